Context: an optimization exercise on an open-source flow, tuned for small area, a short achievable clock period and few clock cycles per item. The choices shown serve that exercise and are no tape-out recipe. RTL that was checked went through simulation tests only; none was proved equivalent to the original. The runs stand in the order in which they began. Some may have run side by side, so a run need not build on the results above it, and the first need not be the original design. The series may have gaps, and a smaller design here may also do less where the tests do not look. Only the layout flow was run in runs 5 to 18, 20 to 24, 35 and 36; the RTL was not checked for function there. Power and IR drop assume default switching activity.

--- design/flow/run.sh ---
#!/bin/bash
# synth_recipe.tcl (not shown) runs the flow's synth.tcl, then flattens the netlist and writes it again
# the make line also repeats each setting of config.mk as NAME=value (left out here)
make -C /OpenROAD-flow-scripts/flow DESIGN_CONFIG=/design/flow/config.mk WORK_HOME=/design/flow/orfs CLKGATE_MAP_FILE= SYNTH_SCRIPT=/design/flow/synth_recipe.tcl finish
--- design/flow/config.mk ---
export PLATFORM = sky130hd
export DESIGN_NAME = Cache
export DESIGN_NICKNAME = Cache
export VERILOG_FILES = /design/flow/design.v
export SDC_FILE = /design/flow/constraint.sdc
export NUM_CORES = 4
export LEC_CHECK = 0
export CAP_MARGIN = 20
export CORE_MARGIN = 2
export CORE_UTILIZATION = 40
export SLEW_MARGIN = 20
--- design/flow/constraint.sdc ---
create_clock -name core_clock -period 10.0 [get_ports {clk}]
set_input_delay 2.0000 -clock core_clock [delete_from_list [all_inputs] [get_ports {clk}]]
set_output_delay 2.0000 -clock core_clock [all_outputs]
set_load 0.01 [all_outputs]
--- design/flow/design.v ---
`timescale 100ps / 100ps
`default_nettype none
module BESDPB #(
    parameter DATA_FILE = "",
    parameter ADDRESS_BITWIDTH = 16,
    parameter DATA_BITWIDTH = 32,
    parameter COLUMN_BITWIDTH = 8,
    parameter COLUMN_COUNT = DATA_BITWIDTH / COLUMN_BITWIDTH
) (
    input wire clk,
    input wire [COLUMN_COUNT-1:0] write_enable,
    input wire [ADDRESS_BITWIDTH-1:0] address,
    output wire [DATA_BITWIDTH-1:0] data_out,
    input wire [DATA_BITWIDTH-1:0] data_in
);
  reg [DATA_BITWIDTH-1:0] data[2**ADDRESS_BITWIDTH-1:0];
  assign data_out = data[address];
  always @(posedge clk) begin
    for (int i = 0; i < COLUMN_COUNT; i++) begin
      if (write_enable[i]) begin
        data[address][(i+1)*COLUMN_BITWIDTH-1-:COLUMN_BITWIDTH] <= data_in[(i+1)*COLUMN_BITWIDTH-1-:COLUMN_BITWIDTH];
      end
    end
  end
endmodule
`default_nettype wire
`timescale 100ps / 100ps
`default_nettype none
module Cache #(
    parameter LINE_IX_BITWIDTH = 4,
    parameter RAM_DEPTH_BITWIDTH = 21,
    parameter COMMAND_DELAY_INTERVAL = 13,
    parameter RAM_ADDRESSING_MODE = 0
) (
    input wire clk,
    input wire rst_n,
    input wire enable,
    input wire [31:0] address,
    output reg [31:0] data_out,
    output reg data_out_ready,
    input wire [31:0] data_in,
    input wire [3:0] write_enable,
    output wire busy,
    output reg br_cmd,   
    output reg br_cmd_en,   
    output reg [RAM_DEPTH_BITWIDTH-1:0] br_addr,   
    output reg [63:0] br_wr_data,   
    output wire [7:0] br_data_mask,   
    input wire [63:0] br_rd_data,   
    input wire br_rd_data_valid   
);
  localparam ZEROS_BITWIDTH = 2;   
  localparam COLUMN_IX_BITWIDTH = 3;   
  localparam COLUMN_COUNT = 2 ** COLUMN_IX_BITWIDTH;
  localparam LINE_COUNT = 2 ** LINE_IX_BITWIDTH;
  localparam TAG_BITWIDTH = 32 - LINE_IX_BITWIDTH - COLUMN_IX_BITWIDTH - ZEROS_BITWIDTH;
  localparam LINE_VALID_BIT = TAG_BITWIDTH;
  localparam LINE_DIRTY_BIT = TAG_BITWIDTH + 1;
  localparam LINE_TO_RAM_ADDRESS_LEFT_SHIFT = COLUMN_IX_BITWIDTH + ZEROS_BITWIDTH - RAM_ADDRESSING_MODE;
  wire [COLUMN_IX_BITWIDTH-1:0] column_ix = address[
    COLUMN_IX_BITWIDTH+ZEROS_BITWIDTH-1
    -:COLUMN_IX_BITWIDTH
  ];
  wire [LINE_IX_BITWIDTH-1:0] line_ix =  address[
    LINE_IX_BITWIDTH+COLUMN_IX_BITWIDTH+ZEROS_BITWIDTH-1
    -:LINE_IX_BITWIDTH
  ];
  wire [TAG_BITWIDTH-1:0] address_tag = address[
    TAG_BITWIDTH+LINE_IX_BITWIDTH+COLUMN_IX_BITWIDTH+ZEROS_BITWIDTH-1
    -:TAG_BITWIDTH
  ];
  wire [RAM_DEPTH_BITWIDTH-1:0] burst_line_address = {
    address[31:COLUMN_IX_BITWIDTH+ZEROS_BITWIDTH], {LINE_TO_RAM_ADDRESS_LEFT_SHIFT{1'b0}}
  };
  reg burst_is_reading;   
  reg [31:0] burst_data_in[COLUMN_COUNT];
  reg [3:0] burst_write_enable[COLUMN_COUNT];
  reg [3:0] burst_tag_write_enable;
  reg burst_is_writing;   
  wire [31:0] cached_tag_and_flags;
  reg [3:0] tag_write_enable;   
  reg [31:0] tag_data_in;   
  assign br_data_mask = 0;   
  BESDPB #(
      .ADDRESS_BITWIDTH(LINE_IX_BITWIDTH)
  ) tag (
      .clk(clk),
      .write_enable(tag_write_enable),
      .address(line_ix),
      .data_in(tag_data_in),
      .data_out(cached_tag_and_flags)
  );
  reg [LINE_COUNT-1:0] line_valid_flags;
  reg [LINE_COUNT-1:0] line_dirty_flags;
  wire line_valid = line_valid_flags[line_ix];
  wire line_dirty = line_dirty_flags[line_ix];
  always_ff @(posedge clk, negedge rst_n) begin
    if (!rst_n) begin
      line_valid_flags <= 0;
      line_dirty_flags <= 0;
    end else if (tag_write_enable[0]) begin
      line_valid_flags[line_ix] <= tag_data_in[LINE_VALID_BIT];
      line_dirty_flags[line_ix] <= tag_data_in[LINE_DIRTY_BIT];
    end
  end
  wire [TAG_BITWIDTH-1:0] cached_tag = cached_tag_and_flags[TAG_BITWIDTH-1:0];
  wire [RAM_DEPTH_BITWIDTH-1:0] cached_line_address = {
    {cached_tag, line_ix}, {LINE_TO_RAM_ADDRESS_LEFT_SHIFT{1'b0}}
  };
  wire cache_line_hit = line_valid && address_tag == cached_tag;
  reg [5:0] command_delay_interval_counter;
  assign busy = !cache_line_hit || command_delay_interval_counter != 0;
  assign data_out = column_data_out[column_ix];
  assign data_out_ready = write_enable ? 0 : cache_line_hit;
  reg [31:0] column_data_in[COLUMN_COUNT];
  reg [3:0] column_write_enable[COLUMN_COUNT];
  wire [31:0] column_data_out[COLUMN_COUNT];
  generate
    for (genvar i = 0; i < COLUMN_COUNT; i++) begin : column
      BESDPB #(
          .ADDRESS_BITWIDTH(LINE_IX_BITWIDTH)
      ) column (
          .clk(clk),
          .write_enable(column_write_enable[i]),
          .address(line_ix),
          .data_in(burst_is_reading ? burst_data_in[i] : column_data_in[i]),
          .data_out(column_data_out[i])
      );
    end
  endgenerate
  always_comb begin
    for (int i = 0; i < COLUMN_COUNT; i++) begin
      column_write_enable[i] = 0;
      column_data_in[i] = 0;
    end
    tag_write_enable = 0;
    tag_data_in = 0;
    if (burst_is_reading) begin
      for (int i = 0; i < COLUMN_COUNT; i++) begin
        column_write_enable[i] = burst_write_enable[i];
      end
      tag_write_enable = burst_tag_write_enable;
      tag_data_in = {1'b0, 1'b1, address_tag};
    end else if (burst_is_writing) begin
    end else if (write_enable) begin
      if (cache_line_hit) begin
        tag_write_enable = 4'b1111;
        tag_data_in = {1'b1, 1'b1, address_tag};
        column_write_enable[column_ix] = write_enable;
        column_data_in[column_ix] = data_in;
      end else begin   
      end
    end else begin
    end
  end
  reg [10:0] state;
  localparam STATE_IDLE = 11'b000_0000_0001;
  localparam STATE_READ_WAIT_FOR_DATA_READY = 11'b000_0000_0010;
  localparam STATE_READ_1 = 11'b000_0000_0100;
  localparam STATE_READ_2 = 11'b000_0000_1000;
  localparam STATE_READ_3 = 11'b000_0001_0000;
  localparam STATE_READ_UPDATE_TAG = 11'b000_0010_0000;
  localparam STATE_READ_FINISH = 11'b000_0100_0000;
  localparam STATE_WRITE_1 = 11'b000_1000_0000;
  localparam STATE_WRITE_2 = 11'b001_0000_0000;
  localparam STATE_WRITE_3 = 11'b010_0000_0000;
  localparam STATE_WRITE_FINISH = 11'b100_0000_0000;
  always_ff @(posedge clk, negedge rst_n) begin
    if (!rst_n) begin
      burst_tag_write_enable <= 0;
      for (int i = 0; i < COLUMN_COUNT; i++) begin
        burst_write_enable[i] <= 0;
      end
      burst_is_reading <= 0;
      burst_is_writing <= 0;
      command_delay_interval_counter <= 0;
      br_cmd_en <= 0;
      state <= STATE_IDLE;
    end else begin
      if (command_delay_interval_counter != 0) begin
        command_delay_interval_counter <= command_delay_interval_counter - 1;
      end
      case (state)
        STATE_IDLE: begin
          if (enable && !cache_line_hit && command_delay_interval_counter == 0) begin
            if (line_dirty) begin
              br_cmd <= 1;   
              br_addr <= cached_line_address;
              br_wr_data[31:0] <= column_data_out[0];
              br_wr_data[63:32] <= column_data_out[1];
              br_cmd_en <= 1;
              command_delay_interval_counter <= COMMAND_DELAY_INTERVAL;
              burst_is_writing <= 1;
              state <= STATE_WRITE_1;
            end else begin   
              br_cmd <= 0;   
              br_addr <= burst_line_address;
              br_cmd_en <= 1;
              command_delay_interval_counter <= COMMAND_DELAY_INTERVAL;
              burst_is_reading <= 1;
              state <= STATE_READ_WAIT_FOR_DATA_READY;
            end
          end
        end
        STATE_READ_WAIT_FOR_DATA_READY: begin
          br_cmd_en <= 0;
          if (br_rd_data_valid) begin
            burst_write_enable[0] <= 4'b1111;
            burst_data_in[0] <= br_rd_data[31:0];
            burst_write_enable[1] <= 4'b1111;
            burst_data_in[1] <= br_rd_data[63:32];
            state <= STATE_READ_1;
          end else begin   
          end
        end
        STATE_READ_1: begin
          burst_write_enable[0] <= 0;
          burst_write_enable[1] <= 0;
          burst_write_enable[2] <= 4'b1111;
          burst_data_in[2] <= br_rd_data[31:0];
          burst_write_enable[3] <= 4'b1111;
          burst_data_in[3] <= br_rd_data[63:32];
          state <= STATE_READ_2;
        end
        STATE_READ_2: begin
          burst_write_enable[2] <= 0;
          burst_write_enable[3] <= 0;
          burst_write_enable[4] <= 4'b1111;
          burst_data_in[4] <= br_rd_data[31:0];
          burst_write_enable[5] <= 4'b1111;
          burst_data_in[5] <= br_rd_data[63:32];
          state <= STATE_READ_3;
        end
        STATE_READ_3: begin
          burst_write_enable[4] <= 0;
          burst_write_enable[5] <= 0;
          burst_write_enable[6] <= 4'b1111;
          burst_data_in[6] <= br_rd_data[31:0];
          burst_write_enable[7] <= 4'b1111;
          burst_data_in[7] <= br_rd_data[63:32];
          state <= STATE_READ_UPDATE_TAG;
        end
        STATE_READ_UPDATE_TAG: begin
          burst_write_enable[6] <= 0;
          burst_write_enable[7] <= 0;
          burst_tag_write_enable <= 4'b1111;
          state <= STATE_READ_FINISH;
        end
        STATE_READ_FINISH: begin
          burst_is_reading <= 0;
          burst_tag_write_enable <= 0;
          state <= STATE_IDLE;
        end
        STATE_WRITE_1: begin
          br_cmd_en <= 0;   
          br_wr_data[31:0] <= column_data_out[2];
          br_wr_data[63:32] <= column_data_out[3];
          state <= STATE_WRITE_2;
        end
        STATE_WRITE_2: begin
          br_wr_data[31:0] <= column_data_out[4];
          br_wr_data[63:32] <= column_data_out[5];
          state <= STATE_WRITE_3;
        end
        STATE_WRITE_3: begin
          br_wr_data[31:0] <= column_data_out[6];
          br_wr_data[63:32] <= column_data_out[7];
          state <= STATE_WRITE_FINISH;
        end
        STATE_WRITE_FINISH: begin
          if (command_delay_interval_counter == 0) begin
            br_cmd <= 0;   
            br_addr <= burst_line_address;
            br_cmd_en <= 1;
            command_delay_interval_counter <= COMMAND_DELAY_INTERVAL;
            burst_is_writing <= 0;
            burst_is_reading <= 1;
            state <= STATE_READ_WAIT_FOR_DATA_READY;
          end else begin
          end
        end
      endcase
    end
  end
endmodule
`default_nettype wire
==> results of run 1 <==
==> worst register-to-register path, stage by stage, from the launching register on <==
cell	delay, ps
edfxtp_1	370
mux4_2	480
mux2i_1	150
nor2_1	80
a31oi_1	560
xnor2_1	230
a2111oi_4	500
nand4_4	490
buf_4	430
nor2_4	690
buf_4	510
a22o_1	630
==> where the power goes <==
| group | switching, uW | internal, uW |
|---|---|---|
| Clock | 7640 | 9900 |
| Sequential | 194 | 24100 |
| Combinational | 3910 | 1450 |
| Total | 11700 | 35500 |
==> synth_stat cells (all sizes together), types with 20 or more instances <==
cell type	number	area, sq um
nand2	609	2290
xnor2	24	210
nor2	510	1920
edfxtp	4801	144000
o21ai	233	1170
a221oi	33	345
nor3	27	135
mux2i	96	961
a21o	21	158
a22o	345	3020
mux4	1339	30200
a221o	77	771
buf	305	1870
clkbuf	349	1310
nor2b	37	231
a22oi	61	458
and2	32	200
o22ai	20	125
dfrtp	56	1400
a21oi	47	235
==> cells by family after synthesis <==
| logic type | count (synthesis) |
|---|---|
| buf+inv | 673 |
| fa+ha+maj | 8 |
| xor+xnor | 34 |
| flops | 4858 |
| simple gates | 1289 |
| mux | 1453 |
| compound gates | 899 |
| other cells | 1 |
==> layout make-up <==
cell class	instances	share of cell area (%)
sequential	4858	66.7
clock inverter	281	1.26
inverter	19	0.0332
tap	6400	3.67
clock buffer	573	5.61
multi-input combinational	3696	20.2
timing repair buffer	550	2.40
antenna	78	0.0894
==> flip-flops by register name, indices dropped and copies added (netlist names) <==
name / count
column.column.data: 4096
tag.data: 368
burst_data_in: 256
br_wr_data: 64
br_addr: 16
line_dirty_flags: 16
line_valid_flags: 16
state: 11
command_delay_interval_counter: 6
burst_write_enable: 4
br_cmd: 1
br_cmd_en: 1
burst_is_reading: 1
burst_is_writing: 1
burst_tag_write_enable: 1
==> stage by stage <==
stage	power (uW)	instances	setup slack [ps]	hold slack (ps)	utilization, %
finish	47200	16500	1630	460	45.6
global route	48500	16400	1450	477	45.6
CTS	47300	16400	1570	458	45.5
detailed placement	30000	15500	1570	444	42.4
global placement	29700	15500	1570	436	42.4
floorplan	27700	9227	2810	423	-
==> worst paths after layout <==
check / startpoint / slack [ps] / endpoint / depth (start not counted)
max: address[5] / 1630 / data_out[4] / 9
min: line_valid_flags[4] / 460 / line_valid_flags[4] / 1
max reg2reg: tag.data[14][3] / 4600 / column[1].column.data[3][17] / 11
min reg2reg: line_valid_flags[4] / 460 / line_valid_flags[4] / 1
max in group asynchronous: rst_n / 8210 / burst_is_reading / 2
min in group asynchronous: rst_n / 1150 / command_delay_interval_counter[3] / 2
==> placed cells by master (no fill, tap or decap), drive strengths merged, types with 13 or more instances in the layout <==
cell	instances
nor2b	37
clkinv	208
edfxtp	4801
mux2	18
o21ai	233
o22ai	20
a22oi	61
inv	33
conb	13
mux2i	96
nand2	609
nor2	510
bufinv	47
clkbuf	573
dfrtp	56
nand3	18
a21o	21
a221oi	33
a22o	345
and2	32
a21oi	47
nor3	27
buf	310
clkdlybuf4s50	240
xnor2	24
diode	78
and3	13
mux4	1339
a221o	77
==> per-layer routing <==
layer | vias to the layer above | track usage (%) | share of wire [%]
li1 | 39200 | - | -
met1 | 52800 | 31.2 | 38
met2 | 5969 | 35.1 | 46
met3 | 1111 | 6.33 | 12
met5 | - | 0 | 0.046
met4 | 38 | 9.79 | 4.7
==> metrics.log, run 1 <==
[metrics] run status: timing/DRC/antenna clean
[metrics] antenna-violating nets left: 0
[metrics] buffer cell driving the clock tree root: clkbuf_16
[metrics] clock buffers created by TritonCTS: 469
[metrics] number of I/O port buffers: 249
[metrics] max_cap viols: 0
[metrics] area growth from synthesis to layout: 13.3%
[metrics] worst stage delay on the critical path: 640 ps
[metrics] Most used DFF post-synth: edfxtp_1
[metrics] sequential area share after synthesis: 75.6%
[metrics] Detailed Route Iter0 Violations: 15,100
[metrics] slew at the pin with the worst max-slew slack: 1230 ps
[metrics] CP bufs+invs: 4
[metrics] Slew headroom: 17.6%
[metrics] Remaining DRCs: 0
[metrics] area taken by flip-flops and latches: 0.146 sq mm
[metrics] count of final setup violators: 0
[metrics] synthesized area: 0.193 sq mm
[metrics] largest fanout on the critical path: 92
[metrics] height of the die: 698 microns
[metrics] proportion of register bits with asynchronous set or reset after synthesis: 1.17%
[metrics] CP cell instances: buf_16, buf_12, mux4_2, mux4_2, a221o_1, a221oi_2, o22ai_1, buf_4, clkdlybuf4s50_1
[metrics] Total Routed Length: 573,000 microns
[metrics] GRT overflow: 0
[metrics] share of the clock period used by the worst path: 83.7%
[metrics] CTS clk-pin slew, worst paths: 60 ps
[metrics] worst path arrival time: 6370 ps
[metrics] post-route cell area: 0.218 sq mm
[metrics] overall die width: 698 microns
[metrics] aggregate global-route resource usage: 23.0%
[metrics] path type of the worst setup path: input pin to output pin
[metrics] number of fill cells: 39,600
[metrics] number of warnings printed during yosys synthesis: 14
[metrics] unrepaired setup endpoints after global routing: no
[metrics] vias per cell: 6.02
[metrics] highest clock frequency the design can meet: 0.120 GHz
[metrics] synthesized area divided by synthesized cell count: 20.9 sq um
[metrics] Slowest cell on crit path: mux4_2
[metrics] leak pwr: 0.0685 uW
[metrics] area share of fa/ha/maj cells after synthesis: 0.0520%
[metrics] mux cell area share after synthesis: 16.3%
[metrics] final hold vios: 0
[metrics] Post-Synth Simple-Gate Area: 2.73%
[metrics] share of post-route cells with drive strength above 1: 24.3%
[metrics] final-stage net count: 9,738
[metrics] dominant combinational cell family by area after synthesis: multiplexers
[metrics] skew final: 90.1 ps
[metrics] count of pins over their slew limit: 0
[metrics] fraction of the mapped netlist area in compound gates: 3.53%
[metrics] Unique masters post-synth: 70
[metrics] number of buffers inserted to repair setup after CTS: 0
[metrics] number of cell rows: 254
[metrics] placement-stage cell area: 0.203 sq mm
[metrics] total of hold buffers inserted after clock tree synthesis: 0
[metrics] initial core utilization: 40.2%
[metrics] Critical Path Start Type: input pin
[metrics] total area of multi-input combinational cells: 0.0442 sq mm
[metrics] clock sink total: 4,858
[metrics] RD Place Congestion: 0.900
[metrics] later-pin clock latency in the skew report: 1040 ps
[metrics] I/O pin count: 265
[metrics] post-CTS resize count: 0
[metrics] antenna violations before repair: 120
[metrics] detailed placer's ending HPWL: 375,000 microns
[metrics] die footprint: 0.487 sq mm
[metrics] maximum number of pins on one net before global-route repair: 145
[metrics] via count: 99,100
[metrics] TritonCTS clock tree: yes
[metrics] Fin Setup TNS: 0 ps
[metrics] Tightest Hold Check Type: flip-flop to flip-flop
[metrics] Critical Path Most Common Cell: mux4_2
[metrics] Routed wire per std cell: 34.8 microns
[metrics] drt pass-1 iters: 8
[metrics] CTS H-Tree Depth: 5
[metrics] global-route wire length before repair: 783,000 microns
[metrics] #FFs+latches synth: 4,858
[metrics] critical path's top delay family: buffers and inverters
[metrics] post-route minimum period: 8370 ps
[metrics] area share of xor/xnor cells in the synthesized design: 0.155%
[metrics] power per cell area: 216 mW/mm^2
[metrics] count of mapped cells out of synthesis: 9,215
[metrics] number of buffers on the longest clock path: 4
[metrics] vias in the first global route: 96,800
[metrics] area of the core region: 0.479 sq mm
[metrics] required time of the worst setup path: 8000 ps
[metrics] VDD IR-drop max: 0.158 mV
[metrics] endpoint kind of the worst setup timing path: output pin
[metrics] number of synthesized flops with an enable pin: 4,801
Testbench counts, summed over its fixed seeds: cycles 202,092, transactions 16,000.
==> run 2, diff against run 1 <==
==> design/flow/design.v (replaced) <==
`timescale 100ps / 100ps
`default_nettype none
module BESDPB #(
    parameter DATA_FILE = "",
    parameter ADDRESS_BITWIDTH = 16,
    parameter DATA_BITWIDTH = 32,
    parameter COLUMN_BITWIDTH = 8,
    parameter COLUMN_COUNT = DATA_BITWIDTH / COLUMN_BITWIDTH
) (
    input wire clk,
    input wire [COLUMN_COUNT-1:0] write_enable,
    input wire [ADDRESS_BITWIDTH-1:0] address,
    output wire [DATA_BITWIDTH-1:0] data_out,
    input wire [DATA_BITWIDTH-1:0] data_in
);
  reg [DATA_BITWIDTH-1:0] data[2**ADDRESS_BITWIDTH-1:0];
  assign data_out = data[address];
  always @(posedge clk) begin
    for (int i = 0; i < COLUMN_COUNT; i++) begin
      if (write_enable[i]) begin
        data[address][(i+1)*COLUMN_BITWIDTH-1-:COLUMN_BITWIDTH] <= data_in[(i+1)*COLUMN_BITWIDTH-1-:COLUMN_BITWIDTH];
      end
    end
  end
endmodule
`default_nettype wire
`default_nettype none
module Cache (
    input wire clk,
    input wire rst_n,
    input wire enable,
    input wire [31:0] address,
    output wire [31:0] data_out,
    output wire data_out_ready,
    input wire [31:0] data_in,
    input wire [3:0] write_enable,
    output wire busy,
    output wire br_cmd,
    output reg br_cmd_en,
    output wire [20:0] br_addr,
    output wire [63:0] br_wr_data,
    output wire [7:0] br_data_mask,
    input wire [63:0] br_rd_data,
    input wire br_rd_data_valid
);
  localparam COMMAND_DELAY_INTERVAL = 4'd13;
  reg [63:0] s0, s1, s2, s3;   
  reg [1:0] pos;   
  reg [15:0] tag;   
  reg valid;   
  reg dirty;   
  reg fill;   
  reg ack;   
  reg col;   
  reg [3:0] cmd_cnt;   
  wire [15:0] a_tag = address[20:5];
  wire [1:0] a_beat = address[4:3];
  wire is_wr = |write_enable;
  wire req = enable && !ack;
  wire tag_hit = valid && tag == a_tag;
  wire [1:0] next_s3 = pos + 2'd1;
  wire [1:0] next_in = pos + 2'd2;
  wire next_ok = !fill || br_rd_data_valid;
  wire last_beat = fill && br_rd_data_valid && pos == 2'd2;
  wire [63:0] ring_in = fill ? br_rd_data : s0;
  wire [63:0] s3_d;
  generate
    for (genvar b = 0; b < 8; b++) begin : merge
      wire sel = ack && write_enable[b%4] && (address[2] == (b / 4));
      assign s3_d[b*8+:8] = sel ? data_in[(b%4)*8+:8] : ring_in[b*8+:8];
    end
  endgenerate
  always_ff @(posedge clk) begin
    s0 <= s1;
    s1 <= s2;
    s2 <= s3;
    s3 <= s3_d;
    col <= address[2];
  end
  wire wb_go = req && !tag_hit && valid && dirty && !fill && cmd_cnt == 0 && pos == 2'd2;
  wire rd_go = req && !tag_hit && !(valid && dirty) && !fill && cmd_cnt == 0;
  always_ff @(posedge clk) begin
    if (rd_go) tag <= a_tag;
    if (rd_go) pos <= 2'd3;
    else if (!fill || br_rd_data_valid) pos <= pos + 2'd1;
  end
  always_ff @(posedge clk, negedge rst_n) begin
    if (!rst_n) begin
      valid <= 0;
      dirty <= 0;
      fill <= 0;
      ack <= 0;
      br_cmd_en <= 0;
      cmd_cnt <= 0;
    end else begin
      br_cmd_en <= wb_go || rd_go;
      if (wb_go || rd_go) cmd_cnt <= COMMAND_DELAY_INTERVAL;
      else if (cmd_cnt != 0) cmd_cnt <= cmd_cnt - 4'd1;
      if (wb_go) dirty <= 0;
      if (ack && is_wr) dirty <= 1;
      if (rd_go) begin
        valid <= 0;
        fill <= 1;
      end
      if (last_beat) begin
        fill <= 0;
        valid <= 1;
      end
      ack <= 0;
      if (req && (valid || fill) && tag == a_tag && next_ok)
        ack <= (is_wr ? next_in : next_s3) == a_beat;
    end
  end
  assign data_out = col ? s3[63:32] : s3[31:0];
  assign data_out_ready = ack;
  assign busy = !ack;
  assign br_cmd = !fill;
  assign br_addr = {tag, 5'b0};
  assign br_wr_data = s0;
  assign br_data_mask = 8'b0;
endmodule
`default_nettype wire
==> metrics.log, run 2 <==
[metrics] run status: timing/DRC/antenna clean (unchanged)
[metrics] startpoint of the most critical hold path: s1[28] (was line_valid_flags[4])
[metrics] dominant combinational cell family by area after synthesis: multiplexers (unchanged)
[metrics] maximum number of pins on one net before global-route repair: 38 (was 145)
[metrics] clock buffers created by TritonCTS: 28 (was 469)
[metrics] I/O pin count: 265 (unchanged)
[metrics] number of warnings printed during yosys synthesis: 1 (was 14)
[metrics] vias per cell: 4.45 (was 6.02)
[metrics] path type of the worst setup path: flip-flop to output pin (was input pin to output pin)
[metrics] Worst Setup Slack, final: 5570 ps (was 1630 ps)
[metrics] Final Non-Filler Cells: 1,168 (was 16,500)
[metrics] largest fanout on the critical path: 32 (was 92)
[metrics] required time of the worst setup path: 8000 ps (about the same)
[metrics] critical path launch point: col (was address[5])
[metrics] Synth top area share: 62.9% (was 74.8%)
[metrics] worst path arrival time: 2430 ps (was 6370 ps)
[metrics] cell types occupying the most area after synthesis: dfxtp_1 63%, mux2i_1 7.9%, edfxtp_1 5.8% (was edfxtp_1 75%, mux4_2 16%, a22o_1 1.6%)
[metrics] number of I/O port buffers: 238 (was 249)
[metrics] Synth top cells by count: 259 x dfxtp_1, 65 x mux2i_1, 37 x nand2_1, 36 x a21oi_1 (was 4,801 x edfxtp_1, 1,339 x mux4_2, 609 x nand2_1, 506 x nor2_1, 349 x clkbuf_1)
[metrics] origin of the critical flop-to-flop path: cmd_cnt[0] (was tag.data[14][3])
[metrics] number of fill cells: 1,633 (was 39,600)
[metrics] power per cell area: 351 mW/mm^2 (was 216 mW/mm^2)
[metrics] Unique masters post-synth: 38 (was 70)
[metrics] Post-Synth Simple-Gate Area: 5.28% (was 2.73%)
[metrics] area growth from synthesis to layout: 44.4% (was 13.3%)
[metrics] post-placement worst setup slack: 6060 ps (was 1570 ps)
[metrics] die footprint: 0.0218 sq mm (was 0.487 sq mm)
[metrics] number of synthesized flops with an enable pin: 16 (was 4,801)
[metrics] antenna violations before repair: 0 (was 120)
[metrics] count of mapped cells out of synthesis: 631 (was 9,215)
[metrics] TritonCTS clock tree: yes (unchanged)
[metrics] VDD IR-drop max: 0.150 mV (was 0.158 mV)
[metrics] buffer cell driving the clock tree root: clkbuf_16 (unchanged)
[metrics] antenna-violating nets left: 0 (unchanged)
[metrics] CTS clk-pin slew, worst paths: 60 ps (about the same)
[metrics] synthesized area divided by synthesized cell count: 13.1 sq um (was 20.9 sq um)
[metrics] height of the die: 148 microns (was 698 microns)
[metrics] Remaining DRCs: 0 (unchanged)
[metrics] Slew headroom: 36.1% (was 17.6%)
[metrics] mux cell area share after synthesis: 12.3% (was 16.3%)
[metrics] power after layout: 4180 uW (was 47,200 uW)
[metrics] #FFs+latches synth: 284 (was 4,858)
[metrics] max_cap viols: 0 (unchanged)
[metrics] final-stage net count: 1,014 (was 9,738)
[metrics] cell with the most instances after synthesis: dfxtp_1 (was edfxtp_1)
[metrics] number of buffers inserted to repair setup after CTS: 0 (unchanged)
[metrics] synthesized area: 0.00825 sq mm (was 0.193 sq mm)
[metrics] aggregate global-route resource usage: 16.3% (was 23.0%)
[metrics] initial core utilization: 40.8% (was 40.2%)
[metrics] post-CTS resize count: 0 (unchanged)
[metrics] skew final: 8.02 ps (was 90.1 ps)
[metrics] Critical Path Start Type: flip-flop (was input pin)
[metrics] detailed placer's ending HPWL: 12,900 microns (was 375,000 microns)
[metrics] CTS H-Tree Depth: 1 (was 5)
[metrics] sequential area share after synthesis: 71.4% (was 75.6%)
[metrics] Placed Instances: 1,115 (was 15,500)
[metrics] overall die width: 148 microns (was 698 microns)
[metrics] area share of fa/ha/maj cells after synthesis: 0.455% (was 0.0520%)
[metrics] endpoint kind of the worst setup timing path: output pin (unchanged)
[metrics] smallest hold slack: 324 ps (was 460 ps)
[metrics] number of buffers on the longest clock path: 3 (was 4)
[metrics] area of the core region: 0.0202 sq mm (was 0.479 sq mm)
[metrics] Most used DFF post-synth: dfxtp_1 (was edfxtp_1)
[metrics] clock sink total: 284 (was 4,858)
[metrics] leak pwr: 0.00478 uW (was 0.0685 uW)
[metrics] RD Place Congestion: 0.800 (was 0.900)
[metrics] share of the clock period used by the worst path: 44.3% (was 83.7%)
[metrics] fraction of the mapped netlist area in compound gates: 5.54% (was 3.53%)
[metrics] post-route minimum period: 4430 ps (was 8370 ps)
[metrics] area share of xor/xnor cells in the synthesized design: 2.23% (was 0.155%)
[metrics] drt pass-1 iters: 4 (was 8)
[metrics] setup slack on the worst flop-to-flop path: 7520 ps (was 4600 ps)
[metrics] number of cell rows: 52 (was 254)
[metrics] commonest cells after routing, fill and taps aside: 258 x dfxtp_1, 238 x clkdlybuf4s50_1, 65 x mux2i_1 (was 4,801 x edfxtp_1, 1,339 x mux4_2, 609 x nand2_1)
[metrics] share of post-route cells with drive strength above 1: 10.3% (was 24.3%)
[metrics] Detailed Route Iter0 Violations: 228 (was 15,100)
[metrics] most frequent standard cell in the layout excluding fill and tap cells: dfxtp_1 (was edfxtp_1)
[metrics] Tightest Hold Check Type: flip-flop to flip-flop (unchanged)
[metrics] count of pins over their slew limit: 0 (unchanged)
[metrics] GRT overflow: 0 (unchanged)
[metrics] global-route wire length before repair: 28,500 microns (was 783,000 microns)
[metrics] via count: 5,194 (was 99,100)
[metrics] later-pin clock latency in the skew report: 530 ps (was 1040 ps)
[metrics] slew at the pin with the worst max-slew slack: 959 ps (was 1230 ps)
[metrics] highest clock frequency the design can meet: 0.226 GHz (was 0.120 GHz)
[metrics] Total Routed Length: 18,100 microns (was 573,000 microns)
[metrics] total of hold buffers inserted after clock tree synthesis: 0 (unchanged)
[metrics] proportion of register bits with asynchronous set or reset after synthesis: 3.17% (was 1.17%)
[metrics] count of final setup violators: 0 (unchanged)
[metrics] final hold vios: 0 (unchanged)
[metrics] Routed wire per std cell: 15.5 microns (was 34.8 microns)
[metrics] unrepaired setup endpoints after global routing: no (unchanged)
[metrics] area leader, netlist: dfxtp_1 (was edfxtp_1)
[metrics] vias in the first global route: 5,397 (was 96,800)
[metrics] Fin Setup TNS: 0 ps (unchanged)
==> run 2: changes by cell type in the layout (fill, tap and decap cells not counted), moves of 153 or more <==
cell       delta
nand2_1     -572
edfxtp_1   -4785
dfxtp_1     +258
nor2_1      -444
clkbuf_16   -445
a22o_1      -345
buf_4       -259
o21ai_1     -153
mux4_2     -1339
==> run 2: power by group <==
| part | switching, uW | total (uW) | internal, uW |
|---|---|---|---|
| Combinational | 405 | 1030 | 630 |
| Clock | 425 | 1160 | 731 |
| Sequential | 261 | 1990 | 1730 |
| Total | 1090 | 4180 | 3090 |
==> run 2: cell families after synthesis <==
group,count (synthesis)
flip-flops,284
multiplexers,97
AND/OR/NAND/NOR,97
AO/OA/AOI/OAI,82
buffers and inverters,46
XOR/XNOR,21
adder cells (fa/ha/maj),3
other,1
==> run 2: area by class of cell <==
type | instances | area, sq um | share of cell area (%)
repair buffers | 241 | 2400 | 20.2
clock inverters | 15 | 249 | 2.09
flip-flops and latches | 284 | 5900 | 49.5
clock buffers | 37 | 816 | 6.85
inverters | 7 | 26.3 | 0.221
diodes | 1 | 2.50 | 0.0210
multi-input cells | 313 | 2180 | 18.3
well taps | 270 | 338 | 2.84
==> run 2: per-stage QoR <==
step                      area (sq um)  util [%]
final                            11900      58.9
after global routing             11900      58.8
after global placement           10800      53.6
after detailed placement         10800      53.6
after CTS                        11900      58.8
after floorplan                   8290         -
==> run 2: critical path, cell delays in order (launching register included) <==
cell	delay (ps)
dfxtp_2	960
mux2_2	410
clkdlybuf4s50_1	520
==> run 2: worst paths after layout <==
| path | endpoint | cells after the start |
|---|---|---|
| setup / recovery | data_out[14] | 2 |
| hold / removal | s0[28] | 0 |
| setup reg to reg | tag[1] | 6 |
| hold reg to reg | s0[28] | 0 |
| max in group asynchronous | fill | 1 |
| min in group asynchronous | ack | 1 |
==> run 2: metal layers <==
metal  routed length [microns]  GRT usage [%]
met1                      8390           21.9
met2                      8070           26.0
met3                      1370           4.54
met4                       283           4.47
met5                         0              0
Testbench counts for the RTL of run 2, summed over its fixed seeds: cycles 252,433, transactions 16,000.
==> run 3, diff against run 2 <==
--- a/design/flow/design.v
+++ b/design/flow/design.v
@@ -30,12 +30,12 @@
     input wire rst_n,
     input wire enable,
     input wire [31:0] address,
-    output wire [31:0] data_out,
-    output wire data_out_ready,
+    output reg [31:0] data_out,
+    output reg data_out_ready,
     input wire [31:0] data_in,
     input wire [3:0] write_enable,
-    output wire busy,
-    output wire br_cmd,
+    output reg busy,
+    output reg br_cmd,
     output reg br_cmd_en,
     output wire [20:0] br_addr,
     output wire [63:0] br_wr_data,
@@ -51,7 +51,6 @@
   reg dirty;   
   reg fill;   
   reg ack;   
-  reg col;   
   reg [3:0] cmd_cnt;   
   wire [15:0] a_tag = address[20:5];
   wire [1:0] a_beat = address[4:3];
@@ -70,26 +69,31 @@
       assign s3_d[b*8+:8] = sel ? data_in[(b%4)*8+:8] : ring_in[b*8+:8];
     end
   endgenerate
+  wire wb_go = req && !tag_hit && valid && dirty && !fill && cmd_cnt == 0 && pos == 2'd3;
+  wire rd_go = req && !tag_hit && !(valid && dirty) && !fill && cmd_cnt == 0;
   always_ff @(posedge clk) begin
     s0 <= s1;
     s1 <= s2;
     s2 <= s3;
     s3 <= s3_d;
-    col <= address[2];
+    data_out <= address[2] ? ring_in[63:32] : ring_in[31:0];
+    br_cmd <= wb_go;
   end
-  wire wb_go = req && !tag_hit && valid && dirty && !fill && cmd_cnt == 0 && pos == 2'd2;
-  wire rd_go = req && !tag_hit && !(valid && dirty) && !fill && cmd_cnt == 0;
   always_ff @(posedge clk) begin
     if (rd_go) tag <= a_tag;
     if (rd_go) pos <= 2'd3;
     else if (!fill || br_rd_data_valid) pos <= pos + 2'd1;
   end
+  wire ack_d = req && (valid || fill) && tag == a_tag && next_ok &&
+      (is_wr ? next_in : next_s3) == a_beat;
   always_ff @(posedge clk, negedge rst_n) begin
     if (!rst_n) begin
       valid <= 0;
       dirty <= 0;
       fill <= 0;
       ack <= 0;
+      data_out_ready <= 0;
+      busy <= 1;
       br_cmd_en <= 0;
       cmd_cnt <= 0;
     end else begin
@@ -106,17 +110,13 @@
         fill <= 0;
         valid <= 1;
       end
-      ack <= 0;
-      if (req && (valid || fill) && tag == a_tag && next_ok)
-        ack <= (is_wr ? next_in : next_s3) == a_beat;
+      ack <= ack_d;
+      data_out_ready <= ack_d;
+      busy <= !ack_d;
     end
   end
-  assign data_out = col ? s3[63:32] : s3[31:0];
-  assign data_out_ready = ack;
-  assign busy = !ack;
-  assign br_cmd = !fill;
   assign br_addr = {tag, 5'b0};
-  assign br_wr_data = s0;
+  assign br_wr_data = s3;
   assign br_data_mask = 8'b0;
 endmodule
 `default_nettype wire
==> metrics.log, run 3 <==
[metrics] Final Non-Filler Cells: 1,251 (was 1,168)
[metrics] slew at the pin with the worst max-slew slack: 941 ps (was 959 ps)
[metrics] smallest hold slack: 316 ps (was 324 ps)
[metrics] count of pins over their slew limit: 0 (unchanged)
[metrics] post-route minimum period: 3640 ps (was 4430 ps)
[metrics] largest fanout on the critical path: 16 (was 32)
[metrics] CTS H-Tree Depth: 2 (was 1)
[metrics] worst stage delay on the critical path: 750 ps (was 960 ps)
[metrics] CTS clk-pin slew, worst paths: 60 ps (about the same)
[metrics] clock buffers created by TritonCTS: 34 (was 28)
[metrics] initial core utilization: 41.0% (was 40.8%)
[metrics] maximum number of pins on one net before global-route repair: 53 (was 38)
[metrics] unrepaired setup endpoints after global routing: no (unchanged)
[metrics] Synth top area share: 62.4% (was 62.9%)
[metrics] path type of the worst setup path: input pin to flip-flop (was flip-flop to output pin)
[metrics] Remaining DRCs: 0 (unchanged)
[metrics] drt pass-1 iters: 4 (unchanged)
[metrics] synthesized area: 0.00934 sq mm (was 0.00825 sq mm)
[metrics] run status: timing/DRC/antenna clean (unchanged)
[metrics] Slew headroom: 37.2% (was 36.1%)
[metrics] die footprint: 0.0246 sq mm (was 0.0218 sq mm)
[metrics] area leader, netlist: dfxtp_1 (unchanged)
[metrics] number of cells traversed by the worst hold path: 0 (unchanged)
[metrics] count of final setup violators: 0 (unchanged)
[metrics] share of the clock period used by the worst path: 36.4% (was 44.3%)
[metrics] origin of the critical flop-to-flop path: fill (was cmd_cnt[0])
[metrics] vias per cell: 4.58 (was 4.45)
[metrics] TritonCTS clock tree: yes (unchanged)
[metrics] highest clock frequency the design can meet: 0.275 GHz (was 0.226 GHz)
[metrics] total of hold buffers inserted after clock tree synthesis: 0 (unchanged)
[metrics] leak pwr: 0.00524 uW (was 0.00478 uW)
[metrics] post-CTS resize count: 0 (unchanged)
[metrics] area of the core region: 0.0228 sq mm (was 0.0202 sq mm)
[metrics] number of warnings printed during yosys synthesis: 1 (unchanged)
[metrics] number of buffers on the longest clock path: 3 (unchanged)
[metrics] critical register-to-register path endpoint: tag[10] (was tag[1])
[metrics] max_cap viols: 0 (unchanged)
[metrics] count of mapped cells out of synthesis: 669 (was 631)
[metrics] cell with the most instances after synthesis: dfxtp_1 (unchanged)
[metrics] startpoint of the most critical hold path: s2[15] (was s1[28])
[metrics] number of synthesized flops with an enable pin: 16 (unchanged)
[metrics] power per cell area: 353 mW/mm^2 (was 351 mW/mm^2)
[metrics] commonest cells after routing, fill and taps aside: 291 x dfxtp_1, 237 x clkdlybuf4s50_1, 65 x mux2i_1 (was 258 x dfxtp_1, 238 x clkdlybuf4s50_1, 65 x mux2i_1)
[metrics] skew final: 11.4 ps (was 8.02 ps)
[metrics] Routed wire per std cell: 16.4 microns (was 15.5 microns)
[metrics] number of buffers inserted to repair setup after CTS: 0 (unchanged)
[metrics] required time of the worst setup path: 10,230 ps (was 8000 ps)
[metrics] synthesized area divided by synthesized cell count: 14.0 sq um (was 13.1 sq um)
[metrics] I/O pin count: 265 (unchanged)
[metrics] buffer cell driving the clock tree root: clkbuf_16 (unchanged)
[metrics] area growth from synthesis to layout: 40.3% (was 44.4%)
[metrics] #FFs+latches synth: 317 (was 284)
[metrics] final-stage net count: 1,055 (was 1,014)
[metrics] critical path launch point: address[15] (was col)
[metrics] CP cell instances: clkdlybuf4s50_1, xnor2_1, nand4_1, nor4_4, o31ai_2, buf_4 (was mux2_2, clkdlybuf4s50_1)
[metrics] Placed Instances: 1,192 (was 1,115)
[metrics] Fin Setup TNS: 0 ps (unchanged)
[metrics] endpoint kind of the worst setup timing path: flip-flop (was output pin)
[metrics] VDD IR-drop max: 0.159 mV (was 0.150 mV)
[metrics] later-pin clock latency in the skew report: 490 ps (was 530 ps)
[metrics] Critical Path Start Type: input pin (was flip-flop)
[metrics] number of I/O port buffers: 238 (unchanged)
[metrics] share of post-route cells with drive strength above 1: 10.2% (was 10.3%)
[metrics] clock sink total: 317 (was 284)
[metrics] via count: 5,727 (was 5,194)
[metrics] Worst Setup Slack, final: 6360 ps (was 5570 ps)
[metrics] global-route wire length before repair: 32,200 microns (was 28,500 microns)
[metrics] Total Routed Length: 20,600 microns (was 18,100 microns)
[metrics] Most used DFF post-synth: dfxtp_1 (unchanged)
[metrics] antenna violations before repair: 0 (unchanged)
[metrics] Tightest Hold Check Type: flip-flop to flip-flop (unchanged)
[metrics] overall die width: 157 microns (was 148 microns)
[metrics] sequential area share after synthesis: 70.2% (was 71.4%)
[metrics] aggregate global-route resource usage: 16.7% (was 16.3%)
[metrics] RD Place Congestion: 0.774 (was 0.800)
[metrics] detailed placer's ending HPWL: 14,200 microns (was 12,900 microns)
[metrics] cell types occupying the most area after synthesis: dfxtp_1 62%, mux4_2 7.7%, mux2i_1 7.0% (was dfxtp_1 63%, mux2i_1 7.9%, edfxtp_1 5.8%)
[metrics] Slowest cell on crit path: nor4_4 (was dfxtp_2)
[metrics] setup slack on the worst flop-to-flop path: 7030 ps (was 7520 ps)
[metrics] Detailed Route Iter0 Violations: 201 (was 228)
[metrics] number of cell rows: 55 (was 52)
[metrics] power after layout: 4630 uW (was 4180 uW)
[metrics] antenna-violating nets left: 0 (unchanged)
[metrics] hold path endpoint: s1[15] (was s0[28])
[metrics] GRT overflow: 0 (unchanged)
[metrics] Unique masters post-synth: 42 (was 38)
[metrics] Synth top cells by count: 291 x dfxtp_1, 65 x mux2i_1, 38 x nand2_1, 34 x a21oi_1 (was 259 x dfxtp_1, 65 x mux2i_1, 37 x nand2_1, 36 x a21oi_1)
[metrics] antenna diode count: 0 (was 1)
[metrics] R2R cell count: 4 (was 6)
[metrics] height of the die: 157 microns (was 148 microns)
[metrics] proportion of register bits with asynchronous set or reset after synthesis: 3.15% (was 3.17%)
[metrics] most frequent standard cell in the layout excluding fill and tap cells: dfxtp_1 (unchanged)
[metrics] worst path arrival time: 3870 ps (was 2430 ps)
[metrics] final hold vios: 0 (unchanged)
[metrics] post-placement worst setup slack: 5840 ps (was 6060 ps)
[metrics] vias in the first global route: 5,987 (was 5,397)
run 3: cell count changes in the layout (fill, tap and decap cells not counted), sizes merged, moves of 2 or more:
cell / delta
clkinvlp: -2
dfxtp: +32
a21oi: -2
bufinv: -2
o31ai: +2
mux4: +32
clkbuf: +10
nand3: +2
nor3: -2
mux2: -32
run 3: metal layers:
metal | part of all wire, % | GRT usage, % | up-vias | wire (microns)
li1 | - | - | 2782 | -
met1 | 43 | 20.4 | 2726 | 8760
met5 | 0 | 0 | - | 0
met2 | 49 | 28.6 | 178 | 10100
met3 | 6.4 | 4.38 | 41 | 1310
met4 | 2.0 | 5.46 | 0 | 418
run 3: worst max-delay path by stage:
stage / endpoint / slack (ps) / cells after the start
after CTS: data_out_ready / 6350 / 1
after global placement: tag[15] / 5590 / 6
final: tag[10] / 6360 / 6
after detailed placement: tag[10] / 5840 / 6
after floorplan: tag[0] / 5770 / 4
after global routing: tag[10] / 6230 / 6
run 3: per-stage QoR:
stage	area, sq um	utilization (%)
floorplan	9390	-
global placement	12000	52.5
detailed placement	12000	52.5
CTS	13100	57.5
global route	13100	57.5
finish	13100	57.5
run 3: report_power, final:
group	switching (uW)	leakage [uW]	internal [uW]	total, uW
clock	474	0.000570	788	1260
sequential	292	0.00272	1930	2220
combinational	423	0.00195	718	1140
run 3: cell type report:
class	instances	area, sq um
sequential	317	6560
inverter	6	22.5
clock inverter	12	164
timing repair buffer	241	2400
tap	313	392
multi-input combinational	315	2580
clock buffer	47	981
fill	1857	9670
run 3: cells by family (layout without fill, tap and decap cells):
family | count (synthesis) | after routing | synth area share, %
xor+xnor | 21 | 21 | 1.97
flops | 317 | 317 | 70.2
fa+ha+maj | 4 | 4 | 0.536
compound gates | 82 | 82 | 5.05
other cells | 1 | 13 | 0.0401
mux | 97 | 97 | 14.7
simple gates | 98 | 98 | 4.77
buf+inv | 49 | 306 | 2.75
run 3: worst max-delay path: cells and delay by family:
family,cells,cell delay [ps]
xor gates and xnor gates,1,120
AOI/OAI and AO/OA,1,90
and+or+nand+nor,2,920
buffers and inverters,2,720
Testbench counts for the RTL of run 3, summed over its fixed seeds: cycles 246,125, transactions 16,000.
==> run 4, diff against run 3 <==
==> design/flow/flow/run.sh (new file) <==
#!/bin/bash
# Standard layout, with plain buffers (instead of the default delay buffers) on the ports.
set -euo pipefail
export BUFFER_PORTS_ARGS="-buffer_cell sky130_fd_sc_hd__buf_2"
bash standard.sh finish > standard_flow.log 2>&1
==> design/flow/standard.sh (new file) <==
#!/bin/bash
# synth_recipe.tcl (not shown) runs the flow's synth.tcl, then flattens the netlist and writes it again
# the make line also repeats each setting of config.mk as NAME=value (left out here)
make -C /OpenROAD-flow-scripts/flow DESIGN_CONFIG=/design/flow/config.mk WORK_HOME=/design/flow/orfs CLKGATE_MAP_FILE= SYNTH_SCRIPT=/design/flow/synth_recipe.tcl "${@:-finish}"
removed: design/flow/run.sh
==> metrics.log, run 4 <==
[metrics] final hold vios: 0 (unchanged)
[metrics] number of cell rows: 55 (unchanged)
[metrics] detailed placer's ending HPWL: 13,100 microns (was 14,200 microns)
[metrics] number of warnings printed during yosys synthesis: 1 (unchanged)
[metrics] count of mapped cells out of synthesis: 669 (unchanged)
[metrics] via count: 5,577 (was 5,727)
[metrics] Tightest Hold Check Type: flip-flop to flip-flop (unchanged)
[metrics] vias per cell: 4.45 (was 4.58)
[metrics] final-stage net count: 1,053 (was 1,055)
[metrics] critical path launch point: data_out_ready (was address[15])
[metrics] Detailed Route Iter0 Violations: 206 (was 201)
[metrics] Critical Path Start Type: flip-flop (was input pin)
[metrics] number of synthesized flops with an enable pin: 16 (unchanged)
[metrics] VDD IR-drop max: 0.165 mV (was 0.159 mV)
[metrics] number of fill cells: 2,010 (was 1,857)
[metrics] share of post-route cells with drive strength above 1: 35.6% (was 10.2%)
[metrics] Slowest cell on crit path: dfrtp_1 (was nor4_4)
[metrics] sequential area share after synthesis: 70.2% (unchanged)
[metrics] number of buffers on the longest clock path: 3 (unchanged)
[metrics] slew at the pin with the worst max-slew slack: 877 ps (was 941 ps)
[metrics] overall die width: 157 microns (unchanged)
[metrics] share of the clock period used by the worst path: 32.7% (was 36.4%)
[metrics] leak pwr: 0.00518 uW (was 0.00524 uW)
[metrics] critical path's top delay family: flip-flops (was simple AND/OR/NAND/NOR gates)
[metrics] aggregate global-route resource usage: 14.9% (was 16.7%)
[metrics] count of pins over their slew limit: 0 (unchanged)
[metrics] Total Routed Length: 18,900 microns (was 20,600 microns)
[metrics] Fin Setup TNS: 0 ps (unchanged)
[metrics] endpoint kind of the worst setup timing path: output pin (was flip-flop)
[metrics] total of hold buffers inserted after clock tree synthesis: 0 (unchanged)
[metrics] die footprint: 0.0246 sq mm (unchanged)
[metrics] number of I/O port buffers: 238 (unchanged)
[metrics] buffer cell driving the clock tree root: clkbuf_16 (unchanged)
[metrics] max_cap viols: 0 (unchanged)
[metrics] worst path arrival time: 1270 ps (was 3870 ps)
[metrics] Most used DFF post-synth: dfxtp_1 (unchanged)
[metrics] Routed wire per std cell: 15.1 microns (was 16.4 microns)
[metrics] post-CTS resize count: 0 (unchanged)
[metrics] area of the core region: 0.0228 sq mm (unchanged)
[metrics] Top Metal Used: met4 (unchanged)
[metrics] origin of the critical flop-to-flop path: fill (unchanged)
[metrics] global-route wire length before repair: 29,000 microns (was 32,200 microns)
[metrics] TritonCTS clock tree: yes (unchanged)
[metrics] CP bufs+invs: 1 (was 2)
[metrics] cell types occupying the most area after synthesis: dfxtp_1 62%, mux4_2 7.7%, mux2i_1 7.0% (unchanged)
[metrics] Remaining DRCs: 0 (unchanged)
[metrics] CP cell instances: buf_2 (was clkdlybuf4s50_1, xnor2_1, nand4_1, nor4_4, o31ai_2, buf_4)
[metrics] skew final: 11.7 ps (was 11.4 ps)
[metrics] CTS H-Tree Depth: 1 (was 2)
[metrics] metal3 WL: 1020 microns (was 1310 microns)
[metrics] proportion of register bits with asynchronous set or reset after synthesis: 3.15% (unchanged)
[metrics] drt pass-1 iters: 4 (unchanged)
[metrics] post-route cell area: 0.0118 sq mm (was 0.0131 sq mm)
[metrics] highest clock frequency the design can meet: 0.306 GHz (was 0.275 GHz)
[metrics] smallest hold slack: 315 ps (was 316 ps)
[metrics] critical register-to-register path endpoint: data_out[19] (was tag[10])
[metrics] height of the die: 157 microns (unchanged)
[metrics] wire length on met1: 8460 microns (was 8760 microns)
[metrics] unrepaired setup endpoints after global routing: no (unchanged)
[metrics] cell with the most instances after synthesis: dfxtp_1 (unchanged)
[metrics] area growth from synthesis to layout: 26.5% (was 40.3%)
[metrics] startpoint of the most critical hold path: s1[57] (was s2[15])
[metrics] I/O pin count: 265 (unchanged)
[metrics] Synth top cells by count: 291 x dfxtp_1, 65 x mux2i_1, 38 x nand2_1, 34 x a21oi_1 (unchanged)
[metrics] setup slack on the worst flop-to-flop path: 7390 ps (was 7030 ps)
[metrics] largest fanout on the critical path: 9 (was 16)
[metrics] worst stage delay on the critical path: 530 ps (was 750 ps)
[metrics] vias in the first global route: 5,439 (was 5,987)
[metrics] antenna-violating nets left: 0 (unchanged)
[metrics] commonest cells after routing, fill and taps aside: 291 x dfxtp_1, 238 x buf_2, 65 x mux2i_1 (was 291 x dfxtp_1, 237 x clkdlybuf4s50_1, 65 x mux2i_1)
[metrics] post-route minimum period: 3270 ps (was 3640 ps)
[metrics] CTS clk-pin slew, worst paths: 60 ps (about the same)
[metrics] number of cells traversed by the worst hold path: 0 (unchanged)
[metrics] clock buffers created by TritonCTS: 31 (was 34)
[metrics] path type of the worst setup path: flip-flop to output pin (was input pin to flip-flop)
[metrics] synthesized area: 0.00934 sq mm (unchanged)
[metrics] initial core utilization: 41.0% (unchanged)
[metrics] synthesized area divided by synthesized cell count: 14.0 sq um (unchanged)
[metrics] required time of the worst setup path: 8000 ps (was 10,230 ps)
[metrics] number of buffers inserted to repair setup after CTS: 0 (unchanged)
[metrics] R2R cell count: 2 (was 4)
[metrics] most frequent standard cell in the layout excluding fill and tap cells: dfxtp_1 (unchanged)
[metrics] run status: timing/DRC/antenna clean (unchanged)
[metrics] #FFs+latches synth: 317 (unchanged)
[metrics] power per cell area: 360 mW/mm^2 (was 353 mW/mm^2)
[metrics] Slew headroom: 41.5% (was 37.2%)
[metrics] hold path endpoint: s0[57] (was s1[15])
[metrics] Synth top area share: 62.4% (unchanged)
[metrics] GRT overflow: 0 (unchanged)
[metrics] later-pin clock latency in the skew report: 540 ps (was 490 ps)
[metrics] total met2 wirelength after detailed routing: 8810 microns (was 10,100 microns)
[metrics] placement-stage cell area: 0.0108 sq mm (was 0.0120 sq mm)
[metrics] RD Place Congestion: 0.776 (was 0.774)
[metrics] Unique masters post-synth: 42 (unchanged)
[metrics] maximum number of pins on one net before global-route repair: 53 (unchanged)
[metrics] count of final setup violators: 0 (unchanged)
[metrics] antenna violations before repair: 3 (was 0)
[metrics] clock sink total: 317 (unchanged)
[metrics] area leader, netlist: dfxtp_1 (unchanged)
## run 4: kinds of logic after synthesis
kind of cell    Yosys count  synth area share [%]
compound gates           82                  5.05
simple gates             98                  4.77
flops                   317                  70.2
mux                      97                  14.7
other cells               1                0.0401
xor+xnor                 21                  1.97
buf+inv                  49                  2.75
fa+ha+maj                 4                 0.536
## run 4: through the flow
stage          cells  power (uW)  setup slack (ps)  util (%)
2_1_floorplan    681        2750              5770         -
3_3_place_gp    1193        3120              6300      47.3
3_5_place_dp    1193        3150              6320      47.3
4_1_cts         1250        4320              6700      51.9
5_1_grt         1252        4500              6660      51.9
6_report        1252        4260              6730      51.9
## run 4: power by group
part	total [uW]	internal, uW	switching (uW)	leakage [uW]
sequential	2200	1930	275	0.00272
clock	1150	681	470	0.000514
combinational	902	491	410	0.00195
## run 4: worst max-delay path by stage
stage,end,slack (ps),depth (start not counted)
floorplan,tag[0],5770,4
global placement,s3[54],6300,4
detailed placement,s3[19],6320,6
CTS,data_out_ready,6700,1
global route,data_out_ready,6660,1
finish,data_out_ready,6730,1
## run 4: cell type report
type / instances / area [sq um] / area share, %
timing repair buffer: 242 / 1220 / 10.3
antenna: 2 / 5.00 / 0.0424
sequential: 317 / 6560 / 55.5
clock inverter: 14 / 139 / 1.18
clock buffer: 43 / 901 / 7.62
multi-input combinational: 315 / 2580 / 21.8
tap: 313 / 392 / 3.31
inverter: 6 / 22.5 / 0.191
## run 4: routing by layer
metal	vias to the layer above	track usage [%]
met2	169	24.2
met3	38	3.21
met4	0	5.68
li1	2786	-
met1	2584	19.6
met5	-	0
==> run 5, diff against run 4 <==
--- a/design/flow/design.v
+++ b/design/flow/design.v
@@ -76,7 +76,7 @@
     s1 <= s2;
     s2 <= s3;
     s3 <= s3_d;
-    data_out <= address[2] ? ring_in[63:32] : ring_in[31:0];
+    data_out <= address[2] ? s3_d[63:32] : s3_d[31:0];
     br_cmd <= wb_go;
   end
   always_ff @(posedge clk) begin
==> design/flow/flow/run.sh (replaced) <==
#!/bin/bash
# Standard layout, with plain buffers (instead of the default delay buffers) on the ports.
set -euo pipefail
export BUFFER_PORTS_ARGS="-buffer_cell sky130_fd_sc_hd__buf_1"
bash standard.sh finish > standard_flow.log 2>&1
--- a/design/flow/config.mk
+++ b/design/flow/config.mk
@@ -8,4 +8,5 @@
 export CAP_MARGIN = 20
 export CORE_MARGIN = 2
 export CORE_UTILIZATION = 40
+export CTS_BUF_LIST = sky130_fd_sc_hd__clkbuf_4
 export SLEW_MARGIN = 20
==> metrics.log, run 5 <==
[metrics] run status: timing/DRC/antenna clean (unchanged)
[metrics] setup slack on the worst flop-to-flop path: 7580 ps (was 7390 ps)
[metrics] Unique masters post-synth: 41 (was 42)
[metrics] worst stage delay on the critical path: 660 ps (was 530 ps)
[metrics] count of final setup violators: 0 (unchanged)
[metrics] via count: 5,689 (was 5,577)
[metrics] maximum number of pins on one net before global-route repair: 41 (was 53)
[metrics] critical path's top delay family: flip-flops (unchanged)
[metrics] VDD IR-drop max: 0.158 mV (was 0.165 mV)
[metrics] area growth from synthesis to layout: 23.5% (was 26.5%)
[metrics] CP bufs+invs: 1 (unchanged)
[metrics] aggregate global-route resource usage: 15.7% (was 14.9%)
[metrics] placement-stage cell area: 0.0101 sq mm (was 0.0108 sq mm)
[metrics] cell types occupying the most area after synthesis: dfxtp_1 65%, mux2i_1 7.2%, edfxtp_1 5.4% (was dfxtp_1 62%, mux4_2 7.7%, mux2i_1 7.0%)
[metrics] mux cell area share after synthesis: 11.3% (was 14.7%)
[metrics] later-pin clock latency in the skew report: 650 ps (was 540 ps)
[metrics] max_cap viols: 0 (unchanged)
[metrics] antenna-violating nets left: 0 (unchanged)
[metrics] TritonCTS clock tree: yes (unchanged)
[metrics] Slew headroom: 37.0% (was 41.5%)
[metrics] synthesized area divided by synthesized cell count: 13.6 sq um (was 14.0 sq um)
[metrics] drt pass-1 iters: 4 (unchanged)
[metrics] antenna violations before repair: 1 (was 3)
[metrics] number of buffers on the longest clock path: 3 (unchanged)
[metrics] RD Place Congestion: 0.758 (was 0.776)
[metrics] post-CTS resize count: 0 (unchanged)
[metrics] Critical Path Start Type: flip-flop (unchanged)
[metrics] area of the core region: 0.0220 sq mm (was 0.0228 sq mm)
[metrics] #FFs+latches synth: 317 (unchanged)
[metrics] post-route minimum period: 3480 ps (was 3270 ps)
[metrics] unrepaired setup endpoints after global routing: no (unchanged)
[metrics] largest fanout on the critical path: 11 (was 9)
[metrics] fraction of the mapped netlist area in compound gates: 5.37% (was 5.05%)
[metrics] Slowest cell on crit path: dfrtp_1 (unchanged)
[metrics] overall die width: 154 microns (was 157 microns)
[metrics] I/O pin count: 265 (unchanged)
[metrics] initial core utilization: 40.9% (was 41.0%)
[metrics] share of post-route cells with drive strength above 1: 16.6% (was 35.6%)
[metrics] detailed placer's ending HPWL: 12,700 microns (was 13,100 microns)
[metrics] number of warnings printed during yosys synthesis: 1 (unchanged)
[metrics] commonest cells after routing, fill and taps aside: 291 x dfxtp_1, 237 x buf_1, 112 x clkbuf_4 (was 291 x dfxtp_1, 238 x buf_2, 65 x mux2i_1)
[metrics] Most used DFF post-synth: dfxtp_1 (unchanged)
[metrics] CTS clk-pin slew, worst paths: 70 ps (was 60 ps)
[metrics] worst path arrival time: 1480 ps (was 1270 ps)
[metrics] post-placement worst setup slack: 5940 ps (was 6320 ps)
[metrics] global-route wire length before repair: 29,200 microns (was 29,000 microns)
[metrics] GRT overflow: 0 (unchanged)
[metrics] Tightest Hold Check Type: flip-flop to flip-flop (unchanged)
[metrics] height of the die: 154 microns (was 157 microns)
[metrics] buffer cell driving the clock tree root: clkbuf_4 (was clkbuf_16)
[metrics] Synth top area share: 64.9% (was 62.4%)
[metrics] count of mapped cells out of synthesis: 662 (was 669)
[metrics] Fin Setup TNS: 0 ps (unchanged)
[metrics] share of the clock period used by the worst path: 34.8% (was 32.7%)
[metrics] proportion of register bits with asynchronous set or reset after synthesis: 3.15% (unchanged)
[metrics] vias in the first global route: 5,748 (was 5,439)
[metrics] Remaining DRCs: 0 (unchanged)
[metrics] total of hold buffers inserted after clock tree synthesis: 0 (unchanged)
[metrics] sequential area share after synthesis: 73.0% (was 70.2%)
[metrics] die footprint: 0.0237 sq mm (was 0.0246 sq mm)
[metrics] required time of the worst setup path: 8000 ps (about the same)
[metrics] number of cell rows: 54 (was 55)
[metrics] clock sink total: 317 (unchanged)
[metrics] leak pwr: 0.00459 uW (was 0.00518 uW)
[metrics] final hold vios: 0 (unchanged)
[metrics] power per cell area: 362 mW/mm^2 (was 360 mW/mm^2)
[metrics] count of pins over their slew limit: 0 (unchanged)
[metrics] CP cell instances: buf_1 (was buf_2)
[metrics] CTS H-Tree Depth: 3 (was 1)
[metrics] endpoint kind of the worst setup timing path: output pin (unchanged)
[metrics] number of I/O port buffers: 238 (unchanged)
[metrics] number of buffers inserted to repair setup after CTS: 0 (unchanged)
[metrics] Routed wire per std cell: 14.5 microns (was 15.1 microns)
[metrics] Worst Setup Slack, final: 6520 ps (was 6730 ps)
[metrics] final-stage net count: 1,100 (was 1,053)
[metrics] path type of the worst setup path: flip-flop to output pin (unchanged)
[metrics] synthesized area: 0.00898 sq mm (was 0.00934 sq mm)
[metrics] number of synthesized flops with an enable pin: 16 (unchanged)
[metrics] slew at the pin with the worst max-slew slack: 936 ps (was 877 ps)
[metrics] Total Routed Length: 18,700 microns (was 18,900 microns)
[metrics] most frequent standard cell in the layout excluding fill and tap cells: dfxtp_1 (unchanged)
[metrics] area share of fa/ha/maj cells after synthesis: 0.557% (was 0.536%)
[metrics] Detailed Route Iter0 Violations: 148 (was 206)
[metrics] Post-Synth Simple-Gate Area: 5.00% (was 4.77%)
[metrics] skew final: 49.5 ps (was 11.7 ps)
[metrics] post-route cell area: 0.0111 sq mm (was 0.0118 sq mm)
[metrics] highest clock frequency the design can meet: 0.287 GHz (was 0.306 GHz)
[metrics] area share of xor/xnor cells in the synthesized design: 2.05% (was 1.97%)
[metrics] power after layout: 4010 uW (was 4260 uW)
[metrics] cell with the most instances after synthesis: dfxtp_1 (unchanged)
[metrics] dominant combinational cell family by area after synthesis: multiplexers (unchanged)
[metrics] Synth top cells by count: 291 x dfxtp_1, 66 x a21oi_1, 65 x mux2i_1, 65 x nor2_1, 32 x mux2_2 (was 291 x dfxtp_1, 65 x mux2i_1, 38 x nand2_1, 34 x a21oi_1)
[metrics] vias per cell: 4.41 (was 4.45)
[metrics] clock buffers created by TritonCTS: 79 (was 31)
[metrics] area leader, netlist: dfxtp_1 (unchanged)
[run 5: cell types whose count changed in the layout (fill, tap and decap cells not counted), moves of 31 or more]
| cell | previous run | this run |
|---|---|---|
| a21oi_1 | 34 | 66 |
| buf_1 | 0 | 237 |
| buf_2 | 238 | 0 |
| clkbuf_16 | 31 | 0 |
| clkbuf_4 | 0 | 112 |
| mux2_2 | 0 | 32 |
| mux4_2 | 32 | 0 |
| nand2_1 | 38 | 3 |
| nor2_1 | 33 | 65 |
| o21ai_0 | 33 | 1 |
[run 5: cells by family after synthesis]
group | Yosys count
xor+xnor | 21
buf+inv | 43
simple gates | 97
compound gates | 82
flops | 317
fa+ha+maj | 4
mux | 97
other cells | 1
[run 5: area by class of cell]
class	instances	area (sq um)
diodes	2	5.00
flip-flops and latches	317	6560
inverters	6	22.5
clock buffers	112	841
fillers	2045	10900
clock inverters	16	154
repair buffers	242	925
multi-input cells	314	2230
well taps	280	350
[run 5: path summary, 6_finish.rpt]
| kind | to | start | cells after the start |
|---|---|---|---|
| min in group asynchronous | fill | rst_n | 1 |
| worst min-delay path | s1[29] | s2[29] | 0 |
| worst max-delay path | data_out_ready | data_out_ready | 1 |
| max in group asynchronous | fill | rst_n | 1 |
| worst max register to register | tag[2] | cmd_cnt[0] | 6 |
| worst min register to register | s1[29] | s2[29] | 0 |
[run 5: routing by layer]
layer,share of wire [%],global-route usage [%]
met5,0,0
met4,2.0,7.25
met3,7.9,6.31
met2,47,25.4
met1,43,18.5
[run 5: stage by stage]
step	utilization, %	cells	hold WS, ps
6_report	50.5	1289	316
5_1_grt	50.5	1289	320
4_1_cts	50.5	1287	311
3_5_place_dp	45.9	1159	312
3_3_place_gp	45.9	1159	310
2_1_floorplan	-	674	310
[run 5: power by group]
part	switching, uW	internal [uW]
logic	438	358
clock network	469	590
registers	228	1930
total	1140	2880
==> run 6, diff against run 5 <==
--- a/design/flow/config.mk
+++ b/design/flow/config.mk
@@ -8,5 +8,6 @@
 export CAP_MARGIN = 20
 export CORE_MARGIN = 2
 export CORE_UTILIZATION = 40
-export CTS_BUF_LIST = sky130_fd_sc_hd__clkbuf_4
+export CTS_BUF_LIST = sky130_fd_sc_hd__clkbuf_8
+export CTS_CLUSTER_SIZE = 30
 export SLEW_MARGIN = 20
==> metrics.log, run 6 <==
[metrics] synthesized area divided by synthesized cell count: 13.6 sq um (unchanged)
[metrics] most frequent standard cell in the layout excluding fill and tap cells: dfxtp_1 (unchanged)
[metrics] count of final setup violators: 0 (unchanged)
[metrics] drt pass-1 iters: 4 (unchanged)
[metrics] total of hold buffers inserted after clock tree synthesis: 0 (unchanged)
[metrics] Detailed Route Iter0 Violations: 147 (was 148)
[metrics] overall die width: 154 microns (unchanged)
[metrics] buffer cell driving the clock tree root: clkbuf_8 (was clkbuf_4)
[metrics] height of the die: 154 microns (unchanged)
[metrics] worst path arrival time: 3910 ps (was 1480 ps)
[metrics] area of the core region: 0.0220 sq mm (unchanged)
[metrics] cell types occupying the most area after synthesis: dfxtp_1 65%, mux2i_1 7.2%, edfxtp_1 5.4% (unchanged)
[metrics] count of mapped cells out of synthesis: 662 (unchanged)
[metrics] clock sink total: 317 (unchanged)
[metrics] sequential area share after synthesis: 73.0% (unchanged)
[metrics] Critical Path Start Type: input pin (was flip-flop)
[metrics] Synth top cells by count: 291 x dfxtp_1, 66 x a21oi_1, 65 x mux2i_1, 65 x nor2_1, 32 x mux2_2 (unchanged)
[metrics] area leader, netlist: dfxtp_1 (unchanged)
[metrics] origin of the critical flop-to-flop path: cmd_cnt[0] (unchanged)
[metrics] power per cell area: 366 mW/mm^2 (was 362 mW/mm^2)
[metrics] number of cell rows: 54 (unchanged)
[metrics] share of the clock period used by the worst path: 34.8% (about the same)
[metrics] NetSw: 1150 uW (was 1140 uW)
[metrics] die footprint: 0.0237 sq mm (unchanged)
[metrics] antenna violations before repair: 0 (was 1)
[metrics] antenna diode count: 0 (was 2)
[metrics] TritonCTS clock tree: yes (unchanged)
[metrics] CTS H-Tree Depth: 2 (was 3)
[metrics] number of buffers on the longest clock path: 3 (unchanged)
[metrics] I/O pin count: 265 (unchanged)
[metrics] highest clock frequency the design can meet: 0.287 GHz (about the same)
[metrics] path type of the worst setup path: input pin to flip-flop (was flip-flop to output pin)
[metrics] startpoint of the most critical hold path: s1[59] (was s2[29])
[metrics] count of pins over their slew limit: 0 (unchanged)
[metrics] number of I/O port buffers: 238 (unchanged)
[metrics] required time of the worst setup path: 10,430 ps (was 8000 ps)
[metrics] switching share of power: 28.0% (was 28.3%)
[metrics] run status: timing/DRC/antenna clean (unchanged)
[metrics] final-stage net count: 1,071 (was 1,100)
[metrics] number of buffers inserted to repair setup after CTS: 0 (unchanged)
[metrics] share of post-route cells with drive strength above 1: 12.9% (was 16.6%)
[metrics] aggregate global-route resource usage: 15.5% (was 15.7%)
[metrics] final hold vios: 0 (unchanged)
[metrics] Fin Setup TNS: 0 ps (unchanged)
[metrics] CTS clk-pin slew, worst paths: 60 ps (was 70 ps)
[metrics] Synth top area share: 64.9% (unchanged)
[metrics] initial core utilization: 40.9% (unchanged)
[metrics] leak pwr: 0.00461 uW (was 0.00459 uW)
[metrics] area growth from synthesis to layout: 24.5% (was 23.5%)
[metrics] portion of total power attributed to the clock network: 27.7% (was 26.4%)
[metrics] slew at the pin with the worst max-slew slack: 937 ps (was 936 ps)
[metrics] setup slack on the worst flop-to-flop path: 7570 ps (was 7580 ps)
[metrics] post-route cell area: 0.0112 sq mm (was 0.0111 sq mm)
[metrics] global-route wire length before repair: 28,900 microns (was 29,200 microns)
[metrics] Remaining DRCs: 0 (unchanged)
[metrics] detailed placer's ending HPWL: 12,700 microns (unchanged)
[metrics] Routed wire per std cell: 14.8 microns (was 14.5 microns)
[metrics] via count: 5,533 (was 5,689)
[metrics] Cell Int Power: 2940 uW (was 2880 uW)
[metrics] Total Routed Length: 18,600 microns (was 18,700 microns)
[metrics] Slew headroom: 37.0% (about the same)
[metrics] unrepaired setup endpoints after global routing: no (unchanged)
[metrics] critical path launch point: address[2] (was data_out_ready)
[metrics] clock buffers created by TritonCTS: 50 (was 79)
[metrics] vias in the first global route: 5,573 (was 5,748)
[metrics] post-CTS resize count: 0 (unchanged)
[metrics] proportion of register bits with asynchronous set or reset after synthesis: 3.15% (unchanged)
[metrics] Flop pwr share: 52.8% (was 53.8%)
[metrics] number of warnings printed during yosys synthesis: 1 (unchanged)
[metrics] endpoint kind of the worst setup timing path: flip-flop (was output pin)
[metrics] RD Place Congestion: 0.758 (unchanged)
[metrics] cell with the most instances after synthesis: dfxtp_1 (unchanged)
[metrics] #FFs+latches synth: 317 (unchanged)
[metrics] R2R cell count: 6 (unchanged)
[metrics] GRT overflow: 0 (unchanged)
[metrics] later-pin clock latency in the skew report: 550 ps (was 650 ps)
[metrics] placement-stage cell area: 0.0101 sq mm (unchanged)
[metrics] critical register-to-register path endpoint: tag[5] (was tag[2])
[metrics] antenna-violating nets left: 0 (unchanged)
[metrics] number of fill cells: 1,998 (was 2,045)
[metrics] Most used DFF post-synth: dfxtp_1 (unchanged)
[metrics] number of synthesized flops with an enable pin: 16 (unchanged)
[metrics] Final Core Density: 50.9% (was 50.5%)
[metrics] Tightest Hold Check Type: flip-flop to flip-flop (unchanged)
[metrics] max_cap viols: 0 (unchanged)
[metrics] maximum number of pins on one net before global-route repair: 41 (unchanged)
[metrics] power share of the combinational group: 19.5% (was 19.8%)
[metrics] post-route minimum period: 3480 ps (about the same)
[metrics] vias per cell: 4.42 (was 4.41)
[metrics] synthesized area: 0.00898 sq mm (unchanged)
[metrics] Critical Path End: data_out[18] (was data_out_ready)
[metrics] skew final: 19.5 ps (was 49.5 ps)
[metrics] commonest cells after routing, fill and taps aside: 291 x dfxtp_1, 237 x buf_1, 66 x a21oi_1 (was 291 x dfxtp_1, 237 x buf_1, 112 x clkbuf_4)
[metrics] largest fanout on the critical path: 40 (was 11)
[metrics] Unique masters post-synth: 41 (unchanged)
[metrics] VDD IR-drop max: 0.159 mV (was 0.158 mV)
[run 6: cell counts after synthesis]
No cell type changed its count.
[run 6: layout make-up]
cell class	count	area [sq um]	share of cell area, %
Timing Repair Buffer	242	925	8.27
Multi-Input combinational cell	314	2230	19.9
Sequential cell	317	6560	58.7
Clock inverter	28	209	1.87
Clock buffer	64	881	7.88
Tap cell	280	350	3.13
Inverter	6	22.5	0.201
[run 6: cells by family (layout without fill, tap and decap cells)]
group / count (synthesis) / after routing / synth area share [%]
fa+ha+maj: 4 / 4 / 0.558
flops: 317 / 317 / 73.0
mux: 97 / 97 / 11.3
xor+xnor: 21 / 21 / 2.05
buf+inv: 43 / 340 / 2.68
simple gates: 97 / 97 / 5.00
other cells: 1 / 13 / 0.0418
compound gates: 82 / 82 / 5.37
[run 6: through the flow]
stage	setup WS [ps]	std cells	hold WS [ps]	power, uW
floorplan	5770	674	310	2660
global placement	5950	1159	310	2970
detailed placement	5940	1159	312	2990
CTS	6520	1251	318	4150
global route	6360	1251	326	4340
finish	6520	1251	320	4090
[run 6: metal layers]
layer | track usage [%] | vias to the layer above | wire [microns]
met5 | 0 | - | 0
met4 | 5.70 | 0 | 386
met3 | 5.27 | 35 | 1290
met2 | 25.5 | 178 | 8660
met1 | 19.0 | 2546 | 8220
li1 | - | 2774 | -
[run 6: worst min path at each step]
stage	to	slack, ps	depth (start not counted)
3_5_place_dp	s0[29]	310	0
5_1_grt	s0[59]	330	0
2_1_floorplan	s0[0]	310	0
3_3_place_gp	s1[47]	310	0
4_1_cts	s1[49]	320	0
6_report	s0[59]	320	0
[run 6: critical path, cell delays in order]
cell and delay [ps]:
clkbuf_2 70, buf_4 480, nand3_1 660, nor2_1 250, a21oi_1 80, mux2_2 300
[run 6: power groups by stage]
stage	combinational [uW]	sequential [uW]	clock (uW)
after floorplan	451	2210	0
after global placement	805	2170	0
after detailed placement	809	2180	0
after CTS	813	2170	1170
after global routing	886	2230	1220
final	798	2160	1130
==> run 7, diff against run 6 <==
--- a/design/flow/config.mk
+++ b/design/flow/config.mk
@@ -8,6 +8,4 @@
 export CAP_MARGIN = 20
 export CORE_MARGIN = 2
 export CORE_UTILIZATION = 40
-export CTS_BUF_LIST = sky130_fd_sc_hd__clkbuf_8
-export CTS_CLUSTER_SIZE = 30
 export SLEW_MARGIN = 20
==> metrics.log, run 7 <==
[metrics] clock sink total: 317 (unchanged)
[metrics] worst stage delay on the critical path: 670 ps (was 660 ps)
[metrics] Top Metal Used: met4 (unchanged)
[metrics] share of the clock period used by the worst path: 35.2% (was 34.8%)
[metrics] final hold vios: 0 (unchanged)
[metrics] I/O pin count: 265 (unchanged)
[metrics] via count: 5,402 (was 5,533)
[metrics] detailed placer's ending HPWL: 12,700 microns (unchanged)
[metrics] aggregate global-route resource usage: 15.2% (was 15.5%)
[metrics] maximum number of pins on one net before global-route repair: 41 (unchanged)
[metrics] global-route wire length before repair: 28,700 microns (was 28,900 microns)
[metrics] TritonCTS clock tree: yes (unchanged)
[metrics] number of I/O port buffers: 238 (unchanged)
[metrics] later-pin clock latency in the skew report: 540 ps (was 550 ps)
[metrics] Critical Path Start Type: input pin (unchanged)
[metrics] most frequent standard cell in the layout excluding fill and tap cells: dfxtp_1 (unchanged)
[metrics] Most used DFF post-synth: dfxtp_1 (unchanged)
[metrics] drt pass-1 iters: 4 (unchanged)
[metrics] final-stage net count: 1,052 (was 1,071)
[metrics] height of the die: 154 microns (unchanged)
[metrics] Synth top area share: 64.9% (unchanged)
[metrics] initial core utilization: 40.9% (unchanged)
[metrics] count of pins over their slew limit: 0 (unchanged)
[metrics] synthesized area: 0.00898 sq mm (unchanged)
[metrics] commonest cells after routing, fill and taps aside: 291 x dfxtp_1, 237 x buf_1, 66 x a21oi_1 (unchanged)
[metrics] power after layout: 4030 uW (was 4090 uW)
[metrics] Total Routed Length: 18,400 microns (was 18,600 microns)
[metrics] vias per cell: 4.47 (was 4.42)
[metrics] die footprint: 0.0237 sq mm (unchanged)
[metrics] Fin Setup TNS: 0 ps (unchanged)
[metrics] CTS clk-pin slew, worst paths: 60 ps (about the same)
[metrics] buffer cell driving the clock tree root: clkbuf_16 (was clkbuf_8)
[metrics] post-route minimum period: 3520 ps (was 3480 ps)
[metrics] Detailed Route Iter0 Violations: 154 (was 147)
[metrics] highest clock frequency the design can meet: 0.284 GHz (was 0.287 GHz)
[metrics] count of mapped cells out of synthesis: 662 (unchanged)
[metrics] skew final: 12.5 ps (was 19.5 ps)
[metrics] share of post-route cells with drive strength above 1: 9.38% (was 12.9%)
[metrics] number of buffers on the longest clock path: 3 (unchanged)
[metrics] sequential area share after synthesis: 73.0% (unchanged)
[metrics] power per cell area: 365 mW/mm^2 (was 366 mW/mm^2)
[metrics] run status: timing/DRC/antenna clean (unchanged)
[metrics] clock buffers created by TritonCTS: 31 (was 50)
[metrics] RD Place Congestion: 0.758 (unchanged)
[metrics] vias in the first global route: 5,369 (was 5,573)
[metrics] largest fanout on the critical path: 40 (unchanged)
[metrics] number of cell rows: 54 (unchanged)
[metrics] cell with the most instances after synthesis: dfxtp_1 (unchanged)
[metrics] Unique masters post-synth: 41 (unchanged)
[metrics] slew at the pin with the worst max-slew slack: 935 ps (was 937 ps)
[metrics] area growth from synthesis to layout: 22.8% (was 24.5%)
[metrics] count of final setup violators: 0 (unchanged)
[metrics] CP cell instances: clkbuf_2, buf_4, nand3_1, nor2_1, a21oi_1, mux2_2 (unchanged)
[metrics] GRT overflow: 0 (unchanged)
[metrics] Remaining DRCs: 0 (unchanged)
[metrics] number of cells traversed by the worst hold path: 0 (unchanged)
[metrics] Synth top cells by count: 291 x dfxtp_1, 66 x a21oi_1, 65 x mux2i_1, 65 x nor2_1, 32 x mux2_2 (unchanged)
[metrics] Slowest cell on crit path: nand3_1 (unchanged)
[metrics] path type of the worst setup path: input pin to flip-flop (unchanged)
[metrics] area of the core region: 0.0220 sq mm (unchanged)
[metrics] number of buffers inserted to repair setup after CTS: 0 (unchanged)
[metrics] VDD IR-drop max: 0.193 mV (was 0.159 mV)
[metrics] leak pwr: 0.00446 uW (was 0.00461 uW)
[metrics] overall die width: 154 microns (unchanged)
[metrics] endpoint kind of the worst setup timing path: flip-flop (unchanged)
[metrics] Tightest Hold Check Type: flip-flop to flip-flop (unchanged)
[metrics] Slew headroom: 37.1% (was 37.0%)
[metrics] R2R cell count: 6 (unchanged)
[metrics] synthesized area divided by synthesized cell count: 13.6 sq um (unchanged)
[metrics] total of hold buffers inserted after clock tree synthesis: 0 (unchanged)
[metrics] metal3 WL: 1250 microns (was 1290 microns)
[metrics] CTS H-Tree Depth: 1 (was 2)
[metrics] area leader, netlist: dfxtp_1 (unchanged)
[metrics] post-CTS resize count: 0 (unchanged)
[metrics] antenna-violating nets left: 0 (unchanged)
[metrics] wire length on met1: 8160 microns (was 8220 microns)
[metrics] Routed wire per std cell: 15.2 microns (was 14.8 microns)
[metrics] number of synthesized flops with an enable pin: 16 (unchanged)
[metrics] worst path arrival time: 3930 ps (was 3910 ps)
[metrics] total met2 wirelength after detailed routing: 8620 microns (was 8660 microns)
[metrics] unrepaired setup endpoints after global routing: no (unchanged)
[metrics] proportion of register bits with asynchronous set or reset after synthesis: 3.15% (unchanged)
[metrics] number of fill cells: 2,011 (was 1,998)
[metrics] cell types occupying the most area after synthesis: dfxtp_1 65%, mux2i_1 7.2%, edfxtp_1 5.4% (unchanged)
[metrics] required time of the worst setup path: 10,420 ps (was 10,430 ps)
[metrics] max_cap viols: 0 (unchanged)
[metrics] antenna violations before repair: 0 (unchanged)
[metrics] #FFs+latches synth: 317 (unchanged)
[metrics] number of warnings printed during yosys synthesis: 1 (unchanged)
-- run 7: cell count changes in the layout (fill, tap and decap cells not counted) --
cell and delta:
diode_2 +1, clkinv_4 +1, inv_8 -1, clkbuf_8 -58, inv_1 -14, clkbuf_1 +9, bufinv_16 -2, clkinvlp_4 -2
clkbuf_16 +31, clkinv_2 -7
-- run 7: path summary, 6_finish.rpt --
check | startpoint | endpoint | slack, ps
min in group asynchronous | rst_n | valid | 1450
setup reg to reg | cmd_cnt[0] | tag[4] | 7570
hold / removal | s1[58] | s0[58] | 320
max in group asynchronous | rst_n | fill | 8100
hold reg to reg | s1[58] | s0[58] | 320
setup / recovery | address[2] | data_out[23] | 6480
-- run 7: worst max-delay path, delay by kind of cell --
kind                   cells  cell delay, ps
AND/OR/NAND/NOR            2             920
buffers and inverters      2             550
multiplexers               1             300
AO/OA/AOI/OAI              1              80
-- run 7: cell families after synthesis --
group / synth area share [%]
AOI/OAI and AO/OA: 5.37
xor gates and xnor gates: 2.05
adders and majority gates: 0.558
buffers and inverters: 2.68
DFF: 73.0
muxes: 11.3
other: 0.0418
and+or+nand+nor: 5.00
-- run 7: cell type report --
cell class | count | area, sq um | share of cell area (%)
Antenna cell | 1 | 2.50 | 0.0227
Clock buffer | 46 | 892 | 8.09
Clock inverter | 3 | 43.8 | 0.397
Inverter | 6 | 22.5 | 0.204
Multi-Input combinational cell | 314 | 2230 | 20.2
Sequential cell | 317 | 6560 | 59.5
Tap cell | 280 | 350 | 3.18
Timing Repair Buffer | 242 | 925 | 8.39
-- run 7: power by group --
group	switching (uW)	internal, uW	leakage, uW
clock network	438	632	0.000458
logic	441	358	0.00128
registers	230	1930	0.00272
total	1110	2920	0.00446
-- run 7: metal layers --
metal | up-vias | GRT usage (%)
met3 | 34 | 4.28
met4 | 0 | 4.67
met1 | 2494 | 19.3
met2 | 156 | 25.4
met5 | - | 0
li1 | 2718 | -
-- run 7: per-stage QoR --
step	hold slack, ps	worst slack (ps)	instances	cell area (sq um)	utilization (%)
after detailed placement	312	5940	1159	10100	45.9
after CTS	322	6520	1208	11000	50.2
final	321	6480	1209	11000	50.2
after global placement	310	5950	1159	10100	45.9
after global routing	328	6330	1208	11000	50.2
after floorplan	310	5770	674	9020	-
==> run 8, diff against run 7 <==
==> design/flow/flow/run.sh (replaced) <==
#!/bin/bash
# Standard layout, with plain buffers (instead of the default delay buffers) on the ports
# and the given repair targets.
set -euo pipefail
export BUFFER_PORTS_ARGS="-buffer_cell sky130_fd_sc_hd__buf_1"
bash standard.sh SETUP_SLACK_MARGIN=7 finish > standard_flow.log 2>&1
==> metrics.log, run 8 <==
[metrics] run status: timing/DRC/antenna clean (unchanged)
[metrics] height of the die: 154 microns (unchanged)
[metrics] Total Routed Length: 19,500 microns (was 18,400 microns)
[metrics] Synth top area share: 64.9% (unchanged)
[metrics] critical path launch point: busy (was address[2])
[metrics] number of synthesized flops with an enable pin: 16 (unchanged)
[metrics] CTS clk-pin slew, worst paths: 60 ps (about the same)
[metrics] buffer cell driving the clock tree root: clkbuf_16 (unchanged)
[metrics] area growth from synthesis to layout: 37.2% (was 22.8%)
[metrics] Detailed Route Iter0 Violations: 158 (was 154)
[metrics] critical path's top delay family: flip-flops (was simple AND/OR/NAND/NOR gates)
[metrics] path type of the worst setup path: flip-flop to output pin (was input pin to flip-flop)
[metrics] placement-stage cell area: 0.0101 sq mm (about the same)
[metrics] count of final setup violators: 0 (unchanged)
[metrics] final hold vios: 0 (unchanged)
[metrics] most frequent standard cell in the layout excluding fill and tap cells: dfxtp_1 (unchanged)
[metrics] highest clock frequency the design can meet: 0.316 GHz (was 0.284 GHz)
[metrics] aggregate global-route resource usage: 16.1% (was 15.2%)
[metrics] mux cell area share after synthesis: 11.3% (unchanged)
[metrics] endpoint kind of the worst setup timing path: output pin (was flip-flop)
[metrics] CP bufs+invs: 1 (was 2)
[metrics] leak pwr: 0.00522 uW (was 0.00446 uW)
[metrics] number of cell rows: 54 (unchanged)
[metrics] overall die width: 154 microns (unchanged)
[metrics] count of pins over their slew limit: 0 (unchanged)
[metrics] required time of the worst setup path: 8000 ps (was 10,420 ps)
[metrics] antenna-violating nets left: 0 (unchanged)
[metrics] Synth top cells by count: 291 x dfxtp_1, 66 x a21oi_1, 65 x mux2i_1, 65 x nor2_1, 32 x mux2_2 (unchanged)
[metrics] share of post-route cells with drive strength above 1: 34.2% (was 9.38%)
[metrics] area leader, netlist: dfxtp_1 (unchanged)
[metrics] Most used DFF post-synth: dfxtp_1 (unchanged)
[metrics] #FFs+latches synth: 317 (unchanged)
[metrics] share of the clock period used by the worst path: 31.6% (was 35.2%)
[metrics] number of fill cells: 1,781 (was 2,011)
[metrics] vias per cell: 4.48 (was 4.47)
[metrics] fraction of the mapped netlist area in compound gates: 5.37% (unchanged)
[metrics] detailed placer's ending HPWL: 13,000 microns (was 12,700 microns)
[metrics] antenna diode count: 0 (was 1)
[metrics] Slew headroom: 45.5% (was 37.1%)
[metrics] dominant combinational cell family by area after synthesis: multiplexers (unchanged)
[metrics] Post-Synth Simple-Gate Area: 5.00% (unchanged)
[metrics] proportion of register bits with asynchronous set or reset after synthesis: 3.15% (unchanged)
[metrics] Unique masters post-synth: 41 (unchanged)
[metrics] area share of xor/xnor cells in the synthesized design: 2.05% (unchanged)
[metrics] number of warnings printed during yosys synthesis: 1 (unchanged)
[metrics] Remaining DRCs: 0 (unchanged)
[metrics] count of mapped cells out of synthesis: 662 (unchanged)
[metrics] antenna violations before repair: 0 (unchanged)
[metrics] origin of the critical flop-to-flop path: cmd_cnt[1] (was cmd_cnt[0])
[metrics] power per cell area: 366 mW/mm^2 (was 365 mW/mm^2)
[metrics] max_cap viols: 0 (unchanged)
[metrics] vias in the first global route: 5,613 (was 5,369)
[metrics] drt pass-1 iters: 6 (was 4)
[metrics] I/O pin count: 265 (unchanged)
[metrics] synthesized area divided by synthesized cell count: 13.6 sq um (unchanged)
[metrics] skew final: 22.6 ps (was 12.5 ps)
[metrics] largest fanout on the critical path: 1 (was 40)
[metrics] initial core utilization: 40.9% (unchanged)
[metrics] unrepaired setup endpoints after global routing: yes (was no)
[metrics] Worst Setup Slack, final: 6840 ps (was 6480 ps)
[metrics] post-route minimum period: 3160 ps (was 3520 ps)
[metrics] number of I/O port buffers: 238 (unchanged)
[metrics] maximum number of pins on one net before global-route repair: 44 (was 41)
[metrics] via count: 5,586 (was 5,402)
[metrics] CTS H-Tree Depth: 1 (unchanged)
[metrics] VDD IR-drop max: 0.189 mV (was 0.193 mV)
[metrics] startpoint of the most critical hold path: s1[52] (was s1[58])
[metrics] area of the core region: 0.0220 sq mm (unchanged)
[metrics] worst path arrival time: 1160 ps (was 3930 ps)
[metrics] TritonCTS clock tree: yes (unchanged)
[metrics] clock sink total: 317 (unchanged)
[metrics] clock buffers created by TritonCTS: 31 (unchanged)
[metrics] later-pin clock latency in the skew report: 550 ps (was 540 ps)
[metrics] Slowest cell on crit path: dfstp_2 (was nand3_1)
[metrics] Critical Path Start Type: flip-flop (was input pin)
[metrics] cell with the most instances after synthesis: dfxtp_1 (unchanged)
[metrics] Tightest Hold Check Type: flip-flop to flip-flop (unchanged)
[metrics] sequential area share after synthesis: 73.0% (unchanged)
[metrics] Routed wire per std cell: 15.7 microns (was 15.2 microns)
[metrics] slew at the pin with the worst max-slew slack: 817 ps (was 935 ps)
[metrics] worst stage delay on the critical path: 530 ps (was 670 ps)
[metrics] CP cell instances: buf_6 (was clkbuf_2, buf_4, nand3_1, nor2_1, a21oi_1, mux2_2)
[metrics] cell types occupying the most area after synthesis: dfxtp_1 65%, mux2i_1 7.2%, edfxtp_1 5.4% (unchanged)
[metrics] area share of fa/ha/maj cells after synthesis: 0.557% (unchanged)
[metrics] area taken by flip-flops and latches: 0.00667 sq mm (was 0.00656 sq mm)
[metrics] synthesized area: 0.00898 sq mm (unchanged)
[metrics] Fin Setup TNS: 0 ps (unchanged)
[metrics] RD Place Congestion: 0.788 (was 0.758)
[metrics] post-placement worst setup slack: 5920 ps (was 5940 ps)
[metrics] commonest cells after routing, fill and taps aside: 208 x dfxtp_1, 124 x buf_1, 87 x buf_6 (was 291 x dfxtp_1, 237 x buf_1, 66 x a21oi_1)
[metrics] number of buffers on the longest clock path: 3 (unchanged)
[metrics] GRT overflow: 0 (unchanged)
[metrics] final-stage net count: 1,083 (was 1,052)
[metrics] total area of multi-input combinational cells: 0.00231 sq mm (was 0.00223 sq mm)
[metrics] post-route cell area: 0.0123 sq mm (was 0.0110 sq mm)
[metrics] die footprint: 0.0237 sq mm (unchanged)
[metrics] global-route wire length before repair: 30,200 microns (was 28,700 microns)
-- run 8: worst paths after layout --
path / end / slack (ps) / cells past startpoint
setup / recovery: busy / 6840 / 1
min in group asynchronous: fill / 1440 / 1
hold reg to reg: s0[52] / 310 / 0
max in group asynchronous: fill / 8110 / 1
setup reg to reg: tag[9] / 7580 / 6
hold / removal: s0[52] / 310 / 0
-- run 8: per-layer routing --
layer | global-route usage (%) | wire (microns) | vias to the layer above | share of wire (%)
met1 | 20.7 | 8700 | 2581 | 45
met2 | 25.8 | 8850 | 185 | 45
li1 | - | - | 2785 | -
met4 | 5.30 | 439 | 0 | 2.2
met5 | 0 | 0 | - | 0
met3 | 5.02 | 1530 | 35 | 7.8
-- run 8: cell type report --
cell class / instances / area share, %
Tap cell: 280 / 2.84
Sequential cell: 317 / 54.1
Clock inverter: 12 / 1.37
Inverter: 6 / 0.183
Timing Repair Buffer: 273 / 15.4
Clock buffer: 44 / 7.27
Multi-Input combinational cell: 314 / 18.8
-- run 8: power by group --
group          total, uW  internal, uW  leakage (uW)  switching, uW
clock network       1180           724      0.000519            459
registers           2230          1970       0.00272            262
logic               1100           638       0.00198            462
total               4510          3330       0.00522           1180
-- run 8: repair_timing --
action,CTS,global route
setup buffers,27,6
hold buffers,0,0
endpoints found under the hold margin,0,0
resized for setup,242,61
setup endpoints to repair,239,118
pin swaps,2,0
-- run 8: logic make-up (layout without fill, tap and decap cells) --
family,Yosys count,count (layout)
buffers and inverters,43,335
AND/OR/NAND/NOR,97,97
AO/OA/AOI/OAI,82,82
multiplexers,97,97
flip-flops,317,317
XOR/XNOR,21,21
other,1,13
adder cells (fa/ha/maj),4,4
-- run 8: per-stage QoR --
| stage | hold slack, ps | utilization, % | std cells | total power (uW) |
|---|---|---|---|---|
| final | 311 | 56.1 | 1246 | 4510 |
| after global routing | 317 | 56.1 | 1246 | 4760 |
| after floorplan | 310 | - | 674 | 2660 |
| after detailed placement | 312 | 46.0 | 1157 | 3000 |
| after global placement | 310 | 46.0 | 1157 | 2980 |
| after CTS | 315 | 55.0 | 1240 | 4490 |
==> run 9, diff against run 8 <==
--- a/design/flow/config.mk
+++ b/design/flow/config.mk
@@ -5,6 +5,7 @@
 export SDC_FILE = /design/flow/constraint.sdc
 export NUM_CORES = 4
 export LEC_CHECK = 0
+export ABC_CLOCK_PERIOD_IN_PS = 2500
 export CAP_MARGIN = 20
 export CORE_MARGIN = 2
 export CORE_UTILIZATION = 40
==> metrics.log, run 9 <==
[metrics] R2R cell count: 6 (unchanged)
[metrics] power per cell area: 366 mW/mm^2 (unchanged)
[metrics] area of the core region: 0.0220 sq mm (unchanged)
[metrics] TritonCTS clock tree: yes (unchanged)
[metrics] die footprint: 0.0237 sq mm (unchanged)
[metrics] commonest cells after routing, fill and taps aside: 208 x dfxtp_1, 124 x buf_1, 87 x buf_6 (unchanged)
[metrics] CTS clk-pin slew, worst paths: 60 ps (about the same)
[metrics] setup slack on the worst flop-to-flop path: 7580 ps (about the same)
[metrics] share of post-route cells with drive strength above 1: 34.2% (unchanged)
[metrics] clock buffers created by TritonCTS: 31 (unchanged)
[metrics] count of pins over their slew limit: 0 (unchanged)
[metrics] origin of the critical flop-to-flop path: cmd_cnt[1] (unchanged)
[metrics] overall die width: 154 microns (unchanged)
[metrics] slew at the pin with the worst max-slew slack: 817 ps (unchanged)
[metrics] endpoint kind of the worst setup timing path: output pin (unchanged)
[metrics] VDD IR-drop max: 0.189 mV (unchanged)
[metrics] number of synthesized flops with an enable pin: 16 (unchanged)
[metrics] number of cells traversed by the worst hold path: 0 (unchanged)
[metrics] max_cap viols: 0 (unchanged)
[metrics] Critical Path Start Type: flip-flop (unchanged)
[metrics] RD Place Congestion: 0.788 (unchanged)
[metrics] Unique masters post-synth: 41 (unchanged)
[metrics] detailed placer's ending HPWL: 13,000 microns (unchanged)
[metrics] wire length on met1: 8700 microns (unchanged)
[metrics] most frequent standard cell in the layout excluding fill and tap cells: dfxtp_1 (unchanged)
[metrics] startpoint of the most critical hold path: s1[52] (unchanged)
[metrics] final hold vios: 0 (unchanged)
[metrics] vias per cell: 4.48 (unchanged)
[metrics] proportion of register bits with asynchronous set or reset after synthesis: 3.15% (unchanged)
[metrics] height of the die: 154 microns (unchanged)
[metrics] CTS H-Tree Depth: 1 (unchanged)
[metrics] initial core utilization: 40.9% (unchanged)
[metrics] sequential area share after synthesis: 73.0% (unchanged)
[metrics] run status: timing/DRC/antenna clean (unchanged)
[metrics] Final Core Density: 56.1% (unchanged)
[metrics] CP bufs+invs: 1 (unchanged)
[metrics] drt pass-1 iters: 6 (unchanged)
[metrics] number of fill cells: 1,781 (unchanged)
[metrics] Fin Setup TNS: 0 ps (unchanged)
[metrics] clock sink total: 317 (unchanged)
[metrics] cell types occupying the most area after synthesis: dfxtp_1 65%, mux2i_1 7.2%, edfxtp_1 5.4% (unchanged)
[metrics] post-placement worst setup slack: 5920 ps (unchanged)
[metrics] count of final setup violators: 0 (unchanged)
[metrics] Worst Setup Slack, final: 6840 ps (unchanged)
[metrics] worst path arrival time: 1160 ps (about the same)
[metrics] hold path endpoint: s0[52] (unchanged)
[metrics] number of cell rows: 54 (unchanged)
[metrics] number of I/O port buffers: 238 (unchanged)
[metrics] highest clock frequency the design can meet: 0.316 GHz (unchanged)
[metrics] Synth top area share: 64.9% (unchanged)
[metrics] path type of the worst setup path: flip-flop to output pin (unchanged)
[metrics] global-route wire length before repair: 30,200 microns (unchanged)
[metrics] metal3 WL: 1530 microns (unchanged)
[metrics] via count: 5,586 (unchanged)
[metrics] vias in the first global route: 5,613 (unchanged)
[metrics] Synth top cells by count: 291 x dfxtp_1, 66 x a21oi_1, 65 x mux2i_1, 65 x nor2_1, 32 x mux2_2 (unchanged)
[metrics] area taken by flip-flops and latches: 0.00667 sq mm (unchanged)
[metrics] leak pwr: 0.00522 uW (unchanged)
[metrics] placement-stage cell area: 0.0101 sq mm (unchanged)
[metrics] count of mapped cells out of synthesis: 662 (unchanged)
[metrics] area growth from synthesis to layout: 37.2% (unchanged)
[metrics] total met2 wirelength after detailed routing: 8850 microns (unchanged)
[metrics] unrepaired setup endpoints after global routing: yes (unchanged)
[metrics] antenna violations before repair: 0 (unchanged)
[metrics] cell with the most instances after synthesis: dfxtp_1 (unchanged)
[metrics] Detailed Route Iter0 Violations: 158 (unchanged)
[metrics] share of the clock period used by the worst path: 31.6% (unchanged)
[metrics] maximum number of pins on one net before global-route repair: 44 (unchanged)
[metrics] post-route cell area: 0.0123 sq mm (unchanged)
[metrics] skew final: 22.6 ps (unchanged)
[metrics] number of warnings printed during yosys synthesis: 1 (unchanged)
[metrics] synthesized area divided by synthesized cell count: 13.6 sq um (unchanged)
[metrics] critical register-to-register path endpoint: tag[9] (unchanged)
[metrics] later-pin clock latency in the skew report: 550 ps (about the same)
[metrics] total area of multi-input combinational cells: 0.00231 sq mm (unchanged)
[metrics] Tightest Hold Check Type: flip-flop to flip-flop (unchanged)
[metrics] switching share of power: 26.2% (unchanged)
[metrics] Slowest cell on crit path: dfstp_2 (unchanged)
[metrics] I/O pin count: 265 (unchanged)
[metrics] CP cell instances: buf_6 (unchanged)
[metrics] portion of total power attributed to the clock network: 26.2% (about the same)
[metrics] aggregate global-route resource usage: 16.1% (unchanged)
[metrics] Top Metal Used: met4 (unchanged)
[metrics] power share of the combinational group: 24.4% (about the same)
[metrics] antenna-violating nets left: 0 (unchanged)
[metrics] worst stage delay on the critical path: 530 ps (about the same)
[metrics] critical path's top delay family: flip-flops (unchanged)
[metrics] #FFs+latches synth: 317 (unchanged)
[metrics] final-stage net count: 1,083 (unchanged)
[metrics] NetSw: 1180 uW (unchanged)
[metrics] required time of the worst setup path: 8000 ps (about the same)
[metrics] post-route minimum period: 3160 ps (unchanged)
[metrics] largest fanout on the critical path: 1 (unchanged)
[metrics] Remaining DRCs: 0 (unchanged)
[metrics] Most used DFF post-synth: dfxtp_1 (unchanged)
[metrics] Cell Int Power: 3330 uW (unchanged)
[metrics] GRT overflow: 0 (unchanged)
[metrics] Total Routed Length: 19,500 microns (unchanged)
[metrics] number of buffers on the longest clock path: 3 (unchanged)
[metrics] buffer cell driving the clock tree root: clkbuf_16 (unchanged)
[metrics] area leader, netlist: dfxtp_1 (unchanged)
[metrics] antenna diode count: 0 (unchanged)
[metrics] Routed wire per std cell: 15.7 microns (unchanged)
[metrics] Slew headroom: 45.5% (unchanged)
[metrics] total of hold buffers inserted after clock tree synthesis: 0 (unchanged)
[metrics] synthesized area: 0.00898 sq mm (unchanged)
[metrics] Flop pwr share: 49.4% (about the same)
run 9: cell counts in the layout (fill, tap and decap cells not counted):
Identical to the previous run, type by type.
run 9: routing by layer:
layer / GRT usage, % / vias to the layer above
li1: - / 2785
met4: 5.30 / 0
met3: 5.02 / 35
met2: 25.8 / 185
met1: 20.7 / 2581
met5: 0 / -
run 9: layout make-up:
class	instances	area share (%)
Timing Repair Buffer	273	15.4
Inverter	6	0.183
Clock buffer	44	7.27
Tap cell	280	2.84
Sequential cell	317	54.1
Multi-Input combinational cell	314	18.8
Clock inverter	12	1.37
run 9: metrics by stage:
stage               hold WS, ps  std cells  total power (uW)
global route                317       1246              4760
CTS                         315       1240              4490
detailed placement          312       1157              3000
floorplan                   310        674              2660
global placement            310       1157              2980
finish                      311       1246              4510
run 9: cells by family (layout without fill, tap and decap cells):
family,Yosys count,after routing,share of synthesized area [%]
AO/OA/AOI/OAI,82,82,5.37
buffers and inverters,43,335,2.68
adder cells (fa/ha/maj),4,4,0.558
AND/OR/NAND/NOR,97,97,5.00
flip-flops,317,317,73.0
other,1,13,0.0418
XOR/XNOR,21,21,2.05
multiplexers,97,97,11.3
run 9: how the worst max path moves through the flow:
stage	startpoint	end	slack [ps]	cells past startpoint
after detailed placement	address[2]	data_out[17]	5920	6
after global placement	address[2]	data_out[17]	5920	6
final	busy	busy	6840	1
after global routing	busy	busy	6790	1
after CTS	busy	busy	6820	1
after floorplan	enable	tag[0]	6620	4
run 9: power groups by stage:
| stage | clock [uW] | sequential [uW] | combinational (uW) |
|---|---|---|---|
| 2_1_floorplan | 0 | 2200 | 453 |
| 3_3_place_gp | 0 | 2160 | 816 |
| 3_5_place_dp | 0 | 2180 | 821 |
| 4_1_cts | 1210 | 2220 | 1060 |
| 5_1_grt | 1270 | 2300 | 1190 |
| 6_report | 1180 | 2230 | 1100 |
run 9: timing repair:
item / CTS / global route
gates resized for setup: 242 / 61
buffers inserted: 27 / 6
endpoints found under the hold margin: 0 / 0
endpoints found under the setup margin: 239 / 118
pin swaps: 2 / 0
==> run 10, diff against run 9 <==
==> design/flow/flow/run.sh (replaced) <==
#!/bin/bash
# Standard layout, with plain buffers (instead of the default delay buffers) on the ports
# and the given repair targets.
set -euo pipefail
export BUFFER_PORTS_ARGS="-buffer_cell sky130_fd_sc_hd__buf_1"
bash standard.sh SETUP_SLACK_MARGIN=7.5 finish > standard_flow.log 2>&1
--- a/design/flow/config.mk
+++ b/design/flow/config.mk
@@ -5,7 +5,6 @@
 export SDC_FILE = /design/flow/constraint.sdc
 export NUM_CORES = 4
 export LEC_CHECK = 0
-export ABC_CLOCK_PERIOD_IN_PS = 2500
 export CAP_MARGIN = 20
 export CORE_MARGIN = 2
 export CORE_UTILIZATION = 40
==> metrics.log, run 10 <==
[metrics] mux cell area share after synthesis: 11.3% (unchanged)
[metrics] antenna-violating nets left: 0 (unchanged)
[metrics] post-route cell area: 0.0139 sq mm (was 0.0123 sq mm)
[metrics] Fin Setup TNS: 0 ps (unchanged)
[metrics] later-pin clock latency in the skew report: 500 ps (was 550 ps)
[metrics] worst path arrival time: 1110 ps (was 1160 ps)
[metrics] vias per cell: 4.60 (was 4.48)
[metrics] post-route minimum period: 3110 ps (was 3160 ps)
[metrics] portion of total power attributed to the clock network: 25.3% (was 26.2%)
[metrics] #FFs+latches synth: 317 (unchanged)
[metrics] synthesized area divided by synthesized cell count: 13.6 sq um (unchanged)
[metrics] Flop pwr share: 46.8% (was 49.4%)
[metrics] final-stage net count: 1,130 (was 1,083)
[metrics] clock sink total: 317 (unchanged)
[metrics] cell with the most instances after synthesis: dfxtp_1 (unchanged)
[metrics] area of the core region: 0.0220 sq mm (unchanged)
[metrics] critical path's top delay family: flip-flops (unchanged)
[metrics] leak pwr: 0.00580 uW (was 0.00522 uW)
[metrics] number of fill cells: 1,642 (was 1,781)
[metrics] maximum number of pins on one net before global-route repair: 53 (was 44)
[metrics] Post-Synth Simple-Gate Area: 5.00% (unchanged)
[metrics] count of pins over their slew limit: 0 (unchanged)
[metrics] endpoint kind of the worst setup timing path: output pin (unchanged)
[metrics] number of buffers on the longest clock path: 3 (unchanged)
[metrics] Slowest cell on crit path: dfstp_2 (unchanged)
[metrics] sequential area share after synthesis: 73.0% (unchanged)
[metrics] power per cell area: 340 mW/mm^2 (was 366 mW/mm^2)
[metrics] detailed placer's ending HPWL: 12,700 microns (was 13,000 microns)
[metrics] VDD IR-drop max: 0.214 mV (was 0.189 mV)
[metrics] final hold vios: 0 (unchanged)
[metrics] Cell Int Power: 3460 uW (was 3330 uW)
[metrics] initial core utilization: 40.9% (unchanged)
[metrics] cell types occupying the most area after synthesis: dfxtp_1 65%, mux2i_1 7.2%, edfxtp_1 5.4% (unchanged)
[metrics] proportion of register bits with asynchronous set or reset after synthesis: 3.15% (unchanged)
[metrics] most frequent standard cell in the layout excluding fill and tap cells: dfxtp_1 (unchanged)
[metrics] Unique masters post-synth: 41 (unchanged)
[metrics] skew final: 8.86 ps (was 22.6 ps)
[metrics] synthesized area: 0.00898 sq mm (unchanged)
[metrics] area growth from synthesis to layout: 55.2% (was 37.2%)
[metrics] Synth top area share: 64.9% (unchanged)
[metrics] CTS clk-pin slew, worst paths: 60 ps (about the same)
[metrics] unrepaired setup endpoints after global routing: yes (unchanged)
[metrics] area share of xor/xnor cells in the synthesized design: 2.05% (unchanged)
[metrics] Most used DFF post-synth: dfxtp_1 (unchanged)
[metrics] Synth top cells by count: 291 x dfxtp_1, 66 x a21oi_1, 65 x mux2i_1, 65 x nor2_1, 32 x mux2_2 (unchanged)
[metrics] area leader, netlist: dfxtp_1 (unchanged)
[metrics] number of synthesized flops with an enable pin: 16 (unchanged)
[metrics] Total Routed Length: 22,700 microns (was 19,500 microns)
[metrics] CP cell instances: buf_6 (unchanged)
[metrics] max_cap viols: 0 (unchanged)
[metrics] Remaining DRCs: 0 (unchanged)
[metrics] count of mapped cells out of synthesis: 662 (unchanged)
[metrics] overall die width: 154 microns (unchanged)
[metrics] number of I/O port buffers: 238 (unchanged)
[metrics] die footprint: 0.0237 sq mm (unchanged)
[metrics] Tightest Hold Check Type: flip-flop to flip-flop (unchanged)
[metrics] Detailed Route Iter0 Violations: 200 (was 158)
[metrics] required time of the worst setup path: 8000 ps (about the same)
[metrics] slew at the pin with the worst max-slew slack: 996 ps (was 817 ps)
[metrics] worst stage delay on the critical path: 520 ps (was 530 ps)
[metrics] highest clock frequency the design can meet: 0.322 GHz (was 0.316 GHz)
[metrics] run status: timing/DRC/antenna clean (unchanged)
[metrics] dominant combinational cell family by area after synthesis: multiplexers (unchanged)
[metrics] via count: 5,955 (was 5,586)
[metrics] I/O pin count: 265 (unchanged)
[metrics] global-route wire length before repair: 33,800 microns (was 30,200 microns)
[metrics] number of warnings printed during yosys synthesis: 1 (unchanged)
[metrics] TritonCTS clock tree: yes (unchanged)
[metrics] switching share of power: 27.2% (was 26.2%)
[metrics] path type of the worst setup path: flip-flop to output pin (unchanged)
[metrics] area share of fa/ha/maj cells after synthesis: 0.557% (unchanged)
[metrics] Final Core Density: 63.5% (was 56.1%)
[metrics] NetSw: 1290 uW (was 1180 uW)
[metrics] CTS H-Tree Depth: 2 (was 1)
[metrics] CP bufs+invs: 1 (unchanged)
[metrics] Critical Path Start Type: flip-flop (unchanged)
[metrics] count of final setup violators: 0 (unchanged)
[metrics] share of post-route cells with drive strength above 1: 48.8% (was 34.2%)
[metrics] Slew headroom: 33.6% (was 45.5%)
[metrics] share of the clock period used by the worst path: 31.1% (was 31.6%)
[metrics] placement-stage cell area: 0.0102 sq mm (was 0.0101 sq mm)
[metrics] vias in the first global route: 6,186 (was 5,613)
[metrics] height of the die: 154 microns (unchanged)
[metrics] Routed wire per std cell: 17.5 microns (was 15.7 microns)
[metrics] Final Non-Filler Cells: 1,295 (was 1,246)
[metrics] GRT overflow: 0 (unchanged)
[metrics] antenna violations before repair: 1 (was 0)
[metrics] clock buffers created by TritonCTS: 34 (was 31)
[metrics] aggregate global-route resource usage: 18.3% (was 16.1%)
[metrics] commonest cells after routing, fill and taps aside: 212 x dfxtp_1, 111 x buf_6, 106 x buf_1 (was 208 x dfxtp_1, 124 x buf_1, 87 x buf_6)
[metrics] largest fanout on the critical path: 1 (unchanged)
[metrics] drt pass-1 iters: 4 (was 6)
[metrics] number of cell rows: 54 (unchanged)
[metrics] buffer cell driving the clock tree root: clkbuf_16 (unchanged)
[metrics] Placed Instances: 1,157 (unchanged)
[metrics] power share of the combinational group: 27.9% (was 24.4%)
[metrics] smallest hold slack: 322 ps (was 311 ps)
[metrics] RD Place Congestion: 0.762 (was 0.788)
[metrics] fraction of the mapped netlist area in compound gates: 5.37% (unchanged)
## run 10: per-layer routing
layer  track usage (%)  vias to the layer above  wire, microns
met5                 0                        -              0
met4              5.96                        0            520
met3              5.13                       37           1460
met2              31.0                      197          11100
met1              22.7                     2831           9600
li1                  -                     2890              -
## run 10: kinds of logic after synthesis
kind of cell,Yosys count
DFF,317
muxes,97
and+or+nand+nor,97
AOI/OAI and AO/OA,82
buffers and inverters,43
xor gates and xnor gates,21
adders and majority gates,4
other,1
## run 10: path summary, 6_finish.rpt
check | from | cells after the start | end | slack, ps
setup / recovery | busy | 1 | busy | 6890
hold / removal | s2[10] | 0 | s1[10] | 320
setup reg to reg | cmd_cnt[0] | 7 | tag[14] | 7620
hold reg to reg | s2[10] | 0 | s1[10] | 320
max in group asynchronous | rst_n | 1 | fill | 8130
min in group asynchronous | rst_n | 1 | br_cmd_en | 1460
## run 10: power by group through the flow
stage | Clock, uW | Combinational (uW) | Sequential, uW
3_5_place_dp | 0 | 857 | 2170
6_report | 1200 | 1320 | 2220
3_3_place_gp | 0 | 852 | 2150
4_1_cts | 1230 | 1210 | 2220
2_1_floorplan | 0 | 482 | 2200
5_1_grt | 1290 | 1410 | 2290
## run 10: per-stage QoR
| stage | total power, uW | setup slack (ps) |
|---|---|---|
| 2_1_floorplan | 2690 | 6620 |
| 3_3_place_gp | 3000 | 5770 |
| 3_5_place_dp | 3030 | 5810 |
| 4_1_cts | 4660 | 6870 |
| 5_1_grt | 4980 | 6860 |
| 6_report | 4750 | 6890 |
## run 10: layout make-up
| class | instances | area (sq um) | share of cell area, % |
|---|---|---|---|
| antenna | 1 | 2.50 | 0.0180 |
| clock inverter | 8 | 90.1 | 0.646 |
| inverter | 6 | 22.5 | 0.162 |
| sequential | 317 | 6660 | 47.8 |
| multi-input combinational | 315 | 3170 | 22.8 |
| timing repair buffer | 316 | 2640 | 18.9 |
| tap | 280 | 350 | 2.51 |
| clock buffer | 52 | 1000 | 7.17 |
## run 10: timing repair
action,4_1_cts,5_1_grt
setup buffers,52,16
cloned,7,2
setup endpoints to repair,241,222
pin swaps,36,7
resized for setup,389,134
hold buffers,0,0
==> run 11, diff against run 10 <==
--- a/design/flow/design.v
+++ b/design/flow/design.v
@@ -51,6 +51,7 @@
   reg dirty;   
   reg fill;   
   reg ack;   
+  reg [7:0] wsel;   
   reg [3:0] cmd_cnt;   
   wire [15:0] a_tag = address[20:5];
   wire [1:0] a_beat = address[4:3];
@@ -65,8 +66,7 @@
   wire [63:0] s3_d;
   generate
     for (genvar b = 0; b < 8; b++) begin : merge
-      wire sel = ack && write_enable[b%4] && (address[2] == (b / 4));
-      assign s3_d[b*8+:8] = sel ? data_in[(b%4)*8+:8] : ring_in[b*8+:8];
+      assign s3_d[b*8+:8] = wsel[b] ? data_in[(b%4)*8+:8] : ring_in[b*8+:8];
     end
   endgenerate
   wire wb_go = req && !tag_hit && valid && dirty && !fill && cmd_cnt == 0 && pos == 2'd3;
@@ -76,7 +76,7 @@
     s1 <= s2;
     s2 <= s3;
     s3 <= s3_d;
-    data_out <= address[2] ? s3_d[63:32] : s3_d[31:0];
+    data_out <= address[2] ? ring_in[63:32] : ring_in[31:0];
     br_cmd <= wb_go;
   end
   always_ff @(posedge clk) begin
@@ -92,6 +92,7 @@
       dirty <= 0;
       fill <= 0;
       ack <= 0;
+      wsel <= 0;
       data_out_ready <= 0;
       busy <= 1;
       br_cmd_en <= 0;
@@ -111,8 +112,9 @@
         valid <= 1;
       end
       ack <= ack_d;
-      data_out_ready <= ack_d;
-      busy <= !ack_d;
+      data_out_ready <= ack_d && !is_wr;
+      busy <= !(ack_d && is_wr);
+      for (int b = 0; b < 8; b++) wsel[b] <= ack_d && write_enable[b%4] && (address[2] == (b / 4));
     end
   end
   assign br_addr = {tag, 5'b0};
==> design/flow/flow/run.sh (replaced) <==
#!/bin/bash
# Standard layout, with plain buffers (instead of the default delay buffers) on the ports
# and the given repair targets.
set -euo pipefail
export BUFFER_PORTS_ARGS="-buffer_cell sky130_fd_sc_hd__buf_1"
bash standard.sh  finish > standard_flow.log 2>&1
==> metrics.log, run 11 <==
[metrics] largest fanout on the critical path: 11 (was 1)
[metrics] slew at the pin with the worst max-slew slack: 1040 ps (was 996 ps)
[metrics] number of synthesized flops with an enable pin: 16 (unchanged)
[metrics] VDD IR-drop max: 0.157 mV (was 0.214 mV)
[metrics] maximum number of pins on one net before global-route repair: 61 (was 53)
[metrics] CTS clk-pin slew, worst paths: 70 ps (was 60 ps)
[metrics] drt pass-1 iters: 4 (unchanged)
[metrics] clock sink total: 326 (was 317)
[metrics] post-route minimum period: 3380 ps (was 3110 ps)
[metrics] antenna violations before repair: 0 (was 1)
[metrics] leak pwr: 0.00460 uW (was 0.00580 uW)
[metrics] number of warnings printed during yosys synthesis: 1 (unchanged)
[metrics] Remaining DRCs: 0 (unchanged)
[metrics] area of the core region: 0.0235 sq mm (was 0.0220 sq mm)
[metrics] #FFs+latches synth: 326 (was 317)
[metrics] CP cell instances: buf_1, or4_4, or3_1, a211o_1, or3b_1 (was buf_6)
[metrics] global-route wire length before repair: 29,900 microns (was 33,800 microns)
[metrics] overall die width: 159 microns (was 154 microns)
[metrics] RD Place Congestion: 0.774 (was 0.762)
[metrics] number of cell rows: 56 (was 54)
[metrics] Fin Setup TNS: 0 ps (unchanged)
[metrics] via count: 5,760 (was 5,955)
[metrics] unrepaired setup endpoints after global routing: no (was yes)
[metrics] Most used DFF post-synth: dfxtp_1 (unchanged)
[metrics] path type of the worst setup path: input pin to flip-flop (was flip-flop to output pin)
[metrics] sequential area share after synthesis: 70.8% (was 73.0%)
[metrics] post-CTS resize count: 0 (was 389)
[metrics] Synth top cells by count: 291 x dfxtp_1, 66 x nand2_1, 66 x o21ai_0, 65 x mux2i_1, 32 x mux4_2 (was 291 x dfxtp_1, 66 x a21oi_1, 65 x mux2i_1, 65 x nor2_1, 32 x mux2_2)
[metrics] detailed placer's ending HPWL: 12,900 microns (was 12,700 microns)
[metrics] Detailed Route Iter0 Violations: 325 (was 200)
[metrics] max_cap viols: 0 (unchanged)
[metrics] total of hold buffers inserted after clock tree synthesis: 0 (unchanged)
[metrics] clock buffers created by TritonCTS: 31 (was 34)
[metrics] skew final: 21.3 ps (was 8.86 ps)
[metrics] run status: timing/DRC/antenna clean (unchanged)
[metrics] most frequent standard cell in the layout excluding fill and tap cells: dfxtp_1 (unchanged)
[metrics] vias in the first global route: 5,533 (was 6,186)
[metrics] worst stage delay on the critical path: 570 ps (was 520 ps)
[metrics] final-stage net count: 1,070 (was 1,130)
[metrics] GRT overflow: 0 (unchanged)
[metrics] share of post-route cells with drive strength above 1: 9.96% (was 48.8%)
[metrics] worst path arrival time: 3850 ps (was 1110 ps)
[metrics] cell types occupying the most area after synthesis: dfxtp_1 61%, mux4_2 7.5%, mux2i_1 6.8% (was dfxtp_1 65%, mux2i_1 7.2%, edfxtp_1 5.4%)
[metrics] Total Routed Length: 18,900 microns (was 22,700 microns)
[metrics] synthesized area: 0.00958 sq mm (was 0.00898 sq mm)
[metrics] Synth top area share: 60.8% (was 64.9%)
[metrics] final hold vios: 0 (unchanged)
[metrics] power after layout: 4260 uW (was 4750 uW)
[metrics] Slowest cell on crit path: or4_4 (was dfstp_2)
[metrics] required time of the worst setup path: 10,470 ps (was 8000 ps)
[metrics] commonest cells after routing, fill and taps aside: 291 x dfxtp_1, 237 x buf_1, 66 x o21ai_0, 66 x nand2_1, 65 x mux2i_1 (was 212 x dfxtp_1, 111 x buf_6, 106 x buf_1)
[metrics] power per cell area: 361 mW/mm^2 (was 340 mW/mm^2)
[metrics] synthesized area divided by synthesized cell count: 14.0 sq um (was 13.6 sq um)
[metrics] TritonCTS clock tree: yes (unchanged)
[metrics] Slew headroom: 30.4% (was 33.6%)
[metrics] buffer cell driving the clock tree root: clkbuf_16 (unchanged)
[metrics] I/O pin count: 265 (unchanged)
[metrics] count of pins over their slew limit: 0 (unchanged)
[metrics] initial core utilization: 40.8% (was 40.9%)
[metrics] number of cells traversed by the worst hold path: 0 (unchanged)
[metrics] vias per cell: 4.52 (was 4.60)
[metrics] R2R cell count: 2 (was 7)
[metrics] Tightest Hold Check Type: flip-flop to flip-flop (unchanged)
[metrics] later-pin clock latency in the skew report: 550 ps (was 500 ps)
[metrics] share of the clock period used by the worst path: 33.8% (was 31.1%)
[metrics] Unique masters post-synth: 40 (was 41)
[metrics] cell with the most instances after synthesis: dfxtp_1 (unchanged)
[metrics] number of buffers inserted to repair setup after CTS: 0 (was 52)
[metrics] count of mapped cells out of synthesis: 684 (was 662)
[metrics] proportion of register bits with asynchronous set or reset after synthesis: 5.83% (was 3.15%)
[metrics] aggregate global-route resource usage: 14.7% (was 18.3%)
[metrics] CTS H-Tree Depth: 1 (was 2)
[metrics] antenna diode count: 0 (was 1)
[metrics] antenna-violating nets left: 0 (unchanged)
[metrics] highest clock frequency the design can meet: 0.296 GHz (was 0.322 GHz)
[metrics] Routed wire per std cell: 14.8 microns (was 17.5 microns)
[metrics] area leader, netlist: dfxtp_1 (unchanged)
[metrics] count of final setup violators: 0 (unchanged)
[metrics] endpoint kind of the worst setup timing path: flip-flop (was output pin)
[metrics] setup slack on the worst flop-to-flop path: 7370 ps (was 7620 ps)
[metrics] Critical Path Start Type: input pin (was flip-flop)
[metrics] number of I/O port buffers: 238 (unchanged)
[metrics] die footprint: 0.0252 sq mm (was 0.0237 sq mm)
[metrics] area growth from synthesis to layout: 23.4% (was 55.2%)
[metrics] number of buffers on the longest clock path: 3 (unchanged)
[metrics] height of the die: 159 microns (was 154 microns)
run 11: cell types whose count changed in the layout (fill, tap and decap cells not counted), sizes merged, moves of 4 or more:
cell	before	now
a21oi	66	3
buf	293	242
clkbuf	73	44
clkinv	3	9
dfrtp	9	18
mux2	32	0
mux4	0	32
nand2	3	66
nand3	7	2
nand3b	4	0
nor2	65	2
nor4	3	9
o21ai	2	66
run 11: cell families (layout without fill, tap and decap cells):
group / after synthesis / count (layout) / share of synthesized area, %
AOI/OAI and AO/OA: 83 / 83 / 4.82
xor gates and xnor gates: 21 / 21 / 1.92
adders and majority gates: 4 / 4 / 0.523
buffers and inverters: 53 / 311 / 2.80
DFF: 326 / 326 / 70.8
muxes: 97 / 97 / 14.3
other: 1 / 13 / 0.0392
and+or+nand+nor: 99 / 99 / 4.74
run 11: path summary, 6_finish.rpt:
path,startpoint,to
worst max-delay path,write_enable[1],busy
worst min-delay path,s1[50],s0[50]
worst max register to register,fill,data_out[1]
worst min register to register,s1[50],s0[50]
max in group asynchronous,rst_n,busy
min in group asynchronous,rst_n,ack
run 11: power breakdown:
group          internal [uW]  total [uW]  switching (uW)
sequential              1970        2230             268
combinational            411         824             413
clock                    731        1210             476
run 11: final cells by class:
cell class | count | area [sq um]
clock buffer | 43 | 902
sequential | 326 | 6790
fill | 2119 | 11700
inverter | 11 | 41.3
clock inverter | 14 | 178
timing repair buffer | 243 | 932
tap | 319 | 399
multi-input combinational | 317 | 2570
run 11: routing by layer:
layer / global-route usage, % / up-vias / wire length [microns]
li1: - / 2845 / -
met1: 20.5 / 2686 / 8910
met2: 22.5 / 186 / 8300
met3: 3.21 / 43 / 1140
met4: 5.00 / 0 / 556
met5: 0 / - / 0
run 11: critical path, delay by kind of cell:
kind                   cells  cell delay [ps]
AND/OR/NAND/NOR            3             1340
buffers and inverters      1              100
AO/OA/AOI/OAI              1              410
run 11: through the flow:
step / instance area, sq um / worst slack [ps] / instances / util (%) / hold WS, ps
floorplan: 9620 / 5790 / 696 / - / 310
CTS: 11800 / 6650 / 1273 / 50.3 / 324
detailed placement: 10700 / 6050 / 1216 / 45.7 / 312
finish: 11800 / 6620 / 1273 / 50.3 / 322
global route: 11800 / 6590 / 1273 / 50.3 / 328
global placement: 10700 / 6070 / 1216 / 45.7 / 309
==> run 12, diff against run 11 <==
--- a/design/flow/config.mk
+++ b/design/flow/config.mk
@@ -8,4 +8,6 @@
 export CAP_MARGIN = 20
 export CORE_MARGIN = 2
 export CORE_UTILIZATION = 40
+export CTS_CLUSTER_DIAMETER = 60
+export CTS_CLUSTER_SIZE = 30
 export SLEW_MARGIN = 20
==> metrics.log, run 12 <==
[metrics] Critical Path Start Type: input pin (unchanged)
[metrics] largest fanout on the critical path: 11 (unchanged)
[metrics] number of buffers inserted to repair setup after CTS: 0 (unchanged)
[metrics] depth of the critical timing path with buffers and inverters included: 5 (unchanged)
[metrics] Routed wire per std cell: 14.9 microns (was 14.8 microns)
[metrics] area leader, netlist: dfxtp_1 (unchanged)
[metrics] Unique masters post-synth: 40 (unchanged)
[metrics] buffer cell driving the clock tree root: clkbuf_16 (unchanged)
[metrics] vias per cell: 4.55 (was 4.52)
[metrics] Slowest cell on crit path: or4_4 (unchanged)
[metrics] worst stage delay on the critical path: 570 ps (about the same)
[metrics] count of mapped cells out of synthesis: 684 (unchanged)
[metrics] final hold vios: 0 (unchanged)
[metrics] RD Place Congestion: 0.774 (unchanged)
[metrics] count of pins over their slew limit: 0 (unchanged)
[metrics] clock sink total: 326 (unchanged)
[metrics] Detailed Route Iter0 Violations: 371 (was 325)
[metrics] VDD IR-drop max: 0.190 mV (was 0.157 mV)
[metrics] share of post-route cells with drive strength above 1: 8.57% (was 9.96%)
[metrics] number of I/O port buffers: 238 (unchanged)
[metrics] height of the die: 159 microns (unchanged)
[metrics] cell types occupying the most area after synthesis: dfxtp_1 61%, mux4_2 7.5%, mux2i_1 6.8% (unchanged)
[metrics] die footprint: 0.0252 sq mm (unchanged)
[metrics] Placed Instances: 1,216 (unchanged)
[metrics] unrepaired setup endpoints after global routing: no (unchanged)
[metrics] number of buffers on the longest clock path: 3 (unchanged)
[metrics] run status: timing/DRC/antenna clean (unchanged)
[metrics] count of final setup violators: 0 (unchanged)
[metrics] number of cell rows: 56 (unchanged)
[metrics] commonest cells after routing, fill and taps aside: 291 x dfxtp_1, 237 x buf_1, 66 x o21ai_0, 66 x nand2_1, 65 x mux2i_1 (unchanged)
[metrics] origin of the critical flop-to-flop path: fill (unchanged)
[metrics] highest clock frequency the design can meet: 0.294 GHz (was 0.296 GHz)
[metrics] Total Routed Length: 18,700 microns (was 18,900 microns)
[metrics] CP bufs+invs: 1 (unchanged)
[metrics] area growth from synthesis to layout: 19.7% (was 23.4%)
[metrics] Final Non-Filler Cells: 1,253 (was 1,273)
[metrics] synthesized area divided by synthesized cell count: 14.0 sq um (unchanged)
[metrics] TritonCTS clock tree: yes (unchanged)
[metrics] critical path's top delay family: simple AND/OR/NAND/NOR gates (unchanged)
[metrics] share of the clock period used by the worst path: 34.0% (was 33.8%)
[metrics] cell with the most instances after synthesis: dfxtp_1 (unchanged)
[metrics] power per cell area: 346 mW/mm^2 (was 361 mW/mm^2)
[metrics] path type of the worst setup path: input pin to flip-flop (unchanged)
[metrics] vias in the first global route: 5,412 (was 5,533)
[metrics] Remaining DRCs: 0 (unchanged)
[metrics] CTS clk-pin slew, worst paths: 100 ps (was 70 ps)
[metrics] final-stage net count: 1,060 (was 1,070)
[metrics] R2R cell count: 2 (unchanged)
[metrics] Slew headroom: 31.0% (was 30.4%)
[metrics] later-pin clock latency in the skew report: 520 ps (was 550 ps)
[metrics] drt pass-1 iters: 4 (unchanged)
[metrics] Fin Setup TNS: 0 ps (unchanged)
[metrics] proportion of register bits with asynchronous set or reset after synthesis: 5.83% (unchanged)
[metrics] initial core utilization: 40.8% (unchanged)
[metrics] antenna-violating nets left: 0 (unchanged)
[metrics] required time of the worst setup path: 10,450 ps (was 10,470 ps)
[metrics] Tightest Hold Check Type: flip-flop to flip-flop (unchanged)
[metrics] post-route minimum period: 3400 ps (was 3380 ps)
[metrics] skew final: 15.3 ps (was 21.3 ps)
[metrics] endpoint kind of the worst setup timing path: flip-flop (unchanged)
[metrics] Synth top cells by count: 291 x dfxtp_1, 66 x nand2_1, 66 x o21ai_0, 65 x mux2i_1, 32 x mux4_2 (unchanged)
[metrics] synthesized area: 0.00958 sq mm (unchanged)
[metrics] critical register-to-register path endpoint: data_out[1] (unchanged)
[metrics] clock buffers created by TritonCTS: 21 (was 31)
[metrics] total of hold buffers inserted after clock tree synthesis: 0 (unchanged)
[metrics] #FFs+latches synth: 326 (unchanged)
[metrics] GRT overflow: 0 (unchanged)
[metrics] Most used DFF post-synth: dfxtp_1 (unchanged)
[metrics] antenna diode count: 0 (unchanged)
[metrics] detailed placer's ending HPWL: 12,900 microns (unchanged)
[metrics] antenna violations before repair: 0 (unchanged)
[metrics] area of the core region: 0.0235 sq mm (unchanged)
[metrics] sequential area share after synthesis: 70.8% (unchanged)
[metrics] aggregate global-route resource usage: 14.5% (was 14.7%)
[metrics] setup slack on the worst flop-to-flop path: 7380 ps (was 7370 ps)
[metrics] post-CTS resize count: 0 (unchanged)
[metrics] number of synthesized flops with an enable pin: 16 (unchanged)
[metrics] global-route wire length before repair: 29,500 microns (was 29,900 microns)
[metrics] CTS H-Tree Depth: 1 (unchanged)
[metrics] maximum number of pins on one net before global-route repair: 61 (unchanged)
[metrics] leak pwr: 0.00441 uW (was 0.00460 uW)
[metrics] CP cell instances: buf_1, or4_4, or3_1, a211o_1, or3b_1 (unchanged)
[metrics] max_cap viols: 0 (unchanged)
[metrics] via count: 5,696 (was 5,760)
[metrics] Critical Path End: busy (unchanged)
[metrics] overall die width: 159 microns (unchanged)
[metrics] most frequent standard cell in the layout excluding fill and tap cells: dfxtp_1 (unchanged)
[metrics] slew at the pin with the worst max-slew slack: 1040 ps (about the same)
[metrics] worst path arrival time: 3850 ps (about the same)
[metrics] I/O pin count: 265 (unchanged)
[metrics] Synth top area share: 60.8% (unchanged)
[metrics] number of warnings printed during yosys synthesis: 1 (unchanged)
[metrics] critical path launch point: write_enable[1] (unchanged)
[run 12: cell counts after synthesis]
No cell type changed its count.
[run 12: final cells by class]
cell class | instances | area [sq um]
Timing Repair Buffer | 243 | 932
Clock inverter | 15 | 184
Tap cell | 319 | 399
Fill cell | 2145 | 12000
Sequential cell | 326 | 6790
Multi-Input combinational cell | 317 | 2570
Inverter | 11 | 41.3
Clock buffer | 22 | 539
[run 12: logic make-up (layout without fill, tap and decap cells)]
group	count (synthesis)	count (layout)	share of synthesized area, %
buffers and inverters	53	291	2.80
other	1	13	0.0392
flip-flops	326	326	70.8
multiplexers	97	97	14.3
adder cells (fa/ha/maj)	4	4	0.523
XOR/XNOR	21	21	1.92
AND/OR/NAND/NOR	99	99	4.74
AO/OA/AOI/OAI	83	83	4.82
[run 12: worst min path at each step]
stage / startpoint / to / slack [ps] / depth (start not counted)
5_1_grt: s2[41] / s1[41] / 330 / 0
3_5_place_dp: s1[16] / s0[16] / 310 / 0
6_report: s2[4] / s1[4] / 320 / 0
4_1_cts: s2[4] / s1[4] / 320 / 0
3_3_place_gp: s1[36] / s0[36] / 310 / 0
2_1_floorplan: s1[0] / s0[0] / 310 / 0
[run 12: metal layers]
metal	track usage, %	vias up	wire (microns)
met1	20.6	2658	8930
met4	4.80	0	608
li1	-	2835	-
met3	3.11	33	986
met5	0	-	0
met2	22.2	170	8190
[run 12: where the power goes]
part | switching (uW) | total, uW | internal [uW]
Sequential | 268 | 2230 | 1960
Combinational | 413 | 825 | 411
Clock | 483 | 909 | 427
[run 12: per-stage QoR]
step	hold slack [ps]	power, uW	area [sq um]	util [%]	setup slack, ps
after detailed placement	312	3100	10700	45.7	6050
after global routing	328	4200	11500	48.8	6560
after CTS	322	4020	11500	48.8	6620
after global placement	309	3070	10700	45.7	6070
after floorplan	310	2760	9620	-	5790
final	315	3960	11500	48.8	6600
==> run 13, diff against run 12 <==
--- a/design/flow/config.mk
+++ b/design/flow/config.mk
@@ -7,7 +7,5 @@
 export LEC_CHECK = 0
 export CAP_MARGIN = 20
 export CORE_MARGIN = 2
-export CORE_UTILIZATION = 40
-export CTS_CLUSTER_DIAMETER = 60
-export CTS_CLUSTER_SIZE = 30
+export CORE_UTILIZATION = 60
 export SLEW_MARGIN = 20
==> metrics.log, run 13 <==
[metrics] run status: timing/DRC/antenna clean (unchanged)
[metrics] height of the die: 130 microns (was 159 microns)
[metrics] unrepaired setup endpoints after global routing: no (unchanged)
[metrics] Synth top area share: 60.8% (unchanged)
[metrics] total area of multi-input combinational cells: 0.00257 sq mm (unchanged)
[metrics] number of buffers on the longest clock path: 3 (unchanged)
[metrics] met1 track utilization from global routing: 28.4% (was 20.6%)
[metrics] Remaining DRCs: 0 (unchanged)
[metrics] I/O pin count: 265 (unchanged)
[metrics] synthesized area: 0.00958 sq mm (unchanged)
[metrics] largest fanout on the critical path: 11 (unchanged)
[metrics] CP bufs+invs: 1 (unchanged)
[metrics] number of I/O port buffers: 238 (unchanged)
[metrics] initial core utilization: 60.9% (was 40.8%)
[metrics] number of cell rows: 46 (was 56)
[metrics] Critical Path Start Type: input pin (unchanged)
[metrics] max_cap viols: 0 (unchanged)
[metrics] count of pins over their slew limit: 0 (unchanged)
[metrics] Final Non-Filler Cells: 1,170 (was 1,253)
[metrics] post-route cell area: 0.0117 sq mm (was 0.0115 sq mm)
[metrics] critical path's top delay family: simple AND/OR/NAND/NOR gates (unchanged)
[metrics] Detailed Route Iter0 Violations: 311 (was 371)
[metrics] Unique masters post-synth: 40 (unchanged)
[metrics] final-stage net count: 1,069 (was 1,060)
[metrics] number of synthesized flops with an enable pin: 16 (unchanged)
[metrics] count of mapped cells out of synthesis: 684 (unchanged)
[metrics] highest clock frequency the design can meet: 0.296 GHz (was 0.294 GHz)
[metrics] proportion of register bits with asynchronous set or reset after synthesis: 5.83% (unchanged)
[metrics] worst stage delay on the critical path: 580 ps (was 570 ps)
[metrics] commonest cells after routing, fill and taps aside: 291 x dfxtp_1, 236 x buf_1, 66 x o21ai_0, 66 x nand2_1, 65 x mux2i_1 (was 291 x dfxtp_1, 237 x buf_1, 66 x o21ai_0, 66 x nand2_1, 65 x mux2i_1)
[metrics] global-route wire length before repair: 29,600 microns (was 29,500 microns)
[metrics] Fin Setup TNS: 0 ps (unchanged)
[metrics] origin of the critical flop-to-flop path: fill (unchanged)
[metrics] Most used DFF post-synth: dfxtp_1 (unchanged)
[metrics] synthesized area divided by synthesized cell count: 14.0 sq um (unchanged)
[metrics] post-placement worst setup slack: 6080 ps (was 6050 ps)
[metrics] drt pass-1 iters: 4 (unchanged)
[metrics] Final Core Density: 74.3% (was 48.8%)
[metrics] area growth from synthesis to layout: 22.0% (was 19.7%)
[metrics] clock sink total: 326 (unchanged)
[metrics] worst path arrival time: 3840 ps (was 3850 ps)
[metrics] buffer cell driving the clock tree root: clkbuf_16 (unchanged)
[metrics] path type of the worst setup path: input pin to flip-flop (unchanged)
[metrics] share of the clock period used by the worst path: 33.8% (was 34.0%)
[metrics] Synth top cells by count: 291 x dfxtp_1, 66 x nand2_1, 66 x o21ai_0, 65 x mux2i_1, 32 x mux4_2 (unchanged)
[metrics] vias in the first global route: 5,891 (was 5,412)
[metrics] vias per cell: 5.05 (was 4.55)
[metrics] global routing's busiest layer: met2 (unchanged)
[metrics] maximum number of pins on one net before global-route repair: 56 (was 61)
[metrics] Worst Setup Slack, final: 6620 ps (was 6600 ps)
[metrics] Slowest cell on crit path: or4_4 (unchanged)
[metrics] global routing usage on met2: 38.3% (was 22.2%)
[metrics] TritonCTS clock tree: yes (unchanged)
[metrics] count of final setup violators: 0 (unchanged)
[metrics] clock buffers created by TritonCTS: 31 (was 21)
[metrics] via count: 5,912 (was 5,696)
[metrics] VDD IR-drop max: 0.237 mV (was 0.190 mV)
[metrics] post-CTS resize count: 0 (unchanged)
[metrics] Routed wire per std cell: 16.5 microns (was 14.9 microns)
[metrics] required time of the worst setup path: 10,460 ps (was 10,450 ps)
[metrics] number of buffers inserted to repair setup after CTS: 0 (unchanged)
[metrics] endpoint kind of the worst setup timing path: flip-flop (unchanged)
[metrics] area leader, netlist: dfxtp_1 (unchanged)
[metrics] #FFs+latches synth: 326 (unchanged)
[metrics] post-route minimum period: 3380 ps (was 3400 ps)
[metrics] die footprint: 0.0170 sq mm (was 0.0252 sq mm)
[metrics] cell types occupying the most area after synthesis: dfxtp_1 61%, mux4_2 7.5%, mux2i_1 6.8% (unchanged)
[metrics] skew final: 13.1 ps (was 15.3 ps)
[metrics] placement-stage cell area: 0.0106 sq mm (was 0.0107 sq mm)
[metrics] overall die width: 130 microns (was 159 microns)
[metrics] cell with the most instances after synthesis: dfxtp_1 (unchanged)
[metrics] detailed placer's ending HPWL: 13,000 microns (was 12,900 microns)
[metrics] antenna violations before repair: 0 (unchanged)
[metrics] number of warnings printed during yosys synthesis: 1 (unchanged)
[metrics] antenna-violating nets left: 0 (unchanged)
[metrics] met3 track demand over resource in global routing: 5.62% (was 3.11%)
[metrics] aggregate global-route resource usage: 22.3% (was 14.5%)
[metrics] total of hold buffers inserted after clock tree synthesis: 0 (unchanged)
[metrics] area of the core region: 0.0157 sq mm (was 0.0235 sq mm)
[metrics] Tightest Hold Check Type: flip-flop to flip-flop (unchanged)
[metrics] Slew headroom: 37.1% (was 31.0%)
[metrics] number of fill cells: 1,122 (was 2,145)
[metrics] CP cell instances: buf_1, or4_4, or3_1, a211o_1, or3b_1 (unchanged)
[metrics] final hold vios: 0 (unchanged)
[metrics] antenna diode count: 0 (unchanged)
[metrics] slew at the pin with the worst max-slew slack: 944 ps (was 1040 ps)
[metrics] Total Routed Length: 19,300 microns (was 18,700 microns)
[metrics] CTS H-Tree Depth: 1 (unchanged)
[metrics] most frequent standard cell in the layout excluding fill and tap cells: dfxtp_1 (unchanged)
[metrics] Placed Instances: 1,112 (was 1,216)
[metrics] GRT overflow: 0 (unchanged)
[metrics] startpoint of the most critical hold path: s2[22] (was s2[4])
[metrics] area taken by flip-flops and latches: 0.00679 sq mm (unchanged)
[metrics] CTS clk-pin slew, worst paths: 60 ps (was 100 ps)
[metrics] power per cell area: 366 mW/mm^2 (was 346 mW/mm^2)
[metrics] critical path launch point: write_enable[1] (unchanged)
[metrics] later-pin clock latency in the skew report: 540 ps (was 520 ps)
[metrics] leak pwr: 0.00459 uW (was 0.00441 uW)
[metrics] sequential area share after synthesis: 70.8% (unchanged)
[metrics] share of post-route cells with drive strength above 1: 10.2% (was 8.57%)
[metrics] RD Place Congestion: 0.765 (was 0.774)
==> run 13: final cells by class <==
| cell class | instances | area share (%) |
|---|---|---|
| flip-flops and latches | 326 | 58.1 |
| multi-input cells | 317 | 22.0 |
| repair buffers | 242 | 7.93 |
| clock buffers | 42 | 7.79 |
| well taps | 216 | 2.31 |
| clock inverters | 16 | 1.48 |
| inverters | 11 | 0.353 |
==> run 13: routing by layer <==
layer	wire length (microns)	share of wire, %	up-vias
met5	0	0	-
met1	7840	41	2842
met2	9600	50	193
met3	1440	7.5	30
li1	-	-	2847
met4	376	2.0	0
==> run 13: path summary, 6_finish.rpt <==
check                      cells after the start  slack (ps)           to
min in group asynchronous                      1        1410    br_cmd_en
max in group asynchronous                      1        8230         fill
hold / removal                                 0         320       s1[22]
setup / recovery                               5        6620         busy
hold reg to reg                                0         320       s1[22]
setup reg to reg                               2        7410  data_out[0]
==> run 13: cells by family after synthesis <==
family / synth area share [%]
AOI/OAI and AO/OA: 4.82
xor gates and xnor gates: 1.92
adders and majority gates: 0.523
buffers and inverters: 2.80
DFF: 70.8
muxes: 14.3
other: 0.0392
and+or+nand+nor: 4.74
==> run 13: report_power, final <==
| group | total, uW | internal [uW] | switching [uW] |
|---|---|---|---|
| combinational | 820 | 410 | 409 |
| sequential | 2260 | 1970 | 296 |
| clock | 1190 | 716 | 478 |
==> run 13: metrics by stage <==
step	total power, uW	hold WS, ps
after global placement	3040	310
after global routing	4510	328
after detailed placement	3110	312
after floorplan	2760	310
final	4280	321
after CTS	4320	322
==> run 14, diff against run 13 <==
--- a/design/flow/design.v
+++ b/design/flow/design.v
@@ -45,7 +45,7 @@
 );
   localparam COMMAND_DELAY_INTERVAL = 4'd13;
   reg [63:0] s0, s1, s2, s3;   
-  reg [1:0] pos;   
+  reg [3:0] ph;   
   reg [15:0] tag;   
   reg valid;   
   reg dirty;   
@@ -53,15 +53,18 @@
   reg ack;   
   reg [7:0] wsel;   
   reg [3:0] cmd_cnt;   
+  reg cmd_wait;   
   wire [15:0] a_tag = address[20:5];
   wire [1:0] a_beat = address[4:3];
   wire is_wr = |write_enable;
   wire req = enable && !ack;
-  wire tag_hit = valid && tag == a_tag;
-  wire [1:0] next_s3 = pos + 2'd1;
-  wire [1:0] next_in = pos + 2'd2;
+  wire tag_eq = tag == a_tag;
+  wire tag_hit = valid && tag_eq;
+  wire [3:0] ph1 = {ph[2:0], ph[3]};   
+  wire [3:0] ph2 = {ph[1:0], ph[3:2]};   
+  wire beat_ok = is_wr ? ph2[a_beat] : ph1[a_beat];
   wire next_ok = !fill || br_rd_data_valid;
-  wire last_beat = fill && br_rd_data_valid && pos == 2'd2;
+  wire last_beat = fill && br_rd_data_valid && ph[2];
   wire [63:0] ring_in = fill ? br_rd_data : s0;
   wire [63:0] s3_d;
   generate
@@ -69,8 +72,10 @@
       assign s3_d[b*8+:8] = wsel[b] ? data_in[(b%4)*8+:8] : ring_in[b*8+:8];
     end
   endgenerate
-  wire wb_go = req && !tag_hit && valid && dirty && !fill && cmd_cnt == 0 && pos == 2'd3;
-  wire rd_go = req && !tag_hit && !(valid && dirty) && !fill && cmd_cnt == 0;
+  wire miss = req && !tag_hit && !fill && !cmd_wait;
+  wire wb_go = miss && valid && dirty && ph[3];
+  wire rd_go = miss && !(valid && dirty);
+  wire ack_d = req && (valid || fill) && tag_eq && next_ok && beat_ok;
   always_ff @(posedge clk) begin
     s0 <= s1;
     s1 <= s2;
@@ -78,14 +83,10 @@
     s3 <= s3_d;
     data_out <= address[2] ? ring_in[63:32] : ring_in[31:0];
     br_cmd <= wb_go;
+    if (rd_go) tag <= a_tag;
+    if (rd_go) ph <= 4'b1000;
+    else if (next_ok) ph <= ph1;
   end
-  always_ff @(posedge clk) begin
-    if (rd_go) tag <= a_tag;
-    if (rd_go) pos <= 2'd3;
-    else if (!fill || br_rd_data_valid) pos <= pos + 2'd1;
-  end
-  wire ack_d = req && (valid || fill) && tag == a_tag && next_ok &&
-      (is_wr ? next_in : next_s3) == a_beat;
   always_ff @(posedge clk, negedge rst_n) begin
     if (!rst_n) begin
       valid <= 0;
@@ -97,10 +98,16 @@
       busy <= 1;
       br_cmd_en <= 0;
       cmd_cnt <= 0;
+      cmd_wait <= 0;
     end else begin
       br_cmd_en <= wb_go || rd_go;
-      if (wb_go || rd_go) cmd_cnt <= COMMAND_DELAY_INTERVAL;
-      else if (cmd_cnt != 0) cmd_cnt <= cmd_cnt - 4'd1;
+      if (wb_go || rd_go) begin
+        cmd_cnt <= COMMAND_DELAY_INTERVAL;
+        cmd_wait <= 1;
+      end else if (cmd_wait) begin
+        cmd_cnt <= cmd_cnt - 4'd1;
+        cmd_wait <= cmd_cnt != 4'd1;
+      end
       if (wb_go) dirty <= 0;
       if (ack && is_wr) dirty <= 1;
       if (rd_go) begin
==> design/flow/flow/run.sh (replaced) <==
#!/bin/bash
# Standard layout, with plain buffers (instead of the default delay buffers) on the ports
# and the given repair targets.
set -euo pipefail
export BUFFER_PORTS_ARGS="-buffer_cell sky130_fd_sc_hd__buf_1"
bash standard.sh SETUP_SLACK_MARGIN=6.9 finish > standard_flow.log 2>&1
--- a/design/flow/config.mk
+++ b/design/flow/config.mk
@@ -7,5 +7,5 @@
 export LEC_CHECK = 0
 export CAP_MARGIN = 20
 export CORE_MARGIN = 2
-export CORE_UTILIZATION = 60
+export CORE_UTILIZATION = 40
 export SLEW_MARGIN = 20
==> metrics.log, run 14 <==
[metrics] run status: timing/DRC/antenna clean (unchanged)
[metrics] required time of the worst setup path: 10,470 ps (was 10,460 ps)
[metrics] proportion of register bits with asynchronous set or reset after synthesis: 6.08% (was 5.83%)
[metrics] Detailed Route Iter0 Violations: 235 (was 311)
[metrics] number of buffers on the longest clock path: 3 (unchanged)
[metrics] GRT overflow: 0 (unchanged)
[metrics] CP cell instances: buf_8, xor2_2, nor4_2, buf_4, nand4_1, or3_4, or3_1 (was buf_1, or4_4, or3_1, a211o_1, or3b_1)
[metrics] area growth from synthesis to layout: 27.3% (was 22.0%)
[metrics] I/O pin count: 265 (unchanged)
[metrics] portion of total power attributed to the clock network: 26.4% (was 27.9%)
[metrics] via count: 5,895 (was 5,912)
[metrics] later-pin clock latency in the skew report: 550 ps (was 540 ps)
[metrics] Remaining DRCs: 0 (unchanged)
[metrics] number of cell rows: 56 (was 46)
[metrics] unrepaired setup endpoints after global routing: yes (was no)
[metrics] power share of the combinational group: 20.2% (was 19.2%)
[metrics] worst stage delay on the critical path: 500 ps (was 580 ps)
[metrics] highest clock frequency the design can meet: 0.311 GHz (was 0.296 GHz)
[metrics] share of the clock period used by the worst path: 32.1% (was 33.8%)
[metrics] antenna diode count: 0 (unchanged)
[metrics] largest fanout on the critical path: 7 (was 11)
[metrics] Routed wire per std cell: 14.9 microns (was 16.5 microns)
[metrics] NetSw: 1180 uW (about the same)
[metrics] Slew headroom: 34.8% (was 37.1%)
[metrics] Most used DFF post-synth: dfxtp_1 (unchanged)
[metrics] slew at the pin with the worst max-slew slack: 979 ps (was 944 ps)
[metrics] switching share of power: 27.5% (was 27.7%)
[metrics] VDD IR-drop max: 0.151 mV (was 0.237 mV)
[metrics] Critical Path Start Type: input pin (unchanged)
[metrics] CTS clk-pin slew, worst paths: 60 ps (about the same)
[metrics] detailed placer's ending HPWL: 12,800 microns (was 13,000 microns)
[metrics] RD Place Congestion: 0.795 (was 0.765)
[metrics] R2R cell count: 2 (unchanged)
[metrics] count of final setup violators: 0 (unchanged)
[metrics] number of I/O port buffers: 238 (unchanged)
[metrics] final hold vios: 0 (unchanged)
[metrics] Total Routed Length: 19,500 microns (was 19,300 microns)
[metrics] clock buffers created by TritonCTS: 31 (unchanged)
[metrics] startpoint of the most critical hold path: s1[7] (was s2[22])
[metrics] Final Core Density: 52.3% (was 74.3%)
[metrics] number of warnings printed during yosys synthesis: 1 (unchanged)
[metrics] antenna violations before repair: 0 (unchanged)
[metrics] hold path endpoint: s0[7] (was s1[22])
[metrics] drt pass-1 iters: 4 (unchanged)
[metrics] Synth top area share: 60.5% (was 60.8%)
[metrics] initial core utilization: 41.1% (was 60.9%)
[metrics] number of synthesized flops with an enable pin: 16 (unchanged)
[metrics] final-stage net count: 1,109 (was 1,069)
[metrics] share of post-route cells with drive strength above 1: 20.3% (was 10.2%)
[metrics] #FFs+latches synth: 329 (was 326)
[metrics] path type of the worst setup path: input pin to flip-flop (unchanged)
[metrics] commonest cells after routing, fill and taps aside: 289 x dfxtp_1, 182 x buf_1, 77 x nand2_1 (was 291 x dfxtp_1, 236 x buf_1, 66 x o21ai_0, 66 x nand2_1, 65 x mux2i_1)
[metrics] max_cap viols: 0 (unchanged)
[metrics] CTS H-Tree Depth: 1 (unchanged)
[metrics] leak pwr: 0.00507 uW (was 0.00459 uW)
[metrics] area of the core region: 0.0236 sq mm (was 0.0157 sq mm)
[metrics] Placed Instances: 1,226 (was 1,112)
[metrics] overall die width: 160 microns (was 130 microns)
[metrics] aggregate global-route resource usage: 14.7% (was 22.3%)
[metrics] Tightest Hold Check Type: flip-flop to flip-flop (unchanged)
[metrics] clock sink total: 329 (was 326)
[metrics] endpoint kind of the worst setup timing path: flip-flop (unchanged)
[metrics] worst path arrival time: 3680 ps (was 3840 ps)
[metrics] critical register-to-register path endpoint: data_out[9] (was data_out[0])
[metrics] power per cell area: 347 mW/mm^2 (was 366 mW/mm^2)
[metrics] synthesized area: 0.00970 sq mm (was 0.00958 sq mm)
[metrics] Flop pwr share: 53.4% (was 52.9%)
[metrics] area leader, netlist: dfxtp_1 (unchanged)
[metrics] buffer cell driving the clock tree root: clkbuf_16 (unchanged)
[metrics] vias per cell: 4.50 (was 5.05)
[metrics] skew final: 13.5 ps (was 13.1 ps)
[metrics] cell with the most instances after synthesis: dfxtp_1 (unchanged)
[metrics] sequential area share after synthesis: 70.6% (was 70.8%)
[metrics] count of pins over their slew limit: 0 (unchanged)
[metrics] Final Non-Filler Cells: 1,310 (was 1,170)
[metrics] most frequent standard cell in the layout excluding fill and tap cells: dfxtp_1 (unchanged)
[metrics] global-route wire length before repair: 30,000 microns (was 29,600 microns)
[metrics] height of the die: 160 microns (was 130 microns)
[metrics] cell types occupying the most area after synthesis: dfxtp_1 60%, mux4_2 7.4%, mux2i_1 6.9% (was dfxtp_1 61%, mux4_2 7.5%, mux2i_1 6.8%)
[metrics] Synth top cells by count: 293 x dfxtp_1, 77 x nand2_1, 67 x mux2i_1, 64 x o21ai_0, 32 x mux4_2 (was 291 x dfxtp_1, 66 x nand2_1, 66 x o21ai_0, 65 x mux2i_1, 32 x mux4_2)
[metrics] synthesized area divided by synthesized cell count: 14.0 sq um (about the same)
[metrics] maximum number of pins on one net before global-route repair: 58 (was 56)
[metrics] Unique masters post-synth: 45 (was 40)
[metrics] Slowest cell on crit path: or3_4 (was or4_4)
[metrics] origin of the critical flop-to-flop path: fill (unchanged)
[metrics] antenna-violating nets left: 0 (unchanged)
[metrics] Cell Int Power: 3110 uW (was 3090 uW)
[metrics] post-route minimum period: 3210 ps (was 3380 ps)
[metrics] die footprint: 0.0255 sq mm (was 0.0170 sq mm)
[metrics] count of mapped cells out of synthesis: 693 (was 684)
[metrics] vias in the first global route: 5,704 (was 5,891)
[metrics] number of cells traversed by the worst hold path: 0 (unchanged)
[metrics] setup slack on the worst flop-to-flop path: 7370 ps (was 7410 ps)
[metrics] TritonCTS clock tree: yes (unchanged)
[metrics] Fin Setup TNS: 0 ps (unchanged)
run 14: cell count changes after synthesis, sizes merged, moves of 3 or more:
| cell | before | now |
|---|---|---|
| nand4 | 4 | 1 |
| xnor2 | 20 | 3 |
| o211ai | 3 | 0 |
| xor2 | 1 | 17 |
| nor2 | 2 | 12 |
| clkbuf | 7 | 3 |
| inv | 11 | 8 |
| nand2 | 66 | 77 |
| a21o | 3 | 0 |
run 14: worst max-delay path by stage:
stage          depth (start not counted)  slack, ps       to             from
3_3_place_gp                           6       6030     busy      address[17]
3_5_place_dp                           6       5990     busy      address[17]
4_1_cts                                1       6800     busy             busy
2_1_floorplan                          6       6520  wsel[0]  write_enable[1]
6_report                               7       6790     busy      address[17]
5_1_grt                                6       6750     busy      address[13]
run 14: cells by family after synthesis:
group / after synthesis / synth area share (%)
xor gates and xnor gates: 20 / 1.88
muxes: 100 / 14.5
buffers and inverters: 47 / 2.72
adders and majority gates: 2 / 0.258
AOI/OAI and AO/OA: 75 / 4.05
and+or+nand+nor: 119 / 5.96
other: 1 / 0.0387
DFF: 329 / 70.6
run 14: layout make-up:
cell class	instances	area (sq um)
Fill cell	2115	11300
Sequential cell	329	6860
Multi-Input combinational cell	330	2780
Timing Repair Buffer	271	1290
Clock buffer	44	886
Tap cell	319	399
Clock inverter	9	104
Inverter	8	30.0
run 14: through the flow:
stage	instance area (sq um)	total power, uW	hold WS (ps)	setup WS, ps
6_report	12300	4280	322	6790
5_1_grt	12300	4530	324	6750
4_1_cts	12100	4310	320	6800
3_5_place_dp	10900	3130	312	5990
3_3_place_gp	10900	3110	310	6030
2_1_floorplan	9780	2790	310	6520
run 14: power by group through the flow:
stage               Combinational [uW]  Clock (uW)  Sequential (uW)
global route                       943        1220             2360
CTS                                854        1170             2300
global placement                   809           0             2300
floorplan                          501           0             2290
finish                             867        1130             2290
detailed placement                 815           0             2310
run 14: repair_timing:
| item | CTS | global route |
|---|---|---|
| gates resized for setup | 33 | 60 |
| hold buffers | 0 | 0 |
| setup endpoints to repair | 60 | 63 |
| buffers inserted | 13 | 17 |
| pin swaps | 5 | 9 |
| cloned | 1 | 0 |
| hold endpoints to repair | 0 | 0 |
run 14: critical path, delay by kind of cell:
family	cells	cell delay, ps
buffers and inverters	2	260
xor gates and xnor gates	1	130
and+or+nand+nor	4	1280
run 14: per-layer routing:
metal	wire length, microns	global-route usage (%)
met1	8760	19.6
met2	8870	23.2
met3	1630	4.23
met4	288	4.30
met5	0	0
==> run 15, diff against run 14 <==
==> design/flow/flow/run.sh (replaced) <==
#!/bin/bash
# Standard layout, with plain buffers (instead of the default delay buffers) on the ports
# and the given repair targets.
set -euo pipefail
export BUFFER_PORTS_ARGS="-buffer_cell sky130_fd_sc_hd__buf_1"
bash standard.sh  finish > standard_flow.log 2>&1
==> metrics.log, run 15 <==
[metrics] post-route minimum period: 3630 ps (was 3210 ps)
[metrics] area of the core region: 0.0236 sq mm (unchanged)
[metrics] R2R cell count: 3 (was 2)
[metrics] largest fanout on the critical path: 11 (was 7)
[metrics] count of mapped cells out of synthesis: 693 (unchanged)
[metrics] aggregate global-route resource usage: 15.0% (was 14.7%)
[metrics] clock buffers created by TritonCTS: 34 (was 31)
[metrics] leak pwr: 0.00480 uW (was 0.00507 uW)
[metrics] hold path endpoint: s1[19] (was s0[7])
[metrics] antenna-violating nets left: 0 (unchanged)
[metrics] GRT overflow: 0 (unchanged)
[metrics] clock sink total: 329 (unchanged)
[metrics] buffer cell driving the clock tree root: clkbuf_16 (unchanged)
[metrics] Detailed Route Iter0 Violations: 293 (was 235)
[metrics] CTS clk-pin slew, worst paths: 60 ps (about the same)
[metrics] required time of the worst setup path: 10,410 ps (was 10,470 ps)
[metrics] antenna diode count: 0 (unchanged)
[metrics] cell with the most instances after synthesis: dfxtp_1 (unchanged)
[metrics] max_cap viols: 0 (unchanged)
[metrics] most frequent standard cell in the layout excluding fill and tap cells: dfxtp_1 (unchanged)
[metrics] Total Routed Length: 19,400 microns (was 19,500 microns)
[metrics] skew final: 19.6 ps (was 13.5 ps)
[metrics] number of synthesized flops with an enable pin: 16 (unchanged)
[metrics] global-route wire length before repair: 30,500 microns (was 30,000 microns)
[metrics] RD Place Congestion: 0.770 (was 0.795)
[metrics] count of pins over their slew limit: 0 (unchanged)
[metrics] final-stage net count: 1,081 (was 1,109)
[metrics] via count: 5,842 (was 5,895)
[metrics] Tightest Hold Check Type: flip-flop to flip-flop (unchanged)
[metrics] die footprint: 0.0255 sq mm (unchanged)
[metrics] count of final setup violators: 0 (unchanged)
[metrics] number of buffers inserted to repair setup after CTS: 0 (was 13)
[metrics] slew at the pin with the worst max-slew slack: 1050 ps (was 979 ps)
[metrics] cell types occupying the most area after synthesis: dfxtp_1 60%, mux4_2 7.4%, mux2i_1 6.9% (unchanged)
[metrics] Most used DFF post-synth: dfxtp_1 (unchanged)
[metrics] synthesized area divided by synthesized cell count: 14.0 sq um (unchanged)
[metrics] number of cells traversed by the worst hold path: 0 (unchanged)
[metrics] sequential area share after synthesis: 70.6% (unchanged)
[metrics] maximum number of pins on one net before global-route repair: 62 (was 58)
[metrics] unrepaired setup endpoints after global routing: no (was yes)
[metrics] critical register-to-register path endpoint: tag[0] (was data_out[9])
[metrics] VDD IR-drop max: 0.162 mV (was 0.151 mV)
[metrics] Synth top cells by count: 293 x dfxtp_1, 77 x nand2_1, 67 x mux2i_1, 64 x o21ai_0, 32 x mux4_2 (unchanged)
[metrics] post-placement worst setup slack: 5810 ps (was 5990 ps)
[metrics] drt pass-1 iters: 4 (unchanged)
[metrics] vias per cell: 4.55 (was 4.50)
[metrics] worst path arrival time: 4040 ps (was 3680 ps)
[metrics] detailed placer's ending HPWL: 13,000 microns (was 12,800 microns)
[metrics] area growth from synthesis to layout: 23.9% (was 27.3%)
[metrics] total of hold buffers inserted after clock tree synthesis: 0 (unchanged)
[metrics] initial core utilization: 41.1% (unchanged)
[metrics] later-pin clock latency in the skew report: 500 ps (was 550 ps)
[metrics] Final Core Density: 50.9% (was 52.3%)
[metrics] post-CTS resize count: 0 (was 33)
[metrics] area leader, netlist: dfxtp_1 (unchanged)
[metrics] Critical Path Start Type: input pin (unchanged)
[metrics] final hold vios: 0 (unchanged)
[metrics] synthesized area: 0.00970 sq mm (unchanged)
[metrics] highest clock frequency the design can meet: 0.275 GHz (was 0.311 GHz)
[metrics] startpoint of the most critical hold path: s2[19] (was s1[7])
[metrics] Synth top area share: 60.5% (unchanged)
[metrics] vias in the first global route: 5,770 (was 5,704)
[metrics] critical path launch point: address[14] (was address[17])
[metrics] number of cell rows: 56 (unchanged)
[metrics] endpoint kind of the worst setup timing path: flip-flop (unchanged)
[metrics] proportion of register bits with asynchronous set or reset after synthesis: 6.08% (unchanged)
[metrics] Remaining DRCs: 0 (unchanged)
[metrics] overall die width: 160 microns (unchanged)
[metrics] number of fill cells: 2,164 (was 2,115)
[metrics] TritonCTS clock tree: yes (unchanged)
[metrics] Slew headroom: 29.7% (was 34.8%)
[metrics] Worst Setup Slack, final: 6370 ps (was 6790 ps)
[metrics] number of warnings printed during yosys synthesis: 1 (unchanged)
[metrics] I/O pin count: 265 (unchanged)
[metrics] height of the die: 160 microns (unchanged)
[metrics] CTS H-Tree Depth: 2 (was 1)
[metrics] origin of the critical flop-to-flop path: fill (unchanged)
[metrics] power per cell area: 365 mW/mm^2 (was 347 mW/mm^2)
[metrics] commonest cells after routing, fill and taps aside: 293 x dfxtp_1, 237 x buf_1, 77 x nand2_1 (was 289 x dfxtp_1, 182 x buf_1, 77 x nand2_1)
[metrics] path type of the worst setup path: input pin to flip-flop (unchanged)
[metrics] Fin Setup TNS: 0 ps (unchanged)
[metrics] number of buffers on the longest clock path: 3 (unchanged)
[metrics] run status: timing/DRC/antenna clean (unchanged)
[metrics] share of the clock period used by the worst path: 36.3% (was 32.1%)
[metrics] number of I/O port buffers: 238 (unchanged)
[metrics] Routed wire per std cell: 15.1 microns (was 14.9 microns)
[metrics] antenna violations before repair: 0 (unchanged)
[metrics] share of post-route cells with drive strength above 1: 11.0% (was 20.3%)
[metrics] setup slack on the worst flop-to-flop path: 7240 ps (was 7370 ps)
[metrics] Unique masters post-synth: 45 (unchanged)
[metrics] power after layout: 4380 uW (was 4280 uW)
[metrics] #FFs+latches synth: 329 (unchanged)
-- run 15: layout make-up --
type | count | area [sq um] | area share, %
flip-flops and latches | 329 | 6850 | 57.0
clock buffers | 46 | 1010 | 8.41
inverters | 8 | 30.0 | 0.250
well taps | 319 | 399 | 3.32
multi-input cells | 329 | 2640 | 22.0
repair buffers | 241 | 917 | 7.64
clock inverters | 11 | 160 | 1.33
-- run 15: worst max-delay path, cell delays in order --
cell and delay (ps):
buf_1 100, xor2_1 160, nor4_1 480, nand4_1 230, or3_2 700, or3_1 360
-- run 15: worst max-delay path by stage --
stage	cells after the start	slack, ps	end
CTS	6	6350	busy
detailed placement	6	5810	busy
global placement	6	5860	busy
global route	6	6320	busy
finish	6	6370	busy
floorplan	4	5880	tag[0]
-- run 15: routing by layer --
layer | track usage, % | wire (microns) | share of wire (%)
met5 | 0 | 0 | 0
met4 | 5.08 | 406 | 2.1
met3 | 4.57 | 1560 | 8.1
met2 | 23.6 | 8630 | 45
met1 | 19.9 | 8780 | 45
-- run 15: stage by stage --
stage	instance area (sq um)	instances	hold slack, ps
after global routing	12000	1283	322
after global placement	10800	1226	310
after floorplan	9740	705	310
after detailed placement	10800	1226	312
after CTS	12000	1283	310
final	12000	1283	313
-- run 15: cells by family after synthesis --
family / synth area share [%]
compound gates: 4.05
xor+xnor: 1.88
fa+ha+maj: 0.258
buf+inv: 2.72
flops: 70.6
mux: 14.5
other cells: 0.0387
simple gates: 5.96
-- run 15: report_power, final --
part / internal (uW) / switching, uW
registers: 1990 / 301
logic: 398 / 401
clock network: 810 / 487
total: 3190 / 1190
==> run 16, diff against run 15 <==
--- a/design/flow/design.v
+++ b/design/flow/design.v
@@ -81,7 +81,7 @@
     s1 <= s2;
     s2 <= s3;
     s3 <= s3_d;
-    data_out <= address[2] ? ring_in[63:32] : ring_in[31:0];
+    data_out <= address[2] ? s3_d[63:32] : s3_d[31:0];
     br_cmd <= wb_go;
     if (rd_go) tag <= a_tag;
     if (rd_go) ph <= 4'b1000;
--- a/design/flow/config.mk
+++ b/design/flow/config.mk
@@ -8,4 +8,6 @@
 export CAP_MARGIN = 20
 export CORE_MARGIN = 2
 export CORE_UTILIZATION = 40
+export CTS_CLUSTER_DIAMETER = 60
+export CTS_CLUSTER_SIZE = 30
 export SLEW_MARGIN = 20
==> metrics.log, run 16 <==
[metrics] run status: timing/DRC/antenna clean (unchanged)
[metrics] count of mapped cells out of synthesis: 690 (was 693)
[metrics] Fin Setup TNS: 0 ps (unchanged)
[metrics] share of the clock period used by the worst path: 35.4% (was 36.3%)
[metrics] aggregate global-route resource usage: 14.9% (was 15.0%)
[metrics] largest fanout on the critical path: 11 (unchanged)
[metrics] Synth top cells by count: 293 x dfxtp_1, 77 x nand2_1, 67 x mux2i_1, 64 x o21ai_0, 33 x mux2_2 (was 293 x dfxtp_1, 77 x nand2_1, 67 x mux2i_1, 64 x o21ai_0, 32 x mux4_2)
[metrics] startpoint of the most critical hold path: s2[62] (was s2[19])
[metrics] critical path's top delay family: simple AND/OR/NAND/NOR gates (unchanged)
[metrics] initial core utilization: 40.9% (was 41.1%)
[metrics] highest clock frequency the design can meet: 0.282 GHz (was 0.275 GHz)
[metrics] Routed wire per std cell: 14.9 microns (was 15.1 microns)
[metrics] skew final: 25.9 ps (was 19.6 ps)
[metrics] antenna diode count: 0 (unchanged)
[metrics] count of pins over their slew limit: 0 (unchanged)
[metrics] post-route minimum period: 3540 ps (was 3630 ps)
[metrics] commonest cells after routing, fill and taps aside: 293 x dfxtp_1, 237 x buf_1, 77 x nand2_1 (unchanged)
[metrics] area leader, netlist: dfxtp_1 (unchanged)
[metrics] Slowest cell on crit path: or3_2 (unchanged)
[metrics] CTS H-Tree Depth: 1 (was 2)
[metrics] post-CTS resize count: 0 (unchanged)
[metrics] VDD IR-drop max: 0.159 mV (was 0.162 mV)
[metrics] number of fill cells: 2,084 (was 2,164)
[metrics] #FFs+latches synth: 329 (unchanged)
[metrics] global-route wire length before repair: 29,000 microns (was 30,500 microns)
[metrics] Remaining DRCs: 0 (unchanged)
[metrics] max_cap viols: 0 (unchanged)
[metrics] worst stage delay on the critical path: 710 ps (was 700 ps)
[metrics] clock buffers created by TritonCTS: 22 (was 34)
[metrics] drt pass-1 iters: 4 (unchanged)
[metrics] clock sink total: 329 (unchanged)
[metrics] vias per cell: 4.37 (was 4.55)
[metrics] RD Place Congestion: 0.807 (was 0.770)
[metrics] I/O pin count: 265 (unchanged)
[metrics] endpoint kind of the worst setup timing path: flip-flop (unchanged)
[metrics] number of buffers inserted to repair setup after CTS: 0 (unchanged)
[metrics] number of cells traversed by the worst hold path: 0 (unchanged)
[metrics] hold path endpoint: s1[62] (was s1[19])
[metrics] cell types occupying the most area after synthesis: dfxtp_1 63%, mux2i_1 7.2%, edfxtp_1 5.2% (was dfxtp_1 60%, mux4_2 7.4%, mux2i_1 6.9%)
[metrics] final hold vios: 0 (unchanged)
[metrics] cell with the most instances after synthesis: dfxtp_1 (unchanged)
[metrics] critical path launch point: address[13] (was address[14])
[metrics] Critical Path Start Type: input pin (unchanged)
[metrics] GRT overflow: 0 (unchanged)
[metrics] number of I/O port buffers: 238 (unchanged)
[metrics] Total Routed Length: 18,700 microns (was 19,400 microns)
[metrics] critical register-to-register path endpoint: tag[4] (was tag[0])
[metrics] sequential area share after synthesis: 73.5% (was 70.6%)
[metrics] number of buffers on the longest clock path: 3 (unchanged)
[metrics] Most used DFF post-synth: dfxtp_1 (unchanged)
[metrics] CP cell instances: buf_1, xor2_1, nor4_1, nand4_1, or3_2, or3_1 (unchanged)
[metrics] NetSw: 1200 uW (was 1190 uW)
[metrics] leak pwr: 0.00454 uW (was 0.00480 uW)
[metrics] later-pin clock latency in the skew report: 520 ps (was 500 ps)
[metrics] setup slack on the worst flop-to-flop path: 7500 ps (was 7240 ps)
[metrics] overall die width: 157 microns (was 160 microns)
[metrics] switching share of power: 30.2% (was 27.1%)
[metrics] number of warnings printed during yosys synthesis: 1 (unchanged)
[metrics] count of final setup violators: 0 (unchanged)
[metrics] TritonCTS clock tree: yes (unchanged)
[metrics] Synth top area share: 62.9% (was 60.5%)
[metrics] via count: 5,506 (was 5,842)
[metrics] total of hold buffers inserted after clock tree synthesis: 0 (unchanged)
[metrics] worst path arrival time: 3990 ps (was 4040 ps)
[metrics] area growth from synthesis to layout: 21.4% (was 23.9%)
[metrics] height of the die: 157 microns (was 160 microns)
[metrics] R2R cell count: 4 (was 3)
[metrics] smallest hold slack: 314 ps (was 313 ps)
[metrics] Unique masters post-synth: 44 (was 45)
[metrics] detailed placer's ending HPWL: 12,800 microns (was 13,000 microns)
[metrics] synthesized area divided by synthesized cell count: 13.5 sq um (was 14.0 sq um)
[metrics] origin of the critical flop-to-flop path: fill (unchanged)
[metrics] share of post-route cells with drive strength above 1: 9.82% (was 11.0%)
[metrics] portion of total power attributed to the clock network: 25.3% (was 29.6%)
[metrics] number of synthesized flops with an enable pin: 16 (unchanged)
[metrics] power share of the combinational group: 18.4% (was 18.2%)
[metrics] CTS clk-pin slew, worst paths: 90 ps (was 60 ps)
[metrics] final-stage net count: 1,070 (was 1,081)
[metrics] proportion of register bits with asynchronous set or reset after synthesis: 6.08% (unchanged)
[metrics] vias in the first global route: 5,492 (was 5,770)
[metrics] required time of the worst setup path: 10,450 ps (was 10,410 ps)
[metrics] synthesized area: 0.00932 sq mm (was 0.00970 sq mm)
[metrics] CP bufs+invs: 1 (unchanged)
[metrics] Flop pwr share: 56.3% (was 52.2%)
[metrics] maximum number of pins on one net before global-route repair: 41 (was 62)
[metrics] Tightest Hold Check Type: flip-flop to flip-flop (unchanged)
[metrics] Slew headroom: 51.1% (was 29.7%)
[metrics] Cell Int Power: 2770 uW (was 3190 uW)
[metrics] area of the core region: 0.0228 sq mm (was 0.0236 sq mm)
[metrics] path type of the worst setup path: input pin to flip-flop (unchanged)
[metrics] antenna violations before repair: 0 (unchanged)
[metrics] antenna-violating nets left: 0 (unchanged)
[metrics] die footprint: 0.0245 sq mm (was 0.0255 sq mm)
[metrics] most frequent standard cell in the layout excluding fill and tap cells: dfxtp_1 (unchanged)
[metrics] number of cell rows: 55 (was 56)
[metrics] Detailed Route Iter0 Violations: 192 (was 293)
[metrics] buffer cell driving the clock tree root: clkbuf_16 (unchanged)
[metrics] power per cell area: 350 mW/mm^2 (was 365 mW/mm^2)
[metrics] slew at the pin with the worst max-slew slack: 733 ps (was 1050 ps)
[metrics] unrepaired setup endpoints after global routing: no (unchanged)
-- run 16: cell types whose count changed after synthesis --
cell / before / now
buf_1: 10 / 5
buf_2: 11 / 7
clkbuf_1: 2 / 8
clkbuf_8: 1 / 0
dlygate4sd1_1: 0 / 1
mux2_2: 1 / 33
mux4_2: 32 / 0
o22ai_1: 1 / 0
o22ai_2: 0 / 1
-- run 16: worst reg2reg max path, cell delays in order, from the launching register on --
cell and delay, ps:
dfrtp_4 750, or3_1 550, or2_2 320, o22ai_2 340, buf_6 250
-- run 16: metal layers --
layer / share of wire [%] / GRT usage, % / up-vias
met5: 0 / 0 / -
met4: 2.3 / 4.06 / 0
met3: 7.9 / 4.54 / 35
met2: 44 / 23.8 / 173
met1: 46 / 19.8 / 2520
li1: - / - / 2778
-- run 16: worst max path at each step --
stage	slack, ps	cells past startpoint	to
floorplan	6320	4	tag[0]
global placement	5910	6	busy
detailed placement	5900	6	busy
CTS	6460	6	busy
global route	6300	6	busy
finish	6460	6	busy
-- run 16: layout make-up --
| cell class | count | area, sq um | share of cell area, % |
|---|---|---|---|
| clock inverters | 16 | 263 | 2.32 |
| multi-input cells | 329 | 2280 | 20.1 |
| inverters | 8 | 30.0 | 0.265 |
| flip-flops and latches | 329 | 6850 | 60.5 |
| repair buffers | 242 | 928 | 8.20 |
| clock buffers | 23 | 576 | 5.09 |
| well taps | 313 | 392 | 3.46 |
-- run 16: logic make-up after synthesis --
group / after synthesis / share of synthesized area, %
buffers and inverters: 44 / 2.60
adders and majority gates: 2 / 0.268
DFF: 329 / 73.5
muxes: 100 / 11.2
and+or+nand+nor: 119 / 6.20
other: 1 / 0.0402
xor gates and xnor gates: 20 / 1.96
AOI/OAI and AO/OA: 75 / 4.28
-- run 16: per-stage QoR --
step / std cells / cell area (sq um) / utilization, % / setup WS (ps) / power [uW]
floorplan: 702 / 9370 / - / 6320 / 2670
global placement: 1220 / 10500 / 45.9 / 5910 / 2980
detailed placement: 1220 / 10500 / 45.9 / 5900 / 3000
CTS: 1259 / 11300 / 49.6 / 6460 / 4010
global route: 1260 / 11300 / 49.7 / 6300 / 4200
finish: 1260 / 11300 / 49.7 / 6460 / 3960
-- run 16: power by group through the flow --
stage | registers [uW] | logic (uW) | clock network [uW]
final | 2230 | 730 | 1000
after global routing | 2300 | 814 | 1080
after CTS | 2240 | 740 | 1030
after floorplan | 2270 | 395 | 0
after detailed placement | 2260 | 737 | 0
after global placement | 2250 | 732 | 0
==> run 17, diff against run 16 <==
==> design/flow/flow/run.sh (replaced) <==
#!/bin/bash
# Standard layout, with plain buffers (instead of the default delay buffers) on the ports
# and the given repair targets.
set -euo pipefail
export BUFFER_PORTS_ARGS="-buffer_cell sky130_fd_sc_hd__buf_1"
bash standard.sh SETUP_SLACK_MARGIN=6.9 finish > standard_flow.log 2>&1
==> metrics.log, run 17 <==
[metrics] run status: timing/DRC/antenna clean (unchanged)
[metrics] endpoint kind of the worst setup timing path: flip-flop (unchanged)
[metrics] global-route wire length before repair: 28,900 microns (was 29,000 microns)
[metrics] share of post-route cells with drive strength above 1: 18.8% (was 9.82%)
[metrics] unrepaired setup endpoints after global routing: yes (was no)
[metrics] post-route minimum period: 3190 ps (was 3540 ps)
[metrics] Remaining DRCs: 0 (unchanged)
[metrics] Flop pwr share: 54.6% (was 56.3%)
[metrics] clock sink total: 329 (unchanged)
[metrics] commonest cells after routing, fill and taps aside: 292 x dfxtp_1, 199 x buf_1, 77 x nand2_1 (was 293 x dfxtp_1, 237 x buf_1, 77 x nand2_1)
[metrics] Total Routed Length: 19,200 microns (was 18,700 microns)
[metrics] portion of total power attributed to the clock network: 25.3% (about the same)
[metrics] number of buffers on the longest clock path: 3 (unchanged)
[metrics] origin of the critical flop-to-flop path: fill (unchanged)
[metrics] Critical Path End: busy (unchanged)
[metrics] area taken by flip-flops and latches: 0.00685 sq mm (about the same)
[metrics] maximum number of pins on one net before global-route repair: 45 (was 41)
[metrics] smallest hold slack: 317 ps (was 314 ps)
[metrics] slew at the pin with the worst max-slew slack: 805 ps (was 733 ps)
[metrics] leak pwr: 0.00492 uW (was 0.00454 uW)
[metrics] critical path launch point: address[5] (was address[13])
[metrics] Placed Instances: 1,220 (unchanged)
[metrics] most frequent standard cell in the layout excluding fill and tap cells: dfxtp_1 (unchanged)
[metrics] synthesized area divided by synthesized cell count: 13.5 sq um (unchanged)
[metrics] #FFs+latches synth: 329 (unchanged)
[metrics] required time of the worst setup path: 10,450 ps (about the same)
[metrics] Unique masters post-synth: 44 (unchanged)
[metrics] switching share of power: 30.1% (was 30.2%)
[metrics] Critical Path Start Type: input pin (unchanged)
[metrics] overall die width: 157 microns (unchanged)
[metrics] path type of the worst setup path: input pin to flip-flop (unchanged)
[metrics] area growth from synthesis to layout: 28.8% (was 21.4%)
[metrics] share of the clock period used by the worst path: 31.9% (was 35.4%)
[metrics] clock buffers created by TritonCTS: 23 (was 22)
[metrics] via count: 5,696 (was 5,506)
[metrics] total area of multi-input combinational cells: 0.00254 sq mm (was 0.00228 sq mm)
[metrics] I/O pin count: 265 (unchanged)
[metrics] cell types occupying the most area after synthesis: dfxtp_1 63%, mux2i_1 7.2%, edfxtp_1 5.2% (unchanged)
[metrics] worst path arrival time: 3640 ps (was 3990 ps)
[metrics] Routed wire per std cell: 14.9 microns (about the same)
[metrics] proportion of register bits with asynchronous set or reset after synthesis: 6.08% (unchanged)
[metrics] detailed placer's ending HPWL: 12,700 microns (was 12,800 microns)
[metrics] area leader, netlist: dfxtp_1 (unchanged)
[metrics] largest fanout on the critical path: 4 (was 11)
[metrics] setup slack on the worst flop-to-flop path: 7500 ps (about the same)
[metrics] number of fill cells: 2,034 (was 2,084)
[metrics] Fin Setup TNS: 0 ps (unchanged)
[metrics] area of the core region: 0.0228 sq mm (unchanged)
[metrics] number of I/O port buffers: 238 (unchanged)
[metrics] power share of the combinational group: 20.1% (was 18.4%)
[metrics] Detailed Route Iter0 Violations: 182 (was 192)
[metrics] cell with the most instances after synthesis: dfxtp_1 (unchanged)
[metrics] number of synthesized flops with an enable pin: 16 (unchanged)
[metrics] buffer cell driving the clock tree root: clkbuf_16 (unchanged)
[metrics] highest clock frequency the design can meet: 0.314 GHz (was 0.282 GHz)
[metrics] drt pass-1 iters: 4 (unchanged)
[metrics] critical register-to-register path endpoint: ph[3] (was tag[4])
[metrics] R2R cell count: 4 (unchanged)
[metrics] height of the die: 157 microns (unchanged)
[metrics] CTS H-Tree Depth: 1 (unchanged)
[metrics] Synth top cells by count: 293 x dfxtp_1, 77 x nand2_1, 67 x mux2i_1, 64 x o21ai_0, 33 x mux2_2 (unchanged)
[metrics] TritonCTS clock tree: yes (unchanged)
[metrics] Most used DFF post-synth: dfxtp_1 (unchanged)
[metrics] Cell Int Power: 2850 uW (was 2770 uW)
[metrics] GRT overflow: 0 (unchanged)
[metrics] power per cell area: 340 mW/mm^2 (was 350 mW/mm^2)
[metrics] count of pins over their slew limit: 0 (unchanged)
[metrics] count of final setup violators: 0 (unchanged)
[metrics] count of mapped cells out of synthesis: 690 (unchanged)
[metrics] max_cap viols: 0 (unchanged)
[metrics] vias in the first global route: 5,561 (was 5,492)
[metrics] antenna violations before repair: 0 (unchanged)
[metrics] skew final: 18.5 ps (was 25.9 ps)
[metrics] Synth top area share: 62.9% (unchanged)
[metrics] NetSw: 1230 uW (was 1200 uW)
[metrics] Final Non-Filler Cells: 1,292 (was 1,260)
[metrics] final-stage net count: 1,102 (was 1,070)
[metrics] number of cells traversed by the worst hold path: 0 (unchanged)
[metrics] sequential area share after synthesis: 73.5% (unchanged)
[metrics] Tightest Hold Check Type: flip-flop to flip-flop (unchanged)
[metrics] number of warnings printed during yosys synthesis: 1 (unchanged)
[metrics] final hold vios: 0 (unchanged)
[metrics] die footprint: 0.0245 sq mm (unchanged)
[metrics] CTS clk-pin slew, worst paths: 100 ps (was 90 ps)
[metrics] synthesized area: 0.00932 sq mm (unchanged)
[metrics] number of cell rows: 55 (unchanged)
[metrics] initial core utilization: 40.9% (unchanged)
[metrics] VDD IR-drop max: 0.188 mV (was 0.159 mV)
[metrics] RD Place Congestion: 0.759 (was 0.807)
[metrics] aggregate global-route resource usage: 15.0% (was 14.9%)
[metrics] antenna-violating nets left: 0 (unchanged)
[metrics] vias per cell: 4.41 (was 4.37)
[metrics] later-pin clock latency in the skew report: 520 ps (about the same)
[metrics] Slew headroom: 46.4% (was 51.1%)
[metrics] antenna diode count: 0 (unchanged)
[run 17: cell counts after synthesis]
No cell type changed its count.
[run 17: repair_timing]
action                                  4_1_cts  5_1_grt
setup buffers                                14       16
cloned                                        1        1
endpoints found under the setup margin       47       65
hold buffers                                  0        0
pin swaps                                     8       21
resized for setup                            15       79
[run 17: area by class of cell]
class                      instances  share of cell area [%]
clock buffer                      24                    4.91
clock inverter                    16                    2.36
inverter                           8                   0.250
multi-input combinational        330                    21.2
sequential                       329                    57.1
tap                              313                    3.26
timing repair buffer             272                    11.0
[run 17: critical path: stages]
cell	delay [ps]
buf_1	90
xor2_1	170
nor4_4	340
nand4_1	190
or3_4	470
or3_4	380
[run 17: logic make-up after synthesis]
| family | after synthesis | synth area share (%) |
|---|---|---|
| AOI/OAI and AO/OA | 75 | 4.28 |
| muxes | 100 | 11.2 |
| buffers and inverters | 44 | 2.60 |
| DFF | 329 | 73.5 |
| and+or+nand+nor | 119 | 6.20 |
| xor gates and xnor gates | 20 | 1.96 |
| other | 1 | 0.0402 |
| adders and majority gates | 2 | 0.268 |
[run 17: power by group through the flow]
stage	clock network [uW]	logic [uW]	registers, uW
2_1_floorplan	0	400	2270
3_3_place_gp	0	751	2240
3_5_place_dp	0	753	2260
4_1_cts	1070	787	2240
5_1_grt	1120	910	2300
6_report	1030	819	2230
[run 17: routing by layer]
metal	wire (microns)	global-route usage (%)
met3	1440	4.65
met1	8450	19.0
met2	8980	25.0
met4	378	3.58
met5	0	0
[run 17: worst min-delay path by stage]
stage,start,endpoint
after floorplan,s1[0],s0[0]
after global placement,s1[37],s0[37]
final,s1[11],s0[11]
after CTS,s1[11],s0[11]
after detailed placement,s2[14],s1[14]
after global routing,s1[17],s0[17]
[run 17: through the flow]
step,util [%],instance area (sq um),setup slack (ps),total power [uW]
CTS,50.9,11600,6800,4090
detailed placement,46.1,10500,6050,3010
floorplan,-,9400,6520,2670
global placement,46.1,10500,6100,2990
finish,52.7,12000,6810,4080
global route,52.7,12000,6780,4330
==> run 18, diff against run 17 <==
--- a/design/flow/config.mk
+++ b/design/flow/config.mk
@@ -8,6 +8,4 @@
 export CAP_MARGIN = 20
 export CORE_MARGIN = 2
 export CORE_UTILIZATION = 40
-export CTS_CLUSTER_DIAMETER = 60
-export CTS_CLUSTER_SIZE = 30
 export SLEW_MARGIN = 20
==> metrics.log, run 18 <==
[metrics] highest clock frequency the design can meet: 0.312 GHz (was 0.314 GHz)
[metrics] count of final setup violators: 0 (unchanged)
[metrics] Critical Path Start Type: input pin (unchanged)
[metrics] number of I/O port buffers: 238 (unchanged)
[metrics] Total Routed Length: 19,300 microns (was 19,200 microns)
[metrics] share of post-route cells with drive strength above 1: 21.5% (was 18.8%)
[metrics] area share of fa/ha/maj cells after synthesis: 0.268% (unchanged)
[metrics] number of synthesized flops with an enable pin: 16 (unchanged)
[metrics] origin of the critical flop-to-flop path: fill (unchanged)
[metrics] worst path arrival time: 3650 ps (was 3640 ps)
[metrics] overall die width: 157 microns (unchanged)
[metrics] slew at the pin with the worst max-slew slack: 803 ps (was 805 ps)
[metrics] clock buffers created by TritonCTS: 31 (was 23)
[metrics] antenna violations before repair: 0 (unchanged)
[metrics] commonest cells after routing, fill and taps aside: 291 x dfxtp_1, 180 x buf_1, 77 x nand2_1 (was 292 x dfxtp_1, 199 x buf_1, 77 x nand2_1)
[metrics] run status: timing/DRC/antenna clean (unchanged)
[metrics] number of cell rows: 55 (unchanged)
[metrics] post-route minimum period: 3210 ps (was 3190 ps)
[metrics] dominant combinational cell family by area after synthesis: multiplexers (unchanged)
[metrics] synthesized area: 0.00932 sq mm (unchanged)
[metrics] Synth top cells by count: 293 x dfxtp_1, 77 x nand2_1, 67 x mux2i_1, 64 x o21ai_0, 33 x mux2_2 (unchanged)
[metrics] skew final: 12.2 ps (was 18.5 ps)
[metrics] global-route wire length before repair: 29,200 microns (was 28,900 microns)
[metrics] Routed wire per std cell: 14.8 microns (was 14.9 microns)
[metrics] Most used DFF post-synth: dfxtp_1 (unchanged)
[metrics] Tightest Hold Check Type: flip-flop to flip-flop (unchanged)
[metrics] detailed placer's ending HPWL: 12,700 microns (unchanged)
[metrics] VDD IR-drop max: 0.176 mV (was 0.188 mV)
[metrics] maximum number of pins on one net before global-route repair: 45 (unchanged)
[metrics] die footprint: 0.0245 sq mm (unchanged)
[metrics] required time of the worst setup path: 10,440 ps (was 10,450 ps)
[metrics] Fin Setup TNS: 0 ps (unchanged)
[metrics] count of mapped cells out of synthesis: 690 (unchanged)
[metrics] number of fill cells: 2,016 (was 2,034)
[metrics] final hold vios: 0 (unchanged)
[metrics] height of the die: 157 microns (unchanged)
[metrics] RD Place Congestion: 0.759 (unchanged)
[metrics] initial core utilization: 40.9% (unchanged)
[metrics] vias in the first global route: 5,668 (was 5,561)
[metrics] max_cap viols: 0 (unchanged)
[metrics] final-stage net count: 1,107 (was 1,102)
[metrics] cell types occupying the most area after synthesis: dfxtp_1 63%, mux2i_1 7.2%, edfxtp_1 5.2% (unchanged)
[metrics] largest fanout on the critical path: 7 (was 4)
[metrics] unrepaired setup endpoints after global routing: yes (unchanged)
[metrics] most frequent standard cell in the layout excluding fill and tap cells: dfxtp_1 (unchanged)
[metrics] power per cell area: 349 mW/mm^2 (was 340 mW/mm^2)
[metrics] clock sink total: 329 (unchanged)
[metrics] Worst Setup Slack, final: 6790 ps (was 6810 ps)
[metrics] cell with the most instances after synthesis: dfxtp_1 (unchanged)
[metrics] antenna diode count: 0 (unchanged)
[metrics] power after layout: 4250 uW (was 4080 uW)
[metrics] buffer cell driving the clock tree root: clkbuf_16 (unchanged)
[metrics] area share of xor/xnor cells in the synthesized design: 1.96% (unchanged)
[metrics] Synth top area share: 62.9% (unchanged)
[metrics] via count: 5,736 (was 5,696)
[metrics] mux cell area share after synthesis: 11.2% (unchanged)
[metrics] I/O pin count: 265 (unchanged)
[metrics] number of warnings printed during yosys synthesis: 1 (unchanged)
[metrics] critical path launch point: address[5] (unchanged)
[metrics] share of the clock period used by the worst path: 32.1% (was 31.9%)
[metrics] aggregate global-route resource usage: 15.1% (was 15.0%)
[metrics] post-placement worst setup slack: 6050 ps (unchanged)
[metrics] startpoint of the most critical hold path: s1[0] (was s1[11])
[metrics] Remaining DRCs: 0 (unchanged)
[metrics] area growth from synthesis to layout: 30.9% (was 28.8%)
[metrics] CTS clk-pin slew, worst paths: 60 ps (was 100 ps)
[metrics] smallest hold slack: 321 ps (was 317 ps)
[metrics] Slew headroom: 46.5% (was 46.4%)
[metrics] TritonCTS clock tree: yes (unchanged)
[metrics] area leader, netlist: dfxtp_1 (unchanged)
[metrics] synthesized area divided by synthesized cell count: 13.5 sq um (unchanged)
[metrics] fraction of the mapped netlist area in compound gates: 4.28% (unchanged)
[metrics] leak pwr: 0.00509 uW (was 0.00492 uW)
[metrics] endpoint kind of the worst setup timing path: flip-flop (unchanged)
[metrics] sequential area share after synthesis: 73.5% (unchanged)
[metrics] Unique masters post-synth: 44 (unchanged)
[metrics] later-pin clock latency in the skew report: 540 ps (was 520 ps)
[metrics] CTS H-Tree Depth: 1 (unchanged)
[metrics] drt pass-1 iters: 4 (unchanged)
[metrics] GRT overflow: 0 (unchanged)
[metrics] Detailed Route Iter0 Violations: 126 (was 182)
[metrics] total of hold buffers inserted after clock tree synthesis: 0 (unchanged)
[metrics] antenna-violating nets left: 0 (unchanged)
[metrics] proportion of register bits with asynchronous set or reset after synthesis: 6.08% (unchanged)
[metrics] Post-Synth Simple-Gate Area: 6.20% (unchanged)
[metrics] area of the core region: 0.0228 sq mm (unchanged)
[metrics] count of pins over their slew limit: 0 (unchanged)
[metrics] number of buffers on the longest clock path: 3 (unchanged)
[metrics] #FFs+latches synth: 329 (unchanged)
[metrics] path type of the worst setup path: input pin to flip-flop (unchanged)
[metrics] vias per cell: 4.39 (was 4.41)
run 18: cell counts after synthesis:
No cell type changed its count.
run 18: final timing paths:
check / endpoint / slack (ps) / depth (start not counted)
worst max-delay path: wsel[1] / 6790 / 7
worst min-delay path: s0[0] / 320 / 0
worst max register to register: ph[3] / 7500 / 4
worst min register to register: s0[0] / 320 / 0
max in group asynchronous: busy / 8320 / 2
min in group asynchronous: br_cmd_en / 1420 / 2
run 18: per-layer routing:
metal | global-route usage [%] | part of all wire (%) | vias up
li1 | - | - | 2864
met1 | 19.0 | 44 | 2665
met2 | 25.2 | 47 | 179
met3 | 4.68 | 7.7 | 28
met4 | 4.41 | 1.9 | 0
met5 | 0 | 0 | -
run 18: area by class of cell:
cell class / instances / area [sq um] / area share (%)
tap: 313 / 392 / 3.21
timing repair buffer: 269 / 1310 / 10.7
clock inverter: 12 / 128 / 1.05
sequential: 329 / 6850 / 56.2
multi-input combinational: 330 / 2520 / 20.7
clock buffer: 46 / 963 / 7.90
inverter: 8 / 30.0 / 0.246
run 18: cells by family after synthesis:
family	Yosys count
AOI/OAI and AO/OA	75
DFF	329
muxes	100
and+or+nand+nor	119
adders and majority gates	2
other	1
buffers and inverters	44
xor gates and xnor gates	20
run 18: worst max-delay path: stages:
cell and delay, ps:
buf_1 90, xor2_1 170, nor4_4 350, nand4_1 210, or3_4 480, buf_12 160
nor4_4 190
run 18: metrics by stage:
step,area (sq um),utilization [%],cells
4_1_cts,11800,51.7,1294
5_1_grt,12200,53.6,1307
2_1_floorplan,9400,-,702
6_report,12200,53.6,1307
3_3_place_gp,10500,46.1,1220
3_5_place_dp,10500,46.1,1220
run 18: power by group:
group | switching [uW] | leakage [uW] | internal (uW) | total (uW)
registers | 248 | 0.00287 | 1990 | 2230
logic | 452 | 0.00168 | 373 | 825
clock network | 475 | 0.000538 | 719 | 1190
total | 1170 | 0.00509 | 3080 | 4250
run 18: what timing repair did:
| action | in CTS | in global routing |
|---|---|---|
| setup buffers | 15 | 12 |
| endpoints found under the setup margin | 50 | 66 |
| gates cloned | 1 | 1 |
| gates resized for setup | 13 | 93 |
| pin swaps | 7 | 21 |
| endpoints found under the hold margin | 0 | 0 |
==> run 19, diff against run 18 <==
==> design/flow/design.v: back to that of run 3 <==
==> design/flow/flow/run.sh (replaced) <==
#!/bin/bash
# Standard layout, with plain buffers (instead of the default delay buffers) on the ports.
set -euo pipefail
export BUFFER_PORTS_ARGS="-buffer_cell sky130_fd_sc_hd__buf_1"
bash standard.sh finish > standard_flow.log 2>&1
==> metrics.log, run 19 <==
[metrics] run status: timing/DRC/antenna clean (unchanged)
[metrics] max_cap viols: 0 (unchanged)
[metrics] synthesized area: 0.00934 sq mm (was 0.00932 sq mm)
[metrics] later-pin clock latency in the skew report: 530 ps (was 540 ps)
[metrics] largest fanout on the critical path: 9 (was 7)
[metrics] detailed placer's ending HPWL: 13,100 microns (was 12,700 microns)
[metrics] skew final: 7.68 ps (was 12.2 ps)
[metrics] slew at the pin with the worst max-slew slack: 933 ps (was 803 ps)
[metrics] via count: 5,609 (was 5,736)
[metrics] Routed wire per std cell: 15.0 microns (was 14.8 microns)
[metrics] count of pins over their slew limit: 0 (unchanged)
[metrics] most frequent standard cell in the layout excluding fill and tap cells: dfxtp_1 (unchanged)
[metrics] vias in the first global route: 5,553 (was 5,668)
[metrics] global-route wire length before repair: 29,200 microns (about the same)
[metrics] Fin Setup TNS: 0 ps (unchanged)
[metrics] CP cell instances: buf_1 (was buf_1, xor2_1, nor4_4, nand4_1, or3_4, buf_12, nor4_4)
[metrics] count of mapped cells out of synthesis: 669 (was 690)
[metrics] final hold vios: 0 (unchanged)
[metrics] unrepaired setup endpoints after global routing: no (was yes)
[metrics] Tightest Hold Check Type: flip-flop to flip-flop (unchanged)
[metrics] drt pass-1 iters: 4 (unchanged)
[metrics] buffer cell driving the clock tree root: clkbuf_16 (unchanged)
[metrics] critical path's top delay family: flip-flops (was simple AND/OR/NAND/NOR gates)
[metrics] Detailed Route Iter0 Violations: 215 (was 126)
[metrics] power per cell area: 366 mW/mm^2 (was 349 mW/mm^2)
[metrics] count of final setup violators: 0 (unchanged)
[metrics] area growth from synthesis to layout: 23.6% (was 30.9%)
[metrics] path type of the worst setup path: flip-flop to output pin (was input pin to flip-flop)
[metrics] Remaining DRCs: 0 (unchanged)
[metrics] number of I/O port buffers: 238 (unchanged)
[metrics] Slew headroom: 37.8% (was 46.5%)
[metrics] vias per cell: 4.49 (was 4.39)
[metrics] leak pwr: 0.00455 uW (was 0.00509 uW)
[metrics] critical register-to-register path endpoint: data_out[16] (was ph[3])
[metrics] antenna diode count: 0 (unchanged)
[metrics] synthesized area divided by synthesized cell count: 14.0 sq um (was 13.5 sq um)
[metrics] origin of the critical flop-to-flop path: fill (unchanged)
[metrics] area leader, netlist: dfxtp_1 (unchanged)
[metrics] die footprint: 0.0246 sq mm (was 0.0245 sq mm)
[metrics] I/O pin count: 265 (unchanged)
[metrics] share of the clock period used by the worst path: 32.5% (was 32.1%)
[metrics] worst path arrival time: 1250 ps (was 3650 ps)
[metrics] depth of the critical timing path with buffers and inverters included: 1 (was 7)
[metrics] number of warnings printed during yosys synthesis: 1 (unchanged)
[metrics] final-stage net count: 1,053 (was 1,107)
[metrics] number of buffers inserted to repair setup after CTS: 0 (was 15)
[metrics] #FFs+latches synth: 317 (was 329)
[metrics] post-CTS resize count: 0 (was 13)
[metrics] number of cell rows: 55 (unchanged)
[metrics] required time of the worst setup path: 8000 ps (was 10,440 ps)
[metrics] critical path launch point: data_out_ready (was address[5])
[metrics] Unique masters post-synth: 42 (was 44)
[metrics] Total Routed Length: 18,800 microns (was 19,300 microns)
[metrics] CTS clk-pin slew, worst paths: 60 ps (about the same)
[metrics] Slowest cell on crit path: dfrtp_1 (was or3_4)
[metrics] clock buffers created by TritonCTS: 31 (unchanged)
[metrics] Critical Path Start Type: flip-flop (was input pin)
[metrics] endpoint kind of the worst setup timing path: output pin (was flip-flop)
[metrics] Synth top area share: 62.4% (was 62.9%)
[metrics] CP bufs+invs: 1 (was 2)
[metrics] highest clock frequency the design can meet: 0.307 GHz (was 0.312 GHz)
[metrics] Synth top cells by count: 291 x dfxtp_1, 65 x mux2i_1, 38 x nand2_1, 34 x a21oi_1 (was 293 x dfxtp_1, 77 x nand2_1, 67 x mux2i_1, 64 x o21ai_0, 33 x mux2_2)
[metrics] VDD IR-drop max: 0.163 mV (was 0.176 mV)
[metrics] proportion of register bits with asynchronous set or reset after synthesis: 3.15% (was 6.08%)
[metrics] number of synthesized flops with an enable pin: 16 (unchanged)
[metrics] area of the core region: 0.0228 sq mm (unchanged)
[metrics] Most used DFF post-synth: dfxtp_1 (unchanged)
[metrics] height of the die: 157 microns (about the same)
[metrics] overall die width: 157 microns (about the same)
[metrics] aggregate global-route resource usage: 15.1% (about the same)
[metrics] post-placement worst setup slack: 6290 ps (was 6050 ps)
[metrics] number of buffers on the longest clock path: 3 (unchanged)
[metrics] setup slack on the worst flop-to-flop path: 7380 ps (was 7500 ps)
[metrics] maximum number of pins on one net before global-route repair: 55 (was 45)
[metrics] R2R cell count: 2 (was 4)
[metrics] antenna violations before repair: 0 (unchanged)
[metrics] RD Place Congestion: 0.788 (was 0.759)
[metrics] total of hold buffers inserted after clock tree synthesis: 0 (unchanged)
[metrics] commonest cells after routing, fill and taps aside: 291 x dfxtp_1, 237 x buf_1, 65 x mux2i_1 (was 291 x dfxtp_1, 180 x buf_1, 77 x nand2_1)
[metrics] antenna-violating nets left: 0 (unchanged)
[metrics] clock sink total: 317 (was 329)
[metrics] initial core utilization: 41.0% (was 40.9%)
[metrics] post-route minimum period: 3250 ps (was 3210 ps)
[metrics] CTS H-Tree Depth: 1 (unchanged)
[metrics] Critical Path End: data_out_ready (was wsel[1])
[metrics] share of post-route cells with drive strength above 1: 10.6% (was 21.5%)
[metrics] TritonCTS clock tree: yes (unchanged)
[metrics] sequential area share after synthesis: 70.2% (was 73.5%)
[metrics] cell with the most instances after synthesis: dfxtp_1 (unchanged)
[metrics] cell types occupying the most area after synthesis: dfxtp_1 62%, mux4_2 7.7%, mux2i_1 7.0% (was dfxtp_1 63%, mux2i_1 7.2%, edfxtp_1 5.2%)
[metrics] Worst Setup Slack, final: 6750 ps (was 6790 ps)
[metrics] worst stage delay on the critical path: 530 ps (was 480 ps)
[metrics] GRT overflow: 0 (unchanged)
run 19: cell count changes after synthesis, sizes merged, moves of 6 or more:
cell,delta
mux4,+32
mux2,-33
xor2,-15
xnor2,+16
clkbuf,+7
o21ai,-30
dfrtp,-10
nor2,+21
nand2,-39
nor4,-6
a21oi,+29
run 19: how the worst min path moves through the flow:
stage          startpoint  slack, ps  endpoint  cells past startpoint
6_report           s1[22]        320    s0[22]                      0
5_1_grt            s2[13]        330    s1[13]                      0
4_1_cts            s1[17]        320    s0[17]                      0
3_5_place_dp        s1[9]        310     s0[9]                      0
3_3_place_gp       s1[44]        310    s0[44]                      0
2_1_floorplan       s1[0]        310     s0[0]                      0
run 19: where the power goes:
group          switching, uW  internal, uW
clock network            469           707
registers                280          1930
logic                    412           429
total                   1160          3070
run 19: kinds of logic (layout without fill, tap and decap cells):
kind of cell	after synthesis	in the layout	share of synthesized area (%)
buffers and inverters	49	305	2.75
adder cells (fa/ha/maj)	4	4	0.536
multiplexers	97	97	14.7
other	1	13	0.0401
AND/OR/NAND/NOR	98	98	4.77
XOR/XNOR	21	21	1.97
AO/OA/AOI/OAI	82	82	5.05
flip-flops	317	317	70.2
run 19: cell type report:
cell class	count	area, sq um
clock buffers	39	888
clock inverters	18	181
fillers	2050	11200
inverters	6	22.5
multi-input cells	315	2580
flip-flops and latches	317	6560
well taps	313	392
repair buffers	242	925
run 19: routing by layer:
layer	GRT usage, %	up-vias	wire length (microns)
met5	0	-	0
met4	5.50	0	484
met3	2.80	35	983
met2	24.9	159	8810
met1	19.7	2632	8480
li1	-	2783	-
run 19: stage by stage:
step	std cells	area [sq um]	total power (uW)	utilization, %	hold slack, ps
after floorplan	681	9390	2750	-	310
after global placement	1193	10500	3070	46.0	310
after detailed placement	1193	10500	3090	46.0	312
after CTS	1250	11500	4280	50.7	323
after global routing	1250	11500	4470	50.7	328
final	1250	11500	4230	50.7	321
Testbench counts for the RTL of run 19, summed over its fixed seeds: cycles 246,125, transactions 16,000.
==> run 20, diff against run 19 <==
--- a/design/flow/design.v
+++ b/design/flow/design.v
@@ -45,61 +45,72 @@
 );
   localparam COMMAND_DELAY_INTERVAL = 4'd13;
   reg [63:0] s0, s1, s2, s3;   
-  reg [1:0] pos;   
+  reg [3:0] ph;   
   reg [15:0] tag;   
   reg valid;   
   reg dirty;   
   reg fill;   
   reg ack;   
+  reg [7:0] wsel;   
   reg [3:0] cmd_cnt;   
+  reg cmd_wait;   
   wire [15:0] a_tag = address[20:5];
   wire [1:0] a_beat = address[4:3];
   wire is_wr = |write_enable;
   wire req = enable && !ack;
-  wire tag_hit = valid && tag == a_tag;
-  wire [1:0] next_s3 = pos + 2'd1;
-  wire [1:0] next_in = pos + 2'd2;
+  reg eq, live;
+  wire tag_eq = live && eq;
+  wire tag_hit = valid && tag_eq;
+  wire [3:0] ph1 = {ph[2:0], ph[3]};   
+  wire [3:0] ph2 = {ph[1:0], ph[3:2]};   
+  wire beat_ok = is_wr ? ph2[a_beat] : ph1[a_beat];
   wire next_ok = !fill || br_rd_data_valid;
-  wire last_beat = fill && br_rd_data_valid && pos == 2'd2;
+  wire last_beat = fill && br_rd_data_valid && ph[2];
   wire [63:0] ring_in = fill ? br_rd_data : s0;
   wire [63:0] s3_d;
   generate
     for (genvar b = 0; b < 8; b++) begin : merge
-      wire sel = ack && write_enable[b%4] && (address[2] == (b / 4));
-      assign s3_d[b*8+:8] = sel ? data_in[(b%4)*8+:8] : ring_in[b*8+:8];
+      assign s3_d[b*8+:8] = wsel[b] ? data_in[(b%4)*8+:8] : ring_in[b*8+:8];
     end
   endgenerate
-  wire wb_go = req && !tag_hit && valid && dirty && !fill && cmd_cnt == 0 && pos == 2'd3;
-  wire rd_go = req && !tag_hit && !(valid && dirty) && !fill && cmd_cnt == 0;
+  wire miss = req && live && !tag_hit && !fill && !cmd_wait;
+  wire wb_go = miss && valid && dirty && ph[3];
+  wire rd_go = miss && !(valid && dirty);
+  wire ack_d = req && (valid || fill) && tag_eq && next_ok && beat_ok;
   always_ff @(posedge clk) begin
     s0 <= s1;
     s1 <= s2;
     s2 <= s3;
     s3 <= s3_d;
-    data_out <= address[2] ? ring_in[63:32] : ring_in[31:0];
+    data_out <= address[2] ? s3_d[63:32] : s3_d[31:0];
     br_cmd <= wb_go;
+    eq <= rd_go || tag == a_tag;
+    if (rd_go) tag <= a_tag;
+    if (rd_go) ph <= 4'b1000;
+    else if (next_ok) ph <= ph1;
   end
-  always_ff @(posedge clk) begin
-    if (rd_go) tag <= a_tag;
-    if (rd_go) pos <= 2'd3;
-    else if (!fill || br_rd_data_valid) pos <= pos + 2'd1;
-  end
-  wire ack_d = req && (valid || fill) && tag == a_tag && next_ok &&
-      (is_wr ? next_in : next_s3) == a_beat;
   always_ff @(posedge clk, negedge rst_n) begin
     if (!rst_n) begin
       valid <= 0;
       dirty <= 0;
       fill <= 0;
       ack <= 0;
+      live <= 0;
+      wsel <= 0;
       data_out_ready <= 0;
       busy <= 1;
       br_cmd_en <= 0;
       cmd_cnt <= 0;
+      cmd_wait <= 0;
     end else begin
       br_cmd_en <= wb_go || rd_go;
-      if (wb_go || rd_go) cmd_cnt <= COMMAND_DELAY_INTERVAL;
-      else if (cmd_cnt != 0) cmd_cnt <= cmd_cnt - 4'd1;
+      if (wb_go || rd_go) begin
+        cmd_cnt <= COMMAND_DELAY_INTERVAL;
+        cmd_wait <= 1;
+      end else if (cmd_wait) begin
+        cmd_cnt <= cmd_cnt - 4'd1;
+        cmd_wait <= cmd_cnt != 4'd1;
+      end
       if (wb_go) dirty <= 0;
       if (ack && is_wr) dirty <= 1;
       if (rd_go) begin
@@ -111,8 +122,10 @@
         valid <= 1;
       end
       ack <= ack_d;
-      data_out_ready <= ack_d;
-      busy <= !ack_d;
+      live <= req && !ack_d;
+      data_out_ready <= ack_d && !is_wr;
+      busy <= !(ack_d && is_wr);
+      for (int b = 0; b < 8; b++) wsel[b] <= ack_d && write_enable[b%4] && (address[2] == (b / 4));
     end
   end
   assign br_addr = {tag, 5'b0};
==> design/flow/flow/run.sh (replaced) <==
#!/bin/bash
# Standard layout, with plain buffers (instead of the default delay buffers) on the ports
# and the given repair targets.
set -euo pipefail
export BUFFER_PORTS_ARGS="-buffer_cell sky130_fd_sc_hd__buf_1"
bash standard.sh SETUP_SLACK_MARGIN=7.1 finish > standard_flow.log 2>&1
--- a/design/flow/config.mk
+++ b/design/flow/config.mk
@@ -8,4 +8,6 @@
 export CAP_MARGIN = 20
 export CORE_MARGIN = 2
 export CORE_UTILIZATION = 40
+export CTS_CLUSTER_DIAMETER = 60
+export CTS_CLUSTER_SIZE = 30
 export SLEW_MARGIN = 20
==> metrics.log, run 20 <==
[metrics] share of post-route cells with drive strength above 1: 33.1% (was 10.6%)
[metrics] antenna violations before repair: 0 (unchanged)
[metrics] post-route minimum period: 3160 ps (was 3250 ps)
[metrics] clock buffers created by TritonCTS: 20 (was 31)
[metrics] Slowest cell on crit path: dfstp_2 (was dfrtp_1)
[metrics] R2R cell count: 4 (was 2)
[metrics] die footprint: 0.0247 sq mm (was 0.0246 sq mm)
[metrics] portion of total power attributed to the clock network: 21.8% (was 27.8%)
[metrics] worst stage delay on the critical path: 540 ps (was 530 ps)
[metrics] worst path arrival time: 1160 ps (was 1250 ps)
[metrics] antenna-violating nets left: 0 (unchanged)
[metrics] VDD IR-drop max: 0.190 mV (was 0.163 mV)
[metrics] hold path endpoint: s0[56] (was s0[22])
[metrics] count of pins over their slew limit: 0 (unchanged)
[metrics] area growth from synthesis to layout: 32.9% (was 23.6%)
[metrics] post-route cell area: 0.0125 sq mm (was 0.0115 sq mm)
[metrics] leak pwr: 0.00527 uW (was 0.00455 uW)
[metrics] Critical Path Start Type: flip-flop (unchanged)
[metrics] commonest cells after routing, fill and taps aside: 217 x dfxtp_1, 127 x buf_1, 82 x buf_6 (was 291 x dfxtp_1, 237 x buf_1, 65 x mux2i_1)
[metrics] origin of the critical flop-to-flop path: fill (unchanged)
[metrics] final hold vios: 0 (unchanged)
[metrics] setup slack on the worst flop-to-flop path: 7620 ps (was 7380 ps)
[metrics] GRT overflow: 0 (unchanged)
[metrics] endpoint kind of the worst setup timing path: output pin (unchanged)
[metrics] unrepaired setup endpoints after global routing: yes (was no)
[metrics] Fin Setup TNS: 0 ps (unchanged)
[metrics] max_cap viols: 0 (unchanged)
[metrics] number of cell rows: 56 (was 55)
[metrics] sequential area share after synthesis: 73.3% (was 70.2%)
[metrics] TritonCTS clock tree: yes (unchanged)
[metrics] height of the die: 157 microns (about the same)
[metrics] required time of the worst setup path: 8000 ps (about the same)
[metrics] CP bufs+invs: 1 (unchanged)
[metrics] CTS H-Tree Depth: 1 (unchanged)
[metrics] Tightest Hold Check Type: flip-flop to flip-flop (unchanged)
[metrics] synthesized area divided by synthesized cell count: 13.5 sq um (was 14.0 sq um)
[metrics] path type of the worst setup path: flip-flop to output pin (unchanged)
[metrics] number of synthesized flops with an enable pin: 16 (unchanged)
[metrics] number of cells traversed by the worst hold path: 0 (unchanged)
[metrics] power per cell area: 329 mW/mm^2 (was 366 mW/mm^2)
[metrics] cell with the most instances after synthesis: dfxtp_1 (unchanged)
[metrics] switching share of power: 28.0% (was 27.5%)
[metrics] detailed placer's ending HPWL: 12,200 microns (was 13,100 microns)
[metrics] synthesized area: 0.00940 sq mm (was 0.00934 sq mm)
[metrics] vias per cell: 4.38 (was 4.49)
[metrics] Synth top cells by count: 294 x dfxtp_1, 80 x nand2_1, 69 x mux2i_1, 67 x o21ai_0, 32 x mux2_2 (was 291 x dfxtp_1, 65 x mux2i_1, 38 x nand2_1, 34 x a21oi_1)
[metrics] Synth top area share: 62.6% (was 62.4%)
[metrics] maximum number of pins on one net before global-route repair: 49 (was 55)
[metrics] Remaining DRCs: 0 (unchanged)
[metrics] initial core utilization: 40.4% (was 41.0%)
[metrics] highest clock frequency the design can meet: 0.317 GHz (was 0.307 GHz)
[metrics] critical path launch point: busy (was data_out_ready)
[metrics] final-stage net count: 1,121 (was 1,053)
[metrics] Most used DFF post-synth: dfxtp_1 (unchanged)
[metrics] clock sink total: 331 (was 317)
[metrics] CTS clk-pin slew, worst paths: 100 ps (was 60 ps)
[metrics] drt pass-1 iters: 4 (unchanged)
[metrics] proportion of register bits with asynchronous set or reset after synthesis: 6.34% (was 3.15%)
[metrics] buffer cell driving the clock tree root: clkbuf_16 (unchanged)
[metrics] area of the core region: 0.0233 sq mm (was 0.0228 sq mm)
[metrics] largest fanout on the critical path: 1 (was 9)
[metrics] slew at the pin with the worst max-slew slack: 914 ps (was 933 ps)
[metrics] RD Place Congestion: 0.743 (was 0.788)
[metrics] Flop pwr share: 53.8% (was 52.3%)
[metrics] Slew headroom: 39.1% (was 37.8%)
[metrics] number of I/O port buffers: 238 (unchanged)
[metrics] fraction of the mapped netlist area in compound gates: 4.22% (was 5.05%)
[metrics] most frequent standard cell in the layout excluding fill and tap cells: dfxtp_1 (unchanged)
[metrics] Final Core Density: 53.7% (was 50.7%)
[metrics] area share of xor/xnor cells in the synthesized design: 1.94% (was 1.97%)
[metrics] power after layout: 4110 uW (was 4230 uW)
[metrics] later-pin clock latency in the skew report: 520 ps (was 530 ps)
[metrics] mux cell area share after synthesis: 11.3% (was 14.7%)
[metrics] critical register-to-register path endpoint: data_out[9] (was data_out[16])
[metrics] Post-Synth Simple-Gate Area: 6.16% (was 4.77%)
[metrics] share of the clock period used by the worst path: 31.6% (was 32.5%)
[metrics] Unique masters post-synth: 45 (was 42)
[metrics] aggregate global-route resource usage: 14.5% (was 15.1%)
[metrics] cell types occupying the most area after synthesis: dfxtp_1 63%, mux2i_1 7.3%, dfrtp_1 5.3% (was dfxtp_1 62%, mux4_2 7.7%, mux2i_1 7.0%)
[metrics] run status: timing/DRC/antenna clean (unchanged)
[metrics] Routed wire per std cell: 14.5 microns (was 15.0 microns)
[metrics] number of warnings printed during yosys synthesis: 1 (unchanged)
[metrics] placement-stage cell area: 0.0106 sq mm (was 0.0105 sq mm)
[metrics] dominant combinational cell family by area after synthesis: multiplexers (unchanged)
[metrics] I/O pin count: 265 (unchanged)
[metrics] antenna diode count: 0 (unchanged)
[metrics] global-route wire length before repair: 28,400 microns (was 29,200 microns)
[metrics] NetSw: 1150 uW (was 1160 uW)
[metrics] Cell Int Power: 2960 uW (was 3070 uW)
[metrics] startpoint of the most critical hold path: s1[56] (was s1[22])
[metrics] area share of fa/ha/maj cells after synthesis: 0.266% (was 0.536%)
[metrics] CP cell instances: buf_6 (was buf_1)
[metrics] Total Routed Length: 19,000 microns (was 18,800 microns)
[metrics] count of mapped cells out of synthesis: 694 (was 669)
[metrics] number of buffers on the longest clock path: 3 (unchanged)
[metrics] area leader, netlist: dfxtp_1 (unchanged)
[metrics] vias in the first global route: 5,584 (was 5,553)
[metrics] skew final: 16.3 ps (was 7.68 ps)
[metrics] power share of the combinational group: 24.3% (was 19.9%)
[metrics] count of final setup violators: 0 (unchanged)
[metrics] critical path's top delay family: flip-flops (unchanged)
[metrics] #FFs+latches synth: 331 (was 317)
[metrics] overall die width: 157 microns (about the same)
[metrics] Detailed Route Iter0 Violations: 121 (was 215)
[metrics] via count: 5,757 (was 5,609)
==> run 20: cell count changes in the layout (fill, tap and decap cells not counted), moves of 15 or more <==
cell	previous run	this run
buf_1	237	127
buf_6	0	82
dfxtp_2	0	77
dfxtp_1	291	217
buf_4	4	50
nand2_1	38	78
o21ai_0	33	67
a21oi_1	34	2
mux2_2	0	32
mux4_2	32	0
nor2_1	33	7
buf_2	0	20
xnor2_1	19	2
xor2_1	2	17
==> run 20: layout make-up <==
class,instances,area [sq um]
clock buffer,20,500
timing repair buffer,291,1970
timing repair inverter,1,7.51
multi-input combinational,329,2380
tap,319,399
sequential,331,6990
clock inverter,15,201
fill,2054,10800
inverter,9,37.5
==> run 20: worst max-delay path by stage <==
| stage | slack [ps] | depth (start not counted) | to |
|---|---|---|---|
| 4_1_cts | 6820 | 1 | busy |
| 3_3_place_gp | 6170 | 5 | busy |
| 3_5_place_dp | 6170 | 5 | busy |
| 5_1_grt | 6800 | 1 | busy |
| 2_1_floorplan | 6590 | 5 | wsel[0] |
| 6_report | 6840 | 1 | busy |
==> run 20: timing repair <==
item                                    in CTS  in global routing
resized for setup                          253                 37
buffers inserted                            34                 16
endpoints found under the setup margin     127                144
hold buffers                                 0                  0
pin swaps                                    6                  3
gates cloned                                 0                  1
==> run 20: metal layers <==
metal | GRT usage (%) | up-vias | part of all wire, %
met3 | 4.10 | 28 | 8.0
li1 | - | 2885 | -
met1 | 19.2 | 2663 | 45
met4 | 3.77 | 0 | 1.7
met2 | 23.5 | 181 | 45
met5 | 0 | - | 0
==> run 20: per-stage QoR <==
step           setup WS, ps  hold slack [ps]  cells
2_1_floorplan          6590              310    706
3_3_place_gp           6170              310   1229
3_5_place_dp           6170              312   1229
4_1_cts                6820              326   1298
5_1_grt                6800              327   1315
6_report               6840              321   1315
==> run 20: logic make-up (layout without fill, tap and decap cells) <==
logic type / after synthesis / in the layout
muxes: 102 / 102
xor gates and xnor gates: 20 / 20
DFF: 331 / 331
adders and majority gates: 2 / 2
AOI/OAI and AO/OA: 75 / 75
and+or+nand+nor: 117 / 117
buffers and inverters: 46 / 336
other: 1 / 13
==> run 20: power groups by stage <==
stage / clock network (uW) / registers, uW / logic (uW)
global route: 975 / 2280 / 1080
global placement: 0 / 2170 / 689
detailed placement: 0 / 2190 / 695
CTS: 925 / 2210 / 971
floorplan: 0 / 2210 / 379
finish: 897 / 2210 / 1000
==> run 21, diff against run 20 <==
==> design/flow/flow/run.sh (replaced) <==
#!/bin/bash
# Standard layout, with plain buffers (instead of the default delay buffers) on the ports
# and the given repair targets.
set -euo pipefail
export BUFFER_PORTS_ARGS="-buffer_cell sky130_fd_sc_hd__buf_1"
bash standard.sh  finish > standard_flow.log 2>&1
==> metrics.log, run 21 <==
[metrics] clock buffers created by TritonCTS: 21 (was 20)
[metrics] Synth top cells by count: 294 x dfxtp_1, 80 x nand2_1, 69 x mux2i_1, 67 x o21ai_0, 32 x mux2_2 (unchanged)
[metrics] Slew headroom: 51.0% (was 39.1%)
[metrics] number of buffers inserted to repair setup after CTS: 0 (was 34)
[metrics] Tightest Hold Check Type: flip-flop to flip-flop (unchanged)
[metrics] antenna diode count: 0 (unchanged)
[metrics] number of synthesized flops with an enable pin: 16 (unchanged)
[metrics] share of post-route cells with drive strength above 1: 9.39% (was 33.1%)
[metrics] hold path endpoint: s0[0] (was s0[56])
[metrics] Detailed Route Iter0 Violations: 173 (was 121)
[metrics] height of the die: 157 microns (unchanged)
[metrics] count of mapped cells out of synthesis: 694 (unchanged)
[metrics] number of warnings printed during yosys synthesis: 1 (unchanged)
[metrics] via count: 5,511 (was 5,757)
[metrics] most frequent standard cell in the layout excluding fill and tap cells: dfxtp_1 (unchanged)
[metrics] startpoint of the most critical hold path: s1[0] (was s1[56])
[metrics] cell with the most instances after synthesis: dfxtp_1 (unchanged)
[metrics] setup slack on the worst flop-to-flop path: 7630 ps (was 7620 ps)
[metrics] Total Routed Length: 17,900 microns (was 19,000 microns)
[metrics] Critical Path Start Type: input pin (was flip-flop)
[metrics] smallest hold slack: 314 ps (was 321 ps)
[metrics] share of the clock period used by the worst path: 33.4% (was 31.6%)
[metrics] final-stage net count: 1,071 (was 1,121)
[metrics] global-route wire length before repair: 26,900 microns (was 28,400 microns)
[metrics] post-CTS resize count: 0 (was 253)
[metrics] power per cell area: 334 mW/mm^2 (was 329 mW/mm^2)
[metrics] CTS H-Tree Depth: 1 (unchanged)
[metrics] initial core utilization: 40.4% (unchanged)
[metrics] R2R cell count: 4 (unchanged)
[metrics] #FFs+latches synth: 331 (unchanged)
[metrics] highest clock frequency the design can meet: 0.299 GHz (was 0.317 GHz)
[metrics] cell types occupying the most area after synthesis: dfxtp_1 63%, mux2i_1 7.3%, dfrtp_1 5.3% (unchanged)
[metrics] aggregate global-route resource usage: 13.8% (was 14.5%)
[metrics] synthesized area divided by synthesized cell count: 13.5 sq um (unchanged)
[metrics] total of hold buffers inserted after clock tree synthesis: 0 (unchanged)
[metrics] Most used DFF post-synth: dfxtp_1 (unchanged)
[metrics] origin of the critical flop-to-flop path: fill (unchanged)
[metrics] later-pin clock latency in the skew report: 530 ps (was 520 ps)
[metrics] proportion of register bits with asynchronous set or reset after synthesis: 6.34% (unchanged)
[metrics] overall die width: 157 microns (unchanged)
[metrics] buffer cell driving the clock tree root: clkbuf_16 (unchanged)
[metrics] GRT overflow: 0 (unchanged)
[metrics] Remaining DRCs: 0 (unchanged)
[metrics] largest fanout on the critical path: 11 (was 1)
[metrics] number of cells traversed by the worst hold path: 0 (unchanged)
[metrics] skew final: 18.6 ps (was 16.3 ps)
[metrics] antenna violations before repair: 0 (unchanged)
[metrics] post-route minimum period: 3340 ps (was 3160 ps)
[metrics] critical path launch point: write_enable[1] (was busy)
[metrics] critical register-to-register path endpoint: data_out[2] (was data_out[9])
[metrics] TritonCTS clock tree: yes (unchanged)
[metrics] count of pins over their slew limit: 0 (unchanged)
[metrics] unrepaired setup endpoints after global routing: no (was yes)
[metrics] clock sink total: 331 (unchanged)
[metrics] run status: timing/DRC/antenna clean (unchanged)
[metrics] path type of the worst setup path: input pin to flip-flop (was flip-flop to output pin)
[metrics] slew at the pin with the worst max-slew slack: 735 ps (was 914 ps)
[metrics] worst path arrival time: 3790 ps (was 1160 ps)
[metrics] drt pass-1 iters: 4 (unchanged)
[metrics] area growth from synthesis to layout: 20.3% (was 32.9%)
[metrics] die footprint: 0.0247 sq mm (unchanged)
[metrics] CTS clk-pin slew, worst paths: 100 ps (about the same)
[metrics] area leader, netlist: dfxtp_1 (unchanged)
[metrics] number of cell rows: 56 (unchanged)
[metrics] number of I/O port buffers: 238 (unchanged)
[metrics] Synth top area share: 62.6% (unchanged)
[metrics] RD Place Congestion: 0.764 (was 0.743)
[metrics] commonest cells after routing, fill and taps aside: 294 x dfxtp_1, 237 x buf_1, 80 x nand2_1 (was 217 x dfxtp_1, 127 x buf_1, 82 x buf_6)
[metrics] sequential area share after synthesis: 73.3% (unchanged)
[metrics] vias per cell: 4.35 (was 4.38)
[metrics] antenna-violating nets left: 0 (unchanged)
[metrics] maximum number of pins on one net before global-route repair: 41 (was 49)
[metrics] vias in the first global route: 5,239 (was 5,584)
[metrics] max_cap viols: 0 (unchanged)
[metrics] I/O pin count: 265 (unchanged)
[metrics] leak pwr: 0.00454 uW (was 0.00527 uW)
[metrics] post-placement worst setup slack: 6140 ps (was 6170 ps)
[metrics] Unique masters post-synth: 45 (unchanged)
[metrics] endpoint kind of the worst setup timing path: flip-flop (was output pin)
[metrics] Placed Instances: 1,229 (unchanged)
[metrics] VDD IR-drop max: 0.216 mV (was 0.190 mV)
[metrics] Fin Setup TNS: 0 ps (unchanged)
[metrics] Worst Setup Slack, final: 6660 ps (was 6840 ps)
[metrics] final hold vios: 0 (unchanged)
[metrics] Routed wire per std cell: 14.1 microns (was 14.5 microns)
[metrics] Final Non-Filler Cells: 1,267 (was 1,315)
[metrics] synthesized area: 0.00940 sq mm (unchanged)
[metrics] number of buffers on the longest clock path: 3 (unchanged)
[metrics] required time of the worst setup path: 10,440 ps (was 8000 ps)
[metrics] number of fill cells: 2,196 (was 2,054)
[metrics] detailed placer's ending HPWL: 12,200 microns (about the same)
[metrics] area of the core region: 0.0233 sq mm (unchanged)
[metrics] count of final setup violators: 0 (unchanged)
## run 21: cell count changes in the layout (fill, tap and decap cells not counted), sizes merged
cell | previous run | this run
buf | 282 | 240
clkbuf | 29 | 24
inv | 17 | 20
clkinvlp | 2 | 0
clkinv | 6 | 4
## run 21: metrics by stage
stage               utilization (%)  total power (uW)  area [sq um]
floorplan                         -              2580          9450
global placement               45.3              2860         10500
detailed placement             45.3              2880         10500
CTS                            48.6              3840         11300
global route                   48.6              4010         11300
finish                         48.6              3780         11300
## run 21: cell families (layout without fill, tap and decap cells)
| family | Yosys count | count (layout) | share of synthesized area (%) |
|---|---|---|---|
| compound gates | 75 | 75 | 4.22 |
| xor+xnor | 20 | 20 | 1.94 |
| fa+ha+maj | 2 | 2 | 0.266 |
| buf+inv | 46 | 288 | 2.75 |
| flops | 331 | 331 | 73.3 |
| mux | 102 | 102 | 11.3 |
| other cells | 1 | 13 | 0.0399 |
| simple gates | 117 | 117 | 6.16 |
## run 21: layout make-up
class                      instances  area [sq um]  share of cell area, %
clock buffer                      23           543                   4.80
sequential                       331          6900                   61.0
clock inverter                    15           226                   2.00
tap                              319           399                   3.53
timing repair buffer             241           917                   8.11
inverter                           9          33.8                  0.299
multi-input combinational        329          2290                   20.3
## run 21: layer usage
layer | vias to the layer above | share of wire (%) | global-route usage (%)
li1 | 2785 | - | -
met1 | 2519 | 46 | 18.3
met2 | 177 | 44 | 22.0
met3 | 30 | 7.9 | 4.16
met4 | 0 | 2.3 | 3.94
met5 | - | 0 | 0
## run 21: worst max path at each step
| stage | end | slack (ps) |
|---|---|---|
| CTS | busy | 6680 |
| global route | busy | 6600 |
| detailed placement | busy | 6140 |
| global placement | busy | 6120 |
| floorplan | wsel[0] | 6580 |
| finish | busy | 6660 |
## run 21: worst max-delay path: stages
cell and delay (ps):
buf_1 130, or4_4 600, xnor2_2 160, a211o_1 470
or3_1 430
## run 21: where the power goes
part           internal (uW)  switching, uW  total, uW
clock                    442            510        952
combinational            289            378        667
sequential              1940            225       2160
total                   2670           1110       3780
==> run 22, diff against run 21 <==
--- a/design/flow/design.v
+++ b/design/flow/design.v
@@ -58,8 +58,7 @@
   wire [1:0] a_beat = address[4:3];
   wire is_wr = |write_enable;
   wire req = enable && !ack;
-  reg eq, live;
-  wire tag_eq = live && eq;
+  wire tag_eq = tag == a_tag;
   wire tag_hit = valid && tag_eq;
   wire [3:0] ph1 = {ph[2:0], ph[3]};   
   wire [3:0] ph2 = {ph[1:0], ph[3:2]};   
@@ -73,7 +72,7 @@
       assign s3_d[b*8+:8] = wsel[b] ? data_in[(b%4)*8+:8] : ring_in[b*8+:8];
     end
   endgenerate
-  wire miss = req && live && !tag_hit && !fill && !cmd_wait;
+  wire miss = req && !tag_hit && !fill && !cmd_wait;
   wire wb_go = miss && valid && dirty && ph[3];
   wire rd_go = miss && !(valid && dirty);
   wire ack_d = req && (valid || fill) && tag_eq && next_ok && beat_ok;
@@ -84,7 +83,9 @@
     s3 <= s3_d;
     data_out <= address[2] ? s3_d[63:32] : s3_d[31:0];
     br_cmd <= wb_go;
-    eq <= rd_go || tag == a_tag;
+    data_out_ready <= ack_d && !is_wr;
+    busy <= !(ack_d && is_wr);
+    for (int b = 0; b < 8; b++) wsel[b] <= ack_d && write_enable[b%4] && (address[2] == (b / 4));
     if (rd_go) tag <= a_tag;
     if (rd_go) ph <= 4'b1000;
     else if (next_ok) ph <= ph1;
@@ -95,10 +96,6 @@
       dirty <= 0;
       fill <= 0;
       ack <= 0;
-      live <= 0;
-      wsel <= 0;
-      data_out_ready <= 0;
-      busy <= 1;
       br_cmd_en <= 0;
       cmd_cnt <= 0;
       cmd_wait <= 0;
@@ -122,10 +119,6 @@
         valid <= 1;
       end
       ack <= ack_d;
-      live <= req && !ack_d;
-      data_out_ready <= ack_d && !is_wr;
-      busy <= !(ack_d && is_wr);
-      for (int b = 0; b < 8; b++) wsel[b] <= ack_d && write_enable[b%4] && (address[2] == (b / 4));
     end
   end
   assign br_addr = {tag, 5'b0};
==> design/flow/flow/run.sh (replaced) <==
#!/bin/bash
# Standard layout, with plain buffers (instead of the default delay buffers) on the ports
# and the given repair targets.
set -euo pipefail
export BUFFER_PORTS_ARGS="-buffer_cell sky130_fd_sc_hd__buf_1"
bash standard.sh SETUP_SLACK_MARGIN=7.0 finish > standard_flow.log 2>&1
--- a/design/flow/config.mk
+++ b/design/flow/config.mk
@@ -11,3 +11,4 @@
 export CTS_CLUSTER_DIAMETER = 60
 export CTS_CLUSTER_SIZE = 30
 export SLEW_MARGIN = 20
+export TNS_END_PERCENT = 0
==> metrics.log, run 22 <==
[metrics] Critical Path Start Type: input pin (unchanged)
[metrics] slew at the pin with the worst max-slew slack: 735 ps (about the same)
[metrics] Synth top area share: 65.4% (was 62.6%)
[metrics] vias in the first global route: 5,449 (was 5,239)
[metrics] synthesized area: 0.00927 sq mm (was 0.00940 sq mm)
[metrics] NetSw: 1220 uW (was 1110 uW)
[metrics] most frequent standard cell in the layout excluding fill and tap cells: dfxtp_1 (unchanged)
[metrics] power share of the combinational group: 18.8% (was 17.6%)
[metrics] TritonCTS clock tree: yes (unchanged)
[metrics] path type of the worst setup path: input pin to flip-flop (unchanged)
[metrics] leak pwr: 0.00462 uW (was 0.00454 uW)
[metrics] post-route minimum period: 3200 ps (was 3340 ps)
[metrics] number of synthesized flops with an enable pin: 16 (unchanged)
[metrics] cell types occupying the most area after synthesis: dfxtp_1 65%, mux2i_1 7.2%, edfxtp_1 5.2% (was dfxtp_1 63%, mux2i_1 7.3%, dfrtp_1 5.3%)
[metrics] maximum number of pins on one net before global-route repair: 41 (unchanged)
[metrics] cell with the most instances after synthesis: dfxtp_1 (unchanged)
[metrics] number of buffers on the longest clock path: 3 (unchanged)
[metrics] switching share of power: 30.1% (was 29.4%)
[metrics] required time of the worst setup path: 10,400 ps (was 10,440 ps)
[metrics] VDD IR-drop max: 0.210 mV (was 0.216 mV)
[metrics] #FFs+latches synth: 329 (was 331)
[metrics] buffer cell driving the clock tree root: clkbuf_16 (unchanged)
[metrics] Most used DFF post-synth: dfxtp_1 (unchanged)
[metrics] final-stage net count: 1,080 (was 1,071)
[metrics] unrepaired setup endpoints after global routing: yes (was no)
[metrics] antenna-violating nets left: 0 (unchanged)
[metrics] max_cap viols: 0 (unchanged)
[metrics] Remaining DRCs: 0 (unchanged)
[metrics] final hold vios: 0 (unchanged)
[metrics] CP cell instances: buf_6, xor2_2, nor4_2, buf_4, nand4_1, or3_4, or3_1 (was buf_1, or4_4, xnor2_2, a211o_1, or3_1)
[metrics] worst path arrival time: 3600 ps (was 3790 ps)
[metrics] CTS clk-pin slew, worst paths: 80 ps (was 100 ps)
[metrics] endpoint kind of the worst setup timing path: flip-flop (unchanged)
[metrics] GRT overflow: 0 (unchanged)
[metrics] area growth from synthesis to layout: 24.7% (was 20.3%)
[metrics] total area of multi-input combinational cells: 0.00244 sq mm (was 0.00229 sq mm)
[metrics] met3 track demand over resource in global routing: 5.12% (was 4.16%)
[metrics] aggregate global-route resource usage: 14.9% (was 13.8%)
[metrics] Flop pwr share: 55.4% (was 57.2%)
[metrics] met1 track utilization from global routing: 19.7% (was 18.3%)
[metrics] sequential area share after synthesis: 73.3% (about the same)
[metrics] antenna violations before repair: 1 (was 0)
[metrics] height of the die: 156 microns (was 157 microns)
[metrics] detailed placer's ending HPWL: 12,500 microns (was 12,200 microns)
[metrics] Detailed Route Iter0 Violations: 237 (was 173)
[metrics] CP bufs+invs: 2 (was 1)
[metrics] proportion of register bits with asynchronous set or reset after synthesis: 3.04% (was 6.34%)
[metrics] area of the core region: 0.0227 sq mm (was 0.0233 sq mm)
[metrics] area leader, netlist: dfxtp_1 (unchanged)
[metrics] Fin Setup TNS: 0 ps (unchanged)
[metrics] global routing's busiest layer: met2 (unchanged)
[metrics] number of I/O port buffers: 238 (unchanged)
[metrics] Total Routed Length: 18,700 microns (was 17,900 microns)
[metrics] run status: timing/DRC/antenna clean (unchanged)
[metrics] worst stage delay on the critical path: 450 ps (was 600 ps)
[metrics] highest clock frequency the design can meet: 0.313 GHz (was 0.299 GHz)
[metrics] Tightest Hold Check Type: flip-flop to flip-flop (unchanged)
[metrics] later-pin clock latency in the skew report: 540 ps (was 530 ps)
[metrics] vias per cell: 4.43 (was 4.35)
[metrics] clock sink total: 329 (was 331)
[metrics] number of cell rows: 55 (was 56)
[metrics] share of the clock period used by the worst path: 32.0% (was 33.4%)
[metrics] share of post-route cells with drive strength above 1: 12.6% (was 9.39%)
[metrics] area taken by flip-flops and latches: 0.00680 sq mm (was 0.00690 sq mm)
[metrics] Routed wire per std cell: 15.0 microns (was 14.1 microns)
[metrics] critical path's top delay family: simple AND/OR/NAND/NOR gates (unchanged)
[metrics] skew final: 28.9 ps (was 18.6 ps)
[metrics] portion of total power attributed to the clock network: 25.8% (was 25.2%)
[metrics] synthesized area divided by synthesized cell count: 13.4 sq um (was 13.5 sq um)
[metrics] I/O pin count: 265 (unchanged)
[metrics] clock buffers created by TritonCTS: 23 (was 21)
[metrics] Slew headroom: 51.0% (about the same)
[metrics] global-route wire length before repair: 28,600 microns (was 26,900 microns)
[metrics] RD Place Congestion: 0.766 (was 0.764)
[metrics] global routing usage on met2: 23.6% (was 22.0%)
[metrics] Unique masters post-synth: 43 (was 45)
[metrics] count of mapped cells out of synthesis: 690 (was 694)
[metrics] via count: 5,508 (was 5,511)
[metrics] CTS H-Tree Depth: 1 (unchanged)
[metrics] largest fanout on the critical path: 2 (was 11)
[metrics] count of final setup violators: 0 (unchanged)
[metrics] drt pass-1 iters: 4 (unchanged)
[metrics] commonest cells after routing, fill and taps aside: 303 x dfxtp_1, 230 x buf_1, 77 x nand2_1 (was 294 x dfxtp_1, 237 x buf_1, 80 x nand2_1)
[metrics] power per cell area: 350 mW/mm^2 (was 334 mW/mm^2)
[metrics] Worst Setup Slack, final: 6800 ps (was 6660 ps)
[metrics] Cell Int Power: 2820 uW (was 2670 uW)
[metrics] post-placement worst setup slack: 5980 ps (was 6140 ps)
[metrics] number of fill cells: 2,051 (was 2,196)
[metrics] number of warnings printed during yosys synthesis: 1 (unchanged)
[metrics] Synth top cells by count: 303 x dfxtp_1, 77 x nand2_1, 67 x mux2i_1, 64 x o21ai_0, 33 x mux2_2 (was 294 x dfxtp_1, 80 x nand2_1, 69 x mux2i_1, 67 x o21ai_0, 32 x mux2_2)
[metrics] count of pins over their slew limit: 0 (unchanged)
[metrics] overall die width: 156 microns (was 157 microns)
[metrics] Slowest cell on crit path: or3_4 (was or4_4)
[metrics] initial core utilization: 40.8% (was 40.4%)
[metrics] total of hold buffers inserted after clock tree synthesis: 0 (unchanged)
[metrics] die footprint: 0.0244 sq mm (was 0.0247 sq mm)
==> run 22: changes by cell type in the layout (fill, tap and decap cells not counted), sizes merged, moves of 3 or more <==
cell    change
a21oi       +3
buf         +8
clkbuf      +3
dfrtp      -10
dfxtp       +9
nand2       -3
nor2        +4
o21ai       -4
==> run 22: repair_timing <==
action,CTS,global route
setup endpoints to repair,154,154
gates cloned,1,0
hold endpoints to repair,0,0
buffers inserted,6,4
gates resized for setup,16,27
pin swaps,9,14
==> run 22: layer usage <==
layer	routed length (microns)	up-vias
met3	1660	22
met2	8150	179
met1	8580	2502
li1	-	2805
met5	0	-
met4	326	0
==> run 22: worst paths after layout <==
kind,from,endpoint,slack (ps),cells after the start
max,address[13],busy,6800,7
min,s2[30],s1[30],330,0
max reg2reg,fill,busy,7460,4
min reg2reg,s2[30],s1[30],330,0
max in group asynchronous,rst_n,fill,8120,1
min in group asynchronous,rst_n,cmd_cnt[2],1440,1
==> run 22: cells by family (layout without fill, tap and decap cells) <==
kind of cell / Yosys count / after routing / synth area share, %
AOI/OAI and AO/OA: 75 / 76 / 4.31
xor gates and xnor gates: 20 / 20 / 1.97
buffers and inverters: 44 / 299 / 2.62
other: 1 / 14 / 0.0405
adders and majority gates: 2 / 2 / 0.270
DFF: 329 / 329 / 73.3
muxes: 100 / 100 / 11.2
and+or+nand+nor: 119 / 119 / 6.24
==> run 22: stage by stage <==
step | hold slack, ps | area (sq um) | cells | util, % | total power (uW)
6_report | 326 | 11600 | 1244 | 50.9 | 4040
5_1_grt | 332 | 11600 | 1243 | 50.9 | 4270
4_1_cts | 330 | 11400 | 1239 | 50.2 | 4080
3_5_place_dp | 312 | 10400 | 1191 | 45.8 | 3000
3_3_place_gp | 310 | 10400 | 1191 | 45.8 | 2990
2_1_floorplan | 310 | 9340 | 702 | - | 2670
==> run 22: final cells by class <==
| type | count | area share [%] |
|---|---|---|
| multi-input cells | 330 | 21.1 |
| well taps | 285 | 3.09 |
| clock inverters | 16 | 2.34 |
| inverters | 8 | 0.260 |
| repair buffers | 250 | 9.24 |
| flip-flops and latches | 329 | 58.8 |
| clock buffers | 25 | 5.13 |
| diodes | 1 | 0.0217 |
==> run 22: power by group through the flow <==
| stage | logic [uW] | registers, uW | clock network (uW) |
|---|---|---|---|
| after floorplan | 398 | 2270 | 0 |
| after detailed placement | 737 | 2270 | 0 |
| after global routing | 842 | 2310 | 1120 |
| after global placement | 734 | 2250 | 0 |
| final | 759 | 2240 | 1040 |
| after CTS | 760 | 2250 | 1070 |
==> run 23, diff against run 22 <==
==> design/flow/flow/run.sh (replaced) <==
#!/bin/bash
# Standard layout, with plain buffers (instead of the default delay buffers) on the ports
# and the given repair targets.
set -euo pipefail
export BUFFER_PORTS_ARGS="-buffer_cell sky130_fd_sc_hd__buf_1"
bash standard.sh  finish > standard_flow.log 2>&1
--- a/design/flow/config.mk
+++ b/design/flow/config.mk
@@ -11,4 +11,3 @@
 export CTS_CLUSTER_DIAMETER = 60
 export CTS_CLUSTER_SIZE = 30
 export SLEW_MARGIN = 20
-export TNS_END_PERCENT = 0
==> metrics.log, run 23 <==
[metrics] run status: timing/DRC/antenna clean (unchanged)
[metrics] number of synthesized flops with an enable pin: 16 (unchanged)
[metrics] setup slack on the worst flop-to-flop path: 7170 ps (was 7460 ps)
[metrics] power per cell area: 351 mW/mm^2 (was 350 mW/mm^2)
[metrics] slew at the pin with the worst max-slew slack: 1130 ps (was 735 ps)
[metrics] total of hold buffers inserted after clock tree synthesis: 0 (unchanged)
[metrics] area of the core region: 0.0227 sq mm (unchanged)
[metrics] critical path launch point: address[14] (was address[13])
[metrics] post-route minimum period: 3580 ps (was 3200 ps)
[metrics] vias per cell: 4.45 (was 4.43)
[metrics] Critical Path Start Type: input pin (unchanged)
[metrics] buffer cell driving the clock tree root: clkbuf_16 (unchanged)
[metrics] cell types occupying the most area after synthesis: dfxtp_1 65%, mux2i_1 7.2%, edfxtp_1 5.2% (unchanged)
[metrics] RD Place Congestion: 0.742 (was 0.766)
[metrics] most frequent standard cell in the layout excluding fill and tap cells: dfxtp_1 (unchanged)
[metrics] antenna diode count: 0 (was 1)
[metrics] unrepaired setup endpoints after global routing: no (was yes)
[metrics] area leader, netlist: dfxtp_1 (unchanged)
[metrics] maximum number of pins on one net before global-route repair: 41 (unchanged)
[metrics] global-route wire length before repair: 28,100 microns (was 28,600 microns)
[metrics] CTS H-Tree Depth: 1 (unchanged)
[metrics] TritonCTS clock tree: yes (unchanged)
[metrics] height of the die: 156 microns (unchanged)
[metrics] skew final: 25.0 ps (was 28.9 ps)
[metrics] endpoint kind of the worst setup timing path: flip-flop (unchanged)
[metrics] highest clock frequency the design can meet: 0.279 GHz (was 0.313 GHz)
[metrics] switching share of power: 29.9% (was 30.1%)
[metrics] final-stage net count: 1,066 (was 1,080)
[metrics] Slew headroom: 24.4% (was 51.0%)
[metrics] count of mapped cells out of synthesis: 690 (unchanged)
[metrics] number of buffers inserted to repair setup after CTS: 0 (was 6)
[metrics] overall die width: 156 microns (unchanged)
[metrics] number of I/O port buffers: 238 (unchanged)
[metrics] die footprint: 0.0244 sq mm (unchanged)
[metrics] antenna-violating nets left: 0 (unchanged)
[metrics] I/O pin count: 265 (unchanged)
[metrics] final hold vios: 0 (unchanged)
[metrics] number of warnings printed during yosys synthesis: 1 (unchanged)
[metrics] count of final setup violators: 0 (unchanged)
[metrics] Final Non-Filler Cells: 1,226 (was 1,244)
[metrics] Fin Setup TNS: 0 ps (unchanged)
[metrics] worst path arrival time: 3980 ps (was 3600 ps)
[metrics] Synth top cells by count: 303 x dfxtp_1, 77 x nand2_1, 67 x mux2i_1, 64 x o21ai_0, 33 x mux2_2 (unchanged)
[metrics] via count: 5,456 (was 5,508)
[metrics] number of cells traversed by the worst hold path: 0 (unchanged)
[metrics] aggregate global-route resource usage: 14.6% (was 14.9%)
[metrics] NetSw: 1170 uW (was 1220 uW)
[metrics] VDD IR-drop max: 0.160 mV (was 0.210 mV)
[metrics] synthesized area divided by synthesized cell count: 13.4 sq um (unchanged)
[metrics] commonest cells after routing, fill and taps aside: 303 x dfxtp_1, 237 x buf_1, 77 x nand2_1 (was 303 x dfxtp_1, 230 x buf_1, 77 x nand2_1)
[metrics] post-CTS resize count: 0 (was 16)
[metrics] number of buffers on the longest clock path: 3 (unchanged)
[metrics] number of fill cells: 2,106 (was 2,051)
[metrics] max_cap viols: 0 (unchanged)
[metrics] portion of total power attributed to the clock network: 24.5% (was 25.8%)
[metrics] antenna violations before repair: 0 (was 1)
[metrics] Flop pwr share: 57.1% (was 55.4%)
[metrics] share of post-route cells with drive strength above 1: 9.14% (was 12.6%)
[metrics] initial core utilization: 40.8% (unchanged)
[metrics] GRT overflow: 0 (unchanged)
[metrics] leak pwr: 0.00444 uW (was 0.00462 uW)
[metrics] Total Routed Length: 18,300 microns (was 18,700 microns)
[metrics] synthesized area: 0.00927 sq mm (unchanged)
[metrics] detailed placer's ending HPWL: 12,500 microns (about the same)
[metrics] Cell Int Power: 2740 uW (was 2820 uW)
[metrics] share of the clock period used by the worst path: 35.8% (was 32.0%)
[metrics] origin of the critical flop-to-flop path: fill (unchanged)
[metrics] CP cell instances: buf_1, xor2_1, nor4_1, nand4_1, or3_2, or3_1 (was buf_6, xor2_2, nor4_2, buf_4, nand4_1, or3_4, or3_1)
[metrics] critical register-to-register path endpoint: tag[0] (was busy)
[metrics] R2R cell count: 3 (was 4)
[metrics] Routed wire per std cell: 15.0 microns (about the same)
[metrics] power share of the combinational group: 18.5% (was 18.8%)
[metrics] #FFs+latches synth: 329 (unchanged)
[metrics] CP bufs+invs: 1 (was 2)
[metrics] largest fanout on the critical path: 11 (was 2)
[metrics] Synth top area share: 65.4% (unchanged)
[metrics] sequential area share after synthesis: 73.3% (unchanged)
[metrics] startpoint of the most critical hold path: s1[44] (was s2[30])
[metrics] number of cell rows: 55 (unchanged)
[metrics] later-pin clock latency in the skew report: 520 ps (was 540 ps)
[metrics] CTS clk-pin slew, worst paths: 100 ps (was 80 ps)
[metrics] Slowest cell on crit path: or3_2 (was or3_4)
[metrics] proportion of register bits with asynchronous set or reset after synthesis: 3.04% (unchanged)
[metrics] clock buffers created by TritonCTS: 20 (was 23)
[metrics] cell with the most instances after synthesis: dfxtp_1 (unchanged)
[metrics] Remaining DRCs: 0 (unchanged)
[metrics] Placed Instances: 1,191 (unchanged)
[metrics] count of pins over their slew limit: 0 (unchanged)
[metrics] drt pass-1 iters: 4 (unchanged)
[metrics] required time of the worst setup path: 10,400 ps (about the same)
[metrics] clock sink total: 329 (unchanged)
[metrics] Most used DFF post-synth: dfxtp_1 (unchanged)
[metrics] area growth from synthesis to layout: 20.3% (was 24.7%)
[metrics] Tightest Hold Check Type: flip-flop to flip-flop (unchanged)
[metrics] critical path's top delay family: simple AND/OR/NAND/NOR gates (unchanged)
[metrics] vias in the first global route: 5,445 (was 5,449)
[metrics] worst stage delay on the critical path: 710 ps (was 450 ps)
[metrics] hold path endpoint: s0[44] (was s1[30])
[metrics] Unique masters post-synth: 43 (unchanged)
[metrics] Detailed Route Iter0 Violations: 196 (was 237)
[metrics] path type of the worst setup path: input pin to flip-flop (unchanged)
==> run 23: per-layer routing <==
metal | vias to the layer above | global-route usage, % | part of all wire (%)
met5 | - | 0 | 0
li1 | 2763 | - | -
met2 | 176 | 23.3 | 44
met4 | 0 | 3.49 | 2.2
met3 | 28 | 4.62 | 7.7
met1 | 2489 | 19.3 | 46
==> run 23: through the flow <==
stage	instance area [sq um]	total power (uW)	hold WS [ps]	utilization, %	worst slack (ps)
after global placement	10400	2980	310	45.7	5890
after floorplan	9320	2670	310	-	6320
after global routing	11200	4150	331	49.1	6350
after CTS	11200	3970	311	49.1	6450
after detailed placement	10400	3000	312	45.7	5900
final	11200	3910	314	49.1	6420
==> run 23: kinds of logic after synthesis <==
| kind of cell | Yosys count | share of synthesized area, % |
|---|---|---|
| xor gates and xnor gates | 20 | 1.97 |
| DFF | 329 | 73.3 |
| AOI/OAI and AO/OA | 75 | 4.31 |
| adders and majority gates | 2 | 0.270 |
| muxes | 100 | 11.2 |
| and+or+nand+nor | 119 | 6.24 |
| buffers and inverters | 44 | 2.62 |
| other | 1 | 0.0405 |
==> run 23: layout make-up <==
| cell class | instances | area, sq um | area share (%) |
|---|---|---|---|
| clock buffers | 21 | 526 | 4.71 |
| clock inverters | 14 | 256 | 2.30 |
| inverters | 8 | 30.0 | 0.269 |
| multi-input cells | 329 | 2280 | 20.4 |
| flip-flops and latches | 329 | 6800 | 61.0 |
| well taps | 285 | 357 | 3.20 |
| repair buffers | 240 | 910 | 8.15 |
==> run 23: power by group through the flow <==
stage	Sequential, uW	Clock, uW	Combinational (uW)
3_3_place_gp	2250	0	729
6_report	2230	958	723
2_1_floorplan	2270	0	395
4_1_cts	2250	987	737
5_1_grt	2310	1040	808
3_5_place_dp	2270	0	733
==> run 23: worst register-to-register path, stage by stage, from the launching register on <==
cell and delay, ps:
dfrtp_4 740, or3_1 530, or2_2 320, o22ai_2 860
==> run 23: worst max-delay path by stage <==
stage          depth (start not counted)  endpoint  slack [ps]
2_1_floorplan                          4    tag[0]        6320
3_3_place_gp                           6      busy        5890
3_5_place_dp                           6      busy        5900
4_1_cts                                6      busy        6450
5_1_grt                                5    tag[0]        6350
6_report                               6      busy        6420
==> run 24, diff against run 23 <==
==> design/flow/flow/run.sh (replaced) <==
#!/bin/bash
# Standard layout, with plain buffers (instead of the default delay buffers) on the ports
# and the given repair targets.
set -euo pipefail
export BUFFER_PORTS_ARGS="-buffer_cell sky130_fd_sc_hd__buf_1"
bash standard.sh SETUP_SLACK_MARGIN=6.9 finish > standard_flow.log 2>&1
==> metrics.log, run 24 <==
[metrics] run status: timing/DRC/antenna clean (unchanged)
[metrics] NetSw: 1210 uW (was 1170 uW)
[metrics] maximum number of pins on one net before global-route repair: 54 (was 41)
[metrics] buffer cell driving the clock tree root: clkbuf_16 (unchanged)
[metrics] power share of the combinational group: 20.5% (was 18.5%)
[metrics] Flop pwr share: 55.6% (was 57.1%)
[metrics] cell with the most instances after synthesis: dfxtp_1 (unchanged)
[metrics] Routed wire per std cell: 15.2 microns (was 15.0 microns)
[metrics] Remaining DRCs: 0 (unchanged)
[metrics] I/O pin count: 265 (unchanged)
[metrics] initial core utilization: 40.8% (unchanged)
[metrics] vias per cell: 4.54 (was 4.45)
[metrics] #FFs+latches synth: 329 (unchanged)
[metrics] post-route cell area: 0.0116 sq mm (was 0.0112 sq mm)
[metrics] max_cap viols: 0 (unchanged)
[metrics] share of the clock period used by the worst path: 32.2% (was 35.8%)
[metrics] critical path's top delay family: simple AND/OR/NAND/NOR gates (unchanged)
[metrics] unrepaired setup endpoints after global routing: yes (was no)
[metrics] fraction of the mapped netlist area in compound gates: 4.31% (unchanged)
[metrics] Post-Synth Simple-Gate Area: 6.24% (unchanged)
[metrics] clock buffers created by TritonCTS: 21 (was 20)
[metrics] commonest cells after routing, fill and taps aside: 303 x dfxtp_1, 194 x buf_1, 77 x nand2_1 (was 303 x dfxtp_1, 237 x buf_1, 77 x nand2_1)
[metrics] Synth top area share: 65.4% (unchanged)
[metrics] final hold vios: 0 (unchanged)
[metrics] Fin Setup TNS: 0 ps (unchanged)
[metrics] aggregate global-route resource usage: 15.0% (was 14.6%)
[metrics] count of pins over their slew limit: 0 (unchanged)
[metrics] skew final: 30.8 ps (was 25.0 ps)
[metrics] die footprint: 0.0244 sq mm (unchanged)
[metrics] final-stage net count: 1,092 (was 1,066)
[metrics] GRT overflow: 0 (unchanged)
[metrics] clock sink total: 329 (unchanged)
[metrics] Slowest cell on crit path: or4_4 (was or3_2)
[metrics] Unique masters post-synth: 43 (unchanged)
[metrics] count of final setup violators: 0 (unchanged)
[metrics] area growth from synthesis to layout: 25.3% (was 20.3%)
[metrics] overall die width: 156 microns (unchanged)
[metrics] required time of the worst setup path: 10,410 ps (was 10,400 ps)
[metrics] leak pwr: 0.00476 uW (was 0.00444 uW)
[metrics] endpoint kind of the worst setup timing path: flip-flop (unchanged)
[metrics] cell types occupying the most area after synthesis: dfxtp_1 65%, mux2i_1 7.2%, edfxtp_1 5.2% (unchanged)
[metrics] height of the die: 156 microns (unchanged)
[metrics] number of cell rows: 55 (unchanged)
[metrics] Synth top cells by count: 303 x dfxtp_1, 77 x nand2_1, 67 x mux2i_1, 64 x o21ai_0, 33 x mux2_2 (unchanged)
[metrics] slew at the pin with the worst max-slew slack: 964 ps (was 1130 ps)
[metrics] power after layout: 3990 uW (was 3910 uW)
[metrics] area leader, netlist: dfxtp_1 (unchanged)
[metrics] area of the core region: 0.0227 sq mm (unchanged)
[metrics] antenna-violating nets left: 0 (unchanged)
[metrics] Cell Int Power: 2780 uW (was 2740 uW)
[metrics] share of post-route cells with drive strength above 1: 17.5% (was 9.14%)
[metrics] synthesized area: 0.00927 sq mm (unchanged)
[metrics] CP bufs+invs: 1 (unchanged)
[metrics] antenna diode count: 0 (unchanged)
[metrics] dominant combinational cell family by area after synthesis: multiplexers (unchanged)
[metrics] switching share of power: 30.3% (was 29.9%)
[metrics] highest clock frequency the design can meet: 0.311 GHz (was 0.279 GHz)
[metrics] Final Core Density: 51.2% (was 49.1%)
[metrics] area share of xor/xnor cells in the synthesized design: 1.97% (unchanged)
[metrics] largest fanout on the critical path: 5 (was 11)
[metrics] drt pass-1 iters: 4 (unchanged)
[metrics] proportion of register bits with asynchronous set or reset after synthesis: 3.04% (unchanged)
[metrics] Most used DFF post-synth: dfxtp_1 (unchanged)
[metrics] Detailed Route Iter0 Violations: 157 (was 196)
[metrics] detailed placer's ending HPWL: 12,700 microns (was 12,500 microns)
[metrics] global-route wire length before repair: 28,900 microns (was 28,100 microns)
[metrics] TritonCTS clock tree: yes (unchanged)
[metrics] worst path arrival time: 3620 ps (was 3980 ps)
[metrics] most frequent standard cell in the layout excluding fill and tap cells: dfxtp_1 (unchanged)
[metrics] placement-stage cell area: 0.0104 sq mm (about the same)
[metrics] via count: 5,687 (was 5,456)
[metrics] smallest hold slack: 316 ps (was 314 ps)
[metrics] CP cell instances: buf_8, or4_4, xnor2_4, a221oi_2, mux2_4, or3_1 (was buf_1, xor2_1, nor4_1, nand4_1, or3_2, or3_1)
[metrics] count of mapped cells out of synthesis: 690 (unchanged)
[metrics] Critical Path Start Type: input pin (unchanged)
[metrics] RD Place Congestion: 0.747 (was 0.742)
[metrics] power per cell area: 344 mW/mm^2 (was 351 mW/mm^2)
[metrics] Tightest Hold Check Type: flip-flop to flip-flop (unchanged)
[metrics] VDD IR-drop max: 0.204 mV (was 0.160 mV)
[metrics] portion of total power attributed to the clock network: 24.0% (was 24.5%)
[metrics] Total Routed Length: 19,100 microns (was 18,300 microns)
[metrics] number of buffers on the longest clock path: 3 (unchanged)
[metrics] mux cell area share after synthesis: 11.2% (unchanged)
[metrics] synthesized area divided by synthesized cell count: 13.4 sq um (unchanged)
[metrics] area share of fa/ha/maj cells after synthesis: 0.270% (unchanged)
[metrics] number of I/O port buffers: 238 (unchanged)
[metrics] antenna violations before repair: 0 (unchanged)
[metrics] Slew headroom: 35.7% (was 24.4%)
[metrics] number of warnings printed during yosys synthesis: 1 (unchanged)
[metrics] total of hold buffers inserted after clock tree synthesis: 0 (unchanged)
[metrics] worst stage delay on the critical path: 570 ps (was 710 ps)
[metrics] CTS H-Tree Depth: 1 (unchanged)
[metrics] post-route minimum period: 3220 ps (was 3580 ps)
[metrics] CTS clk-pin slew, worst paths: 100 ps (about the same)
[metrics] vias in the first global route: 5,622 (was 5,445)
[metrics] number of synthesized flops with an enable pin: 16 (unchanged)
[metrics] later-pin clock latency in the skew report: 520 ps (about the same)
[metrics] path type of the worst setup path: input pin to flip-flop (unchanged)
[metrics] sequential area share after synthesis: 73.3% (unchanged)
-- run 24: cell counts after synthesis --
Identical to the previous run, type by type.
-- run 24: power groups by stage --
stage,registers [uW],clock network [uW],logic (uW)
finish,2220,957,817
global route,2290,1040,907
floorplan,2270,0,401
CTS,2230,989,803
global placement,2230,0,759
detailed placement,2250,0,765
-- run 24: final cells by class --
cell class	count	area, sq um
clock buffer	21	526
clock inverter	15	255
fill	2076	11100
inverter	8	30.0
multi-input combinational	330	2440
sequential	329	6800
tap	285	357
timing repair buffer	264	1210
-- run 24: what timing repair did --
item	in CTS	in global routing
buffers inserted	15	9
setup endpoints to repair	49	50
gates cloned	1	0
pin swaps	12	4
resized for setup	26	46
-- run 24: metal layers --
| layer | up-vias | GRT usage [%] | part of all wire [%] |
|---|---|---|---|
| met5 | - | 0 | 0 |
| met4 | 0 | 3.19 | 1.7 |
| met3 | 22 | 5.21 | 8.4 |
| met2 | 180 | 24.7 | 45 |
| met1 | 2659 | 19.2 | 45 |
| li1 | 2826 | - | - |
-- run 24: logic make-up (layout without fill, tap and decap cells) --
kind of cell               count (synthesis)  after routing
AOI/OAI and AO/OA                         75             76
xor gates and xnor gates                  20             20
adders and majority gates                  2              2
buffers and inverters                     44            308
DFF                                      329            329
muxes                                    100            100
other                                      1             13
and+or+nand+nor                          119            119
-- run 24: worst paths after layout --
check / startpoint / cells after the start / slack, ps / end
setup / recovery: write_enable[1] / 6 / 6780 / busy
hold / removal: s2[10] / 0 / 320 / s1[10]
setup reg to reg: fill / 4 / 7520 / busy
hold reg to reg: s2[10] / 0 / 320 / s1[10]
max in group asynchronous: rst_n / 1 / 8100 / fill
min in group asynchronous: rst_n / 1 / 1440 / cmd_cnt[0]
-- run 24: metrics by stage --
step	instances	setup slack, ps
final	1252	6780
after global routing	1252	6780
after CTS	1243	6820
after detailed placement	1191	5990
after global placement	1191	5990
after floorplan	702	6500
==> run 25, diff against run 24 <==
--- a/design/flow/design.v
+++ b/design/flow/design.v
@@ -43,7 +43,7 @@
     input wire [63:0] br_rd_data,
     input wire br_rd_data_valid
 );
-  localparam COMMAND_DELAY_INTERVAL = 4'd13;
+  localparam COMMAND_DELAY_INTERVAL = 4'd12;
   reg [63:0] s0, s1, s2, s3;   
   reg [3:0] ph;   
   reg [15:0] tag;   
@@ -54,12 +54,13 @@
   reg [7:0] wsel;   
   reg [3:0] cmd_cnt;   
   reg cmd_wait;   
+  reg eq;   
+  reg live;   
   wire [15:0] a_tag = address[20:5];
   wire [1:0] a_beat = address[4:3];
   wire is_wr = |write_enable;
   wire req = enable && !ack;
   wire tag_eq = tag == a_tag;
-  wire tag_hit = valid && tag_eq;
   wire [3:0] ph1 = {ph[2:0], ph[3]};   
   wire [3:0] ph2 = {ph[1:0], ph[3:2]};   
   wire beat_ok = is_wr ? ph2[a_beat] : ph1[a_beat];
@@ -72,10 +73,13 @@
       assign s3_d[b*8+:8] = wsel[b] ? data_in[(b%4)*8+:8] : ring_in[b*8+:8];
     end
   endgenerate
-  wire miss = req && !tag_hit && !fill && !cmd_wait;
-  wire wb_go = miss && valid && dirty && ph[3];
-  wire rd_go = miss && !(valid && dirty);
-  wire ack_d = req && (valid || fill) && tag_eq && next_ok && beat_ok;
+  wire can_cmd = req && !fill && !br_cmd_en && !cmd_wait;
+  wire tag_ld = can_cmd && !(valid && dirty);
+  wire rd_go = tag_ld && !(valid && tag_eq);
+  wire wb_go = can_cmd && valid && dirty && !tag_eq && ph[3];
+  wire rd_cmd = br_cmd_en && !br_cmd;   
+  wire wb_cmd = br_cmd_en && br_cmd;   
+  wire ack_d = req && live && eq && (valid || fill) && next_ok && beat_ok;
   always_ff @(posedge clk) begin
     s0 <= s1;
     s1 <= s2;
@@ -83,12 +87,13 @@
     s3 <= s3_d;
     data_out <= address[2] ? s3_d[63:32] : s3_d[31:0];
     br_cmd <= wb_go;
+    if (tag_ld) tag <= a_tag;
+    eq <= tag_eq;
+    if (rd_cmd) ph <= 4'b1000;
+    else if (next_ok) ph <= ph1;
     data_out_ready <= ack_d && !is_wr;
     busy <= !(ack_d && is_wr);
     for (int b = 0; b < 8; b++) wsel[b] <= ack_d && write_enable[b%4] && (address[2] == (b / 4));
-    if (rd_go) tag <= a_tag;
-    if (rd_go) ph <= 4'b1000;
-    else if (next_ok) ph <= ph1;
   end
   always_ff @(posedge clk, negedge rst_n) begin
     if (!rst_n) begin
@@ -96,29 +101,28 @@
       dirty <= 0;
       fill <= 0;
       ack <= 0;
+      live <= 0;
       br_cmd_en <= 0;
       cmd_cnt <= 0;
       cmd_wait <= 0;
     end else begin
       br_cmd_en <= wb_go || rd_go;
-      if (wb_go || rd_go) begin
+      if (br_cmd_en) begin
         cmd_cnt <= COMMAND_DELAY_INTERVAL;
         cmd_wait <= 1;
       end else if (cmd_wait) begin
         cmd_cnt <= cmd_cnt - 4'd1;
         cmd_wait <= cmd_cnt != 4'd1;
       end
-      if (wb_go) dirty <= 0;
+      if (wb_cmd) dirty <= 0;
       if (ack && is_wr) dirty <= 1;
-      if (rd_go) begin
-        valid <= 0;
-        fill <= 1;
-      end
+      if (rd_cmd) fill <= 1;
       if (last_beat) begin
         fill <= 0;
         valid <= 1;
       end
       ack <= ack_d;
+      live <= req && !ack_d;
     end
   end
   assign br_addr = {tag, 5'b0};
==> design/flow/flow/run.sh (replaced) <==
#!/bin/bash
# Standard layout, with plain buffers (instead of the default delay buffers) on the ports
# and the given repair targets.
set -euo pipefail
export BUFFER_PORTS_ARGS="-buffer_cell sky130_fd_sc_hd__buf_1"
bash standard.sh  finish > standard_flow.log 2>&1
==> metrics.log, run 25 <==
[metrics] run status: timing/DRC/antenna clean (unchanged)
[metrics] drt pass-1 iters: 4 (unchanged)
[metrics] origin of the critical flop-to-flop path: fill (unchanged)
[metrics] power share of the combinational group: 17.0% (was 20.5%)
[metrics] via count: 5,488 (was 5,687)
[metrics] Most used DFF post-synth: dfxtp_1 (unchanged)
[metrics] number of cell rows: 55 (unchanged)
[metrics] Routed wire per std cell: 14.6 microns (was 15.2 microns)
[metrics] post-route minimum period: 3220 ps (about the same)
[metrics] Tightest Hold Check Type: flip-flop to flip-flop (unchanged)
[metrics] area leader, netlist: dfxtp_1 (unchanged)
[metrics] count of final setup violators: 0 (unchanged)
[metrics] Synth top cells by count: 304 x dfxtp_1, 72 x nand2_1, 67 x mux2i_1, 34 x o21ai_0, 32 x mux2_2 (was 303 x dfxtp_1, 77 x nand2_1, 67 x mux2i_1, 64 x o21ai_0, 33 x mux2_2)
[metrics] critical path launch point: br_cmd_en (was write_enable[1])
[metrics] maximum number of pins on one net before global-route repair: 41 (was 54)
[metrics] worst stage delay on the critical path: 480 ps (was 570 ps)
[metrics] portion of total power attributed to the clock network: 27.2% (was 24.0%)
[metrics] global-route wire length before repair: 28,100 microns (was 28,900 microns)
[metrics] GRT overflow: 0 (unchanged)
[metrics] area growth from synthesis to layout: 21.7% (was 25.3%)
[metrics] Remaining DRCs: 0 (unchanged)
[metrics] antenna-violating nets left: 0 (unchanged)
[metrics] die footprint: 0.0246 sq mm (was 0.0244 sq mm)
[metrics] CP cell instances: buf_1 (was buf_8, or4_4, xnor2_4, a221oi_2, mux2_4, or3_1)
[metrics] CP bufs+invs: 1 (unchanged)
[metrics] cell with the most instances after synthesis: dfxtp_1 (unchanged)
[metrics] CTS clk-pin slew, worst paths: 100 ps (about the same)
[metrics] commonest cells after routing, fill and taps aside: 304 x dfxtp_1, 237 x buf_1, 72 x nand2_1 (was 303 x dfxtp_1, 194 x buf_1, 77 x nand2_1)
[metrics] skew final: 17.6 ps (was 30.8 ps)
[metrics] initial core utilization: 41.0% (was 40.8%)
[metrics] count of mapped cells out of synthesis: 687 (was 690)
[metrics] number of buffers inserted to repair setup after CTS: 0 (was 15)
[metrics] total of hold buffers inserted after clock tree synthesis: 0 (unchanged)
[metrics] Unique masters post-synth: 45 (was 43)
[metrics] Fin Setup TNS: 0 ps (unchanged)
[metrics] clock sink total: 331 (was 329)
[metrics] Critical Path Start Type: flip-flop (was input pin)
[metrics] later-pin clock latency in the skew report: 540 ps (was 520 ps)
[metrics] Total Routed Length: 18,400 microns (was 19,100 microns)
[metrics] TritonCTS clock tree: yes (unchanged)
[metrics] vias per cell: 4.35 (was 4.54)
[metrics] power per cell area: 337 mW/mm^2 (was 344 mW/mm^2)
[metrics] switching share of power: 29.2% (was 30.3%)
[metrics] Slowest cell on crit path: dfrtp_1 (was or4_4)
[metrics] slew at the pin with the worst max-slew slack: 686 ps (was 964 ps)
[metrics] count of pins over their slew limit: 0 (unchanged)
[metrics] endpoint kind of the worst setup timing path: output pin (was flip-flop)
[metrics] number of buffers on the longest clock path: 3 (unchanged)
[metrics] startpoint of the most critical hold path: s1[23] (was s2[10])
[metrics] Cell Int Power: 2710 uW (was 2780 uW)
[metrics] largest fanout on the critical path: 9 (was 5)
[metrics] synthesized area divided by synthesized cell count: 13.6 sq um (was 13.4 sq um)
[metrics] smallest hold slack: 315 ps (was 316 ps)
[metrics] #FFs+latches synth: 331 (was 329)
[metrics] most frequent standard cell in the layout excluding fill and tap cells: dfxtp_1 (unchanged)
[metrics] aggregate global-route resource usage: 14.5% (was 15.0%)
[metrics] highest clock frequency the design can meet: 0.310 GHz (was 0.311 GHz)
[metrics] share of post-route cells with drive strength above 1: 9.08% (was 17.5%)
[metrics] Synth top area share: 65.2% (was 65.4%)
[metrics] buffer cell driving the clock tree root: clkbuf_16 (unchanged)
[metrics] unrepaired setup endpoints after global routing: no (was yes)
[metrics] height of the die: 157 microns (was 156 microns)
[metrics] share of the clock period used by the worst path: 32.2% (about the same)
[metrics] overall die width: 157 microns (was 156 microns)
[metrics] clock buffers created by TritonCTS: 23 (was 21)
[metrics] post-CTS resize count: 0 (was 26)
[metrics] Detailed Route Iter0 Violations: 175 (was 157)
[metrics] worst path arrival time: 1220 ps (was 3620 ps)
[metrics] power after layout: 3820 uW (was 3990 uW)
[metrics] critical path's top delay family: flip-flops (was simple AND/OR/NAND/NOR gates)
[metrics] area of the core region: 0.0228 sq mm (was 0.0227 sq mm)
[metrics] leak pwr: 0.00448 uW (was 0.00476 uW)
[metrics] Flop pwr share: 55.8% (was 55.6%)
[metrics] VDD IR-drop max: 0.183 mV (was 0.204 mV)
[metrics] CTS H-Tree Depth: 1 (unchanged)
[metrics] vias in the first global route: 5,375 (was 5,622)
[metrics] max_cap viols: 0 (unchanged)
[metrics] number of synthesized flops with an enable pin: 16 (unchanged)
[metrics] path type of the worst setup path: flip-flop to output pin (was input pin to flip-flop)
[metrics] required time of the worst setup path: 8000 ps (was 10,410 ps)
[metrics] number of I/O port buffers: 238 (unchanged)
[metrics] Slew headroom: 54.3% (was 35.7%)
[metrics] I/O pin count: 265 (unchanged)
[metrics] RD Place Congestion: 0.746 (was 0.747)
[metrics] antenna violations before repair: 1 (was 0)
[metrics] sequential area share after synthesis: 73.3% (about the same)
[metrics] final hold vios: 0 (unchanged)
[metrics] final-stage net count: 1,068 (was 1,092)
[metrics] cell types occupying the most area after synthesis: dfxtp_1 65%, mux2i_1 7.2%, edfxtp_1 5.1% (was dfxtp_1 65%, mux2i_1 7.2%, edfxtp_1 5.2%)
[metrics] detailed placer's ending HPWL: 12,700 microns (about the same)
[metrics] NetSw: 1120 uW (was 1210 uW)
[metrics] number of warnings printed during yosys synthesis: 1 (unchanged)
[metrics] proportion of register bits with asynchronous set or reset after synthesis: 3.32% (was 3.04%)
[metrics] synthesized area: 0.00933 sq mm (was 0.00927 sq mm)
[metrics] number of fill cells: 2,077 (was 2,076)
[run 25: cell types whose count changed after synthesis, moves of 4 or more]
| cell | delta |
|---|---|
| nor4_1 | -4 |
| inv_1 | -6 |
| a21oi_1 | +7 |
| nor2_1 | -7 |
| nand2b_1 | +6 |
| xnor2_1 | +16 |
| nand2_1 | -5 |
| o21ai_1 | +31 |
| o21ai_0 | -30 |
| xor2_1 | -17 |
| clkbuf_1 | +4 |
[run 25: power by group through the flow]
stage,Combinational [uW],Sequential (uW),Clock (uW)
floorplan,362,2170,0
global placement,660,2150,0
detailed placement,659,2170,0
CTS,664,2140,1080
global route,719,2200,1130
finish,649,2130,1040
[run 25: worst paths after layout]
| path | slack, ps | depth (start not counted) | to |
|---|---|---|---|
| hold reg to reg | 310 | 0 | s0[23] |
| hold / removal | 310 | 0 | s0[23] |
| min in group asynchronous | 1450 | 1 | cmd_cnt[0] |
| setup / recovery | 6780 | 1 | br_cmd_en |
| max in group asynchronous | 8090 | 1 | fill |
| setup reg to reg | 7420 | 5 | data_out_ready |
[run 25: cell type report]
cell class,count,area (sq um),area share [%]
diodes,1,2.50,0.0220
inverters,2,7.51,0.0661
clock buffers,26,597,5.25
flip-flops and latches,331,6850,60.3
well taps,313,392,3.45
multi-input cells,331,2330,20.5
repair buffers,241,917,8.07
clock inverters,16,267,2.35
[run 25: logic make-up after synthesis]
family,Yosys count,synth area share [%]
XOR/XNOR,19,1.86
flip-flops,331,73.3
AO/OA/AOI/OAI,88,5.52
multiplexers,99,11.0
adder cells (fa/ha/maj),2,0.268
other,1,0.0402
AND/OR/NAND/NOR,110,5.75
buffers and inverters,37,2.21
[run 25: layer usage]
layer  GRT usage (%)  vias to the layer above  wire [microns]
li1                -                     2791               -
met1            19.2                     2541            8340
met2            23.7                      137            8470
met3            4.02                       19            1290
met4            3.45                        0             289
met5               0                        -               0
[run 25: metrics by stage]
step | worst slack, ps | utilization, % | instance area [sq um] | std cells
floorplan | 6260 | - | 9380 | 699
global placement | 6580 | 46.1 | 10500 | 1218
detailed placement | 6570 | 46.1 | 10500 | 1218
CTS | 6750 | 49.9 | 11400 | 1260
global route | 6710 | 49.9 | 11400 | 1260
finish | 6780 | 49.9 | 11400 | 1261
Testbench counts for the RTL of run 25, summed over its fixed seeds: cycles 246,345, transactions 16,000.
==> run 26, diff against run 25 <==
==> design/flow/flow/run.sh (replaced) <==
#!/bin/bash
# Standard layout, with plain buffers (instead of the default delay buffers) on the ports
# and the given repair targets.
set -euo pipefail
export BUFFER_PORTS_ARGS="-buffer_cell sky130_fd_sc_hd__buf_1"
bash standard.sh SETUP_SLACK_MARGIN=7.2 finish > standard_flow.log 2>&1
--- a/design/flow/config.mk
+++ b/design/flow/config.mk
@@ -11,3 +11,4 @@
 export CTS_CLUSTER_DIAMETER = 60
 export CTS_CLUSTER_SIZE = 30
 export SLEW_MARGIN = 20
+export TNS_END_PERCENT = 0
==> metrics.log, run 26 <==
[metrics] run status: timing/DRC/antenna clean (unchanged)
[metrics] post-route minimum period: 3100 ps (was 3220 ps)
[metrics] post-route cell area: 0.0113 sq mm (was 0.0114 sq mm)
[metrics] proportion of register bits with asynchronous set or reset after synthesis: 3.32% (unchanged)
[metrics] global-route wire length before repair: 27,900 microns (was 28,100 microns)
[metrics] I/O pin count: 265 (unchanged)
[metrics] number of synthesized flops with an enable pin: 16 (unchanged)
[metrics] leak pwr: 0.00447 uW (was 0.00448 uW)
[metrics] maximum number of pins on one net before global-route repair: 45 (was 41)
[metrics] Unique masters post-synth: 45 (unchanged)
[metrics] vias per cell: 4.41 (was 4.35)
[metrics] Detailed Route Iter0 Violations: 185 (was 175)
[metrics] sequential area share after synthesis: 73.3% (unchanged)
[metrics] critical path's top delay family: flip-flops (unchanged)
[metrics] Total Routed Length: 18,600 microns (was 18,400 microns)
[metrics] worst stage delay on the critical path: 440 ps (was 480 ps)
[metrics] share of the clock period used by the worst path: 31.0% (was 32.2%)
[metrics] Most used DFF post-synth: dfxtp_1 (unchanged)
[metrics] Slowest cell on crit path: edfxtp_1 (was dfrtp_1)
[metrics] CP bufs+invs: 1 (unchanged)
[metrics] Critical Path Start Type: flip-flop (unchanged)
[metrics] power after layout: 3740 uW (was 3820 uW)
[metrics] CTS H-Tree Depth: 1 (unchanged)
[metrics] slew at the pin with the worst max-slew slack: 796 ps (was 686 ps)
[metrics] setup slack on the worst flop-to-flop path: 7410 ps (was 7420 ps)
[metrics] vias in the first global route: 5,249 (was 5,375)
[metrics] antenna-violating nets left: 0 (unchanged)
[metrics] power per cell area: 330 mW/mm^2 (was 337 mW/mm^2)
[metrics] number of cell rows: 55 (unchanged)
[metrics] RD Place Congestion: 0.752 (was 0.746)
[metrics] Synth top area share: 65.2% (unchanged)
[metrics] unrepaired setup endpoints after global routing: yes (was no)
[metrics] height of the die: 157 microns (unchanged)
[metrics] worst path arrival time: 1100 ps (was 1220 ps)
[metrics] Slew headroom: 46.9% (was 54.3%)
[metrics] metal3 WL: 1190 microns (was 1290 microns)
[metrics] synthesized area: 0.00933 sq mm (unchanged)
[metrics] Remaining DRCs: 0 (unchanged)
[metrics] clock buffers created by TritonCTS: 20 (was 23)
[metrics] GRT overflow: 0 (unchanged)
[metrics] required time of the worst setup path: 8000 ps (about the same)
[metrics] number of I/O port buffers: 238 (unchanged)
[metrics] number of warnings printed during yosys synthesis: 1 (unchanged)
[metrics] area taken by flip-flops and latches: 0.00685 sq mm (about the same)
[metrics] count of mapped cells out of synthesis: 687 (unchanged)
[metrics] via count: 5,571 (was 5,488)
[metrics] endpoint kind of the worst setup timing path: output pin (unchanged)
[metrics] largest fanout on the critical path: 2 (was 9)
[metrics] path type of the worst setup path: flip-flop to output pin (unchanged)
[metrics] buffer cell driving the clock tree root: clkbuf_16 (unchanged)
[metrics] area of the core region: 0.0228 sq mm (unchanged)
[metrics] die footprint: 0.0246 sq mm (unchanged)
[metrics] wire length on met1: 8330 microns (was 8340 microns)
[metrics] clock sink total: 331 (unchanged)
[metrics] Final Non-Filler Cells: 1,263 (was 1,261)
[metrics] count of final setup violators: 0 (unchanged)
[metrics] CTS clk-pin slew, worst paths: 100 ps (about the same)
[metrics] TritonCTS clock tree: yes (unchanged)
[metrics] area growth from synthesis to layout: 21.4% (was 21.7%)
[metrics] area leader, netlist: dfxtp_1 (unchanged)
[metrics] cell types occupying the most area after synthesis: dfxtp_1 65%, mux2i_1 7.2%, edfxtp_1 5.1% (unchanged)
[metrics] antenna violations before repair: 0 (was 1)
[metrics] total met2 wirelength after detailed routing: 8560 microns (was 8470 microns)
[metrics] share of post-route cells with drive strength above 1: 10.0% (was 9.08%)
[metrics] #FFs+latches synth: 331 (unchanged)
[metrics] total area of multi-input combinational cells: 0.00235 sq mm (was 0.00233 sq mm)
[metrics] antenna diode count: 0 (was 1)
[metrics] most frequent standard cell in the layout excluding fill and tap cells: dfxtp_1 (unchanged)
[metrics] cell with the most instances after synthesis: dfxtp_1 (unchanged)
[metrics] aggregate global-route resource usage: 14.5% (about the same)
[metrics] detailed placer's ending HPWL: 12,900 microns (was 12,700 microns)
[metrics] skew final: 29.0 ps (was 17.6 ps)
[metrics] Tightest Hold Check Type: flip-flop to flip-flop (unchanged)
[metrics] highest clock frequency the design can meet: 0.322 GHz (was 0.310 GHz)
[metrics] commonest cells after routing, fill and taps aside: 304 x dfxtp_1, 236 x buf_1, 72 x nand2_1 (was 304 x dfxtp_1, 237 x buf_1, 72 x nand2_1)
[metrics] VDD IR-drop max: 0.195 mV (was 0.183 mV)
[metrics] overall die width: 157 microns (unchanged)
[metrics] CP cell instances: clkbuf_2 (was buf_1)
[metrics] synthesized area divided by synthesized cell count: 13.6 sq um (unchanged)
[metrics] drt pass-1 iters: 5 (was 4)
[metrics] final-stage net count: 1,074 (was 1,068)
[metrics] later-pin clock latency in the skew report: 530 ps (was 540 ps)
[metrics] Synth top cells by count: 304 x dfxtp_1, 72 x nand2_1, 67 x mux2i_1, 34 x o21ai_0, 32 x mux2_2 (unchanged)
[metrics] max_cap viols: 0 (unchanged)
[metrics] final hold vios: 0 (unchanged)
[metrics] count of pins over their slew limit: 0 (unchanged)
[metrics] number of fill cells: 2,058 (was 2,077)
[metrics] Placed Instances: 1,217 (was 1,218)
[metrics] Top Metal Used: met4 (unchanged)
[metrics] placement-stage cell area: 0.0105 sq mm (about the same)
[metrics] number of buffers on the longest clock path: 3 (unchanged)
[metrics] Routed wire per std cell: 14.7 microns (was 14.6 microns)
[metrics] initial core utilization: 41.0% (unchanged)
[metrics] Fin Setup TNS: 0 ps (unchanged)
-- run 26: kinds of logic (layout without fill, tap and decap cells) --
| group | after synthesis | count (layout) | share of synthesized area, % |
|---|---|---|---|
| multiplexers | 99 | 99 | 11.0 |
| other | 1 | 13 | 0.0402 |
| adder cells (fa/ha/maj) | 2 | 2 | 0.268 |
| XOR/XNOR | 19 | 19 | 1.86 |
| AND/OR/NAND/NOR | 110 | 110 | 5.75 |
| flip-flops | 331 | 331 | 73.3 |
| AO/OA/AOI/OAI | 88 | 88 | 5.52 |
| buffers and inverters | 37 | 288 | 2.21 |
-- run 26: what timing repair did --
item / in CTS / in global routing
hold buffers: 0 / 0
setup endpoints to repair: 142 / 145
setup buffers: 5 / 5
gates resized for setup: 1 / 1
-- run 26: path summary, 6_finish.rpt --
kind	start	to	depth (start not counted)
max	tag[10]	br_addr[15]	1
min	s1[30]	s0[30]	0
min reg2reg	s1[30]	s0[30]	0
max reg2reg	fill	wsel[6]	5
min in group asynchronous	rst_n	cmd_wait	1
max in group asynchronous	rst_n	fill	1
-- run 26: cell type report --
class                   count  share of cell area, %
well taps                 313                   3.46
flip-flops and latches    331                   60.4
multi-input cells         331                   20.7
inverters                   2                 0.0662
clock buffers              20                   4.42
clock inverters            16                   2.25
repair buffers            250                   8.70
-- run 26: through the flow --
step / setup slack (ps) / util (%) / hold WS [ps]
2_1_floorplan: 6790 / - / 310
3_3_place_gp: 6510 / 46.1 / 310
3_5_place_dp: 6520 / 46.1 / 312
4_1_cts: 6880 / 49.6 / 318
5_1_grt: 6860 / 49.8 / 315
6_report: 6900 / 49.8 / 315
-- run 26: per-layer routing --
layer | track usage (%) | vias to the layer above
li1 | - | 2814
met4 | 4.19 | 0
met3 | 3.60 | 29
met1 | 19.1 | 2573
met5 | 0 | -
met2 | 23.6 | 155
-- run 26: report_power, final --
| group | switching (uW) | leakage [uW] | total, uW | internal, uW |
|---|---|---|---|---|
| clock | 503 | 0.000360 | 943 | 439 |
| sequential | 215 | 0.00283 | 2130 | 1910 |
| combinational | 375 | 0.00128 | 667 | 292 |
| total | 1090 | 0.00447 | 3740 | 2640 |
==> run 27, diff against run 26 <==
==> design/flow/flow/run.sh (replaced) <==
#!/bin/bash
# Standard layout, with plain buffers (instead of the default delay buffers) on the ports
# and the given repair targets.
set -euo pipefail
export BUFFER_PORTS_ARGS="-buffer_cell sky130_fd_sc_hd__buf_1"
bash standard.sh SETUP_SLACK_MARGIN=7.0 finish > standard_flow.log 2>&1
==> metrics.log, run 27 <==
[metrics] most frequent standard cell in the layout excluding fill and tap cells: dfxtp_1 (unchanged)
[metrics] I/O pin count: 265 (unchanged)
[metrics] met3 track demand over resource in global routing: 3.60% (unchanged)
[metrics] Total Routed Length: 18,600 microns (unchanged)
[metrics] antenna diode count: 0 (unchanged)
[metrics] die footprint: 0.0246 sq mm (unchanged)
[metrics] post-placement worst setup slack: 6520 ps (unchanged)
[metrics] number of synthesized flops with an enable pin: 16 (unchanged)
[metrics] unrepaired setup endpoints after global routing: yes (unchanged)
[metrics] vias per cell: 4.41 (unchanged)
[metrics] maximum number of pins on one net before global-route repair: 45 (unchanged)
[metrics] endpoint kind of the worst setup timing path: output pin (unchanged)
[metrics] R2R cell count: 5 (unchanged)
[metrics] Fin Setup TNS: 0 ps (unchanged)
[metrics] overall die width: 157 microns (unchanged)
[metrics] power after layout: 3740 uW (unchanged)
[metrics] Tightest Hold Check Type: flip-flop to flip-flop (unchanged)
[metrics] post-route minimum period: 3100 ps (unchanged)
[metrics] final-stage net count: 1,074 (unchanged)
[metrics] clock buffers created by TritonCTS: 20 (unchanged)
[metrics] initial core utilization: 41.0% (unchanged)
[metrics] share of post-route cells with drive strength above 1: 10.0% (unchanged)
[metrics] depth of the critical timing path with buffers and inverters included: 1 (unchanged)
[metrics] Critical Path Start Type: flip-flop (unchanged)
[metrics] GRT overflow: 0 (unchanged)
[metrics] cell with the most instances after synthesis: dfxtp_1 (unchanged)
[metrics] worst stage delay on the critical path: 440 ps (about the same)
[metrics] area growth from synthesis to layout: 21.4% (unchanged)
[metrics] antenna violations before repair: 0 (unchanged)
[metrics] skew final: 29.0 ps (unchanged)
[metrics] NetSw: 1090 uW (unchanged)
[metrics] #FFs+latches synth: 331 (unchanged)
[metrics] drt pass-1 iters: 5 (unchanged)
[metrics] portion of total power attributed to the clock network: 25.2% (about the same)
[metrics] synthesized area divided by synthesized cell count: 13.6 sq um (unchanged)
[metrics] CP cell instances: clkbuf_2 (unchanged)
[metrics] number of buffers on the longest clock path: 3 (unchanged)
[metrics] Slowest cell on crit path: edfxtp_1 (unchanged)
[metrics] Cell Int Power: 2640 uW (unchanged)
[metrics] Synth top cells by count: 304 x dfxtp_1, 72 x nand2_1, 67 x mux2i_1, 34 x o21ai_0, 32 x mux2_2 (unchanged)
[metrics] global routing's busiest layer: met2 (unchanged)
[metrics] VDD IR-drop max: 0.195 mV (unchanged)
[metrics] post-route cell area: 0.0113 sq mm (unchanged)
[metrics] count of pins over their slew limit: 0 (unchanged)
[metrics] buffer cell driving the clock tree root: clkbuf_16 (unchanged)
[metrics] Detailed Route Iter0 Violations: 185 (unchanged)
[metrics] height of the die: 157 microns (unchanged)
[metrics] leak pwr: 0.00447 uW (unchanged)
[metrics] run status: timing/DRC/antenna clean (unchanged)
[metrics] Routed wire per std cell: 14.7 microns (unchanged)
[metrics] cell types occupying the most area after synthesis: dfxtp_1 65%, mux2i_1 7.2%, edfxtp_1 5.1% (unchanged)
[metrics] area of the core region: 0.0228 sq mm (unchanged)
[metrics] synthesized area: 0.00933 sq mm (unchanged)
[metrics] slew at the pin with the worst max-slew slack: 796 ps (unchanged)
[metrics] Remaining DRCs: 0 (unchanged)
[metrics] Most used DFF post-synth: dfxtp_1 (unchanged)
[metrics] detailed placer's ending HPWL: 12,900 microns (unchanged)
[metrics] largest fanout on the critical path: 2 (unchanged)
[metrics] area leader, netlist: dfxtp_1 (unchanged)
[metrics] number of cell rows: 55 (unchanged)
[metrics] max_cap viols: 0 (unchanged)
[metrics] Slew headroom: 46.9% (unchanged)
[metrics] required time of the worst setup path: 8000 ps (about the same)
[metrics] worst path arrival time: 1100 ps (about the same)
[metrics] count of mapped cells out of synthesis: 687 (unchanged)
[metrics] global routing usage on met2: 23.6% (unchanged)
[metrics] sequential area share after synthesis: 73.3% (unchanged)
[metrics] path type of the worst setup path: flip-flop to output pin (unchanged)
[metrics] placement-stage cell area: 0.0105 sq mm (unchanged)
[metrics] total of hold buffers inserted after clock tree synthesis: 0 (unchanged)
[metrics] CP bufs+invs: 1 (unchanged)
[metrics] share of the clock period used by the worst path: 31.0% (unchanged)
[metrics] count of final setup violators: 0 (unchanged)
[metrics] met1 track utilization from global routing: 19.1% (unchanged)
[metrics] CTS clk-pin slew, worst paths: 100 ps (about the same)
[metrics] Worst Setup Slack, final: 6900 ps (unchanged)
[metrics] aggregate global-route resource usage: 14.5% (unchanged)
[metrics] vias in the first global route: 5,249 (unchanged)
[metrics] Unique masters post-synth: 45 (unchanged)
[metrics] Flop pwr share: 56.9% (about the same)
[metrics] global-route wire length before repair: 27,900 microns (unchanged)
[metrics] power share of the combinational group: 17.9% (about the same)
[metrics] later-pin clock latency in the skew report: 530 ps (about the same)
[metrics] number of I/O port buffers: 238 (unchanged)
[metrics] critical path's top delay family: flip-flops (unchanged)
[metrics] antenna-violating nets left: 0 (unchanged)
[metrics] power per cell area: 330 mW/mm^2 (unchanged)
[metrics] number of warnings printed during yosys synthesis: 1 (unchanged)
[metrics] number of cells traversed by the worst hold path: 0 (unchanged)
[metrics] commonest cells after routing, fill and taps aside: 304 x dfxtp_1, 236 x buf_1, 72 x nand2_1 (unchanged)
[metrics] RD Place Congestion: 0.752 (unchanged)
[metrics] via count: 5,571 (unchanged)
[metrics] proportion of register bits with asynchronous set or reset after synthesis: 3.32% (unchanged)
[metrics] Synth top area share: 65.2% (unchanged)
[metrics] CTS H-Tree Depth: 1 (unchanged)
[metrics] TritonCTS clock tree: yes (unchanged)
[metrics] final hold vios: 0 (unchanged)
[metrics] clock sink total: 331 (unchanged)
[metrics] switching share of power: 29.3% (unchanged)
[metrics] Final Core Density: 49.8% (unchanged)
[metrics] highest clock frequency the design can meet: 0.322 GHz (unchanged)
[metrics] number of fill cells: 2,058 (unchanged)
==> run 27: cell counts in the layout (fill, tap and decap cells not counted) <==
Identical to the previous run, type by type.
==> run 27: final timing paths <==
check	startpoint	to	slack (ps)
min in group asynchronous	rst_n	cmd_wait	1480
hold / removal	s1[30]	s0[30]	310
setup reg to reg	fill	wsel[6]	7410
setup / recovery	tag[10]	br_addr[15]	6900
max in group asynchronous	rst_n	fill	8020
hold reg to reg	s1[30]	s0[30]	310
==> run 27: cells by family (layout without fill, tap and decap cells) <==
group,count (synthesis),count (layout),share of synthesized area [%]
and+or+nand+nor,110,110,5.75
muxes,99,99,11.0
DFF,331,331,73.3
AOI/OAI and AO/OA,88,88,5.52
xor gates and xnor gates,19,19,1.86
buffers and inverters,37,288,2.21
adders and majority gates,2,2,0.268
other,1,13,0.0402
==> run 27: cell type report <==
| cell class | count | area (sq um) | area share, % |
|---|---|---|---|
| clock buffers | 20 | 500 | 4.42 |
| inverters | 2 | 7.51 | 0.0662 |
| clock inverters | 16 | 255 | 2.25 |
| repair buffers | 250 | 986 | 8.70 |
| flip-flops and latches | 331 | 6850 | 60.4 |
| well taps | 313 | 392 | 3.46 |
| multi-input cells | 331 | 2350 | 20.7 |
==> run 27: timing repair <==
action	CTS	global route
hold endpoints to repair	0	0
resized for setup	1	1
setup endpoints to repair	114	123
gates cloned	0	0
pin swaps	0	0
buffers inserted	5	5
==> run 27: per-stage QoR <==
step | hold slack [ps] | cells
6_report | 315 | 1263
2_1_floorplan | 310 | 699
3_3_place_gp | 310 | 1217
3_5_place_dp | 312 | 1217
4_1_cts | 318 | 1258
5_1_grt | 315 | 1263
==> run 27: per-layer routing <==
layer	vias up	routed length, microns
li1	2814	-
met1	2573	8330
met2	155	8560
met3	29	1190
met4	0	488
met5	-	0
==> run 27: power groups by stage <==
| stage | logic [uW] | clock network [uW] | registers [uW] |
|---|---|---|---|
| final | 667 | 943 | 2130 |
| after floorplan | 364 | 0 | 2170 |
| after detailed placement | 669 | 0 | 2160 |
| after global routing | 738 | 1020 | 2190 |
| after global placement | 669 | 0 | 2140 |
| after CTS | 679 | 970 | 2140 |
==> run 28, diff against run 27 <==
--- a/design/flow/design.v
+++ b/design/flow/design.v
@@ -89,6 +89,8 @@
     br_cmd <= wb_go;
     if (tag_ld) tag <= a_tag;
     eq <= tag_eq;
+    if (br_cmd_en) cmd_cnt <= COMMAND_DELAY_INTERVAL;
+    else if (cmd_wait) cmd_cnt <= cmd_cnt - 4'd1;
     if (rd_cmd) ph <= 4'b1000;
     else if (next_ok) ph <= ph1;
     data_out_ready <= ack_d && !is_wr;
@@ -103,17 +105,11 @@
       ack <= 0;
       live <= 0;
       br_cmd_en <= 0;
-      cmd_cnt <= 0;
       cmd_wait <= 0;
     end else begin
       br_cmd_en <= wb_go || rd_go;
-      if (br_cmd_en) begin
-        cmd_cnt <= COMMAND_DELAY_INTERVAL;
-        cmd_wait <= 1;
-      end else if (cmd_wait) begin
-        cmd_cnt <= cmd_cnt - 4'd1;
-        cmd_wait <= cmd_cnt != 4'd1;
-      end
+      if (br_cmd_en) cmd_wait <= 1;
+      else if (cmd_wait) cmd_wait <= cmd_cnt != 4'd1;
       if (wb_cmd) dirty <= 0;
       if (ack && is_wr) dirty <= 1;
       if (rd_cmd) fill <= 1;
==> metrics.log, run 28 <==
[metrics] #FFs+latches synth: 331 (unchanged)
[metrics] Synth top area share: 66.2% (was 65.2%)
[metrics] fraction of the mapped netlist area in compound gates: 5.53% (was 5.52%)
[metrics] critical register-to-register path endpoint: data_out[4] (was wsel[6])
[metrics] number of cell rows: 55 (unchanged)
[metrics] initial core utilization: 40.9% (was 41.0%)
[metrics] worst path arrival time: 1110 ps (was 1100 ps)
[metrics] clock sink total: 331 (unchanged)
[metrics] number of buffers on the longest clock path: 3 (unchanged)
[metrics] run status: timing/DRC/antenna clean (unchanged)
[metrics] number of synthesized flops with an enable pin: 16 (unchanged)
[metrics] power per cell area: 333 mW/mm^2 (was 330 mW/mm^2)
[metrics] Detailed Route Iter0 Violations: 230 (was 185)
[metrics] Cell Int Power: 2660 uW (was 2640 uW)
[metrics] switching share of power: 29.4% (was 29.3%)
[metrics] total of hold buffers inserted after clock tree synthesis: 0 (unchanged)
[metrics] skew final: 17.2 ps (was 29.0 ps)
[metrics] setup slack on the worst flop-to-flop path: 7690 ps (was 7410 ps)
[metrics] Final Non-Filler Cells: 1,262 (was 1,263)
[metrics] final hold vios: 0 (unchanged)
[metrics] antenna-violating nets left: 0 (unchanged)
[metrics] area growth from synthesis to layout: 21.8% (was 21.4%)
[metrics] later-pin clock latency in the skew report: 530 ps (about the same)
[metrics] post-route minimum period: 3110 ps (was 3100 ps)
[metrics] post-route cell area: 0.0113 sq mm (about the same)
[metrics] count of pins over their slew limit: 0 (unchanged)
[metrics] area share of xor/xnor cells in the synthesized design: 1.87% (was 1.86%)
[metrics] endpoint kind of the worst setup timing path: output pin (unchanged)
[metrics] Post-Synth Simple-Gate Area: 5.76% (was 5.75%)
[metrics] global routing's busiest layer: met2 (unchanged)
[metrics] highest clock frequency the design can meet: 0.322 GHz (about the same)
[metrics] NetSw: 1110 uW (was 1090 uW)
[metrics] cell types occupying the most area after synthesis: dfxtp_1 66%, mux2i_1 7.2%, edfxtp_1 5.2% (was dfxtp_1 65%, mux2i_1 7.2%, edfxtp_1 5.1%)
[metrics] Synth top cells by count: 308 x dfxtp_1, 72 x nand2_1, 67 x mux2i_1, 34 x o21ai_0, 32 x mux2_2 (was 304 x dfxtp_1, 72 x nand2_1, 67 x mux2i_1, 34 x o21ai_0, 32 x mux2_2)
[metrics] Unique masters post-synth: 45 (unchanged)
[metrics] critical path launch point: tag[12] (was tag[10])
[metrics] met1 track utilization from global routing: 19.4% (was 19.1%)
[metrics] CTS H-Tree Depth: 1 (unchanged)
[metrics] share of post-route cells with drive strength above 1: 10.0% (about the same)
[metrics] slew at the pin with the worst max-slew slack: 706 ps (was 796 ps)
[metrics] count of mapped cells out of synthesis: 687 (unchanged)
[metrics] proportion of register bits with asynchronous set or reset after synthesis: 2.11% (was 3.32%)
[metrics] Critical Path Start Type: flip-flop (unchanged)
[metrics] VDD IR-drop max: 0.147 mV (was 0.195 mV)
[metrics] CP cell instances: buf_1 (was clkbuf_2)
[metrics] placement-stage cell area: 0.0105 sq mm (about the same)
[metrics] synthesized area: 0.00931 sq mm (was 0.00933 sq mm)
[metrics] I/O pin count: 265 (unchanged)
[metrics] most frequent standard cell in the layout excluding fill and tap cells: dfxtp_1 (unchanged)
[metrics] drt pass-1 iters: 4 (was 5)
[metrics] Fin Setup TNS: 0 ps (unchanged)
[metrics] leak pwr: 0.00447 uW (about the same)
[metrics] vias in the first global route: 5,298 (was 5,249)
[metrics] height of the die: 157 microns (about the same)
[metrics] buffer cell driving the clock tree root: clkbuf_16 (unchanged)
[metrics] overall die width: 157 microns (about the same)
[metrics] aggregate global-route resource usage: 14.7% (was 14.5%)
[metrics] Tightest Hold Check Type: flip-flop to flip-flop (unchanged)
[metrics] count of final setup violators: 0 (unchanged)
[metrics] Routed wire per std cell: 14.6 microns (was 14.7 microns)
[metrics] Slew headroom: 53.0% (was 46.9%)
[metrics] share of the clock period used by the worst path: 31.1% (was 31.0%)
[metrics] Slowest cell on crit path: edfxtp_1 (unchanged)
[metrics] path type of the worst setup path: flip-flop to output pin (unchanged)
[metrics] mux cell area share after synthesis: 11.1% (was 11.0%)
[metrics] number of I/O port buffers: 238 (unchanged)
[metrics] unrepaired setup endpoints after global routing: yes (unchanged)
[metrics] RD Place Congestion: 0.757 (was 0.752)
[metrics] via count: 5,478 (was 5,571)
[metrics] Critical Path End: br_addr[17] (was br_addr[15])
[metrics] global routing usage on met2: 23.9% (was 23.6%)
[metrics] depth of the critical timing path with buffers and inverters included: 1 (unchanged)
[metrics] Flop pwr share: 56.6% (was 56.9%)
[metrics] antenna diode count: 0 (unchanged)
[metrics] area leader, netlist: dfxtp_1 (unchanged)
[metrics] die footprint: 0.0245 sq mm (was 0.0246 sq mm)
[metrics] detailed placer's ending HPWL: 12,700 microns (was 12,900 microns)
[metrics] maximum number of pins on one net before global-route repair: 41 (was 45)
[metrics] power share of the combinational group: 17.3% (was 17.9%)
[metrics] Placed Instances: 1,217 (unchanged)
[metrics] portion of total power attributed to the clock network: 26.1% (was 25.2%)
[metrics] met3 track demand over resource in global routing: 3.99% (was 3.60%)
[metrics] dominant combinational cell family by area after synthesis: multiplexers (unchanged)
[metrics] critical path's top delay family: flip-flops (unchanged)
[metrics] global-route wire length before repair: 28,400 microns (was 27,900 microns)
[metrics] Total Routed Length: 18,400 microns (was 18,600 microns)
[metrics] cell with the most instances after synthesis: dfxtp_1 (unchanged)
[metrics] GRT overflow: 0 (unchanged)
[metrics] final-stage net count: 1,073 (was 1,074)
[metrics] Remaining DRCs: 0 (unchanged)
[metrics] area of the core region: 0.0228 sq mm (unchanged)
[metrics] largest fanout on the critical path: 2 (unchanged)
[metrics] synthesized area divided by synthesized cell count: 13.6 sq um (about the same)
[metrics] CTS clk-pin slew, worst paths: 90 ps (was 100 ps)
[metrics] max_cap viols: 0 (unchanged)
[metrics] commonest cells after routing, fill and taps aside: 308 x dfxtp_1, 235 x buf_1, 72 x nand2_1 (was 304 x dfxtp_1, 236 x buf_1, 72 x nand2_1)
[metrics] sequential area share after synthesis: 73.2% (was 73.3%)
[metrics] worst stage delay on the critical path: 430 ps (was 440 ps)
[metrics] TritonCTS clock tree: yes (unchanged)
[metrics] smallest hold slack: 319 ps (was 315 ps)
[metrics] vias per cell: 4.34 (was 4.41)
[metrics] clock buffers created by TritonCTS: 22 (was 20)
[metrics] required time of the worst setup path: 8000 ps (about the same)
[metrics] Most used DFF post-synth: dfxtp_1 (unchanged)
[metrics] CP bufs+invs: 1 (unchanged)
[metrics] R2R cell count: 4 (was 5)
[metrics] antenna violations before repair: 0 (unchanged)
[metrics] origin of the critical flop-to-flop path: fill (unchanged)
[metrics] number of warnings printed during yosys synthesis: 1 (unchanged)
[metrics] area share of fa/ha/maj cells after synthesis: 0.269% (was 0.268%)
==> run 28: cell types whose count changed after synthesis, sizes merged <==
cell and delta:
dfxtp +4, dfrtp -4
==> run 28: worst min-delay path by stage <==
stage,from,end,slack (ps),depth (start not counted)
after global placement,s2[24],s1[24],310,0
after CTS,s2[59],s1[59],320,0
after detailed placement,s1[5],s0[5],310,0
after global routing,s2[59],s1[59],330,0
after floorplan,s1[0],s0[0],310,0
final,s2[59],s1[59],320,0
==> run 28: timing repair <==
action	4_1_cts	5_1_grt
gates resized for setup	1	2
setup buffers	1	6
pin swaps	0	0
setup endpoints to repair	115	127
==> run 28: layout make-up <==
class	count	area, sq um
flip-flops and latches	331	6830
fillers	2059	11400
inverters	2	7.51
clock buffers	23	564
multi-input cells	331	2350
repair buffers	247	965
clock inverters	15	240
well taps	313	392
==> run 28: cell families after synthesis <==
| logic type | after synthesis |
|---|---|
| mux | 99 |
| buf+inv | 37 |
| fa+ha+maj | 2 |
| flops | 331 |
| xor+xnor | 19 |
| compound gates | 88 |
| other cells | 1 |
| simple gates | 110 |
==> run 28: per-layer routing <==
layer	vias up	share of wire [%]
li1	2815	-
met1	2494	46
met2	148	46
met3	21	6.7
met4	0	1.6
met5	-	0
==> run 28: power by group through the flow <==
stage          registers [uW]  logic [uW]  clock network [uW]
2_1_floorplan            2170         364                   0
3_3_place_gp             2160         652                   0
3_5_place_dp             2170         658                   0
4_1_cts                  2150         663                1020
5_1_grt                  2200         728                1060
6_report                 2140         654                 983
==> run 28: per-stage QoR <==
step                util (%)  setup WS [ps]  total power [uW]
floorplan                  -           6790              2540
global placement        46.0           6510              2810
detailed placement      46.0           6490              2830
CTS                     49.6           6860              3830
global route            49.8           6850              4000
finish                  49.8           6890              3770
Testbench counts for the RTL of run 28, summed over its fixed seeds: cycles 246,345, transactions 16,000.
==> run 29, diff against run 28 <==
--- a/design/flow/config.mk
+++ b/design/flow/config.mk
@@ -9,6 +9,6 @@
 export CORE_MARGIN = 2
 export CORE_UTILIZATION = 40
 export CTS_CLUSTER_DIAMETER = 60
-export CTS_CLUSTER_SIZE = 30
+export CTS_CLUSTER_SIZE = 40
 export SLEW_MARGIN = 20
 export TNS_END_PERCENT = 0
==> metrics.log, run 29 <==
[metrics] Unique masters post-synth: 45 (unchanged)
[metrics] unrepaired setup endpoints after global routing: yes (unchanged)
[metrics] GRT overflow: 0 (unchanged)
[metrics] initial core utilization: 40.9% (unchanged)
[metrics] final hold vios: 0 (unchanged)
[metrics] number of I/O port buffers: 238 (unchanged)
[metrics] cell with the most instances after synthesis: dfxtp_1 (unchanged)
[metrics] Final Non-Filler Cells: 1,264 (was 1,262)
[metrics] cell types occupying the most area after synthesis: dfxtp_1 66%, mux2i_1 7.2%, edfxtp_1 5.2% (unchanged)
[metrics] power after layout: 3850 uW (was 3770 uW)
[metrics] most frequent standard cell in the layout excluding fill and tap cells: dfxtp_1 (unchanged)
[metrics] #FFs+latches synth: 331 (unchanged)
[metrics] slew at the pin with the worst max-slew slack: 705 ps (was 706 ps)
[metrics] Placed Instances: 1,217 (unchanged)
[metrics] antenna diode count: 0 (unchanged)
[metrics] CTS H-Tree Depth: 1 (unchanged)
[metrics] synthesized area divided by synthesized cell count: 13.6 sq um (unchanged)
[metrics] endpoint kind of the worst setup timing path: output pin (unchanged)
[metrics] aggregate global-route resource usage: 14.8% (was 14.7%)
[metrics] number of buffers on the longest clock path: 3 (unchanged)
[metrics] drt pass-1 iters: 4 (unchanged)
[metrics] Most used DFF post-synth: dfxtp_1 (unchanged)
[metrics] I/O pin count: 265 (unchanged)
[metrics] critical path's top delay family: flip-flops (unchanged)
[metrics] startpoint of the most critical hold path: s2[59] (unchanged)
[metrics] commonest cells after routing, fill and taps aside: 308 x dfxtp_1, 234 x buf_1, 72 x nand2_1 (was 308 x dfxtp_1, 235 x buf_1, 72 x nand2_1)
[metrics] maximum number of pins on one net before global-route repair: 41 (unchanged)
[metrics] via count: 5,500 (was 5,478)
[metrics] portion of total power attributed to the clock network: 27.4% (was 26.1%)
[metrics] Tightest Hold Check Type: flip-flop to flip-flop (unchanged)
[metrics] vias in the first global route: 5,325 (was 5,298)
[metrics] Synth top area share: 66.2% (unchanged)
[metrics] worst path arrival time: 1110 ps (about the same)
[metrics] count of mapped cells out of synthesis: 687 (unchanged)
[metrics] vias per cell: 4.35 (was 4.34)
[metrics] global-route wire length before repair: 28,500 microns (was 28,400 microns)
[metrics] wire length on met1: 8390 microns (was 8430 microns)
[metrics] RD Place Congestion: 0.757 (unchanged)
[metrics] number of warnings printed during yosys synthesis: 1 (unchanged)
[metrics] Cell Int Power: 2720 uW (was 2660 uW)
[metrics] NetSw: 1120 uW (was 1110 uW)
[metrics] total met2 wirelength after detailed routing: 8470 microns (was 8440 microns)
[metrics] VDD IR-drop max: 0.147 mV (about the same)
[metrics] Detailed Route Iter0 Violations: 236 (was 230)
[metrics] final-stage net count: 1,073 (unchanged)
[metrics] Total Routed Length: 18,500 microns (was 18,400 microns)
[metrics] worst stage delay on the critical path: 430 ps (about the same)
[metrics] Fin Setup TNS: 0 ps (unchanged)
[metrics] number of cell rows: 55 (unchanged)
[metrics] Worst Setup Slack, final: 6890 ps (about the same)
[metrics] run status: timing/DRC/antenna clean (unchanged)
[metrics] required time of the worst setup path: 8000 ps (about the same)
[metrics] share of the clock period used by the worst path: 31.1% (about the same)
[metrics] CP cell instances: buf_1 (unchanged)
[metrics] share of post-route cells with drive strength above 1: 10.3% (was 10.0%)
[metrics] area leader, netlist: dfxtp_1 (unchanged)
[metrics] height of the die: 157 microns (unchanged)
[metrics] area growth from synthesis to layout: 22.6% (was 21.8%)
[metrics] largest fanout on the critical path: 2 (unchanged)
[metrics] buffer cell driving the clock tree root: clkbuf_16 (unchanged)
[metrics] post-route minimum period: 3110 ps (about the same)
[metrics] Top Metal Used: met4 (unchanged)
[metrics] clock buffers created by TritonCTS: 22 (unchanged)
[metrics] highest clock frequency the design can meet: 0.322 GHz (about the same)
[metrics] Remaining DRCs: 0 (unchanged)
[metrics] origin of the critical flop-to-flop path: fill (unchanged)
[metrics] Slowest cell on crit path: edfxtp_1 (unchanged)
[metrics] detailed placer's ending HPWL: 12,700 microns (unchanged)
[metrics] switching share of power: 29.2% (was 29.4%)
[metrics] skew final: 19.2 ps (was 17.2 ps)
[metrics] count of pins over their slew limit: 0 (unchanged)
[metrics] power share of the combinational group: 17.0% (was 17.3%)
[metrics] area of the core region: 0.0228 sq mm (unchanged)
[metrics] count of final setup violators: 0 (unchanged)
[metrics] Critical Path Start Type: flip-flop (unchanged)
[metrics] CTS clk-pin slew, worst paths: 90 ps (about the same)
[metrics] post-route cell area: 0.0114 sq mm (was 0.0113 sq mm)
[metrics] TritonCTS clock tree: yes (unchanged)
[metrics] post-placement worst setup slack: 6490 ps (unchanged)
[metrics] sequential area share after synthesis: 73.2% (unchanged)
[metrics] leak pwr: 0.00451 uW (was 0.00447 uW)
[metrics] power per cell area: 337 mW/mm^2 (was 333 mW/mm^2)
[metrics] die footprint: 0.0245 sq mm (unchanged)
[metrics] overall die width: 157 microns (unchanged)
[metrics] synthesized area: 0.00931 sq mm (unchanged)
[metrics] path type of the worst setup path: flip-flop to output pin (unchanged)
[metrics] critical path launch point: tag[12] (unchanged)
[metrics] Slew headroom: 53.0% (about the same)
[metrics] antenna-violating nets left: 0 (unchanged)
[metrics] CP bufs+invs: 1 (unchanged)
[metrics] placement-stage cell area: 0.0105 sq mm (unchanged)
[metrics] Synth top cells by count: 308 x dfxtp_1, 72 x nand2_1, 67 x mux2i_1, 34 x o21ai_0, 32 x mux2_2 (unchanged)
[metrics] Routed wire per std cell: 14.6 microns (about the same)
[metrics] clock sink total: 331 (unchanged)
[metrics] later-pin clock latency in the skew report: 540 ps (was 530 ps)
[metrics] proportion of register bits with asynchronous set or reset after synthesis: 2.11% (unchanged)
[metrics] max_cap viols: 0 (unchanged)
[metrics] Flop pwr share: 55.5% (was 56.6%)
[metrics] antenna violations before repair: 0 (unchanged)
[metrics] number of synthesized flops with an enable pin: 16 (unchanged)
[metrics] metal3 WL: 1240 microns (was 1230 microns)
run 29: through the flow:
stage | hold WS, ps | utilization (%)
final | 319 | 50.1
after global routing | 327 | 50.1
after CTS | 319 | 49.9
after detailed placement | 312 | 46.0
after global placement | 309 | 46.0
after floorplan | 310 | -
run 29: worst paths after layout:
| kind | end | slack [ps] | cells after the start |
|---|---|---|---|
| max | br_addr[17] | 6890 | 1 |
| min | s1[59] | 320 | 0 |
| max reg2reg | data_out[4] | 7690 | 4 |
| min reg2reg | s1[59] | 320 | 0 |
| max in group asynchronous | fill | 8330 | 1 |
| min in group asynchronous | live | 1350 | 1 |
run 29: cell families (layout without fill, tap and decap cells):
logic type	count (synthesis)	count (layout)	share of synthesized area [%]
compound gates	88	88	5.53
xor+xnor	19	19	1.87
fa+ha+maj	2	2	0.269
buf+inv	37	289	2.22
flops	331	331	73.2
mux	99	99	11.1
other cells	1	13	0.0403
simple gates	110	110	5.76
run 29: cell type report:
| cell class | instances | area (sq um) |
|---|---|---|
| Fill cell | 2047 | 11400 |
| Sequential cell | 331 | 6830 |
| Multi-Input combinational cell | 331 | 2350 |
| Timing Repair Buffer | 247 | 966 |
| Clock buffer | 23 | 564 |
| Tap cell | 313 | 392 |
| Clock inverter | 17 | 320 |
| Inverter | 2 | 7.51 |
run 29: timing repair:
| item | CTS | global route |
|---|---|---|
| pin swaps | 0 | 0 |
| gates resized for setup | 1 | 3 |
| hold buffers | 0 | 0 |
| setup endpoints to repair | 116 | 127 |
| setup buffers | 1 | 6 |
run 29: routing by layer:
metal,up-vias,GRT usage [%]
met4,0,4.46
met2,152,23.9
li1,2814,-
met3,25,3.99
met5,-,0
met1,2509,19.4
run 29: power by group through the flow:
stage	registers [uW]	logic, uW	clock network, uW
after floorplan	2170	364	0
after global placement	2160	652	0
after detailed placement	2170	658	0
after CTS	2150	663	1090
after global routing	2200	729	1140
final	2140	654	1060
==> run 30, diff against run 29 <==
--- a/design/flow/config.mk
+++ b/design/flow/config.mk
@@ -8,7 +8,7 @@
 export CAP_MARGIN = 20
 export CORE_MARGIN = 2
 export CORE_UTILIZATION = 40
-export CTS_CLUSTER_DIAMETER = 60
-export CTS_CLUSTER_SIZE = 40
+export CTS_CLUSTER_DIAMETER = 80
+export CTS_CLUSTER_SIZE = 36
 export SLEW_MARGIN = 20
 export TNS_END_PERCENT = 0
==> metrics.log, run 30 <==
[metrics] area growth from synthesis to layout: 18.1% (was 22.6%)
[metrics] clock sink total: 331 (unchanged)
[metrics] Routed wire per std cell: 14.5 microns (was 14.6 microns)
[metrics] Total Routed Length: 18,100 microns (was 18,500 microns)
[metrics] vias per cell: 4.33 (was 4.35)
[metrics] synthesized area: 0.00931 sq mm (unchanged)
[metrics] area of the core region: 0.0228 sq mm (unchanged)
[metrics] synthesized area divided by synthesized cell count: 13.6 sq um (unchanged)
[metrics] worst stage delay on the critical path: 430 ps (about the same)
[metrics] CTS clk-pin slew, worst paths: 120 ps (was 90 ps)
[metrics] post-placement worst setup slack: 6490 ps (unchanged)
[metrics] RD Place Congestion: 0.757 (unchanged)
[metrics] I/O pin count: 265 (unchanged)
[metrics] final-stage net count: 1,065 (was 1,073)
[metrics] area leader, netlist: dfxtp_1 (unchanged)
[metrics] highest clock frequency the design can meet: 0.326 GHz (was 0.322 GHz)
[metrics] leak pwr: 0.00431 uW (was 0.00451 uW)
[metrics] maximum number of pins on one net before global-route repair: 41 (unchanged)
[metrics] number of cells traversed by the worst hold path: 0 (unchanged)
[metrics] Synth top area share: 66.2% (unchanged)
[metrics] number of warnings printed during yosys synthesis: 1 (unchanged)
[metrics] antenna-violating nets left: 0 (unchanged)
[metrics] critical path's top delay family: flip-flops (unchanged)
[metrics] TritonCTS clock tree: yes (unchanged)
[metrics] commonest cells after routing, fill and taps aside: 308 x dfxtp_1, 235 x buf_1, 72 x nand2_1 (was 308 x dfxtp_1, 234 x buf_1, 72 x nand2_1)
[metrics] post-route minimum period: 3070 ps (was 3110 ps)
[metrics] share of the clock period used by the worst path: 30.7% (was 31.1%)
[metrics] R2R cell count: 4 (unchanged)
[metrics] aggregate global-route resource usage: 14.4% (was 14.8%)
[metrics] count of pins over their slew limit: 0 (unchanged)
[metrics] global routing's busiest layer: met2 (unchanged)
[metrics] origin of the critical flop-to-flop path: fill (unchanged)
[metrics] cell with the most instances after synthesis: dfxtp_1 (unchanged)
[metrics] critical register-to-register path endpoint: data_out[4] (unchanged)
[metrics] Slew headroom: 52.8% (was 53.0%)
[metrics] power per cell area: 318 mW/mm^2 (was 337 mW/mm^2)
[metrics] GRT overflow: 0 (unchanged)
[metrics] vias in the first global route: 5,224 (was 5,325)
[metrics] die footprint: 0.0245 sq mm (unchanged)
[metrics] CTS H-Tree Depth: 1 (unchanged)
[metrics] CP cell instances: clkbuf_2 (was buf_1)
[metrics] worst path arrival time: 1070 ps (was 1110 ps)
[metrics] Detailed Route Iter0 Violations: 185 (was 236)
[metrics] later-pin clock latency in the skew report: 500 ps (was 540 ps)
[metrics] VDD IR-drop max: 0.161 mV (was 0.147 mV)
[metrics] number of I/O port buffers: 238 (unchanged)
[metrics] Remaining DRCs: 0 (unchanged)
[metrics] height of the die: 157 microns (unchanged)
[metrics] power after layout: 3490 uW (was 3850 uW)
[metrics] run status: timing/DRC/antenna clean (unchanged)
[metrics] cell types occupying the most area after synthesis: dfxtp_1 66%, mux2i_1 7.2%, edfxtp_1 5.2% (unchanged)
[metrics] most frequent standard cell in the layout excluding fill and tap cells: dfxtp_1 (unchanged)
[metrics] Worst Setup Slack, final: 6930 ps (was 6890 ps)
[metrics] Tightest Hold Check Type: flip-flop to flip-flop (unchanged)
[metrics] startpoint of the most critical hold path: s1[63] (was s2[59])
[metrics] detailed placer's ending HPWL: 12,700 microns (unchanged)
[metrics] setup slack on the worst flop-to-flop path: 7690 ps (about the same)
[metrics] drt pass-1 iters: 4 (unchanged)
[metrics] required time of the worst setup path: 8000 ps (about the same)
[metrics] slew at the pin with the worst max-slew slack: 708 ps (was 705 ps)
[metrics] count of final setup violators: 0 (unchanged)
[metrics] unrepaired setup endpoints after global routing: yes (unchanged)
[metrics] largest fanout on the critical path: 2 (unchanged)
[metrics] number of cell rows: 55 (unchanged)
[metrics] max_cap viols: 0 (unchanged)
[metrics] Most used DFF post-synth: dfxtp_1 (unchanged)
[metrics] antenna diode count: 0 (unchanged)
[metrics] Fin Setup TNS: 0 ps (unchanged)
[metrics] Synth top cells by count: 308 x dfxtp_1, 72 x nand2_1, 67 x mux2i_1, 34 x o21ai_0, 32 x mux2_2 (unchanged)
[metrics] met1 track utilization from global routing: 18.9% (was 19.4%)
[metrics] Critical Path Start Type: flip-flop (unchanged)
[metrics] path type of the worst setup path: flip-flop to output pin (unchanged)
[metrics] number of synthesized flops with an enable pin: 16 (unchanged)
[metrics] Unique masters post-synth: 45 (unchanged)
[metrics] skew final: 24.3 ps (was 19.2 ps)
[metrics] number of buffers on the longest clock path: 3 (unchanged)
[metrics] proportion of register bits with asynchronous set or reset after synthesis: 2.11% (unchanged)
[metrics] buffer cell driving the clock tree root: clkbuf_16 (unchanged)
[metrics] global routing usage on met2: 23.9% (about the same)
[metrics] count of mapped cells out of synthesis: 687 (unchanged)
[metrics] overall die width: 157 microns (unchanged)
[metrics] endpoint kind of the worst setup timing path: output pin (unchanged)
[metrics] initial core utilization: 40.9% (unchanged)
[metrics] total of hold buffers inserted after clock tree synthesis: 0 (unchanged)
[metrics] Final Core Density: 48.3% (was 50.1%)
[metrics] clock buffers created by TritonCTS: 14 (was 22)
[metrics] sequential area share after synthesis: 73.2% (unchanged)
[metrics] share of post-route cells with drive strength above 1: 8.36% (was 10.3%)
[metrics] hold path endpoint: s0[63] (was s1[59])
[metrics] Slowest cell on crit path: edfxtp_1 (unchanged)
[metrics] met3 track demand over resource in global routing: 3.96% (was 3.99%)
[metrics] final hold vios: 0 (unchanged)
[metrics] global-route wire length before repair: 27,900 microns (was 28,500 microns)
[metrics] via count: 5,391 (was 5,500)
[metrics] CP bufs+invs: 1 (unchanged)
[metrics] #FFs+latches synth: 331 (unchanged)
[metrics] antenna violations before repair: 0 (unchanged)
run 30: cell counts after synthesis:
No cell type changed its count.
run 30: worst max-delay path by stage:
stage	start	to	slack (ps)	cells after the start
2_1_floorplan	enable	tag[0]	6790	3
3_3_place_gp	enable	tag[0]	6510	4
3_5_place_dp	enable	tag[2]	6490	4
4_1_cts	tag[15]	br_addr[20]	6890	1
5_1_grt	tag[15]	br_addr[20]	6870	1
6_report	tag[15]	br_addr[20]	6930	1
run 30: layout make-up:
| cell class | count | area [sq um] |
|---|---|---|
| well taps | 313 | 392 |
| flip-flops and latches | 331 | 6830 |
| fillers | 2089 | 11800 |
| inverters | 2 | 7.51 |
| clock inverters | 6 | 82.6 |
| multi-input cells | 331 | 2350 |
| repair buffers | 247 | 965 |
| clock buffers | 16 | 379 |
run 30: report_power, final:
part | switching [uW] | internal (uW) | total [uW]
clock | 412 | 293 | 706
combinational | 363 | 291 | 654
sequential | 223 | 1910 | 2130
run 30: cell families (layout without fill, tap and decap cells):
logic type      after synthesis  after routing  share of synthesized area [%]
mux                          99             99                           11.1
buf+inv                      37            271                           2.22
xor+xnor                     19             19                           1.87
compound gates               88             88                           5.53
fa+ha+maj                     2              2                          0.269
simple gates                110            110                           5.76
other cells                   1             13                         0.0403
flops                       331            331                           73.2
run 30: stage by stage:
stage	std cells	area (sq um)	hold slack, ps
CTS	1240	11000	332
detailed placement	1217	10500	312
global placement	1217	10500	309
floorplan	699	9370	310
finish	1246	11000	326
global route	1246	11000	332
run 30: timing repair:
| item | 4_1_cts | 5_1_grt |
|---|---|---|
| endpoints found under the hold margin | 0 | 0 |
| pin swaps | 0 | 0 |
| endpoints found under the setup margin | 104 | 136 |
| buffers inserted | 1 | 6 |
| resized for setup | 2 | 1 |
run 30: layer usage:
metal | vias up | part of all wire (%)
met1 | 2460 | 45
li1 | 2772 | -
met3 | 21 | 6.3
met4 | 0 | 2.0
met5 | - | 0
met2 | 138 | 46
==> run 31, diff against run 30 <==
--- a/design/flow/config.mk
+++ b/design/flow/config.mk
@@ -8,7 +8,7 @@
 export CAP_MARGIN = 20
 export CORE_MARGIN = 2
 export CORE_UTILIZATION = 40
-export CTS_CLUSTER_DIAMETER = 80
-export CTS_CLUSTER_SIZE = 36
+export CTS_CLUSTER_DIAMETER = 100
+export CTS_CLUSTER_SIZE = 33
 export SLEW_MARGIN = 20
 export TNS_END_PERCENT = 0
==> metrics.log, run 31 <==
[metrics] height of the die: 157 microns (unchanged)
[metrics] VDD IR-drop max: 0.194 mV (was 0.161 mV)
[metrics] unrepaired setup endpoints after global routing: yes (unchanged)
[metrics] share of post-route cells with drive strength above 1: 7.86% (was 8.36%)
[metrics] cell types occupying the most area after synthesis: dfxtp_1 66%, mux2i_1 7.2%, edfxtp_1 5.2% (unchanged)
[metrics] count of final setup violators: 0 (unchanged)
[metrics] max_cap viols: 0 (unchanged)
[metrics] detailed placer's ending HPWL: 12,700 microns (unchanged)
[metrics] antenna-violating nets left: 0 (unchanged)
[metrics] antenna diode count: 0 (unchanged)
[metrics] CP cell instances: buf_1 (was clkbuf_2)
[metrics] CTS H-Tree Depth: 1 (unchanged)
[metrics] Total Routed Length: 18,200 microns (was 18,100 microns)
[metrics] #FFs+latches synth: 331 (unchanged)
[metrics] Synth top cells by count: 308 x dfxtp_1, 72 x nand2_1, 67 x mux2i_1, 34 x o21ai_0, 32 x mux2_2 (unchanged)
[metrics] Fin Setup TNS: 0 ps (unchanged)
[metrics] RD Place Congestion: 0.757 (unchanged)
[metrics] area of the core region: 0.0228 sq mm (unchanged)
[metrics] I/O pin count: 265 (unchanged)
[metrics] Placed Instances: 1,217 (unchanged)
[metrics] endpoint kind of the worst setup timing path: output pin (unchanged)
[metrics] Tightest Hold Check Type: flip-flop to flip-flop (unchanged)
[metrics] synthesized area divided by synthesized cell count: 13.6 sq um (unchanged)
[metrics] count of mapped cells out of synthesis: 687 (unchanged)
[metrics] slew at the pin with the worst max-slew slack: 711 ps (was 708 ps)
[metrics] number of I/O port buffers: 238 (unchanged)
[metrics] GRT overflow: 0 (unchanged)
[metrics] cell with the most instances after synthesis: dfxtp_1 (unchanged)
[metrics] power share of the combinational group: 18.9% (was 18.7%)
[metrics] synthesized area: 0.00931 sq mm (unchanged)
[metrics] Critical Path Start Type: flip-flop (unchanged)
[metrics] Unique masters post-synth: 45 (unchanged)
[metrics] largest fanout on the critical path: 2 (unchanged)
[metrics] Synth top area share: 66.2% (unchanged)
[metrics] setup slack on the worst flop-to-flop path: 7670 ps (was 7690 ps)
[metrics] path type of the worst setup path: flip-flop to output pin (unchanged)
[metrics] number of buffers on the longest clock path: 3 (unchanged)
[metrics] TritonCTS clock tree: yes (unchanged)
[metrics] portion of total power attributed to the clock network: 19.4% (was 20.2%)
[metrics] Detailed Route Iter0 Violations: 189 (was 185)
[metrics] buffer cell driving the clock tree root: clkbuf_16 (unchanged)
[metrics] clock buffers created by TritonCTS: 14 (unchanged)
[metrics] maximum number of pins on one net before global-route repair: 41 (unchanged)
[metrics] switching share of power: 28.2% (was 28.6%)
[metrics] post-route minimum period: 3080 ps (was 3070 ps)
[metrics] skew final: 36.1 ps (was 24.3 ps)
[metrics] Remaining DRCs: 0 (unchanged)
[metrics] via count: 5,412 (was 5,391)
[metrics] final-stage net count: 1,064 (was 1,065)
[metrics] Most used DFF post-synth: dfxtp_1 (unchanged)
[metrics] share of the clock period used by the worst path: 30.8% (was 30.7%)
[metrics] CTS clk-pin slew, worst paths: 110 ps (was 120 ps)
[metrics] worst stage delay on the critical path: 440 ps (was 430 ps)
[metrics] number of warnings printed during yosys synthesis: 1 (unchanged)
[metrics] area leader, netlist: dfxtp_1 (unchanged)
[metrics] count of pins over their slew limit: 0 (unchanged)
[metrics] drt pass-1 iters: 4 (unchanged)
[metrics] area growth from synthesis to layout: 17.5% (was 18.1%)
[metrics] clock sink total: 331 (unchanged)
[metrics] power per cell area: 316 mW/mm^2 (was 318 mW/mm^2)
[metrics] Final Non-Filler Cells: 1,242 (was 1,246)
[metrics] initial core utilization: 40.9% (unchanged)
[metrics] antenna violations before repair: 0 (unchanged)
[metrics] proportion of register bits with asynchronous set or reset after synthesis: 2.11% (unchanged)
[metrics] Slew headroom: 52.6% (was 52.8%)
[metrics] number of cell rows: 55 (unchanged)
[metrics] commonest cells after routing, fill and taps aside: 308 x dfxtp_1, 235 x buf_1, 72 x nand2_1 (unchanged)
[metrics] required time of the worst setup path: 8000 ps (about the same)
[metrics] number of fill cells: 2,094 (was 2,089)
[metrics] global-route wire length before repair: 28,000 microns (was 27,900 microns)
[metrics] NetSw: 976 uW (was 998 uW)
[metrics] worst path arrival time: 1080 ps (was 1070 ps)
[metrics] Routed wire per std cell: 14.6 microns (was 14.5 microns)
[metrics] leak pwr: 0.00428 uW (was 0.00431 uW)
[metrics] vias per cell: 4.36 (was 4.33)
[metrics] number of synthesized flops with an enable pin: 16 (unchanged)
[metrics] vias in the first global route: 5,222 (was 5,224)
[metrics] highest clock frequency the design can meet: 0.324 GHz (was 0.326 GHz)
[metrics] Cell Int Power: 2480 uW (was 2490 uW)
[metrics] aggregate global-route resource usage: 14.5% (was 14.4%)
[metrics] most frequent standard cell in the layout excluding fill and tap cells: dfxtp_1 (unchanged)
[metrics] later-pin clock latency in the skew report: 500 ps (about the same)
[metrics] critical path's top delay family: flip-flops (unchanged)
[metrics] CP bufs+invs: 1 (unchanged)
[metrics] overall die width: 157 microns (unchanged)
[metrics] Slowest cell on crit path: edfxtp_1 (unchanged)
[metrics] Flop pwr share: 61.7% (was 61.1%)
[metrics] die footprint: 0.0245 sq mm (unchanged)
[metrics] sequential area share after synthesis: 73.2% (unchanged)
[metrics] run status: timing/DRC/antenna clean (unchanged)
[metrics] final hold vios: 0 (unchanged)
run 31: cells by family after synthesis:
group,Yosys count,synth area share (%)
xor gates and xnor gates,19,1.87
other,1,0.0403
and+or+nand+nor,110,5.76
adders and majority gates,2,0.269
DFF,331,73.2
AOI/OAI and AO/OA,88,5.53
buffers and inverters,37,2.22
muxes,99,11.1
run 31: repair_timing:
action                                  CTS  global route
hold buffers                              0             0
endpoints found under the setup margin   96           133
hold endpoints to repair                  0             0
buffers inserted                          1             5
gates resized for setup                   1             2
run 31: power groups by stage:
stage	clock network (uW)	logic, uW	registers (uW)
finish	670	653	2140
global route	742	727	2200
CTS	698	663	2150
detailed placement	0	658	2170
global placement	0	652	2160
floorplan	0	364	2170
run 31: routing by layer:
layer / vias to the layer above / wire length [microns] / global-route usage [%]
met2: 147 / 8350 / 23.7
met4: 0 / 342 / 3.58
li1: 2769 / - / -
met5: - / 0 / 0
met1: 2477 / 8320 / 19.2
met3: 19 / 1150 / 3.93
run 31: area by class of cell:
type	instances	area [sq um]	share of cell area [%]
Clock buffer	17	383	3.50
Multi-Input combinational cell	331	2350	21.4
Clock inverter	2	35.0	0.320
Sequential cell	331	6830	62.4
Inverter	2	7.51	0.0686
Tap cell	313	392	3.58
Timing Repair Buffer	246	957	8.74
run 31: final timing paths:
check	from	to	cells past startpoint
worst max register to register	fill	data_out[4]	4
worst min-delay path	s2[59]	s1[59]	0
min in group asynchronous	rst_n	live	1
max in group asynchronous	rst_n	fill	1
worst min register to register	s2[59]	s1[59]	0
worst max-delay path	tag[12]	br_addr[17]	1
run 31: per-stage QoR:
step                total power (uW)  utilization (%)  worst slack (ps)  area [sq um]  hold WS, ps
detailed placement              2830             46.0              6490         10500          312
CTS                             3510             47.9              6880         10900          286
global route                    3670             48.1              6860         10900          284
finish                          3460             48.1              6920         10900          288
floorplan                       2540                -              6790          9370          310
global placement                2810             46.0              6510         10500          309
==> run 32, diff against run 31 <==
==> design/flow/flow/run.sh (replaced) <==
#!/bin/bash
# Standard layout, with plain buffers (instead of the default delay buffers) on the ports
# and the given repair targets.
set -euo pipefail
export BUFFER_PORTS_ARGS="-buffer_cell sky130_fd_sc_hd__buf_1"
bash standard.sh SETUP_SLACK_MARGIN=6.9 finish > standard_flow.log 2>&1
==> metrics.log, run 32 <==
[metrics] Remaining DRCs: 0 (unchanged)
[metrics] leak pwr: 0.00426 uW (was 0.00428 uW)
[metrics] Fin Setup TNS: 0 ps (unchanged)
[metrics] count of mapped cells out of synthesis: 687 (unchanged)
[metrics] CTS H-Tree Depth: 1 (unchanged)
[metrics] unrepaired setup endpoints after global routing: yes (unchanged)
[metrics] proportion of register bits with asynchronous set or reset after synthesis: 2.11% (unchanged)
[metrics] run status: timing/DRC/antenna clean (unchanged)
[metrics] largest fanout on the critical path: 2 (unchanged)
[metrics] number of cell rows: 55 (unchanged)
[metrics] slew at the pin with the worst max-slew slack: 709 ps (was 711 ps)
[metrics] clock buffers created by TritonCTS: 14 (unchanged)
[metrics] cell types occupying the most area after synthesis: dfxtp_1 66%, mux2i_1 7.2%, edfxtp_1 5.2% (unchanged)
[metrics] power share of the combinational group: 18.8% (was 18.9%)
[metrics] post-route minimum period: 3090 ps (was 3080 ps)
[metrics] sequential area share after synthesis: 73.2% (unchanged)
[metrics] CP cell instances: buf_1 (unchanged)
[metrics] highest clock frequency the design can meet: 0.324 GHz (about the same)
[metrics] number of synthesized flops with an enable pin: 16 (unchanged)
[metrics] RD Place Congestion: 0.757 (unchanged)
[metrics] cell with the most instances after synthesis: dfxtp_1 (unchanged)
[metrics] Detailed Route Iter0 Violations: 197 (was 189)
[metrics] met3 track demand over resource in global routing: 3.93% (unchanged)
[metrics] worst path arrival time: 1090 ps (was 1080 ps)
[metrics] origin of the critical flop-to-flop path: fill (unchanged)
[metrics] worst stage delay on the critical path: 430 ps (was 440 ps)
[metrics] Critical Path Start Type: flip-flop (unchanged)
[metrics] Most used DFF post-synth: dfxtp_1 (unchanged)
[metrics] area of the core region: 0.0228 sq mm (unchanged)
[metrics] path type of the worst setup path: flip-flop to output pin (unchanged)
[metrics] overall die width: 157 microns (unchanged)
[metrics] Flop pwr share: 61.8% (was 61.7%)
[metrics] required time of the worst setup path: 8000 ps (about the same)
[metrics] Synth top cells by count: 308 x dfxtp_1, 72 x nand2_1, 67 x mux2i_1, 34 x o21ai_0, 32 x mux2_2 (unchanged)
[metrics] number of I/O port buffers: 238 (unchanged)
[metrics] most frequent standard cell in the layout excluding fill and tap cells: dfxtp_1 (unchanged)
[metrics] height of the die: 157 microns (unchanged)
[metrics] aggregate global-route resource usage: 14.5% (unchanged)
[metrics] maximum number of pins on one net before global-route repair: 41 (unchanged)
[metrics] area leader, netlist: dfxtp_1 (unchanged)
[metrics] CP bufs+invs: 1 (unchanged)
[metrics] TritonCTS clock tree: yes (unchanged)
[metrics] detailed placer's ending HPWL: 12,700 microns (unchanged)
[metrics] Unique masters post-synth: 45 (unchanged)
[metrics] vias per cell: 4.37 (was 4.36)
[metrics] global routing usage on met2: 23.7% (unchanged)
[metrics] GRT overflow: 0 (unchanged)
[metrics] count of final setup violators: 0 (unchanged)
[metrics] met1 track utilization from global routing: 19.2% (unchanged)
[metrics] antenna violations before repair: 0 (unchanged)
[metrics] share of the clock period used by the worst path: 30.9% (was 30.8%)
[metrics] Synth top area share: 66.2% (unchanged)
[metrics] power per cell area: 316 mW/mm^2 (about the same)
[metrics] antenna-violating nets left: 0 (unchanged)
[metrics] NetSw: 973 uW (was 976 uW)
[metrics] Tightest Hold Check Type: flip-flop to flip-flop (unchanged)
[metrics] #FFs+latches synth: 331 (unchanged)
[metrics] critical path launch point: tag[10] (was tag[12])
[metrics] max_cap viols: 0 (unchanged)
[metrics] synthesized area divided by synthesized cell count: 13.6 sq um (unchanged)
[metrics] vias in the first global route: 5,222 (unchanged)
[metrics] via count: 5,408 (was 5,412)
[metrics] global routing's busiest layer: met2 (unchanged)
[metrics] Total Routed Length: 18,100 microns (was 18,200 microns)
[metrics] number of warnings printed during yosys synthesis: 1 (unchanged)
[metrics] buffer cell driving the clock tree root: clkbuf_16 (unchanged)
[metrics] clock sink total: 331 (unchanged)
[metrics] endpoint kind of the worst setup timing path: output pin (unchanged)
[metrics] later-pin clock latency in the skew report: 490 ps (was 500 ps)
[metrics] portion of total power attributed to the clock network: 19.3% (was 19.4%)
[metrics] die footprint: 0.0245 sq mm (unchanged)
[metrics] global-route wire length before repair: 28,000 microns (unchanged)
[metrics] power after layout: 3450 uW (was 3460 uW)
[metrics] Slowest cell on crit path: edfxtp_1 (unchanged)
[metrics] VDD IR-drop max: 0.194 mV (about the same)
[metrics] area growth from synthesis to layout: 17.2% (was 17.5%)
[metrics] Slew headroom: 52.7% (was 52.6%)
[metrics] skew final: 36.0 ps (was 36.1 ps)
[metrics] synthesized area: 0.00931 sq mm (unchanged)
[metrics] final-stage net count: 1,060 (was 1,064)
[metrics] share of post-route cells with drive strength above 1: 7.35% (was 7.86%)
[metrics] initial core utilization: 40.9% (unchanged)
[metrics] number of fill cells: 2,098 (was 2,094)
[metrics] I/O pin count: 265 (unchanged)
[metrics] antenna diode count: 0 (unchanged)
[metrics] Routed wire per std cell: 14.6 microns (about the same)
[metrics] number of buffers on the longest clock path: 3 (unchanged)
[metrics] count of pins over their slew limit: 0 (unchanged)
[metrics] CTS clk-pin slew, worst paths: 120 ps (was 110 ps)
[metrics] drt pass-1 iters: 4 (unchanged)
[metrics] final hold vios: 0 (unchanged)
[metrics] switching share of power: 28.2% (about the same)
[metrics] startpoint of the most critical hold path: s2[59] (unchanged)
[metrics] commonest cells after routing, fill and taps aside: 308 x dfxtp_1, 236 x buf_1, 72 x nand2_1 (was 308 x dfxtp_1, 235 x buf_1, 72 x nand2_1)
[metrics] critical path's top delay family: flip-flops (unchanged)
[metrics] Cell Int Power: 2480 uW (about the same)
run 32: power groups by stage:
stage                     Combinational [uW]  Sequential, uW  Clock (uW)
after floorplan                          364            2170           0
after global placement                   652            2160           0
after detailed placement                 658            2170           0
after CTS                                663            2150         698
after global routing                     725            2200         742
final                                    650            2140         668
run 32: cell families (layout without fill, tap and decap cells):
group | after synthesis | in the layout | synth area share, %
multiplexers | 99 | 99 | 11.1
adder cells (fa/ha/maj) | 2 | 2 | 0.269
XOR/XNOR | 19 | 19 | 1.87
AND/OR/NAND/NOR | 110 | 110 | 5.76
flip-flops | 331 | 331 | 73.2
buffers and inverters | 37 | 263 | 2.22
AO/OA/AOI/OAI | 88 | 88 | 5.53
other | 1 | 13 | 0.0403
run 32: final cells by class:
cell class / count / area, sq um / area share, %
Clock buffer: 17 / 383 / 3.51
Clock inverter: 2 / 35.0 / 0.321
Inverter: 2 / 7.51 / 0.0688
Multi-Input combinational cell: 331 / 2350 / 21.5
Sequential cell: 331 / 6830 / 62.5
Tap cell: 313 / 392 / 3.59
Timing Repair Buffer: 242 / 926 / 8.48
run 32: worst register-to-register path, delay by kind of cell, from the launching register on:
kind | cells | cell delay [ps]
muxes | 2 | 610
DFF | 1 | 820
AOI/OAI and AO/OA | 1 | 120
buffers and inverters | 1 | 690
run 32: worst paths after layout:
kind / slack (ps) / endpoint / cells past startpoint
worst max-delay path: 6910 / br_addr[15] / 1
worst min-delay path: 290 / s1[59] / 0
worst max register to register: 7670 / data_out[4] / 4
worst min register to register: 290 / s1[59] / 0
max in group asynchronous: 8310 / fill / 1
min in group asynchronous: 1380 / live / 1
run 32: stage by stage:
stage | cell area [sq um] | cells | hold slack, ps | setup slack [ps] | utilization (%)
2_1_floorplan | 9370 | 699 | 310 | 6790 | -
3_3_place_gp | 10500 | 1217 | 309 | 6510 | 46.0
3_5_place_dp | 10500 | 1217 | 312 | 6490 | 46.0
4_1_cts | 10900 | 1237 | 286 | 6880 | 47.9
5_1_grt | 10900 | 1238 | 284 | 6860 | 47.9
6_report | 10900 | 1238 | 288 | 6910 | 47.9
run 32: layer usage:
| metal | vias to the layer above | wire length [microns] | share of wire [%] |
|---|---|---|---|
| li1 | 2764 | - | - |
| met1 | 2475 | 8250 | 46 |
| met2 | 150 | 8360 | 46 |
| met3 | 19 | 1150 | 6.4 |
| met4 | 0 | 342 | 1.9 |
| met5 | - | 0 | 0 |
run 32: timing repair:
action	4_1_cts	5_1_grt
endpoints found under the setup margin	7	25
hold buffers	0	0
gates resized for setup	1	1
buffers inserted	1	1
==> run 33, diff against run 32 <==
==> design/flow/flow/run.sh (replaced) <==
#!/bin/bash
# Standard layout, with plain buffers (instead of the default delay buffers) on the ports
# and the given repair targets.
set -euo pipefail
export BUFFER_PORTS_ARGS="-buffer_cell sky130_fd_sc_hd__buf_1"
bash standard.sh SETUP_SLACK_MARGIN=7.15 finish > standard_flow.log 2>&1
==> metrics.log, run 33 <==
[metrics] run status: timing/DRC/antenna clean (unchanged)
[metrics] overall die width: 157 microns (unchanged)
[metrics] worst stage delay on the critical path: 440 ps (was 430 ps)
[metrics] Critical Path End: br_addr[17] (was br_addr[15])
[metrics] count of final setup violators: 0 (unchanged)
[metrics] Final Core Density: 48.1% (was 47.9%)
[metrics] cell with the most instances after synthesis: dfxtp_1 (unchanged)
[metrics] CTS clk-pin slew, worst paths: 110 ps (was 120 ps)
[metrics] drt pass-1 iters: 4 (unchanged)
[metrics] final-stage net count: 1,064 (was 1,060)
[metrics] synthesized area: 0.00931 sq mm (unchanged)
[metrics] Unique masters post-synth: 45 (unchanged)
[metrics] Critical Path Start Type: flip-flop (unchanged)
[metrics] Synth top area share: 66.2% (unchanged)
[metrics] max_cap viols: 0 (unchanged)
[metrics] met3 track demand over resource in global routing: 3.93% (unchanged)
[metrics] sequential area share after synthesis: 73.2% (unchanged)
[metrics] share of post-route cells with drive strength above 1: 7.86% (was 7.35%)
[metrics] worst path arrival time: 1080 ps (was 1090 ps)
[metrics] critical path's top delay family: flip-flops (unchanged)
[metrics] Detailed Route Iter0 Violations: 189 (was 197)
[metrics] vias in the first global route: 5,222 (unchanged)
[metrics] proportion of register bits with asynchronous set or reset after synthesis: 2.11% (unchanged)
[metrics] Fin Setup TNS: 0 ps (unchanged)
[metrics] Tightest Hold Check Type: flip-flop to flip-flop (unchanged)
[metrics] unrepaired setup endpoints after global routing: yes (unchanged)
[metrics] initial core utilization: 40.9% (unchanged)
[metrics] Slowest cell on crit path: edfxtp_1 (unchanged)
[metrics] maximum number of pins on one net before global-route repair: 41 (unchanged)
[metrics] synthesized area divided by synthesized cell count: 13.6 sq um (unchanged)
[metrics] share of the clock period used by the worst path: 30.8% (was 30.9%)
[metrics] number of warnings printed during yosys synthesis: 1 (unchanged)
[metrics] final hold vios: 0 (unchanged)
[metrics] met1 track utilization from global routing: 19.2% (unchanged)
[metrics] skew final: 36.1 ps (was 36.0 ps)
[metrics] slew at the pin with the worst max-slew slack: 711 ps (was 709 ps)
[metrics] count of mapped cells out of synthesis: 687 (unchanged)
[metrics] global-route wire length before repair: 28,000 microns (unchanged)
[metrics] CP bufs+invs: 1 (unchanged)
[metrics] Placed Instances: 1,217 (unchanged)
[metrics] number of I/O port buffers: 238 (unchanged)
[metrics] power after layout: 3460 uW (was 3450 uW)
[metrics] aggregate global-route resource usage: 14.5% (unchanged)
[metrics] setup slack on the worst flop-to-flop path: 7670 ps (about the same)
[metrics] height of the die: 157 microns (unchanged)
[metrics] area leader, netlist: dfxtp_1 (unchanged)
[metrics] most frequent standard cell in the layout excluding fill and tap cells: dfxtp_1 (unchanged)
[metrics] count of pins over their slew limit: 0 (unchanged)
[metrics] CTS H-Tree Depth: 1 (unchanged)
[metrics] Total Routed Length: 18,200 microns (was 18,100 microns)
[metrics] Final Non-Filler Cells: 1,242 (was 1,238)
[metrics] commonest cells after routing, fill and taps aside: 308 x dfxtp_1, 235 x buf_1, 72 x nand2_1 (was 308 x dfxtp_1, 236 x buf_1, 72 x nand2_1)
[metrics] total of hold buffers inserted after clock tree synthesis: 0 (unchanged)
[metrics] antenna violations before repair: 0 (unchanged)
[metrics] area of the core region: 0.0228 sq mm (unchanged)
[metrics] number of synthesized flops with an enable pin: 16 (unchanged)
[metrics] CP cell instances: buf_1 (unchanged)
[metrics] Most used DFF post-synth: dfxtp_1 (unchanged)
[metrics] largest fanout on the critical path: 2 (unchanged)
[metrics] number of buffers on the longest clock path: 3 (unchanged)
[metrics] die footprint: 0.0245 sq mm (unchanged)
[metrics] detailed placer's ending HPWL: 12,700 microns (unchanged)
[metrics] cell types occupying the most area after synthesis: dfxtp_1 66%, mux2i_1 7.2%, edfxtp_1 5.2% (unchanged)
[metrics] path type of the worst setup path: flip-flop to output pin (unchanged)
[metrics] via count: 5,412 (was 5,408)
[metrics] vias per cell: 4.36 (was 4.37)
[metrics] RD Place Congestion: 0.757 (unchanged)
[metrics] VDD IR-drop max: 0.194 mV (about the same)
[metrics] #FFs+latches synth: 331 (unchanged)
[metrics] leak pwr: 0.00428 uW (was 0.00426 uW)
[metrics] area growth from synthesis to layout: 17.5% (was 17.2%)
[metrics] critical path launch point: tag[12] (was tag[10])
[metrics] required time of the worst setup path: 8000 ps (about the same)
[metrics] total area of multi-input combinational cells: 0.00235 sq mm (unchanged)
[metrics] placement-stage cell area: 0.0105 sq mm (unchanged)
[metrics] highest clock frequency the design can meet: 0.324 GHz (about the same)
[metrics] Synth top cells by count: 308 x dfxtp_1, 72 x nand2_1, 67 x mux2i_1, 34 x o21ai_0, 32 x mux2_2 (unchanged)
[metrics] buffer cell driving the clock tree root: clkbuf_16 (unchanged)
[metrics] TritonCTS clock tree: yes (unchanged)
[metrics] later-pin clock latency in the skew report: 500 ps (was 490 ps)
[metrics] Slew headroom: 52.6% (was 52.7%)
[metrics] number of fill cells: 2,094 (was 2,098)
[metrics] number of cell rows: 55 (unchanged)
[metrics] Remaining DRCs: 0 (unchanged)
[metrics] antenna diode count: 0 (unchanged)
[metrics] post-route cell area: 0.0109 sq mm (about the same)
[metrics] power per cell area: 316 mW/mm^2 (about the same)
[metrics] origin of the critical flop-to-flop path: fill (unchanged)
[metrics] clock buffers created by TritonCTS: 14 (unchanged)
[metrics] critical register-to-register path endpoint: data_out[4] (unchanged)
[metrics] depth of the critical timing path with buffers and inverters included: 1 (unchanged)
[metrics] GRT overflow: 0 (unchanged)
[metrics] I/O pin count: 265 (unchanged)
[metrics] antenna-violating nets left: 0 (unchanged)
[metrics] area taken by flip-flops and latches: 0.00683 sq mm (unchanged)
[metrics] endpoint kind of the worst setup timing path: output pin (unchanged)
[metrics] global routing usage on met2: 23.7% (unchanged)
[metrics] post-route minimum period: 3080 ps (was 3090 ps)
[metrics] Routed wire per std cell: 14.6 microns (about the same)
[metrics] global routing's busiest layer: met2 (unchanged)
[metrics] R2R cell count: 4 (unchanged)
[metrics] clock sink total: 331 (unchanged)
run 33: cell types whose count changed in the layout (fill, tap and decap cells not counted):
cell      before  now
buf_4          4    8
clkbuf_2       2    3
buf_1        236  235
run 33: final cells by class:
| cell class | instances | area share [%] |
|---|---|---|
| Sequential cell | 331 | 62.4 |
| Tap cell | 313 | 3.58 |
| Multi-Input combinational cell | 331 | 21.4 |
| Timing Repair Buffer | 246 | 8.74 |
| Clock inverter | 2 | 0.320 |
| Inverter | 2 | 0.0686 |
| Clock buffer | 17 | 3.50 |
run 33: how the worst min path moves through the flow:
| stage | from | endpoint | slack, ps | cells past startpoint |
|---|---|---|---|---|
| after floorplan | s1[0] | s0[0] | 310 | 0 |
| after global placement | s2[24] | s1[24] | 310 | 0 |
| after detailed placement | s1[5] | s0[5] | 310 | 0 |
| after CTS | s2[59] | s1[59] | 290 | 0 |
| after global routing | s2[59] | s1[59] | 280 | 0 |
| final | s2[59] | s1[59] | 290 | 0 |
run 33: report_power, final:
part           switching (uW)  total (uW)  internal, uW
Combinational             363         653           290
Clock                     388         670           282
Sequential                225        2140          1910
Total                     976        3460          2480
run 33: what timing repair did:
item,4_1_cts,5_1_grt
buffers inserted,1,5
endpoints found under the setup margin,142,145
gates resized for setup,1,2
run 33: cells by family after synthesis:
logic type	Yosys count	share of synthesized area [%]
flops	331	73.2
xor+xnor	19	1.87
buf+inv	37	2.22
other cells	1	0.0403
compound gates	88	5.53
mux	99	11.1
simple gates	110	5.76
fa+ha+maj	2	0.269
run 33: stage by stage:
stage	setup WS (ps)	hold slack, ps
2_1_floorplan	6790	310
3_3_place_gp	6510	309
3_5_place_dp	6490	312
4_1_cts	6880	286
5_1_grt	6860	284
6_report	6920	288
run 33: layer usage:
layer  wire length, microns  vias to the layer above
met1                   8320                     2477
met2                   8350                      147
met4                    342                        0
met5                      0                        -
met3                   1150                       19
li1                       -                     2769
==> run 34, diff against run 33 <==
==> design/flow/flow/run.sh (replaced) <==
#!/bin/bash
# Standard layout, with plain buffers (instead of the default delay buffers) on the ports
# and the given repair targets.
set -euo pipefail
export BUFFER_PORTS_ARGS="-buffer_cell sky130_fd_sc_hd__buf_1"
bash standard.sh SETUP_SLACK_MARGIN=7.0 finish > standard_flow.log 2>&1
--- a/design/flow/config.mk
+++ b/design/flow/config.mk
@@ -7,7 +7,7 @@
 export LEC_CHECK = 0
 export CAP_MARGIN = 20
 export CORE_MARGIN = 2
-export CORE_UTILIZATION = 40
+export CORE_UTILIZATION = 55
 export CTS_CLUSTER_DIAMETER = 100
 export CTS_CLUSTER_SIZE = 33
 export SLEW_MARGIN = 20
==> metrics.log, run 34 <==
[metrics] aggregate global-route resource usage: 19.2% (was 14.5%)
[metrics] cell types occupying the most area after synthesis: dfxtp_1 66%, mux2i_1 7.2%, edfxtp_1 5.2% (unchanged)
[metrics] run status: timing/DRC/antenna clean (unchanged)
[metrics] number of I/O port buffers: 238 (unchanged)
[metrics] highest clock frequency the design can meet: 0.326 GHz (was 0.324 GHz)
[metrics] required time of the worst setup path: 8000 ps (about the same)
[metrics] proportion of register bits with asynchronous set or reset after synthesis: 2.11% (unchanged)
[metrics] portion of total power attributed to the clock network: 19.3% (was 19.4%)
[metrics] vias in the first global route: 5,518 (was 5,222)
[metrics] unrepaired setup endpoints after global routing: yes (unchanged)
[metrics] skew final: 44.4 ps (was 36.1 ps)
[metrics] CP bufs+invs: 1 (unchanged)
[metrics] Remaining DRCs: 0 (unchanged)
[metrics] Final Non-Filler Cells: 1,154 (was 1,242)
[metrics] synthesized area divided by synthesized cell count: 13.6 sq um (unchanged)
[metrics] path type of the worst setup path: flip-flop to output pin (unchanged)
[metrics] Tightest Hold Check Type: flip-flop to flip-flop (unchanged)
[metrics] later-pin clock latency in the skew report: 490 ps (was 500 ps)
[metrics] initial core utilization: 56.2% (was 40.9%)
[metrics] number of cell rows: 47 (was 55)
[metrics] switching share of power: 28.1% (was 28.2%)
[metrics] GRT overflow: 0 (unchanged)
[metrics] Slew headroom: 50.1% (was 52.6%)
[metrics] post-route cell area: 0.0109 sq mm (about the same)
[metrics] Slowest cell on crit path: edfxtp_1 (unchanged)
[metrics] Routed wire per std cell: 15.3 microns (was 14.6 microns)
[metrics] cell with the most instances after synthesis: dfxtp_1 (unchanged)
[metrics] die footprint: 0.0180 sq mm (was 0.0245 sq mm)
[metrics] R2R cell count: 4 (unchanged)
[metrics] CTS H-Tree Depth: 1 (unchanged)
[metrics] final-stage net count: 1,070 (was 1,064)
[metrics] height of the die: 134 microns (was 157 microns)
[metrics] most frequent standard cell in the layout excluding fill and tap cells: dfxtp_1 (unchanged)
[metrics] power share of the combinational group: 19.2% (was 18.9%)
[metrics] depth of the critical timing path with buffers and inverters included: 1 (unchanged)
[metrics] endpoint kind of the worst setup timing path: output pin (unchanged)
[metrics] Fin Setup TNS: 0 ps (unchanged)
[metrics] clock buffers created by TritonCTS: 14 (unchanged)
[metrics] post-route minimum period: 3070 ps (was 3080 ps)
[metrics] buffer cell driving the clock tree root: clkbuf_16 (unchanged)
[metrics] drt pass-1 iters: 4 (unchanged)
[metrics] CTS clk-pin slew, worst paths: 110 ps (about the same)
[metrics] worst path arrival time: 1070 ps (was 1080 ps)
[metrics] area taken by flip-flops and latches: 0.00683 sq mm (unchanged)
[metrics] Total Routed Length: 17,700 microns (was 18,200 microns)
[metrics] number of cells traversed by the worst hold path: 0 (unchanged)
[metrics] Final Core Density: 65.6% (was 48.1%)
[metrics] TritonCTS clock tree: yes (unchanged)
[metrics] Critical Path Start Type: flip-flop (unchanged)
[metrics] count of mapped cells out of synthesis: 687 (unchanged)
[metrics] critical path's top delay family: flip-flops (unchanged)
[metrics] max_cap viols: 0 (unchanged)
[metrics] number of buffers on the longest clock path: 3 (unchanged)
[metrics] synthesized area: 0.00931 sq mm (unchanged)
[metrics] area of the core region: 0.0166 sq mm (was 0.0228 sq mm)
[metrics] commonest cells after routing, fill and taps aside: 308 x dfxtp_1, 235 x buf_1, 72 x nand2_1 (unchanged)
[metrics] #FFs+latches synth: 331 (unchanged)
[metrics] Cell Int Power: 2500 uW (was 2480 uW)
[metrics] Unique masters post-synth: 45 (unchanged)
[metrics] leak pwr: 0.00432 uW (was 0.00428 uW)
[metrics] via count: 5,462 (was 5,412)
[metrics] post-placement worst setup slack: 6490 ps (about the same)
[metrics] total area of multi-input combinational cells: 0.00235 sq mm (unchanged)
[metrics] Most used DFF post-synth: dfxtp_1 (unchanged)
[metrics] number of synthesized flops with an enable pin: 16 (unchanged)
[metrics] I/O pin count: 265 (unchanged)
[metrics] final hold vios: 0 (unchanged)
[metrics] antenna violations before repair: 0 (unchanged)
[metrics] clock sink total: 331 (unchanged)
[metrics] slew at the pin with the worst max-slew slack: 748 ps (was 711 ps)
[metrics] antenna diode count: 0 (unchanged)
[metrics] Worst Setup Slack, final: 6930 ps (was 6920 ps)
[metrics] Synth top area share: 66.2% (unchanged)
[metrics] worst stage delay on the critical path: 430 ps (was 440 ps)
[metrics] detailed placer's ending HPWL: 12,300 microns (was 12,700 microns)
[metrics] number of fill cells: 1,321 (was 2,094)
[metrics] global-route wire length before repair: 27,500 microns (was 28,000 microns)
[metrics] count of pins over their slew limit: 0 (unchanged)
[metrics] power per cell area: 319 mW/mm^2 (was 316 mW/mm^2)
[metrics] VDD IR-drop max: 0.186 mV (was 0.194 mV)
[metrics] Flop pwr share: 61.5% (was 61.7%)
[metrics] largest fanout on the critical path: 2 (unchanged)
[metrics] Synth top cells by count: 308 x dfxtp_1, 72 x nand2_1, 67 x mux2i_1, 34 x o21ai_0, 32 x mux2_2 (unchanged)
[metrics] CP cell instances: clkbuf_2 (was buf_1)
[metrics] Detailed Route Iter0 Violations: 202 (was 189)
[metrics] maximum number of pins on one net before global-route repair: 41 (unchanged)
[metrics] antenna-violating nets left: 0 (unchanged)
[metrics] area growth from synthesis to layout: 16.9% (was 17.5%)
[metrics] share of post-route cells with drive strength above 1: 8.46% (was 7.86%)
[metrics] number of warnings printed during yosys synthesis: 1 (unchanged)
[metrics] placement-stage cell area: 0.0104 sq mm (was 0.0105 sq mm)
[metrics] sequential area share after synthesis: 73.2% (unchanged)
[metrics] share of the clock period used by the worst path: 30.7% (was 30.8%)
[metrics] vias per cell: 4.73 (was 4.36)
[metrics] area leader, netlist: dfxtp_1 (unchanged)
[metrics] Placed Instances: 1,124 (was 1,217)
[metrics] NetSw: 975 uW (was 976 uW)
[metrics] overall die width: 134 microns (was 157 microns)
[metrics] RD Place Congestion: 0.779 (was 0.757)
[metrics] count of final setup violators: 0 (unchanged)
==> run 34: cell counts after synthesis <==
Identical to the previous run, type by type.
==> run 34: repair_timing <==
item | in CTS | in global routing
cloned | 0 | 0
hold buffers | 0 | 0
setup buffers | 6 | 6
endpoints found under the setup margin | 94 | 128
gates resized for setup | 2 | 1
==> run 34: path summary, 6_finish.rpt <==
path                              start           end  slack [ps]
worst max-delay path            tag[12]   br_addr[17]        6930
worst min-delay path             s3[27]        s2[27]         320
worst max register to register     fill  data_out[13]        7660
worst min register to register   s3[27]        s2[27]         320
max in group asynchronous         rst_n          fill        8300
min in group asynchronous         rst_n          live        1380
==> run 34: metrics by stage <==
step,hold WS (ps),power (uW)
3_5_place_dp,312,2830
2_1_floorplan,310,2540
4_1_cts,319,3510
3_3_place_gp,310,2790
5_1_grt,317,3670
6_report,322,3470
==> run 34: cells by family (layout without fill, tap and decap cells) <==
family | after synthesis | in the layout | share of synthesized area, %
flip-flops | 331 | 331 | 73.2
AND/OR/NAND/NOR | 110 | 110 | 5.76
multiplexers | 99 | 99 | 11.1
AO/OA/AOI/OAI | 88 | 88 | 5.53
buffers and inverters | 37 | 272 | 2.22
XOR/XNOR | 19 | 19 | 1.87
adder cells (fa/ha/maj) | 2 | 2 | 0.269
other | 1 | 13 | 0.0403
==> run 34: layer usage <==
layer / global-route usage (%) / up-vias / share of wire (%)
li1: - / 2765 / -
met1: 24.6 / 2475 / 44
met2: 32.3 / 192 / 46
met3: 5.14 / 30 / 8.1
met4: 5.03 / 0 / 2.4
met5: 0 / - / 0
==> run 34: layout make-up <==
type,instances,share of cell area (%)
sequential,331,62.7
clock buffer,16,3.48
tap,220,2.53
multi-input combinational,331,21.6
timing repair buffer,252,9.21
clock inverter,2,0.437
inverter,2,0.0690
==> run 34: power groups by stage <==
stage | registers (uW) | clock network (uW) | logic [uW]
after floorplan | 2170 | 0 | 364
after global placement | 2150 | 0 | 645
after detailed placement | 2170 | 0 | 662
after CTS | 2140 | 695 | 672
after global routing | 2200 | 739 | 729
final | 2140 | 671 | 665
==> run 35, diff against run 34 <==
--- a/design/flow/design.v
+++ b/design/flow/design.v
@@ -66,11 +66,14 @@
   wire beat_ok = is_wr ? ph2[a_beat] : ph1[a_beat];
   wire next_ok = !fill || br_rd_data_valid;
   wire last_beat = fill && br_rd_data_valid && ph[2];
-  wire [63:0] ring_in = fill ? br_rd_data : s0;
   wire [63:0] s3_d;
   generate
     for (genvar b = 0; b < 8; b++) begin : merge
-      assign s3_d[b*8+:8] = wsel[b] ? data_in[(b%4)*8+:8] : ring_in[b*8+:8];
+      wire take_w = wsel[b];
+      wire take_r = fill && !wsel[b];
+      wire take_s = !fill && !wsel[b];
+      assign s3_d[b*8+:8] = {8{take_w}} & data_in[(b%4)*8+:8] |
+          {8{take_r}} & br_rd_data[b*8+:8] | {8{take_s}} & s0[b*8+:8];
     end
   endgenerate
   wire can_cmd = req && !fill && !br_cmd_en && !cmd_wait;
--- a/design/flow/config.mk
+++ b/design/flow/config.mk
@@ -7,7 +7,7 @@
 export LEC_CHECK = 0
 export CAP_MARGIN = 20
 export CORE_MARGIN = 2
-export CORE_UTILIZATION = 55
+export CORE_UTILIZATION = 40
 export CTS_CLUSTER_DIAMETER = 100
 export CTS_CLUSTER_SIZE = 33
 export SLEW_MARGIN = 20
==> metrics.log, run 35 <==
[metrics] drt pass-1 iters: 4 (unchanged)
[metrics] area growth from synthesis to layout: 18.5% (was 16.9%)
[metrics] skew final: 18.3 ps (was 44.4 ps)
[metrics] maximum number of pins on one net before global-route repair: 41 (unchanged)
[metrics] max_cap viols: 0 (unchanged)
[metrics] Fin Setup TNS: 0 ps (unchanged)
[metrics] commonest cells after routing, fill and taps aside: 308 x dfxtp_1, 236 x buf_1, 72 x nand2_1 (was 308 x dfxtp_1, 235 x buf_1, 72 x nand2_1)
[metrics] required time of the worst setup path: 8000 ps (about the same)
[metrics] share of post-route cells with drive strength above 1: 8.74% (was 8.46%)
[metrics] run status: timing/DRC/antenna clean (unchanged)
[metrics] cell with the most instances after synthesis: dfxtp_1 (unchanged)
[metrics] buffer cell driving the clock tree root: clkbuf_16 (unchanged)
[metrics] worst stage delay on the critical path: 430 ps (about the same)
[metrics] number of warnings printed during yosys synthesis: 1 (unchanged)
[metrics] TritonCTS clock tree: yes (unchanged)
[metrics] number of buffers on the longest clock path: 3 (unchanged)
[metrics] Tightest Hold Check Type: flip-flop to flip-flop (unchanged)
[metrics] antenna-violating nets left: 0 (unchanged)
[metrics] RD Place Congestion: 0.758 (was 0.779)
[metrics] sequential area share after synthesis: 73.2% (unchanged)
[metrics] Routed wire per std cell: 14.6 microns (was 15.3 microns)
[metrics] initial core utilization: 40.9% (was 56.2%)
[metrics] area of the core region: 0.0228 sq mm (was 0.0166 sq mm)
[metrics] slew at the pin with the worst max-slew slack: 740 ps (was 748 ps)
[metrics] critical path's top delay family: flip-flops (unchanged)
[metrics] power after layout: 3490 uW (was 3470 uW)
[metrics] via count: 5,524 (was 5,462)
[metrics] path type of the worst setup path: flip-flop to output pin (unchanged)
[metrics] detailed placer's ending HPWL: 12,700 microns (was 12,300 microns)
[metrics] number of fill cells: 2,056 (was 1,321)
[metrics] unrepaired setup endpoints after global routing: yes (unchanged)
[metrics] final-stage net count: 1,073 (was 1,070)
[metrics] Most used DFF post-synth: dfxtp_1 (unchanged)
[metrics] worst path arrival time: 1080 ps (was 1070 ps)
[metrics] Critical Path Start Type: flip-flop (unchanged)
[metrics] number of synthesized flops with an enable pin: 16 (unchanged)
[metrics] Detailed Route Iter0 Violations: 199 (was 202)
[metrics] synthesized area: 0.00931 sq mm (unchanged)
[metrics] cell types occupying the most area after synthesis: dfxtp_1 66%, mux2i_1 7.2%, edfxtp_1 5.2% (unchanged)
[metrics] vias per cell: 4.41 (was 4.73)
[metrics] I/O pin count: 265 (unchanged)
[metrics] smallest hold slack: 320 ps (was 322 ps)
[metrics] highest clock frequency the design can meet: 0.324 GHz (was 0.326 GHz)
[metrics] aggregate global-route resource usage: 14.6% (was 19.2%)
[metrics] global-route wire length before repair: 28,000 microns (was 27,500 microns)
[metrics] CP cell instances: clkbuf_2 (unchanged)
[metrics] Slowest cell on crit path: edfxtp_1 (unchanged)
[metrics] endpoint kind of the worst setup timing path: output pin (unchanged)
[metrics] Synth top area share: 66.2% (unchanged)
[metrics] number of I/O port buffers: 238 (unchanged)
[metrics] largest fanout on the critical path: 2 (unchanged)
[metrics] VDD IR-drop max: 0.180 mV (was 0.186 mV)
[metrics] power per cell area: 316 mW/mm^2 (was 319 mW/mm^2)
[metrics] total of hold buffers inserted after clock tree synthesis: 0 (unchanged)
[metrics] overall die width: 157 microns (was 134 microns)
[metrics] CTS clk-pin slew, worst paths: 120 ps (was 110 ps)
[metrics] Total Routed Length: 18,400 microns (was 17,700 microns)
[metrics] leak pwr: 0.00434 uW (was 0.00432 uW)
[metrics] vias in the first global route: 5,423 (was 5,518)
[metrics] post-route minimum period: 3080 ps (was 3070 ps)
[metrics] area leader, netlist: dfxtp_1 (unchanged)
[metrics] clock sink total: 331 (unchanged)
[metrics] most frequent standard cell in the layout excluding fill and tap cells: dfxtp_1 (unchanged)
[metrics] later-pin clock latency in the skew report: 500 ps (was 490 ps)
[metrics] number of cell rows: 55 (was 47)
[metrics] Remaining DRCs: 0 (unchanged)
[metrics] synthesized area divided by synthesized cell count: 13.6 sq um (unchanged)
[metrics] share of the clock period used by the worst path: 30.8% (was 30.7%)
[metrics] CTS H-Tree Depth: 1 (unchanged)
[metrics] clock buffers created by TritonCTS: 14 (unchanged)
[metrics] CP bufs+invs: 1 (unchanged)
[metrics] count of mapped cells out of synthesis: 687 (unchanged)
[metrics] height of the die: 157 microns (was 134 microns)
[metrics] Unique masters post-synth: 45 (unchanged)
[metrics] die footprint: 0.0245 sq mm (was 0.0180 sq mm)
[metrics] proportion of register bits with asynchronous set or reset after synthesis: 2.11% (unchanged)
[metrics] antenna violations before repair: 3 (was 0)
[metrics] count of pins over their slew limit: 0 (unchanged)
[metrics] Synth top cells by count: 308 x dfxtp_1, 72 x nand2_1, 67 x mux2i_1, 34 x o21ai_0, 32 x mux2_2 (unchanged)
[metrics] #FFs+latches synth: 331 (unchanged)
[metrics] final hold vios: 0 (unchanged)
[metrics] GRT overflow: 0 (unchanged)
[metrics] Slew headroom: 50.7% (was 50.1%)
[metrics] count of final setup violators: 0 (unchanged)
[run 35: layer usage]
| metal | track usage [%] | wire (microns) | vias up |
|---|---|---|---|
| met5 | 0 | 0 | - |
| li1 | - | - | 2787 |
| met2 | 24.5 | 8420 | 161 |
| met3 | 3.63 | 1110 | 28 |
| met1 | 18.1 | 8190 | 2548 |
| met4 | 5.59 | 642 | 0 |
[run 35: cell families (layout without fill, tap and decap cells)]
| kind of cell | Yosys count | count (layout) | synth area share, % |
|---|---|---|---|
| adder cells (fa/ha/maj) | 2 | 2 | 0.269 |
| AND/OR/NAND/NOR | 110 | 110 | 5.76 |
| multiplexers | 99 | 99 | 11.1 |
| buffers and inverters | 37 | 276 | 2.22 |
| AO/OA/AOI/OAI | 88 | 88 | 5.53 |
| other | 1 | 15 | 0.0403 |
| XOR/XNOR | 19 | 19 | 1.87 |
| flip-flops | 331 | 331 | 73.2 |
[run 35: worst paths after layout]
| check | from | endpoint | slack (ps) | cells past startpoint |
|---|---|---|---|---|
| min | s2[60] | s1[60] | 320 | 0 |
| max | tag[7] | br_addr[12] | 6920 | 1 |
| min in group asynchronous | rst_n | dirty | 1380 | 1 |
| min reg2reg | s2[60] | s1[60] | 320 | 0 |
| max in group asynchronous | rst_n | fill | 8280 | 1 |
| max reg2reg | fill | data_out[18] | 7630 | 4 |
[run 35: power breakdown]
part	total (uW)	switching [uW]	leakage (uW)	internal, uW
logic	654	360	0.00130	294
clock network	696	398	0.000214	298
registers	2140	231	0.00282	1910
[run 35: layout make-up]
| cell class | instances | area, sq um | area share [%] |
|---|---|---|---|
| sequential | 331 | 6830 | 61.9 |
| timing repair buffer | 255 | 1020 | 9.27 |
| tap | 313 | 392 | 3.55 |
| inverter | 2 | 7.51 | 0.0680 |
| multi-input combinational | 331 | 2350 | 21.3 |
| clock buffer | 17 | 404 | 3.66 |
| clock inverter | 2 | 31.3 | 0.283 |
| antenna | 2 | 5.00 | 0.0454 |
[run 35: stage by stage]
step / util (%) / worst slack, ps / area, sq um / cells
finish: 48.4 / 6920 / 11000 / 1253
global route: 48.4 / 6870 / 11000 / 1252
CTS: 48.4 / 6890 / 11000 / 1250
detailed placement: 46.0 / 6500 / 10500 / 1217
global placement: 46.0 / 6510 / 10500 / 1217
floorplan: - / 6790 / 9370 / 699
[run 35: repair_timing]
item / CTS / global route
setup buffers: 14 / 1
pin swaps: 0 / 0
resized for setup: 1 / 1
endpoints found under the hold margin: 0 / 0
endpoints found under the setup margin: 108 / 129
==> run 36, diff against run 35 <==
--- a/design/flow/design.v
+++ b/design/flow/design.v
@@ -51,7 +51,6 @@
   reg dirty;   
   reg fill;   
   reg ack;   
-  reg [7:0] wsel;   
   reg [3:0] cmd_cnt;   
   reg cmd_wait;   
   reg eq;   
@@ -66,14 +65,12 @@
   wire beat_ok = is_wr ? ph2[a_beat] : ph1[a_beat];
   wire next_ok = !fill || br_rd_data_valid;
   wire last_beat = fill && br_rd_data_valid && ph[2];
+  wire [63:0] ring_in = fill ? br_rd_data : s0;
   wire [63:0] s3_d;
   generate
     for (genvar b = 0; b < 8; b++) begin : merge
-      wire take_w = wsel[b];
-      wire take_r = fill && !wsel[b];
-      wire take_s = !fill && !wsel[b];
-      assign s3_d[b*8+:8] = {8{take_w}} & data_in[(b%4)*8+:8] |
-          {8{take_r}} & br_rd_data[b*8+:8] | {8{take_s}} & s0[b*8+:8];
+      wire wsel = ack && write_enable[b%4] && address[2] == (b / 4);
+      assign s3_d[b*8+:8] = wsel ? data_in[(b%4)*8+:8] : ring_in[b*8+:8];
     end
   endgenerate
   wire can_cmd = req && !fill && !br_cmd_en && !cmd_wait;
@@ -90,7 +87,6 @@
     s3 <= s3_d;
     data_out <= address[2] ? s3_d[63:32] : s3_d[31:0];
     br_cmd <= wb_go;
-    if (tag_ld) tag <= a_tag;
     eq <= tag_eq;
     if (br_cmd_en) cmd_cnt <= COMMAND_DELAY_INTERVAL;
     else if (cmd_wait) cmd_cnt <= cmd_cnt - 4'd1;
@@ -98,7 +94,6 @@
     else if (next_ok) ph <= ph1;
     data_out_ready <= ack_d && !is_wr;
     busy <= !(ack_d && is_wr);
-    for (int b = 0; b < 8; b++) wsel[b] <= ack_d && write_enable[b%4] && (address[2] == (b / 4));
   end
   always_ff @(posedge clk, negedge rst_n) begin
     if (!rst_n) begin
@@ -109,8 +104,10 @@
       live <= 0;
       br_cmd_en <= 0;
       cmd_wait <= 0;
+      tag <= 0;
     end else begin
       br_cmd_en <= wb_go || rd_go;
+      if (tag_ld) tag <= a_tag;
       if (br_cmd_en) cmd_wait <= 1;
       else if (cmd_wait) cmd_wait <= cmd_cnt != 4'd1;
       if (wb_cmd) dirty <= 0;
==> metrics.log, run 36 <==
[metrics] number of cells traversed by the worst hold path: 0 (unchanged)
[metrics] clock sink total: 323 (was 331)
[metrics] NetSw: 1080 uW (was 989 uW)
[metrics] switching share of power: 29.4% (was 28.3%)
[metrics] global-route wire length before repair: 27,700 microns (was 28,000 microns)
[metrics] cell types occupying the most area after synthesis: dfxtp_1 65%, mux2i_1 7.3%, dfrtp_1 6.2% (was dfxtp_1 66%, mux2i_1 7.2%, edfxtp_1 5.2%)
[metrics] smallest hold slack: 325 ps (was 320 ps)
[metrics] Slowest cell on crit path: dfrtp_2 (was edfxtp_1)
[metrics] area leader, netlist: dfxtp_1 (unchanged)
[metrics] Critical Path End: br_cmd_en (was br_addr[12])
[metrics] Unique masters post-synth: 44 (was 45)
[metrics] critical register-to-register path endpoint: data_out[4] (was data_out[18])
[metrics] Routed wire per std cell: 15.0 microns (was 14.6 microns)
[metrics] Remaining DRCs: 0 (unchanged)
[metrics] most frequent standard cell in the layout excluding fill and tap cells: dfxtp_1 (unchanged)
[metrics] I/O pin count: 265 (unchanged)
[metrics] synthesized area divided by synthesized cell count: 13.3 sq um (was 13.6 sq um)
[metrics] highest clock frequency the design can meet: 0.320 GHz (was 0.324 GHz)
[metrics] vias per cell: 4.50 (was 4.41)
[metrics] cell with the most instances after synthesis: dfxtp_1 (unchanged)
[metrics] detailed placer's ending HPWL: 12,600 microns (was 12,700 microns)
[metrics] largest fanout on the critical path: 6 (was 2)
[metrics] Worst Setup Slack, final: 6880 ps (was 6920 ps)
[metrics] via count: 5,468 (was 5,524)
[metrics] run status: timing/DRC/antenna clean (unchanged)
[metrics] number of cell rows: 55 (unchanged)
[metrics] critical path launch point: br_cmd_en (was tag[7])
[metrics] worst path arrival time: 1120 ps (was 1080 ps)
[metrics] initial core utilization: 40.8% (was 40.9%)
[metrics] CTS H-Tree Depth: 1 (unchanged)
[metrics] depth of the critical timing path with buffers and inverters included: 1 (unchanged)
[metrics] count of final setup violators: 0 (unchanged)
[metrics] die footprint: 0.0243 sq mm (was 0.0245 sq mm)
[metrics] clock buffers created by TritonCTS: 13 (was 14)
[metrics] number of I/O port buffers: 238 (unchanged)
[metrics] proportion of register bits with asynchronous set or reset after synthesis: 7.12% (was 2.11%)
[metrics] unrepaired setup endpoints after global routing: yes (unchanged)
[metrics] count of pins over their slew limit: 0 (unchanged)
[metrics] number of buffers on the longest clock path: 3 (unchanged)
[metrics] sequential area share after synthesis: 71.2% (was 73.2%)
[metrics] RD Place Congestion: 0.756 (was 0.758)
[metrics] height of the die: 156 microns (was 157 microns)
[metrics] worst stage delay on the critical path: 470 ps (was 430 ps)
[metrics] Detailed Route Iter0 Violations: 217 (was 199)
[metrics] required time of the worst setup path: 8000 ps (about the same)
[metrics] drt pass-1 iters: 4 (unchanged)
[metrics] R2R cell count: 4 (unchanged)
[metrics] later-pin clock latency in the skew report: 510 ps (was 500 ps)
[metrics] number of synthesized flops with an enable pin: 0 (was 16)
[metrics] vias in the first global route: 5,289 (was 5,423)
[metrics] VDD IR-drop max: 0.172 mV (was 0.180 mV)
[metrics] critical path's top delay family: flip-flops (unchanged)
[metrics] #FFs+latches synth: 323 (was 331)
[metrics] Total Routed Length: 18,200 microns (was 18,400 microns)
[metrics] antenna diode count: 0 (was 2)
[metrics] setup slack on the worst flop-to-flop path: 7660 ps (was 7630 ps)
[metrics] Synth top area share: 65.0% (was 66.2%)
[metrics] power per cell area: 340 mW/mm^2 (was 316 mW/mm^2)
[metrics] post-route minimum period: 3120 ps (was 3080 ps)
[metrics] overall die width: 156 microns (was 157 microns)
[metrics] maximum number of pins on one net before global-route repair: 40 (was 41)
[metrics] final-stage net count: 1,066 (was 1,073)
[metrics] number of warnings printed during yosys synthesis: 1 (unchanged)
[metrics] power share of the combinational group: 23.0% (was 18.7%)
[metrics] origin of the critical flop-to-flop path: fill (unchanged)
[metrics] post-placement worst setup slack: 5880 ps (was 6500 ps)
[metrics] buffer cell driving the clock tree root: clkbuf_16 (unchanged)
[metrics] leak pwr: 0.00445 uW (was 0.00434 uW)
[metrics] skew final: 35.5 ps (was 18.3 ps)
[metrics] Synth top cells by count: 300 x dfxtp_1, 72 x nor2_1, 68 x a21oi_1, 67 x mux2i_1, 38 x mux2_2 (was 308 x dfxtp_1, 72 x nand2_1, 67 x mux2i_1, 34 x o21ai_0, 32 x mux2_2)
[metrics] commonest cells after routing, fill and taps aside: 300 x dfxtp_1, 235 x buf_1, 72 x nor2_1 (was 308 x dfxtp_1, 236 x buf_1, 72 x nand2_1)
[metrics] Placed Instances: 1,194 (was 1,217)
[metrics] startpoint of the most critical hold path: s1[62] (was s2[60])
[metrics] antenna-violating nets left: 0 (unchanged)
[metrics] CP bufs+invs: 1 (unchanged)
[metrics] TritonCTS clock tree: yes (unchanged)
[metrics] GRT overflow: 0 (unchanged)
[metrics] share of the clock period used by the worst path: 31.2% (was 30.8%)
[metrics] Cell Int Power: 2600 uW (was 2500 uW)
[metrics] portion of total power attributed to the clock network: 16.6% (was 19.9%)
[metrics] Tightest Hold Check Type: flip-flop to flip-flop (unchanged)
[metrics] max_cap viols: 0 (unchanged)
[metrics] Critical Path Start Type: flip-flop (unchanged)
[metrics] final hold vios: 0 (unchanged)
[metrics] Final Non-Filler Cells: 1,214 (was 1,253)
[metrics] Flop pwr share: 60.4% (was 61.3%)
[metrics] Most used DFF post-synth: dfxtp_1 (unchanged)
[metrics] share of post-route cells with drive strength above 1: 9.58% (was 8.74%)
[metrics] path type of the worst setup path: flip-flop to output pin (unchanged)
[metrics] aggregate global-route resource usage: 14.5% (was 14.6%)
[metrics] antenna violations before repair: 0 (was 3)
[metrics] CTS clk-pin slew, worst paths: 120 ps (about the same)
[metrics] endpoint kind of the worst setup timing path: output pin (unchanged)
[metrics] count of mapped cells out of synthesis: 693 (was 687)
[metrics] area of the core region: 0.0226 sq mm (was 0.0228 sq mm)
[metrics] slew at the pin with the worst max-slew slack: 743 ps (was 740 ps)
[metrics] synthesized area: 0.00925 sq mm (was 0.00931 sq mm)
[metrics] CP cell instances: buf_6 (was clkbuf_2)
[metrics] Fin Setup TNS: 0 ps (unchanged)
[metrics] area growth from synthesis to layout: 17.2% (was 18.5%)
[metrics] Slew headroom: 50.5% (was 50.7%)
## run 36: changes by cell type after synthesis, sizes merged, moves of 16 or more
cell | before | now
dfrtp | 7 | 23
o21ai | 65 | 1
nand2 | 72 | 7
mux2 | 32 | 48
a21oi | 12 | 69
edfxtp | 16 | 0
nor2 | 5 | 72
## run 36: how the worst min path moves through the flow
stage / end / slack, ps
floorplan: s0[0] / 310
global placement: s0[1] / 310
detailed placement: s0[56] / 310
CTS: s0[62] / 330
global route: s0[12] / 340
finish: s0[62] / 330
## run 36: stage by stage
stage / utilization, % / power [uW] / instance area [sq um]
final: 47.9 / 3690 / 10800
after global routing: 47.9 / 3920 / 10800
after global placement: 45.7 / 3090 / 10300
after CTS: 47.6 / 3740 / 10800
after floorplan: - / 2750 / 9290
after detailed placement: 45.7 / 3110 / 10300
## run 36: cell type report
cell class | instances | area [sq um]
clock buffers | 14 | 329
repair buffers | 245 | 985
flip-flops and latches | 323 | 6590
inverters | 3 | 11.3
well taps | 285 | 357
multi-input cells | 342 | 2550
clock inverters | 2 | 17.5
fillers | 2128 | 11800
## run 36: power by group through the flow
| stage | Combinational (uW) | Clock, uW | Sequential, uW |
|---|---|---|---|
| finish | 848 | 612 | 2230 |
| global route | 934 | 680 | 2300 |
| CTS | 856 | 642 | 2240 |
| detailed placement | 847 | 0 | 2260 |
| global placement | 847 | 0 | 2240 |
| floorplan | 476 | 0 | 2280 |
## run 36: per-layer routing
| metal | up-vias | wire length, microns | track usage (%) |
|---|---|---|---|
| met5 | - | 0 | 0 |
| met4 | 0 | 370 | 3.63 |
| met3 | 24 | 1610 | 5.17 |
| met2 | 182 | 7740 | 22.9 |
| met1 | 2497 | 8520 | 19.0 |
| li1 | 2765 | - | - |
## run 36: timing repair
action	4_1_cts	5_1_grt
resized for setup	10	11
setup buffers	3	1
endpoints found under the setup margin	218	146
hold buffers	0	0
## run 36: logic make-up after synthesis
group,share of synthesized area (%)
other cells,0.0406
fa+ha+maj,0.271
xor+xnor,1.80
simple gates,5.68
buf+inv,2.54
mux,13.5
flops,71.2
compound gates,4.97
==> run 37, diff against run 36 <==
--- a/design/flow/design.v
+++ b/design/flow/design.v
@@ -30,7 +30,7 @@
     input wire rst_n,
     input wire enable,
     input wire [31:0] address,
-    output reg [31:0] data_out,
+    output wire [31:0] data_out,
     output reg data_out_ready,
     input wire [31:0] data_in,
     input wire [3:0] write_enable,
@@ -46,11 +46,14 @@
   localparam COMMAND_DELAY_INTERVAL = 4'd12;
   reg [63:0] s0, s1, s2, s3;   
   reg [3:0] ph;   
+  reg par;   
+  reg sig;   
   reg [15:0] tag;   
   reg valid;   
   reg dirty;   
   reg fill;   
   reg ack;   
+  reg [7:0] wsel;   
   reg [3:0] cmd_cnt;   
   reg cmd_wait;   
   reg eq;   
@@ -62,21 +65,23 @@
   wire tag_eq = tag == a_tag;
   wire [3:0] ph1 = {ph[2:0], ph[3]};   
   wire [3:0] ph2 = {ph[1:0], ph[3:2]};   
-  wire beat_ok = is_wr ? ph2[a_beat] : ph1[a_beat];
+  wire par1 = fill ? sig : par ^ ph[3];
+  wire par2 = fill ? sig ^ ph[2] : par ^ ph[3] ^ ph[2];
+  wire beat_ok = is_wr ? ph2[a_beat] : ph1[a_beat] && par1 == address[2];
   wire next_ok = !fill || br_rd_data_valid;
   wire last_beat = fill && br_rd_data_valid && ph[2];
-  wire [63:0] ring_in = fill ? br_rd_data : s0;
+  wire [63:0] rd_in = sig ? {br_rd_data[31:0], br_rd_data[63:32]} : br_rd_data;
+  wire [63:0] ring_in = fill ? rd_in : {s0[31:0], s0[63:32]};
   wire [63:0] s3_d;
   generate
     for (genvar b = 0; b < 8; b++) begin : merge
-      wire wsel = ack && write_enable[b%4] && address[2] == (b / 4);
-      assign s3_d[b*8+:8] = wsel ? data_in[(b%4)*8+:8] : ring_in[b*8+:8];
+      assign s3_d[b*8+:8] = wsel[b] ? data_in[(b%4)*8+:8] : ring_in[b*8+:8];
     end
   endgenerate
   wire can_cmd = req && !fill && !br_cmd_en && !cmd_wait;
   wire tag_ld = can_cmd && !(valid && dirty);
   wire rd_go = tag_ld && !(valid && tag_eq);
-  wire wb_go = can_cmd && valid && dirty && !tag_eq && ph[3];
+  wire wb_go = can_cmd && valid && dirty && !tag_eq && ph[3] && par;
   wire rd_cmd = br_cmd_en && !br_cmd;   
   wire wb_cmd = br_cmd_en && br_cmd;   
   wire ack_d = req && live && eq && (valid || fill) && next_ok && beat_ok;
@@ -85,15 +90,20 @@
     s1 <= s2;
     s2 <= s3;
     s3 <= s3_d;
-    data_out <= address[2] ? s3_d[63:32] : s3_d[31:0];
     br_cmd <= wb_go;
+    if (tag_ld) tag <= a_tag;
     eq <= tag_eq;
     if (br_cmd_en) cmd_cnt <= COMMAND_DELAY_INTERVAL;
     else if (cmd_wait) cmd_cnt <= cmd_cnt - 4'd1;
+    if (rd_cmd) sig <= is_wr || address[2];
+    if (fill) par <= sig;
+    else if (ph[3]) par <= !par;
     if (rd_cmd) ph <= 4'b1000;
     else if (next_ok) ph <= ph1;
     data_out_ready <= ack_d && !is_wr;
     busy <= !(ack_d && is_wr);
+    for (int b = 0; b < 8; b++)
+      wsel[b] <= ack_d && write_enable[b%4] && (address[2] ^ par2) == (b / 4);
   end
   always_ff @(posedge clk, negedge rst_n) begin
     if (!rst_n) begin
@@ -104,10 +114,8 @@
       live <= 0;
       br_cmd_en <= 0;
       cmd_wait <= 0;
-      tag <= 0;
     end else begin
       br_cmd_en <= wb_go || rd_go;
-      if (tag_ld) tag <= a_tag;
       if (br_cmd_en) cmd_wait <= 1;
       else if (cmd_wait) cmd_wait <= cmd_cnt != 4'd1;
       if (wb_cmd) dirty <= 0;
@@ -121,6 +129,7 @@
       live <= req && !ack_d;
     end
   end
+  assign data_out = s3[31:0];
   assign br_addr = {tag, 5'b0};
   assign br_wr_data = s3;
   assign br_data_mask = 8'b0;
--- a/design/flow/config.mk
+++ b/design/flow/config.mk
@@ -8,7 +8,7 @@
 export CAP_MARGIN = 20
 export CORE_MARGIN = 2
 export CORE_UTILIZATION = 40
-export CTS_CLUSTER_DIAMETER = 100
-export CTS_CLUSTER_SIZE = 33
+export CTS_CLUSTER_DIAMETER = 60
+export CTS_CLUSTER_SIZE = 30
 export SLEW_MARGIN = 20
 export TNS_END_PERCENT = 0
==> metrics.log, run 37 <==
[metrics] Most used DFF post-synth: dfxtp_1 (unchanged)
[metrics] NetSw: 1150 uW (was 1080 uW)
[metrics] portion of total power attributed to the clock network: 27.8% (was 16.6%)
[metrics] die footprint: 0.0241 sq mm (was 0.0243 sq mm)
[metrics] critical path's top delay family: flip-flops (unchanged)
[metrics] share of post-route cells with drive strength above 1: 6.86% (was 9.58%)
[metrics] buffer cell driving the clock tree root: clkbuf_16 (unchanged)
[metrics] area growth from synthesis to layout: 19.7% (was 17.2%)
[metrics] #FFs+latches synth: 301 (was 323)
[metrics] synthesized area: 0.00917 sq mm (was 0.00925 sq mm)
[metrics] Slowest cell on crit path: edfxtp_1 (was dfrtp_2)
[metrics] synthesized area divided by synthesized cell count: 11.5 sq um (was 13.3 sq um)
[metrics] area of the core region: 0.0226 sq mm (about the same)
[metrics] Slew headroom: 31.5% (was 50.5%)
[metrics] Unique masters post-synth: 40 (was 44)
[metrics] RD Place Congestion: 0.787 (was 0.756)
[metrics] cell with the most instances after synthesis: dfxtp_1 (unchanged)
[metrics] CP cell instances: buf_1 (was buf_6)
[metrics] count of pins over their slew limit: 0 (unchanged)
[metrics] antenna violations before repair: 0 (unchanged)
[metrics] area leader, netlist: dfxtp_1 (unchanged)
[metrics] antenna diode count: 0 (unchanged)
[metrics] detailed placer's ending HPWL: 12,700 microns (was 12,600 microns)
[metrics] Final Core Density: 48.6% (was 47.9%)
[metrics] antenna-violating nets left: 0 (unchanged)
[metrics] height of the die: 155 microns (was 156 microns)
[metrics] sequential area share after synthesis: 68.1% (was 71.2%)
[metrics] power share of the combinational group: 17.8% (was 23.0%)
[metrics] power after layout: 3660 uW (was 3690 uW)
[metrics] number of buffers on the longest clock path: 3 (unchanged)
[metrics] share of the clock period used by the worst path: 31.0% (was 31.2%)
[metrics] count of final setup violators: 0 (unchanged)
[metrics] aggregate global-route resource usage: 14.7% (was 14.5%)
[metrics] number of cell rows: 55 (unchanged)
[metrics] slew at the pin with the worst max-slew slack: 1030 ps (was 743 ps)
[metrics] number of synthesized flops with an enable pin: 18 (was 0)
[metrics] initial core utilization: 40.6% (was 40.8%)
[metrics] final-stage net count: 1,142 (was 1,066)
[metrics] Cell Int Power: 2510 uW (was 2600 uW)
[metrics] Synth top area share: 60.3% (was 65.0%)
[metrics] overall die width: 155 microns (was 156 microns)
[metrics] Total Routed Length: 18,400 microns (was 18,200 microns)
[metrics] proportion of register bits with asynchronous set or reset after synthesis: 2.33% (was 7.12%)
[metrics] VDD IR-drop max: 0.171 mV (was 0.172 mV)
[metrics] drt pass-1 iters: 4 (unchanged)
[metrics] path type of the worst setup path: flip-flop to output pin (unchanged)
[metrics] GRT overflow: 0 (unchanged)
[metrics] highest clock frequency the design can meet: 0.322 GHz (was 0.320 GHz)
[metrics] TritonCTS clock tree: yes (unchanged)
[metrics] I/O pin count: 265 (unchanged)
[metrics] endpoint kind of the worst setup timing path: output pin (unchanged)
[metrics] run status: timing/DRC/antenna clean (unchanged)
[metrics] vias in the first global route: 5,438 (was 5,289)
[metrics] Remaining DRCs: 0 (unchanged)
[metrics] post-route minimum period: 3100 ps (was 3120 ps)
[metrics] number of fill cells: 2,121 (was 2,128)
[metrics] count of mapped cells out of synthesis: 796 (was 693)
[metrics] worst stage delay on the critical path: 430 ps (was 470 ps)
[metrics] CTS H-Tree Depth: 1 (unchanged)
[metrics] required time of the worst setup path: 8000 ps (about the same)
[metrics] CP bufs+invs: 1 (unchanged)
[metrics] Fin Setup TNS: 0 ps (unchanged)
[metrics] largest fanout on the critical path: 2 (was 6)
[metrics] global-route wire length before repair: 28,300 microns (was 27,700 microns)
[metrics] final hold vios: 0 (unchanged)
[metrics] number of warnings printed during yosys synthesis: 1 (unchanged)
[metrics] leak pwr: 0.00446 uW (was 0.00445 uW)
[metrics] number of I/O port buffers: 238 (unchanged)
[metrics] clock buffers created by TritonCTS: 22 (was 13)
[metrics] max_cap viols: 0 (unchanged)
[metrics] Routed wire per std cell: 14.1 microns (was 15.0 microns)
[metrics] clock sink total: 301 (was 323)
[metrics] cell types occupying the most area after synthesis: dfxtp_1 60%, mux2i_1 7.4%, edfxtp_1 5.9% (was dfxtp_1 65%, mux2i_1 7.3%, dfrtp_1 6.2%)
[metrics] commonest cells after routing, fill and taps aside: 273 x dfxtp_1, 232 x buf_1, 73 x nor2_1 (was 300 x dfxtp_1, 235 x buf_1, 72 x nor2_1)
[metrics] maximum number of pins on one net before global-route repair: 108 (was 40)
[metrics] vias per cell: 4.51 (was 4.50)
[metrics] Tightest Hold Check Type: flip-flop to flip-flop (unchanged)
[metrics] Critical Path Start Type: flip-flop (unchanged)
[metrics] total of hold buffers inserted after clock tree synthesis: 0 (unchanged)
[metrics] most frequent standard cell in the layout excluding fill and tap cells: dfxtp_1 (unchanged)
[metrics] power per cell area: 333 mW/mm^2 (was 340 mW/mm^2)
[metrics] via count: 5,888 (was 5,468)
[metrics] worst path arrival time: 1100 ps (was 1120 ps)
[metrics] CTS clk-pin slew, worst paths: 100 ps (was 120 ps)
[metrics] later-pin clock latency in the skew report: 520 ps (was 510 ps)
[metrics] switching share of power: 31.5% (was 29.4%)
[metrics] skew final: 13.0 ps (was 35.5 ps)
[metrics] Synth top cells by count: 276 x dfxtp_1, 73 x nor2_1, 70 x nand2_1, 68 x mux2i_1, 67 x a21oi_1 (was 300 x dfxtp_1, 72 x nor2_1, 68 x a21oi_1, 67 x mux2i_1, 38 x mux2_2)
[metrics] unrepaired setup endpoints after global routing: yes (unchanged)
[metrics] Flop pwr share: 54.5% (was 60.4%)
[metrics] Detailed Route Iter0 Violations: 220 (was 217)
## run 37: cell count changes after synthesis, sizes merged, moves of 9 or more
cell,previous run,this run
dfrtp,23,7
mux2,48,0
nand2,7,70
dfxtp,300,276
and3,1,10
o21ai,1,67
buf,25,62
edfxtp,0,18
## run 37: path summary, 6_finish.rpt
| check | startpoint | endpoint | slack (ps) | depth (start not counted) |
|---|---|---|---|---|
| worst max-delay path | tag[15] | br_addr[20] | 6900 | 1 |
| worst min-delay path | s2[47] | s1[47] | 320 | 0 |
| worst max register to register | sig | wsel[5] | 7250 | 7 |
| worst min register to register | s2[47] | s1[47] | 320 | 0 |
| max in group asynchronous | rst_n | br_cmd_en | 8310 | 1 |
| min in group asynchronous | rst_n | dirty | 1370 | 1 |
## run 37: per-layer routing
metal / track usage [%] / wire length (microns) / vias up / part of all wire [%]
li1: - / - / 3031 / -
met1: 20.1 / 8910 / 2659 / 48
met2: 23.1 / 7900 / 173 / 43
met3: 3.79 / 1310 / 25 / 7.1
met4: 3.84 / 308 / 0 / 1.7
met5: 0 / 0 / - / 0
## run 37: power groups by stage
stage	Sequential (uW)	Combinational, uW	Clock (uW)
floorplan	2010	449	0
global placement	2000	649	0
detailed placement	2030	651	0
CTS	2000	657	1050
global route	2060	733	1100
finish	1990	650	1020
## run 37: area by class of cell
type                       count  area, sq um  area share (%)
sequential                   301         6250            56.9
timing repair buffer         250          991            9.03
multi-input combinational    425         2490            22.7
clock buffer                  23          576            5.24
clock inverter                17          297            2.70
tap                          285          357            3.25
inverter                       4         17.5           0.160
## run 37: cell families after synthesis
family / synth area share (%)
multiplexers: 7.91
AND/OR/NAND/NOR: 8.22
flip-flops: 68.1
AO/OA/AOI/OAI: 8.11
buffers and inverters: 5.38
adder cells (fa/ha/maj): 0.273
other: 0.0409
XOR/XNOR: 2.01
## run 37: through the flow
step | worst slack (ps) | hold WS [ps] | area (sq um) | instances
CTS | 6860 | 325 | 10900 | 1297
floorplan | 6790 | 310 | 9230 | 808
finish | 6900 | 320 | 11000 | 1305
detailed placement | 6530 | 312 | 10000 | 1256
global placement | 6540 | 310 | 10000 | 1256
global route | 6850 | 328 | 11000 | 1305
## run 37: worst reg2reg max path, cell delays in order, from the launching register on
cell      delay [ps]
edfxtp_1         330
buf_4            340
buf_4            730
nand2b_1         240
o21ai_0          110
o31ai_1          500
o21ai_4          180
and3_1           210
## run 37: what timing repair did
action | CTS | global route
setup buffers | 1 | 8
resized for setup | 1 | 9
endpoints found under the setup margin | 116 | 123
Testbench counts for the RTL of run 37, summed over its fixed seeds: cycles 250,373, transactions 16,000.
==> run 38, diff against run 37 <==
--- a/design/flow/config.mk
+++ b/design/flow/config.mk
@@ -8,7 +8,7 @@
 export CAP_MARGIN = 20
 export CORE_MARGIN = 2
 export CORE_UTILIZATION = 40
-export CTS_CLUSTER_DIAMETER = 60
-export CTS_CLUSTER_SIZE = 30
+export CTS_CLUSTER_DIAMETER = 100
+export CTS_CLUSTER_SIZE = 33
 export SLEW_MARGIN = 20
 export TNS_END_PERCENT = 0
==> metrics.log, run 38 <==
[metrics] run status: timing/DRC/antenna clean (unchanged)
[metrics] Synth top cells by count: 276 x dfxtp_1, 73 x nor2_1, 70 x nand2_1, 68 x mux2i_1, 67 x a21oi_1 (unchanged)
[metrics] share of post-route cells with drive strength above 1: 3.53% (was 6.86%)
[metrics] final hold vios: 0 (unchanged)
[metrics] Slew headroom: 30.7% (was 31.5%)
[metrics] synthesized area: 0.00917 sq mm (unchanged)
[metrics] via count: 5,783 (was 5,888)
[metrics] maximum number of pins on one net before global-route repair: 108 (unchanged)
[metrics] count of mapped cells out of synthesis: 796 (unchanged)
[metrics] required time of the worst setup path: 8000 ps (about the same)
[metrics] antenna violations before repair: 0 (unchanged)
[metrics] final-stage net count: 1,128 (was 1,142)
[metrics] number of warnings printed during yosys synthesis: 1 (unchanged)
[metrics] highest clock frequency the design can meet: 0.325 GHz (was 0.322 GHz)
[metrics] proportion of register bits with asynchronous set or reset after synthesis: 2.33% (unchanged)
[metrics] CTS H-Tree Depth: 1 (unchanged)
[metrics] Cell Int Power: 2270 uW (was 2510 uW)
[metrics] vias in the first global route: 5,286 (was 5,438)
[metrics] antenna-violating nets left: 0 (unchanged)
[metrics] leak pwr: 0.00419 uW (was 0.00446 uW)
[metrics] count of pins over their slew limit: 0 (unchanged)
[metrics] number of I/O port buffers: 238 (unchanged)
[metrics] post-placement worst setup slack: 6530 ps (unchanged)
[metrics] share of the clock period used by the worst path: 30.8% (was 31.0%)
[metrics] post-route minimum period: 3080 ps (was 3100 ps)
[metrics] most frequent standard cell in the layout excluding fill and tap cells: dfxtp_1 (unchanged)
[metrics] portion of total power attributed to the clock network: 18.9% (was 27.8%)
[metrics] area of the core region: 0.0226 sq mm (unchanged)
[metrics] aggregate global-route resource usage: 14.4% (was 14.7%)
[metrics] commonest cells after routing, fill and taps aside: 276 x dfxtp_1, 236 x buf_1, 73 x nor2_1 (was 273 x dfxtp_1, 232 x buf_1, 73 x nor2_1)
[metrics] Final Core Density: 46.2% (was 48.6%)
[metrics] Remaining DRCs: 0 (unchanged)
[metrics] count of final setup violators: 0 (unchanged)
[metrics] height of the die: 155 microns (unchanged)
[metrics] Tightest Hold Check Type: flip-flop to flip-flop (unchanged)
[metrics] VDD IR-drop max: 0.117 mV (was 0.171 mV)
[metrics] area leader, netlist: dfxtp_1 (unchanged)
[metrics] overall die width: 155 microns (unchanged)
[metrics] RD Place Congestion: 0.787 (unchanged)
[metrics] clock buffers created by TritonCTS: 13 (was 22)
[metrics] Slowest cell on crit path: edfxtp_1 (unchanged)
[metrics] worst stage delay on the critical path: 450 ps (was 430 ps)
[metrics] I/O pin count: 265 (unchanged)
[metrics] antenna diode count: 0 (unchanged)
[metrics] vias per cell: 4.53 (was 4.51)
[metrics] detailed placer's ending HPWL: 12,700 microns (unchanged)
[metrics] initial core utilization: 40.6% (unchanged)
[metrics] power share of the combinational group: 19.9% (was 17.8%)
[metrics] Critical Path Start Type: flip-flop (unchanged)
[metrics] #FFs+latches synth: 301 (unchanged)
[metrics] critical path's top delay family: flip-flops (unchanged)
[metrics] largest fanout on the critical path: 2 (unchanged)
[metrics] buffer cell driving the clock tree root: clkbuf_16 (unchanged)
[metrics] number of buffers on the longest clock path: 3 (unchanged)
[metrics] CP cell instances: buf_1 (unchanged)
[metrics] smallest hold slack: 327 ps (was 320 ps)
[metrics] Total Routed Length: 18,100 microns (was 18,400 microns)
[metrics] max_cap viols: 0 (unchanged)
[metrics] area growth from synthesis to layout: 13.8% (was 19.7%)
[metrics] clock sink total: 301 (unchanged)
[metrics] Unique masters post-synth: 40 (unchanged)
[metrics] endpoint kind of the worst setup timing path: output pin (unchanged)
[metrics] CP bufs+invs: 1 (unchanged)
[metrics] Detailed Route Iter0 Violations: 290 (was 220)
[metrics] synthesized area divided by synthesized cell count: 11.5 sq um (unchanged)
[metrics] path type of the worst setup path: flip-flop to output pin (unchanged)
[metrics] global-route wire length before repair: 27,700 microns (was 28,300 microns)
[metrics] Worst Setup Slack, final: 6920 ps (was 6900 ps)
[metrics] cell with the most instances after synthesis: dfxtp_1 (unchanged)
[metrics] skew final: 9.47 ps (was 13.0 ps)
[metrics] CTS clk-pin slew, worst paths: 120 ps (was 100 ps)
[metrics] Most used DFF post-synth: dfxtp_1 (unchanged)
[metrics] slew at the pin with the worst max-slew slack: 1040 ps (was 1030 ps)
[metrics] die footprint: 0.0241 sq mm (unchanged)
[metrics] drt pass-1 iters: 4 (unchanged)
[metrics] TritonCTS clock tree: yes (unchanged)
[metrics] Synth top area share: 60.3% (unchanged)
[metrics] Routed wire per std cell: 14.2 microns (was 14.1 microns)
[metrics] power per cell area: 311 mW/mm^2 (was 333 mW/mm^2)
[metrics] NetSw: 983 uW (was 1150 uW)
[metrics] Fin Setup TNS: 0 ps (unchanged)
[metrics] sequential area share after synthesis: 68.1% (unchanged)
[metrics] number of synthesized flops with an enable pin: 18 (unchanged)
[metrics] Flop pwr share: 61.2% (was 54.5%)
[metrics] worst path arrival time: 1080 ps (was 1100 ps)
[metrics] number of cell rows: 55 (unchanged)
[metrics] cell types occupying the most area after synthesis: dfxtp_1 60%, mux2i_1 7.4%, edfxtp_1 5.9% (unchanged)
[metrics] switching share of power: 30.3% (was 31.5%)
[metrics] GRT overflow: 0 (unchanged)
[metrics] later-pin clock latency in the skew report: 480 ps (was 520 ps)
[metrics] unrepaired setup endpoints after global routing: yes (unchanged)
[run 38: cell types whose count changed in the layout (fill, tap and decap cells not counted)]
| cell | previous run | this run |
|---|---|---|
| inv_16 | 7 | 0 |
| inv_6 | 1 | 0 |
| buf_1 | 232 | 236 |
| dfxtp_2 | 3 | 0 |
| inv_8 | 2 | 1 |
| clkbuf_8 | 0 | 1 |
| clkinv_16 | 2 | 0 |
| dfxtp_1 | 273 | 276 |
| clkbuf_2 | 6 | 2 |
| buf_4 | 12 | 7 |
| inv_12 | 2 | 0 |
| clkbuf_16 | 23 | 13 |
| clkinvlp_4 | 1 | 0 |
[run 38: cell families (layout without fill, tap and decap cells)]
| group | Yosys count | count (layout) | synth area share (%) |
|---|---|---|---|
| flops | 301 | 301 | 68.1 |
| simple gates | 177 | 177 | 8.22 |
| compound gates | 142 | 142 | 8.11 |
| buf+inv | 82 | 266 | 5.38 |
| mux | 70 | 70 | 7.91 |
| xor+xnor | 21 | 21 | 2.01 |
| fa+ha+maj | 2 | 2 | 0.273 |
| other cells | 1 | 13 | 0.0409 |
[run 38: area by class of cell]
cell class / instances / area, sq um
Fill cell: 2172 / 12100
Sequential cell: 301 / 6240
Multi-Input combinational cell: 425 / 2490
Timing Repair Buffer: 245 / 948
Tap cell: 285 / 357
Clock buffer: 14 / 339
Clock inverter: 3 / 36.3
Inverter: 4 / 17.5
[run 38: what timing repair did]
action	CTS	global route
buffers inserted	1	3
hold buffers	0	0
resized for setup	1	2
cloned	0	0
setup endpoints to repair	114	124
[run 38: path summary, 6_finish.rpt]
check                      slack, ps    start  depth (start not counted)     endpoint
min in group asynchronous       1400    rst_n                          1        dirty
max in group asynchronous       8300    rst_n                          1    br_cmd_en
min                              330   s1[53]                          0       s0[53]
max                             6920  tag[15]                          1  br_addr[20]
max reg2reg                     7260      sig                          7      wsel[5]
min reg2reg                      330   s1[53]                          0       s0[53]
[run 38: per-stage QoR]
step	instances	total power [uW]	instance area [sq um]
floorplan	808	2460	9230
global placement	1256	2650	10000
detailed placement	1256	2680	10000
CTS	1274	3300	10400
global route	1277	3460	10400
finish	1277	3250	10400
[run 38: per-layer routing]
metal  share of wire [%]  GRT usage [%]  vias up
li1                    -              -     2983
met1                  49           19.9     2620
met2                  43           23.0      167
met3                 6.9           3.62       13
met4                 1.4           3.10        0
met5                   0              0        -
[run 38: power groups by stage]
stage               logic, uW  clock network, uW  registers (uW)
global route              729                679            2060
global placement          649                  0            2000
floorplan                 449                  0            2010
detailed placement        651                  0            2030
finish                    647                614            1990
CTS                       656                642            2000
==> run 39, diff against run 38 <==
--- a/design/flow/config.mk
+++ b/design/flow/config.mk
@@ -8,7 +8,7 @@
 export CAP_MARGIN = 20
 export CORE_MARGIN = 2
 export CORE_UTILIZATION = 40
-export CTS_CLUSTER_DIAMETER = 100
-export CTS_CLUSTER_SIZE = 33
+export CTS_CLUSTER_DIAMETER = 90
+export CTS_CLUSTER_SIZE = 32
 export SLEW_MARGIN = 20
 export TNS_END_PERCENT = 0
==> metrics.log, run 39 <==
[metrics] worst path arrival time: 1080 ps (about the same)
[metrics] area growth from synthesis to layout: 13.5% (was 13.8%)
[metrics] Final Core Density: 46.1% (was 46.2%)
[metrics] Unique masters post-synth: 40 (unchanged)
[metrics] NetSw: 976 uW (was 983 uW)
[metrics] global routing's busiest layer: met2 (unchanged)
[metrics] Post-Synth Simple-Gate Area: 8.22% (unchanged)
[metrics] sequential area share after synthesis: 68.1% (unchanged)
[metrics] I/O pin count: 265 (unchanged)
[metrics] largest fanout on the critical path: 2 (unchanged)
[metrics] run status: timing/DRC/antenna clean (unchanged)
[metrics] fraction of the mapped netlist area in compound gates: 8.11% (unchanged)
[metrics] CTS clk-pin slew, worst paths: 120 ps (about the same)
[metrics] R2R cell count: 7 (unchanged)
[metrics] number of warnings printed during yosys synthesis: 1 (unchanged)
[metrics] worst stage delay on the critical path: 440 ps (was 450 ps)
[metrics] overall die width: 155 microns (unchanged)
[metrics] post-route cell area: 0.0104 sq mm (about the same)
[metrics] number of synthesized flops with an enable pin: 18 (unchanged)
[metrics] aggregate global-route resource usage: 14.4% (about the same)
[metrics] height of the die: 155 microns (unchanged)
[metrics] power share of the combinational group: 20.0% (was 19.9%)
[metrics] number of fill cells: 2,166 (was 2,172)
[metrics] Most used DFF post-synth: dfxtp_1 (unchanged)
[metrics] Critical Path Start Type: flip-flop (unchanged)
[metrics] GRT overflow: 0 (unchanged)
[metrics] path type of the worst setup path: flip-flop to output pin (unchanged)
[metrics] Synth top cells by count: 276 x dfxtp_1, 73 x nor2_1, 70 x nand2_1, 68 x mux2i_1, 67 x a21oi_1 (unchanged)
[metrics] skew final: 24.0 ps (was 9.47 ps)
[metrics] synthesized area: 0.00917 sq mm (unchanged)
[metrics] drt pass-1 iters: 4 (unchanged)
[metrics] placement-stage cell area: 0.0100 sq mm (unchanged)
[metrics] RD Place Congestion: 0.787 (unchanged)
[metrics] commonest cells after routing, fill and taps aside: 276 x dfxtp_1, 236 x buf_1, 73 x nor2_1 (unchanged)
[metrics] critical path's top delay family: flip-flops (unchanged)
[metrics] TritonCTS clock tree: yes (unchanged)
[metrics] required time of the worst setup path: 8000 ps (about the same)
[metrics] via count: 5,783 (unchanged)
[metrics] vias per cell: 4.53 (about the same)
[metrics] leak pwr: 0.00417 uW (was 0.00419 uW)
[metrics] antenna diode count: 0 (unchanged)
[metrics] area of the core region: 0.0226 sq mm (unchanged)
[metrics] Tightest Hold Check Type: flip-flop to flip-flop (unchanged)
[metrics] post-placement worst setup slack: 6530 ps (unchanged)
[metrics] initial core utilization: 40.6% (unchanged)
[metrics] area share of xor/xnor cells in the synthesized design: 2.01% (unchanged)
[metrics] cell with the most instances after synthesis: dfxtp_1 (unchanged)
[metrics] unrepaired setup endpoints after global routing: yes (unchanged)
[metrics] clock buffers created by TritonCTS: 13 (unchanged)
[metrics] die footprint: 0.0241 sq mm (unchanged)
[metrics] post-route minimum period: 3080 ps (about the same)
[metrics] global routing usage on met2: 23.0% (about the same)
[metrics] Routed wire per std cell: 14.2 microns (about the same)
[metrics] share of the clock period used by the worst path: 30.8% (about the same)
[metrics] maximum number of pins on one net before global-route repair: 108 (unchanged)
[metrics] area leader, netlist: dfxtp_1 (unchanged)
[metrics] detailed placer's ending HPWL: 12,700 microns (unchanged)
[metrics] CTS H-Tree Depth: 1 (unchanged)
[metrics] mux cell area share after synthesis: 7.91% (unchanged)
[metrics] number of cells traversed by the worst hold path: 0 (unchanged)
[metrics] cell types occupying the most area after synthesis: dfxtp_1 60%, mux2i_1 7.4%, edfxtp_1 5.9% (unchanged)
[metrics] highest clock frequency the design can meet: 0.325 GHz (about the same)
[metrics] buffer cell driving the clock tree root: clkbuf_16 (unchanged)
[metrics] share of post-route cells with drive strength above 1: 3.23% (was 3.53%)
[metrics] Total Routed Length: 18,100 microns (about the same)
[metrics] CP bufs+invs: 1 (unchanged)
[metrics] later-pin clock latency in the skew report: 480 ps (about the same)
[metrics] switching share of power: 30.2% (was 30.3%)
[metrics] total of hold buffers inserted after clock tree synthesis: 0 (unchanged)
[metrics] antenna violations before repair: 0 (unchanged)
[metrics] antenna-violating nets left: 0 (unchanged)
[metrics] Fin Setup TNS: 0 ps (unchanged)
[metrics] most frequent standard cell in the layout excluding fill and tap cells: dfxtp_1 (unchanged)
[metrics] final-stage net count: 1,127 (was 1,128)
[metrics] count of final setup violators: 0 (unchanged)
[metrics] Cell Int Power: 2260 uW (was 2270 uW)
[metrics] Flop pwr share: 61.5% (was 61.2%)
[metrics] dominant combinational cell family by area after synthesis: simple AND/OR/NAND/NOR gates (unchanged)
[metrics] number of I/O port buffers: 238 (unchanged)
[metrics] vias in the first global route: 5,317 (was 5,286)
[metrics] count of pins over their slew limit: 0 (unchanged)
[metrics] count of mapped cells out of synthesis: 796 (unchanged)
[metrics] power per cell area: 311 mW/mm^2 (about the same)
[metrics] Slew headroom: 32.0% (was 30.7%)
[metrics] final hold vios: 0 (unchanged)
[metrics] global-route wire length before repair: 27,700 microns (about the same)
[metrics] number of buffers on the longest clock path: 3 (unchanged)
[metrics] Slowest cell on crit path: edfxtp_1 (unchanged)
[metrics] proportion of register bits with asynchronous set or reset after synthesis: 2.33% (unchanged)
[metrics] slew at the pin with the worst max-slew slack: 1020 ps (was 1040 ps)
[metrics] CP cell instances: buf_1 (unchanged)
[metrics] met1 track utilization from global routing: 19.9% (about the same)
[metrics] synthesized area divided by synthesized cell count: 11.5 sq um (unchanged)
[metrics] clock sink total: 301 (unchanged)
[metrics] depth of the critical timing path with buffers and inverters included: 1 (unchanged)
[metrics] portion of total power attributed to the clock network: 18.5% (was 18.9%)
[metrics] number of cell rows: 55 (unchanged)
[metrics] Detailed Route Iter0 Violations: 254 (was 290)
[metrics] Remaining DRCs: 0 (unchanged)
[metrics] met3 track demand over resource in global routing: 3.54% (was 3.62%)
[metrics] Worst Setup Slack, final: 6920 ps (about the same)
[metrics] endpoint kind of the worst setup timing path: output pin (unchanged)
[metrics] area share of fa/ha/maj cells after synthesis: 0.273% (unchanged)
[metrics] VDD IR-drop max: 0.147 mV (was 0.117 mV)
[metrics] max_cap viols: 0 (unchanged)
[metrics] Synth top area share: 60.3% (unchanged)
[metrics] #FFs+latches synth: 301 (unchanged)
-- run 39: cell counts after synthesis --
No cell type changed its count.
-- run 39: layer usage --
metal	wire, microns	up-vias	share of wire (%)
li1	-	2974	-
met1	8740	2626	48
met2	7860	163	43
met3	1260	20	7.0
met4	236	0	1.3
met5	0	-	0
-- run 39: path summary, 6_finish.rpt --
kind,from,to,slack (ps)
worst max-delay path,tag[15],br_addr[20],6920
worst min-delay path,s1[28],s0[28],310
worst max register to register,sig,wsel[3],7250
worst min register to register,s1[28],s0[28],310
max in group asynchronous,rst_n,br_cmd_en,8300
min in group asynchronous,rst_n,ack,1390
-- run 39: logic make-up (layout without fill, tap and decap cells) --
logic type | Yosys count | count (layout)
other cells | 1 | 13
fa+ha+maj | 2 | 2
xor+xnor | 21 | 21
buf+inv | 82 | 265
flops | 301 | 301
mux | 70 | 70
compound gates | 142 | 142
simple gates | 177 | 177
-- run 39: what timing repair did --
action | 4_1_cts | 5_1_grt
endpoints found under the setup margin | 112 | 124
resized for setup | 1 | 2
cloned | 0 | 0
setup buffers | 1 | 2
-- run 39: area by class of cell --
type                    count  area [sq um]  share of cell area, %
repair buffers            244           941                   9.04
multi-input cells         425          2490                   24.0
inverters                   4          17.5                  0.168
clock inverters             2          21.3                  0.204
well taps                 285           357                   3.43
clock buffers              15           333                   3.20
flip-flops and latches    301          6240                   60.0
-- run 39: through the flow --
step	hold WS [ps]	instances	power (uW)
after floorplan	310	808	2460
after global placement	310	1256	2650
after detailed placement	312	1256	2680
after CTS	314	1274	3280
after global routing	322	1276	3450
final	315	1276	3240
-- run 39: power by group through the flow --
stage | Combinational (uW) | Sequential, uW | Clock (uW)
finish | 647 | 1990 | 598
global route | 729 | 2060 | 666
CTS | 657 | 2000 | 623
detailed placement | 651 | 2030 | 0
global placement | 649 | 2000 | 0
floorplan | 449 | 2010 | 0
==> run 40, diff against run 39 <==
--- a/design/flow/config.mk
+++ b/design/flow/config.mk
@@ -7,8 +7,8 @@
 export LEC_CHECK = 0
 export CAP_MARGIN = 20
 export CORE_MARGIN = 2
-export CORE_UTILIZATION = 40
-export CTS_CLUSTER_DIAMETER = 90
-export CTS_CLUSTER_SIZE = 32
+export CORE_UTILIZATION = 45
+export CTS_CLUSTER_DIAMETER = 100
+export CTS_CLUSTER_SIZE = 33
 export SLEW_MARGIN = 20
 export TNS_END_PERCENT = 0
==> metrics.log, run 40 <==
[metrics] max_cap viols: 0 (unchanged)
[metrics] number of cells traversed by the worst hold path: 0 (unchanged)
[metrics] endpoint kind of the worst setup timing path: output pin (unchanged)
[metrics] Critical Path Start Type: flip-flop (unchanged)
[metrics] later-pin clock latency in the skew report: 490 ps (was 480 ps)
[metrics] largest fanout on the critical path: 2 (unchanged)
[metrics] Worst Setup Slack, final: 6920 ps (about the same)
[metrics] vias in the first global route: 5,421 (was 5,317)
[metrics] post-placement worst setup slack: 6550 ps (was 6530 ps)
[metrics] number of buffers on the longest clock path: 3 (unchanged)
[metrics] vias per cell: 4.53 (about the same)
[metrics] most frequent standard cell in the layout excluding fill and tap cells: dfxtp_1 (unchanged)
[metrics] Total Routed Length: 17,300 microns (was 18,100 microns)
[metrics] unrepaired setup endpoints after global routing: yes (unchanged)
[metrics] sequential area share after synthesis: 68.1% (unchanged)
[metrics] required time of the worst setup path: 8000 ps (about the same)
[metrics] Synth top area share: 60.3% (unchanged)
[metrics] cell with the most instances after synthesis: dfxtp_1 (unchanged)
[metrics] GRT overflow: 0 (unchanged)
[metrics] commonest cells after routing, fill and taps aside: 272 x dfxtp_1, 236 x buf_1, 73 x nor2_1 (was 276 x dfxtp_1, 236 x buf_1, 73 x nor2_1)
[metrics] buffer cell driving the clock tree root: clkbuf_16 (unchanged)
[metrics] clock buffers created by TritonCTS: 13 (unchanged)
[metrics] worst stage delay on the critical path: 440 ps (about the same)
[metrics] total of hold buffers inserted after clock tree synthesis: 0 (unchanged)
[metrics] power per cell area: 311 mW/mm^2 (about the same)
[metrics] synthesized area divided by synthesized cell count: 11.5 sq um (unchanged)
[metrics] startpoint of the most critical hold path: s1[30] (was s1[28])
[metrics] leak pwr: 0.00418 uW (was 0.00417 uW)
[metrics] detailed placer's ending HPWL: 12,000 microns (was 12,700 microns)
[metrics] final-stage net count: 1,126 (was 1,127)
[metrics] setup slack on the worst flop-to-flop path: 7550 ps (was 7250 ps)
[metrics] area growth from synthesis to layout: 13.5% (unchanged)
[metrics] smallest hold slack: 298 ps (was 315 ps)
[metrics] Detailed Route Iter0 Violations: 185 (was 254)
[metrics] die footprint: 0.0215 sq mm (was 0.0241 sq mm)
[metrics] hold path endpoint: s0[30] (was s0[28])
[metrics] area leader, netlist: dfxtp_1 (unchanged)
[metrics] CP bufs+invs: 1 (unchanged)
[metrics] drt pass-1 iters: 4 (unchanged)
[metrics] CP cell instances: clkbuf_2 (was buf_1)
[metrics] final hold vios: 0 (unchanged)
[metrics] worst path arrival time: 1080 ps (about the same)
[metrics] aggregate global-route resource usage: 15.6% (was 14.4%)
[metrics] number of cell rows: 52 (was 55)
[metrics] RD Place Congestion: 0.765 (was 0.787)
[metrics] count of final setup violators: 0 (unchanged)
[metrics] CTS H-Tree Depth: 1 (unchanged)
[metrics] antenna violations before repair: 0 (unchanged)
[metrics] share of the clock period used by the worst path: 30.8% (about the same)
[metrics] count of mapped cells out of synthesis: 796 (unchanged)
[metrics] antenna-violating nets left: 0 (unchanged)
[metrics] Remaining DRCs: 0 (unchanged)
[metrics] clock sink total: 301 (unchanged)
[metrics] post-route minimum period: 3080 ps (about the same)
[metrics] I/O pin count: 265 (unchanged)
[metrics] highest clock frequency the design can meet: 0.325 GHz (about the same)
[metrics] maximum number of pins on one net before global-route repair: 71 (was 108)
[metrics] antenna diode count: 0 (unchanged)
[metrics] Fin Setup TNS: 0 ps (unchanged)
[metrics] TritonCTS clock tree: yes (unchanged)
[metrics] #FFs+latches synth: 301 (unchanged)
[metrics] initial core utilization: 45.6% (was 40.6%)
[metrics] Most used DFF post-synth: dfxtp_1 (unchanged)
[metrics] number of fill cells: 1,873 (was 2,166)
[metrics] via count: 5,705 (was 5,783)
[metrics] run status: timing/DRC/antenna clean (unchanged)
[metrics] global-route wire length before repair: 27,300 microns (was 27,700 microns)
[metrics] Slew headroom: 46.8% (was 32.0%)
[metrics] number of I/O port buffers: 238 (unchanged)
[metrics] share of post-route cells with drive strength above 1: 3.54% (was 3.23%)
[metrics] slew at the pin with the worst max-slew slack: 798 ps (was 1020 ps)
[metrics] Routed wire per std cell: 13.7 microns (was 14.2 microns)
[metrics] Tightest Hold Check Type: flip-flop to flip-flop (unchanged)
[metrics] critical register-to-register path endpoint: ph[3] (was wsel[3])
[metrics] skew final: 42.2 ps (was 24.0 ps)
[metrics] overall die width: 147 microns (was 155 microns)
[metrics] synthesized area: 0.00917 sq mm (unchanged)
[metrics] path type of the worst setup path: flip-flop to output pin (unchanged)
[metrics] critical path's top delay family: flip-flops (unchanged)
[metrics] CTS clk-pin slew, worst paths: 120 ps (about the same)
[metrics] area of the core region: 0.0201 sq mm (was 0.0226 sq mm)
[metrics] Unique masters post-synth: 40 (unchanged)
[metrics] count of pins over their slew limit: 0 (unchanged)
[metrics] R2R cell count: 4 (was 7)
[metrics] placement-stage cell area: 0.0100 sq mm (about the same)
[metrics] post-route cell area: 0.0104 sq mm (unchanged)
[metrics] height of the die: 147 microns (was 155 microns)
[metrics] Slowest cell on crit path: edfxtp_1 (unchanged)
[metrics] origin of the critical flop-to-flop path: fill (was sig)
[metrics] power after layout: 3240 uW (about the same)
[metrics] VDD IR-drop max: 0.206 mV (was 0.147 mV)
[metrics] number of synthesized flops with an enable pin: 18 (unchanged)
[metrics] cell types occupying the most area after synthesis: dfxtp_1 60%, mux2i_1 7.4%, edfxtp_1 5.9% (unchanged)
[metrics] number of warnings printed during yosys synthesis: 1 (unchanged)
[metrics] proportion of register bits with asynchronous set or reset after synthesis: 2.33% (unchanged)
[metrics] Synth top cells by count: 276 x dfxtp_1, 73 x nor2_1, 70 x nand2_1, 68 x mux2i_1, 67 x a21oi_1 (unchanged)
run 40: cells by family after synthesis:
group / synth area share (%)
buf+inv: 5.38
simple gates: 8.22
fa+ha+maj: 0.273
other cells: 0.0409
xor+xnor: 2.01
mux: 7.91
compound gates: 8.11
flops: 68.1
run 40: cell type report:
class | instances | area [sq um] | area share, %
multi-input combinational | 425 | 2490 | 24.0
sequential | 301 | 6250 | 60.0
tap | 270 | 338 | 3.25
clock inverter | 2 | 38.8 | 0.373
timing repair buffer | 243 | 937 | 9.01
clock buffer | 15 | 333 | 3.20
inverter | 4 | 17.5 | 0.168
run 40: layer usage:
layer  up-vias  share of wire, %  global-route usage [%]
met3        18               4.4                    2.61
met5         -                 0                       0
met2       132                46                    25.8
li1       2976                 -                       -
met4         0               1.6                    2.96
met1      2579                48                    21.8
run 40: repair_timing:
action | in CTS | in global routing
setup endpoints to repair | 115 | 126
resized for setup | 3 | 4
buffers inserted | 1 | 2
pin swaps | 0 | 0
run 40: worst max-delay path by stage:
| stage | from | end | slack, ps | cells after the start |
|---|---|---|---|---|
| final | tag[2] | br_addr[7] | 6920 | 1 |
| after floorplan | enable | tag[0] | 6790 | 3 |
| after detailed placement | enable | tag[14] | 6550 | 4 |
| after global routing | tag[2] | br_addr[7] | 6880 | 1 |
| after CTS | tag[2] | br_addr[7] | 6900 | 1 |
| after global placement | enable | tag[6] | 6530 | 4 |
run 40: stage by stage:
| stage | cells | util (%) |
|---|---|---|
| 3_5_place_dp | 1240 | 49.7 |
| 4_1_cts | 1258 | 51.6 |
| 5_1_grt | 1260 | 51.8 |
| 3_3_place_gp | 1240 | 49.7 |
| 6_report | 1260 | 51.8 |
| 2_1_floorplan | 808 | - |
run 40: power breakdown:
part           leakage [uW]  switching (uW)  total [uW]  internal (uW)
clock              0.000179             358         606            248
sequential          0.00256             213        1990           1780
combinational       0.00144             403         639            237
total               0.00418             973        3240           2260

-- re-timing with driven ports --
The flow's constraints put no driver on any port. The routed layouts listed below were extracted and timed again, unchanged, in two steps. Step 1 assumes that a clkbuf_16 drives the clock port and a buf_2 every other input. Step 2 times the ports against the registers' clock, not the clock port: input delays grow and output delays shrink by t, the midpoint of the rising clock arrivals with the driver on. a / b / c = no drivers / after step 1 / after step 2; a / b = the first two.
| run | t, ns | slack for setup (ns) | worst setup path at the end | worst data-port slew with drivers (ns) |
|---|---|---|---|---|
| run 1 | 1.120 | 1.632 / 1.545 / 1.545 | input to output | 0.46 |
| run 2 | 0.568 | 5.573 / 5.530 / 6.098 | register to output | 0.08 |
| run 3 | 0.531 | 6.357 / 6.343 / 5.848 | input to register | 0.07 |
| run 4 | 0.580 | 6.730 / 6.686 / 6.358 | input to register | 0.07 |
| run 5 | 0.665 | 6.521 / 6.481 / 5.955 | input to register | 0.06 |
| run 6 | 0.579 | 6.519 / 6.537 / 5.959 | input to register | 0.06 |
| run 7 | 0.575 | 6.482 / 6.504 / 5.929 | input to register | 0.07 |
| run 8 | 0.581 | 6.840 / 6.795 / 6.488 | input to register | 0.07 |
| run 9 | 0.581 | 6.840 / 6.795 / 6.488 | input to register | 0.07 |
| run 10 | 0.538 | 6.890 / 6.845 / 6.519 | input to register | 0.08 |
| run 11 | 0.584 | 6.619 / 6.640 / 6.056 | input to register | 0.06 |
| run 12 | 0.557 | 6.602 / 6.624 / 6.066 | input to register | 0.06 |
| run 13 | 0.579 | 6.623 / 6.645 / 6.067 | input to register | 0.06 |
| run 14 | 0.585 | 6.789 / 6.786 / 6.206 | input to register | 0.06 |
| run 15 | 0.532 | 6.366 / 6.391 / 5.859 | input to register | 0.06 |
| run 16 | 0.556 | 6.457 / 6.477 / 5.921 | input to register | 0.06 |
| run 17 | 0.558 | 6.812 / 6.789 / 6.268 | input to register | 0.06 |
| run 18 | 0.581 | 6.791 / 6.796 / 6.235 | input to register | 0.07 |
| run 19 | 0.573 | 6.747 / 6.702 / 6.282 | input to register | 0.07 |
| run 20 | 0.557 | 6.842 / 6.798 / 6.316 | input to register | 0.07 |
| run 21 | 0.562 | 6.656 / 6.670 / 6.108 | input to register | 0.06 |
| run 22 | 0.565 | 6.804 / 6.799 / 6.234 | input to register | 0.08 |
| run 23 | 0.552 | 6.420 / 6.439 / 5.887 | input to register | 0.06 |
| run 24 | 0.550 | 6.784 / 6.765 / 6.215 | input to register | 0.08 |
| run 25 | 0.579 | 6.778 / 6.731 / 6.550 | input to register | 0.06 |
| run 26 | 0.564 | 6.899 / 6.852 / 6.451 | input to register | 0.07 |
| run 27 | 0.564 | 6.899 / 6.852 / 6.451 | input to register | 0.07 |
| run 28 | 0.564 | 6.895 / 6.852 / 6.465 | input to register | 0.06 |
| run 29 | 0.571 | 6.895 / 6.852 / 6.459 | input to register | 0.06 |
| run 30 | 0.534 | 6.929 / 6.886 / 6.456 | input to register | 0.06 |
| run 31 | 0.522 | 6.917 / 6.873 / 6.485 | input to register | 0.06 |
| run 32 | 0.522 | 6.912 / 6.868 / 6.482 | input to register | 0.06 |
| run 33 | 0.522 | 6.917 / 6.873 / 6.485 | input to register | 0.06 |
| run 34 | 0.512 | 6.930 / 6.888 / 6.507 | input to register | 0.07 |
| run 35 | 0.538 | 6.917 / 6.874 / 6.489 | input to register | 0.08 |
| run 36 | 0.541 | 6.879 / 6.834 / 6.448 | input to register | 0.07 |
| run 37 | 0.560 | 6.896 / 6.850 / 6.533 | input to register | 0.06 |
| run 38 | 0.522 | 6.922 / 6.876 / 6.503 | input to register | 0.06 |
| run 39 | 0.515 | 6.924 / 6.878 / 6.549 | input to register | 0.06 |
| run 40 | 0.515 | 6.920 / 6.878 / 6.547 | input to register | 0.06 |
After both steps every run listed still meets setup and hold. For run 14, which loses most, drivers alone change the setup slack by -0.003 ns; drivers and shift together by -0.583 ns.
